This is an optimization exercise on Yosys and OpenROAD, whose aim is small area and a short achievable clock period, not a production implementation.
At most, simulation tests tie the RTL to the original design; equivalence was not proved.
The runs stand in the order in which they began. Some may have run side by side, so a run need not build on the results above it, and the first need not be the original design.
Not every run is shown, and edits may drop behaviour that the tests do not exercise.
The RTL of runs 3 to 9, 12 to 14, 20, 28, 30, 31 and 37 was laid out without a check of its function.
No activity file was given, so power comes from the tool's default toggle rates.

==> design/flow/config.mk <==
export PLATFORM = sky130hd
export DESIGN_NAME = BLOCK_ULA_OPS
export DESIGN_NICKNAME = BLOCK_ULA_OPS
export VERILOG_FILES = /design/flow/design.v
export SDC_FILE = /design/flow/constraint.sdc
export NUM_CORES = 4
export LEC_CHECK = 0
export CAP_MARGIN = 20
export CORE_MARGIN = 2
export CORE_UTILIZATION = 40
export SLEW_MARGIN = 20
==> design/flow/constraint.sdc <==
create_clock -name core_clock -period 11.0 [get_ports {clk}]
set_input_delay 2.2000 -clock core_clock [delete_from_list [all_inputs] [get_ports {clk}]]
set_output_delay 2.2000 -clock core_clock [all_outputs]
set_load 0.01 [all_outputs]
==> design/flow/design.v <==
module BLOCK_ULA_OPS #(
    parameter DATA_WIDTH = 8,
    parameter ADDR_WIDTH = 12,
    parameter ULA_WIDTH = 24
    ) (
        input clk,
        input [(ADDR_WIDTH-1):0] MUX_REG1_IN,                    
        input [(DATA_WIDTH-1):0] REG1_IN,
        input [(DATA_WIDTH-1):0] MUX_REG2_IN_0,  
        input [(ADDR_WIDTH-1):0] MUX_REG2_IN_1,  
        input [(ADDR_WIDTH-1):0] MUX_REG2_IN_2,  
        input [(DATA_WIDTH-1):0] REG2_IN,
        output wire [(ULA_WIDTH-1):0] ULA_OUT,
        output reg REG_COMP_OUT,
        output reg REG_OVERFLOW_OUT,
        input [1:0] SEL_MUX1,
        input [1:0] SEL_MUX2,
        input CTRL_REG_OP1, CTRL_REG_OP2,
        input CTRL_REG_OVERFLOW, CTRL_REG_COMP,
        input [3:0] SEL_ULA
    );
reg [(DATA_WIDTH-1):0] REG1_OUT, REG2_OUT;
wire [(ULA_WIDTH-1):0] MUX1_OUT, MUX2_OUT;
wire [(ULA_WIDTH-1):0] ULA_IN_1, ULA_IN_2;
wire ULA_COMP_OUT, ULA_OVERFLOW_OUT;
wire [(ULA_WIDTH-1):0] ULA_MATH_ADD, ULA_MATH_SUB, ULA_MATH_MULT, ULA_MATH_DIV;
wire [(ULA_WIDTH-1):0] ULA_DATA1, ULA_DATA2;
wire [(ULA_WIDTH-1):0] ULA_MATH_PLUS1, ULA_MATH_LESS1, ULA_MATH_PLUS2;
wire ULA_COMP_EQUAL, ULA_COMP_BIGGER, ULA_COMP_SMALLER;
wire [(ULA_WIDTH-1):0] ULA_LOGIC_NOT, ULA_LOGIC_AND, ULA_LOGIC_OR, ULA_LOGIC_XOR;
    always @ (posedge clk)  
    begin
        if(CTRL_REG_OP1)
            REG1_OUT <= REG1_IN;
    end
    always @ (posedge clk)  
    begin
        if(CTRL_REG_OP2)
            REG2_OUT <= REG2_IN;
    end
    always @ (posedge clk)   
    begin
        if(CTRL_REG_COMP)
            REG_COMP_OUT <= ULA_COMP_OUT;
    end
    always @ (posedge clk)  
    begin
        if(CTRL_REG_OVERFLOW)
            REG_OVERFLOW_OUT <= ULA_OVERFLOW_OUT;
    end
    assign ULA_MATH_ADD = ULA_IN_2 + ULA_IN_1;
    assign ULA_MATH_SUB = ULA_IN_2 - ULA_IN_1;
    assign ULA_MATH_MULT = ULA_IN_2 * ULA_IN_1;
    assign ULA_MATH_DIV = {ULA_WIDTH{1'b0}};
    assign ULA_DATA1 = ULA_IN_1;
    assign ULA_DATA2 = ULA_IN_2;
    assign ULA_MATH_PLUS1 = ULA_IN_2 + {ULA_WIDTH{1'b1}};
    assign ULA_MATH_LESS1 = ULA_IN_2 - {ULA_WIDTH{1'b1}};
    assign ULA_MATH_PLUS2 = ULA_IN_2 + {ULA_WIDTH/2{2'b10}};
    assign ULA_COMP_EQUAL = (ULA_IN_2 == ULA_IN_1) ? 1'b1 :
                            1'b0;
    assign ULA_COMP_BIGGER = (ULA_IN_2 > ULA_IN_1) ? 1'b1 :
                             1'b0;
    assign ULA_COMP_SMALLER = (ULA_IN_2 < ULA_IN_1) ? 1'b1 :
                              1'b0;
    assign ULA_LOGIC_NOT = ~ULA_IN_1;
    assign ULA_LOGIC_AND = ULA_IN_2 & ULA_IN_1;
    assign ULA_LOGIC_OR = ULA_IN_2 | ULA_IN_1;
    assign ULA_LOGIC_XOR = ULA_IN_2 ^ ULA_IN_1;
    assign ULA_OUT = (SEL_ULA == 4'b0000) ? ULA_MATH_ADD :
                     (SEL_ULA == 4'b0001) ? ULA_MATH_SUB :
                     (SEL_ULA == 4'b0010) ? ULA_MATH_MULT :
                     (SEL_ULA == 4'b0011) ? ULA_MATH_DIV :
                     (SEL_ULA == 4'b0100) ? ULA_DATA1 :
                     (SEL_ULA == 4'b0101) ? ULA_DATA2 :
                     (SEL_ULA == 4'b0110) ? ULA_MATH_PLUS1 :
                     (SEL_ULA == 4'b0111) ? ULA_MATH_LESS1 :
                     (SEL_ULA == 4'b1000) ? ULA_MATH_PLUS2 :
                     (SEL_ULA == 4'b1100) ? ULA_LOGIC_NOT :
                     (SEL_ULA == 4'b1101) ? ULA_LOGIC_AND :
                     (SEL_ULA == 4'b1110) ? ULA_LOGIC_OR :
                     (SEL_ULA == 4'b1111) ? ULA_LOGIC_XOR :
                     {ULA_WIDTH{1'b0}};
    assign ULA_COMP_OUT = (SEL_ULA == 4'b1001) ? ULA_COMP_EQUAL :
                          (SEL_ULA == 4'b1010) ? ULA_COMP_SMALLER :
                          (SEL_ULA == 4'b1011) ? ULA_COMP_BIGGER :
                          1'b0;
    assign ULA_OVERFLOW_OUT = ((SEL_ULA == 4'b0000) && (ULA_MATH_ADD > 255)) ? 1'b1 :
                              ((SEL_ULA == 4'b0001) && (ULA_MATH_SUB < 0)) ? 1'b1 :
                              ((SEL_ULA == 4'b0010) && (ULA_MATH_MULT > 255)) ? 1'b1 :
                              1'b0;
    assign MUX1_OUT = (SEL_MUX1 == 2'b00) ? {ULA_WIDTH{1'b0}} :
                      (SEL_MUX1 == 2'b01) ? {ULA_WIDTH{1'b1}} :
                      (SEL_MUX1 == 2'b10) ? MUX_REG1_IN :    
                      (SEL_MUX1 == 2'b11) ? REG1_OUT :       
                      {ULA_WIDTH{1'b0}};
    assign MUX2_OUT = (SEL_MUX2 == 2'b00) ? MUX_REG2_IN_2 :    
                      (SEL_MUX2 == 2'b01) ? MUX_REG2_IN_1 :
                      (SEL_MUX2 == 2'b10) ? MUX_REG2_IN_0 :
                      (SEL_MUX2 == 2'b11) ? REG2_OUT :       
                      {ULA_WIDTH{1'b0}};
    assign ULA_IN_1 = MUX1_OUT;
    assign ULA_IN_2 = MUX2_OUT;
endmodule
==> design/flow/run.sh <==
#!/bin/bash
# synth_recipe.tcl (not shown) runs the flow's synth.tcl, then flattens the netlist and writes it again
# the make line also repeats each setting of config.mk as NAME=value (left out here)
make -C /OpenROAD-flow-scripts/flow DESIGN_CONFIG=/design/flow/config.mk WORK_HOME=/design/flow/orfs CLKGATE_MAP_FILE= SYNTH_SCRIPT=/design/flow/synth_recipe.tcl finish
==> summary.txt, run 1 <==
Worst hold path
The min-delay analysis places its worst path in the category flop to flop. The startpoint identified for the worst hold timing path is REG1_OUT[1].

Setup path
Of all nets on the critical path, the largest fanout is 10. The worst setup path is launched from a primary input. The launching point of the worst reg2reg path is REG2_OUT[3]. The kind of end point of the critical path is a primary output. The capture instance of the worst register-to-register path is REG_OVERFLOW_OUT. The worst setup path is of the primary input to primary output kind. For flop-to-flop paths, the worst setup slack is 4.03 ns. The number of cells on the worst reg-to-reg path is 23. The required time of the critical path is 8.80 ns. The data arrival time of the critical path is 8.60 ns. The start point of the critical path is SEL_MUX1[1]. The capture point of the worst path is ULA_OUT[11].

Final layout
The area growth from synthesis to layout is 30.5%. The number of nets in the layout is 1789. The fraction of final layout cells with drive strength greater than 1 is 0.194. In the layout the commonest cells are sky130_fd_sc_hd__inv_1 (223), sky130_fd_sc_hd__buf_4 (188), sky130_fd_sc_hd__nand2_1 (172). The library cell used most frequently in the layout, excluding fill and tap cells, is sky130_fd_sc_hd__inv_1. Registers take 541 sq um. The count of fill cells added during filler insertion is 2394. The area of the multi-input gates is 8520 sq um. The final instance count without filler cells is 1811.

0 antenna diodes ended up in the layout.

Detailed routing
The total via count after detailed routing is 10000. The post-route antenna net violation count is 0. The number of detailed-routing iterations run before antenna repair is 6. In the routed design, unresolved DRC markers number 0. The routed wire length is 37200 microns.

The number of vias per cell is 5.54. The per-cell routed wire length is 20.5 microns. The number of DRC markers in iteration 0 is 955.

Synthesis
The portion of synthesized area spent on multiplexers is 0.0443. The synthesized-area fraction occupied by ao, oa, aoi and oai cells was 0.179. The gate count after technology mapping is 1256. After synthesis, the cell types taking the most area are sky130_fd_sc_hd__fa_1 (29%), sky130_fd_sc_hd__ha_1 (10%), sky130_fd_sc_hd__inv_1 (8.5%). The primary flip-flop cell chosen by synthesis mapping is sky130_fd_sc_hd__edfxtp_1. The summed instance area of the synthesized netlist is 9980 sq um. Of the post-synthesis cell area, the dominant cell type holds 0.291. The flip-flop and latch count after synthesis is 18. Of the total synthesized cell area, the portion taken by XOR and XNOR cells is 0.0527. The synthesized area per cell is 7.94 sq um. In this run, synthesis inferred 18 flip-flops with an integrated enable.

The largest area contributor in the netlist is sky130_fd_sc_hd__fa_1. The share of synthesized flip-flops with an asynchronous set or reset is 0. The main combinational cell family by area after synthesis is adder cells. Of the total synthesized cell area, the portion taken by AND, OR, NAND and NOR gates is 0.155. Of the total synthesized cell area, the portion taken by full adders, half adders and majority gates is 0.395. The sequential fraction of the synthesis area is 0.0542. The count of synthesis-stage warnings from yosys is 1. The distinct cell type count after synthesis is 78.

CTS
The buffer depth of the longest clock path is 2. TritonCTS built the clock tree. The count of H-tree levels built during CTS is 1. Buffers inserted to repair hold after CTS numbered 0. The clock latency on the worst-skew pair is 0.26 ns. Counting the buffers created by CTS gives 3.

The tree is rooted in a sky130_fd_sc_hd__clkbuf_16. The clock transition time at the flip-flop clock pins of the worst setup and hold paths is 0.06 ns. For this design, the sink count on the clock tree is 18.

Placed design
Port buffering added 98 buffers. The final estimated routing congestion in global placement is 1.03. The setup slack after placement is -0.528 ns. After detailed placement, the design holds a cell count of 1797. The placed wire-length estimate is 31300 microns.

Timing
Static timing analysis puts the maximum clock frequency at 92.6 MHz. The worst pin sits at a relative slew slack of 0.338. Setup violations remaining at the end of the flow were counted as 0. The worst setup margin is 0.200 ns. The final-layout worst hold slack is 1.46 ns. At the pin with the least slew margin, the transition time is 0.991 ns. The number of pins exceeding their max-slew limit in the final report came to 0.

The maximum clock skew at final layout is 0.00398 ns. The number of hold-slack violations in the final timing report is 0. The final critical-path share of the clock period is 0.982. For the finished layout, the period the worst path requires is 10.80 ns.

Global routing
The number of antenna violations at the first check in global routing came to 0. Entering global routing, the biggest net connects 33 pins. The via count of the first global-routing pass was 10100.

The global routing usage summed across all routing layers is 0.288. The global-route wire length before repair is 58000 microns. Global routing finished with a remaining overflow of 0.

Power and ir drop
The leakage power figure is 6.18 nW. In this run the power density over the cells is 334 nW/um^2. The worst IR drop on VDD is 0.000366 V.

Flow run
Across the run, the number of max-cap violations was 0.

Run status
The run finished with no timing, DRC or antenna violations.

Floorplan
During I/O placement, the number of pins put on the boundary was 99. The row count is 57. The vertical die dimension is 162 microns. The initial core utilization is 0.409. The die area is 26200 sq um. In this run the standard cell core region covers 24400 sq um. The floorplan step set the die width to 162 microns.
-- critical path, stage by stage --
cell,delay (ns)
sky130_fd_sc_hd__clkdlybuf4s50_1,0.52
sky130_fd_sc_hd__buf_6,0.16
sky130_fd_sc_hd__nand2_2,0.09
sky130_fd_sc_hd__buf_4,0.16
sky130_fd_sc_hd__o21a_1,0.21
sky130_fd_sc_hd__buf_4,0.18
sky130_fd_sc_hd__ha_1,0.24
sky130_fd_sc_hd__fa_1,0.46
sky130_fd_sc_hd__ha_1,0.24
sky130_fd_sc_hd__fa_1,0.53
sky130_fd_sc_hd__inv_1,0.05
sky130_fd_sc_hd__fa_1,0.46
sky130_fd_sc_hd__fa_1,0.55
sky130_fd_sc_hd__inv_1,0.04
sky130_fd_sc_hd__ha_1,0.32
sky130_fd_sc_hd__buf_4,0.17
sky130_fd_sc_hd__o21ai_1,0.14
sky130_fd_sc_hd__o21ai_1,0.12
sky130_fd_sc_hd__buf_4,0.16
sky130_fd_sc_hd__buf_4,0.14
sky130_fd_sc_hd__a21oi_1,0.15
sky130_fd_sc_hd__xnor2_1,0.21
sky130_fd_sc_hd__a221oi_2,0.35
sky130_fd_sc_hd__o221ai_1,0.19
sky130_fd_sc_hd__clkdlybuf4s50_1,0.53
-- state kept, by name, summed over array words and instances (netlist names) --
register and flops:
REG1_OUT 8, REG_COMP_OUT 1, REG2_OUT 8, REG_OVERFLOW_OUT 1
-- how the worst min path moves through the flow --
| stage | slack [ns] | to | depth (start not counted) |
|---|---|---|---|
| 2_1_floorplan | 1.21 | REG_COMP_OUT | 6 |
| 3_3_place_gp | 1.53 | REG_COMP_OUT | 6 |
| 3_5_place_dp | 1.51 | REG_COMP_OUT | 6 |
| 4_1_cts | 1.53 | REG_COMP_OUT | 6 |
| 5_1_grt | 1.50 | REG_COMP_OUT | 6 |
| 6_report | 1.46 | REG_COMP_OUT | 6 |
-- cells by family after synthesis --
family / after synthesis
simple gates: 354
buf+inv: 309
flops: 18
mux: 24
fa+ha+maj: 228
xor+xnor: 60
compound gates: 263
-- metal layers --
layer | vias to the layer above | global-route usage | part of all wire
met2 | 439 | 0.464 | 0.46
met5 | - | 0 | 0
met4 | 0 | 0.0619 | 0.023
met1 | 4951 | 0.408 | 0.43
met3 | 54 | 0.0498 | 0.080
li1 | 4581 | - | -
-- Yosys cell counts, types with 13 or more instances --
master	instances
sky130_fd_sc_hd__nand2_1	174
sky130_fd_sc_hd__nor2_1	98
sky130_fd_sc_hd__a21oi_1	63
sky130_fd_sc_hd__o21ai_0	41
sky130_fd_sc_hd__edfxtp_1	18
sky130_fd_sc_hd__mux4_2	16
sky130_fd_sc_hd__xnor2_1	47
sky130_fd_sc_hd__fa_1	145
sky130_fd_sc_hd__clkbuf_1	50
sky130_fd_sc_hd__a21o_1	18
sky130_fd_sc_hd__nor3_1	14
sky130_fd_sc_hd__xor2_1	13
sky130_fd_sc_hd__ha_1	83
sky130_fd_sc_hd__inv_1	227
sky130_fd_sc_hd__o21a_1	15
-- through the flow --
step                      setup TNS [ns]   util  instance area (sq um)  total power, mW
after floorplan                        0      -                   9980             2.04
after global placement             -2.24  0.515                  12600             3.67
after detailed placement           -2.62  0.515                  12600             3.71
after CTS                              0  0.523                  12700             3.99
after global routing             -0.0620  0.534                  13000             4.75
final                                  0  0.534                  13000             4.36
-- final cells by class --
class	instances	share of cell area
multi-input cells	929	0.654
repair buffers	297	0.198
inverters	239	0.0697
flip-flops and latches	18	0.0415
well taps	324	0.0311
clock buffers	3	0.00576
clock inverters	1	0.000288
-- where the power goes --
part	internal, mW	switching (mW)
Sequential	0.0821	0.00162
Clock	0.0485	0.0275
Combinational	1.96	2.24
-- timing repair --
item,in CTS,in global routing
pin swaps,14,21
gates resized for setup,34,58
setup endpoints to repair,9,14
setup buffers,3,7
==> run 2, diff against run 1 <==
==> design/flow/design.v (replaced) <==
module ULA_FA (input a, input b, input c, output s, output co);
    assign s = a ^ b ^ c;
    assign co = (a & b) | (a & c) | (b & c);
endmodule
module BLOCK_ULA_OPS #(
    parameter DATA_WIDTH = 8,
    parameter ADDR_WIDTH = 12,
    parameter ULA_WIDTH = 24
    ) (
        input clk,
        input [(ADDR_WIDTH-1):0] MUX_REG1_IN,                    
        input [(DATA_WIDTH-1):0] REG1_IN,
        input [(DATA_WIDTH-1):0] MUX_REG2_IN_0,  
        input [(ADDR_WIDTH-1):0] MUX_REG2_IN_1,  
        input [(ADDR_WIDTH-1):0] MUX_REG2_IN_2,  
        input [(DATA_WIDTH-1):0] REG2_IN,
        output wire [(ULA_WIDTH-1):0] ULA_OUT,
        output reg REG_COMP_OUT,
        output reg REG_OVERFLOW_OUT,
        input [1:0] SEL_MUX1,
        input [1:0] SEL_MUX2,
        input CTRL_REG_OP1, CTRL_REG_OP2,
        input CTRL_REG_OVERFLOW, CTRL_REG_COMP,
        input [3:0] SEL_ULA
    );
reg [(DATA_WIDTH-1):0] REG1_OUT, REG2_OUT;
    always @ (posedge clk)  
    begin
        if(CTRL_REG_OP1)
            REG1_OUT <= REG1_IN;
    end
    always @ (posedge clk)  
    begin
        if(CTRL_REG_OP2)
            REG2_OUT <= REG2_IN;
    end
    wire ahi = (SEL_MUX1 == 2'b01);
    wire [11:0] a12 = (SEL_MUX1 == 2'b00) ? 12'h000 :
                      (SEL_MUX1 == 2'b01) ? 12'hFFF :
                      (SEL_MUX1 == 2'b10) ? MUX_REG1_IN :
                                            {4'h0, REG1_OUT};
    wire [11:0] b12 = (SEL_MUX2 == 2'b00) ? MUX_REG2_IN_2 :
                      (SEL_MUX2 == 2'b01) ? MUX_REG2_IN_1 :
                      (SEL_MUX2 == 2'b10) ? {4'h0, MUX_REG2_IN_0} :
                                            {4'h0, REG2_OUT};
    wire op_mul = (SEL_ULA == 4'd2);
    wire op_cmp = (SEL_ULA == 4'd9) || (SEL_ULA == 4'd10) || (SEL_ULA == 4'd11);
    wire op_brow = (SEL_ULA == 4'd0) || (SEL_ULA == 4'd1) || (SEL_ULA == 4'd6) ||
                   (SEL_ULA == 4'd7) || (SEL_ULA == 4'd8) || op_cmp;
    wire [11:0] am = ({12{op_mul}} & a12) | {11'h000, op_brow};
    reg [11:0] x;
    reg cin;
    always @* begin
        cin = 1'b0;
        case (SEL_ULA)
            4'd0, 4'd4:  x = a12;
            4'd1, 4'd12: begin x = ~a12; cin = (SEL_ULA == 4'd1); end
            4'd5:        x = b12;
            4'd6:        x = 12'hFFF;
            4'd7:        begin x = 12'h000; cin = 1'b1; end
            4'd8:        x = 12'hAAA;
            4'd9, 4'd10, 4'd11: begin x = ~a12; cin = 1'b1; end
            4'd13:       x = a12 & b12;
            4'd14:       x = a12 | b12;
            4'd15:       x = a12 ^ b12;
            default:     x = 12'h000;
        endcase
    end
    wire [11:0] ppn [0:11];
    genvar gi, gj;
    generate for (gi = 0; gi < 12; gi = gi + 1) begin : g_pp
        for (gj = 0; gj < 12; gj = gj + 1) begin : g_ppj
            if (gj == 1 && gi < 11)
                assign ppn[gi][gj] = ~((b12[gi] & am[gj]) | x[gi + 1]);
            else
                assign ppn[gi][gj] = ~(b12[gi] & am[gj]);
        end
    end endgenerate
    wire [11:0] xn = ~x;
    wire cinn = ~cin;
    wire tc_2, tc_4, tc_6, tc_8, tc_10, tc_12, tc_14, tc_16, tc_18, tc_20, tc_22, tc_24, tc_26, tc_28, tc_30, tc_32, tc_34, tc_36, tc_38, tc_40, tc_42, tc_44, tc_46, tc_48, tc_50, tc_52, tc_54, tc_56, tc_58, tc_60, tc_62, tc_64, tc_66, tc_68, tc_70, tc_72, tc_74, tc_76, tc_78, tc_80, tc_82, tc_84, tc_86, tc_88, tc_90, tc_92, tc_94, tc_96, tc_98, tc_100, tc_102, tc_104, tc_106, tc_108, tc_110, tc_112, tc_114, tc_116, tc_118, tc_120, tc_122, tc_124, tc_126, tc_128, tc_130, tc_132, tc_134, tc_136, tc_138, tc_140, tc_142, tc_144, tc_146, tc_148, tc_150, tc_152, tc_154, tc_156, tc_158, tc_160, tc_162, tc_164, tc_166, tc_168, tc_170, tc_172, tc_174, tc_176, tc_178, tc_180, tc_182, tc_184, tc_186, tc_188, tc_190, tc_192, tc_194, tc_196, tc_198, tc_200, tc_202, tc_204, tc_206, tc_208, tc_210, tc_212, tc_214, tc_216, tc_218, tc_220, tc_222, tc_224, ts_1, ts_3, ts_5, ts_7, ts_9, ts_11, ts_13, ts_15, ts_17, ts_19, ts_21, ts_23, ts_25, ts_27, ts_29, ts_31, ts_33, ts_35, ts_37, ts_39, ts_41, ts_43, ts_45, ts_47, ts_49, ts_51, ts_53, ts_55, ts_57, ts_59, ts_61, ts_63, ts_65, ts_67, ts_69, ts_71, ts_73, ts_75, ts_77, ts_79, ts_81, ts_83, ts_85, ts_87, ts_89, ts_91, ts_93, ts_95, ts_97, ts_99, ts_101, ts_103, ts_105, ts_107, ts_109, ts_111, ts_113, ts_115, ts_117, ts_119, ts_121, ts_123, ts_125, ts_127, ts_129, ts_131, ts_133, ts_135, ts_137, ts_139, ts_141, ts_143, ts_145, ts_147, ts_149, ts_151, ts_153, ts_155, ts_157, ts_159, ts_161, ts_163, ts_165, ts_167, ts_169, ts_171, ts_173, ts_175, ts_177, ts_179, ts_181, ts_183, ts_185, ts_187, ts_189, ts_191, ts_193, ts_195, ts_197, ts_199, ts_201, ts_203, ts_205, ts_207, ts_209, ts_211, ts_213, ts_215, ts_217, ts_219, ts_221, ts_223;
    ULA_FA fa0 (.a(ppn[0][10]), .b(ppn[1][9]), .c(ppn[2][8]), .s(ts_3), .co(tc_4));
    ULA_FA fa1 (.a(ppn[0][11]), .b(ppn[1][10]), .c(ppn[2][9]), .s(ts_7), .co(tc_8));
    ULA_FA fa2 (.a(ppn[3][8]), .b(ppn[4][7]), .c(ppn[5][6]), .s(ts_9), .co(tc_10));
    ULA_FA fa3 (.a(ppn[1][11]), .b(ppn[2][10]), .c(ppn[3][9]), .s(ts_13), .co(tc_14));
    ULA_FA fa4 (.a(ppn[4][8]), .b(ppn[5][7]), .c(ppn[6][6]), .s(ts_15), .co(tc_16));
    ULA_FA fa5 (.a(ppn[2][11]), .b(ppn[3][10]), .c(ppn[4][9]), .s(ts_19), .co(tc_20));
    ULA_FA fa6 (.a(ppn[5][8]), .b(ppn[6][7]), .c(ppn[7][6]), .s(ts_21), .co(tc_22));
    ULA_FA fa7 (.a(ppn[3][11]), .b(ppn[4][10]), .c(ppn[5][9]), .s(ts_23), .co(tc_24));
    ULA_FA fa8 (.a(ppn[0][7]), .b(ppn[1][6]), .c(ppn[2][5]), .s(ts_27), .co(tc_28));
    ULA_FA fa9 (.a(ppn[0][8]), .b(ppn[1][7]), .c(ppn[2][6]), .s(ts_31), .co(tc_32));
    ULA_FA fa10 (.a(ppn[3][5]), .b(ppn[4][4]), .c(ppn[5][3]), .s(ts_33), .co(tc_34));
    ULA_FA fa11 (.a(ts_1), .b(ppn[2][7]), .c(ppn[3][6]), .s(ts_37), .co(tc_38));
    ULA_FA fa12 (.a(ppn[4][5]), .b(ppn[5][4]), .c(ppn[6][3]), .s(ts_39), .co(tc_40));
    ULA_FA fa13 (.a(ppn[7][2]), .b(ppn[8][1]), .c(ppn[9][0]), .s(ts_41), .co(tc_42));
    ULA_FA fa14 (.a(tc_2), .b(ts_3), .c(ts_5), .s(ts_43), .co(tc_44));
    ULA_FA fa15 (.a(ppn[5][5]), .b(ppn[6][4]), .c(ppn[7][3]), .s(ts_45), .co(tc_46));
    ULA_FA fa16 (.a(ppn[8][2]), .b(ppn[9][1]), .c(ppn[10][0]), .s(ts_47), .co(tc_48));
    ULA_FA fa17 (.a(tc_4), .b(tc_6), .c(ts_7), .s(ts_49), .co(tc_50));
    ULA_FA fa18 (.a(ts_9), .b(ts_11), .c(ppn[8][3]), .s(ts_51), .co(tc_52));
    ULA_FA fa19 (.a(ppn[9][2]), .b(ppn[10][1]), .c(ppn[11][0]), .s(ts_53), .co(tc_54));
    ULA_FA fa20 (.a(tc_8), .b(tc_10), .c(tc_12), .s(ts_55), .co(tc_56));
    ULA_FA fa21 (.a(ts_13), .b(ts_15), .c(ts_17), .s(ts_57), .co(tc_58));
    ULA_FA fa22 (.a(ppn[9][3]), .b(ppn[10][2]), .c(ppn[11][1]), .s(ts_59), .co(tc_60));
    ULA_FA fa23 (.a(tc_14), .b(tc_16), .c(tc_18), .s(ts_61), .co(tc_62));
    ULA_FA fa24 (.a(ts_19), .b(ts_21), .c(ppn[8][5]), .s(ts_63), .co(tc_64));
    ULA_FA fa25 (.a(ppn[9][4]), .b(ppn[10][3]), .c(ppn[11][2]), .s(ts_65), .co(tc_66));
    ULA_FA fa26 (.a(tc_20), .b(tc_22), .c(ts_23), .s(ts_67), .co(tc_68));
    ULA_FA fa27 (.a(ppn[6][8]), .b(ppn[7][7]), .c(ppn[8][6]), .s(ts_69), .co(tc_70));
    ULA_FA fa28 (.a(ppn[9][5]), .b(ppn[10][4]), .c(ppn[11][3]), .s(ts_71), .co(tc_72));
    ULA_FA fa29 (.a(tc_24), .b(ppn[4][11]), .c(ppn[5][10]), .s(ts_73), .co(tc_74));
    ULA_FA fa30 (.a(ppn[6][9]), .b(ppn[7][8]), .c(ppn[8][7]), .s(ts_75), .co(tc_76));
    ULA_FA fa31 (.a(ppn[9][6]), .b(ppn[10][5]), .c(ppn[11][4]), .s(ts_77), .co(tc_78));
    ULA_FA fa32 (.a(ppn[5][11]), .b(ppn[6][10]), .c(ppn[7][9]), .s(ts_79), .co(tc_80));
    ULA_FA fa33 (.a(ppn[8][8]), .b(ppn[9][7]), .c(ppn[10][6]), .s(ts_81), .co(tc_82));
    ULA_FA fa34 (.a(ppn[6][11]), .b(ppn[7][10]), .c(ppn[8][9]), .s(ts_83), .co(tc_84));
    ULA_FA fa35 (.a(ppn[0][5]), .b(ppn[1][4]), .c(ppn[2][3]), .s(ts_87), .co(tc_88));
    ULA_FA fa36 (.a(ts_25), .b(ppn[2][4]), .c(ppn[3][3]), .s(ts_91), .co(tc_92));
    ULA_FA fa37 (.a(ppn[4][2]), .b(ppn[5][1]), .c(ppn[6][0]), .s(ts_93), .co(tc_94));
    ULA_FA fa38 (.a(tc_26), .b(ts_27), .c(ts_29), .s(ts_95), .co(tc_96));
    ULA_FA fa39 (.a(ppn[5][2]), .b(ppn[6][1]), .c(ppn[7][0]), .s(ts_97), .co(tc_98));
    ULA_FA fa40 (.a(tc_28), .b(tc_30), .c(ts_31), .s(ts_99), .co(tc_100));
    ULA_FA fa41 (.a(ts_33), .b(ts_35), .c(ppn[8][0]), .s(ts_101), .co(tc_102));
    ULA_FA fa42 (.a(tc_32), .b(tc_34), .c(tc_36), .s(ts_103), .co(tc_104));
    ULA_FA fa43 (.a(ts_37), .b(ts_39), .c(ts_41), .s(ts_105), .co(tc_106));
    ULA_FA fa44 (.a(tc_38), .b(tc_40), .c(tc_42), .s(ts_107), .co(tc_108));
    ULA_FA fa45 (.a(ts_43), .b(ts_45), .c(ts_47), .s(ts_109), .co(tc_110));
    ULA_FA fa46 (.a(tc_44), .b(tc_46), .c(tc_48), .s(ts_111), .co(tc_112));
    ULA_FA fa47 (.a(ts_49), .b(ts_51), .c(ts_53), .s(ts_113), .co(tc_114));
    ULA_FA fa48 (.a(tc_50), .b(tc_52), .c(tc_54), .s(ts_115), .co(tc_116));
    ULA_FA fa49 (.a(ts_55), .b(ts_57), .c(ts_59), .s(ts_117), .co(tc_118));
    ULA_FA fa50 (.a(tc_56), .b(tc_58), .c(tc_60), .s(ts_119), .co(tc_120));
    ULA_FA fa51 (.a(ts_61), .b(ts_63), .c(ts_65), .s(ts_121), .co(tc_122));
    ULA_FA fa52 (.a(tc_62), .b(tc_64), .c(tc_66), .s(ts_123), .co(tc_124));
    ULA_FA fa53 (.a(ts_67), .b(ts_69), .c(ts_71), .s(ts_125), .co(tc_126));
    ULA_FA fa54 (.a(tc_68), .b(tc_70), .c(tc_72), .s(ts_127), .co(tc_128));
    ULA_FA fa55 (.a(ts_73), .b(ts_75), .c(ts_77), .s(ts_129), .co(tc_130));
    ULA_FA fa56 (.a(tc_74), .b(tc_76), .c(tc_78), .s(ts_131), .co(tc_132));
    ULA_FA fa57 (.a(ts_79), .b(ts_81), .c(ppn[11][5]), .s(ts_133), .co(tc_134));
    ULA_FA fa58 (.a(tc_80), .b(tc_82), .c(ts_83), .s(ts_135), .co(tc_136));
    ULA_FA fa59 (.a(ppn[9][8]), .b(ppn[10][7]), .c(ppn[11][6]), .s(ts_137), .co(tc_138));
    ULA_FA fa60 (.a(tc_84), .b(ppn[7][11]), .c(ppn[8][10]), .s(ts_139), .co(tc_140));
    ULA_FA fa61 (.a(ppn[9][9]), .b(ppn[10][8]), .c(ppn[11][7]), .s(ts_141), .co(tc_142));
    ULA_FA fa62 (.a(ppn[8][11]), .b(ppn[9][10]), .c(ppn[10][9]), .s(ts_143), .co(tc_144));
    ULA_FA fa63 (.a(ts_85), .b(ppn[2][2]), .c(ppn[3][1]), .s(ts_147), .co(tc_148));
    ULA_FA fa64 (.a(tc_86), .b(ts_87), .c(ts_89), .s(ts_149), .co(tc_150));
    ULA_FA fa65 (.a(tc_88), .b(tc_90), .c(ts_91), .s(ts_151), .co(tc_152));
    ULA_FA fa66 (.a(tc_92), .b(tc_94), .c(ts_95), .s(ts_153), .co(tc_154));
    ULA_FA fa67 (.a(tc_96), .b(tc_98), .c(ts_99), .s(ts_155), .co(tc_156));
    ULA_FA fa68 (.a(tc_100), .b(tc_102), .c(ts_103), .s(ts_157), .co(tc_158));
    ULA_FA fa69 (.a(tc_104), .b(tc_106), .c(ts_107), .s(ts_159), .co(tc_160));
    ULA_FA fa70 (.a(tc_108), .b(tc_110), .c(ts_111), .s(ts_161), .co(tc_162));
    ULA_FA fa71 (.a(tc_112), .b(tc_114), .c(ts_115), .s(ts_163), .co(tc_164));
    ULA_FA fa72 (.a(tc_116), .b(tc_118), .c(ts_119), .s(ts_165), .co(tc_166));
    ULA_FA fa73 (.a(tc_120), .b(tc_122), .c(ts_123), .s(ts_167), .co(tc_168));
    ULA_FA fa74 (.a(tc_124), .b(tc_126), .c(ts_127), .s(ts_169), .co(tc_170));
    ULA_FA fa75 (.a(tc_128), .b(tc_130), .c(ts_131), .s(ts_171), .co(tc_172));
    ULA_FA fa76 (.a(tc_132), .b(tc_134), .c(ts_135), .s(ts_173), .co(tc_174));
    ULA_FA fa77 (.a(tc_136), .b(tc_138), .c(ts_139), .s(ts_175), .co(tc_176));
    ULA_FA fa78 (.a(tc_140), .b(tc_142), .c(ts_143), .s(ts_177), .co(tc_178));
    ULA_FA fa79 (.a(tc_144), .b(ppn[9][11]), .c(ppn[10][10]), .s(ts_179), .co(tc_180));
    ULA_FA fa80 (.a(ppn[0][2]), .b(ppn[1][1]), .c(ppn[2][0]), .s(ts_185), .co(tc_186));
    ULA_FA fa81 (.a(ts_145), .b(ppn[2][1]), .c(ppn[3][0]), .s(ts_187), .co(tc_188));
    ULA_FA fa82 (.a(tc_146), .b(ts_147), .c(ppn[4][0]), .s(ts_189), .co(tc_190));
    ULA_FA fa83 (.a(tc_148), .b(ts_149), .c(ppn[5][0]), .s(ts_191), .co(tc_192));
    ULA_FA fa84 (.a(tc_150), .b(ts_151), .c(ts_93), .s(ts_193), .co(tc_194));
    ULA_FA fa85 (.a(tc_152), .b(ts_153), .c(ts_97), .s(ts_195), .co(tc_196));
    ULA_FA fa86 (.a(tc_154), .b(ts_155), .c(ts_101), .s(ts_197), .co(tc_198));
    ULA_FA fa87 (.a(tc_156), .b(ts_157), .c(ts_105), .s(ts_199), .co(tc_200));
    ULA_FA fa88 (.a(tc_158), .b(ts_159), .c(ts_109), .s(ts_201), .co(tc_202));
    ULA_FA fa89 (.a(tc_160), .b(ts_161), .c(ts_113), .s(ts_203), .co(tc_204));
    ULA_FA fa90 (.a(tc_162), .b(ts_163), .c(ts_117), .s(ts_205), .co(tc_206));
    ULA_FA fa91 (.a(tc_164), .b(ts_165), .c(ts_121), .s(ts_207), .co(tc_208));
    ULA_FA fa92 (.a(tc_166), .b(ts_167), .c(ts_125), .s(ts_209), .co(tc_210));
    ULA_FA fa93 (.a(tc_168), .b(ts_169), .c(ts_129), .s(ts_211), .co(tc_212));
    ULA_FA fa94 (.a(tc_170), .b(ts_171), .c(ts_133), .s(ts_213), .co(tc_214));
    ULA_FA fa95 (.a(tc_172), .b(ts_173), .c(ts_137), .s(ts_215), .co(tc_216));
    ULA_FA fa96 (.a(tc_174), .b(ts_175), .c(ts_141), .s(ts_217), .co(tc_218));
    ULA_FA fa97 (.a(tc_176), .b(ts_177), .c(ppn[11][8]), .s(ts_219), .co(tc_220));
    ULA_FA fa98 (.a(tc_178), .b(ts_179), .c(ppn[11][9]), .s(ts_221), .co(tc_222));
    ULA_FA fa99 (.a(tc_180), .b(ppn[10][11]), .c(ppn[11][10]), .s(ts_223), .co(tc_224));
    assign ts_1 = ~(ppn[0][9] ^ ppn[1][8]);
    assign tc_2 = ppn[0][9] | ppn[1][8];
    assign ts_5 = ~(ppn[3][7] ^ ppn[4][6]);
    assign tc_6 = ppn[3][7] | ppn[4][6];
    assign ts_11 = ~(ppn[6][5] ^ ppn[7][4]);
    assign tc_12 = ppn[6][5] | ppn[7][4];
    assign ts_17 = ~(ppn[7][5] ^ ppn[8][4]);
    assign tc_18 = ppn[7][5] | ppn[8][4];
    assign ts_25 = ~(ppn[0][6] ^ ppn[1][5]);
    assign tc_26 = ppn[0][6] | ppn[1][5];
    assign ts_29 = ~(ppn[3][4] ^ ppn[4][3]);
    assign tc_30 = ppn[3][4] | ppn[4][3];
    assign ts_35 = ~(ppn[6][2] ^ ppn[7][1]);
    assign tc_36 = ppn[6][2] | ppn[7][1];
    assign ts_85 = ~(ppn[0][4] ^ ppn[1][3]);
    assign tc_86 = ppn[0][4] | ppn[1][3];
    assign ts_89 = ~(ppn[3][2] ^ ppn[4][1]);
    assign tc_90 = ppn[3][2] | ppn[4][1];
    assign ts_145 = ~(ppn[0][3] ^ ppn[1][2]);
    assign tc_146 = ppn[0][3] | ppn[1][2];
    assign ts_181 = ~(ppn[0][0] ^ xn[0]);
    assign tc_182 = ppn[0][0] | xn[0];
    assign ts_183 = ~(ppn[0][1] ^ ppn[1][0]);
    assign tc_184 = ppn[0][1] | ppn[1][0];
    wire [23:0] row1 = {1'b1, tc_224, tc_222, tc_220, tc_218, tc_216, tc_214, tc_212, tc_210, tc_208, tc_206, tc_204, tc_202, tc_200, tc_198, tc_196, tc_194, tc_192, tc_190, tc_188, tc_186, tc_184, tc_182, ts_181};
    wire [23:0] row2 = {1'b1, ppn[11][11], ts_223, ts_221, ts_219, ts_217, ts_215, ts_213, ts_211, ts_209, ts_207, ts_205, ts_203, ts_201, ts_199, ts_197, ts_195, ts_193, ts_191, ts_189, ts_187, ts_185, ts_183, cinn};
    wire [23:0] res = ~(row1 + row2 + 24'd1);
    wire hf = ((SEL_ULA == 4'd0) || (SEL_ULA == 4'd4) || (SEL_ULA == 4'd14) || (SEL_ULA == 4'd15)) ? ahi :
              ((SEL_ULA == 4'd1) || (SEL_ULA == 4'd12)) ? ~ahi :
              (SEL_ULA == 4'd6);
    wire ha = (SEL_ULA == 4'd8);
    wire mneg = op_mul & ahi;
    wire keep = ~hf & ~op_cmp & ~mneg;
    wire bnz = |b12;
    wire [11:0] hi = ({12{keep}} & res[23:12]) | {12{hf & ~res[12]}} |
                     ({12{ha}} & 12'hAAA) | {12{mneg & bnz}};
    wire [11:0] lo = res[11:0] & {12{~op_cmp}};
    assign ULA_OUT = {hi, lo};
    wire zl = ~|res[11:0];
    wire c12 = res[12];
    wire comp = (SEL_ULA == 4'd9)  ? (~ahi & zl) :
                (SEL_ULA == 4'd10) ? (ahi | ~c12) :
                (SEL_ULA == 4'd11) ? (~ahi & c12 & ~zl) :
                1'b0;
    wire ovf = ((SEL_ULA == 4'd0) || (SEL_ULA == 4'd2)) && (|ULA_OUT[23:8]);
    always @ (posedge clk)   
    begin
        if(CTRL_REG_COMP)
            REG_COMP_OUT <= comp;
    end
    always @ (posedge clk)  
    begin
        if(CTRL_REG_OVERFLOW)
            REG_OVERFLOW_OUT <= ovf;
    end
endmodule
--- a/design/flow/config.mk
+++ b/design/flow/config.mk
@@ -10,2 +10,3 @@
 export CORE_UTILIZATION = 40
 export SLEW_MARGIN = 20
+export SYNTH_HIERARCHICAL = 1
==> run 2 against run 1 <==
Non-clock buffer count decreased by 139. Utilization shrank 2.8 points. Critical path depth decreased by 3. Clock power up 11%. First-iteration DRC count decreased by 38%. Fmax is 0.71% higher. Synthesized area shrank 34%. Setup slack improved by 0.077 ns. Sequential power is 2% lower. Synthesized cell count fell by 38%. Hold slack better by 0.44 ns. Critical path type unchanged. Largest power group unchanged. Highest routed layer is now met5.
==> summary.txt, run 2 <==
Run status
The flow ran to the end and the layout has no timing, DRC or antenna violations.

Power and ir drop
The leakage power figure is 2.65 nW. The worst IR drop on VDD is 0.000101 V. The total power divided by cell area is 94.7 nW/um^2. The internal power is 0.412 mW. The share of total power dissipated in combinational logic is 0.788. The design draws 0.786 mW. The net switching power is 0.374 mW. The switching part of the total power is 0.475. The clock power share is 0.107. The register share of total power is 0.105.

Final layout
In the layout the commonest cells are sky130_fd_sc_hd__nand2_1 (165), sky130_fd_sc_hd__fa_1 (101), sky130_fd_sc_hd__clkdlybuf4s50_1 (98). At the end of the flow, the number of nets in the layout was 1127. Leaving out fill and tap cells, the most frequent cell in the layout is sky130_fd_sc_hd__nand2_1. The fraction of final layout cells with drive strength greater than 1 is 0.114.

The multi-input combinational cells in the finished layout cover a total of 5800 sq um. The count of fill cells added during filler insertion is 1561. The sequential cell area in the final layout is 541 sq um. 0 antenna diodes ended up in the layout. From synthesis to final layout, the design area changed by 25.3%. Summing all non-filler instances in the final layout gives an area of 8310 sq um. The largest registers in the layout are REG1_OUT x8, REG2_OUT x8. The final instance count without filler cells is 1115.

Global routing
The number of antenna violations at the first check in global routing was 1. The via count of the first global-routing pass was 6521. In the global route stage, overall resource usage came out at 0.247.

The pin count of the biggest net entering global routing is 32. After global routing the overflow that remains totals 0. The global-route wire length before repair is 34300 microns.

Setup path
The worst setup path is captured at a primary output. The launching point of the worst reg2reg path is REG2_OUT[5]. The data arrival time of the critical path is 8.52 ns.

The endpoint identified for the worst register-to-register timing path is REG_OVERFLOW_OUT. The required time of the critical path is 8.80 ns. In this run the worst path has a maximum fanout of 8. The critical path class is primary input to primary output. The reg-to-reg setup timing slack is 4.27 ns.

The worst reg2reg path depth is 20. STA classifies the critical path startpoint as a primary input.

Placed design
Routability-driven placement finished with a final weighted congestion of 0.922. The number of buffers inserted by port buffering is 98. The placed wire-length estimate is 17500 microns. The number of cells in the design after placement is 1110.

The area of placed instances is 8130 sq um.

Detailed routing
The number of DRC markers in iteration 0 is 595. The per-cell routed wire length is 19.2 microns. The total via count after detailed routing is 6371. The routed wire length is 21500 microns. The post-route antenna net violation count is 0.

After detailed routing, the number of vias per cell comes to 5.71. The detailed-route DRC error count is 0. The number of detailed-routing iterations run before antenna repair is 5.

Timing
At the pin with the least slew margin, the transition time is 0.821 ns. The number of pins exceeding their max-slew limit in the final report is 0. The worst-case headroom to the max-slew limit is 0.445. The minimum clock period is 10.72 ns.

The number of endpoints failing setup at the final stage is 0. The final critical-path share of the clock period is 0.975. The top achievable clock speed is 93.3 MHz. The number of hold-slack violations in the final timing report came to 0. Between clock sinks in the finished design, the worst skew comes to 0.00942 ns.

CTS
The TritonCTS buffer count is 3. In this run the number of H-tree levels came out at 1. The number of buffers inserted for hold repair after clock tree synthesis is 0.

The CTS tree is done. The cell sitting at the root of the clock tree is a sky130_fd_sc_hd__clkbuf_16. The clock transition time at the flip-flop clock pins of the worst setup and hold paths is 0.07 ns. The clock latency on the worst-skew pair is 0.27 ns.

Counting along the longest clock path gives a buffer depth of 2. The CTS sink count is 18.

Synthesis
The summed instance area of the synthesized netlist is 6630 sq um. Ranked by total cell area, the synthesized netlist is headed by sky130_fd_sc_hd__fa_1 (30%), sky130_fd_sc_hd__ha_1 (11%), sky130_fd_sc_hd__nand2_1 (9.4%). The area share of the leading cell type in the synthesized netlist is 0.305. The share of synthesized flip-flops with an asynchronous set or reset is 0. Among all flip-flop cells after synthesis, the most frequent one is sky130_fd_sc_hd__edfxtp_1. During synthesis, Yosys emitted a total of 7 warnings. The sequential fraction of the synthesis area is 0.0815.

Of all cell types, the one taking the most synthesized area is sky130_fd_sc_hd__fa_1. After synthesis the netlist holds a flip-flop and latch count of 18. The distinct cell type count after synthesis is 70. In this run the mean area of a mapped cell was 8.47 sq um.

The most repeated cell in the gate-level netlist after synthesis is sky130_fd_sc_hd__nand2_1. In the synthesized netlist, the number of instances is 783. The commonest cells after synthesis are sky130_fd_sc_hd__nand2_1 (166), sky130_fd_sc_hd__fa_1 (101), sky130_fd_sc_hd__nor2_1 (61), sky130_fd_sc_hd__ha_1 (57).

The number of flops mapped to enable cells by yosys is 18.

Floorplan
The floorplan step defined a core boundary enclosing 16400 sq um. The die area is 17600 sq um. In this run the core area contains 47 standard-cell rows. In this run the horizontal extent of the chip is 133 microns. 99 I/O pins were placed.

The vertical die dimension is 133 microns. The initial core utilization is 0.404.

Worst hold path
In this run the most critical hold path is launched from REG2_OUT[6]. The class of the worst hold path is flop to flop. Along the worst hold path, the cell count comes to 7. The path with the worst hold slack has its endpoint at REG_OVERFLOW_OUT.

Flow run
Across the run, the number of max-cap violations was 0.
-- run 2: cell types whose count changed in the layout (fill, tap and decap cells not counted), moves of 11 or more --
cell                              before  now
sky130_fd_sc_hd__a22oi_1               6   17
sky130_fd_sc_hd__nor2_1               94   55
sky130_fd_sc_hd__a21oi_1              59   37
sky130_fd_sc_hd__clkdlybuf4s50_1      84   98
sky130_fd_sc_hd__o21ai_0              34   19
sky130_fd_sc_hd__ha_1                 77   55
sky130_fd_sc_hd__o21ai_1              18    7
sky130_fd_sc_hd__inv_1               223   44
sky130_fd_sc_hd__buf_4               188   60
sky130_fd_sc_hd__fa_1                145  101
sky130_fd_sc_hd__xnor2_1              44   14
sky130_fd_sc_hd__a21o_1               18    5
-- run 2: power groups by stage --
stage	clock, mW	combinational [mW]	sequential [mW]
after floorplan	0	0.353	0.0840
after detailed placement	0	0.604	0.0840
final	0.0841	0.620	0.0824
after CTS	0.0854	0.606	0.0825
after global routing	0.0893	0.670	0.0829
after global placement	0	0.595	0.0839
-- run 2: critical path: stages --
cell	delay (ns)
sky130_fd_sc_hd__clkdlybuf4s50_1	0.61
sky130_fd_sc_hd__nor2b_1	0.10
sky130_fd_sc_hd__a21oi_1	0.26
sky130_fd_sc_hd__ha_1	0.28
sky130_fd_sc_hd__mux2i_1	0.14
sky130_fd_sc_hd__o22ai_1	0.10
sky130_fd_sc_hd__a221o_1	0.29
sky130_fd_sc_hd__a221oi_2	0.30
sky130_fd_sc_hd__fa_1	0.49
sky130_fd_sc_hd__fa_1	0.40
sky130_fd_sc_hd__fa_1	0.54
sky130_fd_sc_hd__fa_1	0.42
sky130_fd_sc_hd__ha_1	0.35
sky130_fd_sc_hd__buf_4	0.19
sky130_fd_sc_hd__a31oi_2	0.25
sky130_fd_sc_hd__nor3b_1	0.27
sky130_fd_sc_hd__a21oi_2	0.12
sky130_fd_sc_hd__a31oi_1	0.20
sky130_fd_sc_hd__o21ai_1	0.10
sky130_fd_sc_hd__xor2_1	0.16
sky130_fd_sc_hd__o21ai_0	0.19
sky130_fd_sc_hd__clkdlybuf4s50_1	0.57
-- run 2: how the worst max path moves through the flow --
| stage | startpoint | to | depth (start not counted) |
|---|---|---|---|
| 4_1_cts | SEL_MUX2[0] | ULA_OUT[22] | 23 |
| 3_5_place_dp | SEL_MUX2[0] | ULA_OUT[22] | 23 |
| 2_1_floorplan | SEL_ULA[1] | ULA_OUT[21] | 24 |
| 6_report | SEL_MUX1[0] | ULA_OUT[22] | 22 |
| 3_3_place_gp | SEL_MUX2[0] | ULA_OUT[22] | 23 |
| 5_1_grt | SEL_MUX2[0] | ULA_OUT[21] | 23 |
-- run 2: area by class of cell --
type,count,area share
clock buffers,3,0.00904
clock inverters,1,0.000452
inverters,48,0.0218
multi-input cells,667,0.698
flip-flops and latches,18,0.0651
well taps,220,0.0331
repair buffers,158,0.172
-- run 2: modules after synthesis, one instance, submodules excluded --
module,cells,area (sq um),flops+latches,copies in the design
BLOCK_ULA_OPS,683,4630,18,1
ULA_FA,1,20.0,0,100
-- run 2: kinds of logic (layout without fill, tap and decap cells) --
| kind of cell | Yosys count | after routing | synth area share |
|---|---|---|---|
| buffers and inverters | 98 | 210 | 0.0570 |
| adder cells (fa/ha/maj) | 158 | 158 | 0.413 |
| XOR/XNOR | 19 | 19 | 0.0251 |
| multiplexers | 20 | 20 | 0.0464 |
| AO/OA/AOI/OAI | 165 | 165 | 0.173 |
| AND/OR/NAND/NOR | 305 | 305 | 0.204 |
| flip-flops | 18 | 18 | 0.0815 |
-- run 2: routing by layer --
metal,GRT usage,vias up,part of all wire
li1,-,2923,-
met2,0.413,261,0.48
met4,0.0806,2,0.032
met1,0.338,3154,0.43
met5,0,-,0.00047
met3,0.0261,31,0.063
-- run 2: repair_timing --
action | CTS | global route
resized for setup | 0 | 22
setup endpoints to repair | 0 | 12
buffers inserted | 0 | 1
-- run 2: per-stage QoR --
step           setup WS (ns)  utilization  hold slack (ns)  setup TNS [ns]
2_1_floorplan          0.819            -             1.39               0
3_3_place_gp           0.151        0.496             1.87               0
3_5_place_dp          0.0629        0.496             1.86               0
4_1_cts               0.0591        0.500             1.88               0
5_1_grt              -0.0201        0.506             1.97         -0.0201
6_report               0.277        0.506             1.89               0
==> run 3, diff against run 2 <==
==> design/flow/design.v (replaced) <==
module ULA_FA (input a, input b, input c, output s, output co);
    assign s = a ^ b ^ c;
    assign co = (a & b) | (a & c) | (b & c);
endmodule
module BLOCK_ULA_OPS #(
    parameter DATA_WIDTH = 8,
    parameter ADDR_WIDTH = 12,
    parameter ULA_WIDTH = 24
    ) (
        input clk,
        input [(ADDR_WIDTH-1):0] MUX_REG1_IN,                    
        input [(DATA_WIDTH-1):0] REG1_IN,
        input [(DATA_WIDTH-1):0] MUX_REG2_IN_0,  
        input [(ADDR_WIDTH-1):0] MUX_REG2_IN_1,  
        input [(ADDR_WIDTH-1):0] MUX_REG2_IN_2,  
        input [(DATA_WIDTH-1):0] REG2_IN,
        output wire [(ULA_WIDTH-1):0] ULA_OUT,
        output reg REG_COMP_OUT,
        output reg REG_OVERFLOW_OUT,
        input [1:0] SEL_MUX1,
        input [1:0] SEL_MUX2,
        input CTRL_REG_OP1, CTRL_REG_OP2,
        input CTRL_REG_OVERFLOW, CTRL_REG_COMP,
        input [3:0] SEL_ULA
    );
reg [(DATA_WIDTH-1):0] REG1_OUT, REG2_OUT;
    always @ (posedge clk)  
    begin
        if(CTRL_REG_OP1)
            REG1_OUT <= REG1_IN;
    end
    always @ (posedge clk)  
    begin
        if(CTRL_REG_OP2)
            REG2_OUT <= REG2_IN;
    end
    wire ahi = (SEL_MUX1 == 2'b01);
    wire [11:0] a12 = (SEL_MUX1 == 2'b00) ? 12'h000 :
                      (SEL_MUX1 == 2'b01) ? 12'hFFF :
                      (SEL_MUX1 == 2'b10) ? MUX_REG1_IN :
                                            {4'h0, REG1_OUT};
    wire [11:0] b12 = (SEL_MUX2 == 2'b00) ? MUX_REG2_IN_2 :
                      (SEL_MUX2 == 2'b01) ? MUX_REG2_IN_1 :
                      (SEL_MUX2 == 2'b10) ? {4'h0, MUX_REG2_IN_0} :
                                            {4'h0, REG2_OUT};
    wire op_mul = (SEL_ULA == 4'd2);
    wire op_cmp = (SEL_ULA == 4'd9) || (SEL_ULA == 4'd10) || (SEL_ULA == 4'd11);
    wire op_brow = (SEL_ULA == 4'd0) || (SEL_ULA == 4'd1) || (SEL_ULA == 4'd6) ||
                   (SEL_ULA == 4'd7) || (SEL_ULA == 4'd8) || op_cmp;
    wire [11:0] am = ({12{op_mul}} & a12) | {11'h000, op_brow};
    reg [11:0] x;
    reg cin;
    always @* begin
        cin = 1'b0;
        case (SEL_ULA)
            4'd0, 4'd4:  x = a12;
            4'd1, 4'd12: begin x = ~a12; cin = (SEL_ULA == 4'd1); end
            4'd5:        x = b12;
            4'd6:        x = 12'hFFF;
            4'd7:        begin x = 12'h000; cin = 1'b1; end
            4'd8:        x = 12'hAAA;
            4'd9, 4'd10, 4'd11: begin x = ~a12; cin = 1'b1; end
            4'd13:       x = a12 & b12;
            4'd14:       x = a12 | b12;
            4'd15:       x = a12 ^ b12;
            default:     x = 12'h000;
        endcase
    end
    wire [11:0] ppn [0:11];
    genvar gi, gj;
    generate for (gi = 0; gi < 12; gi = gi + 1) begin : g_pp
        for (gj = 0; gj < 12; gj = gj + 1) begin : g_ppj
            if (gj == 1 && gi < 11)
                assign ppn[gi][gj] = ~((b12[gi] & am[gj]) | x[gi + 1]);
            else
                assign ppn[gi][gj] = ~(b12[gi] & am[gj]);
        end
    end endgenerate
    wire [11:0] xn = ~x;
    wire cinn = ~cin;
    wire ts_1, tc_2, ts_3, tc_4, ts_5, tc_6, ts_7, tc_8, ts_9, tc_10, ts_11, tc_12, ts_13, tc_14, ts_15, tc_16, ts_17, tc_18, ts_19, tc_20, ts_21, tc_22, ts_23, tc_24, ts_25, tc_26, ts_27, tc_28, ts_29, tc_30, ts_31, tc_32, ts_33, tc_34, ts_35, tc_36, ts_37, tc_38, ts_39, tc_40, ts_43, tc_44, ts_45, tc_46, ts_49, tc_50, ts_51, tc_52, ts_55, tc_56, ts_57, tc_58, ts_61, tc_62, ts_63, tc_64, ts_65, tc_66, ts_67, tc_68, ts_69, tc_70, ts_71, tc_72, ts_73, tc_74, ts_75, tc_76, ts_77, tc_78, ts_79, tc_80, ts_81, tc_82, ts_83, tc_84, ts_85, tc_86, ts_87, tc_88, ts_89, tc_90, ts_91, tc_92, ts_95, tc_96, ts_99, tc_100, ts_103, tc_104, ts_105, tc_106, ts_107, tc_108, ts_109, tc_110, ts_111, tc_112, ts_113, tc_114, ts_115, tc_116, ts_117, tc_118, ts_119, tc_120, ts_121, tc_122, ts_123, tc_124, ts_125, tc_126, ts_127, tc_128, ts_129, tc_130, ts_131, tc_132, ts_133, tc_134, ts_135, tc_136, ts_137, tc_138, ts_139, tc_140, ts_141, tc_142, ts_143, tc_144, ts_145, tc_146, ts_147, tc_148, ts_149, tc_150, ts_151, tc_152, ts_153, tc_154, ts_155, tc_156, ts_157, tc_158, ts_159, tc_160, ts_161, tc_162, ts_163, tc_164, ts_165, tc_166, ts_167, tc_168, ts_169, tc_170, ts_171, tc_172, ts_173, tc_174, ts_175, tc_176, ts_177, tc_178, ts_179, tc_180, ts_181, tc_182, ts_185, tc_186, ts_193, tc_194, ts_195, tc_196, ts_197, tc_198, ts_199, tc_200, ts_201, tc_202, ts_203, tc_204, ts_205, tc_206, ts_207, tc_208, ts_209, tc_210, ts_211, tc_212, ts_213, tc_214, ts_215, tc_216, ts_217, tc_218, ts_219, tc_220, ts_221, tc_222, ts_223, tc_224, ts_41, tc_42, ts_47, tc_48, ts_53, tc_54, ts_59, tc_60, ts_93, tc_94, ts_97, tc_98, ts_101, tc_102, ts_183, tc_184, ts_187, tc_188, ts_189, tc_190, ts_191, tc_192;
    ULA_FA fa0 (.a(ppn[0][9]), .b(ppn[1][8]), .c(ppn[2][7]), .s(ts_1), .co(tc_2));
    ULA_FA fa1 (.a(ppn[0][10]), .b(ppn[1][9]), .c(ppn[2][8]), .s(ts_3), .co(tc_4));
    ULA_FA fa2 (.a(ppn[3][7]), .b(ppn[4][6]), .c(ppn[5][5]), .s(ts_5), .co(tc_6));
    ULA_FA fa3 (.a(ppn[0][11]), .b(ppn[1][10]), .c(ppn[2][9]), .s(ts_7), .co(tc_8));
    ULA_FA fa4 (.a(ppn[3][8]), .b(ppn[4][7]), .c(ppn[5][6]), .s(ts_9), .co(tc_10));
    ULA_FA fa5 (.a(ppn[6][5]), .b(ppn[7][4]), .c(ppn[8][3]), .s(ts_11), .co(tc_12));
    ULA_FA fa6 (.a(ppn[1][11]), .b(ppn[2][10]), .c(ppn[3][9]), .s(ts_13), .co(tc_14));
    ULA_FA fa7 (.a(ppn[4][8]), .b(ppn[5][7]), .c(ppn[6][6]), .s(ts_15), .co(tc_16));
    ULA_FA fa8 (.a(ppn[7][5]), .b(ppn[8][4]), .c(ppn[9][3]), .s(ts_17), .co(tc_18));
    ULA_FA fa9 (.a(ppn[2][11]), .b(ppn[3][10]), .c(ppn[4][9]), .s(ts_19), .co(tc_20));
    ULA_FA fa10 (.a(ppn[5][8]), .b(ppn[6][7]), .c(ppn[7][6]), .s(ts_21), .co(tc_22));
    ULA_FA fa11 (.a(ppn[3][11]), .b(ppn[4][10]), .c(ppn[5][9]), .s(ts_23), .co(tc_24));
    ULA_FA fa12 (.a(ppn[0][6]), .b(ppn[1][5]), .c(ppn[2][4]), .s(ts_25), .co(tc_26));
    ULA_FA fa13 (.a(ppn[0][7]), .b(ppn[1][6]), .c(ppn[2][5]), .s(ts_27), .co(tc_28));
    ULA_FA fa14 (.a(ppn[3][4]), .b(ppn[4][3]), .c(ppn[5][2]), .s(ts_29), .co(tc_30));
    ULA_FA fa15 (.a(ppn[0][8]), .b(ppn[1][7]), .c(ppn[2][6]), .s(ts_31), .co(tc_32));
    ULA_FA fa16 (.a(ppn[3][5]), .b(ppn[4][4]), .c(ppn[5][3]), .s(ts_33), .co(tc_34));
    ULA_FA fa17 (.a(ppn[6][2]), .b(ppn[8][0]), .c(ppn[7][1]), .s(ts_35), .co(tc_36));
    ULA_FA fa18 (.a(ppn[3][6]), .b(ppn[4][5]), .c(ppn[5][4]), .s(ts_37), .co(tc_38));
    ULA_FA fa19 (.a(ppn[6][3]), .b(ppn[7][2]), .c(ppn[9][0]), .s(ts_39), .co(tc_40));
    ULA_FA fa20 (.a(ppn[6][4]), .b(ppn[7][3]), .c(ppn[8][2]), .s(ts_43), .co(tc_44));
    ULA_FA fa21 (.a(ppn[10][0]), .b(ppn[9][1]), .c(tc_2), .s(ts_45), .co(tc_46));
    ULA_FA fa22 (.a(ppn[9][2]), .b(ppn[11][0]), .c(ppn[10][1]), .s(ts_49), .co(tc_50));
    ULA_FA fa23 (.a(tc_4), .b(tc_6), .c(ts_7), .s(ts_51), .co(tc_52));
    ULA_FA fa24 (.a(ppn[10][2]), .b(ppn[11][1]), .c(tc_8), .s(ts_55), .co(tc_56));
    ULA_FA fa25 (.a(tc_10), .b(tc_12), .c(ts_13), .s(ts_57), .co(tc_58));
    ULA_FA fa26 (.a(ppn[8][5]), .b(ppn[9][4]), .c(ppn[10][3]), .s(ts_61), .co(tc_62));
    ULA_FA fa27 (.a(ppn[11][2]), .b(tc_14), .c(tc_16), .s(ts_63), .co(tc_64));
    ULA_FA fa28 (.a(tc_18), .b(ts_19), .c(ts_21), .s(ts_65), .co(tc_66));
    ULA_FA fa29 (.a(ppn[6][8]), .b(ppn[7][7]), .c(ppn[8][6]), .s(ts_67), .co(tc_68));
    ULA_FA fa30 (.a(ppn[9][5]), .b(ppn[10][4]), .c(ppn[11][3]), .s(ts_69), .co(tc_70));
    ULA_FA fa31 (.a(tc_20), .b(tc_22), .c(ts_23), .s(ts_71), .co(tc_72));
    ULA_FA fa32 (.a(ppn[4][11]), .b(ppn[5][10]), .c(ppn[6][9]), .s(ts_73), .co(tc_74));
    ULA_FA fa33 (.a(ppn[7][8]), .b(ppn[8][7]), .c(ppn[9][6]), .s(ts_75), .co(tc_76));
    ULA_FA fa34 (.a(ppn[10][5]), .b(ppn[11][4]), .c(tc_24), .s(ts_77), .co(tc_78));
    ULA_FA fa35 (.a(ppn[5][11]), .b(ppn[6][10]), .c(ppn[7][9]), .s(ts_79), .co(tc_80));
    ULA_FA fa36 (.a(ppn[8][8]), .b(ppn[9][7]), .c(ppn[10][6]), .s(ts_81), .co(tc_82));
    ULA_FA fa37 (.a(ppn[6][11]), .b(ppn[7][10]), .c(ppn[8][9]), .s(ts_83), .co(tc_84));
    ULA_FA fa38 (.a(ppn[0][4]), .b(ppn[1][3]), .c(ppn[2][2]), .s(ts_85), .co(tc_86));
    ULA_FA fa39 (.a(ppn[0][5]), .b(ppn[1][4]), .c(ppn[2][3]), .s(ts_87), .co(tc_88));
    ULA_FA fa40 (.a(ppn[3][2]), .b(ppn[5][0]), .c(ppn[4][1]), .s(ts_89), .co(tc_90));
    ULA_FA fa41 (.a(ppn[3][3]), .b(ppn[4][2]), .c(ppn[6][0]), .s(ts_91), .co(tc_92));
    ULA_FA fa42 (.a(ppn[7][0]), .b(ppn[6][1]), .c(tc_26), .s(ts_95), .co(tc_96));
    ULA_FA fa43 (.a(tc_28), .b(tc_30), .c(ts_31), .s(ts_99), .co(tc_100));
    ULA_FA fa44 (.a(tc_32), .b(tc_34), .c(tc_36), .s(ts_103), .co(tc_104));
    ULA_FA fa45 (.a(ts_37), .b(ts_39), .c(ts_41), .s(ts_105), .co(tc_106));
    ULA_FA fa46 (.a(tc_38), .b(tc_40), .c(ts_43), .s(ts_107), .co(tc_108));
    ULA_FA fa47 (.a(ts_45), .b(tc_42), .c(ts_47), .s(ts_109), .co(tc_110));
    ULA_FA fa48 (.a(tc_44), .b(ts_49), .c(tc_46), .s(ts_111), .co(tc_112));
    ULA_FA fa49 (.a(tc_48), .b(ts_51), .c(ts_53), .s(ts_113), .co(tc_114));
    ULA_FA fa50 (.a(tc_50), .b(ts_55), .c(tc_52), .s(ts_115), .co(tc_116));
    ULA_FA fa51 (.a(tc_54), .b(ts_57), .c(ts_59), .s(ts_117), .co(tc_118));
    ULA_FA fa52 (.a(ts_61), .b(tc_56), .c(tc_58), .s(ts_119), .co(tc_120));
    ULA_FA fa53 (.a(tc_60), .b(ts_63), .c(ts_65), .s(ts_121), .co(tc_122));
    ULA_FA fa54 (.a(tc_62), .b(ts_67), .c(ts_69), .s(ts_123), .co(tc_124));
    ULA_FA fa55 (.a(tc_64), .b(tc_66), .c(ts_71), .s(ts_125), .co(tc_126));
    ULA_FA fa56 (.a(tc_68), .b(tc_70), .c(ts_73), .s(ts_127), .co(tc_128));
    ULA_FA fa57 (.a(ts_75), .b(ts_77), .c(tc_72), .s(ts_129), .co(tc_130));
    ULA_FA fa58 (.a(ppn[11][5]), .b(tc_74), .c(tc_76), .s(ts_131), .co(tc_132));
    ULA_FA fa59 (.a(ts_79), .b(ts_81), .c(tc_78), .s(ts_133), .co(tc_134));
    ULA_FA fa60 (.a(ppn[9][8]), .b(ppn[10][7]), .c(ppn[11][6]), .s(ts_135), .co(tc_136));
    ULA_FA fa61 (.a(tc_80), .b(tc_82), .c(ts_83), .s(ts_137), .co(tc_138));
    ULA_FA fa62 (.a(ppn[7][11]), .b(ppn[8][10]), .c(ppn[9][9]), .s(ts_139), .co(tc_140));
    ULA_FA fa63 (.a(ppn[10][8]), .b(ppn[11][7]), .c(tc_84), .s(ts_141), .co(tc_142));
    ULA_FA fa64 (.a(ppn[8][11]), .b(ppn[9][10]), .c(ppn[10][9]), .s(ts_143), .co(tc_144));
    ULA_FA fa65 (.a(ppn[0][3]), .b(ppn[1][2]), .c(ppn[3][0]), .s(ts_145), .co(tc_146));
    ULA_FA fa66 (.a(ppn[4][0]), .b(ppn[3][1]), .c(ts_85), .s(ts_147), .co(tc_148));
    ULA_FA fa67 (.a(tc_86), .b(ts_87), .c(ts_89), .s(ts_149), .co(tc_150));
    ULA_FA fa68 (.a(tc_88), .b(tc_90), .c(ts_91), .s(ts_151), .co(tc_152));
    ULA_FA fa69 (.a(tc_92), .b(ts_95), .c(tc_94), .s(ts_153), .co(tc_154));
    ULA_FA fa70 (.a(tc_96), .b(tc_98), .c(ts_99), .s(ts_155), .co(tc_156));
    ULA_FA fa71 (.a(tc_100), .b(ts_103), .c(tc_102), .s(ts_157), .co(tc_158));
    ULA_FA fa72 (.a(tc_104), .b(ts_107), .c(tc_106), .s(ts_159), .co(tc_160));
    ULA_FA fa73 (.a(tc_108), .b(ts_111), .c(tc_110), .s(ts_161), .co(tc_162));
    ULA_FA fa74 (.a(tc_112), .b(ts_115), .c(tc_114), .s(ts_163), .co(tc_164));
    ULA_FA fa75 (.a(tc_116), .b(ts_119), .c(tc_118), .s(ts_165), .co(tc_166));
    ULA_FA fa76 (.a(ts_123), .b(tc_120), .c(tc_122), .s(ts_167), .co(tc_168));
    ULA_FA fa77 (.a(tc_124), .b(ts_127), .c(ts_129), .s(ts_169), .co(tc_170));
    ULA_FA fa78 (.a(tc_128), .b(ts_131), .c(ts_133), .s(ts_171), .co(tc_172));
    ULA_FA fa79 (.a(ts_135), .b(tc_132), .c(ts_137), .s(ts_173), .co(tc_174));
    ULA_FA fa80 (.a(tc_136), .b(ts_139), .c(ts_141), .s(ts_175), .co(tc_176));
    ULA_FA fa81 (.a(ppn[11][8]), .b(tc_140), .c(ts_143), .s(ts_177), .co(tc_178));
    ULA_FA fa82 (.a(ppn[9][11]), .b(ppn[10][10]), .c(ppn[11][9]), .s(ts_179), .co(tc_180));
    ULA_FA fa83 (.a(ppn[0][0]), .b(xn[0]), .c(cinn), .s(ts_181), .co(tc_182));
    ULA_FA fa84 (.a(ppn[0][2]), .b(ppn[2][0]), .c(ppn[1][1]), .s(ts_185), .co(tc_186));
    ULA_FA fa85 (.a(tc_150), .b(ts_151), .c(ts_93), .s(ts_193), .co(tc_194));
    ULA_FA fa86 (.a(tc_152), .b(ts_97), .c(ts_153), .s(ts_195), .co(tc_196));
    ULA_FA fa87 (.a(ts_101), .b(tc_154), .c(ts_155), .s(ts_197), .co(tc_198));
    ULA_FA fa88 (.a(tc_156), .b(ts_105), .c(ts_157), .s(ts_199), .co(tc_200));
    ULA_FA fa89 (.a(tc_158), .b(ts_109), .c(ts_159), .s(ts_201), .co(tc_202));
    ULA_FA fa90 (.a(ts_113), .b(tc_160), .c(ts_161), .s(ts_203), .co(tc_204));
    ULA_FA fa91 (.a(ts_117), .b(tc_162), .c(ts_163), .s(ts_205), .co(tc_206));
    ULA_FA fa92 (.a(ts_121), .b(tc_164), .c(ts_165), .s(ts_207), .co(tc_208));
    ULA_FA fa93 (.a(ts_125), .b(tc_166), .c(ts_167), .s(ts_209), .co(tc_210));
    ULA_FA fa94 (.a(tc_126), .b(tc_168), .c(ts_169), .s(ts_211), .co(tc_212));
    ULA_FA fa95 (.a(tc_130), .b(ts_171), .c(tc_170), .s(ts_213), .co(tc_214));
    ULA_FA fa96 (.a(tc_134), .b(ts_173), .c(tc_172), .s(ts_215), .co(tc_216));
    ULA_FA fa97 (.a(tc_138), .b(ts_175), .c(tc_174), .s(ts_217), .co(tc_218));
    ULA_FA fa98 (.a(tc_142), .b(ts_177), .c(tc_176), .s(ts_219), .co(tc_220));
    ULA_FA fa99 (.a(tc_144), .b(ts_179), .c(tc_178), .s(ts_221), .co(tc_222));
    ULA_FA fa100 (.a(ppn[10][11]), .b(ppn[11][10]), .c(tc_180), .s(ts_223), .co(tc_224));
    ULA_FA ha0 (.a(ppn[8][1]), .b(ts_1), .c(1'b1), .s(ts_41), .co(tc_42));
    ULA_FA ha1 (.a(ts_3), .b(ts_5), .c(1'b1), .s(ts_47), .co(tc_48));
    ULA_FA ha2 (.a(ts_9), .b(ts_11), .c(1'b1), .s(ts_53), .co(tc_54));
    ULA_FA ha3 (.a(ts_15), .b(ts_17), .c(1'b1), .s(ts_59), .co(tc_60));
    ULA_FA ha4 (.a(ppn[5][1]), .b(ts_25), .c(1'b1), .s(ts_93), .co(tc_94));
    ULA_FA ha5 (.a(ts_27), .b(ts_29), .c(1'b1), .s(ts_97), .co(tc_98));
    ULA_FA ha6 (.a(ts_33), .b(ts_35), .c(1'b1), .s(ts_101), .co(tc_102));
    ULA_FA ha7 (.a(ppn[1][0]), .b(ppn[0][1]), .c(1'b1), .s(ts_183), .co(tc_184));
    ULA_FA ha8 (.a(ppn[2][1]), .b(ts_145), .c(1'b1), .s(ts_187), .co(tc_188));
    ULA_FA ha9 (.a(tc_146), .b(ts_147), .c(1'b1), .s(ts_189), .co(tc_190));
    ULA_FA ha10 (.a(tc_148), .b(ts_149), .c(1'b1), .s(ts_191), .co(tc_192));
    wire [23:0] row1 = {1'b1, tc_224, tc_222, tc_220, tc_218, tc_216, tc_214, tc_212, tc_210, tc_208, tc_206, tc_204, tc_202, tc_200, tc_198, tc_196, tc_194, tc_192, tc_190, tc_188, tc_186, tc_184, tc_182, ts_181};
    wire [23:0] row2 = {1'b1, ppn[11][11], ts_223, ts_221, ts_219, ts_217, ts_215, ts_213, ts_211, ts_209, ts_207, ts_205, ts_203, ts_201, ts_199, ts_197, ts_195, ts_193, ts_191, ts_189, ts_187, ts_185, ts_183, 1'b1};
    wire [23:0] res = ~(row1 + row2 + 24'd1);
    wire hf = ((SEL_ULA == 4'd0) || (SEL_ULA == 4'd4) || (SEL_ULA == 4'd14) || (SEL_ULA == 4'd15)) ? ahi :
              ((SEL_ULA == 4'd1) || (SEL_ULA == 4'd12)) ? ~ahi :
              (SEL_ULA == 4'd6);
    wire ha = (SEL_ULA == 4'd8);
    wire mneg = op_mul & ahi;
    wire keep = ~hf & ~op_cmp & ~mneg;
    wire bnz = |b12;
    wire [11:0] hi = ({12{keep}} & res[23:12]) | {12{hf & ~res[12]}} |
                     ({12{ha}} & 12'hAAA) | {12{mneg & bnz}};
    wire [11:0] lo = res[11:0] & {12{~op_cmp}};
    assign ULA_OUT = {hi, lo};
    wire zl = ~|res[11:0];
    wire c12 = res[12];
    wire comp = (SEL_ULA == 4'd9)  ? (~ahi & zl) :
                (SEL_ULA == 4'd10) ? (ahi | ~c12) :
                (SEL_ULA == 4'd11) ? (~ahi & c12 & ~zl) :
                1'b0;
    wire ovf = ((SEL_ULA == 4'd0) || (SEL_ULA == 4'd2)) && (|ULA_OUT[23:8]);
    always @ (posedge clk)   
    begin
        if(CTRL_REG_COMP)
            REG_COMP_OUT <= comp;
    end
    always @ (posedge clk)  
    begin
        if(CTRL_REG_OVERFLOW)
            REG_OVERFLOW_OUT <= ovf;
    end
endmodule
==> run 3 against run 2 <==
Still clean on timing, DRC and antenna. Final area increased by 2.1%. Non-clock buffer count increased by 4. First-iteration DRC count decreased by 13%. Flip-flop and latch count unchanged. Critical path type unchanged.
==> summary.txt, run 3 <==
Synthesis
The distinct cell type count after synthesis is 67. During synthesis, Yosys emitted a total of 7 warnings. The summed instance area of the synthesized netlist is 6750 sq um.

Among all flip-flop cells after synthesis, the most frequent one is sky130_fd_sc_hd__edfxtp_1. Of the total synthesized cell area, the portion taken by XOR and XNOR cells is 0.0258. The synthesized area per cell is 8.67 sq um. The sequential fraction of the synthesis area is 0.0801.

The synthesized design contains 18 register bits. The synthesized-area fraction occupied by ao, oa, aoi and oai cells was 0.172. The largest area contributor in the netlist is sky130_fd_sc_hd__fa_1. The most repeated cell in the gate-level netlist after synthesis is sky130_fd_sc_hd__nand2_1. The share of synthesized flip-flops with an asynchronous set or reset is 0. The adder-cell share of the synthesized area is 0.421.

The share of synthesized area in the top cell type comes to 0.335. In the post-synthesis netlist, the biggest area contributors are sky130_fd_sc_hd__fa_1 (34%), sky130_fd_sc_hd__nand2_1 (9.2%), sky130_fd_sc_hd__ha_1 (8.5%). The number of flops mapped to enable cells by yosys is 18.

Of the total synthesized cell area, the portion taken by AND, OR, NAND and NOR gates is 0.193. The main combinational cell family by area after synthesis is adder cells. The mux cell area share after synthesis is 0.0549. Counting instances in the post-synthesis netlist gives the leading cell types as sky130_fd_sc_hd__nand2_1 (166), sky130_fd_sc_hd__fa_1 (113), sky130_fd_sc_hd__nor2_1 (58), sky130_fd_sc_hd__ha_1 (46), sky130_fd_sc_hd__clkbuf_1 (38). The cell count after synthesis came out at 778.

Setup path
The required time of the critical path is 8.80 ns. The reg-to-reg setup timing slack is 4.67 ns. The launching point of the worst reg2reg path is REG2_OUT[7]. The worst register-to-register path has a depth of 21. The kind of end point of the critical path is a primary output. The capture instance of the worst register-to-register path is REG_OVERFLOW_OUT.

The maximum fanout along the worst path is 5. The data arrival time of the critical path is 8.50 ns. The critical path class is primary input to primary output. The kind of start point of the critical path is a primary input.

Placed design
The area of placed instances is 8320 sq um. Prior to clock tree synthesis, the placed netlist has a worst setup slack of -0.0565 ns. The congestion estimate from routability-driven global placement came to 0.944. The number of cells in the design after placement is 1115. The number of buffers inserted by port buffering is 98. Summed over all nets, the half-perimeter wirelength after detailed placement is 17300 microns.

Timing
The routed design could run at a clock period as short as 10.70 ns. The number of pins exceeding their max-slew limit in the final report is 0. The maximum clock skew at final layout is 0.00443 ns.

In the finished design, the share of the clock period the worst path needs comes to 0.973. Headroom to the max-slew limit came out at 0.451. The worst setup margin is 0.296 ns. The top achievable clock speed is 93.4 MHz.

The number of hold-slack violations in the final timing report came to 0. The number of endpoints failing setup at the final stage is 0. The transition time of the tightest slew-check pin is 0.823 ns.

Global routing
The first global-routing pass estimated 34500 microns of wire. The pin count of the biggest net entering global routing is 43. The via count of the first global-routing pass is 6785. For this run the aggregate overflow at the end of global routing stands at 0. The number of antenna violations at the first check in global routing is 0. In the global route stage, overall resource usage came out at 0.242.

Floorplan
The vertical die dimension is 134 microns. The die covers 17900 sq um. The initial core utilization is 0.408.

From left edge to right edge, the die measures 134 microns. The total I/O pin count is 99. The row count is 47.

In this run the standard cell core region covers 16500 sq um.

Flow run
The number of max-cap violations is 0.

CTS
For this design, the sink count on the clock tree is 18. The clock reaches the later pin of the worst-skew pair after 0.25 ns. The TritonCTS buffer count is 3. The clock passes through at most 2 buffers. The count of H-tree levels built during CTS is 1.

The tree is rooted in a sky130_fd_sc_hd__clkbuf_16. The CTS tree is done. The number of buffers inserted for hold repair after clock tree synthesis is 0. Clock-pin slew was measured on the worst setup and hold paths at 0.06 ns.

Worst hold path
The sink of the worst hold path is REG_OVERFLOW_OUT. The number of cells on the worst hold path is 7. The beginning of the worst hold path is REG2_OUT[3].

The tightest min-delay check is of the flop to flop type.

Final layout
The number of antenna repair diodes is 0. The largest registers in the layout are REG1_OUT x8, REG2_OUT x8. The final core area utilization is 0.513. The library cells used most frequently in the layout, excluding fill and tap cells, are sky130_fd_sc_hd__nand2_1 (165), sky130_fd_sc_hd__fa_1 (113), sky130_fd_sc_hd__clkdlybuf4s50_1 (97). Across the whole layout, storage elements account for 541 sq um.

The final instance count without filler cells is 1119. The relative area change from synthesis to final layout is 25.7%. Summing all non-filler instances in the final layout gives an area of 8480 sq um. The fraction of final layout cells with drive strength greater than 1 is 0.116. The count of fill cells added during filler insertion is 1527. In the final layout, the multi-input gates occupy 5970 sq um.

The library cell used most frequently in the layout, excluding fill and tap cells, is sky130_fd_sc_hd__nand2_1. The number of nets in the layout is 1132.

Detailed routing
In the routed design, unresolved DRC markers number 0. The total via count after detailed routing is 6441. After the first detailed-routing iteration, the DRC count stood at 519. The post-route antenna net violation count is 0. The number of detailed-routing iterations run before antenna repair is 5. Summed over all layers, the routed wires come to 21000 microns. The number of vias per cell is 5.76. The per-cell routed wire length is 18.7 microns.

Run status
The flow ran to the end and the layout has no timing, DRC or antenna violations.

Power and ir drop
The design draws 1.04 mW. In this run the power density over the cells is 123 nW/um^2. The leakage power figure is 2.81 nW. IR analysis of the VDD net gives a maximum drop of 0.000196 V.
## run 3: changes by cell type after synthesis, sizes merged, moves of 8 or more
cell / delta
a21o: +8
a22o: -8
a22oi: -8
buf: +11
fa: +12
ha: -11
inv: -14
nor3: -15
o21ai: +15
## run 3: cells by family (layout without fill, tap and decap cells)
family | after synthesis | in the layout
multiplexers | 27 | 27
adder cells (fa/ha/maj) | 159 | 159
buffers and inverters | 88 | 199
XOR/XNOR | 19 | 19
other | 1 | 11
flip-flops | 18 | 18
AND/OR/NAND/NOR | 296 | 296
AO/OA/AOI/OAI | 170 | 170
## run 3: report_power, final
part | leakage [nW] | switching [mW] | total (mW) | internal [mW]
Combinational | 2.60 | 0.455 | 0.880 | 0.425
Sequential | 0.178 | 0.00116 | 0.0829 | 0.0818
Clock | 0.0385 | 0.0282 | 0.0766 | 0.0485
Total | 2.81 | 0.484 | 1.04 | 0.555
## run 3: worst max-delay path by stage
stage | from | to | slack [ns]
after floorplan | SEL_MUX1[1] | ULA_OUT[23] | 1.08
after global placement | SEL_MUX2[0] | ULA_OUT[23] | 0.06
after detailed placement | SEL_MUX2[0] | ULA_OUT[23] | -0.06
after CTS | SEL_MUX2[0] | ULA_OUT[23] | 0.05
after global routing | SEL_MUX1[1] | ULA_OUT[23] | -0.02
final | SEL_MUX1[1] | ULA_OUT[23] | 0.30
## run 3: per-module statistics from Yosys, one instance, submodules excluded
module	flip-flops and latches	area [sq um]
ULA_FA	0	20.0
BLOCK_ULA_OPS	18	4500
## run 3: cell type report
| type | count | area share |
|---|---|---|
| clock buffers | 3 | 0.00885 |
| flip-flops and latches | 18 | 0.0637 |
| inverters | 33 | 0.0146 |
| well taps | 220 | 0.0324 |
| repair buffers | 162 | 0.176 |
| clock inverters | 1 | 0.000442 |
| multi-input cells | 682 | 0.704 |
## run 3: per-stage QoR
stage,TNS [ns],hold slack (ns)
4_1_cts,0,1.80
3_5_place_dp,-0.0565,1.79
2_1_floorplan,0,1.47
6_report,0,1.81
3_3_place_gp,0,1.76
5_1_grt,-0.0187,1.84
## run 3: metal layers
metal | track usage | wire length, microns | share of wire
met5 | 0 | 0 | 0
met4 | 0.0762 | 658 | 0.031
met3 | 0.0457 | 1600 | 0.076
met2 | 0.413 | 10200 | 0.49
met1 | 0.311 | 8540 | 0.41
## run 3: critical path: stages
cell	delay (ns)
sky130_fd_sc_hd__clkdlybuf4s50_1	0.55
sky130_fd_sc_hd__nor2b_1	0.20
sky130_fd_sc_hd__buf_4	0.18
sky130_fd_sc_hd__a21oi_2	0.08
sky130_fd_sc_hd__ha_1	0.28
sky130_fd_sc_hd__mux2i_1	0.14
sky130_fd_sc_hd__o22ai_1	0.10
sky130_fd_sc_hd__nand2_1	0.07
sky130_fd_sc_hd__and3_1	0.15
sky130_fd_sc_hd__a21oi_1	0.04
sky130_fd_sc_hd__a221oi_1	0.30
sky130_fd_sc_hd__buf_4	0.20
sky130_fd_sc_hd__fa_1	0.40
sky130_fd_sc_hd__fa_1	0.39
sky130_fd_sc_hd__fa_1	0.51
sky130_fd_sc_hd__fa_1	0.42
sky130_fd_sc_hd__ha_1	0.32
sky130_fd_sc_hd__buf_4	0.16
sky130_fd_sc_hd__o211ai_1	0.11
sky130_fd_sc_hd__a211o_1	0.24
sky130_fd_sc_hd__nand3_1	0.20
sky130_fd_sc_hd__a311oi_2	0.26
sky130_fd_sc_hd__buf_4	0.16
sky130_fd_sc_hd__o211ai_1	0.08
sky130_fd_sc_hd__and2_1	0.20
sky130_fd_sc_hd__inv_1	0.05
sky130_fd_sc_hd__clkdlybuf4s50_1	0.52
## run 3: timing repair
action / CTS / global route
setup endpoints to repair: 2 / 12
resized for setup: 1 / 22
setup buffers: 0 / 0
==> run 4, diff against run 3 <==
==> design/flow/flow/run.sh (new file) <==
#!/bin/bash
# The standard layout, with the port buffers that buffer_ports inserts made
# sky130_fd_sc_hd__buf_1 instead of the cell it picks on its own.
set -euo pipefail
bash standard.sh BUFFER_PORTS_ARGS="-buffer_cell sky130_fd_sc_hd__buf_1" finish > standard_make.log 2>&1
==> design/flow/standard.sh (new file) <==
#!/bin/bash
# synth_recipe.tcl (not shown) runs the flow's synth.tcl, then flattens the netlist and writes it again
# the make line also repeats each setting of config.mk as NAME=value (left out here)
make -C /OpenROAD-flow-scripts/flow DESIGN_CONFIG=/design/flow/config.mk WORK_HOME=/design/flow/orfs CLKGATE_MAP_FILE= SYNTH_SCRIPT=/design/flow/synth_recipe.tcl "${@:-finish}"
removed: design/flow/run.sh
==> run 4 against run 3 <==
Still clean on timing, DRC and antenna. Register-to-register slack worse by 0.17 ns. Utilization fell by 5.3 points. Final area decreased by 10%. Synthesized cell count is the same. Final cell count is 2.0% lower. Sequential power barely moved. Total power is 15% lower. Non-clock buffer count decreased by 21.
==> summary.txt, run 4 <==
Run status
The flow ran to the end and the layout has no timing, DRC or antenna violations.

Setup path
The most critical setup path has its startpoint at SEL_MUX1[0]. The kind of start point of the critical path is a primary input. Broken down by cell family, the worst path's largest delay share belongs to adder cells.

Data on the critical path arrives at its endpoint at 8.39 ns. The dominant cell type by count on the critical path is sky130_fd_sc_hd__fa_1. The worst path buffer plus inverter count is 4. The kind of end point of the critical path is a primary output. Traced cell by cell, the critical path runs through buf_1, nor2b_1, buf_4, a22oi_1, nor2_1, buf_4, nand2_1, fa_1, fa_1, fa_1, fa_1, fa_1, ha_1, a21o_1, and4_1, a2111oi_2, nand4_1, a31oi_1, xnor2_1, o21ai_1, buf_1. In this run the worst path has a maximum fanout of 12. The launching point of the worst reg2reg path is REG2_OUT[7]. The peak per-stage delay on the critical path is 0.49 ns.

The worst-path cell with the longest stage delay is sky130_fd_sc_hd__a2111oi_2. The critical path is of the primary input to primary output type. Data on the critical path is required at its endpoint by 8.80 ns.

Timing
Based on the critical path, the design can be clocked at up to 94.4 MHz. Setup repair after global routing left no endpoint under its margin. The maximum clock skew at final layout is 0.000867 ns.

The worst-case headroom to the max-slew limit is 0.596. The number of hold-slack violations in the final timing report is 0. The summed negative setup slack over all endpoints is 0 ns. The number of pins exceeding their max-slew limit in the final report is 0. Dividing the final minimum period by the clock period gives 0.963. The transition time of the tightest slew-check pin is 0.606 ns.

The minimum clock period is 10.59 ns. The number of endpoints failing setup at the final stage is 0.

Floorplan
The initial core utilization is 0.408. The overall die width is 134 microns. The total I/O pin count is 99. The floorplan step set the die height to 134 microns. The floorplan step defined a die boundary enclosing 17900 sq um.

The total area inside the core boundary comes to 16500 sq um. In this run the core area contains 47 standard-cell rows.

Final layout
In the final design database the tool counted 1111 nets. The layout has 1674 filler cells. The most common cell after layout, fill and taps aside is sky130_fd_sc_hd__nand2_1.

The relative area change from synthesis to final layout is 12.7%. The largest registers in the layout are REG1_OUT x8, REG2_OUT x8. The fraction of final layout cells with drive strength greater than 1 is 0.0730. In the layout the commonest cells are sky130_fd_sc_hd__nand2_1 (166), sky130_fd_sc_hd__fa_1 (113), sky130_fd_sc_hd__buf_1 (97).

The number of antenna repair diodes is 0.

Synthesis
Of all cell types, the one taking the most synthesized area is sky130_fd_sc_hd__fa_1. The sequential fraction of the synthesis area is 0.0801. The summed instance area of the synthesized netlist is 6750 sq um.

In this run, distinct cell masters in the synthesized netlist total 67. Of all flip-flops after synthesis, the portion carrying an async set or reset was 0. Sorting the synthesized cells by how often they occur yields sky130_fd_sc_hd__nand2_1 (166), sky130_fd_sc_hd__fa_1 (113), sky130_fd_sc_hd__nor2_1 (58), sky130_fd_sc_hd__ha_1 (46), sky130_fd_sc_hd__clkbuf_1 (38). The most used flip-flop cell after synthesis is sky130_fd_sc_hd__edfxtp_1. The area share of the leading cell type in the synthesized netlist is 0.335. After synthesis, the cell types taking the most area are sky130_fd_sc_hd__fa_1 (34%), sky130_fd_sc_hd__nand2_1 (9.2%), sky130_fd_sc_hd__ha_1 (8.5%). During synthesis, Yosys emitted a total of 7 warnings.

Counting every instance in the synthesized netlist gives 778. The synthesized design contains 18 enable-type register cells. The flip-flop and latch count after synthesis is 18. Among all cell types in the netlist, the one instantiated most often is sky130_fd_sc_hd__nand2_1. Dividing the synthesized area by the synthesized cell count gives 8.67 sq um.

Detailed routing
The per-cell routed wire length is 18.2 microns. In this run, the number of DRC markers left after iteration 0 of detailed routing was 427. The routed design has 19900 microns of wire. The routed layout has 6177 vias. The number of vias per cell is 5.63. The number of detailed-routing iterations run before antenna repair is 6. For this run, design rule violations remaining after detail routing come to 0. The post-route antenna net violation count is 0.

Global routing
The pin count of the biggest net entering global routing is 43. Global routing finished with a remaining overflow of 0. The global-route wire length before repair is 33100 microns.

The via count of the first global-routing pass is 6374. The number of antenna violations at the first check in global routing was 0. In the global route stage, overall resource usage came out at 0.232.

Power and ir drop
Across the VDD grid, the largest voltage drop is 0.0000955 V. The post-route total power is 0.885 mW. The total power divided by cell area is 116 nW/um^2. The leakage power figure is 2.42 nW.

CTS
TritonCTS built the clock tree. The clock transition time at the flip-flop clock pins of the worst setup and hold paths is 0.05 ns. The count of H-tree levels built during CTS is 1. The buffer depth of the longest clock path is 2.

The clock latency on the worst-skew pair is 0.25 ns. The post-CTS setup-driven buffer insertion count is 0. The clock net in this run drives a total of 18 sinks. The root buffer selected by CTS is sky130_fd_sc_hd__clkbuf_16. TritonCTS created 3 clock buffers.

Flow run
The number of max-cap violations is 0.

Worst hold path
The worst hold path belongs to the class flop to flop. The beginning of the worst hold path is REG2_OUT[1].

Placed design
The wire-length estimate of the detail-placed layout is 16200 microns. Routability-driven placement finished with a final weighted congestion of 0.882. The number of buffers inserted by port buffering is 98.
## run 4: cell counts after synthesis
Identical to the previous run, type by type.
## run 4: path summary, 6_finish.rpt
kind,to,slack [ns],depth (start not counted)
setup / recovery,ULA_OUT[21],0.41,21
hold / removal,REG_OVERFLOW_OUT,1.94,7
setup reg to reg,REG_OVERFLOW_OUT,4.50,21
hold reg to reg,REG_OVERFLOW_OUT,1.94,7
## run 4: cell families (layout without fill, tap and decap cells)
family	count (synthesis)	count (layout)	synth area share
AO/OA/AOI/OAI	170	170	0.172
other	1	11	0.000556
AND/OR/NAND/NOR	296	296	0.193
XOR/XNOR	19	19	0.0258
buffers and inverters	88	177	0.0527
flip-flops	18	18	0.0801
multiplexers	27	27	0.0549
adder cells (fa/ha/maj)	159	159	0.421
## run 4: metrics by stage
step / hold WS, ns / utilization / area (sq um) / setup WS, ns / std cells
4_1_cts: 1.93 / 0.460 / 7590 / 0.0914 / 1097
2_1_floorplan: 1.47 / - / 6780 / 1.08 / 788
3_3_place_gp: 1.88 / 0.455 / 7520 / 0.0568 / 1094
5_1_grt: 2.03 / 0.460 / 7600 / 0.0104 / 1097
6_report: 1.94 / 0.460 / 7600 / 0.410 / 1097
3_5_place_dp: 1.90 / 0.455 / 7520 / 0.105 / 1094
## run 4: final cells by class
type                    count  area [sq um]  area share
well taps                 220           275      0.0362
flip-flops and latches     18           541      0.0711
clock buffers               3          75.1     0.00988
repair buffers            141           692      0.0910
multi-input cells         682          5890       0.775
inverters                  33           124      0.0163
## run 4: per-module statistics from Yosys (local to each module, per instance)
module,copies in the design,cell area (sq um),flops+latches,cells inside
BLOCK_ULA_OPS,1,4500,18,666
ULA_FA,112,20.0,0,1
## run 4: power by group
part	switching (mW)	total, mW	internal, mW
Clock	0.0227	0.0705	0.0478
Combinational	0.441	0.732	0.291
Sequential	0.00109	0.0830	0.0819
## run 4: layer usage
layer,vias to the layer above,GRT usage,wire [microns]
li1,2880,-,-
met1,3018,0.312,8540
met2,242,0.381,9300
met3,37,0.0397,1450
met4,0,0.0757,649
met5,-,0,0
## run 4: what timing repair did
item                                    CTS  global route
hold buffers                              0             0
endpoints found under the setup margin    0             1
gates resized for setup                   0             2
## run 4: worst reg2reg max path: cells and delay by family, from the launching register on
family | cells | cell delay (ns)
xor+xnor | 1 | 0.45
buf+inv | 1 | 0.10
compound gates | 11 | 2.31
flops | 1 | 0.36
mux | 1 | 0.61
simple gates | 2 | 0.49
fa+ha+maj | 5 | 1.90
==> run 5, diff against run 4 <==
==> design/flow/flow/run.sh (replaced) <==
#!/bin/bash
# The standard layout, with the port buffers that buffer_ports inserts made
# sky130_fd_sc_hd__buf_2 instead of the cell it picks on its own.
set -euo pipefail
bash standard.sh BUFFER_PORTS_ARGS="-buffer_cell sky130_fd_sc_hd__buf_2" finish > standard_make.log 2>&1
==> run 5 against run 4 <==
Flip-flop and latch count stayed put. First-iteration DRC count rose by 8.7%. Die area is the same. Critical path type unchanged. Via count down 1.0%. Synthesized cell count is the same. Critical path depth fell by 2. Largest cell class unchanged. Global-route usage fell by 0.072 points. Clock skew grew 0.00092 ns. Critical endpoint unchanged. Still clean on timing, DRC and antenna.
==> summary.txt, run 5 <==
Synthesis
The most repeated cell in the gate-level netlist after synthesis is sky130_fd_sc_hd__nand2_1. The netlist uses 67 different library cells. Synthesis handed over a netlist of 778 instances. The flip-flop and latch count after synthesis is 18.

The primary flip-flop cell chosen by synthesis mapping is sky130_fd_sc_hd__edfxtp_1. The largest area contributor in the netlist is sky130_fd_sc_hd__fa_1. Of the post-synthesis cell area, the dominant cell type holds 0.335.

The share of synthesized flip-flops with an asynchronous set or reset is 0. The summed instance area of the synthesized netlist is 6750 sq um. The share of the Yosys chip area taken by registers is 0.0801. For this run, the number of Yosys warnings is 7.

Counting instances in the post-synthesis netlist gives the leading cell types as sky130_fd_sc_hd__nand2_1 (166), sky130_fd_sc_hd__fa_1 (113), sky130_fd_sc_hd__nor2_1 (58), sky130_fd_sc_hd__ha_1 (46), sky130_fd_sc_hd__clkbuf_1 (38). In the post-synthesis netlist, the biggest area contributors are sky130_fd_sc_hd__fa_1 (34%), sky130_fd_sc_hd__nand2_1 (9.2%), sky130_fd_sc_hd__ha_1 (8.5%). The synthesized area per cell is 8.67 sq um.

The number of flops mapped to enable cells by yosys is 18.

Floorplan
The die covers 17900 sq um. The total I/O pin count is 99. The vertical die dimension is 134 microns. The row count is 47. The placeable core region is 16500 sq um. The die is 134 microns wide. The initial core utilization is 0.408.

CTS
The later pin in the worst-skew pair is clocked with a latency of 0.25 ns. The post-CTS setup-driven buffer insertion count is 0. After clock tree synthesis, the clock-pin slew on the worst setup and hold paths is 0.05 ns. CTS built an H-tree with a depth of 1. The number of buffers inserted for hold repair after clock tree synthesis is 0. CTS placed an instance of sky130_fd_sc_hd__clkbuf_16 at the clock tree root. The TritonCTS buffer count is 3.

Once the clock tree was built, the resizer swapped 0 gates to a different size. The clock drives 18 sinks. The CTS tree is done. In this run the deepest clock path goes through 2 buffers.

Setup path
STA classifies the critical path startpoint as a primary input. The kind of end point of the critical path is a primary output. The kind of cell adding the most delay to the critical path is adder cells. The peak per-stage delay on the critical path is 0.58 ns. At the worst endpoint, the required time is 8.80 ns. The worst register-to-register path begins at REG2_OUT[7]. The worst path buffer plus inverter count is 2. Along the worst path, the maximum fanout reaches 9.

The critical path goes through buf_2, nor2_1, nand2_1, nor2_1, nand2_1, fa_1, fa_1, fa_1, fa_1, fa_1, ha_1, a21o_1, and4_1, a2111oi_0, nand4_1, a31oi_1, xnor2_1, o21ai_1, buf_2. The largest individual stage delay along the critical path comes from the cell sky130_fd_sc_hd__a2111oi_0. The number of cells on the worst reg-to-reg path is 22. The worst register-to-register path ends at REG_OVERFLOW_OUT. The data arrival time of the critical path is 8.24 ns. The critical path class is primary input to primary output. By instance count, the cell type seen most on the critical path is sky130_fd_sc_hd__fa_1. The reg-to-reg setup timing slack is 4.58 ns.

Final layout
The fraction of final layout cells with drive strength greater than 1 is 0.179. The relative area change from synthesis to final layout is 13.9%. The number of nets in the layout is 1107. The number of antenna diodes in the final layout is 0. The most common cell after layout, fill and taps aside is sky130_fd_sc_hd__nand2_1. The count of fill cells added during filler insertion is 1651. In the final layout, the registers with the most flip-flops are REG1_OUT x8, REG2_OUT x8. The library cells used most frequently in the layout, excluding fill and tap cells, are sky130_fd_sc_hd__nand2_1 (166), sky130_fd_sc_hd__fa_1 (113), sky130_fd_sc_hd__buf_2 (98).

Power and ir drop
Summed over all cells, the static leakage comes to 2.69 nW. Dividing total power by cell area gives a power density of 119 nW/um^2. The post-route total power is 0.915 mW. The worst IR drop on VDD is 0.000104 V.

Detailed routing
The detailed-route DRC error count is 0. The post-route antenna net violation count is 0. Dividing the detail-routed via count by the number of cells gives 5.59. In this run, the number of DRC markers left after iteration 0 of detailed routing was 464. The per-cell routed wire length is 18.3 microns. The routed design has 20000 microns of wire. The total via count after detailed routing is 6113. The number of detailed-routing iterations run before antenna repair is 7.

Timing
The worst-case headroom to the max-slew limit is 0.579. The clock period could shrink to 10.44 ns. The transition time of the tightest slew-check pin is 0.616 ns. The clock arrives with 0.00179 ns of skew. For this run, the top clock speed supported by timing is 95.8 MHz.

The number of pins exceeding their max-slew limit in the final report came to 0. The number of endpoints failing setup at the final stage is 0. The number of hold-slack violations in the final timing report is 0. Setup repair after global routing left no endpoint under its margin. Hold timing on the final database bottoms out at a slack of 2.05 ns.

The worst setup margin is 0.563 ns. The final critical-path share of the clock period is 0.949. The summed negative setup slack over all endpoints is 0 ns.

Flow run
Max-cap violations in this run came to 0.

Placed design
The final estimated routing congestion in global placement is 0.880. Timing analysis after detailed placement gives a worst setup slack of 0.550 ns. The number of buffers inserted by port buffering is 98. The placed wire-length estimate is 16000 microns.

Worst hold path
The worst hold path was traced through 7 stages. In this run the most critical hold path is launched from REG2_OUT[3]. The class of the worst hold path is flop to flop. The path with the worst hold slack has its endpoint at REG_OVERFLOW_OUT.

Global routing
Global routing finished with a remaining overflow of 0. The number of antenna violations at the first check in global routing came to 0. The global routing usage summed across all routing layers is 0.231.

The via count of the first global-routing pass is 6291. The first global-routing pass estimated 33100 microns of wire. Entering global routing, the biggest net connects 43 pins.

Run status
The run finished with no timing, DRC or antenna violations.
[run 5: cell types whose count changed in the layout (fill, tap and decap cells not counted)]
cell | previous run | this run
sky130_fd_sc_hd__a2111oi_0 | 0 | 1
sky130_fd_sc_hd__a2111oi_2 | 2 | 1
sky130_fd_sc_hd__buf_1 | 97 | 0
sky130_fd_sc_hd__buf_2 | 0 | 98
sky130_fd_sc_hd__buf_4 | 43 | 39
sky130_fd_sc_hd__clkbuf_2 | 1 | 0
[run 5: cells by family after synthesis]
group	after synthesis	share of synthesized area
flops	18	0.0801
simple gates	296	0.193
compound gates	170	0.172
other cells	1	0.000556
xor+xnor	19	0.0258
mux	27	0.0549
fa+ha+maj	159	0.421
buf+inv	88	0.0527
[run 5: layout make-up]
| type | count | area [sq um] | share of cell area |
|---|---|---|---|
| sequential | 18 | 541 | 0.0703 |
| tap | 220 | 275 | 0.0358 |
| timing repair buffer | 137 | 783 | 0.102 |
| clock buffer | 3 | 75.1 | 0.00977 |
| inverter | 33 | 124 | 0.0161 |
| multi-input combinational | 682 | 5890 | 0.766 |
[run 5: worst max path at each step]
stage | from | endpoint | slack (ns) | depth (start not counted)
finish | SEL_ULA[0] | ULA_OUT[21] | 0.56 | 19
floorplan | SEL_MUX1[1] | ULA_OUT[23] | 1.08 | 22
global placement | SEL_ULA[0] | ULA_OUT[21] | 0.59 | 19
detailed placement | SEL_ULA[0] | ULA_OUT[21] | 0.55 | 21
CTS | SEL_ULA[0] | ULA_OUT[21] | 0.54 | 19
global route | SEL_ULA[0] | ULA_OUT[21] | 0.16 | 19
[run 5: power by group]
group          switching, mW  internal, mW  total, mW
clock network         0.0231        0.0478     0.0708
registers            0.00100        0.0819     0.0829
logic                  0.439         0.322      0.761
[run 5: tightest hold or removal path, delay by kind of cell (launching register included)]
| kind | cells | cell delay, ns |
|---|---|---|
| AO/OA/AOI/OAI | 4 | 0.78 |
| AND/OR/NAND/NOR | 2 | 0.28 |
| flip-flops | 1 | 0.31 |
| multiplexers | 1 | 0.52 |
[run 5: per-layer routing]
metal,part of all wire,GRT usage,up-vias
li1,-,-,2860
met1,0.43,0.318,3009
met2,0.48,0.395,216
met3,0.057,0.0193,28
met4,0.029,0.0615,0
met5,0,0,-
[run 5: modules after synthesis (local to each module, per instance)]
module,cell area [sq um],copies in the design,flip-flops and latches,cells inside
ULA_FA,20.0,112,0,1
BLOCK_ULA_OPS,4500,1,18,666
[run 5: through the flow]
stage               utilization  cells  cell area, sq um
global placement          0.461   1090              7610
finish                    0.465   1093              7690
detailed placement        0.461   1090              7610
CTS                       0.465   1093              7690
global route              0.465   1093              7690
floorplan                     -    788              6780
==> run 6, diff against run 5 <==
--- a/design/flow/design.v
+++ b/design/flow/design.v
@@ -194,5 +194,82 @@
     wire [23:0] row1 = {1'b1, tc_224, tc_222, tc_220, tc_218, tc_216, tc_214, tc_212, tc_210, tc_208, tc_206, tc_204, tc_202, tc_200, tc_198, tc_196, tc_194, tc_192, tc_190, tc_188, tc_186, tc_184, tc_182, ts_181};
     wire [23:0] row2 = {1'b1, ppn[11][11], ts_223, ts_221, ts_219, ts_217, ts_215, ts_213, ts_211, ts_209, ts_207, ts_205, ts_203, ts_201, ts_199, ts_197, ts_195, ts_193, ts_191, ts_189, ts_187, ts_185, ts_183, 1'b1};
-    wire [23:0] res = ~(row1 + row2 + 24'd1);
+    wire [23:0] cp = row1 ^ row2;
+    wire [23:0] cg = row1 & row2;
+    wire ag1 = cg[1] | (cp[1] & (cg[0] | cp[0]));
+    wire ag2 = cg[2] | (cp[2] & ag1);
+    wire ag3 = cg[3] | (cp[3] & ag2);
+    wire ag4 = cg[4] | (cp[4] & ag3);
+    wire ag5 = cg[6] | (cp[6] & cg[5]);
+    wire ap5 = cp[6] & cp[5];
+    wire ag6 = cg[8] | (cp[8] & cg[7]);
+    wire ap6 = cp[8] & cp[7];
+    wire ag7 = cg[10] | (cp[10] & cg[9]);
+    wire ap7 = cp[10] & cp[9];
+    wire ag8 = cg[12] | (cp[12] & cg[11]);
+    wire ap8 = cp[12] & cp[11];
+    wire ag9 = cg[14] | (cp[14] & cg[13]);
+    wire ap9 = cp[14] & cp[13];
+    wire ag10 = cg[16] | (cp[16] & cg[15]);
+    wire ap10 = cp[16] & cp[15];
+    wire ag11 = cg[18] | (cp[18] & cg[17]);
+    wire ap11 = cp[18] & cp[17];
+    wire ag12 = cg[20] | (cp[20] & cg[19]);
+    wire ap12 = cp[20] & cp[19];
+    wire ag13 = cg[22] | (cp[22] & cg[21]);
+    wire ap13 = cp[22] & cp[21];
+    wire ag14 = ag5 | (ap5 & ag4);
+    wire ag15 = ag7 | (ap7 & ag6);
+    wire ap15 = ap7 & ap6;
+    wire ag16 = ag9 | (ap9 & ag8);
+    wire ap16 = ap9 & ap8;
+    wire ag17 = ag11 | (ap11 & ag10);
+    wire ap17 = ap11 & ap10;
+    wire ag18 = ag13 | (ap13 & ag12);
+    wire ap18 = ap13 & ap12;
+    wire ag19 = ag15 | (ap15 & ag14);
+    wire ag20 = ag17 | (ap17 & ag16);
+    wire ap20 = ap17 & ap16;
+    wire ag21 = ag20 | (ap20 & ag19);
+    wire ag22 = ag16 | (ap16 & ag19);
+    wire ag23 = ag18 | (ap18 & ag21);
+    wire ag24 = ag6 | (ap6 & ag14);
+    wire ag25 = ag8 | (ap8 & ag19);
+    wire ag26 = ag10 | (ap10 & ag22);
+    wire ag27 = ag12 | (ap12 & ag21);
+    wire ag28 = cg[5] | (cp[5] & ag4);
+    wire ag29 = cg[7] | (cp[7] & ag14);
+    wire ag30 = cg[9] | (cp[9] & ag24);
+    wire ag31 = cg[11] | (cp[11] & ag19);
+    wire ag32 = cg[13] | (cp[13] & ag25);
+    wire ag33 = cg[15] | (cp[15] & ag22);
+    wire ag34 = cg[17] | (cp[17] & ag26);
+    wire ag35 = cg[19] | (cp[19] & ag21);
+    wire ag36 = cg[21] | (cp[21] & ag27);
+    wire ag37 = cg[23] | (cp[23] & ag23);
+    wire [23:0] res;
+    assign res[0] = cp[0];
+    assign res[1] = ~(cp[1] ^ (cg[0] | cp[0]));
+    assign res[2] = ~(cp[2] ^ ag1);
+    assign res[3] = ~(cp[3] ^ ag2);
+    assign res[4] = ~(cp[4] ^ ag3);
+    assign res[5] = ~(cp[5] ^ ag4);
+    assign res[6] = ~(cp[6] ^ ag28);
+    assign res[7] = ~(cp[7] ^ ag14);
+    assign res[8] = ~(cp[8] ^ ag29);
+    assign res[9] = ~(cp[9] ^ ag24);
+    assign res[10] = ~(cp[10] ^ ag30);
+    assign res[11] = ~(cp[11] ^ ag19);
+    assign res[12] = ~(cp[12] ^ ag31);
+    assign res[13] = ~(cp[13] ^ ag25);
+    assign res[14] = ~(cp[14] ^ ag32);
+    assign res[15] = ~(cp[15] ^ ag22);
+    assign res[16] = ~(cp[16] ^ ag33);
+    assign res[17] = ~(cp[17] ^ ag26);
+    assign res[18] = ~(cp[18] ^ ag34);
+    assign res[19] = ~(cp[19] ^ ag21);
+    assign res[20] = ~(cp[20] ^ ag35);
+    assign res[21] = ~(cp[21] ^ ag27);
+    assign res[22] = ~(cp[22] ^ ag36);
+    assign res[23] = ~(cp[23] ^ ag23);
     wire hf = ((SEL_ULA == 4'd0) || (SEL_ULA == 4'd4) || (SEL_ULA == 4'd14) || (SEL_ULA == 4'd15)) ? ahi :
               ((SEL_ULA == 4'd1) || (SEL_ULA == 4'd12)) ? ~ahi :
==> design/flow/flow/run.sh (replaced) <==
#!/bin/bash
# The standard layout, with the port buffers that buffer_ports inserts made
# sky130_fd_sc_hd__buf_1 instead of the cell it picks on its own.
set -euo pipefail
bash standard.sh BUFFER_PORTS_ARGS="-buffer_cell sky130_fd_sc_hd__buf_1" finish > standard_make.log 2>&1
==> run 6 against run 5 <==
Setup slack worse by 0.20 ns. First-iteration DRC count fell by 9.1%. Synthesized cell count shrank 11%. Critical endpoint is now ULA_OUT[15]. Highest routed layer unchanged.
==> summary.txt, run 6 <==
Floorplan
After floorplanning, the core was divided into 46 placement rows. The die area is 16900 sq um. The overall die width is 130 microns. For this configuration, the core starts out at a cell density of 0.404.

The vertical die dimension is 130 microns. In this run the standard cell core region covers 15700 sq um. The total I/O pin count is 99.

Power and ir drop
The worst-case IR drop observed on VDD is 0.0000682 V. The analysis attributes to cell leakage a power of 2.29 nW. Total power for the finished layout comes to 0.762 mW. The total power divided by cell area is 103 nW/um^2.

Timing
The minimum clock period is 10.63 ns. The worst setup margin is 0.368 ns. The final critical-path share of the clock period is 0.967. Clock skew on the completed layout was measured at 0.00171 ns.

The summed negative setup slack over all endpoints is 0 ns. The transition time of the tightest slew-check pin is 0.869 ns. The number of pins exceeding their max-slew limit in the final report is 0.

The number of endpoints failing setup at the final stage is 0. The worst-case headroom to the max-slew limit is 0.405. The number of hold-slack violations in the final timing report is 0. Setup repair after global routing left no endpoint under its margin. For this run, the top clock speed supported by timing is 94.1 MHz.

Final layout
Excluding fillers, the count of instances in the completed layout stands at 1024. In the final layout, the registers with the most flip-flops are REG1_OUT x8, REG2_OUT x8. Leaving out fill and tap cells, the most frequent cells in the layout are sky130_fd_sc_hd__nand2_1 (156), sky130_fd_sc_hd__fa_1 (124), sky130_fd_sc_hd__buf_1 (96). In the final layout, the share of cells above drive strength 1 is 0.100. The number of nets in the layout is 1049.

The final core area utilization is 0.469. Leaving out fill and tap cells, the most frequent cell in the layout is sky130_fd_sc_hd__nand2_1. 0 antenna diodes ended up in the layout. Compared with the post-synthesis result, the final layout area differs by 16.0%.

Fill cells in the final layout number 1526.

Global routing
Summed over all layers, the global routing overflow is 0. The first global-routing pass estimated 30100 microns of wire. The pin count of the biggest net entering global routing is 28. In the global route stage, overall resource usage came out at 0.229. The via count of the first global-routing pass is 5659. The number of antenna violations at the first check in global routing is 0.

Synthesis
Counting flops with a built-in enable in the synthesized netlist gives 18. A synthesized cell averages 9.13 sq um. The most repeated cell in the gate-level netlist after synthesis is sky130_fd_sc_hd__nand2_1. The share of synthesized flip-flops with an asynchronous set or reset is 0. The cell area that synthesis handed to floorplanning was 6350 sq um. In this run, synthesis produced a sequential element count of 18.

The largest area contributor in the netlist is sky130_fd_sc_hd__fa_1. The commonest cells after synthesis are sky130_fd_sc_hd__nand2_1 (156), sky130_fd_sc_hd__fa_1 (124), sky130_fd_sc_hd__nor2_1 (50), sky130_fd_sc_hd__ha_1 (43), sky130_fd_sc_hd__inv_1 (36). The primary flip-flop cell chosen by synthesis mapping is sky130_fd_sc_hd__edfxtp_1. The count of synthesis-stage warnings from yosys is 7. Ranked by total cell area, the synthesized netlist is headed by sky130_fd_sc_hd__fa_1 (39%), sky130_fd_sc_hd__nand2_1 (9.2%), sky130_fd_sc_hd__edfxtp_1 (8.5%). Of the post-synthesis cell area, the dominant cell type holds 0.391. The gate count after technology mapping is 695.

The netlist uses 55 different library cells. The share of the Yosys chip area taken by registers is 0.0852.

Run status
The run finished with no timing, DRC or antenna violations.

Detailed routing
The number of vias per cell is 5.30. The detailed-route DRC error count is 0. The post-route antenna net violation count is 0.

In the final routed layout, each cell accounts on average for 17.9 microns. The number of DRC markers in iteration 0 is 422. Summed over all layers, the routed wires come to 18300 microns. The number of detailed-routing iterations run before antenna repair is 5. The total via count after detailed routing is 5426.

Setup path
The worst setup path is launched from a primary input. Counting stages on the worst path, the most repeated cell is sky130_fd_sc_hd__fa_1. The data arrival time of the critical path is 8.43 ns. The required time of the critical path is 8.80 ns.

The kind of end point of the critical path is a primary output. Together, buffers and inverters on the worst path number 4. The slowest stage of the critical path is the sky130_fd_sc_hd__fa_1 cell. The kind of cell adding the most delay to the critical path is adder cells. The maximum fanout along the worst path is 11. The peak per-stage delay on the critical path is 0.54 ns. The critical path class is primary input to primary output.

Placed design
The placed wire-length estimate is 14900 microns. The setup slack after placement is 0.206 ns. Buffers placed on the I/O ports in this run total 98.

The final estimated routing congestion in global placement is 0.874. Counting tap cells, the placed design contains a total of 1020 instances.

CTS
After clock tree synthesis, the clock-pin slew on the worst setup and hold paths is 0.05 ns. Buffers inserted during clock tree synthesis total 3. In this run the number of H-tree levels came out at 1.

The root buffer selected by CTS is sky130_fd_sc_hd__clkbuf_16. The CTS tree is done. For the worst-skew pair, the clock arrives at the later sink with an insertion delay of 0.25 ns. The buffer depth of the longest clock path is 2. Counting every sink on the clock net gives 18.

Worst hold path
In this run the worst hold path is classified as flop to flop.

Flow run
Max-cap violations in this run came to 0.
==> run 6: cell count changes after synthesis, moves of 9 or more <==
cell / before / now
sky130_fd_sc_hd__fa_1: 113 / 124
sky130_fd_sc_hd__a21o_1: 13 / 4
sky130_fd_sc_hd__o21ai_0: 33 / 11
sky130_fd_sc_hd__nand2_1: 166 / 156
sky130_fd_sc_hd__o21ai_1: 9 / 22
sky130_fd_sc_hd__a21oi_1: 37 / 21
==> run 6: path summary, 6_finish.rpt <==
| check | startpoint | end | slack, ns | depth (start not counted) |
|---|---|---|---|---|
| worst min register to register | REG2_OUT[1] | REG_OVERFLOW_OUT | 1.60 | 5 |
| worst max-delay path | SEL_MUX1[1] | ULA_OUT[15] | 0.37 | 26 |
| worst max register to register | REG2_OUT[7] | REG_OVERFLOW_OUT | 4.01 | 26 |
| worst min-delay path | REG2_OUT[1] | REG_OVERFLOW_OUT | 1.60 | 5 |
==> run 6: Yosys stat by module (local to each module, per instance) <==
module | cell area, sq um | flops+latches | cells inside
BLOCK_ULA_OPS | 4110 | 18 | 583
ULA_FA | 20.0 | 0 | 1
==> run 6: what timing repair did <==
action | 4_1_cts | 5_1_grt
buffers inserted | 0 | 0
resized for setup | 0 | 6
setup endpoints to repair | 0 | 7
hold buffers | 0 | 0
==> run 6: metal layers <==
metal	GRT usage	wire, microns	vias to the layer above
li1	-	-	2551
met1	0.330	8150	2657
met2	0.381	8670	201
met3	0.0299	1200	17
met4	0.0329	269	0
met5	0	0	-
==> run 6: worst min-delay path, cell delays in order, from the launching register on <==
cell and delay [ns]:
sky130_fd_sc_hd__edfxtp_1 0.31, sky130_fd_sc_hd__mux4_2 0.53, sky130_fd_sc_hd__nor4_4 0.10, sky130_fd_sc_hd__a31oi_2 0.30
sky130_fd_sc_hd__a21oi_4 0.08, sky130_fd_sc_hd__a31oi_1 0.14
==> run 6: cell families (layout without fill, tap and decap cells) <==
logic type	after synthesis	after routing	synth area share
AOI/OAI and AO/OA	119	119	0.124
xor gates and xnor gates	11	11	0.0152
adders and majority gates	167	167	0.476
buffers and inverters	89	192	0.0558
DFF	18	18	0.0852
muxes	30	30	0.0631
other	1	11	0.000591
and+or+nand+nor	260	260	0.180
==> run 6: layout make-up <==
type / instances / area, sq um / area share
clock buffers: 3 / 75.1 / 0.0102
clock inverters: 1 / 3.75 / 0.000510
inverters: 42 / 158 / 0.0214
multi-input cells: 598 / 5520 / 0.750
flip-flops and latches: 18 / 541 / 0.0734
well taps: 216 / 270 / 0.0367
repair buffers: 146 / 793 / 0.108
==> run 6: metrics by stage <==
step,hold slack (ns),cell area [sq um]
after floorplan,1.18,6380
after global placement,1.58,7260
after detailed placement,1.57,7260
after CTS,1.59,7340
after global routing,1.66,7360
final,1.60,7360
==> run 6: where the power goes <==
| group | internal, mW | switching, mW | total [mW] | leakage, nW |
|---|---|---|---|---|
| Sequential | 0.0818 | 0.00126 | 0.0831 | 0.178 |
| Clock | 0.0483 | 0.0255 | 0.0738 | 0.0385 |
| Combinational | 0.246 | 0.359 | 0.605 | 2.07 |
==> run 7, diff against run 6 <==
--- a/design/flow/config.mk
+++ b/design/flow/config.mk
@@ -9,4 +9,5 @@
 export CORE_MARGIN = 2
 export CORE_UTILIZATION = 40
+export SETUP_SLACK_MARGIN = 1.0
 export SLEW_MARGIN = 20
 export SYNTH_HIERARCHICAL = 1
==> run 7 against run 6 <==
Synthesized area is the same. Final cell count grew 5.4%. Hold slack lost 0.049 ns. Total power grew 28%. Utilization grew 6.2 points. Critical path depth shrank 1. Via count grew 7.5%. Die area is the same. Global-route usage grew 1.4 points. Highest routed layer unchanged.
==> summary.txt, run 7 <==
Final layout
Once layout is complete, the utilization of the core stands at 0.531. The largest registers in the layout are REG1_OUT x8, REG2_OUT x8. Leaving out fill and tap cells, the most frequent cells in the layout are sky130_fd_sc_hd__nand2_1 (150), sky130_fd_sc_hd__fa_1 (112), sky130_fd_sc_hd__buf_4 (89).

The number of antenna repair diodes is 0. The fraction of final layout cells with drive strength greater than 1 is 0.254. In the final design database the tool counted 1104 nets. The relative area change from synthesis to final layout is 31.3%.

The most common cell after layout, fill and taps aside is sky130_fd_sc_hd__nand2_1.

Timing
The transition time of the tightest slew-check pin is 0.867 ns. In this run the tightest slew margin relative to its limit is 0.420. The number of hold-slack violations in the final timing report is 0. The worst setup margin is 0.988 ns. The number of endpoints failing setup at the final stage is 0. The minimum clock period is 10.01 ns. The top achievable clock speed is 99.9 MHz. The final critical-path share of the clock period is 0.910.

Setup repair after global routing could not meet its margin everywhere. The number of pins exceeding their max-slew limit in the final report was 0. The summed negative setup slack over all endpoints is 0 ns. For the final database, setup skew stands at 0.00436 ns.

Detailed routing
The number of detailed-routing iterations run before antenna repair is 5. In the routed design, unresolved DRC markers number 0. In the final routed layout, each cell accounts on average for 18.3 microns. The post-route antenna net violation count is 0. After detailed routing, the total wire length is 19800 microns. Across all layers, the routed design uses 5833 vias.

After detailed routing, the number of vias per cell comes to 5.41. The number of DRC markers in iteration 0 is 560.

Synthesis
The summed instance area of the synthesized netlist is 6350 sq um. The most repeated cell in the gate-level netlist after synthesis is sky130_fd_sc_hd__nand2_1. The largest area contributor in the netlist is sky130_fd_sc_hd__fa_1. In this run, synthesis produced a sequential element count of 18. The adder-cell share of the synthesized area is 0.476. The gate count after technology mapping is 695. The synthesized-area fraction occupied by ao, oa, aoi and oai cells is 0.124. The primary flip-flop cell chosen by synthesis mapping is sky130_fd_sc_hd__edfxtp_1. By count the netlist is led by sky130_fd_sc_hd__nand2_1 (156), sky130_fd_sc_hd__fa_1 (124), sky130_fd_sc_hd__nor2_1 (50), sky130_fd_sc_hd__ha_1 (43), sky130_fd_sc_hd__inv_1 (36). The count of synthesis-stage warnings from yosys is 7. The post-synthesis share of cell area spent on xor and xnor gates is 0.0152. Of the post-synthesis cell area, the dominant cell type holds 0.391. Of all flip-flops after synthesis, the portion carrying an async set or reset was 0. The synthesized area per cell is 9.13 sq um. The netlist uses 55 different library cells. The main combinational cell family by area after synthesis is adder cells. The sequential fraction of the synthesis area is 0.0852.

The post-synthesis share of cell area spent on and, or, nand and nor gates is 0.180. By area the synthesized netlist is led by sky130_fd_sc_hd__fa_1 (39%), sky130_fd_sc_hd__nand2_1 (9.2%), sky130_fd_sc_hd__edfxtp_1 (8.5%). Yosys mapped a number of flops with a built-in enable equal to 18. The mux cell area share after synthesis is 0.0631.

Setup path
The largest individual stage delay along the critical path comes from the cell sky130_fd_sc_hd__fa_1. The peak per-stage delay on the critical path is 0.59 ns. The kind of end point of the critical path is a primary output. Of all nets on the critical path, the largest fanout is 7.

For the worst setup path, the data required time is 8.80 ns. At the worst endpoint, the arrival time is 7.81 ns. The dominant cell type by count on the critical path is sky130_fd_sc_hd__fa_1. The kind of start point of the critical path is a primary input. The setup path with the least slack is of type primary input to primary output. The start point of the critical path is SEL_MUX2[0].

The launching point of the worst reg2reg path is REG2_OUT[0]. The reg-to-reg setup timing slack is 4.47 ns. The worst reg2reg path depth is 21.

Floorplan
After floorplanning, the core was sized to cover 15700 sq um. The floorplan step set the die width to 130 microns. From bottom edge to top edge, the die measures 130 microns. The die covers 16900 sq um.

The initial utilization of the core area, before any placement, comes to 0.404. The row count is 46. 99 I/O pins were placed.

CTS
Buffers inserted during clock tree synthesis total 3. The longest clock path from root to sink contains 2 buffers. The later pin in the worst-skew pair is clocked with a latency of 0.25 ns. The clock net in this run drives a total of 18 sinks. In this run the number of H-tree levels came out at 1. After clock tree synthesis, the clock-pin slew on the worst setup and hold paths is 0.06 ns. The CTS tree is done. The root buffer selected by CTS is sky130_fd_sc_hd__clkbuf_16.

The number of buffers inserted for hold repair after clock tree synthesis is 0.

Power and ir drop
Dividing total power by cell area gives a power density of 117 nW/um^2. The combinational share of power is 0.839. Of the total power, registers draw 0.085. Of the total power, the clock network draws 0.075. The internal power of the cells totals 0.505 mW. Of the total power, the share spent switching nets is 0.482.

The analysis attributes to cell leakage a power of 2.72 nW. The worst-case IR drop observed on VDD is 0.0000836 V. The net switching power is 0.471 mW.

Worst hold path
In this run the worst hold path is classified as flop to flop. In this run the most critical hold path is launched from REG2_OUT[6]. The worst hold path passes through 6 cells.

Global routing
The total global routing overflow is 0. The global routing usage summed across all routing layers is 0.244. The via count of the first global-routing pass came to 6208. Entering global routing, the biggest net connects 28 pins. The global-route wire length before repair is 32000 microns. The number of antenna violations at the first check in global routing is 0.

Placed design
The setup slack after placement is 0.167 ns. The final estimated routing congestion in global placement is 0.896. The number of buffers inserted by port buffering is 98. After legalization and detailed placement, the total HPWL measured 14600 microns.

Run status
The flow ran to the end and the layout has no timing, DRC or antenna violations.

Flow run
The number of max-cap violations is 0.
==> run 7: modules after synthesis, one instance, submodules excluded <==
module,times used,flops+latches
BLOCK_ULA_OPS,1,18
ULA_FA,112,0
==> run 7: layout make-up <==
| cell class | instances | area [sq um] |
|---|---|---|
| fillers | 1472 | 7380 |
| multi-input cells | 599 | 6000 |
| repair buffers | 200 | 1290 |
| flip-flops and latches | 18 | 541 |
| well taps | 216 | 270 |
| inverters | 42 | 158 |
| clock buffers | 3 | 75.1 |
| clock inverters | 1 | 3.75 |
==> run 7: power by group through the flow <==
stage          Combinational (mW)  Sequential, mW  Clock (mW)
6_report                    0.820          0.0834      0.0734
5_1_grt                     0.897          0.0839      0.0780
4_1_cts                     0.738          0.0834      0.0745
3_5_place_dp                0.620          0.0845           0
3_3_place_gp                0.620          0.0844           0
2_1_floorplan               0.408          0.0844           0
==> run 7: critical path: cells and delay by family <==
| family | cells | cell delay, ns |
|---|---|---|
| adders and majority gates | 6 | 2.36 |
| AOI/OAI and AO/OA | 8 | 1.50 |
| muxes | 2 | 0.67 |
| and+or+nand+nor | 4 | 0.50 |
| buffers and inverters | 4 | 0.44 |
| xor gates and xnor gates | 1 | 0.17 |
==> run 7: worst paths after layout <==
| check | endpoint |
|---|---|
| setup / recovery | ULA_OUT[19] |
| hold / removal | REG_OVERFLOW_OUT |
| setup reg to reg | REG_OVERFLOW_OUT |
| hold reg to reg | REG_OVERFLOW_OUT |
==> run 7: kinds of logic after synthesis <==
group / Yosys count
other cells: 1
flops: 18
buf+inv: 89
xor+xnor: 11
compound gates: 119
simple gates: 260
mux: 30
fa+ha+maj: 167
==> run 7: through the flow <==
step                power [mW]  cells  area (sq um)  hold WS (ns)
floorplan                0.492    705          6440          1.20
global placement         0.704   1012          7190          1.52
detailed placement       0.705   1012          7190          1.51
CTS                      0.896   1056          8010          1.53
global route              1.06   1079          8340          1.61
finish                   0.976   1079          8340          1.55
==> run 7: metal layers <==
layer	vias up	global-route usage	wire [microns]
li1	2661	-	-
met3	28	0.0349	1200
met1	2909	0.338	8580
met2	235	0.417	9830
met5	-	0	0
met4	0	0.0386	188
==> run 7: what timing repair did <==
action,4_1_cts,5_1_grt
gates resized for setup,85,42
cloned,2,0
setup endpoints to repair,12,12
pin swaps,37,45
buffers inserted,38,23
hold endpoints to repair,0,0
==> run 8, diff against run 7 <==
--- a/design/flow/config.mk
+++ b/design/flow/config.mk
@@ -8,6 +8,6 @@
 export CAP_MARGIN = 20
 export CORE_MARGIN = 2
-export CORE_UTILIZATION = 40
-export SETUP_SLACK_MARGIN = 1.0
+export CORE_UTILIZATION = 65
+export PLACE_DENSITY = 0.75
 export SLEW_MARGIN = 20
 export SYNTH_HIERARCHICAL = 1
==> run 8 against run 7 <==
Still clean on timing, DRC and antenna. Sequential share of layout area up 1.1 points. Combinational power is 27% lower. Clock power is 37% lower. Die area shrank 37%. Utilization increased by 21 points. Hold slack lost 0.082 ns. Register-to-register slack got worse by 0.46 ns. Wire length down 8.8%.
==> summary.txt, run 8 <==
Final layout
In the layout the commonest cells are sky130_fd_sc_hd__nand2_1 (156), sky130_fd_sc_hd__fa_1 (124), sky130_fd_sc_hd__buf_1 (94). Leaving out fill and tap cells, the most frequent cell in the layout is sky130_fd_sc_hd__nand2_1. The relative area change from synthesis to final layout is 12.4%. The largest registers in the layout are REG1_OUT x8, REG2_OUT x8. The number of antenna diodes in the final layout is 0. The fraction of final layout cells with drive strength greater than 1 is 0.0986. The number of nets in the layout is 1042.

Floorplan
The overall die width is 103 microns. The floorplan step defined a die boundary enclosing 10600 sq um. The placeable core region is 9640 sq um.

The row count is 36. The initial core utilization is 0.658. The vertical die dimension is 103 microns. The total I/O pin count is 99.

Power and ir drop
For this design the static power due to leakage is 2.23 nW. Across the VDD grid, the largest voltage drop is 0.000124 V. In this run the power density over the cells is 102 nW/um^2. Power comes to 0.726 mW.

CTS
CTS saw 18 sinks. In this run, CTS created clock tree buffers numbering 3. The buffer depth of the longest clock path is 2. The number of buffers inserted for hold repair after clock tree synthesis is 0.

The root buffer selected by CTS is sky130_fd_sc_hd__clkbuf_8. TritonCTS built the clock tree. In this run the number of H-tree levels came out at 1. For the worst-skew pair, the clock arrives at the later sink with an insertion delay of 0.25 ns. The clock transition time at the flip-flop clock pins of the worst setup and hold paths is 0.07 ns.

Worst hold path
The class of the worst hold path is flop to flop.

Detailed routing
Dividing the detail-routed via count by the number of cells gives 6.09. In the routed design, unresolved DRC markers number 0. After detailed routing, the average wire length per cell comes to 19.3 microns.

The routed wire length is 18000 microns. The number of detailed-routing iterations run before antenna repair is 6. The detailed router finished its first iteration with 457 violations. The final route contains 5690 vias. The post-route antenna net violation count is 0.

Synthesis
sky130_fd_sc_hd__nand2_1 is the most common cell in the netlist. In the synthesized netlist the dominant register cell turns out to be sky130_fd_sc_hd__edfxtp_1. After technology mapping, the gate count stands at 695. The share of the Yosys chip area taken by registers is 0.0852. By count the netlist is led by sky130_fd_sc_hd__nand2_1 (156), sky130_fd_sc_hd__fa_1 (124), sky130_fd_sc_hd__nor2_1 (50), sky130_fd_sc_hd__ha_1 (43), sky130_fd_sc_hd__inv_1 (36). The share of synthesized flip-flops with an asynchronous set or reset is 0. Sorting the synthesized cells by area gives the leading types as sky130_fd_sc_hd__fa_1 (39%), sky130_fd_sc_hd__nand2_1 (9.2%), sky130_fd_sc_hd__edfxtp_1 (8.5%). The count of synthesis-stage warnings from yosys is 7. The flip-flop and latch count after synthesis is 18. In this run, synthesis inferred 18 flip-flops with an integrated enable. The area share of the leading cell type in the synthesized netlist is 0.391. Synthesis instantiated 55 different standard cells from the library. After synthesis, the mean cell area works out to 9.13 sq um. The summed instance area of the synthesized netlist is 6350 sq um. The largest area contributor in the netlist is sky130_fd_sc_hd__fa_1.

Global routing
The number of antenna violations at the first check in global routing is 0. The first global-routing pass estimated 29100 microns of wire. The via count of the first global-routing pass came to 5955. The pin count of the biggest net entering global routing is 28. For this run, the total global-route usage over all layers was measured as 0.363. The total global routing overflow is 0.

Timing
The worst-case headroom to the max-slew limit is 0.452. Based on the critical path, the design can be clocked at up to 93.3 MHz. The final critical-path share of the clock period is 0.974.

Setup repair after global routing left no endpoint under its margin. The number of hold-slack violations in the final timing report came to 0. For the pin with the worst max-slew slack, the measured transition is 0.819 ns. The clock period could shrink to 10.72 ns. After layout, the worst setup slack is 0.283 ns. The clock arrives with 0.00404 ns of skew. Setup violations remaining at the end of the flow were counted as 0. The number of pins exceeding their max-slew limit in the final report is 0.

Setup path
The critical path goes through clkdlybuf4s15_1, nand2_1, nor2_1, nand2_1, fa_1, fa_1, fa_1, fa_1, fa_1, ha_1, a21oi_2, o21a_1, o22ai_1, a211oi_2, inv_1, a31o_1, fa_1, xor2_1, o21ai_1, buf_1. The worst setup path is captured at a primary output. On the worst path, the slowest cell contributes a delay of 0.58 ns. The largest individual stage delay along the critical path comes from the cell sky130_fd_sc_hd__clkdlybuf4s15_1. Together, buffers and inverters on the worst path number 3. Of all nets on the critical path, the largest fanout is 16.

The kind of start point of the critical path is a primary input. The critical path class is primary input to primary output. The kind of cell adding the most delay to the critical path is adder cells. For the worst setup path, the data arrival time is 8.52 ns. The dominant cell type by count on the critical path is sky130_fd_sc_hd__fa_1.

STA puts the critical path data required time at 8.80 ns.

Placed design
Routability-driven placement finished with a final weighted congestion of 1.00. Timing analysis after detailed placement gives a worst setup slack of -0.0946 ns. Buffers placed on the I/O ports in this run total 98. The placed wire-length estimate is 14700 microns.

Flow run
The number of max-cap violations is 0.

Run status
The flow ran to the end and the layout has no timing, DRC or antenna violations.
-- run 8: cell count changes in the layout (fill, tap and decap cells not counted), sizes merged --
cell           change
buf               -60
clkbuf             -2
clkdlybuf4s15      +1
mux4               -1
-- run 8: worst paths after layout --
check / from / endpoint / slack, ns / cells past startpoint
max: SEL_ULA[1] / ULA_OUT[22] / 0.28 / 20
min: REG2_OUT[0] / REG_OVERFLOW_OUT / 1.47 / 5
max reg2reg: REG2_OUT[7] / REG_OVERFLOW_OUT / 4.01 / 25
min reg2reg: REG2_OUT[0] / REG_OVERFLOW_OUT / 1.47 / 5
-- run 8: kinds of logic (layout without fill, tap and decap cells) --
logic type      count (synthesis)  count (layout)  share of synthesized area
other cells                     1              11                   0.000591
mux                            30              30                     0.0631
xor+xnor                       11              11                     0.0152
fa+ha+maj                     167             167                      0.476
flops                          18              18                     0.0852
simple gates                  260             260                      0.180
compound gates                119             119                      0.124
buf+inv                        89             185                     0.0558
-- run 8: layout make-up --
type | instances | area, sq um
clock buffers | 3 | 41.3
repair buffers | 139 | 686
multi-input cells | 598 | 5540
fillers | 773 | 2510
well taps | 133 | 166
flip-flops and latches | 18 | 541
clock inverters | 1 | 3.75
inverters | 42 | 158
-- run 8: layer usage --
| layer | vias to the layer above | global-route usage | wire (microns) |
|---|---|---|---|
| li1 | 2531 | - | - |
| met1 | 2838 | 0.472 | 7120 |
| met2 | 277 | 0.626 | 9150 |
| met3 | 44 | 0.0631 | 1340 |
| met4 | 0 | 0.110 | 430 |
| met5 | - | 0 | 0 |
-- run 8: power breakdown --
part | switching [mW] | internal [mW]
Sequential | 0.00133 | 0.0818
Clock | 0.0217 | 0.0248
Combinational | 0.360 | 0.237
Total | 0.383 | 0.343
-- run 8: per-module statistics from Yosys (local to each module, per instance) --
| module | flip-flops and latches | cells |
|---|---|---|
| ULA_FA | 0 | 1 |
| BLOCK_ULA_OPS | 18 | 583 |
-- run 8: tightest hold or removal path: stages (launching register included) --
cell                       delay (ns)
sky130_fd_sc_hd__edfxtp_1        0.33
sky130_fd_sc_hd__mux4_2          0.33
sky130_fd_sc_hd__nor4_4          0.07
sky130_fd_sc_hd__a31oi_2         0.32
sky130_fd_sc_hd__a21oi_4         0.10
sky130_fd_sc_hd__a31oi_1         0.18
-- run 8: repair_timing --
item                       CTS  global route
resized for setup            1            14
setup buffers                0             0
hold endpoints to repair     0             0
setup endpoints to repair    7            10
-- run 8: metrics by stage --
step | instance area, sq um | TNS (ns) | hold WS [ns] | utilization | instances
after floorplan | 6380 | 0 | 1.18 | - | 705
after global placement | 7030 | 0 | 1.42 | 0.729 | 930
after detailed placement | 7040 | -0.449 | 1.42 | 0.730 | 930
after CTS | 7080 | 0 | 1.46 | 0.735 | 934
after global routing | 7130 | 0 | 1.51 | 0.740 | 934
final | 7130 | 0 | 1.47 | 0.740 | 934
==> run 9, diff against run 8 <==
--- a/design/flow/config.mk
+++ b/design/flow/config.mk
@@ -8,6 +8,6 @@
 export CAP_MARGIN = 20
 export CORE_MARGIN = 2
-export CORE_UTILIZATION = 65
-export PLACE_DENSITY = 0.75
+export CORE_UTILIZATION = 40
+export GPL_TIMING_DRIVEN = 0
 export SLEW_MARGIN = 20
 export SYNTH_HIERARCHICAL = 1
==> run 9 against run 8 <==
Still clean. Synthesized area unchanged. Clock power up 64%. Final area grew 2.6%. Synthesized cell count stayed put. Highest routed layer unchanged.
==> summary.txt, run 9 <==
Detailed routing
The number of detailed-routing iterations run before antenna repair is 7. The final layout contains routed wiring with a total length of 18400 microns. The post-route antenna net violation count is 0.

In the final routed layout, each cell accounts on average for 17.9 microns. The final route contains 5494 vias. The detailed-route DRC error count is 0. In the routed layout, each cell is associated on average with a via count of 5.35. After the first detailed-routing iteration, the DRC count stood at 431.

Timing
In the finished design, the share of the clock period the worst path needs comes to 0.978. The minimum clock period is 10.76 ns. The number of endpoints failing setup at the final stage is 0. The number of pins exceeding their max-slew limit in the final report is 0. The number of hold-slack violations in the final timing report is 0. For the final database, setup skew stands at 0.00257 ns.

The worst-case headroom to the max-slew limit is 0.483. Derived from the worst setup path, the maximum achievable clock frequency is 93.0 MHz. The transition time of the tightest slew-check pin is 0.775 ns.

Setup path
The dominant cell type by count on the critical path is sky130_fd_sc_hd__fa_1. The peak per-stage delay on the critical path is 0.57 ns. STA classifies the critical path startpoint as a primary input. The maximum fanout along the worst path is 10. The critical path class is primary input to primary output. The worst setup path is captured at a primary output. The data arrival time of the critical path is 8.56 ns.

Among all stages on the critical path, the largest delay is contributed by sky130_fd_sc_hd__mux4_2. The required time of the critical path is 8.80 ns.

Final layout
The number of antenna repair diodes is 0. The most common cell after layout, fill and taps aside is sky130_fd_sc_hd__nand2_1. The final layout contains 1051 nets. The library cells used most frequently in the layout, excluding fill and tap cells, are sky130_fd_sc_hd__nand2_1 (156), sky130_fd_sc_hd__fa_1 (123), sky130_fd_sc_hd__buf_1 (99). The sequential cell area in the final layout is 541 sq um. The fraction of final layout cells with drive strength greater than 1 is 0.0988. After filler insertion, the fill cell instance count of the layout stands at 1567. From synthesis to final layout, the design area changed by 15.3%. The area of the multi-input gates is 5620 sq um. Summing all non-filler instances in the final layout gives an area of 7320 sq um.

The largest registers in the layout are REG1_OUT x8, REG2_OUT x8.

CTS
No sink is reached through more buffers than the 2 on the longest clock path. The CTS sink count is 18. For this design, the CTS-stage hold fixing added 0 buffers. The CTS tree is done. The number of clock buffers added by TritonCTS is 3. The later pin in the worst-skew pair is clocked with a latency of 0.26 ns. The clock transition time at the flip-flop clock pins of the worst setup and hold paths is 0.05 ns.

In this run the number of H-tree levels came out at 1. The tree is rooted in a sky130_fd_sc_hd__clkbuf_16.

Global routing
In the global route stage, overall resource usage came out at 0.235. The via count of the first global-routing pass came to 5716. The number of antenna violations at the first check in global routing is 0. Global routing finished with a remaining overflow of 0. Entering global routing, the biggest net connects 17 pins. The global-route wire length before repair is 30400 microns.

Placed design
In this run the cell area measured after placement is 7020 sq um. Summed over all nets, the half-perimeter wirelength after detailed placement is 15000 microns. Buffers placed on the I/O ports in this run total 96. The final estimated routing congestion in global placement is 0.921.

Power and ir drop
The internal portion of the total power is 0.379 mW. The net switching power is 0.424 mW. Overall power consumption after layout is estimated at 0.804 mW. The clock power share is 0.095. The total power divided by cell area is 110 nW/um^2. IR analysis of the VDD net gives a maximum drop of 0.000126 V.

The combinational share of power is 0.802. The leakage power figure is 2.22 nW. Of the total power, the share spent switching nets is 0.528.

The register share of total power is 0.103.

Floorplan
The initial core utilization is 0.404. The overall die width is 130 microns. In this run the core area contains 46 standard-cell rows. The floorplan step defined a die boundary enclosing 16900 sq um. 99 I/O pins were placed.

The placeable core region is 15700 sq um. The vertical die dimension is 130 microns.

Run status
The run finished with no timing, DRC or antenna violations.

Synthesis
The most used flip-flop cell after synthesis is sky130_fd_sc_hd__edfxtp_1. Averaged over all synthesized cells, the footprint is 9.13 sq um. The flip-flop and latch count after synthesis is 18. By count the netlist is led by sky130_fd_sc_hd__nand2_1 (156), sky130_fd_sc_hd__fa_1 (124), sky130_fd_sc_hd__nor2_1 (50), sky130_fd_sc_hd__ha_1 (43), sky130_fd_sc_hd__inv_1 (36). The share of the Yosys chip area taken by registers is 0.0852. The number of flops mapped to enable cells by yosys is 18. In the synthesized netlist, the number of instances is 695.

Sorting the synthesized cells by area gives the leading types as sky130_fd_sc_hd__fa_1 (39%), sky130_fd_sc_hd__nand2_1 (9.2%), sky130_fd_sc_hd__edfxtp_1 (8.5%). The most repeated cell in the gate-level netlist after synthesis is sky130_fd_sc_hd__nand2_1. The area share of the leading cell type in the synthesized netlist is 0.391.

Summing every instance area after synthesis gives 6350 sq um. The Yosys step of the flow raised 7 warnings. Synthesis instantiated 55 different standard cells from the library. Of all cell types, the one taking the most synthesized area is sky130_fd_sc_hd__fa_1. For this run, asynchronously set or reset flops after synthesis account for 0.

Worst hold path
The class of the worst hold path is flop to flop.

Flow run
Max-cap violations in this run came to 0.
==> run 9: cell counts after synthesis <==
No cell type changed its count.
==> run 9: per-module statistics from Yosys (local to each module, per instance) <==
| module | flip-flops and latches | copies in the design |
|---|---|---|
| BLOCK_ULA_OPS | 18 | 1 |
| ULA_FA | 0 | 112 |
==> run 9: cells by family after synthesis <==
group | count (synthesis) | share of synthesized area
simple gates | 260 | 0.180
fa+ha+maj | 167 | 0.476
compound gates | 119 | 0.124
buf+inv | 89 | 0.0558
mux | 30 | 0.0631
flops | 18 | 0.0852
xor+xnor | 11 | 0.0152
other cells | 1 | 0.000591
==> run 9: worst max-delay path, delay by kind of cell <==
kind / cells / cell delay (ns)
buffers and inverters: 5 / 0.73
adder cells (fa/ha/maj): 6 / 2.48
XOR/XNOR: 1 / 0.20
AO/OA/AOI/OAI: 8 / 1.77
AND/OR/NAND/NOR: 4 / 0.47
multiplexers: 2 / 0.71
==> run 9: path summary, 6_finish.rpt <==
| kind | cells after the start | endpoint | start | slack (ns) |
|---|---|---|---|---|
| worst max register to register | 24 | REG_OVERFLOW_OUT | REG2_OUT[5] | 3.89 |
| worst max-delay path | 26 | ULA_OUT[15] | SEL_MUX2[0] | 0.24 |
| worst min register to register | 6 | REG_OVERFLOW_OUT | REG2_OUT[7] | 1.45 |
| worst min-delay path | 6 | REG_OVERFLOW_OUT | REG2_OUT[7] | 1.45 |
==> run 9: repair_timing <==
item                                    4_1_cts  5_1_grt
endpoints found under the setup margin       14       11
endpoints found under the hold margin         0        0
setup buffers                                 1        5
gates resized for setup                      31       48
pin swaps                                     1        2
==> run 9: power by group through the flow <==
stage	clock (mW)	sequential [mW]	combinational [mW]
floorplan	0	0.0844	0.392
global route	0.0803	0.0834	0.716
global placement	0	0.0842	0.585
finish	0.0762	0.0829	0.644
detailed placement	0	0.0843	0.591
CTS	0.0774	0.0829	0.630
==> run 9: metrics by stage <==
step	worst slack, ns	std cells	util	hold WS, ns	TNS [ns]
5_1_grt	-0.0392	1026	0.466	1.55	-0.179
4_1_cts	0.0271	1021	0.458	1.44	0
3_3_place_gp	-1.61	1017	0.446	1.38	-15.95
3_5_place_dp	-1.65	1017	0.446	1.35	-16.44
2_1_floorplan	0.621	705	-	1.18	0
6_report	0.244	1026	0.466	1.45	0
==> run 9: area by class of cell <==
type / count / share of cell area
plain buffers: 46 / 0.0335
clock buffers: 3 / 0.0103
clock inverters: 1 / 0.000513
inverters: 42 / 0.0215
multi-input cells: 598 / 0.768
flip-flops and latches: 18 / 0.0739
well taps: 216 / 0.0369
repair buffers: 102 / 0.0554
==> run 9: routing by layer <==
metal / vias to the layer above / part of all wire / track usage
met5: - / 0 / 0
met4: 0 / 0.021 / 0.0544
met3: 25 / 0.061 / 0.0344
met2: 196 / 0.47 / 0.392
met1: 2718 / 0.44 / 0.326
li1: 2555 / - / -
==> run 10, diff against run 9 <==
--- a/design/flow/design.v
+++ b/design/flow/design.v
@@ -45,32 +45,49 @@
                                             {4'h0, REG2_OUT};
     wire op_mul = (SEL_ULA == 4'd2);
-    wire op_cmp = (SEL_ULA == 4'd9) || (SEL_ULA == 4'd10) || (SEL_ULA == 4'd11);
-    wire op_brow = (SEL_ULA == 4'd0) || (SEL_ULA == 4'd1) || (SEL_ULA == 4'd6) ||
-                   (SEL_ULA == 4'd7) || (SEL_ULA == 4'd8) || op_cmp;
-    wire [11:0] am = ({12{op_mul}} & a12) | {11'h000, op_brow};
-    reg [11:0] x;
+    wire mneg = op_mul & ahi;
+    wire op_brow = (SEL_ULA == 4'd0) || (SEL_ULA == 4'd1) || (SEL_ULA == 4'd5) ||
+                   (SEL_ULA == 4'd6) || (SEL_ULA == 4'd7) || (SEL_ULA == 4'd8);
+    genvar gi, gj;
+    wire mul_j = op_mul & (SEL_MUX1 == 2'b10);
+    wire mul_r = op_mul & (SEL_MUX1 == 2'b11);
+    wire [11:0] am = ({12{mul_j}} & MUX_REG1_IN) | ({12{mul_r}} & {4'h0, REG1_OUT}) |
+                     {11'h000, op_brow};
+    reg [3:0] tt_e, tt_o;
     reg cin;
     always @* begin
         cin = 1'b0;
+        tt_e = 4'b0000;
         case (SEL_ULA)
-            4'd0, 4'd4:  x = a12;
-            4'd1, 4'd12: begin x = ~a12; cin = (SEL_ULA == 4'd1); end
-            4'd5:        x = b12;
-            4'd6:        x = 12'hFFF;
-            4'd7:        begin x = 12'h000; cin = 1'b1; end
-            4'd8:        x = 12'hAAA;
-            4'd9, 4'd10, 4'd11: begin x = ~a12; cin = 1'b1; end
-            4'd13:       x = a12 & b12;
-            4'd14:       x = a12 | b12;
-            4'd15:       x = a12 ^ b12;
-            default:     x = 12'h000;
+            4'd0, 4'd4:  tt_e = 4'b1100;                    
+            4'd1:        begin tt_e = 4'b0011; cin = 1'b1; end  
+            4'd2:        begin tt_e = {1'b0, mneg, 1'b0, mneg}; cin = mneg; end  
+            4'd6:        tt_e = 4'b1111;
+            4'd7:        cin = 1'b1;
+            4'd12:       tt_e = 4'b0011;                    
+            4'd13:       tt_e = 4'b1000;                    
+            4'd14:       tt_e = 4'b1110;                    
+            4'd15:       tt_e = 4'b0110;                    
+            default:     tt_e = 4'b0000;
         endcase
+        tt_o = (SEL_ULA == 4'd8) ? 4'b1111 : tt_e;
     end
+    wire [11:0] x;
+    generate for (gi = 0; gi < 12; gi = gi + 1) begin : g_x
+        wire [3:0] tt = gi[0] ? tt_o : tt_e;
+        assign x[gi] = (tt[3] & a12[gi] & b12[gi]) | (tt[2] & a12[gi] & ~b12[gi]) |
+                       (tt[1] & ~a12[gi] & b12[gi]) | (tt[0] & ~a12[gi] & ~b12[gi]);
+    end endgenerate
+    wire hf = ((SEL_ULA == 4'd0) || (SEL_ULA == 4'd4) || (SEL_ULA == 4'd14) || (SEL_ULA == 4'd15)) ? ahi :
+              ((SEL_ULA == 4'd1) || (SEL_ULA == 4'd12)) ? ~ahi :
+              (SEL_ULA == 4'd6) || mneg;
+    wire ha = (SEL_ULA == 4'd8);
+    wire [23:12] h = {12{hf}} | ({12{ha}} & 12'hAAA);
     wire [11:0] ppn [0:11];
-    genvar gi, gj;
     generate for (gi = 0; gi < 12; gi = gi + 1) begin : g_pp
         for (gj = 0; gj < 12; gj = gj + 1) begin : g_ppj
             if (gj == 1 && gi < 11)
                 assign ppn[gi][gj] = ~((b12[gi] & am[gj]) | x[gi + 1]);
+            else if (gj == 11 && gi > 0)
+                assign ppn[gi][gj] = ~((b12[gi] & am[gj]) | h[gi + 11]);
             else
                 assign ppn[gi][gj] = ~(b12[gi] & am[gj]);
@@ -79,4 +96,5 @@
     wire [11:0] xn = ~x;
     wire cinn = ~cin;
+    wire hn23 = ~h[23];
     wire ts_1, tc_2, ts_3, tc_4, ts_5, tc_6, ts_7, tc_8, ts_9, tc_10, ts_11, tc_12, ts_13, tc_14, ts_15, tc_16, ts_17, tc_18, ts_19, tc_20, ts_21, tc_22, ts_23, tc_24, ts_25, tc_26, ts_27, tc_28, ts_29, tc_30, ts_31, tc_32, ts_33, tc_34, ts_35, tc_36, ts_37, tc_38, ts_39, tc_40, ts_43, tc_44, ts_45, tc_46, ts_49, tc_50, ts_51, tc_52, ts_55, tc_56, ts_57, tc_58, ts_61, tc_62, ts_63, tc_64, ts_65, tc_66, ts_67, tc_68, ts_69, tc_70, ts_71, tc_72, ts_73, tc_74, ts_75, tc_76, ts_77, tc_78, ts_79, tc_80, ts_81, tc_82, ts_83, tc_84, ts_85, tc_86, ts_87, tc_88, ts_89, tc_90, ts_91, tc_92, ts_95, tc_96, ts_99, tc_100, ts_103, tc_104, ts_105, tc_106, ts_107, tc_108, ts_109, tc_110, ts_111, tc_112, ts_113, tc_114, ts_115, tc_116, ts_117, tc_118, ts_119, tc_120, ts_121, tc_122, ts_123, tc_124, ts_125, tc_126, ts_127, tc_128, ts_129, tc_130, ts_131, tc_132, ts_133, tc_134, ts_135, tc_136, ts_137, tc_138, ts_139, tc_140, ts_141, tc_142, ts_143, tc_144, ts_145, tc_146, ts_147, tc_148, ts_149, tc_150, ts_151, tc_152, ts_153, tc_154, ts_155, tc_156, ts_157, tc_158, ts_159, tc_160, ts_161, tc_162, ts_163, tc_164, ts_165, tc_166, ts_167, tc_168, ts_169, tc_170, ts_171, tc_172, ts_173, tc_174, ts_175, tc_176, ts_177, tc_178, ts_179, tc_180, ts_181, tc_182, ts_185, tc_186, ts_193, tc_194, ts_195, tc_196, ts_197, tc_198, ts_199, tc_200, ts_201, tc_202, ts_203, tc_204, ts_205, tc_206, ts_207, tc_208, ts_209, tc_210, ts_211, tc_212, ts_213, tc_214, ts_215, tc_216, ts_217, tc_218, ts_219, tc_220, ts_221, tc_222, ts_223, tc_224, ts_41, tc_42, ts_47, tc_48, ts_53, tc_54, ts_59, tc_60, ts_93, tc_94, ts_97, tc_98, ts_101, tc_102, ts_183, tc_184, ts_187, tc_188, ts_189, tc_190, ts_191, tc_192;
     ULA_FA fa0 (.a(ppn[0][9]), .b(ppn[1][8]), .c(ppn[2][7]), .s(ts_1), .co(tc_2));
@@ -86,10 +104,10 @@
     ULA_FA fa4 (.a(ppn[3][8]), .b(ppn[4][7]), .c(ppn[5][6]), .s(ts_9), .co(tc_10));
     ULA_FA fa5 (.a(ppn[6][5]), .b(ppn[7][4]), .c(ppn[8][3]), .s(ts_11), .co(tc_12));
-    ULA_FA fa6 (.a(ppn[1][11]), .b(ppn[2][10]), .c(ppn[3][9]), .s(ts_13), .co(tc_14));
-    ULA_FA fa7 (.a(ppn[4][8]), .b(ppn[5][7]), .c(ppn[6][6]), .s(ts_15), .co(tc_16));
-    ULA_FA fa8 (.a(ppn[7][5]), .b(ppn[8][4]), .c(ppn[9][3]), .s(ts_17), .co(tc_18));
-    ULA_FA fa9 (.a(ppn[2][11]), .b(ppn[3][10]), .c(ppn[4][9]), .s(ts_19), .co(tc_20));
-    ULA_FA fa10 (.a(ppn[5][8]), .b(ppn[6][7]), .c(ppn[7][6]), .s(ts_21), .co(tc_22));
-    ULA_FA fa11 (.a(ppn[3][11]), .b(ppn[4][10]), .c(ppn[5][9]), .s(ts_23), .co(tc_24));
+    ULA_FA fa6 (.a(ppn[2][10]), .b(ppn[3][9]), .c(ppn[4][8]), .s(ts_13), .co(tc_14));
+    ULA_FA fa7 (.a(ppn[5][7]), .b(ppn[6][6]), .c(ppn[7][5]), .s(ts_15), .co(tc_16));
+    ULA_FA fa8 (.a(ppn[8][4]), .b(ppn[9][3]), .c(ppn[10][2]), .s(ts_17), .co(tc_18));
+    ULA_FA fa9 (.a(ppn[3][10]), .b(ppn[4][9]), .c(ppn[5][8]), .s(ts_19), .co(tc_20));
+    ULA_FA fa10 (.a(ppn[6][7]), .b(ppn[7][6]), .c(ppn[8][5]), .s(ts_21), .co(tc_22));
+    ULA_FA fa11 (.a(ppn[4][10]), .b(ppn[5][9]), .c(ppn[6][8]), .s(ts_23), .co(tc_24));
     ULA_FA fa12 (.a(ppn[0][6]), .b(ppn[1][5]), .c(ppn[2][4]), .s(ts_25), .co(tc_26));
     ULA_FA fa13 (.a(ppn[0][7]), .b(ppn[1][6]), .c(ppn[2][5]), .s(ts_27), .co(tc_28));
@@ -104,18 +122,18 @@
     ULA_FA fa22 (.a(ppn[9][2]), .b(ppn[11][0]), .c(ppn[10][1]), .s(ts_49), .co(tc_50));
     ULA_FA fa23 (.a(tc_4), .b(tc_6), .c(ts_7), .s(ts_51), .co(tc_52));
-    ULA_FA fa24 (.a(ppn[10][2]), .b(ppn[11][1]), .c(tc_8), .s(ts_55), .co(tc_56));
+    ULA_FA fa24 (.a(ppn[11][1]), .b(ppn[1][11]), .c(tc_8), .s(ts_55), .co(tc_56));
     ULA_FA fa25 (.a(tc_10), .b(tc_12), .c(ts_13), .s(ts_57), .co(tc_58));
-    ULA_FA fa26 (.a(ppn[8][5]), .b(ppn[9][4]), .c(ppn[10][3]), .s(ts_61), .co(tc_62));
-    ULA_FA fa27 (.a(ppn[11][2]), .b(tc_14), .c(tc_16), .s(ts_63), .co(tc_64));
+    ULA_FA fa26 (.a(ppn[9][4]), .b(ppn[10][3]), .c(ppn[11][2]), .s(ts_61), .co(tc_62));
+    ULA_FA fa27 (.a(ppn[2][11]), .b(tc_14), .c(tc_16), .s(ts_63), .co(tc_64));
     ULA_FA fa28 (.a(tc_18), .b(ts_19), .c(ts_21), .s(ts_65), .co(tc_66));
-    ULA_FA fa29 (.a(ppn[6][8]), .b(ppn[7][7]), .c(ppn[8][6]), .s(ts_67), .co(tc_68));
-    ULA_FA fa30 (.a(ppn[9][5]), .b(ppn[10][4]), .c(ppn[11][3]), .s(ts_69), .co(tc_70));
+    ULA_FA fa29 (.a(ppn[7][7]), .b(ppn[8][6]), .c(ppn[9][5]), .s(ts_67), .co(tc_68));
+    ULA_FA fa30 (.a(ppn[10][4]), .b(ppn[11][3]), .c(ppn[3][11]), .s(ts_69), .co(tc_70));
     ULA_FA fa31 (.a(tc_20), .b(tc_22), .c(ts_23), .s(ts_71), .co(tc_72));
-    ULA_FA fa32 (.a(ppn[4][11]), .b(ppn[5][10]), .c(ppn[6][9]), .s(ts_73), .co(tc_74));
-    ULA_FA fa33 (.a(ppn[7][8]), .b(ppn[8][7]), .c(ppn[9][6]), .s(ts_75), .co(tc_76));
-    ULA_FA fa34 (.a(ppn[10][5]), .b(ppn[11][4]), .c(tc_24), .s(ts_77), .co(tc_78));
-    ULA_FA fa35 (.a(ppn[5][11]), .b(ppn[6][10]), .c(ppn[7][9]), .s(ts_79), .co(tc_80));
-    ULA_FA fa36 (.a(ppn[8][8]), .b(ppn[9][7]), .c(ppn[10][6]), .s(ts_81), .co(tc_82));
-    ULA_FA fa37 (.a(ppn[6][11]), .b(ppn[7][10]), .c(ppn[8][9]), .s(ts_83), .co(tc_84));
+    ULA_FA fa32 (.a(ppn[5][10]), .b(ppn[6][9]), .c(ppn[7][8]), .s(ts_73), .co(tc_74));
+    ULA_FA fa33 (.a(ppn[8][7]), .b(ppn[9][6]), .c(ppn[10][5]), .s(ts_75), .co(tc_76));
+    ULA_FA fa34 (.a(ppn[11][4]), .b(ppn[4][11]), .c(tc_24), .s(ts_77), .co(tc_78));
+    ULA_FA fa35 (.a(ppn[6][10]), .b(ppn[7][9]), .c(ppn[8][8]), .s(ts_79), .co(tc_80));
+    ULA_FA fa36 (.a(ppn[9][7]), .b(ppn[10][6]), .c(ppn[11][5]), .s(ts_81), .co(tc_82));
+    ULA_FA fa37 (.a(ppn[7][10]), .b(ppn[8][9]), .c(ppn[9][8]), .s(ts_83), .co(tc_84));
     ULA_FA fa38 (.a(ppn[0][4]), .b(ppn[1][3]), .c(ppn[2][2]), .s(ts_85), .co(tc_86));
     ULA_FA fa39 (.a(ppn[0][5]), .b(ppn[1][4]), .c(ppn[2][3]), .s(ts_87), .co(tc_88));
@@ -138,11 +156,11 @@
     ULA_FA fa56 (.a(tc_68), .b(tc_70), .c(ts_73), .s(ts_127), .co(tc_128));
     ULA_FA fa57 (.a(ts_75), .b(ts_77), .c(tc_72), .s(ts_129), .co(tc_130));
-    ULA_FA fa58 (.a(ppn[11][5]), .b(tc_74), .c(tc_76), .s(ts_131), .co(tc_132));
+    ULA_FA fa58 (.a(ppn[5][11]), .b(tc_74), .c(tc_76), .s(ts_131), .co(tc_132));
     ULA_FA fa59 (.a(ts_79), .b(ts_81), .c(tc_78), .s(ts_133), .co(tc_134));
-    ULA_FA fa60 (.a(ppn[9][8]), .b(ppn[10][7]), .c(ppn[11][6]), .s(ts_135), .co(tc_136));
+    ULA_FA fa60 (.a(ppn[10][7]), .b(ppn[11][6]), .c(ppn[6][11]), .s(ts_135), .co(tc_136));
     ULA_FA fa61 (.a(tc_80), .b(tc_82), .c(ts_83), .s(ts_137), .co(tc_138));
-    ULA_FA fa62 (.a(ppn[7][11]), .b(ppn[8][10]), .c(ppn[9][9]), .s(ts_139), .co(tc_140));
-    ULA_FA fa63 (.a(ppn[10][8]), .b(ppn[11][7]), .c(tc_84), .s(ts_141), .co(tc_142));
-    ULA_FA fa64 (.a(ppn[8][11]), .b(ppn[9][10]), .c(ppn[10][9]), .s(ts_143), .co(tc_144));
+    ULA_FA fa62 (.a(ppn[8][10]), .b(ppn[9][9]), .c(ppn[10][8]), .s(ts_139), .co(tc_140));
+    ULA_FA fa63 (.a(ppn[11][7]), .b(ppn[7][11]), .c(tc_84), .s(ts_141), .co(tc_142));
+    ULA_FA fa64 (.a(ppn[9][10]), .b(ppn[10][9]), .c(ppn[11][8]), .s(ts_143), .co(tc_144));
     ULA_FA fa65 (.a(ppn[0][3]), .b(ppn[1][2]), .c(ppn[3][0]), .s(ts_145), .co(tc_146));
     ULA_FA fa66 (.a(ppn[4][0]), .b(ppn[3][1]), .c(ts_85), .s(ts_147), .co(tc_148));
@@ -161,6 +179,6 @@
     ULA_FA fa79 (.a(ts_135), .b(tc_132), .c(ts_137), .s(ts_173), .co(tc_174));
     ULA_FA fa80 (.a(tc_136), .b(ts_139), .c(ts_141), .s(ts_175), .co(tc_176));
-    ULA_FA fa81 (.a(ppn[11][8]), .b(tc_140), .c(ts_143), .s(ts_177), .co(tc_178));
-    ULA_FA fa82 (.a(ppn[9][11]), .b(ppn[10][10]), .c(ppn[11][9]), .s(ts_179), .co(tc_180));
+    ULA_FA fa81 (.a(ppn[8][11]), .b(tc_140), .c(ts_143), .s(ts_177), .co(tc_178));
+    ULA_FA fa82 (.a(ppn[10][10]), .b(ppn[11][9]), .c(ppn[9][11]), .s(ts_179), .co(tc_180));
     ULA_FA fa83 (.a(ppn[0][0]), .b(xn[0]), .c(cinn), .s(ts_181), .co(tc_182));
     ULA_FA fa84 (.a(ppn[0][2]), .b(ppn[2][0]), .c(ppn[1][1]), .s(ts_185), .co(tc_186));
@@ -180,5 +198,5 @@
     ULA_FA fa98 (.a(tc_142), .b(ts_177), .c(tc_176), .s(ts_219), .co(tc_220));
     ULA_FA fa99 (.a(tc_144), .b(ts_179), .c(tc_178), .s(ts_221), .co(tc_222));
-    ULA_FA fa100 (.a(ppn[10][11]), .b(ppn[11][10]), .c(tc_180), .s(ts_223), .co(tc_224));
+    ULA_FA fa100 (.a(ppn[11][10]), .b(ppn[10][11]), .c(tc_180), .s(ts_223), .co(tc_224));
     ULA_FA ha0 (.a(ppn[8][1]), .b(ts_1), .c(1'b1), .s(ts_41), .co(tc_42));
     ULA_FA ha1 (.a(ts_3), .b(ts_5), .c(1'b1), .s(ts_47), .co(tc_48));
@@ -192,5 +210,5 @@
     ULA_FA ha9 (.a(tc_146), .b(ts_147), .c(1'b1), .s(ts_189), .co(tc_190));
     ULA_FA ha10 (.a(tc_148), .b(ts_149), .c(1'b1), .s(ts_191), .co(tc_192));
-    wire [23:0] row1 = {1'b1, tc_224, tc_222, tc_220, tc_218, tc_216, tc_214, tc_212, tc_210, tc_208, tc_206, tc_204, tc_202, tc_200, tc_198, tc_196, tc_194, tc_192, tc_190, tc_188, tc_186, tc_184, tc_182, ts_181};
+    wire [23:0] row1 = {(hn23), tc_224, tc_222, tc_220, tc_218, tc_216, tc_214, tc_212, tc_210, tc_208, tc_206, tc_204, tc_202, tc_200, tc_198, tc_196, tc_194, tc_192, tc_190, tc_188, tc_186, tc_184, tc_182, ts_181};
     wire [23:0] row2 = {1'b1, ppn[11][11], ts_223, ts_221, ts_219, ts_217, ts_215, ts_213, ts_211, ts_209, ts_207, ts_205, ts_203, ts_201, ts_199, ts_197, ts_195, ts_193, ts_191, ts_189, ts_187, ts_185, ts_183, 1'b1};
     wire [23:0] cp = row1 ^ row2;
@@ -272,20 +290,15 @@
     assign res[22] = ~(cp[22] ^ ag36);
     assign res[23] = ~(cp[23] ^ ag23);
-    wire hf = ((SEL_ULA == 4'd0) || (SEL_ULA == 4'd4) || (SEL_ULA == 4'd14) || (SEL_ULA == 4'd15)) ? ahi :
-              ((SEL_ULA == 4'd1) || (SEL_ULA == 4'd12)) ? ~ahi :
-              (SEL_ULA == 4'd6);
-    wire ha = (SEL_ULA == 4'd8);
-    wire mneg = op_mul & ahi;
-    wire keep = ~hf & ~op_cmp & ~mneg;
-    wire bnz = |b12;
-    wire [11:0] hi = ({12{keep}} & res[23:12]) | {12{hf & ~res[12]}} |
-                     ({12{ha}} & 12'hAAA) | {12{mneg & bnz}};
-    wire [11:0] lo = res[11:0] & {12{~op_cmp}};
-    assign ULA_OUT = {hi, lo};
-    wire zl = ~|res[11:0];
-    wire c12 = res[12];
-    wire comp = (SEL_ULA == 4'd9)  ? (~ahi & zl) :
-                (SEL_ULA == 4'd10) ? (ahi | ~c12) :
-                (SEL_ULA == 4'd11) ? (~ahi & c12 & ~zl) :
+    assign ULA_OUT = res;
+    wire [12:0] blt, bgt;
+    assign blt[0] = 1'b0;
+    assign bgt[0] = 1'b0;
+    generate for (gi = 0; gi < 12; gi = gi + 1) begin : g_cmp
+        assign blt[gi + 1] = (~b12[gi] & a12[gi]) | (~b12[gi] & blt[gi]) | (a12[gi] & blt[gi]);
+        assign bgt[gi + 1] = (b12[gi] & ~a12[gi]) | (b12[gi] & bgt[gi]) | (~a12[gi] & bgt[gi]);
+    end endgenerate
+    wire comp = (SEL_ULA == 4'd9)  ? (~ahi & ~blt[12] & ~bgt[12]) :
+                (SEL_ULA == 4'd10) ? (ahi | blt[12]) :
+                (SEL_ULA == 4'd11) ? (~ahi & bgt[12]) :
                 1'b0;
     wire ovf = ((SEL_ULA == 4'd0) || (SEL_ULA == 4'd2)) && (|ULA_OUT[23:8]);
--- a/design/flow/config.mk
+++ b/design/flow/config.mk
@@ -9,5 +9,4 @@
 export CORE_MARGIN = 2
 export CORE_UTILIZATION = 40
-export GPL_TIMING_DRIVEN = 0
 export SLEW_MARGIN = 20
 export SYNTH_HIERARCHICAL = 1
==> run 10 against run 9 <==
Fmax rose by 1.8%. Via count is 8.5% lower. Wire length shrank 12%. Final cell count fell by 13%. Flip-flop and latch count unchanged. Die area down 8.1%. Synthesized cell count down 14%. Sequential power rose by 1%.
==> summary.txt, run 10 <==
Run status
The run finished with no timing, DRC or antenna violations.

Global routing
The via count of the first global-routing pass is 5370. The global routing usage summed across all routing layers is 0.216. The number of antenna violations at the first check in global routing is 0. Entering global routing, the biggest net connects 19 pins. Summed over all layers, the global routing overflow is 0. The global-route wire length before repair is 27100 microns.

Detailed routing
Dividing the detail-routed wire length by the instance count gives 18.2 microns. The total via count after detailed routing is 5027. The number of DRC markers in iteration 0 is 327. Summed over all layers, the routed wires come to 16200 microns. The post-route antenna net violation count is 0. The detailed-route DRC error count is 0. After detailed routing, the number of vias per cell comes to 5.65. For this run, the detailed router's first-pass iteration total came to 7.

Floorplan
The row count is 44. The total I/O pin count is 99. The vertical die dimension is 125 microns.

The die covers 15500 sq um. In this run the standard cell core region covers 14400 sq um. From left edge to right edge, the die measures 125 microns. The initial core utilization is 0.405.

CTS
The number of buffers inserted for hold repair after clock tree synthesis is 0. The CTS sink count is 18. The CTS tree is done. The post-CTS setup-driven buffer insertion count is 0. In this run the clock root is driven by a sky130_fd_sc_hd__clkbuf_16.

TritonCTS created 3 clock buffers. After clock tree synthesis, the clock-pin slew on the worst setup and hold paths is 0.05 ns. The clock latency on the worst-skew pair is 0.25 ns. In this run the deepest clock path goes through 2 buffers. The count of H-tree levels built during CTS is 1.

Placed design
The number of buffers inserted by port buffering is 98. The setup slack after placement is 0.398 ns. The wire-length estimate of the detail-placed layout is 13600 microns. The congestion estimate from routability-driven global placement came to 0.958.

Synthesis
Ranked by total cell area, the synthesized netlist is headed by sky130_fd_sc_hd__fa_1 (43%), sky130_fd_sc_hd__nand2_1 (9.6%), sky130_fd_sc_hd__edfxtp_1 (9.3%). A synthesized cell averages 9.74 sq um. Counting flops with a built-in enable in the synthesized netlist gives 18.

The gate count after technology mapping is 597. The share of synthesized flip-flops with an asynchronous set or reset is 0. The primary flip-flop cell chosen by synthesis mapping is sky130_fd_sc_hd__edfxtp_1. Of the synthesized area, sequential elements account for 0.0929. The distinct cell type count after synthesis is 59.

In this run, synthesis produced a sequential element count of 18. Yosys printed 7 warnings. After synthesis, the most frequently instantiated cells are sky130_fd_sc_hd__nand2_1 (148), sky130_fd_sc_hd__fa_1 (124), sky130_fd_sc_hd__a21oi_1 (47), sky130_fd_sc_hd__clkbuf_1 (32), sky130_fd_sc_hd__inv_1 (30). The area share of the leading cell type in the synthesized netlist is 0.427. The largest area contributor in the netlist is sky130_fd_sc_hd__fa_1. In this run the cell area of the synthesized design comes to 5820 sq um. The most repeated cell in the gate-level netlist after synthesis is sky130_fd_sc_hd__nand2_1.

Setup path
The worst-path cell with the longest stage delay is sky130_fd_sc_hd__fa_1. Data arrives at the worst endpoint at 8.37 ns. Broken down by cell family, the worst path's largest delay share belongs to adder cells.

The kind of start point of the critical path is a primary input. The kind of end point of the critical path is a primary output. The worst reg2reg path depth is 20. On the worst path, the slowest cell contributes a delay of 0.53 ns. In this run the critical register-to-register path is launched from REG1_OUT[5]. The capture instance of the worst register-to-register path is REG_OVERFLOW_OUT. The dominant cell type by count on the critical path is sky130_fd_sc_hd__fa_1. The critical path class is primary input to primary output. Of all nets on the critical path, the largest fanout is 16.

Counting both buffers and inverters, the worst setup path holds a total of 2. Traced cell by cell, the critical path runs through buf_1, nor2_1, nand2_1, o21ai_0, nand2b_1, mux4_2, a21oi_1, fa_1, fa_1, fa_1, fa_1, ha_1, or4_1, o211ai_1, a21oi_1, o22a_1, a211oi_1, nor3_1, fa_1, xnor2_1, buf_1. The required time of the critical path is 8.80 ns. The reg-to-reg setup timing slack is 3.96 ns.

Power and ir drop
The leakage power figure is 1.99 nW. The worst IR drop on VDD is 0.0000643 V. Of the total power, the clock network draws 0.122.

The combinational share of power is 0.738. Summed over all nets, the switching power comes to 0.293 mW. The internal power is 0.308 mW.

The register share of total power is 0.139. The post-route total power is 0.601 mW. In this run the power density over the cells is 90.7 nW/um^2. The switching part of the total power is 0.487.

Timing
The final critical-path share of the clock period is 0.961. The worst setup margin is 0.430 ns. The worst-case headroom to the max-slew limit is 0.433. The summed negative setup slack over all endpoints is 0 ns. The top achievable clock speed is 94.6 MHz. Setup violations remaining at the end of the flow were counted as 0. The number of pins exceeding their max-slew limit in the final report is 0. The worst path in the final design needs a cycle of 10.57 ns, including I/O delays and setup. The transition time of the tightest slew-check pin is 0.841 ns. Setup repair after global routing left no endpoint under its margin. Between clock sinks in the finished design, the worst skew comes to 0.00337 ns. The number of hold-slack violations in the final timing report is 0.

Final layout
In the final layout, the multi-input gates occupy 5040 sq um. The top cell types in the final layout, fill and taps aside, are sky130_fd_sc_hd__nand2_1 (148), sky130_fd_sc_hd__fa_1 (124), sky130_fd_sc_hd__buf_1 (97). At the end of the flow, the number of nets in the layout was 923. The relative area change from synthesis to final layout is 14.0%. Fill cells in the final layout number 1386. The most common cell after layout, fill and taps aside is sky130_fd_sc_hd__nand2_1. The largest registers in the layout are REG1_OUT x8, REG2_OUT x8.

The fraction of final layout cells with drive strength greater than 1 is 0.0907. The number of antenna diodes in the final layout is 0. Summing all flip-flop and latch instances after layout gives 541 sq um.

Worst hold path
For hold timing, the worst endpoint is REG_COMP_OUT. The worst hold path was traced through 7 stages. The class of the worst hold path is flop to flop.

The startpoint identified for the worst hold timing path is REG1_OUT[4].

Flow run
The number of max-cap violations is 0.
-- run 10: cell types whose count changed after synthesis, moves of 8 or more --
cell / delta
sky130_fd_sc_hd__a21oi_1: +26
sky130_fd_sc_hd__a22oi_1: -11
sky130_fd_sc_hd__ha_1: -24
sky130_fd_sc_hd__mux2i_1: -12
sky130_fd_sc_hd__mux4_2: +8
sky130_fd_sc_hd__nand2_1: -8
sky130_fd_sc_hd__nor2_1: -30
sky130_fd_sc_hd__o21ai_1: -20
-- run 10: final cells by class --
class / instances / area share
clock buffers: 3 / 0.0113
multi-input cells: 521 / 0.760
flip-flops and latches: 18 / 0.0815
inverters: 30 / 0.0170
repair buffers: 133 / 0.0953
well taps: 184 / 0.0347
clock inverters: 1 / 0.000566
-- run 10: worst max path at each step --
stage                      from           to  slack [ns]  depth (start not counted)
floorplan           SEL_MUX1[1]  ULA_OUT[22]        0.77                         21
global placement     SEL_ULA[0]  ULA_OUT[22]        0.54                         21
detailed placement   SEL_ULA[0]  ULA_OUT[22]        0.40                         21
CTS                  SEL_ULA[0]  ULA_OUT[22]        0.38                         21
global route         SEL_ULA[2]  ULA_OUT[22]        0.04                         20
finish               SEL_ULA[2]  ULA_OUT[22]        0.43                         21
-- run 10: per-layer routing --
layer  wire (microns)  up-vias  share of wire  GRT usage
li1                 -     2228              -          -
met1             6840     2537           0.42      0.294
met2             7930      228           0.49      0.374
met3             1070       34          0.066     0.0210
met4              388        0          0.024     0.0502
met5                0        -              0          0
-- run 10: cells by family after synthesis --
group / synth area share
AO/OA/AOI/OAI: 0.116
XOR/XNOR: 0.0151
adder cells (fa/ha/maj): 0.480
buffers and inverters: 0.0473
flip-flops: 0.0929
multiplexers: 0.0901
other: 0.000645
AND/OR/NAND/NOR: 0.158
-- run 10: stage by stage --
stage / utilization / instances / cell area (sq um) / hold WS [ns]
3_5_place_dp: 0.456 / 886 / 6550 / 1.42
5_1_grt: 0.462 / 890 / 6630 / 1.51
6_report: 0.462 / 890 / 6630 / 1.42
4_1_cts: 0.462 / 890 / 6630 / 1.42
2_1_floorplan: - / 607 / 5850 / 1.18
3_3_place_gp: 0.456 / 886 / 6550 / 1.43
-- run 10: tightest hold or removal path: stages, from the launching register on --
cell and delay, ns:
sky130_fd_sc_hd__edfxtp_1 0.41, sky130_fd_sc_hd__inv_1 0.07, sky130_fd_sc_hd__a311oi_1 0.11, sky130_fd_sc_hd__o21a_1 0.21, sky130_fd_sc_hd__a21boi_0 0.16, sky130_fd_sc_hd__o21ai_1 0.11, sky130_fd_sc_hd__nand3_1 0.10, sky130_fd_sc_hd__a31oi_1 0.07
-- run 10: what timing repair did --
action / 4_1_cts / 5_1_grt
gates resized for setup: 0 / 1
setup endpoints to repair: 0 / 1
endpoints found under the hold margin: 0 / 0
-- run 10: power by group through the flow --
stage | registers, mW | logic [mW] | clock network (mW)
2_1_floorplan | 0.0844 | 0.310 | 0
3_3_place_gp | 0.0850 | 0.441 | 0
3_5_place_dp | 0.0851 | 0.448 | 0
4_1_cts | 0.0838 | 0.450 | 0.0748
5_1_grt | 0.0843 | 0.504 | 0.0769
6_report | 0.0838 | 0.444 | 0.0737
-- run 10: Yosys stat by module (local to each module, per instance) --
| module | times used | flip-flops and latches | cells |
|---|---|---|---|
| BLOCK_ULA_OPS | 1 | 18 | 485 |
| ULA_FA | 112 | 0 | 1 |
==> run 11, diff against run 10 <==
--- a/design/flow/config.mk
+++ b/design/flow/config.mk
@@ -8,5 +8,6 @@
 export CAP_MARGIN = 20
 export CORE_MARGIN = 2
-export CORE_UTILIZATION = 40
+export CORE_UTILIZATION = 65
+export PLACE_DENSITY = 0.75
 export SLEW_MARGIN = 20
 export SYNTH_HIERARCHICAL = 1
==> run 11 against run 10 <==
Still clean. Total power down 3.0%. Fmax about the same. Final area down 2.2%. Largest cell class unchanged. Largest power group unchanged.
==> summary.txt, run 11 <==
Synthesis
The synthesized-area fraction occupied by ao, oa, aoi and oai cells came to 0.116. The count of synthesis-stage warnings from yosys is 7. The sequential fraction of the synthesis area is 0.0929. Of the post-synthesis cell area, the part taken by muxes is 0.0901. The distinct cell type count after synthesis is 59. The adder-cell share of the synthesized area is 0.480. Of all cell types, the one taking the most synthesized area is sky130_fd_sc_hd__fa_1.

The share of synthesized flip-flops with an asynchronous set or reset is 0. The cell count after synthesis came out at 597. The post-synthesis share of cell area spent on xor and xnor gates is 0.0151. The most repeated cell in the gate-level netlist after synthesis is sky130_fd_sc_hd__nand2_1. After synthesis, the cell types taking the most area are sky130_fd_sc_hd__fa_1 (43%), sky130_fd_sc_hd__nand2_1 (9.6%), sky130_fd_sc_hd__edfxtp_1 (9.3%). Yosys mapped a number of flops with a built-in enable equal to 18. The area share of the leading cell type in the synthesized netlist is 0.427. The primary flip-flop cell chosen by synthesis mapping is sky130_fd_sc_hd__edfxtp_1.

Of the total synthesized cell area, the portion taken by AND, OR, NAND and NOR gates is 0.158. The main combinational cell family by area after synthesis is adder cells. Dividing the synthesized area by the synthesized cell count gives 9.74 sq um.

In this run the cell area of the synthesized design comes to 5820 sq um. After synthesis, the most frequently instantiated cells are sky130_fd_sc_hd__nand2_1 (148), sky130_fd_sc_hd__fa_1 (124), sky130_fd_sc_hd__a21oi_1 (47), sky130_fd_sc_hd__clkbuf_1 (32), sky130_fd_sc_hd__inv_1 (30). The flip-flop and latch count after synthesis is 18.

Timing
Setup violations remaining at the end of the flow were counted as 0. The minimum clock period is 10.57 ns. Setup repair after global routing left no endpoint under its margin. The number of pins exceeding their max-slew limit in the final report came to 0.

For the pin with the worst max-slew slack, the measured transition is 0.839 ns. The top achievable clock speed is 94.6 MHz. The summed negative setup slack over all endpoints is 0 ns. The worst-case headroom to the max-slew limit is 0.439. The number of hold-slack violations in the final timing report is 0. The worst setup margin is 0.426 ns. The maximum clock skew at final layout is 0.00639 ns.

The final critical-path share of the clock period is 0.961.

Placed design
The placed wire-length estimate is 12800 microns. The number of buffers inserted by port buffering is 98. The setup slack after placement is 0.548 ns. The final estimated routing congestion in global placement is 1.02.

After detailed placement, the total cell area comes to 6440 sq um.

Setup path
Data on the critical path is required at its endpoint by 8.80 ns. For the worst setup path, the data arrival time is 8.37 ns. The worst setup path is launched from a primary input. Along the worst path, the maximum fanout reaches 8. The critical path class is primary input to primary output. STA classifies the critical path endpoint as a primary output.

Global routing
Global routing finished with a remaining overflow of 0. The pin count of the biggest net entering global routing is 19. The global-route wire length before repair is 26400 microns.

In the global route stage, overall resource usage came out at 0.346. The via count of the first global-routing pass is 5448. The number of antenna violations at the first check in global routing is 0.

Final layout
At the end of the flow, the number of nets in the layout was 921. The largest registers in the layout are REG1_OUT x8, REG2_OUT x8. Once layout is done, the placed cells without fillers occupy 6490 sq um. At the end of the flow the core is filled with cells to 0.744. The fraction of final layout cells with drive strength greater than 1 is 0.0866.

The number of antenna repair diodes is 0. Fill cells in the final layout number 648. Relative to the synthesized area, the layout overhead comes to 11.5%. In the layout the commonest cells are sky130_fd_sc_hd__nand2_1 (148), sky130_fd_sc_hd__fa_1 (124), sky130_fd_sc_hd__buf_1 (98).

The library cell used most frequently in the layout, excluding fill and tap cells, is sky130_fd_sc_hd__nand2_1.

Detailed routing
After detailed routing, the average wire length per cell comes to 19.3 microns. The number of detailed-routing iterations run before antenna repair is 6. The detailed-route DRC error count is 0. The number of DRC markers in iteration 0 is 392.

Summed over all layers, the routed wires come to 15600 microns. The total via count after detailed routing is 5041. The post-route antenna net violation count is 0.

The number of vias per cell is 6.21.

Floorplan
The initial core utilization is 0.667. The die area is 9720 sq um. Measured along the y axis, the die boundary spans 98.6 microns. The die is 98.6 microns wide. After floorplanning, the core was sized to cover 8720 sq um. The row count is 34. During I/O placement, the number of pins put on the boundary was 99.

Power and ir drop
The switching part of the total power is 0.511. The total power divided by cell area is 89.9 nW/um^2. The post-route total power is 0.584 mW.

The clock power share is 0.084. The net switching power is 0.298 mW. Cell internal power was estimated by the tool at 0.285 mW. The combinational share of power is 0.773. The register share of total power is 0.143. The worst-case IR drop observed on VDD is 0.0000813 V. The leakage power figure is 1.96 nW.

Run status
The flow ran to the end and the layout has no timing, DRC or antenna violations.

CTS
The root buffer selected by CTS is sky130_fd_sc_hd__clkbuf_8. CTS built an H-tree with a depth of 1. The number of resized instances in the post-cts repair step is 0. In this run the post-CTS setup repair buffer count came out at 0. The clock latency on the worst-skew pair is 0.26 ns. The TritonCTS buffer count is 3. The CTS tree is done.

The CTS sink count is 18. The buffer depth of the longest clock path is 2. After clock tree synthesis, the flow added hold-fix buffers numbering 0. The clock transition time at the flip-flop clock pins of the worst setup and hold paths is 0.07 ns.

Worst hold path
The path class of the tightest hold or removal check is flop to flop.

Flow run
The number of max-cap violations is 0.
==> run 11: cell counts after synthesis <==
Identical to the previous run, type by type.
==> run 11: layout make-up <==
class,count,area (sq um),area share
clock buffer,3,41.3,0.00636
clock inverter,1,3.75,0.000579
inverter,30,113,0.0174
multi-input combinational,521,5040,0.777
sequential,18,541,0.0833
tap,108,135,0.0208
timing repair buffer,131,616,0.0949
==> run 11: through the flow <==
stage | hold WS [ns] | std cells
global route | 1.50 | 812
CTS | 1.45 | 812
detailed placement | 1.44 | 808
global placement | 1.41 | 808
floorplan | 1.18 | 607
finish | 1.47 | 812
==> run 11: worst paths after layout <==
check / start / to / slack [ns] / depth (start not counted)
min: REG1_OUT[0] / REG_COMP_OUT / 1.47 / 7
max reg2reg: REG1_OUT[0] / REG_OVERFLOW_OUT / 3.78 / 22
max: SEL_MUX1[1] / ULA_OUT[22] / 0.43 / 23
min reg2reg: REG1_OUT[0] / REG_COMP_OUT / 1.47 / 7
==> run 11: routing by layer <==
metal | GRT usage | wire length (microns)
met1 | 0.451 | 6020
met2 | 0.588 | 7800
met3 | 0.0660 | 1260
met4 | 0.122 | 554
met5 | 0 | 0
==> run 11: modules after synthesis (local to each module, per instance) <==
module / flops+latches / area, sq um
BLOCK_ULA_OPS: 18 / 3570
ULA_FA: 0 / 20.0
==> run 11: kinds of logic after synthesis <==
family	after synthesis
fa+ha+maj	150
simple gates	215
flops	18
xor+xnor	10
mux	29
buf+inv	68
compound gates	106
other cells	1
==> run 11: power by group through the flow <==
stage	Clock (mW)	Combinational (mW)	Sequential, mW
2_1_floorplan	0	0.310	0.0844
4_1_cts	0.0489	0.448	0.0834
6_report	0.0491	0.451	0.0834
3_3_place_gp	0	0.433	0.0848
5_1_grt	0.0518	0.501	0.0839
3_5_place_dp	0	0.445	0.0849
==> run 11: critical path, stage by stage <==
cell                       delay (ns)
sky130_fd_sc_hd__buf_1           0.25
sky130_fd_sc_hd__nor2b_1         0.12
sky130_fd_sc_hd__nor2_1          0.20
sky130_fd_sc_hd__nor2_1          0.06
sky130_fd_sc_hd__a21oi_1         0.16
sky130_fd_sc_hd__o21ai_0         0.12
sky130_fd_sc_hd__buf_4           0.18
sky130_fd_sc_hd__mux4_2          0.48
sky130_fd_sc_hd__a21oi_1         0.18
sky130_fd_sc_hd__fa_1            0.47
sky130_fd_sc_hd__fa_1            0.44
sky130_fd_sc_hd__fa_1            0.54
sky130_fd_sc_hd__fa_1            0.46
sky130_fd_sc_hd__ha_1            0.25
sky130_fd_sc_hd__or4_1           0.53
sky130_fd_sc_hd__o211ai_1        0.11
sky130_fd_sc_hd__a21oi_1         0.10
sky130_fd_sc_hd__o22a_1          0.30
sky130_fd_sc_hd__a211oi_1        0.32
sky130_fd_sc_hd__nor3_1          0.12
sky130_fd_sc_hd__fa_1            0.39
sky130_fd_sc_hd__xnor2_1         0.21
sky130_fd_sc_hd__buf_1           0.17
==> run 12, diff against run 11 <==
--- a/design/flow/design.v
+++ b/design/flow/design.v
@@ -212,82 +212,5 @@
     wire [23:0] row1 = {(hn23), tc_224, tc_222, tc_220, tc_218, tc_216, tc_214, tc_212, tc_210, tc_208, tc_206, tc_204, tc_202, tc_200, tc_198, tc_196, tc_194, tc_192, tc_190, tc_188, tc_186, tc_184, tc_182, ts_181};
     wire [23:0] row2 = {1'b1, ppn[11][11], ts_223, ts_221, ts_219, ts_217, ts_215, ts_213, ts_211, ts_209, ts_207, ts_205, ts_203, ts_201, ts_199, ts_197, ts_195, ts_193, ts_191, ts_189, ts_187, ts_185, ts_183, 1'b1};
-    wire [23:0] cp = row1 ^ row2;
-    wire [23:0] cg = row1 & row2;
-    wire ag1 = cg[1] | (cp[1] & (cg[0] | cp[0]));
-    wire ag2 = cg[2] | (cp[2] & ag1);
-    wire ag3 = cg[3] | (cp[3] & ag2);
-    wire ag4 = cg[4] | (cp[4] & ag3);
-    wire ag5 = cg[6] | (cp[6] & cg[5]);
-    wire ap5 = cp[6] & cp[5];
-    wire ag6 = cg[8] | (cp[8] & cg[7]);
-    wire ap6 = cp[8] & cp[7];
-    wire ag7 = cg[10] | (cp[10] & cg[9]);
-    wire ap7 = cp[10] & cp[9];
-    wire ag8 = cg[12] | (cp[12] & cg[11]);
-    wire ap8 = cp[12] & cp[11];
-    wire ag9 = cg[14] | (cp[14] & cg[13]);
-    wire ap9 = cp[14] & cp[13];
-    wire ag10 = cg[16] | (cp[16] & cg[15]);
-    wire ap10 = cp[16] & cp[15];
-    wire ag11 = cg[18] | (cp[18] & cg[17]);
-    wire ap11 = cp[18] & cp[17];
-    wire ag12 = cg[20] | (cp[20] & cg[19]);
-    wire ap12 = cp[20] & cp[19];
-    wire ag13 = cg[22] | (cp[22] & cg[21]);
-    wire ap13 = cp[22] & cp[21];
-    wire ag14 = ag5 | (ap5 & ag4);
-    wire ag15 = ag7 | (ap7 & ag6);
-    wire ap15 = ap7 & ap6;
-    wire ag16 = ag9 | (ap9 & ag8);
-    wire ap16 = ap9 & ap8;
-    wire ag17 = ag11 | (ap11 & ag10);
-    wire ap17 = ap11 & ap10;
-    wire ag18 = ag13 | (ap13 & ag12);
-    wire ap18 = ap13 & ap12;
-    wire ag19 = ag15 | (ap15 & ag14);
-    wire ag20 = ag17 | (ap17 & ag16);
-    wire ap20 = ap17 & ap16;
-    wire ag21 = ag20 | (ap20 & ag19);
-    wire ag22 = ag16 | (ap16 & ag19);
-    wire ag23 = ag18 | (ap18 & ag21);
-    wire ag24 = ag6 | (ap6 & ag14);
-    wire ag25 = ag8 | (ap8 & ag19);
-    wire ag26 = ag10 | (ap10 & ag22);
-    wire ag27 = ag12 | (ap12 & ag21);
-    wire ag28 = cg[5] | (cp[5] & ag4);
-    wire ag29 = cg[7] | (cp[7] & ag14);
-    wire ag30 = cg[9] | (cp[9] & ag24);
-    wire ag31 = cg[11] | (cp[11] & ag19);
-    wire ag32 = cg[13] | (cp[13] & ag25);
-    wire ag33 = cg[15] | (cp[15] & ag22);
-    wire ag34 = cg[17] | (cp[17] & ag26);
-    wire ag35 = cg[19] | (cp[19] & ag21);
-    wire ag36 = cg[21] | (cp[21] & ag27);
-    wire ag37 = cg[23] | (cp[23] & ag23);
-    wire [23:0] res;
-    assign res[0] = cp[0];
-    assign res[1] = ~(cp[1] ^ (cg[0] | cp[0]));
-    assign res[2] = ~(cp[2] ^ ag1);
-    assign res[3] = ~(cp[3] ^ ag2);
-    assign res[4] = ~(cp[4] ^ ag3);
-    assign res[5] = ~(cp[5] ^ ag4);
-    assign res[6] = ~(cp[6] ^ ag28);
-    assign res[7] = ~(cp[7] ^ ag14);
-    assign res[8] = ~(cp[8] ^ ag29);
-    assign res[9] = ~(cp[9] ^ ag24);
-    assign res[10] = ~(cp[10] ^ ag30);
-    assign res[11] = ~(cp[11] ^ ag19);
-    assign res[12] = ~(cp[12] ^ ag31);
-    assign res[13] = ~(cp[13] ^ ag25);
-    assign res[14] = ~(cp[14] ^ ag32);
-    assign res[15] = ~(cp[15] ^ ag22);
-    assign res[16] = ~(cp[16] ^ ag33);
-    assign res[17] = ~(cp[17] ^ ag26);
-    assign res[18] = ~(cp[18] ^ ag34);
-    assign res[19] = ~(cp[19] ^ ag21);
-    assign res[20] = ~(cp[20] ^ ag35);
-    assign res[21] = ~(cp[21] ^ ag27);
-    assign res[22] = ~(cp[22] ^ ag36);
-    assign res[23] = ~(cp[23] ^ ag23);
+    wire [23:0] res = ~(row1 + row2 + 24'd1);
     assign ULA_OUT = res;
     wire [12:0] blt, bgt;
==> run 12 against run 11 <==
Still clean. Clock power decreased by 5.1%. Final cell count is 7.9% higher. Via count increased by 12%. First-iteration DRC count grew 42%. Flip-flop and latch count is the same. Sequential power hardly changed. Final area up 3.3%. Synthesized area is 2.3% higher. Largest cell class unchanged. Largest power group unchanged. Highest routed layer unchanged.
==> summary.txt, run 12 <==
Floorplan
The placeable core region is 8810 sq um. The floorplan step set the die width to 99.7 microns. Pin placement for this block handled 99 I/O pins. The row count is 34. The initial utilization of the core area, before any placement, comes to 0.675.

The die area is 9930 sq um. The vertical die dimension is 99.7 microns.

Setup path
The capture instance of the worst register-to-register path is REG_OVERFLOW_OUT. The launching point of the worst reg2reg path is REG2_OUT[4]. Traced cell by cell, the critical path runs through buf_1, nor2b_1, buf_4, and3_1, and2_1, buf_4, nand2_1, fa_1, fa_1, fa_1, fa_1, fa_1, ha_1, o21a_1, o2111ai_1, o221ai_1, a222oi_1, a21oi_1, a21o_1, a21oi_1, xor2_1, buf_1.

The start point of the critical path is SEL_MUX1[1]. In this design, the stage delay of the slowest critical-path cell is 0.54 ns. The worst-path cell with the longest stage delay is sky130_fd_sc_hd__fa_1.

In this design, the critical path's most frequently occurring cell is sky130_fd_sc_hd__fa_1. The reg-to-reg setup timing slack is 3.64 ns. Of all nets on the critical path, the largest fanout is 11. The critical path is of the primary input to primary output type. For the worst setup path, the data arrival time is 8.42 ns.

The required time of the critical path is 8.80 ns. The kind of end point of the critical path is a primary output. The worst reg2reg path depth is 19. The worst setup path is launched from a primary input. The capture point of the worst path is ULA_OUT[22].

Synthesis
Counting every instance in the synthesized netlist gives 656. In this run, synthesis inferred 18 flip-flops with an integrated enable. The summed instance area of the synthesized netlist is 5950 sq um. The synthesized netlist contains 62 unique library cells. The primary flip-flop cell chosen by synthesis mapping is sky130_fd_sc_hd__edfxtp_1.

After synthesis, the cell types taking the most area are sky130_fd_sc_hd__fa_1 (38%), sky130_fd_sc_hd__nand2_1 (10%), sky130_fd_sc_hd__edfxtp_1 (9.1%). The synthesized area per cell is 9.07 sq um. For this run, the register share of the synthesized area comes to 0.0909. Of all cell types, the one taking the most synthesized area is sky130_fd_sc_hd__fa_1. The flip-flop and latch count after synthesis is 18. The area share of the leading cell type in the synthesized netlist is 0.380. The count of synthesis-stage warnings from yosys is 7.

Of all flip-flops after synthesis, the portion carrying an async set or reset was 0. The most repeated cell in the gate-level netlist after synthesis is sky130_fd_sc_hd__nand2_1. Ranked by instance count, the synthesized netlist is headed by sky130_fd_sc_hd__nand2_1 (162), sky130_fd_sc_hd__fa_1 (113), sky130_fd_sc_hd__a21oi_1 (64), sky130_fd_sc_hd__clkbuf_1 (36), sky130_fd_sc_hd__nor2_1 (35).

Placed design
The number of cells in the design after placement is 872. The final estimated routing congestion in global placement is 0.958. The placed wire-length estimate is 13700 microns. The count of buffers added on input and output ports is 98.

Final layout
The number of antenna repair diodes is 0. The area growth from synthesis to layout is 12.7%. The most common cell after layout, fill and taps aside is sky130_fd_sc_hd__nand2_1. In the final layout, the share of cells above drive strength 1 is 0.0977. Leaving out filler cells and counting taps, the final layout contains 876. The library cells used most frequently in the layout, excluding fill and tap cells, are sky130_fd_sc_hd__nand2_1 (162), sky130_fd_sc_hd__fa_1 (113), sky130_fd_sc_hd__buf_1 (98). The number of nets in the layout is 977. The largest registers in the layout are REG1_OUT x8, REG2_OUT x8.

Timing
Static timing analysis puts the maximum clock frequency at 94.1 MHz. The summed negative setup slack over all endpoints is 0 ns. For the pin with the worst max-slew slack, the measured transition is 0.668 ns. The number of endpoints failing setup at the final stage is 0. The final critical-path share of the clock period is 0.966. Measured against its own limit, the worst slew margin works out to 0.553. The final-layout worst hold slack is 1.43 ns. Subtracting the final worst setup slack from the clock period gives 10.62 ns. Between clock sinks in the finished design, the worst skew comes to 0.00370 ns.

The number of hold-slack violations in the final timing report was 0. The number of pins exceeding their max-slew limit in the final report came to 0.

Detailed routing
The detailed router finished its first iteration with 557 violations. The routed length on met1 is 6210 microns. The met2 routed wirelength is 8510 microns. The post-route antenna net violation count is 0.

The number of detailed-routing iterations run before antenna repair is 5. Dividing the detail-routed via count by the number of cells gives 6.42. The routed wire length is 16900 microns. The wire length on met3 is 1530 microns. The per-cell routed wire length is 19.3 microns. Routed signal wires occupy layers up through met4.

The total via count after detailed routing is 5621. The detailed-route DRC error count is 0.

Power and ir drop
In this run the power density over the cells is 103 nW/um^2. The design draws 0.688 mW. In this run the static leakage power is 1.94 nW. IR analysis of the VDD net gives a maximum drop of 0.0000926 V.

Global routing
The via count of the first global-routing pass is 5661. The total global routing overflow is 0. The number of antenna violations at the first check in global routing is 0.

The pin count of the biggest net entering global routing is 20. The global-route wire length before repair is 27500 microns. In the global route stage, overall resource usage came out at 0.353.

CTS
The TritonCTS buffer count is 3. The post-CTS setup-driven buffer insertion count is 0. The CTS tree is done. CTS placed an instance of sky130_fd_sc_hd__clkbuf_8 at the clock tree root.

Clock tree synthesis found a total of 18 sinks. CTS built an H-tree with a depth of 1. The clock transition time at the flip-flop clock pins of the worst setup and hold paths is 0.07 ns. The buffer depth of the longest clock path is 2. For the worst-skew pair, the clock arrives at the later sink with an insertion delay of 0.25 ns.

Worst hold path
The class of the worst hold path is flop to flop. The worst hold path begins at REG1_OUT[5].

Run status
The run finished with no timing, DRC or antenna violations.

Flow run
Across the run, the number of max-cap violations was 0.
## run 12: cell types whose count changed in the layout (fill, tap and decap cells not counted), sizes merged, moves of 5 or more
cell	previous run	this run
nand2	148	162
maj3	7	2
fa	124	113
a21oi	47	66
mux4	18	13
inv	30	9
xnor2	6	11
buf	131	137
nor2	20	35
o21ai	13	33
## run 12: timing repair
item,in CTS,in global routing
gates resized for setup,0,5
hold buffers,0,0
setup endpoints to repair,0,3
## run 12: logic make-up (layout without fill, tap and decap cells)
logic type / count (synthesis) / after routing / share of synthesized area
multiplexers: 22 / 22 / 0.0648
AO/OA/AOI/OAI: 165 / 165 / 0.179
adder cells (fa/ha/maj): 137 / 137 / 0.430
XOR/XNOR: 17 / 17 / 0.0263
AND/OR/NAND/NOR: 248 / 248 / 0.178
buffers and inverters: 48 / 150 / 0.0305
flip-flops: 18 / 18 / 0.0909
other: 1 / 11 / 0.000630
## run 12: power by group
group | internal, mW | total [mW] | leakage [nW] | switching [mW]
sequential | 0.0814 | 0.0834 | 0.177 | 0.00193
combinational | 0.224 | 0.558 | 1.74 | 0.335
clock | 0.0248 | 0.0466 | 0.0231 | 0.0218
total | 0.330 | 0.688 | 1.94 | 0.358
## run 12: layer usage
layer  vias up  global-route usage
li1       2489                   -
met1      2722               0.458
met2       350               0.615
met3        60              0.0443
met4         0               0.126
met5         -                   0
## run 12: final cells by class
| type | count | area (sq um) |
|---|---|---|
| multi-input cells | 600 | 5290 |
| fillers | 659 | 2100 |
| repair buffers | 137 | 661 |
| flip-flops and latches | 18 | 541 |
| well taps | 108 | 135 |
| clock buffers | 3 | 41.3 |
| inverters | 9 | 33.8 |
| clock inverters | 1 | 3.75 |
## run 12: worst min path at each step
stage	endpoint	slack, ns	cells past startpoint
2_1_floorplan	REG_COMP_OUT	1.18	6
3_3_place_gp	REG_COMP_OUT	1.37	6
3_5_place_dp	REG_COMP_OUT	1.37	7
4_1_cts	REG_COMP_OUT	1.40	7
5_1_grt	REG_COMP_OUT	1.50	7
6_report	REG_COMP_OUT	1.43	7
## run 12: Yosys stat by module, one instance, submodules excluded
| module | copies in the design | area (sq um) |
|---|---|---|
| ULA_FA | 112 | 20.0 |
| BLOCK_ULA_OPS | 1 | 3710 |
## run 12: metrics by stage
stage | area, sq um | util | setup slack (ns)
final | 6700 | 0.761 | 0.378
after global routing | 6700 | 0.761 | -0.0117
after CTS | 6680 | 0.758 | 0.207
after detailed placement | 6630 | 0.753 | 0.210
after global placement | 6630 | 0.753 | 0.340
after floorplan | 5990 | - | 0.894
## run 12: worst max-delay path: cells and delay by family
| kind | cells | cell delay (ns) |
|---|---|---|
| AOI/OAI and AO/OA | 7 | 1.72 |
| xor gates and xnor gates | 1 | 0.19 |
| adders and majority gates | 6 | 2.73 |
| buffers and inverters | 4 | 0.88 |
| and+or+nand+nor | 4 | 0.69 |
==> run 13, diff against run 12 <==
--- a/design/flow/design.v
+++ b/design/flow/design.v
@@ -2,4 +2,10 @@
     assign s = a ^ b ^ c;
     assign co = (a & b) | (a & c) | (b & c);
+endmodule
+module ULA_HS (input a, input b, output s);
+    assign s = ~(a ^ b);
+endmodule
+module ULA_HC (input a, input b, output co);
+    assign co = a | b;
 endmodule
 module BLOCK_ULA_OPS #(
@@ -199,15 +205,26 @@
     ULA_FA fa99 (.a(tc_144), .b(ts_179), .c(tc_178), .s(ts_221), .co(tc_222));
     ULA_FA fa100 (.a(ppn[11][10]), .b(ppn[10][11]), .c(tc_180), .s(ts_223), .co(tc_224));
-    ULA_FA ha0 (.a(ppn[8][1]), .b(ts_1), .c(1'b1), .s(ts_41), .co(tc_42));
-    ULA_FA ha1 (.a(ts_3), .b(ts_5), .c(1'b1), .s(ts_47), .co(tc_48));
-    ULA_FA ha2 (.a(ts_9), .b(ts_11), .c(1'b1), .s(ts_53), .co(tc_54));
-    ULA_FA ha3 (.a(ts_15), .b(ts_17), .c(1'b1), .s(ts_59), .co(tc_60));
-    ULA_FA ha4 (.a(ppn[5][1]), .b(ts_25), .c(1'b1), .s(ts_93), .co(tc_94));
-    ULA_FA ha5 (.a(ts_27), .b(ts_29), .c(1'b1), .s(ts_97), .co(tc_98));
-    ULA_FA ha6 (.a(ts_33), .b(ts_35), .c(1'b1), .s(ts_101), .co(tc_102));
-    ULA_FA ha7 (.a(ppn[1][0]), .b(ppn[0][1]), .c(1'b1), .s(ts_183), .co(tc_184));
-    ULA_FA ha8 (.a(ppn[2][1]), .b(ts_145), .c(1'b1), .s(ts_187), .co(tc_188));
-    ULA_FA ha9 (.a(tc_146), .b(ts_147), .c(1'b1), .s(ts_189), .co(tc_190));
-    ULA_FA ha10 (.a(tc_148), .b(ts_149), .c(1'b1), .s(ts_191), .co(tc_192));
+    ULA_HS ha0s (.a(ppn[8][1]), .b(ts_1), .s(ts_41));
+    ULA_HC ha0c (.a(ppn[8][1]), .b(ts_1), .co(tc_42));
+    ULA_HS ha1s (.a(ts_3), .b(ts_5), .s(ts_47));
+    ULA_HC ha1c (.a(ts_3), .b(ts_5), .co(tc_48));
+    ULA_HS ha2s (.a(ts_9), .b(ts_11), .s(ts_53));
+    ULA_HC ha2c (.a(ts_9), .b(ts_11), .co(tc_54));
+    ULA_HS ha3s (.a(ts_15), .b(ts_17), .s(ts_59));
+    ULA_HC ha3c (.a(ts_15), .b(ts_17), .co(tc_60));
+    ULA_HS ha4s (.a(ppn[5][1]), .b(ts_25), .s(ts_93));
+    ULA_HC ha4c (.a(ppn[5][1]), .b(ts_25), .co(tc_94));
+    ULA_HS ha5s (.a(ts_27), .b(ts_29), .s(ts_97));
+    ULA_HC ha5c (.a(ts_27), .b(ts_29), .co(tc_98));
+    ULA_HS ha6s (.a(ts_33), .b(ts_35), .s(ts_101));
+    ULA_HC ha6c (.a(ts_33), .b(ts_35), .co(tc_102));
+    ULA_HS ha7s (.a(ppn[1][0]), .b(ppn[0][1]), .s(ts_183));
+    ULA_HC ha7c (.a(ppn[1][0]), .b(ppn[0][1]), .co(tc_184));
+    ULA_HS ha8s (.a(ppn[2][1]), .b(ts_145), .s(ts_187));
+    ULA_HC ha8c (.a(ppn[2][1]), .b(ts_145), .co(tc_188));
+    ULA_HS ha9s (.a(tc_146), .b(ts_147), .s(ts_189));
+    ULA_HC ha9c (.a(tc_146), .b(ts_147), .co(tc_190));
+    ULA_HS ha10s (.a(tc_148), .b(ts_149), .s(ts_191));
+    ULA_HC ha10c (.a(tc_148), .b(ts_149), .co(tc_192));
     wire [23:0] row1 = {(hn23), tc_224, tc_222, tc_220, tc_218, tc_216, tc_214, tc_212, tc_210, tc_208, tc_206, tc_204, tc_202, tc_200, tc_198, tc_196, tc_194, tc_192, tc_190, tc_188, tc_186, tc_184, tc_182, ts_181};
     wire [23:0] row2 = {1'b1, ppn[11][11], ts_223, ts_221, ts_219, ts_217, ts_215, ts_213, ts_211, ts_209, ts_207, ts_205, ts_203, ts_201, ts_199, ts_197, ts_195, ts_193, ts_191, ts_189, ts_187, ts_185, ts_183, 1'b1};
==> run 13 against run 12 <==
Sequential power barely moved. Final cell count rose by 7.2%. Sequential share of layout area fell by 0.14 points. Count of clock-buffer cells in the layout did not move. Clock skew barely moved. Synthesized cell count rose by 9.8%. Hold slack improved by 0.10 ns. Non-clock buffer count fell by 12. Clock power rose by 7.5%. Global-route usage rose by 1.1 points. Synthesized area rose by 4.4%. Highest routed layer unchanged.
==> summary.txt, run 13 <==
Placed design
The final estimated routing congestion in global placement is 0.999. Buffers placed on the I/O ports in this run total 98. After legalization and detailed placement, the total HPWL measured 14200 microns.

Synthesis
The summed instance area of the synthesized netlist is 6210 sq um. For this run, the leading register cell type out of synthesis is sky130_fd_sc_hd__edfxtp_1. The mux cell area share after synthesis is 0.0794. For this run, asynchronously set or reset flops after synthesis account for 0. Yosys attributes the largest share of cell area to sky130_fd_sc_hd__fa_1 (33%), sky130_fd_sc_hd__nand2_1 (10%), sky130_fd_sc_hd__edfxtp_1 (8.7%). In the synthesized netlist, the cells that appear most often are sky130_fd_sc_hd__nand2_1 (167), sky130_fd_sc_hd__fa_1 (102), sky130_fd_sc_hd__a21oi_1 (49), sky130_fd_sc_hd__nor2_1 (45), sky130_fd_sc_hd__clkbuf_1 (33). The adder-cell share of the synthesized area is 0.379. The synthesized-area fraction occupied by ao, oa, aoi and oai cells is 0.175. The distinct cell type count after synthesis is 65.

The flip-flop and latch count after synthesis is 18. The post-synthesis share of cell area spent on xor and xnor gates is 0.0282. Synthesis produced 720 cells. The main combinational cell family by area after synthesis is adder cells. Yosys instantiated no cell more often than sky130_fd_sc_hd__nand2_1. Of the post-synthesis cell area, the dominant cell type holds 0.329. Summed over all instances, the cell type with the most area after synthesis is sky130_fd_sc_hd__fa_1. Of the total synthesized cell area, the portion taken by AND, OR, NAND and NOR gates is 0.210. The sequential fraction of the synthesis area is 0.0871. The count of synthesis-stage warnings from yosys is 7. After synthesis, the mean cell area works out to 8.62 sq um. The number of flops mapped to enable cells by yosys is 18.

Worst hold path
The number of cells on the worst hold path is 6. The startpoint identified for the worst hold timing path is REG1_OUT[6]. The class of the worst hold path is flop to flop. The sink of the worst hold path is REG_COMP_OUT.

Timing
Setup repair after global routing left no endpoint under its margin. The worst-case headroom to the max-slew limit is 0.488. Final hold analysis gives a worst-case slack of 1.53 ns. The minimum clock period is 10.67 ns. The number of pins exceeding their max-slew limit in the final report is 0.

The top achievable clock speed is 93.7 MHz. At the pin with the least slew margin, the transition time is 0.757 ns. Adding up every negative setup slack in the final design gives 0 ns.

The number of hold-slack violations in the final timing report came to 0. Setup violations remaining at the end of the flow were counted as 0. Of the available clock period, the critical path in the final layout requires 0.970. Across the routed clock network, the largest skew measured is 0.00351 ns.

Floorplan
99 I/O pins were placed. The core region is 9240 sq um. The floorplan has 35 rows. The overall die width is 102 microns. The initial utilization of the core area, before any placement, comes to 0.672. The vertical die dimension is 102 microns. The die area is 10300 sq um.

Power and ir drop
The analysis attributes to net switching a power of 0.280 mW. VDD sags by at most 0.0000744 V. Of the total power, registers draw 0.154. The combinational share of power is 0.753. The share of total power dissipated in the clock network is 0.092.

The internal power of the cells totals 0.262 mW. In this run the static leakage power is 1.99 nW. Of the total power, the share spent switching nets is 0.516. The total power divided by cell area is 79.4 nW/um^2.

Global routing
The number of antenna violations at the first check in global routing is 0. The via count of the first global-routing pass is 6087. The total global routing overflow is 0.

The pin count of the biggest net entering global routing is 18. The first global-routing pass estimated 29300 microns of wire. For this run, the total global-route usage over all layers was measured as 0.364.

Detailed routing
The routed wire length is 18100 microns. The number of detailed-routing iterations run before antenna repair is 9. The number of vias per cell is 6.54. In this run the remaining antenna-violating nets after routing total 0. The detailed-route DRC error count is 0. Across all layers, the routed design uses 6145 vias. The first routing iteration left 780 violations.

Dividing the detail-routed wire length by the instance count gives 19.3 microns.

Final layout
After the last flow step, the layout net total stands at 1008. The relative area change from synthesis to final layout is 9.98%. The count of fill cells added during filler insertion is 678. 0 antenna diodes ended up in the layout. In the layout the commonest cells are sky130_fd_sc_hd__nand2_1 (167), sky130_fd_sc_hd__fa_1 (102), sky130_fd_sc_hd__buf_1 (95). The area of the multi-input gates is 5410 sq um. The largest registers in the layout are REG1_OUT x8, REG2_OUT x8. The fraction of final layout cells with drive strength greater than 1 is 0.0741. The sequential cell area in the final layout is 541 sq um. Leaving out fill and tap cells, the most frequent cell in the layout is sky130_fd_sc_hd__nand2_1.

CTS
The CTS tree is done. Once the clock tree was built, the setup fixing pass inserted 0 buffers. The clock latency on the worst-skew pair is 0.26 ns. The tree is rooted in a sky130_fd_sc_hd__clkbuf_8. In this run the deepest clock path goes through 2 buffers. The clock transition time at the flip-flop clock pins of the worst setup and hold paths is 0.08 ns. The TritonCTS buffer count is 3.

The tree built by TritonCTS fans out to 18 sinks. CTS built an H-tree with a depth of 1.

Setup path
The launching point of the worst reg2reg path is REG2_OUT[0]. Data arrives at the worst endpoint at 8.47 ns. The required time of the critical path is 8.80 ns. The capture instance of the worst register-to-register path is REG_OVERFLOW_OUT. The critical path class is primary input to primary output. The kind of end point of the critical path is a primary output.

The worst reg2reg path depth is 17. The reg-to-reg setup timing slack is 4.61 ns. The kind of start point of the critical path is a primary input. The maximum fanout along the worst path is 16. The start point of the critical path is SEL_MUX2[0].

Run status
The flow ran to the end and the layout has no timing, DRC or antenna violations.

Flow run
The tool flagged a number of max-cap violations equal to 0.
[run 13: cell types whose count changed after synthesis, moves of 5 or more]
cell	before	now
sky130_fd_sc_hd__inv_1	9	26
sky130_fd_sc_hd__a21oi_1	64	49
sky130_fd_sc_hd__fa_1	113	102
sky130_fd_sc_hd__or2_1	0	11
sky130_fd_sc_hd__nor2_1	35	45
sky130_fd_sc_hd__nor3_1	6	15
sky130_fd_sc_hd__a221oi_1	1	8
sky130_fd_sc_hd__mux2i_1	7	14
sky130_fd_sc_hd__or3_1	1	7
sky130_fd_sc_hd__mux2_2	2	7
sky130_fd_sc_hd__nand2_1	162	167
sky130_fd_sc_hd__nand4_1	0	5
sky130_fd_sc_hd__or4_1	5	0
sky130_fd_sc_hd__xnor2_1	10	15
[run 13: final cells by class]
cell class / instances / area share
repair buffers: 125 / 0.0841
inverters: 26 / 0.0143
well taps: 129 / 0.0236
multi-input cells: 637 / 0.792
clock inverters: 1 / 0.000550
flip-flops and latches: 18 / 0.0792
clock buffers: 3 / 0.00605
[run 13: metrics by stage]
step                power, mW  std cells  utilization  worst slack [ns]  area, sq um
detailed placement      0.483        935        0.733             0.292         6780
floorplan               0.369        720            -             0.579         6210
finish                  0.542        939        0.739             0.327         6830
CTS                     0.534        939        0.738             0.288         6820
global route            0.584        939        0.739           0.00527         6830
global placement        0.470        935        0.733             0.490         6780
[run 13: worst max-delay path by stage]
stage	endpoint	slack (ns)	cells past startpoint
2_1_floorplan	ULA_OUT[23]	0.58	22
3_3_place_gp	ULA_OUT[23]	0.49	21
3_5_place_dp	ULA_OUT[23]	0.29	21
4_1_cts	ULA_OUT[23]	0.29	21
5_1_grt	ULA_OUT[23]	0.005	18
6_report	ULA_OUT[23]	0.33	19
[run 13: per-layer routing]
layer  part of all wire  global-route usage  up-vias
met5                  0                   0        -
met4              0.038               0.126        0
met3               0.10              0.0738       83
met2               0.48               0.605      400
met1               0.38               0.478     2952
li1                   -                   -     2710
[run 13: power groups by stage]
stage | logic, mW | registers, mW | clock network, mW
2_1_floorplan | 0.285 | 0.0845 | 0
3_3_place_gp | 0.385 | 0.0850 | 0
3_5_place_dp | 0.398 | 0.0853 | 0
4_1_cts | 0.400 | 0.0837 | 0.0507
5_1_grt | 0.447 | 0.0842 | 0.0528
6_report | 0.408 | 0.0837 | 0.0501
[run 13: worst max-delay path, stage by stage]
cell and delay, ns:
sky130_fd_sc_hd__buf_1 0.41, sky130_fd_sc_hd__buf_4 0.26, sky130_fd_sc_hd__mux4_2 0.73, sky130_fd_sc_hd__nand2_1 0.16
sky130_fd_sc_hd__fa_1 0.46, sky130_fd_sc_hd__or2_1 0.27, sky130_fd_sc_hd__fa_1 0.44, sky130_fd_sc_hd__fa_1 0.52
sky130_fd_sc_hd__fa_1 0.43, sky130_fd_sc_hd__ha_1 0.41, sky130_fd_sc_hd__nand4_1 0.14, sky130_fd_sc_hd__a211oi_1 0.34
sky130_fd_sc_hd__o41ai_1 0.23, sky130_fd_sc_hd__a211oi_1 0.40, sky130_fd_sc_hd__o2111a_1 0.29, sky130_fd_sc_hd__o21ai_1 0.14
sky130_fd_sc_hd__a211o_1 0.33, sky130_fd_sc_hd__and3_1 0.17, sky130_fd_sc_hd__buf_1 0.12
[run 13: repair_timing]
| action | CTS | global route |
|---|---|---|
| hold buffers | 0 | 0 |
| setup endpoints to repair | 0 | 3 |
| resized for setup | 0 | 4 |
[run 13: logic make-up (layout without fill, tap and decap cells)]
kind of cell,Yosys count,count (layout)
adder cells (fa/ha/maj),127,127
XOR/XNOR,20,20
AO/OA/AOI/OAI,162,162
flip-flops,18,18
AND/OR/NAND/NOR,295,295
buffers and inverters,65,155
multiplexers,33,33
[run 13: per-module statistics from Yosys (local to each module, per instance)]
module | times used | cell area, sq um
ULA_HS | 11 | 8.76
BLOCK_ULA_OPS | 1 | 4020
ULA_HC | 11 | 6.26
ULA_FA | 101 | 20.0
==> run 14, diff against run 13 <==
--- a/design/flow/design.v
+++ b/design/flow/design.v
@@ -125,7 +125,7 @@
     ULA_FA fa19 (.a(ppn[6][3]), .b(ppn[7][2]), .c(ppn[9][0]), .s(ts_39), .co(tc_40));
     ULA_FA fa20 (.a(ppn[6][4]), .b(ppn[7][3]), .c(ppn[8][2]), .s(ts_43), .co(tc_44));
-    ULA_FA fa21 (.a(ppn[10][0]), .b(ppn[9][1]), .c(tc_2), .s(ts_45), .co(tc_46));
-    ULA_FA fa22 (.a(ppn[9][2]), .b(ppn[11][0]), .c(ppn[10][1]), .s(ts_49), .co(tc_50));
-    ULA_FA fa23 (.a(tc_4), .b(tc_6), .c(ts_7), .s(ts_51), .co(tc_52));
+    ULA_FA fa21 (.a(ppn[10][0]), .b(tc_2), .c(ts_3), .s(ts_45), .co(tc_46));
+    ULA_FA fa22 (.a(ppn[9][2]), .b(ppn[11][0]), .c(tc_4), .s(ts_49), .co(tc_50));
+    ULA_FA fa23 (.a(tc_6), .b(ts_7), .c(ts_9), .s(ts_51), .co(tc_52));
     ULA_FA fa24 (.a(ppn[11][1]), .b(ppn[1][11]), .c(tc_8), .s(ts_55), .co(tc_56));
     ULA_FA fa25 (.a(tc_10), .b(tc_12), .c(ts_13), .s(ts_57), .co(tc_58));
@@ -146,20 +146,20 @@
     ULA_FA fa40 (.a(ppn[3][2]), .b(ppn[5][0]), .c(ppn[4][1]), .s(ts_89), .co(tc_90));
     ULA_FA fa41 (.a(ppn[3][3]), .b(ppn[4][2]), .c(ppn[6][0]), .s(ts_91), .co(tc_92));
-    ULA_FA fa42 (.a(ppn[7][0]), .b(ppn[6][1]), .c(tc_26), .s(ts_95), .co(tc_96));
+    ULA_FA fa42 (.a(ppn[7][0]), .b(tc_26), .c(ts_27), .s(ts_95), .co(tc_96));
     ULA_FA fa43 (.a(tc_28), .b(tc_30), .c(ts_31), .s(ts_99), .co(tc_100));
-    ULA_FA fa44 (.a(tc_32), .b(tc_34), .c(tc_36), .s(ts_103), .co(tc_104));
-    ULA_FA fa45 (.a(ts_37), .b(ts_39), .c(ts_41), .s(ts_105), .co(tc_106));
+    ULA_FA fa44 (.a(tc_32), .b(tc_34), .c(ts_37), .s(ts_103), .co(tc_104));
+    ULA_FA fa45 (.a(ts_39), .b(tc_36), .c(ts_41), .s(ts_105), .co(tc_106));
     ULA_FA fa46 (.a(tc_38), .b(tc_40), .c(ts_43), .s(ts_107), .co(tc_108));
     ULA_FA fa47 (.a(ts_45), .b(tc_42), .c(ts_47), .s(ts_109), .co(tc_110));
     ULA_FA fa48 (.a(tc_44), .b(ts_49), .c(tc_46), .s(ts_111), .co(tc_112));
-    ULA_FA fa49 (.a(tc_48), .b(ts_51), .c(ts_53), .s(ts_113), .co(tc_114));
+    ULA_FA fa49 (.a(ts_51), .b(tc_48), .c(ts_53), .s(ts_113), .co(tc_114));
     ULA_FA fa50 (.a(tc_50), .b(ts_55), .c(tc_52), .s(ts_115), .co(tc_116));
-    ULA_FA fa51 (.a(tc_54), .b(ts_57), .c(ts_59), .s(ts_117), .co(tc_118));
+    ULA_FA fa51 (.a(ts_57), .b(ts_59), .c(tc_54), .s(ts_117), .co(tc_118));
     ULA_FA fa52 (.a(ts_61), .b(tc_56), .c(tc_58), .s(ts_119), .co(tc_120));
     ULA_FA fa53 (.a(tc_60), .b(ts_63), .c(ts_65), .s(ts_121), .co(tc_122));
     ULA_FA fa54 (.a(tc_62), .b(ts_67), .c(ts_69), .s(ts_123), .co(tc_124));
     ULA_FA fa55 (.a(tc_64), .b(tc_66), .c(ts_71), .s(ts_125), .co(tc_126));
-    ULA_FA fa56 (.a(tc_68), .b(tc_70), .c(ts_73), .s(ts_127), .co(tc_128));
-    ULA_FA fa57 (.a(ts_75), .b(ts_77), .c(tc_72), .s(ts_129), .co(tc_130));
+    ULA_FA fa56 (.a(tc_68), .b(ts_73), .c(ts_75), .s(ts_127), .co(tc_128));
+    ULA_FA fa57 (.a(tc_70), .b(ts_77), .c(tc_72), .s(ts_129), .co(tc_130));
     ULA_FA fa58 (.a(ppn[5][11]), .b(tc_74), .c(tc_76), .s(ts_131), .co(tc_132));
     ULA_FA fa59 (.a(ts_79), .b(ts_81), .c(tc_78), .s(ts_133), .co(tc_134));
@@ -170,31 +170,31 @@
     ULA_FA fa64 (.a(ppn[9][10]), .b(ppn[10][9]), .c(ppn[11][8]), .s(ts_143), .co(tc_144));
     ULA_FA fa65 (.a(ppn[0][3]), .b(ppn[1][2]), .c(ppn[3][0]), .s(ts_145), .co(tc_146));
-    ULA_FA fa66 (.a(ppn[4][0]), .b(ppn[3][1]), .c(ts_85), .s(ts_147), .co(tc_148));
+    ULA_FA fa66 (.a(ppn[4][0]), .b(ts_85), .c(ppn[3][1]), .s(ts_147), .co(tc_148));
     ULA_FA fa67 (.a(tc_86), .b(ts_87), .c(ts_89), .s(ts_149), .co(tc_150));
-    ULA_FA fa68 (.a(tc_88), .b(tc_90), .c(ts_91), .s(ts_151), .co(tc_152));
+    ULA_FA fa68 (.a(tc_88), .b(ts_91), .c(tc_90), .s(ts_151), .co(tc_152));
     ULA_FA fa69 (.a(tc_92), .b(ts_95), .c(tc_94), .s(ts_153), .co(tc_154));
-    ULA_FA fa70 (.a(tc_96), .b(tc_98), .c(ts_99), .s(ts_155), .co(tc_156));
+    ULA_FA fa70 (.a(tc_96), .b(ts_99), .c(tc_98), .s(ts_155), .co(tc_156));
     ULA_FA fa71 (.a(tc_100), .b(ts_103), .c(tc_102), .s(ts_157), .co(tc_158));
     ULA_FA fa72 (.a(tc_104), .b(ts_107), .c(tc_106), .s(ts_159), .co(tc_160));
     ULA_FA fa73 (.a(tc_108), .b(ts_111), .c(tc_110), .s(ts_161), .co(tc_162));
-    ULA_FA fa74 (.a(tc_112), .b(ts_115), .c(tc_114), .s(ts_163), .co(tc_164));
-    ULA_FA fa75 (.a(tc_116), .b(ts_119), .c(tc_118), .s(ts_165), .co(tc_166));
+    ULA_FA fa74 (.a(tc_112), .b(ts_115), .c(ts_117), .s(ts_163), .co(tc_164));
+    ULA_FA fa75 (.a(tc_116), .b(ts_119), .c(ts_121), .s(ts_165), .co(tc_166));
     ULA_FA fa76 (.a(ts_123), .b(tc_120), .c(tc_122), .s(ts_167), .co(tc_168));
-    ULA_FA fa77 (.a(tc_124), .b(ts_127), .c(ts_129), .s(ts_169), .co(tc_170));
+    ULA_FA fa77 (.a(ts_127), .b(tc_124), .c(ts_129), .s(ts_169), .co(tc_170));
     ULA_FA fa78 (.a(tc_128), .b(ts_131), .c(ts_133), .s(ts_171), .co(tc_172));
     ULA_FA fa79 (.a(ts_135), .b(tc_132), .c(ts_137), .s(ts_173), .co(tc_174));
-    ULA_FA fa80 (.a(tc_136), .b(ts_139), .c(ts_141), .s(ts_175), .co(tc_176));
+    ULA_FA fa80 (.a(ts_139), .b(tc_136), .c(ts_141), .s(ts_175), .co(tc_176));
     ULA_FA fa81 (.a(ppn[8][11]), .b(tc_140), .c(ts_143), .s(ts_177), .co(tc_178));
     ULA_FA fa82 (.a(ppn[10][10]), .b(ppn[11][9]), .c(ppn[9][11]), .s(ts_179), .co(tc_180));
     ULA_FA fa83 (.a(ppn[0][0]), .b(xn[0]), .c(cinn), .s(ts_181), .co(tc_182));
     ULA_FA fa84 (.a(ppn[0][2]), .b(ppn[2][0]), .c(ppn[1][1]), .s(ts_185), .co(tc_186));
-    ULA_FA fa85 (.a(tc_150), .b(ts_151), .c(ts_93), .s(ts_193), .co(tc_194));
-    ULA_FA fa86 (.a(tc_152), .b(ts_97), .c(ts_153), .s(ts_195), .co(tc_196));
-    ULA_FA fa87 (.a(ts_101), .b(tc_154), .c(ts_155), .s(ts_197), .co(tc_198));
+    ULA_FA fa85 (.a(ts_93), .b(ts_151), .c(tc_150), .s(ts_193), .co(tc_194));
+    ULA_FA fa86 (.a(ts_97), .b(tc_152), .c(ts_153), .s(ts_195), .co(tc_196));
+    ULA_FA fa87 (.a(tc_154), .b(ts_155), .c(ts_101), .s(ts_197), .co(tc_198));
     ULA_FA fa88 (.a(tc_156), .b(ts_105), .c(ts_157), .s(ts_199), .co(tc_200));
-    ULA_FA fa89 (.a(tc_158), .b(ts_109), .c(ts_159), .s(ts_201), .co(tc_202));
+    ULA_FA fa89 (.a(ts_109), .b(tc_158), .c(ts_159), .s(ts_201), .co(tc_202));
     ULA_FA fa90 (.a(ts_113), .b(tc_160), .c(ts_161), .s(ts_203), .co(tc_204));
-    ULA_FA fa91 (.a(ts_117), .b(tc_162), .c(ts_163), .s(ts_205), .co(tc_206));
-    ULA_FA fa92 (.a(ts_121), .b(tc_164), .c(ts_165), .s(ts_207), .co(tc_208));
+    ULA_FA fa91 (.a(tc_114), .b(tc_162), .c(ts_163), .s(ts_205), .co(tc_206));
+    ULA_FA fa92 (.a(tc_118), .b(ts_165), .c(tc_164), .s(ts_207), .co(tc_208));
     ULA_FA fa93 (.a(ts_125), .b(tc_166), .c(ts_167), .s(ts_209), .co(tc_210));
     ULA_FA fa94 (.a(tc_126), .b(tc_168), .c(ts_169), .s(ts_211), .co(tc_212));
@@ -205,22 +205,22 @@
     ULA_FA fa99 (.a(tc_144), .b(ts_179), .c(tc_178), .s(ts_221), .co(tc_222));
     ULA_FA fa100 (.a(ppn[11][10]), .b(ppn[10][11]), .c(tc_180), .s(ts_223), .co(tc_224));
-    ULA_HS ha0s (.a(ppn[8][1]), .b(ts_1), .s(ts_41));
-    ULA_HC ha0c (.a(ppn[8][1]), .b(ts_1), .co(tc_42));
-    ULA_HS ha1s (.a(ts_3), .b(ts_5), .s(ts_47));
-    ULA_HC ha1c (.a(ts_3), .b(ts_5), .co(tc_48));
-    ULA_HS ha2s (.a(ts_9), .b(ts_11), .s(ts_53));
-    ULA_HC ha2c (.a(ts_9), .b(ts_11), .co(tc_54));
+    ULA_HS ha0s (.a(ts_1), .b(ppn[8][1]), .s(ts_41));
+    ULA_HC ha0c (.a(ts_1), .b(ppn[8][1]), .co(tc_42));
+    ULA_HS ha1s (.a(ts_5), .b(ppn[9][1]), .s(ts_47));
+    ULA_HC ha1c (.a(ts_5), .b(ppn[9][1]), .co(tc_48));
+    ULA_HS ha2s (.a(ts_11), .b(ppn[10][1]), .s(ts_53));
+    ULA_HC ha2c (.a(ts_11), .b(ppn[10][1]), .co(tc_54));
     ULA_HS ha3s (.a(ts_15), .b(ts_17), .s(ts_59));
     ULA_HC ha3c (.a(ts_15), .b(ts_17), .co(tc_60));
-    ULA_HS ha4s (.a(ppn[5][1]), .b(ts_25), .s(ts_93));
-    ULA_HC ha4c (.a(ppn[5][1]), .b(ts_25), .co(tc_94));
-    ULA_HS ha5s (.a(ts_27), .b(ts_29), .s(ts_97));
-    ULA_HC ha5c (.a(ts_27), .b(ts_29), .co(tc_98));
+    ULA_HS ha4s (.a(ts_25), .b(ppn[5][1]), .s(ts_93));
+    ULA_HC ha4c (.a(ts_25), .b(ppn[5][1]), .co(tc_94));
+    ULA_HS ha5s (.a(ts_29), .b(ppn[6][1]), .s(ts_97));
+    ULA_HC ha5c (.a(ts_29), .b(ppn[6][1]), .co(tc_98));
     ULA_HS ha6s (.a(ts_33), .b(ts_35), .s(ts_101));
     ULA_HC ha6c (.a(ts_33), .b(ts_35), .co(tc_102));
     ULA_HS ha7s (.a(ppn[1][0]), .b(ppn[0][1]), .s(ts_183));
     ULA_HC ha7c (.a(ppn[1][0]), .b(ppn[0][1]), .co(tc_184));
-    ULA_HS ha8s (.a(ppn[2][1]), .b(ts_145), .s(ts_187));
-    ULA_HC ha8c (.a(ppn[2][1]), .b(ts_145), .co(tc_188));
+    ULA_HS ha8s (.a(ts_145), .b(ppn[2][1]), .s(ts_187));
+    ULA_HC ha8c (.a(ts_145), .b(ppn[2][1]), .co(tc_188));
     ULA_HS ha9s (.a(tc_146), .b(ts_147), .s(ts_189));
     ULA_HC ha9c (.a(tc_146), .b(ts_147), .co(tc_190));
@@ -229,5 +229,82 @@
     wire [23:0] row1 = {(hn23), tc_224, tc_222, tc_220, tc_218, tc_216, tc_214, tc_212, tc_210, tc_208, tc_206, tc_204, tc_202, tc_200, tc_198, tc_196, tc_194, tc_192, tc_190, tc_188, tc_186, tc_184, tc_182, ts_181};
     wire [23:0] row2 = {1'b1, ppn[11][11], ts_223, ts_221, ts_219, ts_217, ts_215, ts_213, ts_211, ts_209, ts_207, ts_205, ts_203, ts_201, ts_199, ts_197, ts_195, ts_193, ts_191, ts_189, ts_187, ts_185, ts_183, 1'b1};
-    wire [23:0] res = ~(row1 + row2 + 24'd1);
+    wire [23:0] cp = row1 ^ row2;
+    wire [23:0] cg = row1 & row2;
+    wire ag1 = cg[1] | (cp[1] & (cg[0] | cp[0]));
+    wire ag2 = cg[2] | (cp[2] & ag1);
+    wire ag3 = cg[3] | (cp[3] & ag2);
+    wire ag4 = cg[4] | (cp[4] & ag3);
+    wire ag5 = cg[6] | (cp[6] & cg[5]);
+    wire ap5 = cp[6] & cp[5];
+    wire ag6 = cg[8] | (cp[8] & cg[7]);
+    wire ap6 = cp[8] & cp[7];
+    wire ag7 = cg[10] | (cp[10] & cg[9]);
+    wire ap7 = cp[10] & cp[9];
+    wire ag8 = cg[12] | (cp[12] & cg[11]);
+    wire ap8 = cp[12] & cp[11];
+    wire ag9 = cg[14] | (cp[14] & cg[13]);
+    wire ap9 = cp[14] & cp[13];
+    wire ag10 = cg[16] | (cp[16] & cg[15]);
+    wire ap10 = cp[16] & cp[15];
+    wire ag11 = cg[18] | (cp[18] & cg[17]);
+    wire ap11 = cp[18] & cp[17];
+    wire ag12 = cg[20] | (cp[20] & cg[19]);
+    wire ap12 = cp[20] & cp[19];
+    wire ag13 = cg[22] | (cp[22] & cg[21]);
+    wire ap13 = cp[22] & cp[21];
+    wire ag14 = ag5 | (ap5 & ag4);
+    wire ag15 = ag7 | (ap7 & ag6);
+    wire ap15 = ap7 & ap6;
+    wire ag16 = ag9 | (ap9 & ag8);
+    wire ap16 = ap9 & ap8;
+    wire ag17 = ag11 | (ap11 & ag10);
+    wire ap17 = ap11 & ap10;
+    wire ag18 = ag13 | (ap13 & ag12);
+    wire ap18 = ap13 & ap12;
+    wire ag19 = ag15 | (ap15 & ag14);
+    wire ag20 = ag17 | (ap17 & ag16);
+    wire ap20 = ap17 & ap16;
+    wire ag21 = ag20 | (ap20 & ag19);
+    wire ag22 = ag16 | (ap16 & ag19);
+    wire ag23 = ag18 | (ap18 & ag21);
+    wire ag24 = ag6 | (ap6 & ag14);
+    wire ag25 = ag8 | (ap8 & ag19);
+    wire ag26 = ag10 | (ap10 & ag22);
+    wire ag27 = ag12 | (ap12 & ag21);
+    wire ag28 = cg[5] | (cp[5] & ag4);
+    wire ag29 = cg[7] | (cp[7] & ag14);
+    wire ag30 = cg[9] | (cp[9] & ag24);
+    wire ag31 = cg[11] | (cp[11] & ag19);
+    wire ag32 = cg[13] | (cp[13] & ag25);
+    wire ag33 = cg[15] | (cp[15] & ag22);
+    wire ag34 = cg[17] | (cp[17] & ag26);
+    wire ag35 = cg[19] | (cp[19] & ag21);
+    wire ag36 = cg[21] | (cp[21] & ag27);
+    wire ag37 = cg[23] | (cp[23] & ag23);
+    wire [23:0] res;
+    assign res[0] = cp[0];
+    assign res[1] = ~(cp[1] ^ (cg[0] | cp[0]));
+    assign res[2] = ~(cp[2] ^ ag1);
+    assign res[3] = ~(cp[3] ^ ag2);
+    assign res[4] = ~(cp[4] ^ ag3);
+    assign res[5] = ~(cp[5] ^ ag4);
+    assign res[6] = ~(cp[6] ^ ag28);
+    assign res[7] = ~(cp[7] ^ ag14);
+    assign res[8] = ~(cp[8] ^ ag29);
+    assign res[9] = ~(cp[9] ^ ag24);
+    assign res[10] = ~(cp[10] ^ ag30);
+    assign res[11] = ~(cp[11] ^ ag19);
+    assign res[12] = ~(cp[12] ^ ag31);
+    assign res[13] = ~(cp[13] ^ ag25);
+    assign res[14] = ~(cp[14] ^ ag32);
+    assign res[15] = ~(cp[15] ^ ag22);
+    assign res[16] = ~(cp[16] ^ ag33);
+    assign res[17] = ~(cp[17] ^ ag26);
+    assign res[18] = ~(cp[18] ^ ag34);
+    assign res[19] = ~(cp[19] ^ ag21);
+    assign res[20] = ~(cp[20] ^ ag35);
+    assign res[21] = ~(cp[21] ^ ag27);
+    assign res[22] = ~(cp[22] ^ ag36);
+    assign res[23] = ~(cp[23] ^ ag23);
     assign ULA_OUT = res;
     wire [12:0] blt, bgt;
==> run 14 against run 13 <==
Register-to-register slack worse by 0.67 ns. Final area fell by 5.8%. Synthesized cell count decreased by 13%. Sequential share of layout area grew 0.49 points. Critical path type unchanged. Largest cell class unchanged. Largest power group unchanged.
==> summary.txt, run 14 <==
Run status
The flow ran to the end and the layout has no timing, DRC or antenna violations.

Synthesis
The number of flops mapped to enable cells by yosys is 18. Ranked by total cell area, the synthesized netlist is headed by sky130_fd_sc_hd__fa_1 (39%), sky130_fd_sc_hd__nand2_1 (9.9%), sky130_fd_sc_hd__edfxtp_1 (9.4%). The gate count after technology mapping is 630. Of the post-synthesis cell area, the dominant cell type holds 0.394. During synthesis, Yosys emitted a total of 7 warnings. The share of synthesized flip-flops with an asynchronous set or reset is 0. The synthesized area per cell is 9.10 sq um. Yosys mapped the design onto 52 distinct sky130hd cell types. By count the netlist is led by sky130_fd_sc_hd__nand2_1 (152), sky130_fd_sc_hd__fa_1 (113), sky130_fd_sc_hd__a21oi_1 (44), sky130_fd_sc_hd__nor2_1 (32). Of the synthesized area, sequential elements account for 0.0942.

The most repeated cell in the gate-level netlist after synthesis is sky130_fd_sc_hd__nand2_1. The flip-flop and latch count after synthesis is 18. The biggest area contributor in the post-synthesis netlist is sky130_fd_sc_hd__fa_1.

The primary flip-flop cell chosen by synthesis mapping is sky130_fd_sc_hd__edfxtp_1. In this run the cell area of the synthesized design comes to 5740 sq um.

Setup path
The worst setup path is of the primary input to primary output kind. For the worst setup path, the data arrival time is 8.29 ns. The worst setup path is launched from a primary input.

The kind of end point of the critical path is a primary output. In this run the worst path has a maximum fanout of 11. The required time of the critical path is 8.80 ns.

Final layout
The count of fill cells added during filler insertion is 673. The finished cells cover 6430 sq um. The top cell types in the final layout, fill and taps aside, are sky130_fd_sc_hd__nand2_1 (152), sky130_fd_sc_hd__fa_1 (113), sky130_fd_sc_hd__buf_1 (96).

In the final layout, the share of cells above drive strength 1 is 0.0872. The sequential cells in the finished layout cover a total of 541 sq um. The largest registers in the layout are REG1_OUT x8, REG2_OUT x8.

The multi-input combinational cells in the finished layout cover a total of 4930 sq um. Once layout is complete, the utilization of the core stands at 0.744. The relative area change from synthesis to final layout is 12.1%. The net count of the finished layout is 940.

The number of antenna repair diodes is 0. The most common cell after layout, fill and taps aside is sky130_fd_sc_hd__nand2_1.

Floorplan
The row count is 34. Pin placement for this block handled 99 I/O pins. In this run the vertical extent of the chip is 97.9 microns. In this run the horizontal extent of the chip is 97.9 microns. The core region is 8640 sq um. The die area is 9590 sq um. For this configuration, the core starts out at a cell density of 0.664.

Detailed routing
In the final routed layout, each cell accounts on average for 18.7 microns. The count of nets left with antenna violations once routing finished came out at 0. The first routing iteration left 361 violations. Summed over all layers, the routed wires come to 15800 microns. The number of vias per cell is 6.15. The number of detailed-routing iterations run before antenna repair is 5. After detailed routing, the number of remaining DRC violations is 0. The total via count after detailed routing is 5181.

Placed design
Routability-driven placement finished with a final weighted congestion of 0.949. The placed wire-length estimate is 13200 microns. The area of placed instances is 6370 sq um. The number of buffers inserted by port buffering is 98.

CTS
The TritonCTS buffer count is 3. The CTS sink count is 18. The count of H-tree levels built during CTS is 1. Buffers inserted to repair hold after CTS numbered 0.

The CTS tree is done. In this run the clock root is driven by a sky130_fd_sc_hd__clkbuf_8. The later pin in the worst-skew pair is clocked with a latency of 0.25 ns. Counting along the longest clock path gives a buffer depth of 2. Clock-pin slew was measured on the worst setup and hold paths at 0.07 ns.

Timing
Derived from the worst setup path, the maximum achievable clock frequency is 95.3 MHz. The number of endpoints failing setup at the final stage is 0. For the pin with the worst max-slew slack, the measured transition is 0.623 ns. The clock arrives with 0.00234 ns of skew.

Setup repair after global routing left no endpoint under its margin. For the finished layout, the period the worst path requires is 10.49 ns. The number of hold-slack violations in the final timing report came to 0.

The number of pins exceeding their max-slew limit in the final report is 0. Dividing the final minimum period by the clock period gives 0.954. The worst-case headroom to the max-slew limit is 0.585. The summed negative setup slack over all endpoints is 0 ns.

Worst hold path
The tightest min-delay check is of the flop to flop type.

Global routing
The number of antenna violations at the first check in global routing came to 0. For this run, the total global-route usage over all layers was measured as 0.350. The via count of the first global-routing pass was 5523. The pin count of the biggest net entering global routing is 19. The first global-routing pass estimated 26600 microns of wire. The total global routing overflow is 0.

Power and ir drop
The leakage power figure is 1.95 nW. The worst IR drop on VDD is 0.000109 V. In this run the power density over the cells is 70.4 nW/um^2. The post-route total power is 0.452 mW.

Flow run
The number of max-cap violations is 0.
-- run 14: logic make-up after synthesis --
| kind of cell | Yosys count | share of synthesized area |
|---|---|---|
| AOI/OAI and AO/OA | 122 | 0.136 |
| xor gates and xnor gates | 20 | 0.0305 |
| and+or+nand+nor | 239 | 0.179 |
| muxes | 26 | 0.0672 |
| DFF | 18 | 0.0942 |
| buffers and inverters | 68 | 0.0476 |
| adders and majority gates | 137 | 0.446 |
-- run 14: path summary, 6_finish.rpt --
kind / slack, ns / startpoint / to / cells after the start
worst max-delay path: 0.51 / SEL_ULA[1] / ULA_OUT[22] / 23
worst min-delay path: 1.33 / REG1_OUT[7] / REG_COMP_OUT / 6
worst max register to register: 3.94 / REG2_OUT[3] / REG_OVERFLOW_OUT / 18
worst min register to register: 1.33 / REG1_OUT[7] / REG_COMP_OUT / 6
-- run 14: worst max-delay path, cell delays in order --
cell and delay [ns]:
sky130_fd_sc_hd__buf_1 0.09, sky130_fd_sc_hd__inv_1 0.09, sky130_fd_sc_hd__nor2_2 0.24, sky130_fd_sc_hd__nand3_1 0.25, sky130_fd_sc_hd__buf_4 0.23, sky130_fd_sc_hd__a21oi_1 0.19
sky130_fd_sc_hd__buf_4 0.24, sky130_fd_sc_hd__nand2_1 0.10, sky130_fd_sc_hd__fa_1 0.53, sky130_fd_sc_hd__xnor2_1 0.26, sky130_fd_sc_hd__fa_1 0.48, sky130_fd_sc_hd__fa_1 0.51
sky130_fd_sc_hd__fa_1 0.42, sky130_fd_sc_hd__ha_1 0.33, sky130_fd_sc_hd__a2111oi_1 0.45, sky130_fd_sc_hd__a2111oi_0 0.19, sky130_fd_sc_hd__buf_4 0.17, sky130_fd_sc_hd__o21ai_0 0.24
sky130_fd_sc_hd__nand2b_1 0.09, sky130_fd_sc_hd__a21o_1 0.20, sky130_fd_sc_hd__fa_1 0.37, sky130_fd_sc_hd__xnor2_1 0.20, sky130_fd_sc_hd__buf_1 0.18
-- run 14: area by class of cell --
type	count	share of cell area
Multi-Input combinational cell	544	0.767
Timing Repair Buffer	137	0.103
Sequential cell	18	0.0841
Tap cell	108	0.0210
Inverter	31	0.0181
Clock buffer	3	0.00642
Clock inverter	1	0.000584
-- run 14: power by group --
group          leakage (nW)  switching [mW]  internal [mW]
logic                  1.75           0.195          0.127
registers             0.177         0.00209         0.0814
clock network        0.0231          0.0219         0.0248
-- run 14: metrics by stage --
stage / instances / hold WS, ns / setup slack, ns
after floorplan: 630 / 1.03 / 0.713
after global placement: 838 / 1.26 / 0.474
after detailed placement: 838 / 1.28 / 0.339
after CTS: 842 / 1.29 / 0.343
after global routing: 842 / 1.42 / 0.0148
final: 842 / 1.33 / 0.506
-- run 14: what timing repair did --
item                       4_1_cts  5_1_grt
gates resized for setup          0        5
setup endpoints to repair        0        2
buffers inserted                 0        0
-- run 14: Yosys stat by module, one instance, submodules excluded --
| module | flip-flops and latches | area [sq um] | copies in the design |
|---|---|---|---|
| BLOCK_ULA_OPS | 18 | 3550 | 1 |
| ULA_HS | 0 | 8.76 | 11 |
| ULA_HC | 0 | 6.26 | 11 |
| ULA_FA | 0 | 20.0 | 101 |
-- run 14: metal layers --
layer / vias up / global-route usage / share of wire
met5: - / 0 / 0
met4: 0 / 0.159 / 0.053
met2: 249 / 0.589 / 0.49
met3: 58 / 0.0494 / 0.072
li1: 2332 / - / -
met1: 2542 / 0.455 / 0.39
==> run 15, diff against run 14 <==
--- a/design/flow/design.v
+++ b/design/flow/design.v
@@ -125,7 +125,7 @@
     ULA_FA fa19 (.a(ppn[6][3]), .b(ppn[7][2]), .c(ppn[9][0]), .s(ts_39), .co(tc_40));
     ULA_FA fa20 (.a(ppn[6][4]), .b(ppn[7][3]), .c(ppn[8][2]), .s(ts_43), .co(tc_44));
-    ULA_FA fa21 (.a(ppn[10][0]), .b(tc_2), .c(ts_3), .s(ts_45), .co(tc_46));
-    ULA_FA fa22 (.a(ppn[9][2]), .b(ppn[11][0]), .c(tc_4), .s(ts_49), .co(tc_50));
-    ULA_FA fa23 (.a(tc_6), .b(ts_7), .c(ts_9), .s(ts_51), .co(tc_52));
+    ULA_FA fa21 (.a(ppn[10][0]), .b(ppn[9][1]), .c(tc_2), .s(ts_45), .co(tc_46));
+    ULA_FA fa22 (.a(ppn[9][2]), .b(ppn[11][0]), .c(ppn[10][1]), .s(ts_49), .co(tc_50));
+    ULA_FA fa23 (.a(tc_4), .b(tc_6), .c(ts_7), .s(ts_51), .co(tc_52));
     ULA_FA fa24 (.a(ppn[11][1]), .b(ppn[1][11]), .c(tc_8), .s(ts_55), .co(tc_56));
     ULA_FA fa25 (.a(tc_10), .b(tc_12), .c(ts_13), .s(ts_57), .co(tc_58));
@@ -146,20 +146,20 @@
     ULA_FA fa40 (.a(ppn[3][2]), .b(ppn[5][0]), .c(ppn[4][1]), .s(ts_89), .co(tc_90));
     ULA_FA fa41 (.a(ppn[3][3]), .b(ppn[4][2]), .c(ppn[6][0]), .s(ts_91), .co(tc_92));
-    ULA_FA fa42 (.a(ppn[7][0]), .b(tc_26), .c(ts_27), .s(ts_95), .co(tc_96));
+    ULA_FA fa42 (.a(ppn[7][0]), .b(ppn[6][1]), .c(tc_26), .s(ts_95), .co(tc_96));
     ULA_FA fa43 (.a(tc_28), .b(tc_30), .c(ts_31), .s(ts_99), .co(tc_100));
-    ULA_FA fa44 (.a(tc_32), .b(tc_34), .c(ts_37), .s(ts_103), .co(tc_104));
-    ULA_FA fa45 (.a(ts_39), .b(tc_36), .c(ts_41), .s(ts_105), .co(tc_106));
+    ULA_FA fa44 (.a(tc_32), .b(tc_34), .c(tc_36), .s(ts_103), .co(tc_104));
+    ULA_FA fa45 (.a(ts_37), .b(ts_39), .c(ts_41), .s(ts_105), .co(tc_106));
     ULA_FA fa46 (.a(tc_38), .b(tc_40), .c(ts_43), .s(ts_107), .co(tc_108));
     ULA_FA fa47 (.a(ts_45), .b(tc_42), .c(ts_47), .s(ts_109), .co(tc_110));
     ULA_FA fa48 (.a(tc_44), .b(ts_49), .c(tc_46), .s(ts_111), .co(tc_112));
-    ULA_FA fa49 (.a(ts_51), .b(tc_48), .c(ts_53), .s(ts_113), .co(tc_114));
+    ULA_FA fa49 (.a(tc_48), .b(ts_51), .c(ts_53), .s(ts_113), .co(tc_114));
     ULA_FA fa50 (.a(tc_50), .b(ts_55), .c(tc_52), .s(ts_115), .co(tc_116));
-    ULA_FA fa51 (.a(ts_57), .b(ts_59), .c(tc_54), .s(ts_117), .co(tc_118));
+    ULA_FA fa51 (.a(tc_54), .b(ts_57), .c(ts_59), .s(ts_117), .co(tc_118));
     ULA_FA fa52 (.a(ts_61), .b(tc_56), .c(tc_58), .s(ts_119), .co(tc_120));
     ULA_FA fa53 (.a(tc_60), .b(ts_63), .c(ts_65), .s(ts_121), .co(tc_122));
     ULA_FA fa54 (.a(tc_62), .b(ts_67), .c(ts_69), .s(ts_123), .co(tc_124));
     ULA_FA fa55 (.a(tc_64), .b(tc_66), .c(ts_71), .s(ts_125), .co(tc_126));
-    ULA_FA fa56 (.a(tc_68), .b(ts_73), .c(ts_75), .s(ts_127), .co(tc_128));
-    ULA_FA fa57 (.a(tc_70), .b(ts_77), .c(tc_72), .s(ts_129), .co(tc_130));
+    ULA_FA fa56 (.a(tc_68), .b(tc_70), .c(ts_73), .s(ts_127), .co(tc_128));
+    ULA_FA fa57 (.a(ts_75), .b(ts_77), .c(tc_72), .s(ts_129), .co(tc_130));
     ULA_FA fa58 (.a(ppn[5][11]), .b(tc_74), .c(tc_76), .s(ts_131), .co(tc_132));
     ULA_FA fa59 (.a(ts_79), .b(ts_81), .c(tc_78), .s(ts_133), .co(tc_134));
@@ -170,31 +170,31 @@
     ULA_FA fa64 (.a(ppn[9][10]), .b(ppn[10][9]), .c(ppn[11][8]), .s(ts_143), .co(tc_144));
     ULA_FA fa65 (.a(ppn[0][3]), .b(ppn[1][2]), .c(ppn[3][0]), .s(ts_145), .co(tc_146));
-    ULA_FA fa66 (.a(ppn[4][0]), .b(ts_85), .c(ppn[3][1]), .s(ts_147), .co(tc_148));
+    ULA_FA fa66 (.a(ppn[4][0]), .b(ppn[3][1]), .c(ts_85), .s(ts_147), .co(tc_148));
     ULA_FA fa67 (.a(tc_86), .b(ts_87), .c(ts_89), .s(ts_149), .co(tc_150));
-    ULA_FA fa68 (.a(tc_88), .b(ts_91), .c(tc_90), .s(ts_151), .co(tc_152));
+    ULA_FA fa68 (.a(tc_88), .b(tc_90), .c(ts_91), .s(ts_151), .co(tc_152));
     ULA_FA fa69 (.a(tc_92), .b(ts_95), .c(tc_94), .s(ts_153), .co(tc_154));
-    ULA_FA fa70 (.a(tc_96), .b(ts_99), .c(tc_98), .s(ts_155), .co(tc_156));
+    ULA_FA fa70 (.a(tc_96), .b(tc_98), .c(ts_99), .s(ts_155), .co(tc_156));
     ULA_FA fa71 (.a(tc_100), .b(ts_103), .c(tc_102), .s(ts_157), .co(tc_158));
     ULA_FA fa72 (.a(tc_104), .b(ts_107), .c(tc_106), .s(ts_159), .co(tc_160));
     ULA_FA fa73 (.a(tc_108), .b(ts_111), .c(tc_110), .s(ts_161), .co(tc_162));
-    ULA_FA fa74 (.a(tc_112), .b(ts_115), .c(ts_117), .s(ts_163), .co(tc_164));
-    ULA_FA fa75 (.a(tc_116), .b(ts_119), .c(ts_121), .s(ts_165), .co(tc_166));
+    ULA_FA fa74 (.a(tc_112), .b(ts_115), .c(tc_114), .s(ts_163), .co(tc_164));
+    ULA_FA fa75 (.a(tc_116), .b(ts_119), .c(tc_118), .s(ts_165), .co(tc_166));
     ULA_FA fa76 (.a(ts_123), .b(tc_120), .c(tc_122), .s(ts_167), .co(tc_168));
-    ULA_FA fa77 (.a(ts_127), .b(tc_124), .c(ts_129), .s(ts_169), .co(tc_170));
+    ULA_FA fa77 (.a(tc_124), .b(ts_127), .c(ts_129), .s(ts_169), .co(tc_170));
     ULA_FA fa78 (.a(tc_128), .b(ts_131), .c(ts_133), .s(ts_171), .co(tc_172));
     ULA_FA fa79 (.a(ts_135), .b(tc_132), .c(ts_137), .s(ts_173), .co(tc_174));
-    ULA_FA fa80 (.a(ts_139), .b(tc_136), .c(ts_141), .s(ts_175), .co(tc_176));
+    ULA_FA fa80 (.a(tc_136), .b(ts_139), .c(ts_141), .s(ts_175), .co(tc_176));
     ULA_FA fa81 (.a(ppn[8][11]), .b(tc_140), .c(ts_143), .s(ts_177), .co(tc_178));
     ULA_FA fa82 (.a(ppn[10][10]), .b(ppn[11][9]), .c(ppn[9][11]), .s(ts_179), .co(tc_180));
     ULA_FA fa83 (.a(ppn[0][0]), .b(xn[0]), .c(cinn), .s(ts_181), .co(tc_182));
     ULA_FA fa84 (.a(ppn[0][2]), .b(ppn[2][0]), .c(ppn[1][1]), .s(ts_185), .co(tc_186));
-    ULA_FA fa85 (.a(ts_93), .b(ts_151), .c(tc_150), .s(ts_193), .co(tc_194));
-    ULA_FA fa86 (.a(ts_97), .b(tc_152), .c(ts_153), .s(ts_195), .co(tc_196));
-    ULA_FA fa87 (.a(tc_154), .b(ts_155), .c(ts_101), .s(ts_197), .co(tc_198));
+    ULA_FA fa85 (.a(tc_150), .b(ts_151), .c(ts_93), .s(ts_193), .co(tc_194));
+    ULA_FA fa86 (.a(tc_152), .b(ts_97), .c(ts_153), .s(ts_195), .co(tc_196));
+    ULA_FA fa87 (.a(ts_101), .b(tc_154), .c(ts_155), .s(ts_197), .co(tc_198));
     ULA_FA fa88 (.a(tc_156), .b(ts_105), .c(ts_157), .s(ts_199), .co(tc_200));
-    ULA_FA fa89 (.a(ts_109), .b(tc_158), .c(ts_159), .s(ts_201), .co(tc_202));
+    ULA_FA fa89 (.a(tc_158), .b(ts_109), .c(ts_159), .s(ts_201), .co(tc_202));
     ULA_FA fa90 (.a(ts_113), .b(tc_160), .c(ts_161), .s(ts_203), .co(tc_204));
-    ULA_FA fa91 (.a(tc_114), .b(tc_162), .c(ts_163), .s(ts_205), .co(tc_206));
-    ULA_FA fa92 (.a(tc_118), .b(ts_165), .c(tc_164), .s(ts_207), .co(tc_208));
+    ULA_FA fa91 (.a(ts_117), .b(tc_162), .c(ts_163), .s(ts_205), .co(tc_206));
+    ULA_FA fa92 (.a(ts_121), .b(tc_164), .c(ts_165), .s(ts_207), .co(tc_208));
     ULA_FA fa93 (.a(ts_125), .b(tc_166), .c(ts_167), .s(ts_209), .co(tc_210));
     ULA_FA fa94 (.a(tc_126), .b(tc_168), .c(ts_169), .s(ts_211), .co(tc_212));
@@ -205,22 +205,22 @@
     ULA_FA fa99 (.a(tc_144), .b(ts_179), .c(tc_178), .s(ts_221), .co(tc_222));
     ULA_FA fa100 (.a(ppn[11][10]), .b(ppn[10][11]), .c(tc_180), .s(ts_223), .co(tc_224));
-    ULA_HS ha0s (.a(ts_1), .b(ppn[8][1]), .s(ts_41));
-    ULA_HC ha0c (.a(ts_1), .b(ppn[8][1]), .co(tc_42));
-    ULA_HS ha1s (.a(ts_5), .b(ppn[9][1]), .s(ts_47));
-    ULA_HC ha1c (.a(ts_5), .b(ppn[9][1]), .co(tc_48));
-    ULA_HS ha2s (.a(ts_11), .b(ppn[10][1]), .s(ts_53));
-    ULA_HC ha2c (.a(ts_11), .b(ppn[10][1]), .co(tc_54));
+    ULA_HS ha0s (.a(ppn[8][1]), .b(ts_1), .s(ts_41));
+    ULA_HC ha0c (.a(ppn[8][1]), .b(ts_1), .co(tc_42));
+    ULA_HS ha1s (.a(ts_3), .b(ts_5), .s(ts_47));
+    ULA_HC ha1c (.a(ts_3), .b(ts_5), .co(tc_48));
+    ULA_HS ha2s (.a(ts_9), .b(ts_11), .s(ts_53));
+    ULA_HC ha2c (.a(ts_9), .b(ts_11), .co(tc_54));
     ULA_HS ha3s (.a(ts_15), .b(ts_17), .s(ts_59));
     ULA_HC ha3c (.a(ts_15), .b(ts_17), .co(tc_60));
-    ULA_HS ha4s (.a(ts_25), .b(ppn[5][1]), .s(ts_93));
-    ULA_HC ha4c (.a(ts_25), .b(ppn[5][1]), .co(tc_94));
-    ULA_HS ha5s (.a(ts_29), .b(ppn[6][1]), .s(ts_97));
-    ULA_HC ha5c (.a(ts_29), .b(ppn[6][1]), .co(tc_98));
+    ULA_HS ha4s (.a(ppn[5][1]), .b(ts_25), .s(ts_93));
+    ULA_HC ha4c (.a(ppn[5][1]), .b(ts_25), .co(tc_94));
+    ULA_HS ha5s (.a(ts_27), .b(ts_29), .s(ts_97));
+    ULA_HC ha5c (.a(ts_27), .b(ts_29), .co(tc_98));
     ULA_HS ha6s (.a(ts_33), .b(ts_35), .s(ts_101));
     ULA_HC ha6c (.a(ts_33), .b(ts_35), .co(tc_102));
     ULA_HS ha7s (.a(ppn[1][0]), .b(ppn[0][1]), .s(ts_183));
     ULA_HC ha7c (.a(ppn[1][0]), .b(ppn[0][1]), .co(tc_184));
-    ULA_HS ha8s (.a(ts_145), .b(ppn[2][1]), .s(ts_187));
-    ULA_HC ha8c (.a(ts_145), .b(ppn[2][1]), .co(tc_188));
+    ULA_HS ha8s (.a(ppn[2][1]), .b(ts_145), .s(ts_187));
+    ULA_HC ha8c (.a(ppn[2][1]), .b(ts_145), .co(tc_188));
     ULA_HS ha9s (.a(tc_146), .b(ts_147), .s(ts_189));
     ULA_HC ha9c (.a(tc_146), .b(ts_147), .co(tc_190));
==> run 15 against run 14 <==
Still clean on timing, DRC and antenna. Count of clock-buffer cells in the layout unchanged. Sequential share of layout area up 0.071 points. Combinational power about the same. Critical path depth down 1. Wire length down 1.8%. Total power up 0.25%. Final cell count down 0.83%. Die area unchanged. Via count up 0.37%. Synthesized area unchanged. Critical path type unchanged. Largest cell class unchanged. Largest power group unchanged.
==> summary.txt, run 15 <==
Synthesis
In the synthesized netlist the dominant register cell turns out to be sky130_fd_sc_hd__edfxtp_1. Yosys printed 7 warnings. The flip-flop and latch count after synthesis is 18. The synthesized netlist contains 52 unique library cells. The gate count after technology mapping is 630. The most common cell in the synthesized netlist is sky130_fd_sc_hd__nand2_1.

By area the synthesized netlist is led by sky130_fd_sc_hd__fa_1 (39%), sky130_fd_sc_hd__nand2_1 (9.9%), sky130_fd_sc_hd__edfxtp_1 (9.4%). The summed instance area of the synthesized netlist is 5740 sq um. Of the synthesized area, sequential elements account for 0.0942. The number of flops mapped to enable cells by yosys is 18. The synthesized area per cell is 9.10 sq um. The largest area contributor in the netlist is sky130_fd_sc_hd__fa_1.

By count the netlist is led by sky130_fd_sc_hd__nand2_1 (152), sky130_fd_sc_hd__fa_1 (113), sky130_fd_sc_hd__a21oi_1 (44), sky130_fd_sc_hd__nor2_1 (32). The share of synthesized flip-flops with an asynchronous set or reset is 0. The share of synthesized area in the top cell type comes to 0.394.

Setup path
The required time of the critical path is 8.80 ns. The maximum fanout along the worst path is 6. STA classifies the critical path endpoint as a primary output. The data arrival time of the critical path is 8.31 ns. The worst setup path is launched from a primary input.

The critical path class is primary input to primary output.

Timing
The number of hold-slack violations in the final timing report is 0. Setup repair after global routing left no endpoint under its margin. The worst-case headroom to the max-slew limit is 0.579.

The minimum clock period is 10.51 ns. The tightest hold path in the finished design has a slack of 1.35 ns. Setup violations remaining at the end of the flow were counted as 0. In the final timing run, aggregate negative setup slack is 0 ns. The number of pins exceeding their max-slew limit in the final report was 0. Static timing analysis puts the maximum clock frequency at 95.2 MHz. For the pin with the worst max-slew slack, the measured transition is 0.628 ns.

Dividing the final minimum period by the clock period gives 0.955. The maximum clock skew at final layout is 0.00113 ns.

CTS
The count of H-tree levels built during CTS is 1. The buffer depth of the longest clock path is 2. Post-CTS timing repair inserted 0 buffers for setup.

The TritonCTS buffer count is 3. Counting every sink on the clock net gives 18. The clock transition time at the flip-flop clock pins of the worst setup and hold paths is 0.07 ns. The CTS tree is done. Clock latency on the worst-skew pair, taken at its later pin, is 0.25 ns. The root buffer selected by CTS is sky130_fd_sc_hd__clkbuf_8.

Power and ir drop
The leakage power figure is 1.92 nW. The total power divided by cell area is 71.1 nW/um^2. The worst-case IR drop observed on VDD is 0.000104 V.

Final layout
Of the cells placed in the final design, the portion with a size suffix greater than 1 is 0.0743. The sequential cell area in the final layout is 541 sq um. The most common cell after layout, fill and taps aside is sky130_fd_sc_hd__nand2_1.

The area of the multi-input gates is 4930 sq um. Fill cells in the final layout number 675. The number of nets in the layout is 933. Relative to the synthesized area, the layout overhead comes to 11.1%. The largest registers in the layout are REG1_OUT x8, REG2_OUT x8. In the layout the commonest cells are sky130_fd_sc_hd__nand2_1 (152), sky130_fd_sc_hd__fa_1 (113), sky130_fd_sc_hd__buf_1 (98). 0 antenna diodes ended up in the layout.

Global routing
The total overflow left after global routing is 0. The first global-routing pass estimated 25900 microns of wire. The number of antenna violations at the first check in global routing was 0. The global routing usage summed across all routing layers is 0.340. The via count of the first global-routing pass is 5521. The pin count of the biggest net entering global routing is 18.

Detailed routing
The detailed-route DRC error count is 0. In the detailed route, the total length drawn on met3 is 1200 microns. The met2 routed wirelength is 7670 microns. The routed length on met1 is 5870 microns. Wires add up to 15500 microns. In this run, the number of DRC markers left after iteration 0 of detailed routing was 322. The final route contains 5200 vias. In this run the top signal layer used is met4.

Dividing the detail-routed wire length by the instance count gives 18.6 microns. Dividing the detail-routed via count by the number of cells gives 6.23. The number of detailed-routing iterations run before antenna repair is 5. The post-route antenna net violation count is 0.

Worst hold path
The class of the worst hold path is flop to flop.

Floorplan
In this run the horizontal extent of the chip is 97.9 microns. The vertical die dimension is 97.9 microns. The row count is 34. The die covers 9590 sq um.

The initial core utilization is 0.664. The total I/O pin count is 99. The placeable core region is 8640 sq um.

Placed design
The number of buffers inserted by port buffering is 98. The final estimated routing congestion in global placement is 0.958. The placed wire-length estimate is 12700 microns.

Flow run
The number of max-cap violations is 0.

Run status
The flow ran to the end and the layout has no timing, DRC or antenna violations.
## run 15: cell counts after synthesis
Identical to the previous run, type by type.
## run 15: critical path, stage by stage
cell and delay [ns]:
sky130_fd_sc_hd__buf_1 0.11, sky130_fd_sc_hd__nor2b_1 0.34, sky130_fd_sc_hd__nor2_1 0.15, sky130_fd_sc_hd__a221oi_1 0.54
sky130_fd_sc_hd__inv_1 0.19, sky130_fd_sc_hd__nand2_1 0.22, sky130_fd_sc_hd__mux2i_1 0.11, sky130_fd_sc_hd__nor2_1 0.11
sky130_fd_sc_hd__a221oi_1 0.07, sky130_fd_sc_hd__fa_1 0.49, sky130_fd_sc_hd__fa_1 0.44, sky130_fd_sc_hd__fa_1 0.59
sky130_fd_sc_hd__fa_1 0.42, sky130_fd_sc_hd__ha_1 0.33, sky130_fd_sc_hd__a2111oi_1 0.48, sky130_fd_sc_hd__a2111oi_1 0.20
sky130_fd_sc_hd__o21ai_0 0.27, sky130_fd_sc_hd__nand2b_1 0.08, sky130_fd_sc_hd__a21o_1 0.19, sky130_fd_sc_hd__fa_1 0.37
sky130_fd_sc_hd__xnor2_1 0.21, sky130_fd_sc_hd__buf_1 0.18
## run 15: power by group
group          internal (mW)  total, mW  switching, mW
logic                  0.126      0.323          0.197
registers             0.0815     0.0836        0.00212
clock network         0.0248     0.0463         0.0215
total                  0.233      0.453          0.221
## run 15: path summary, 6_finish.rpt
| kind | slack, ns | end | start | cells past startpoint |
|---|---|---|---|---|
| min reg2reg | 1.35 | REG_COMP_OUT | REG1_OUT[5] | 6 |
| max | 0.49 | ULA_OUT[22] | SEL_MUX1[1] | 22 |
| max reg2reg | 4.12 | REG_OVERFLOW_OUT | REG2_OUT[1] | 17 |
| min | 1.35 | REG_COMP_OUT | REG1_OUT[5] | 6 |
## run 15: layer usage
metal / track usage / up-vias
met4: 0.161 / 0
met2: 0.587 / 312
met5: 0 / -
met3: 0.0301 / 65
met1: 0.435 / 2508
li1: - / 2315
## run 15: timing repair
action | CTS | global route
endpoints found under the setup margin | 0 | 4
resized for setup | 0 | 3
hold buffers | 0 | 0
## run 15: cells by family after synthesis
kind of cell | after synthesis | share of synthesized area
adder cells (fa/ha/maj) | 137 | 0.446
AO/OA/AOI/OAI | 122 | 0.136
flip-flops | 18 | 0.0942
XOR/XNOR | 20 | 0.0305
multiplexers | 26 | 0.0672
AND/OR/NAND/NOR | 239 | 0.179
buffers and inverters | 68 | 0.0476
## run 15: per-stage QoR
step	util	cell area [sq um]	setup slack, ns	total power [mW]	cells
after floorplan	-	5740	0.797	0.308	630
after global placement	0.732	6320	0.540	0.397	831
after detailed placement	0.732	6320	0.374	0.404	831
after CTS	0.737	6370	0.365	0.452	835
after global routing	0.738	6370	0.0195	0.493	835
final	0.738	6370	0.493	0.453	835
## run 15: modules after synthesis, one instance, submodules excluded
| module | area [sq um] | copies in the design | flip-flops and latches |
|---|---|---|---|
| ULA_HS | 8.76 | 11 | 0 |
| ULA_HC | 6.26 | 11 | 0 |
| ULA_FA | 20.0 | 101 | 0 |
| BLOCK_ULA_OPS | 3550 | 1 | 18 |
## run 15: final cells by class
type / instances / share of cell area
Multi-Input combinational cell: 544 / 0.773
Timing Repair Buffer: 130 / 0.0954
Clock buffer: 3 / 0.00648
Tap cell: 108 / 0.0212
Inverter: 31 / 0.0183
Clock inverter: 1 / 0.000589
Sequential cell: 18 / 0.0848
==> run 16, diff against run 15 <==
==> design/flow/flow/run.sh (replaced) <==
#!/bin/bash
# The standard layout, with the port buffers that buffer_ports inserts made
# sky130_fd_sc_hd__buf_2 instead of the cell it picks on its own.
set -euo pipefail
bash standard.sh BUFFER_PORTS_ARGS="-buffer_cell sky130_fd_sc_hd__buf_2" finish > standard_make.log 2>&1
==> run 16 against run 15 <==
Still clean on timing, DRC and antenna. Register-to-register slack improved by 0.02 ns. Clock power fell by 3%. Total power rose by 1.3%. Synthesized area unchanged. Count of clock-buffer cells in the layout unchanged. Final area rose by 0.69%. Clock skew about the same. Fmax is 0.15% lower. Critical endpoint is now ULA_OUT[21]. Highest routed layer unchanged.
==> summary.txt, run 16 <==
Run status
The run finished with no timing, DRC or antenna violations.

CTS
The CTS sink count is 18. The clock transition time at the flip-flop clock pins of the worst setup and hold paths is 0.06 ns. TritonCTS built the clock tree.

The clock latency on the worst-skew pair is 0.25 ns. The root buffer selected by CTS is sky130_fd_sc_hd__clkbuf_8. In this run, CTS created clock tree buffers numbering 3. No sink is reached through more buffers than the 2 on the longest clock path. The count of H-tree levels built during CTS is 1.

Setup path
For flop-to-flop paths, the worst setup slack is 4.14 ns. The launching point of the worst reg2reg path is REG2_OUT[1]. The kind of end point of the critical path is a primary output. In this run the critical register-to-register path is captured at REG_OVERFLOW_OUT. The number of cells on the worst reg-to-reg path is 17. The critical path class is primary input to primary output.

The required time of the critical path is 8.80 ns. STA classifies the critical path startpoint as a primary input. In this run the worst path has a maximum fanout of 16. Data arrives at the worst endpoint at 8.32 ns.

Detailed routing
The number of vias per cell is 6.35. After detailed routing, the number of remaining DRC violations is 0. The number of detailed-routing iterations run before antenna repair is 5.

The number of DRC markers in iteration 0 is 354. For this block, the via count after detailed routing is 5229. The post-route antenna net violation count is 0. For this block, the routed nets add up to 16000 microns of wire. Dividing the detail-routed wire length by the instance count gives 19.5 microns.

Timing
The top achievable clock speed is 95.0 MHz. Dividing the final minimum period by the clock period gives 0.957. The number of hold-slack violations in the final timing report came to 0. The maximum clock skew at final layout is 0.00141 ns. The number of pins exceeding their max-slew limit in the final report is 0. The worst setup margin is 0.477 ns. The number of endpoints failing setup at the final stage is 0. The final-layout worst hold slack is 1.40 ns. For the final routed database, the setup TNS stands at 0 ns. Setup repair after global routing left no endpoint under its margin.

For the pin with the worst max-slew slack, the measured transition is 0.688 ns. The worst-case headroom to the max-slew limit is 0.540. The minimum clock period is 10.52 ns.

Floorplan
The floorplan step defined a die boundary enclosing 9590 sq um. The floorplan has 34 rows. The die is 97.9 microns wide.

For this configuration, the core starts out at a cell density of 0.664. The vertical die dimension is 97.9 microns. The total I/O pin count is 99. In this run the standard cell core region covers 8640 sq um.

Final layout
The fraction of final layout cells with drive strength greater than 1 is 0.198. The net count of the finished layout is 922. The repair_antennas step left the layout with diodes totalling 0.

Leaving out fill and tap cells, the most frequent cell in the layout is sky130_fd_sc_hd__nand2_1. The area of the multi-input gates is 4930 sq um. Compared with the post-synthesis result, the final layout area differs by 11.9%. The largest registers in the layout are REG1_OUT x8, REG2_OUT x8. The top cell types in the final layout, fill and taps aside, are sky130_fd_sc_hd__nand2_1 (152), sky130_fd_sc_hd__fa_1 (113), sky130_fd_sc_hd__buf_2 (98). After filler insertion, the fill cell instance count of the layout stands at 642. The sequential cell area in the final layout is 541 sq um.

Synthesis
The gate count after technology mapping is 630. Among all flip-flop cells after synthesis, the most frequent one is sky130_fd_sc_hd__edfxtp_1. By area the synthesized netlist is led by sky130_fd_sc_hd__fa_1 (39%), sky130_fd_sc_hd__nand2_1 (9.9%), sky130_fd_sc_hd__edfxtp_1 (9.4%). Of the synthesized area, sequential elements account for 0.0942.

By count the netlist is led by sky130_fd_sc_hd__nand2_1 (152), sky130_fd_sc_hd__fa_1 (113), sky130_fd_sc_hd__a21oi_1 (44), sky130_fd_sc_hd__nor2_1 (32). The number of flops mapped to enable cells by yosys is 18. The synthesized netlist occupies a cell area of 5740 sq um.

In this run, synthesis produced a sequential element count of 18. Averaged over all synthesized cells, the footprint is 9.10 sq um. Yosys instantiated no cell more often than sky130_fd_sc_hd__nand2_1.

Yosys mapped the design onto 52 distinct sky130hd cell types. Summed over all instances, the cell type with the most area after synthesis is sky130_fd_sc_hd__fa_1. The share of synthesized area in the top cell type comes to 0.394. The count of synthesis-stage warnings from yosys is 7. The share of synthesized flip-flops with an asynchronous set or reset is 0.

Power and ir drop
The post-route total power is 0.459 mW. VDD sags by at most 0.0000896 V. The leakage power figure is 2.15 nW. The total power divided by cell area is 71.5 nW/um^2.

Worst hold path
In this run the most critical hold path is launched from REG1_OUT[7]. The path with the worst hold slack has its endpoint at REG_COMP_OUT. The number of cells on the worst hold path is 5.

The path class of the tightest hold or removal check is flop to flop.

Global routing
The number of antenna violations at the first check in global routing is 0. The met1 capacity usage during global routing is 0.444. The global-route met2 utilization is 0.599. The most congested layer reported by global routing is met2. The global routing usage summed across all routing layers is 0.348. The global-route wire length before repair is 26400 microns. The via count of the first global-routing pass came to 5658.

For met3 alone, demand over resource in global routing was 0.0451. The total overflow left after global routing is 0. Entering global routing, the biggest net connects 19 pins.

Placed design
The HPWL after detailed placement is 12700 microns. At the end of routability-driven placement, the weighted congestion stood at 0.966. Prior to clock tree synthesis, the placed netlist has a worst setup slack of 0.349 ns.

During placement, the flow inserted port buffers numbering 98.

Flow run
Max-cap violations in this run came to 0.
-- run 16: cell count changes in the layout (fill, tap and decap cells not counted), sizes merged --
cell  change
buf      -11
-- run 16: Yosys stat by module, one instance, submodules excluded --
module / cell area [sq um] / cells / flops+latches
ULA_HS: 8.76 / 1 / 0
BLOCK_ULA_OPS: 3550 / 507 / 18
ULA_FA: 20.0 / 1 / 0
ULA_HC: 6.26 / 1 / 0
-- run 16: final cells by class --
class,count,area share
Sequential cell,18,0.0842
Tap cell,108,0.0211
Clock buffer,3,0.00643
Timing Repair Buffer,119,0.101
Multi-Input combinational cell,544,0.769
Clock inverter,1,0.000585
Inverter,31,0.0181
-- run 16: cells by family (layout without fill, tap and decap cells) --
group / after synthesis / in the layout / synth area share
buf+inv: 68 / 154 / 0.0476
simple gates: 239 / 239 / 0.179
flops: 18 / 18 / 0.0942
compound gates: 122 / 122 / 0.136
mux: 26 / 26 / 0.0672
fa+ha+maj: 137 / 137 / 0.446
xor+xnor: 20 / 20 / 0.0305
-- run 16: worst max-delay path, stage by stage --
cell and delay (ns):
sky130_fd_sc_hd__buf_2 0.26, sky130_fd_sc_hd__nor2b_1 0.16, sky130_fd_sc_hd__nor2_1 0.26, sky130_fd_sc_hd__o22a_1 0.17, sky130_fd_sc_hd__o21ai_1 0.06, sky130_fd_sc_hd__nand2b_1 0.24, sky130_fd_sc_hd__mux2i_1 0.17, sky130_fd_sc_hd__nor2_1 0.06
sky130_fd_sc_hd__a221oi_1 0.39, sky130_fd_sc_hd__fa_1 0.54, sky130_fd_sc_hd__fa_1 0.52, sky130_fd_sc_hd__fa_1 0.55, sky130_fd_sc_hd__fa_1 0.46, sky130_fd_sc_hd__ha_1 0.29, sky130_fd_sc_hd__o21ai_0 0.07, sky130_fd_sc_hd__nand2b_1 0.08
sky130_fd_sc_hd__a21oi_1 0.08, sky130_fd_sc_hd__a2111oi_1 0.66, sky130_fd_sc_hd__o21ai_0 0.24, sky130_fd_sc_hd__nand2b_1 0.12, sky130_fd_sc_hd__a21o_1 0.13, sky130_fd_sc_hd__fa_1 0.40, sky130_fd_sc_hd__inv_1 0.08, sky130_fd_sc_hd__buf_2 0.13
-- run 16: timing repair --
item                                    4_1_cts  5_1_grt
hold buffers                                  0        0
endpoints found under the setup margin        0        6
setup buffers                                 0        0
gates resized for setup                       0        4
-- run 16: metrics by stage --
step | cells | util | instance area [sq um]
global placement | 820 | 0.737 | 6360
floorplan | 630 | - | 5740
finish | 824 | 0.743 | 6420
CTS | 824 | 0.742 | 6410
detailed placement | 820 | 0.737 | 6360
global route | 824 | 0.743 | 6420
-- run 16: where the power goes --
group / switching (mW) / internal [mW]
registers: 0.00212 / 0.0815
logic: 0.196 / 0.134
clock network: 0.0203 / 0.0247
total: 0.219 / 0.241
-- run 16: worst max-delay path by stage --
| stage | startpoint | end | slack (ns) | cells after the start |
|---|---|---|---|---|
| finish | SEL_MUX1[1] | ULA_OUT[21] | 0.48 | 24 |
| global route | SEL_ULA[1] | ULA_OUT[22] | 0.03 | 20 |
| CTS | SEL_MUX1[0] | ULA_OUT[22] | 0.34 | 22 |
| detailed placement | SEL_MUX1[0] | ULA_OUT[22] | 0.35 | 22 |
| global placement | SEL_ULA[1] | ULA_OUT[21] | 0.59 | 22 |
| floorplan | SEL_MUX1[1] | ULA_OUT[22] | 0.80 | 20 |
-- run 16: per-layer routing --
| metal | part of all wire | vias up |
|---|---|---|
| li1 | - | 2301 |
| met1 | 0.38 | 2568 |
| met2 | 0.50 | 293 |
| met3 | 0.078 | 67 |
| met4 | 0.041 | 0 |
| met5 | 0 | - |
==> run 17, diff against run 16 <==
==> design/flow/flow/run.sh (replaced) <==
#!/bin/bash
# The standard layout, with the port buffers that buffer_ports inserts made
# sky130_fd_sc_hd__buf_1 instead of the cell it picks on its own.
set -euo pipefail
bash standard.sh BUFFER_PORTS_ARGS="-buffer_cell sky130_fd_sc_hd__buf_1" finish > standard_make.log 2>&1
--- a/design/flow/config.mk
+++ b/design/flow/config.mk
@@ -9,4 +9,6 @@
 export CORE_MARGIN = 2
 export CORE_UTILIZATION = 65
+export CTS_BUF_LIST = sky130_fd_sc_hd__clkbuf_4
+export CTS_CLUSTER_SIZE = 30
 export PLACE_DENSITY = 0.75
 export SLEW_MARGIN = 20
==> run 17 against run 16 <==
Final area shrank 0.97%. Combinational power shrank 2%. Fmax shrank 0.19%. Synthesized area is the same. Sequential share of layout area grew 0.083 points.
==> summary.txt, run 17 <==
Synthesis
In the post-synthesis netlist, the biggest area contributors are sky130_fd_sc_hd__fa_1 (39%), sky130_fd_sc_hd__nand2_1 (9.9%), sky130_fd_sc_hd__edfxtp_1 (9.4%). The count of synthesis-stage warnings from yosys is 7. The netlist uses 52 different library cells. Yosys mapped a number of flops with a built-in enable equal to 18. The sequential fraction of the synthesis area is 0.0942.

Each instance of the synthesized netlist takes up on average 9.10 sq um. Synthesis produced a netlist whose cell count is 630. In the synthesized netlist the async set-or-reset flop fraction comes to 0. Of the post-synthesis cell area, the dominant cell type holds 0.394. The largest area contributor in the netlist is sky130_fd_sc_hd__fa_1. The most repeated cell in the gate-level netlist after synthesis is sky130_fd_sc_hd__nand2_1. The summed instance area of the synthesized netlist is 5740 sq um.

In the synthesized netlist, the cells that appear most often are sky130_fd_sc_hd__nand2_1 (152), sky130_fd_sc_hd__fa_1 (113), sky130_fd_sc_hd__a21oi_1 (44), sky130_fd_sc_hd__nor2_1 (32). The primary flip-flop cell chosen by synthesis mapping is sky130_fd_sc_hd__edfxtp_1. After synthesis the netlist holds a flip-flop and latch count of 18.

CTS
In this run the clock root is driven by a sky130_fd_sc_hd__clkbuf_4. The CTS tree is done. The clock transition time at the flip-flop clock pins of the worst setup and hold paths is 0.10 ns. In this run the deepest clock path goes through 2 buffers.

The TritonCTS buffer count is 3. The later pin in the worst-skew pair is clocked with a latency of 0.29 ns. CTS built an H-tree with a depth of 1.

CTS saw 18 sinks. The number of setup buffers added after CTS is 0.

Detailed routing
After detailed routing, the number of remaining DRC violations is 0. In the final routed layout, each cell accounts on average for 18.6 microns. The detail route stage leaves a number of antenna-violating nets equal to 0.

For this block, the via count after detailed routing is 5210. The number of DRC markers in iteration 0 is 350. The first detailed-routing pass ran for 5 iterations.

Wires add up to 15500 microns. After detailed routing, the number of vias per cell comes to 6.24.

Final layout
Leaving out fill and tap cells, the most frequent cells in the layout are sky130_fd_sc_hd__nand2_1 (152), sky130_fd_sc_hd__fa_1 (113), sky130_fd_sc_hd__buf_1 (98). The fraction of final layout cells with drive strength greater than 1 is 0.0743. The count of fill cells added during filler insertion is 678.

0 antenna diodes ended up in the layout. In the final layout, the registers with the most flip-flops are REG1_OUT x8, REG2_OUT x8. Summing all flip-flop and latch instances after layout gives 541 sq um. Compared with the post-synthesis result, the final layout area differs by 10.8%. The multi-input combinational cells in the finished layout cover a total of 4930 sq um. The library cell used most frequently in the layout, excluding fill and tap cells, is sky130_fd_sc_hd__nand2_1.

In the final design database the tool counted 933 nets. Measured on the finished design, the core utilization comes to 0.736.

Placed design
The final estimated routing congestion in global placement is 0.958. The placed wire-length estimate is 12700 microns. During placement, the flow inserted port buffers numbering 98.

Timing
On the final layout, the worst clock skew is 0.00280 ns. Setup repair after global routing left no endpoint under its margin. The number of endpoints failing setup at the final stage is 0. The number of hold-slack violations in the final timing report is 0. Measured against its own limit, the worst slew margin works out to 0.582.

Dividing the final minimum period by the clock period gives 0.958. The summed negative setup slack over all endpoints is 0 ns. The routed design could run at a clock period as short as 10.54 ns. The number of pins exceeding their max-slew limit in the final report is 0. At the pin with the least slew margin, the transition time is 0.624 ns.

Timing would allow up to 94.8 MHz.

Setup path
The kind of start point of the critical path is a primary input. The critical path class is primary input to primary output. The critical path goes through buf_1, nor2b_1, nor2_1, a221oi_1, inv_1, nand2_1, mux2i_1, nor2_1, a221oi_1, fa_1, fa_1, fa_1, fa_1, ha_1, a2111oi_1, a2111oi_1, o21ai_0, nand2b_1, a21o_1, fa_1, xnor2_1, buf_1. The peak per-stage delay on the critical path is 0.59 ns. The most critical setup path has its startpoint at SEL_MUX1[1]. Among the stages of the critical path, the cell type that occurs most often is sky130_fd_sc_hd__fa_1. The data arrival time of the critical path is 8.34 ns. For the worst setup path, the data required time is 8.80 ns.

The kind of end point of the critical path is a primary output. Among all stages on the critical path, the largest delay is contributed by sky130_fd_sc_hd__fa_1. The launching point of the worst reg2reg path is REG2_OUT[1]. The kind of cell adding the most delay to the critical path is adder cells.

The worst path buffer plus inverter count is 3. The maximum fanout along the worst path is 6.

Floorplan
The die is 97.9 microns wide. The total I/O pin count is 99. The row count is 34. The die area is 9590 sq um. The floorplan step defined a core boundary enclosing 8640 sq um.

The initial utilization of the core area, before any placement, comes to 0.664. The vertical die dimension is 97.9 microns.

Power and ir drop
The leakage power figure is 1.91 nW. The total power divided by cell area is 69.2 nW/um^2. VDD sags by at most 0.0000928 V.

Global routing
The via count of the first global-routing pass is 5521. Entering global routing, the biggest net connects 18 pins. The total global routing overflow is 0. The number of antenna violations at the first check in global routing came to 0.

The global-route wire length before repair is 25900 microns. Across every metal layer, demand over resource in global routing totals 0.339.

Run status
The run finished with no timing, DRC or antenna violations.

Worst hold path
The tightest min-delay check is of the flop to flop type. In this run the most critical hold path is launched from REG1_OUT[5].

Flow run
The number of max-cap violations is 0.
==> run 17: cell counts after synthesis <==
No cell type changed its count.
==> run 17: worst paths after layout <==
kind                            slack, ns                to  cells after the start
worst max-delay path                 0.46       ULA_OUT[22]                     22
worst min-delay path                 1.35      REG_COMP_OUT                      6
worst max register to register       4.09  REG_OVERFLOW_OUT                     17
worst min register to register       1.35      REG_COMP_OUT                      6
==> run 17: final cells by class <==
cell class | count | area share
clock inverter | 1 | 0.000591
clock buffer | 3 | 0.00354
tap | 108 | 0.0213
inverter | 31 | 0.0183
timing repair buffer | 130 | 0.0957
multi-input combinational | 544 | 0.776
sequential | 18 | 0.0851
==> run 17: repair_timing <==
action,in CTS,in global routing
hold endpoints to repair,0,0
setup endpoints to repair,0,4
hold buffers,0,0
resized for setup,0,3
==> run 17: modules after synthesis, one instance, submodules excluded <==
module | flops+latches | cell area (sq um) | copies in the design
ULA_FA | 0 | 20.0 | 101
ULA_HS | 0 | 8.76 | 11
BLOCK_ULA_OPS | 18 | 3550 | 1
ULA_HC | 0 | 6.26 | 11
==> run 17: power breakdown <==
group | total (mW) | leakage, nW | internal [mW] | switching [mW]
Combinational | 0.324 | 1.72 | 0.126 | 0.197
Clock | 0.0329 | 0.0154 | 0.0132 | 0.0197
Sequential | 0.0835 | 0.177 | 0.0813 | 0.00212
Total | 0.440 | 1.91 | 0.221 | 0.219
==> run 17: worst reg2reg max path, stage by stage, from the launching register on <==
cell and delay, ns:
sky130_fd_sc_hd__edfxtp_1 0.39, sky130_fd_sc_hd__mux4_2 0.70, sky130_fd_sc_hd__nand2_1 0.19, sky130_fd_sc_hd__fa_1 0.44, sky130_fd_sc_hd__fa_1 0.48, sky130_fd_sc_hd__fa_1 0.43
sky130_fd_sc_hd__fa_1 0.54, sky130_fd_sc_hd__fa_1 0.42, sky130_fd_sc_hd__ha_1 0.33, sky130_fd_sc_hd__a2111oi_1 0.48, sky130_fd_sc_hd__a2111oi_1 0.20, sky130_fd_sc_hd__or2_2 0.34
sky130_fd_sc_hd__fa_1 0.49, sky130_fd_sc_hd__inv_1 0.05, sky130_fd_sc_hd__or4_1 0.52, sky130_fd_sc_hd__nor4_1 0.19, sky130_fd_sc_hd__nand3_1 0.20, sky130_fd_sc_hd__o31a_1 0.28
==> run 17: kinds of logic (layout without fill, tap and decap cells) <==
kind of cell             Yosys count  after routing  share of synthesized area
buffers and inverters             68            165                     0.0476
AO/OA/AOI/OAI                    122            122                      0.136
flip-flops                        18             18                     0.0942
adder cells (fa/ha/maj)          137            137                      0.446
XOR/XNOR                          20             20                     0.0305
multiplexers                      26             26                     0.0672
AND/OR/NAND/NOR                  239            239                      0.179
==> run 17: stage by stage <==
stage / power (mW) / std cells / setup slack, ns / area, sq um / hold slack (ns)
5_1_grt: 0.479 / 835 / 0.0195 / 6350 / 1.47
6_report: 0.440 / 835 / 0.457 / 6350 / 1.35
3_5_place_dp: 0.404 / 831 / 0.374 / 6320 / 1.31
3_3_place_gp: 0.397 / 831 / 0.540 / 6320 / 1.30
4_1_cts: 0.438 / 835 / 0.365 / 6350 / 1.33
2_1_floorplan: 0.308 / 630 / 0.797 / 5740 / 1.03
==> run 17: routing by layer <==
metal | up-vias | global-route usage | part of all wire
li1 | 2315 | - | -
met1 | 2517 | 0.436 | 0.36
met4 | 0 | 0.158 | 0.043
met3 | 59 | 0.0315 | 0.095
met2 | 319 | 0.585 | 0.50
met5 | - | 0 | 0
==> run 18, diff against run 17 <==
--- a/design/flow/config.mk
+++ b/design/flow/config.mk
@@ -8,8 +8,6 @@
 export CAP_MARGIN = 20
 export CORE_MARGIN = 2
-export CORE_UTILIZATION = 65
-export CTS_BUF_LIST = sky130_fd_sc_hd__clkbuf_4
-export CTS_CLUSTER_SIZE = 30
-export PLACE_DENSITY = 0.75
+export CORE_UTILIZATION = 75
+export PLACE_DENSITY = 0.85
 export SLEW_MARGIN = 20
 export SYNTH_HIERARCHICAL = 1
==> run 18 against run 17 <==
Still clean. Register-to-register slack got worse by 0.10 ns. Synthesized cell count unchanged. Via count increased by 8.7%. Critical path depth unchanged. Utilization increased by 14 points. Clock skew increased by 0.0035 ns. Synthesized area unchanged. Wire length increased by 13%. Combinational power increased by 5%. Critical endpoint unchanged.
==> summary.txt, run 18 <==
Timing
The worst-case headroom to the max-slew limit is 0.400. At the pin with the least slew margin, the transition time is 0.897 ns. Setup slack closes at 0.340 ns. The final critical-path share of the clock period is 0.969. The number of pins exceeding their max-slew limit in the final report is 0. The number of hold-slack violations in the final timing report is 0. The maximum clock skew at final layout is 0.00627 ns. The number of endpoints failing setup at the final stage is 0. The minimum clock period is 10.66 ns.

Setup repair after global routing left no endpoint under its margin. The top achievable clock speed is 93.8 MHz. The summed negative setup slack over all endpoints is 0 ns.

Placed design
The setup slack after placement is 0.106 ns. The congestion estimate from routability-driven global placement came to 1.05. The placed wire-length estimate is 14200 microns.

The number of buffers inserted by port buffering is 98.

Setup path
The worst path buffer plus inverter count is 3. The worst setup path is captured at a primary output. Walking the worst path, the cells encountered are buf_1, nor2b_1, nor2_1, a221oi_1, inv_1, nand2_1, mux2i_1, nor2_1, a221oi_1, fa_1, fa_1, fa_1, fa_1, ha_1, a2111oi_2, a2111oi_2, o21ai_0, nand2b_1, a21o_1, fa_1, xnor2_1, buf_1. The slowest stage of the critical path belongs to the cell sky130_fd_sc_hd__fa_1. Data on the critical path arrives at its endpoint at 8.46 ns.

The most numerous cell type found on the critical path is sky130_fd_sc_hd__fa_1. The peak per-stage delay on the critical path is 0.58 ns. The required time of the critical path is 8.80 ns. The worst setup path is launched from a primary input. By startpoint and endpoint, the worst setup path is classified as primary input to primary output. The maximum fanout along the worst path is 6. Among cell families on the critical path, the largest total delay comes from adder cells.

Synthesis
By count the netlist is led by sky130_fd_sc_hd__nand2_1 (152), sky130_fd_sc_hd__fa_1 (113), sky130_fd_sc_hd__a21oi_1 (44), sky130_fd_sc_hd__nor2_1 (32). The largest area contributor in the netlist is sky130_fd_sc_hd__fa_1. Of the synthesized area, sequential elements account for 0.0942. The distinct cell type count after synthesis is 52. The average instance in the mapped netlist occupies 9.10 sq um. The synthesized design contains 18 register bits.

The primary flip-flop cell chosen by synthesis mapping is sky130_fd_sc_hd__edfxtp_1. Synthesis produced 630 cells. The share of synthesized flip-flops with an asynchronous set or reset is 0. The area share of the leading cell type in the synthesized netlist is 0.394. The mapped netlist covers 5740 sq um. By instance count, the leading cell after synthesis is sky130_fd_sc_hd__nand2_1.

The number of flops mapped to enable cells by yosys is 18. After synthesis, the cell types taking the most area are sky130_fd_sc_hd__fa_1 (39%), sky130_fd_sc_hd__nand2_1 (9.9%), sky130_fd_sc_hd__edfxtp_1 (9.4%). Yosys printed 7 warnings.

Floorplan
Row generation in the floorplan step produced 31 rows. The vertical die dimension is 91.5 microns. From left edge to right edge, the die measures 91.5 microns. The initial utilization of the core area, before any placement, comes to 0.782.

The die area is 8360 sq um. The placeable core region is 7330 sq um. The total I/O pin count is 99.

Final layout
The relative area change from synthesis to final layout is 11.5%. The largest registers in the layout are REG1_OUT x8, REG2_OUT x8. After the last flow step, the layout net total stands at 936. The layout has 372 filler cells. The top cell types in the final layout, fill and taps aside, are sky130_fd_sc_hd__nand2_1 (152), sky130_fd_sc_hd__fa_1 (113), sky130_fd_sc_hd__buf_1 (98). The fraction of final layout cells with drive strength greater than 1 is 0.0808. The number of antenna diodes in the final layout is 0. Leaving out fill and tap cells, the most frequent cell in the layout is sky130_fd_sc_hd__nand2_1.

Flow run
Max-cap violations in this run came to 0.

Global routing
Across every metal layer, demand over resource in global routing totals 0.440. The via count of the first global-routing pass came to 6048. The pin count of the biggest net entering global routing is 19. The total global routing overflow is 0. The number of antenna violations at the first check in global routing is 0.

The first global-routing pass estimated 28800 microns of wire.

Detailed routing
The total via count after detailed routing is 5665. The first detailed-routing pass took 6 iterations. The detail route stage leaves a number of antenna-violating nets equal to 0. After the first detailed-routing iteration, the DRC count stood at 637. In the routed design, unresolved DRC markers number 0. The number of vias per cell is 6.83. In the final routed layout, each cell accounts on average for 21.1 microns. The routed wire length is 17500 microns.

CTS
The number of buffers inserted for hold repair after clock tree synthesis is 0. CTS built an H-tree with a depth of 1. Clock tree synthesis selected as its root buffer the cell sky130_fd_sc_hd__clkbuf_8. The longest clock path from root to sink contains 2 buffers.

The clock transition time at the flip-flop clock pins of the worst setup and hold paths is 0.07 ns. The clock reaches the later pin of the worst-skew pair after 0.26 ns. The TritonCTS buffer count is 3. TritonCTS built the clock tree. CTS saw 18 sinks.

Power and ir drop
VDD sags by at most 0.0000951 V. The total power divided by cell area is 74.1 nW/um^2. The analysis attributes to cell leakage a power of 1.93 nW. The design draws 0.474 mW.

Worst hold path
The tightest min-delay check is of the flop to flop type.

Run status
The run finished with no timing, DRC or antenna violations.
[run 18: kinds of logic after synthesis]
kind of cell,synth area share
and+or+nand+nor,0.179
xor gates and xnor gates,0.0305
adders and majority gates,0.446
AOI/OAI and AO/OA,0.136
muxes,0.0672
buffers and inverters,0.0476
DFF,0.0942
[run 18: what timing repair did]
item	in CTS	in global routing
setup buffers	0	0
setup endpoints to repair	0	4
gates resized for setup	0	5
[run 18: modules after synthesis, one instance, submodules excluded]
module | flip-flops and latches | cells inside
ULA_HC | 0 | 1
BLOCK_ULA_OPS | 18 | 507
ULA_FA | 0 | 1
ULA_HS | 0 | 1
[run 18: final cells by class]
cell class,count,area (sq um),area share
Clock inverter,1,3.75,0.000587
Clock buffer,3,41.3,0.00646
Inverter,31,116,0.0182
Multi-Input combinational cell,544,4940,0.772
Sequential cell,18,541,0.0845
Tap cell,99,124,0.0194
Timing Repair Buffer,133,631,0.0986
[run 18: final timing paths]
check	slack, ns	start	to	depth (start not counted)
worst max register to register	3.99	REG2_OUT[0]	REG_OVERFLOW_OUT	19
worst max-delay path	0.34	SEL_MUX1[0]	ULA_OUT[22]	22
worst min register to register	1.24	REG1_OUT[5]	REG_COMP_OUT	7
worst min-delay path	1.24	REG1_OUT[5]	REG_COMP_OUT	7
[run 18: routing by layer]
metal  part of all wire  vias to the layer above  track usage
met4              0.078                        0        0.278
met5                  0                        -            0
met1               0.32                     2643        0.522
li1                   -                     2324            -
met3               0.12                      173       0.0838
met2               0.48                      525        0.737
[run 18: metrics by stage]
step | cell area (sq um) | util | instances | hold slack, ns
6_report | 6390 | 0.872 | 829 | 1.24
5_1_grt | 6390 | 0.872 | 829 | 1.31
4_1_cts | 6380 | 0.870 | 829 | 1.24
3_5_place_dp | 6330 | 0.864 | 825 | 1.22
3_3_place_gp | 6330 | 0.864 | 825 | 1.19
2_1_floorplan | 5740 | - | 630 | 1.03
[run 18: power breakdown]
part / switching (mW) / internal [mW]
registers: 0.00222 / 0.0814
clock network: 0.0240 / 0.0249
logic: 0.212 / 0.130
[run 18: worst min-delay path, cell delays in order, from the launching register on]
cell	delay (ns)
sky130_fd_sc_hd__edfxtp_1	0.36
sky130_fd_sc_hd__o21ai_1	0.09
sky130_fd_sc_hd__buf_4	0.16
sky130_fd_sc_hd__nand2_1	0.09
sky130_fd_sc_hd__nand3_1	0.08
sky130_fd_sc_hd__o211ai_2	0.18
sky130_fd_sc_hd__a21oi_1	0.06
sky130_fd_sc_hd__o32ai_1	0.10
==> run 19, diff against run 18 <==
--- a/design/flow/design.v
+++ b/design/flow/design.v
@@ -125,7 +125,7 @@
     ULA_FA fa19 (.a(ppn[6][3]), .b(ppn[7][2]), .c(ppn[9][0]), .s(ts_39), .co(tc_40));
     ULA_FA fa20 (.a(ppn[6][4]), .b(ppn[7][3]), .c(ppn[8][2]), .s(ts_43), .co(tc_44));
-    ULA_FA fa21 (.a(ppn[10][0]), .b(ppn[9][1]), .c(tc_2), .s(ts_45), .co(tc_46));
-    ULA_FA fa22 (.a(ppn[9][2]), .b(ppn[11][0]), .c(ppn[10][1]), .s(ts_49), .co(tc_50));
-    ULA_FA fa23 (.a(tc_4), .b(tc_6), .c(ts_7), .s(ts_51), .co(tc_52));
+    ULA_FA fa21 (.a(ppn[10][0]), .b(tc_2), .c(ts_3), .s(ts_45), .co(tc_46));
+    ULA_FA fa22 (.a(ppn[9][2]), .b(ppn[11][0]), .c(tc_4), .s(ts_49), .co(tc_50));
+    ULA_FA fa23 (.a(tc_6), .b(ts_7), .c(ts_9), .s(ts_51), .co(tc_52));
     ULA_FA fa24 (.a(ppn[11][1]), .b(ppn[1][11]), .c(tc_8), .s(ts_55), .co(tc_56));
     ULA_FA fa25 (.a(tc_10), .b(tc_12), .c(ts_13), .s(ts_57), .co(tc_58));
@@ -146,20 +146,20 @@
     ULA_FA fa40 (.a(ppn[3][2]), .b(ppn[5][0]), .c(ppn[4][1]), .s(ts_89), .co(tc_90));
     ULA_FA fa41 (.a(ppn[3][3]), .b(ppn[4][2]), .c(ppn[6][0]), .s(ts_91), .co(tc_92));
-    ULA_FA fa42 (.a(ppn[7][0]), .b(ppn[6][1]), .c(tc_26), .s(ts_95), .co(tc_96));
+    ULA_FA fa42 (.a(ppn[7][0]), .b(tc_26), .c(ts_27), .s(ts_95), .co(tc_96));
     ULA_FA fa43 (.a(tc_28), .b(tc_30), .c(ts_31), .s(ts_99), .co(tc_100));
-    ULA_FA fa44 (.a(tc_32), .b(tc_34), .c(tc_36), .s(ts_103), .co(tc_104));
-    ULA_FA fa45 (.a(ts_37), .b(ts_39), .c(ts_41), .s(ts_105), .co(tc_106));
+    ULA_FA fa44 (.a(tc_32), .b(tc_34), .c(ts_37), .s(ts_103), .co(tc_104));
+    ULA_FA fa45 (.a(ts_39), .b(tc_36), .c(ts_41), .s(ts_105), .co(tc_106));
     ULA_FA fa46 (.a(tc_38), .b(tc_40), .c(ts_43), .s(ts_107), .co(tc_108));
     ULA_FA fa47 (.a(ts_45), .b(tc_42), .c(ts_47), .s(ts_109), .co(tc_110));
     ULA_FA fa48 (.a(tc_44), .b(ts_49), .c(tc_46), .s(ts_111), .co(tc_112));
-    ULA_FA fa49 (.a(tc_48), .b(ts_51), .c(ts_53), .s(ts_113), .co(tc_114));
+    ULA_FA fa49 (.a(ts_51), .b(tc_48), .c(ts_53), .s(ts_113), .co(tc_114));
     ULA_FA fa50 (.a(tc_50), .b(ts_55), .c(tc_52), .s(ts_115), .co(tc_116));
-    ULA_FA fa51 (.a(tc_54), .b(ts_57), .c(ts_59), .s(ts_117), .co(tc_118));
+    ULA_FA fa51 (.a(ts_57), .b(ts_59), .c(tc_54), .s(ts_117), .co(tc_118));
     ULA_FA fa52 (.a(ts_61), .b(tc_56), .c(tc_58), .s(ts_119), .co(tc_120));
     ULA_FA fa53 (.a(tc_60), .b(ts_63), .c(ts_65), .s(ts_121), .co(tc_122));
     ULA_FA fa54 (.a(tc_62), .b(ts_67), .c(ts_69), .s(ts_123), .co(tc_124));
     ULA_FA fa55 (.a(tc_64), .b(tc_66), .c(ts_71), .s(ts_125), .co(tc_126));
-    ULA_FA fa56 (.a(tc_68), .b(tc_70), .c(ts_73), .s(ts_127), .co(tc_128));
-    ULA_FA fa57 (.a(ts_75), .b(ts_77), .c(tc_72), .s(ts_129), .co(tc_130));
+    ULA_FA fa56 (.a(tc_68), .b(ts_73), .c(ts_75), .s(ts_127), .co(tc_128));
+    ULA_FA fa57 (.a(tc_70), .b(ts_77), .c(tc_72), .s(ts_129), .co(tc_130));
     ULA_FA fa58 (.a(ppn[5][11]), .b(tc_74), .c(tc_76), .s(ts_131), .co(tc_132));
     ULA_FA fa59 (.a(ts_79), .b(ts_81), .c(tc_78), .s(ts_133), .co(tc_134));
@@ -170,31 +170,31 @@
     ULA_FA fa64 (.a(ppn[9][10]), .b(ppn[10][9]), .c(ppn[11][8]), .s(ts_143), .co(tc_144));
     ULA_FA fa65 (.a(ppn[0][3]), .b(ppn[1][2]), .c(ppn[3][0]), .s(ts_145), .co(tc_146));
-    ULA_FA fa66 (.a(ppn[4][0]), .b(ppn[3][1]), .c(ts_85), .s(ts_147), .co(tc_148));
+    ULA_FA fa66 (.a(ppn[4][0]), .b(ts_85), .c(ppn[3][1]), .s(ts_147), .co(tc_148));
     ULA_FA fa67 (.a(tc_86), .b(ts_87), .c(ts_89), .s(ts_149), .co(tc_150));
-    ULA_FA fa68 (.a(tc_88), .b(tc_90), .c(ts_91), .s(ts_151), .co(tc_152));
+    ULA_FA fa68 (.a(tc_88), .b(ts_91), .c(tc_90), .s(ts_151), .co(tc_152));
     ULA_FA fa69 (.a(tc_92), .b(ts_95), .c(tc_94), .s(ts_153), .co(tc_154));
-    ULA_FA fa70 (.a(tc_96), .b(tc_98), .c(ts_99), .s(ts_155), .co(tc_156));
+    ULA_FA fa70 (.a(tc_96), .b(ts_99), .c(tc_98), .s(ts_155), .co(tc_156));
     ULA_FA fa71 (.a(tc_100), .b(ts_103), .c(tc_102), .s(ts_157), .co(tc_158));
     ULA_FA fa72 (.a(tc_104), .b(ts_107), .c(tc_106), .s(ts_159), .co(tc_160));
     ULA_FA fa73 (.a(tc_108), .b(ts_111), .c(tc_110), .s(ts_161), .co(tc_162));
-    ULA_FA fa74 (.a(tc_112), .b(ts_115), .c(tc_114), .s(ts_163), .co(tc_164));
-    ULA_FA fa75 (.a(tc_116), .b(ts_119), .c(tc_118), .s(ts_165), .co(tc_166));
+    ULA_FA fa74 (.a(tc_112), .b(ts_115), .c(ts_117), .s(ts_163), .co(tc_164));
+    ULA_FA fa75 (.a(tc_116), .b(ts_119), .c(ts_121), .s(ts_165), .co(tc_166));
     ULA_FA fa76 (.a(ts_123), .b(tc_120), .c(tc_122), .s(ts_167), .co(tc_168));
-    ULA_FA fa77 (.a(tc_124), .b(ts_127), .c(ts_129), .s(ts_169), .co(tc_170));
+    ULA_FA fa77 (.a(ts_127), .b(tc_124), .c(ts_129), .s(ts_169), .co(tc_170));
     ULA_FA fa78 (.a(tc_128), .b(ts_131), .c(ts_133), .s(ts_171), .co(tc_172));
     ULA_FA fa79 (.a(ts_135), .b(tc_132), .c(ts_137), .s(ts_173), .co(tc_174));
-    ULA_FA fa80 (.a(tc_136), .b(ts_139), .c(ts_141), .s(ts_175), .co(tc_176));
+    ULA_FA fa80 (.a(ts_139), .b(tc_136), .c(ts_141), .s(ts_175), .co(tc_176));
     ULA_FA fa81 (.a(ppn[8][11]), .b(tc_140), .c(ts_143), .s(ts_177), .co(tc_178));
     ULA_FA fa82 (.a(ppn[10][10]), .b(ppn[11][9]), .c(ppn[9][11]), .s(ts_179), .co(tc_180));
     ULA_FA fa83 (.a(ppn[0][0]), .b(xn[0]), .c(cinn), .s(ts_181), .co(tc_182));
     ULA_FA fa84 (.a(ppn[0][2]), .b(ppn[2][0]), .c(ppn[1][1]), .s(ts_185), .co(tc_186));
-    ULA_FA fa85 (.a(tc_150), .b(ts_151), .c(ts_93), .s(ts_193), .co(tc_194));
-    ULA_FA fa86 (.a(tc_152), .b(ts_97), .c(ts_153), .s(ts_195), .co(tc_196));
-    ULA_FA fa87 (.a(ts_101), .b(tc_154), .c(ts_155), .s(ts_197), .co(tc_198));
+    ULA_FA fa85 (.a(ts_93), .b(ts_151), .c(tc_150), .s(ts_193), .co(tc_194));
+    ULA_FA fa86 (.a(ts_97), .b(tc_152), .c(ts_153), .s(ts_195), .co(tc_196));
+    ULA_FA fa87 (.a(tc_154), .b(ts_155), .c(ts_101), .s(ts_197), .co(tc_198));
     ULA_FA fa88 (.a(tc_156), .b(ts_105), .c(ts_157), .s(ts_199), .co(tc_200));
-    ULA_FA fa89 (.a(tc_158), .b(ts_109), .c(ts_159), .s(ts_201), .co(tc_202));
+    ULA_FA fa89 (.a(ts_109), .b(tc_158), .c(ts_159), .s(ts_201), .co(tc_202));
     ULA_FA fa90 (.a(ts_113), .b(tc_160), .c(ts_161), .s(ts_203), .co(tc_204));
-    ULA_FA fa91 (.a(ts_117), .b(tc_162), .c(ts_163), .s(ts_205), .co(tc_206));
-    ULA_FA fa92 (.a(ts_121), .b(tc_164), .c(ts_165), .s(ts_207), .co(tc_208));
+    ULA_FA fa91 (.a(tc_114), .b(tc_162), .c(ts_163), .s(ts_205), .co(tc_206));
+    ULA_FA fa92 (.a(tc_118), .b(ts_165), .c(tc_164), .s(ts_207), .co(tc_208));
     ULA_FA fa93 (.a(ts_125), .b(tc_166), .c(ts_167), .s(ts_209), .co(tc_210));
     ULA_FA fa94 (.a(tc_126), .b(tc_168), .c(ts_169), .s(ts_211), .co(tc_212));
@@ -205,22 +205,22 @@
     ULA_FA fa99 (.a(tc_144), .b(ts_179), .c(tc_178), .s(ts_221), .co(tc_222));
     ULA_FA fa100 (.a(ppn[11][10]), .b(ppn[10][11]), .c(tc_180), .s(ts_223), .co(tc_224));
-    ULA_HS ha0s (.a(ppn[8][1]), .b(ts_1), .s(ts_41));
-    ULA_HC ha0c (.a(ppn[8][1]), .b(ts_1), .co(tc_42));
-    ULA_HS ha1s (.a(ts_3), .b(ts_5), .s(ts_47));
-    ULA_HC ha1c (.a(ts_3), .b(ts_5), .co(tc_48));
-    ULA_HS ha2s (.a(ts_9), .b(ts_11), .s(ts_53));
-    ULA_HC ha2c (.a(ts_9), .b(ts_11), .co(tc_54));
+    ULA_HS ha0s (.a(ts_1), .b(ppn[8][1]), .s(ts_41));
+    ULA_HC ha0c (.a(ts_1), .b(ppn[8][1]), .co(tc_42));
+    ULA_HS ha1s (.a(ts_5), .b(ppn[9][1]), .s(ts_47));
+    ULA_HC ha1c (.a(ts_5), .b(ppn[9][1]), .co(tc_48));
+    ULA_HS ha2s (.a(ts_11), .b(ppn[10][1]), .s(ts_53));
+    ULA_HC ha2c (.a(ts_11), .b(ppn[10][1]), .co(tc_54));
     ULA_HS ha3s (.a(ts_15), .b(ts_17), .s(ts_59));
     ULA_HC ha3c (.a(ts_15), .b(ts_17), .co(tc_60));
-    ULA_HS ha4s (.a(ppn[5][1]), .b(ts_25), .s(ts_93));
-    ULA_HC ha4c (.a(ppn[5][1]), .b(ts_25), .co(tc_94));
-    ULA_HS ha5s (.a(ts_27), .b(ts_29), .s(ts_97));
-    ULA_HC ha5c (.a(ts_27), .b(ts_29), .co(tc_98));
+    ULA_HS ha4s (.a(ts_25), .b(ppn[5][1]), .s(ts_93));
+    ULA_HC ha4c (.a(ts_25), .b(ppn[5][1]), .co(tc_94));
+    ULA_HS ha5s (.a(ts_29), .b(ppn[6][1]), .s(ts_97));
+    ULA_HC ha5c (.a(ts_29), .b(ppn[6][1]), .co(tc_98));
     ULA_HS ha6s (.a(ts_33), .b(ts_35), .s(ts_101));
     ULA_HC ha6c (.a(ts_33), .b(ts_35), .co(tc_102));
     ULA_HS ha7s (.a(ppn[1][0]), .b(ppn[0][1]), .s(ts_183));
     ULA_HC ha7c (.a(ppn[1][0]), .b(ppn[0][1]), .co(tc_184));
-    ULA_HS ha8s (.a(ppn[2][1]), .b(ts_145), .s(ts_187));
-    ULA_HC ha8c (.a(ppn[2][1]), .b(ts_145), .co(tc_188));
+    ULA_HS ha8s (.a(ts_145), .b(ppn[2][1]), .s(ts_187));
+    ULA_HC ha8c (.a(ts_145), .b(ppn[2][1]), .co(tc_188));
     ULA_HS ha9s (.a(tc_146), .b(ts_147), .s(ts_189));
     ULA_HC ha9c (.a(tc_146), .b(ts_147), .co(tc_190));
@@ -232,79 +232,116 @@
     wire [23:0] cg = row1 & row2;
     wire ag1 = cg[1] | (cp[1] & (cg[0] | cp[0]));
-    wire ag2 = cg[2] | (cp[2] & ag1);
-    wire ag3 = cg[3] | (cp[3] & ag2);
-    wire ag4 = cg[4] | (cp[4] & ag3);
-    wire ag5 = cg[6] | (cp[6] & cg[5]);
-    wire ap5 = cp[6] & cp[5];
-    wire ag6 = cg[8] | (cp[8] & cg[7]);
-    wire ap6 = cp[8] & cp[7];
-    wire ag7 = cg[10] | (cp[10] & cg[9]);
-    wire ap7 = cp[10] & cp[9];
-    wire ag8 = cg[12] | (cp[12] & cg[11]);
-    wire ap8 = cp[12] & cp[11];
-    wire ag9 = cg[14] | (cp[14] & cg[13]);
-    wire ap9 = cp[14] & cp[13];
-    wire ag10 = cg[16] | (cp[16] & cg[15]);
-    wire ap10 = cp[16] & cp[15];
-    wire ag11 = cg[18] | (cp[18] & cg[17]);
-    wire ap11 = cp[18] & cp[17];
-    wire ag12 = cg[20] | (cp[20] & cg[19]);
-    wire ap12 = cp[20] & cp[19];
-    wire ag13 = cg[22] | (cp[22] & cg[21]);
-    wire ap13 = cp[22] & cp[21];
-    wire ag14 = ag5 | (ap5 & ag4);
-    wire ag15 = ag7 | (ap7 & ag6);
-    wire ap15 = ap7 & ap6;
-    wire ag16 = ag9 | (ap9 & ag8);
-    wire ap16 = ap9 & ap8;
-    wire ag17 = ag11 | (ap11 & ag10);
-    wire ap17 = ap11 & ap10;
-    wire ag18 = ag13 | (ap13 & ag12);
-    wire ap18 = ap13 & ap12;
-    wire ag19 = ag15 | (ap15 & ag14);
-    wire ag20 = ag17 | (ap17 & ag16);
-    wire ap20 = ap17 & ap16;
-    wire ag21 = ag20 | (ap20 & ag19);
-    wire ag22 = ag16 | (ap16 & ag19);
-    wire ag23 = ag18 | (ap18 & ag21);
-    wire ag24 = ag6 | (ap6 & ag14);
-    wire ag25 = ag8 | (ap8 & ag19);
-    wire ag26 = ag10 | (ap10 & ag22);
-    wire ag27 = ag12 | (ap12 & ag21);
-    wire ag28 = cg[5] | (cp[5] & ag4);
-    wire ag29 = cg[7] | (cp[7] & ag14);
-    wire ag30 = cg[9] | (cp[9] & ag24);
-    wire ag31 = cg[11] | (cp[11] & ag19);
-    wire ag32 = cg[13] | (cp[13] & ag25);
-    wire ag33 = cg[15] | (cp[15] & ag22);
-    wire ag34 = cg[17] | (cp[17] & ag26);
-    wire ag35 = cg[19] | (cp[19] & ag21);
-    wire ag36 = cg[21] | (cp[21] & ag27);
-    wire ag37 = cg[23] | (cp[23] & ag23);
+    wire ag2 = cg[3] | (cp[3] & cg[2]);
+    wire ap2 = cp[3] & cp[2];
+    wire ag3 = cg[5] | (cp[5] & cg[4]);
+    wire ap3 = cp[5] & cp[4];
+    wire ag4 = cg[7] | (cp[7] & cg[6]);
+    wire ap4 = cp[7] & cp[6];
+    wire ag5 = cg[2] | (cp[2] & ag1);
+    wire ag6 = ag2 | (ap2 & ag1);
+    wire ag7 = cg[6] | (cp[6] & ag3);
+    wire ap7 = cp[6] & ap3;
+    wire ag8 = ag4 | (ap4 & ag3);
+    wire ap8 = ap4 & ap3;
+    wire ag9 = cg[4] | (cp[4] & ag6);
+    wire ag10 = ag3 | (ap3 & ag6);
+    wire ag11 = ag7 | (ap7 & ag6);
+    wire ag12 = ag8 | (ap8 & ag6);
+    wire ag13 = cg[9] | (cp[9] & cg[8]);
+    wire ap13 = cp[9] & cp[8];
+    wire ag14 = cg[11] | (cp[11] & cg[10]);
+    wire ap14 = cp[11] & cp[10];
+    wire ag15 = cg[13] | (cp[13] & cg[12]);
+    wire ap15 = cp[13] & cp[12];
+    wire ag16 = cg[15] | (cp[15] & cg[14]);
+    wire ap16 = cp[15] & cp[14];
+    wire ag17 = cg[17] | (cp[17] & cg[16]);
+    wire ap17 = cp[17] & cp[16];
+    wire ag18 = cg[19] | (cp[19] & cg[18]);
+    wire ap18 = cp[19] & cp[18];
+    wire ag19 = cg[21] | (cp[21] & cg[20]);
+    wire ap19 = cp[21] & cp[20];
+    wire ag20 = cg[10] | (cp[10] & ag13);
+    wire ap20 = cp[10] & ap13;
+    wire ag21 = ag14 | (ap14 & ag13);
+    wire ap21 = ap14 & ap13;
+    wire ag22 = cg[14] | (cp[14] & ag15);
+    wire ap22 = cp[14] & ap15;
+    wire ag23 = ag16 | (ap16 & ag15);
+    wire ap23 = ap16 & ap15;
+    wire ag24 = cg[18] | (cp[18] & ag17);
+    wire ap24 = cp[18] & ap17;
+    wire ag25 = ag18 | (ap18 & ag17);
+    wire ap25 = ap18 & ap17;
+    wire ag26 = cg[22] | (cp[22] & ag19);
+    wire ap26 = cp[22] & ap19;
+    wire ag27 = cg[12] | (cp[12] & ag21);
+    wire ap27 = cp[12] & ap21;
+    wire ag28 = ag15 | (ap15 & ag21);
+    wire ap28 = ap15 & ap21;
+    wire ag29 = ag22 | (ap22 & ag21);
+    wire ap29 = ap22 & ap21;
+    wire ag30 = ag23 | (ap23 & ag21);
+    wire ap30 = ap23 & ap21;
+    wire ag31 = cg[20] | (cp[20] & ag25);
+    wire ap31 = cp[20] & ap25;
+    wire ag32 = ag19 | (ap19 & ag25);
+    wire ap32 = ap19 & ap25;
+    wire ag33 = ag26 | (ap26 & ag25);
+    wire ap33 = ap26 & ap25;
+    wire ag34 = cg[16] | (cp[16] & ag30);
+    wire ap34 = cp[16] & ap30;
+    wire ag35 = ag17 | (ap17 & ag30);
+    wire ap35 = ap17 & ap30;
+    wire ag36 = ag24 | (ap24 & ag30);
+    wire ap36 = ap24 & ap30;
+    wire ag37 = ag25 | (ap25 & ag30);
+    wire ap37 = ap25 & ap30;
+    wire ag38 = ag31 | (ap31 & ag30);
+    wire ap38 = ap31 & ap30;
+    wire ag39 = ag32 | (ap32 & ag30);
+    wire ap39 = ap32 & ap30;
+    wire ag40 = ag33 | (ap33 & ag30);
+    wire ap40 = ap33 & ap30;
+    wire ag41 = cg[8] | (cp[8] & ag12);
+    wire ag42 = ag13 | (ap13 & ag12);
+    wire ag43 = ag20 | (ap20 & ag12);
+    wire ag44 = ag21 | (ap21 & ag12);
+    wire ag45 = ag27 | (ap27 & ag12);
+    wire ag46 = ag28 | (ap28 & ag12);
+    wire ag47 = ag29 | (ap29 & ag12);
+    wire ag48 = ag30 | (ap30 & ag12);
+    wire ag49 = ag34 | (ap34 & ag12);
+    wire ag50 = ag35 | (ap35 & ag12);
+    wire ag51 = ag36 | (ap36 & ag12);
+    wire ag52 = ag37 | (ap37 & ag12);
+    wire ag53 = ag38 | (ap38 & ag12);
+    wire ag54 = ag39 | (ap39 & ag12);
+    wire ag55 = ag40 | (ap40 & ag12);
     wire [23:0] res;
     assign res[0] = cp[0];
     assign res[1] = ~(cp[1] ^ (cg[0] | cp[0]));
     assign res[2] = ~(cp[2] ^ ag1);
-    assign res[3] = ~(cp[3] ^ ag2);
-    assign res[4] = ~(cp[4] ^ ag3);
-    assign res[5] = ~(cp[5] ^ ag4);
-    assign res[6] = ~(cp[6] ^ ag28);
-    assign res[7] = ~(cp[7] ^ ag14);
-    assign res[8] = ~(cp[8] ^ ag29);
-    assign res[9] = ~(cp[9] ^ ag24);
-    assign res[10] = ~(cp[10] ^ ag30);
-    assign res[11] = ~(cp[11] ^ ag19);
-    assign res[12] = ~(cp[12] ^ ag31);
-    assign res[13] = ~(cp[13] ^ ag25);
-    assign res[14] = ~(cp[14] ^ ag32);
-    assign res[15] = ~(cp[15] ^ ag22);
-    assign res[16] = ~(cp[16] ^ ag33);
-    assign res[17] = ~(cp[17] ^ ag26);
-    assign res[18] = ~(cp[18] ^ ag34);
-    assign res[19] = ~(cp[19] ^ ag21);
-    assign res[20] = ~(cp[20] ^ ag35);
-    assign res[21] = ~(cp[21] ^ ag27);
-    assign res[22] = ~(cp[22] ^ ag36);
-    assign res[23] = ~(cp[23] ^ ag23);
+    assign res[3] = ~(cp[3] ^ ag5);
+    assign res[4] = ~(cp[4] ^ ag6);
+    assign res[5] = ~(cp[5] ^ ag9);
+    assign res[6] = ~(cp[6] ^ ag10);
+    assign res[7] = ~(cp[7] ^ ag11);
+    assign res[8] = ~(cp[8] ^ ag12);
+    assign res[9] = ~(cp[9] ^ ag41);
+    assign res[10] = ~(cp[10] ^ ag42);
+    assign res[11] = ~(cp[11] ^ ag43);
+    assign res[12] = ~(cp[12] ^ ag44);
+    assign res[13] = ~(cp[13] ^ ag45);
+    assign res[14] = ~(cp[14] ^ ag46);
+    assign res[15] = ~(cp[15] ^ ag47);
+    assign res[16] = ~(cp[16] ^ ag48);
+    assign res[17] = ~(cp[17] ^ ag49);
+    assign res[18] = ~(cp[18] ^ ag50);
+    assign res[19] = ~(cp[19] ^ ag51);
+    assign res[20] = ~(cp[20] ^ ag52);
+    assign res[21] = ~(cp[21] ^ ag53);
+    assign res[22] = ~(cp[22] ^ ag54);
+    assign res[23] = ~(cp[23] ^ ag55);
     assign ULA_OUT = res;
     wire [12:0] blt, bgt;
--- a/design/flow/config.mk
+++ b/design/flow/config.mk
@@ -8,6 +8,6 @@
 export CAP_MARGIN = 20
 export CORE_MARGIN = 2
-export CORE_UTILIZATION = 75
-export PLACE_DENSITY = 0.85
+export CORE_UTILIZATION = 65
+export PLACE_DENSITY = 0.75
 export SLEW_MARGIN = 20
 export SYNTH_HIERARCHICAL = 1
==> run 19 against run 18 <==
Still clean. First-iteration DRC count is 47% lower. Die area is 17% higher. Count of clock-buffer cells in the layout stayed put. Hold slack worse by 0.091 ns. Sequential share of layout area hardly changed. Total power is 0.12% lower. Critical path depth stayed put. Wire length is 6.3% lower. Flip-flop and latch count stayed put. Global-route usage is 8.5 points lower. Critical path type unchanged.
==> summary.txt, run 19 <==
Final layout
The fraction of final layout cells with drive strength greater than 1 is 0.0531. The repair_antennas step left the layout with diodes totalling 0. The largest registers in the layout are REG1_OUT x8, REG2_OUT x8. The final core area utilization is 0.731. Leaving out fill and tap cells, the most frequent cell in the layout is sky130_fd_sc_hd__nand2_1. The post-layout instance area is 6380 sq um. The number of nets in the layout is 954.

The top cell types in the final layout, fill and taps aside, are sky130_fd_sc_hd__nand2_1 (165), sky130_fd_sc_hd__fa_1 (104), sky130_fd_sc_hd__buf_1 (98). The relative area change from synthesis to final layout is 9.38%.

Power and ir drop
In this run the power density over the cells is 74.2 nW/um^2. The net switching power is 0.235 mW. Total power for the finished layout comes to 0.473 mW.

The register share of total power is 0.177. The leakage power figure is 1.79 nW. Of the total power, the share spent switching nets is 0.497. The worst IR drop on VDD is 0.0000965 V. The internal power is 0.238 mW. The clock power share is 0.100. Of the total power, combinational logic draws 0.723.

Worst hold path
The beginning of the worst hold path is REG1_OUT[7]. The class of the worst hold path is flop to flop. The number of cells on the worst hold path is 4. The sink of the worst hold path is REG_COMP_OUT.

Synthesis
sky130_fd_sc_hd__nand2_1 is the most common cell in the netlist. Of all flip-flops after synthesis, the portion carrying an async set or reset was 0. After technology mapping, the gate count stands at 673.

The largest area contributor in the netlist is sky130_fd_sc_hd__fa_1. Counting instances in the post-synthesis netlist gives the leading cell types as sky130_fd_sc_hd__nand2_1 (165), sky130_fd_sc_hd__fa_1 (104), sky130_fd_sc_hd__a21oi_1 (49), sky130_fd_sc_hd__clkbuf_1 (39), sky130_fd_sc_hd__nor2_1 (38). The synthesized area per cell is 8.66 sq um. The cell area that synthesis handed to floorplanning was 5830 sq um. The most used flip-flop cell after synthesis is sky130_fd_sc_hd__edfxtp_1. By area the synthesized netlist is led by sky130_fd_sc_hd__fa_1 (36%), sky130_fd_sc_hd__nand2_1 (11%), sky130_fd_sc_hd__edfxtp_1 (9.3%).

The number of flops mapped to enable cells by yosys is 18. Of the synthesized area, sequential elements account for 0.0927. Yosys mapped the design onto 49 distinct sky130hd cell types. The count of synthesis-stage warnings from yosys is 7. Of the post-synthesis cell area, the dominant cell type holds 0.357. The flip-flop and latch count after synthesis is 18.

Floorplan
The floorplan step set the die height to 98.7 microns. The core region is 8720 sq um. The initialized floorplan defines 34 standard-cell rows. The initial core utilization is 0.669. For this design the top-level I/O count stands at 99. The die area is 9740 sq um. In this run the horizontal extent of the chip is 98.7 microns.

CTS
The tree is rooted in a sky130_fd_sc_hd__clkbuf_8. Clock tree synthesis inserted a total of 3 buffers. The CTS tree is done. The clock transition time at the flip-flop clock pins of the worst setup and hold paths is 0.07 ns. The buffer depth of the longest clock path is 2. The post-CTS setup-driven buffer insertion count is 0. In this run, post-CTS hold repair placed 0 buffers. The CTS sink count is 18. In this run the number of H-tree levels came out at 1. The clock latency on the worst-skew pair is 0.25 ns. The number of resized instances in the post-cts repair step is 0.

Global routing
The pin count of the biggest net entering global routing is 25. Global routing finished with a remaining overflow of 0. The via count of the first global-routing pass is 5806. The global-route wire length before repair is 27700 microns. Across every metal layer, demand over resource in global routing totals 0.355. The number of antenna violations at the first check in global routing is 0.

Detailed routing
For this block, the via count after detailed routing is 5556. The number of DRC markers in iteration 0 is 340. Dividing the detail-routed wire length by the instance count gives 19.0 microns. In the routed design, unresolved DRC markers number 0.

The post-route antenna net violation count is 0. The routed wire length is 16400 microns. For this run, the detailed router's first-pass iteration total came to 6. Using the TritonRoute via totals, the vias-per-cell ratio works out to 6.45.

Timing
The transition time of the tightest slew-check pin is 0.918 ns. The minimum clock period is 10.44 ns. The final-layout worst hold slack is 1.15 ns. The maximum clock skew at final layout is 0.00226 ns. The number of pins exceeding their max-slew limit in the final report is 0. The number of hold-slack violations in the final timing report is 0. In this run the tightest slew margin relative to its limit is 0.388.

Derived from the worst setup path, the maximum achievable clock frequency is 95.8 MHz. In the final timing run, aggregate negative setup slack is 0 ns. Setup repair after global routing left no endpoint under its margin. The final critical-path share of the clock period is 0.949. The number of endpoints failing setup at the final stage is 0.

Setup path
The kind of end point of the critical path is a primary output. The capture instance of the worst register-to-register path is REG_OVERFLOW_OUT. On the worst path, the slowest cell contributes a delay of 0.63 ns.

Walking the worst path, the cells encountered are buf_1, nor2b_1, nor2_1, nor2_1, a21oi_1, o21ai_0, nor2_1, a21oi_1, a221oi_1, fa_1, fa_1, fa_1, fa_1, ha_1, or3_1, o211ai_1, a21oi_2, o21a_1, o21a_1, nor2_1, xor2_1, buf_1. At the worst endpoint, the required time is 8.80 ns. The reg-to-reg setup timing slack is 4.22 ns. In this run the worst path has a maximum fanout of 14. The worst register-to-register path begins at REG2_OUT[4]. At the worst endpoint, the arrival time is 8.24 ns.

For this design, the slowest cell found on the critical path is sky130_fd_sc_hd__o21ai_0. For the worst flop-to-flop path, the logic depth is 18. The worst setup path is of the primary input to primary output kind. The kind of start point of the critical path is a primary input.

Placed design
The wire-length estimate of the detail-placed layout is 12800 microns. The area of placed instances is 6330 sq um. The number of buffers inserted by port buffering is 98. The congestion estimate from routability-driven global placement came to 0.997.

Run status
The flow ran to the end and the layout has no timing, DRC or antenna violations.

Flow run
Max-cap violations in this run came to 0.
==> run 19: layout make-up <==
cell class | instances | area (sq um)
inverter | 16 | 60.1
fill | 689 | 2340
tap | 108 | 135
timing repair buffer | 119 | 526
sequential | 18 | 541
clock inverter | 1 | 3.75
clock buffer | 3 | 41.3
multi-input combinational | 597 | 5070
==> run 19: kinds of logic after synthesis <==
logic type	Yosys count	share of synthesized area
AOI/OAI and AO/OA	153	0.165
buffers and inverters	58	0.0376
muxes	22	0.0592
adders and majority gates	127	0.406
DFF	18	0.0927
xor gates and xnor gates	29	0.0436
and+or+nand+nor	266	0.196
==> run 19: worst max path at each step <==
stage	startpoint	endpoint	slack (ns)
floorplan	SEL_MUX1[1]	ULA_OUT[21]	1.46
global route	SEL_MUX1[1]	ULA_OUT[21]	0.16
global placement	SEL_MUX1[1]	ULA_OUT[21]	0.71
CTS	SEL_MUX1[1]	ULA_OUT[21]	0.60
finish	SEL_MUX1[1]	ULA_OUT[21]	0.56
detailed placement	SEL_MUX1[1]	ULA_OUT[21]	0.63
==> run 19: Yosys stat by module (local to each module, per instance) <==
module	cells	area (sq um)	flip-flops and latches
BLOCK_ULA_OPS	550	3640	18
ULA_HS	1	8.76	0
ULA_HC	1	6.26	0
ULA_FA	1	20.0	0
==> run 19: routing by layer <==
metal  wire (microns)  up-vias  share of wire  GRT usage
li1                 -     2477              -          -
met5                0        -              0          0
met4              639        0          0.039      0.141
met3             1340       62          0.082     0.0362
met2             8190      324           0.50      0.607
met1             6210     2693           0.38      0.468
==> run 19: power by group through the flow <==
stage / Combinational [mW] / Clock, mW / Sequential [mW]
2_1_floorplan: 0.239 / 0 / 0.0845
3_3_place_gp: 0.326 / 0 / 0.0848
3_5_place_dp: 0.337 / 0 / 0.0850
4_1_cts: 0.339 / 0.0476 / 0.0835
5_1_grt: 0.376 / 0.0508 / 0.0841
6_report: 0.342 / 0.0474 / 0.0836
==> run 19: worst max-delay path, delay by kind of cell <==
| kind | cells | cell delay (ns) |
|---|---|---|
| compound gates | 8 | 1.70 |
| buf+inv | 2 | 0.44 |
| fa+ha+maj | 5 | 2.16 |
| simple gates | 6 | 1.51 |
| xor+xnor | 1 | 0.20 |
==> run 19: per-stage QoR <==
stage / worst slack, ns / instances
final: 0.564 / 862
after floorplan: 1.46 / 673
after detailed placement: 0.630 / 858
after global routing: 0.155 / 862
after global placement: 0.714 / 858
after CTS: 0.599 / 862
==> run 20, diff against run 19 <==
--- a/design/flow/design.v
+++ b/design/flow/design.v
@@ -238,110 +238,100 @@
     wire ag4 = cg[7] | (cp[7] & cg[6]);
     wire ap4 = cp[7] & cp[6];
-    wire ag5 = cg[2] | (cp[2] & ag1);
-    wire ag6 = ag2 | (ap2 & ag1);
-    wire ag7 = cg[6] | (cp[6] & ag3);
-    wire ap7 = cp[6] & ap3;
-    wire ag8 = ag4 | (ap4 & ag3);
-    wire ap8 = ap4 & ap3;
-    wire ag9 = cg[4] | (cp[4] & ag6);
-    wire ag10 = ag3 | (ap3 & ag6);
-    wire ag11 = ag7 | (ap7 & ag6);
-    wire ag12 = ag8 | (ap8 & ag6);
-    wire ag13 = cg[9] | (cp[9] & cg[8]);
-    wire ap13 = cp[9] & cp[8];
-    wire ag14 = cg[11] | (cp[11] & cg[10]);
-    wire ap14 = cp[11] & cp[10];
-    wire ag15 = cg[13] | (cp[13] & cg[12]);
-    wire ap15 = cp[13] & cp[12];
-    wire ag16 = cg[15] | (cp[15] & cg[14]);
-    wire ap16 = cp[15] & cp[14];
-    wire ag17 = cg[17] | (cp[17] & cg[16]);
-    wire ap17 = cp[17] & cp[16];
-    wire ag18 = cg[19] | (cp[19] & cg[18]);
-    wire ap18 = cp[19] & cp[18];
-    wire ag19 = cg[21] | (cp[21] & cg[20]);
-    wire ap19 = cp[21] & cp[20];
-    wire ag20 = cg[10] | (cp[10] & ag13);
-    wire ap20 = cp[10] & ap13;
-    wire ag21 = ag14 | (ap14 & ag13);
-    wire ap21 = ap14 & ap13;
-    wire ag22 = cg[14] | (cp[14] & ag15);
-    wire ap22 = cp[14] & ap15;
-    wire ag23 = ag16 | (ap16 & ag15);
-    wire ap23 = ap16 & ap15;
-    wire ag24 = cg[18] | (cp[18] & ag17);
-    wire ap24 = cp[18] & ap17;
-    wire ag25 = ag18 | (ap18 & ag17);
-    wire ap25 = ap18 & ap17;
-    wire ag26 = cg[22] | (cp[22] & ag19);
-    wire ap26 = cp[22] & ap19;
-    wire ag27 = cg[12] | (cp[12] & ag21);
-    wire ap27 = cp[12] & ap21;
-    wire ag28 = ag15 | (ap15 & ag21);
-    wire ap28 = ap15 & ap21;
-    wire ag29 = ag22 | (ap22 & ag21);
-    wire ap29 = ap22 & ap21;
-    wire ag30 = ag23 | (ap23 & ag21);
-    wire ap30 = ap23 & ap21;
-    wire ag31 = cg[20] | (cp[20] & ag25);
-    wire ap31 = cp[20] & ap25;
-    wire ag32 = ag19 | (ap19 & ag25);
-    wire ap32 = ap19 & ap25;
-    wire ag33 = ag26 | (ap26 & ag25);
-    wire ap33 = ap26 & ap25;
-    wire ag34 = cg[16] | (cp[16] & ag30);
-    wire ap34 = cp[16] & ap30;
-    wire ag35 = ag17 | (ap17 & ag30);
-    wire ap35 = ap17 & ap30;
-    wire ag36 = ag24 | (ap24 & ag30);
-    wire ap36 = ap24 & ap30;
-    wire ag37 = ag25 | (ap25 & ag30);
-    wire ap37 = ap25 & ap30;
-    wire ag38 = ag31 | (ap31 & ag30);
-    wire ap38 = ap31 & ap30;
-    wire ag39 = ag32 | (ap32 & ag30);
-    wire ap39 = ap32 & ap30;
-    wire ag40 = ag33 | (ap33 & ag30);
-    wire ap40 = ap33 & ap30;
-    wire ag41 = cg[8] | (cp[8] & ag12);
-    wire ag42 = ag13 | (ap13 & ag12);
-    wire ag43 = ag20 | (ap20 & ag12);
-    wire ag44 = ag21 | (ap21 & ag12);
-    wire ag45 = ag27 | (ap27 & ag12);
-    wire ag46 = ag28 | (ap28 & ag12);
-    wire ag47 = ag29 | (ap29 & ag12);
-    wire ag48 = ag30 | (ap30 & ag12);
-    wire ag49 = ag34 | (ap34 & ag12);
-    wire ag50 = ag35 | (ap35 & ag12);
-    wire ag51 = ag36 | (ap36 & ag12);
-    wire ag52 = ag37 | (ap37 & ag12);
-    wire ag53 = ag38 | (ap38 & ag12);
-    wire ag54 = ag39 | (ap39 & ag12);
-    wire ag55 = ag40 | (ap40 & ag12);
+    wire ag5 = cg[9] | (cp[9] & cg[8]);
+    wire ap5 = cp[9] & cp[8];
+    wire ag6 = cg[2] | (cp[2] & ag1);
+    wire ag7 = ag2 | (ap2 & ag1);
+    wire ag8 = cg[6] | (cp[6] & ag3);
+    wire ap8 = cp[6] & ap3;
+    wire ag9 = ag4 | (ap4 & ag3);
+    wire ap9 = ap4 & ap3;
+    wire ag10 = cg[4] | (cp[4] & ag7);
+    wire ag11 = ag3 | (ap3 & ag7);
+    wire ag12 = ag8 | (ap8 & ag7);
+    wire ag13 = ag9 | (ap9 & ag7);
+    wire ag14 = cg[8] | (cp[8] & ag13);
+    wire ag15 = ag5 | (ap5 & ag13);
+    wire ag16 = cg[11] | (cp[11] & cg[10]);
+    wire ap16 = cp[11] & cp[10];
+    wire ag17 = cg[13] | (cp[13] & cg[12]);
+    wire ap17 = cp[13] & cp[12];
+    wire ag18 = cg[15] | (cp[15] & cg[14]);
+    wire ap18 = cp[15] & cp[14];
+    wire ag19 = cg[17] | (cp[17] & cg[16]);
+    wire ap19 = cp[17] & cp[16];
+    wire ag20 = cg[19] | (cp[19] & cg[18]);
+    wire ap20 = cp[19] & cp[18];
+    wire ag21 = cg[21] | (cp[21] & cg[20]);
+    wire ap21 = cp[21] & cp[20];
+    wire ag22 = cg[12] | (cp[12] & ag16);
+    wire ap22 = cp[12] & ap16;
+    wire ag23 = ag17 | (ap17 & ag16);
+    wire ap23 = ap17 & ap16;
+    wire ag24 = cg[16] | (cp[16] & ag18);
+    wire ap24 = cp[16] & ap18;
+    wire ag25 = ag19 | (ap19 & ag18);
+    wire ap25 = ap19 & ap18;
+    wire ag26 = cg[20] | (cp[20] & ag20);
+    wire ap26 = cp[20] & ap20;
+    wire ag27 = ag21 | (ap21 & ag20);
+    wire ap27 = ap21 & ap20;
+    wire ag28 = cg[14] | (cp[14] & ag23);
+    wire ap28 = cp[14] & ap23;
+    wire ag29 = ag18 | (ap18 & ag23);
+    wire ap29 = ap18 & ap23;
+    wire ag30 = ag24 | (ap24 & ag23);
+    wire ap30 = ap24 & ap23;
+    wire ag31 = ag25 | (ap25 & ag23);
+    wire ap31 = ap25 & ap23;
+    wire ag32 = cg[22] | (cp[22] & ag27);
+    wire ap32 = cp[22] & ap27;
+    wire ag33 = cg[18] | (cp[18] & ag31);
+    wire ap33 = cp[18] & ap31;
+    wire ag34 = ag20 | (ap20 & ag31);
+    wire ap34 = ap20 & ap31;
+    wire ag35 = ag26 | (ap26 & ag31);
+    wire ap35 = ap26 & ap31;
+    wire ag36 = ag27 | (ap27 & ag31);
+    wire ap36 = ap27 & ap31;
+    wire ag37 = ag32 | (ap32 & ag31);
+    wire ap37 = ap32 & ap31;
+    wire ag38 = cg[10] | (cp[10] & ag15);
+    wire ag39 = ag16 | (ap16 & ag15);
+    wire ag40 = ag22 | (ap22 & ag15);
+    wire ag41 = ag23 | (ap23 & ag15);
+    wire ag42 = ag28 | (ap28 & ag15);
+    wire ag43 = ag29 | (ap29 & ag15);
+    wire ag44 = ag30 | (ap30 & ag15);
+    wire ag45 = ag31 | (ap31 & ag15);
+    wire ag46 = ag33 | (ap33 & ag15);
+    wire ag47 = ag34 | (ap34 & ag15);
+    wire ag48 = ag35 | (ap35 & ag15);
+    wire ag49 = ag36 | (ap36 & ag15);
+    wire ag50 = ag37 | (ap37 & ag15);
     wire [23:0] res;
     assign res[0] = cp[0];
     assign res[1] = ~(cp[1] ^ (cg[0] | cp[0]));
     assign res[2] = ~(cp[2] ^ ag1);
-    assign res[3] = ~(cp[3] ^ ag5);
-    assign res[4] = ~(cp[4] ^ ag6);
-    assign res[5] = ~(cp[5] ^ ag9);
-    assign res[6] = ~(cp[6] ^ ag10);
-    assign res[7] = ~(cp[7] ^ ag11);
-    assign res[8] = ~(cp[8] ^ ag12);
-    assign res[9] = ~(cp[9] ^ ag41);
-    assign res[10] = ~(cp[10] ^ ag42);
-    assign res[11] = ~(cp[11] ^ ag43);
-    assign res[12] = ~(cp[12] ^ ag44);
-    assign res[13] = ~(cp[13] ^ ag45);
-    assign res[14] = ~(cp[14] ^ ag46);
-    assign res[15] = ~(cp[15] ^ ag47);
-    assign res[16] = ~(cp[16] ^ ag48);
-    assign res[17] = ~(cp[17] ^ ag49);
-    assign res[18] = ~(cp[18] ^ ag50);
-    assign res[19] = ~(cp[19] ^ ag51);
-    assign res[20] = ~(cp[20] ^ ag52);
-    assign res[21] = ~(cp[21] ^ ag53);
-    assign res[22] = ~(cp[22] ^ ag54);
-    assign res[23] = ~(cp[23] ^ ag55);
+    assign res[3] = ~(cp[3] ^ ag6);
+    assign res[4] = ~(cp[4] ^ ag7);
+    assign res[5] = ~(cp[5] ^ ag10);
+    assign res[6] = ~(cp[6] ^ ag11);
+    assign res[7] = ~(cp[7] ^ ag12);
+    assign res[8] = ~(cp[8] ^ ag13);
+    assign res[9] = ~(cp[9] ^ ag14);
+    assign res[10] = ~(cp[10] ^ ag15);
+    assign res[11] = ~(cp[11] ^ ag38);
+    assign res[12] = ~(cp[12] ^ ag39);
+    assign res[13] = ~(cp[13] ^ ag40);
+    assign res[14] = ~(cp[14] ^ ag41);
+    assign res[15] = ~(cp[15] ^ ag42);
+    assign res[16] = ~(cp[16] ^ ag43);
+    assign res[17] = ~(cp[17] ^ ag44);
+    assign res[18] = ~(cp[18] ^ ag45);
+    assign res[19] = ~(cp[19] ^ ag46);
+    assign res[20] = ~(cp[20] ^ ag47);
+    assign res[21] = ~(cp[21] ^ ag48);
+    assign res[22] = ~(cp[22] ^ ag49);
+    assign res[23] = ~(cp[23] ^ ag50);
     assign ULA_OUT = res;
     wire [12:0] blt, bgt;
==> run 20 against run 19 <==
Still clean on timing, DRC and antenna. Synthesized cell count down 2.1%. Setup slack worse by 0.18 ns. Sequential power about the same. Utilization increased by 1.3 points. Clock power is 4% lower. Total power up 5.8%. Flip-flop and latch count stayed put. Via count about the same. Global-route usage is 0.42 points higher. Sequential share of layout area down 0.19 points. Critical path type unchanged.
==> summary.txt, run 20 <==
Synthesis
The most common cell in the synthesized netlist is sky130_fd_sc_hd__nand2_1. In the synthesized netlist the dominant register cell turns out to be sky130_fd_sc_hd__edfxtp_1. In this run, distinct cell masters in the synthesized netlist total 58. A synthesized cell averages 8.92 sq um.

By area the synthesized netlist is led by sky130_fd_sc_hd__fa_1 (36%), sky130_fd_sc_hd__nand2_1 (9.6%), sky130_fd_sc_hd__edfxtp_1 (9.2%). The count of synthesis-stage warnings from yosys is 7. The largest area contributor in the netlist is sky130_fd_sc_hd__fa_1. The area share of the leading cell type in the synthesized netlist is 0.358. The commonest cells after synthesis are sky130_fd_sc_hd__nand2_1 (151), sky130_fd_sc_hd__fa_1 (105), sky130_fd_sc_hd__a21oi_1 (52), sky130_fd_sc_hd__nor2_1 (36), sky130_fd_sc_hd__clkbuf_1 (34). The sequential fraction of the synthesis area is 0.0920. The gate count after technology mapping is 659.

The number of flops mapped to enable cells by yosys is 18. After synthesis the cells add up to 5880 sq um. Counting flops with an async set or reset pin after synthesis yields a share of 0. The flip-flop and latch count after synthesis is 18.

CTS
The count of H-tree levels built during CTS is 1. The tree is rooted in a sky130_fd_sc_hd__clkbuf_8. The buffer depth of the longest clock path is 2. The number of resized instances in the post-cts repair step is 0. The clock latency on the worst-skew pair is 0.25 ns. TritonCTS built the clock tree. CTS saw 18 sinks. The clock transition time at the flip-flop clock pins of the worst setup and hold paths is 0.07 ns. In this run the post-CTS setup repair buffer count came out at 0. Hold repair after CTS inserted 0 buffers. The number of clock buffers added by TritonCTS is 3.

Final layout
The fraction of final layout cells with drive strength greater than 1 is 0.0742. The number of nets in the layout is 956. The relative area change from synthesis to final layout is 11.0%. In the final layout, the registers with the most flip-flops are REG1_OUT x8, REG2_OUT x8. The sequential cell area in the final layout is 541 sq um. The library cell used most frequently in the layout, excluding fill and tap cells, is sky130_fd_sc_hd__nand2_1.

The area of the multi-input gates is 5130 sq um. The layout has 656 filler cells. The count of cells in the finished layout, fillers not included, comes to 863. Leaving out fill and tap cells, the most frequent cells in the layout are sky130_fd_sc_hd__nand2_1 (151), sky130_fd_sc_hd__fa_1 (105), sky130_fd_sc_hd__buf_1 (98). 0 antenna diodes ended up in the layout. The post-layout instance area is 6520 sq um.

Detailed routing
The number of vias per cell is 6.44. In the final routed layout, each cell accounts on average for 19.3 microns. Across all layers, the routed design uses 5559 vias. The post-route antenna net violation count is 0. After detailed routing, the total wire length is 16700 microns. In the routed design, unresolved DRC markers number 0. The first routing iteration left 453 violations. The number of detailed-routing iterations run before antenna repair is 5.

Worst hold path
The number of cells on the worst hold path is 6. The class of the worst hold path is flop to flop.

Placed design
At the end of routability-driven placement, the weighted congestion stood at 1.05. The number of buffers inserted by port buffering is 98. The number of cells in the design after placement is 859.

The setup slack after placement is 0.166 ns. The placed wire-length estimate is 13700 microns. The area of placed instances is 6460 sq um.

Power and ir drop
The post-route total power is 0.501 mW. The analysis attributes to cell leakage a power of 1.84 nW. The total power divided by cell area is 76.8 nW/um^2.

The worst IR drop on VDD is 0.0000816 V.

Timing
For the pin with the worst max-slew slack, the measured transition is 0.898 ns. The number of endpoints failing setup at the final stage is 0. The maximum clock skew at final layout is 0.00243 ns.

After layout, the minimum clock period comes to 10.61 ns. Setup repair after global routing left no endpoint under its margin. The number of pins exceeding their max-slew limit in the final report is 0. Measured against its own limit, the worst slew margin works out to 0.395. The final critical-path share of the clock period is 0.965. For the final routed database, the setup TNS stands at 0 ns. The number of hold-slack violations in the final timing report is 0. The worst setup margin is 0.388 ns. The top achievable clock speed is 94.2 MHz.

Floorplan
The initial core utilization is 0.671. The floorplan has 34 rows. The die area is 9820 sq um. The placeable core region is 8760 sq um. The overall die width is 99.1 microns. The die is 99.1 microns tall. The total I/O pin count is 99.

Global routing
The global routing usage summed across all routing layers is 0.359. The pin count of the biggest net entering global routing is 20. The number of antenna violations at the first check in global routing is 0. The total global routing overflow is 0. The first global-routing pass estimated 28100 microns of wire. The via count of the first global-routing pass was 5796.

Setup path
Walking the worst path, the cells encountered are buf_1, clkinv_1, nor2_1, and3_1, and2_1, nand2_1, fa_1, fa_1, fa_1, fa_1, fa_1, ha_1, a21o_1, nor2b_1, or4_1, a2111oi_2, nor3_1, or2_1, nor2_1, xor2_1, buf_1. The kind of cell adding the most delay to the critical path is adder cells. The worst-path cell with the longest stage delay is sky130_fd_sc_hd__fa_1. The peak per-stage delay on the critical path is 0.55 ns. The critical path crosses 21 cells after its start point. The worst setup path is launched from a primary input. STA classifies the critical path endpoint as a primary output. The worst path buffer plus inverter count is 3. The most numerous cell type found on the critical path is sky130_fd_sc_hd__fa_1. The critical path class is primary input to primary output. Along the worst path, the maximum fanout reaches 12.

For the worst setup path, the data required time is 8.80 ns. For the worst setup path, the data arrival time is 8.41 ns. The worst reg2reg path depth is 19.

Run status
The run finished with no timing, DRC or antenna violations.

Flow run
The number of max-cap violations is 0.
[run 20: cell types whose count changed after synthesis, moves of 5 or more]
cell                       before  now
sky130_fd_sc_hd__o221ai_1       9    1
sky130_fd_sc_hd__clkbuf_1      39   34
sky130_fd_sc_hd__mux2_2         0    5
sky130_fd_sc_hd__nand2_1      165  151
sky130_fd_sc_hd__o22ai_1       10    3
sky130_fd_sc_hd__a31oi_1        7    2
[run 20: modules after synthesis (local to each module, per instance)]
module | cells inside | flops+latches | copies in the design
BLOCK_ULA_OPS | 536 | 18 | 1
ULA_FA | 1 | 0 | 101
ULA_HS | 1 | 0 | 11
ULA_HC | 1 | 0 | 11
[run 20: logic make-up (layout without fill, tap and decap cells)]
kind of cell	Yosys count	in the layout	synth area share
fa+ha+maj	128	128	0.406
simple gates	257	257	0.192
flops	18	18	0.0920
buf+inv	55	151	0.0381
compound gates	145	145	0.158
xor+xnor	27	27	0.0402
mux	29	29	0.0739
[run 20: worst reg2reg max path, cell delays in order, from the launching register on]
cell and delay [ns]:
sky130_fd_sc_hd__edfxtp_1 0.40, sky130_fd_sc_hd__mux4_2 0.66, sky130_fd_sc_hd__a222oi_1 0.37, sky130_fd_sc_hd__o21ai_0 0.13, sky130_fd_sc_hd__a21oi_1 0.27, sky130_fd_sc_hd__fa_1 0.50, sky130_fd_sc_hd__or2_1 0.27, sky130_fd_sc_hd__fa_1 0.51
sky130_fd_sc_hd__fa_1 0.43, sky130_fd_sc_hd__ha_1 0.37, sky130_fd_sc_hd__a21oi_1 0.15, sky130_fd_sc_hd__nand2_1 0.09, sky130_fd_sc_hd__o21bai_1 0.17, sky130_fd_sc_hd__fa_1 0.50, sky130_fd_sc_hd__inv_1 0.05, sky130_fd_sc_hd__nor4_1 0.65
sky130_fd_sc_hd__o211ai_1 0.25, sky130_fd_sc_hd__nor4_1 0.24, sky130_fd_sc_hd__nand4_1 0.12, sky130_fd_sc_hd__o31a_1 0.30
[run 20: final timing paths]
path | start | end | slack (ns)
setup / recovery | SEL_ULA[1] | ULA_OUT[23] | 0.39
hold / removal | REG1_OUT[5] | REG_COMP_OUT | 1.34
setup reg to reg | REG2_OUT[7] | REG_OVERFLOW_OUT | 4.31
hold reg to reg | REG1_OUT[5] | REG_COMP_OUT | 1.34
[run 20: power breakdown]
part / internal, mW / switching (mW) / leakage, nW / total [mW]
Combinational: 0.146 / 0.225 / 1.64 / 0.371
Clock: 0.0247 / 0.0210 / 0.0231 / 0.0457
Sequential: 0.0815 / 0.00233 / 0.177 / 0.0838
Total: 0.252 / 0.248 / 1.84 / 0.501
[run 20: per-stage QoR]
step / utilization / hold WS (ns)
after floorplan: - / 1.05
after global placement: 0.738 / 1.31
after detailed placement: 0.738 / 1.31
after CTS: 0.743 / 1.32
after global routing: 0.744 / 1.41
final: 0.744 / 1.34
[run 20: final cells by class]
class / instances / share of cell area
Tap cell: 108 / 0.0207
Clock buffer: 3 / 0.00633
Timing Repair Buffer: 131 / 0.0944
Multi-Input combinational cell: 586 / 0.786
Sequential cell: 18 / 0.0829
Clock inverter: 1 / 0.000575
Inverter: 16 / 0.00921
[run 20: routing by layer]
metal  share of wire  track usage  wire length (microns)  vias to the layer above
met5               0            0                      0                        -
met4           0.030        0.119                    498                        0
met3           0.095       0.0548                   1580                       50
met2            0.49        0.606                   8180                      308
met1            0.38        0.480                   6420                     2725
li1                -            -                      -                     2476
==> run 21, diff against run 20 <==
==> design/flow/design.v: back to that of run 19 <==
--- a/design/flow/config.mk
+++ b/design/flow/config.mk
@@ -10,4 +10,5 @@
 export CORE_UTILIZATION = 65
 export PLACE_DENSITY = 0.75
+export SETUP_SLACK_MARGIN = 0.7
 export SLEW_MARGIN = 20
 export SYNTH_HIERARCHICAL = 1
==> run 21 against run 20 <==
Utilization is 0.93 points lower. Clock power is 4% higher. Via count is 0.68% higher. Non-clock buffer count is 12 lower. Setup slack better by 0.58 ns. Synthesized area is 0.81% lower. Still clean on timing, DRC and antenna. Hold slack worse by 0.17 ns. First-iteration DRC count is 9.1% lower. Sequential power hardly changed. Highest routed layer unchanged. Final area is 1.7% lower.
==> summary.txt, run 21 <==
Timing
Final hold analysis gives a worst-case slack of 1.16 ns. The number of hold-slack violations in the final timing report came to 0. Static timing analysis puts the maximum clock frequency at 99.7 MHz.

The worst pin sits at a relative slew slack of 0.500. The transition time of the tightest slew-check pin is 0.743 ns. Setup violations remaining at the end of the flow were counted as 0. Of the available clock period, the critical path in the final layout requires 0.912. Setup slack on the critical path of the routed design comes to 0.972 ns. Setup repair after global routing left no endpoint under its margin. The maximum clock skew at final layout is 0.000916 ns.

In the final timing run, aggregate negative setup slack is 0 ns. The number of pins exceeding their max-slew limit in the final report is 0. The minimum clock period is 10.03 ns.

Setup path
The worst reg2reg path depth is 18. The startpoint identified for the worst register-to-register timing path is REG2_OUT[4]. The start point of the critical path is SEL_ULA[1]. Of all nets on the critical path, the largest fanout is 23. By startpoint and endpoint, the worst setup path is classified as primary input to primary output. For the worst setup path, the data required time is 8.80 ns.

The worst setup path is launched from a primary input. STA classifies the critical path endpoint as a primary output. The endpoint identified for the worst register-to-register timing path is REG_OVERFLOW_OUT. For the worst setup path, the data arrival time is 7.83 ns.

The worst register-to-register path has a setup slack of 4.21 ns.

Detailed routing
The detailed-route DRC error count is 0. The total via count after detailed routing is 5597. The number of vias per cell is 6.49. The number of detailed-routing iterations run before antenna repair is 6. After detailed routing, the average wire length per cell comes to 19.1 microns.

The post-route antenna net violation count is 0. The final layout contains routed wiring with a total length of 16500 microns. The number of DRC markers in iteration 0 is 412.

CTS
The tree is rooted in a sky130_fd_sc_hd__clkbuf_8. The count of H-tree levels built during CTS is 1. The post-CTS setup-driven buffer insertion count is 0. The clock reaches the later pin of the worst-skew pair after 0.25 ns.

The CTS tree is done. The clock transition time at the flip-flop clock pins of the worst setup and hold paths is 0.07 ns. Counting along the longest clock path gives a buffer depth of 2. The number of buffers inserted for hold repair after clock tree synthesis is 0. The TritonCTS buffer count is 3. The CTS sink count is 18.

Synthesis
Each instance of the synthesized netlist takes up on average 8.66 sq um. The share of synthesized flip-flops with an asynchronous set or reset is 0. Counting flops and latches in the post-synthesis netlist gives 18. The number of flops mapped to enable cells by yosys is 18. The share of the Yosys chip area taken by registers is 0.0927. The synthesized design spends more area on one cell type than any other, namely sky130_fd_sc_hd__fa_1. The gate count after technology mapping is 673.

By area the synthesized netlist is led by sky130_fd_sc_hd__fa_1 (36%), sky130_fd_sc_hd__nand2_1 (11%), sky130_fd_sc_hd__edfxtp_1 (9.3%). Sorting the synthesized cells by how often they occur yields sky130_fd_sc_hd__nand2_1 (165), sky130_fd_sc_hd__fa_1 (104), sky130_fd_sc_hd__a21oi_1 (49), sky130_fd_sc_hd__clkbuf_1 (39), sky130_fd_sc_hd__nor2_1 (38). The primary flip-flop cell chosen by synthesis mapping is sky130_fd_sc_hd__edfxtp_1. The most repeated cell in the gate-level netlist after synthesis is sky130_fd_sc_hd__nand2_1. Yosys printed 7 warnings. The distinct cell type count after synthesis is 49. The summed instance area of the synthesized netlist is 5830 sq um. The area share of the leading cell type in the synthesized netlist is 0.357.

Placed design
The setup slack after placement is 0.630 ns. Summing all placed instances gives a cell area of 6330 sq um. The number of cells in the design after placement is 858.

Buffers placed on the I/O ports in this run total 98. The final estimated routing congestion in global placement is 0.997. The placed wire-length estimate is 12800 microns.

Global routing
The via count of the first global-routing pass is 5802. The global routing usage summed across all routing layers is 0.356. Entering global routing, the biggest net connects 25 pins. The first global-routing pass estimated 27700 microns of wire. The number of antenna violations at the first check in global routing is 0.

Global routing finished with a remaining overflow of 0.

Power and ir drop
The register share of total power is 0.176. For this design the total switching power over the nets is 0.235 mW. The leakage power figure is 1.80 nW. The total power divided by cell area is 73.9 nW/um^2. The switching part of the total power is 0.497.

The worst IR drop on VDD is 0.0000955 V. The clock power share is 0.100. The combinational share of power is 0.724.

The internal power is 0.238 mW.

Floorplan
The vertical die dimension is 98.7 microns. Pin placement for this block handled 99 I/O pins. In this run the core area contains 34 standard-cell rows. After floorplanning, the core was sized to cover 8720 sq um. The floorplan step set the die width to 98.7 microns.

The initial core utilization is 0.669. The die covers 9740 sq um.

Final layout
The filler cells instantiated in the layout total 680. In the final layout, the share of cells above drive strength 1 is 0.0690. The largest registers in the layout are REG1_OUT x8, REG2_OUT x8. Leaving out fill and tap cells, the most frequent cells in the layout are sky130_fd_sc_hd__nand2_1 (165), sky130_fd_sc_hd__fa_1 (104), sky130_fd_sc_hd__buf_1 (96). Summing all multi-input logic gate instances after layout gives 5100 sq um. The post-layout instance area is 6410 sq um.

In the final layout, flip-flops and latches occupy 541 sq um. The number of nets in the layout is 954. Relative to the synthesized area, the layout overhead comes to 9.96%. The final instance count without filler cells is 862. 0 antenna diodes ended up in the layout. The most common cell after layout, fill and taps aside is sky130_fd_sc_hd__nand2_1.

Worst hold path
The path class of the tightest hold or removal check is flop to flop. The worst hold path terminates at REG_COMP_OUT. The beginning of the worst hold path is REG1_OUT[7]. Counting instances, the worst hold path has a depth of 4.

Flow run
Max-cap violations in this run came to 0.

Run status
The run finished with no timing, DRC or antenna violations.
[run 21: changes by cell type in the layout (fill, tap and decap cells not counted), sizes merged, moves of 4 or more]
cell | before | now
nand2 | 151 | 165
mux2 | 5 | 0
a31oi | 2 | 7
a221oi | 8 | 4
a2111oi | 4 | 0
a21boi | 4 | 8
buf | 131 | 117
o21bai | 4 | 0
o221ai | 1 | 9
o22ai | 3 | 10
[run 21: per-module statistics from Yosys, one instance, submodules excluded]
module	times used	cell area, sq um	cells
ULA_HS	11	8.76	1
BLOCK_ULA_OPS	1	3640	550
ULA_FA	101	20.0	1
ULA_HC	11	6.26	1
[run 21: cell families after synthesis]
group           synth area share
buf+inv                   0.0376
compound gates             0.165
simple gates               0.196
fa+ha+maj                  0.406
flops                     0.0927
mux                       0.0592
xor+xnor                  0.0436
[run 21: final cells by class]
class / count / area share
Clock buffer: 3 / 0.00644
Clock inverter: 1 / 0.000585
Inverter: 16 / 0.00937
Multi-Input combinational cell: 597 / 0.796
Sequential cell: 18 / 0.0843
Tap cell: 108 / 0.0211
Timing Repair Buffer: 119 / 0.0824
[run 21: power by group through the flow]
stage          Sequential (mW)  Combinational (mW)  Clock (mW)
2_1_floorplan           0.0845               0.239           0
3_3_place_gp            0.0848               0.326           0
3_5_place_dp            0.0850               0.337           0
4_1_cts                 0.0835               0.339      0.0476
5_1_grt                 0.0841               0.377      0.0508
6_report                0.0835               0.343      0.0473
[run 21: metal layers]
metal | global-route usage | vias up | wire length [microns]
met5 | 0 | - | 0
met2 | 0.608 | 308 | 8300
met3 | 0.0362 | 59 | 1240
met1 | 0.471 | 2750 | 6320
met4 | 0.141 | 0 | 621
li1 | - | 2480 | -
[run 21: worst max-delay path by stage]
stage,to
finish,ULA_OUT[21]
global route,ULA_OUT[21]
CTS,ULA_OUT[21]
detailed placement,ULA_OUT[21]
global placement,ULA_OUT[21]
floorplan,ULA_OUT[21]
[run 21: timing repair]
action | CTS | global route
setup endpoints to repair | 5 | 11
resized for setup | 2 | 12
pin swaps | 0 | 0
[run 21: worst max-delay path: stages]
cell	delay (ns)
sky130_fd_sc_hd__buf_1	0.07
sky130_fd_sc_hd__buf_4	0.25
sky130_fd_sc_hd__inv_1	0.09
sky130_fd_sc_hd__nor2_1	0.22
sky130_fd_sc_hd__and3_1	0.25
sky130_fd_sc_hd__and2_2	0.32
sky130_fd_sc_hd__nand2_1	0.12
sky130_fd_sc_hd__fa_1	0.59
sky130_fd_sc_hd__fa_1	0.44
sky130_fd_sc_hd__fa_1	0.47
sky130_fd_sc_hd__fa_1	0.51
sky130_fd_sc_hd__fa_1	0.41
sky130_fd_sc_hd__ha_1	0.23
sky130_fd_sc_hd__or3_1	0.39
sky130_fd_sc_hd__o211ai_1	0.19
sky130_fd_sc_hd__a21oi_2	0.16
sky130_fd_sc_hd__o21a_1	0.22
sky130_fd_sc_hd__o21a_1	0.19
sky130_fd_sc_hd__nor2_1	0.11
sky130_fd_sc_hd__xor2_1	0.20
sky130_fd_sc_hd__buf_1	0.17
[run 21: per-stage QoR]
step | utilization | power (mW)
after floorplan | - | 0.324
after global placement | 0.726 | 0.411
after detailed placement | 0.726 | 0.422
after CTS | 0.732 | 0.470
after global routing | 0.735 | 0.512
final | 0.735 | 0.474
==> run 22, diff against run 21 <==
--- a/design/flow/config.mk
+++ b/design/flow/config.mk
@@ -9,6 +9,6 @@
 export CORE_MARGIN = 2
 export CORE_UTILIZATION = 65
+export GPL_TIMING_DRIVEN = 0
 export PLACE_DENSITY = 0.75
-export SETUP_SLACK_MARGIN = 0.7
 export SLEW_MARGIN = 20
 export SYNTH_HIERARCHICAL = 1
==> run 22 against run 21 <==
Still clean. Synthesized cell count stayed put. Sequential power about the same. Setup slack got worse by 0.65 ns. Register-to-register slack worse by 0.15 ns. Count of clock-buffer cells in the layout is the same. Flip-flop and latch count unchanged. Critical path depth unchanged. Critical path type unchanged.
==> summary.txt, run 22 <==
Floorplan
In this run the core area contains 34 standard-cell rows. The die is 98.7 microns wide. The die covers 9740 sq um. The initial utilization of the core area, before any placement, comes to 0.669. The placeable core region is 8720 sq um.

The vertical die dimension is 98.7 microns. The total I/O pin count is 99.

Global routing
For this run, the total global-route usage over all layers was measured as 0.356. The number of antenna violations at the first check in global routing is 0. The via count of the first global-routing pass came to 5782. Entering global routing, the biggest net connects 11 pins. Summed over all layers, the global routing overflow is 0. The first global-routing pass estimated 27500 microns of wire.

Setup path
The worst setup path is launched from a primary input. By instance count, the cell type seen most on the critical path is sky130_fd_sc_hd__fa_1. Counting both buffers and inverters, the worst setup path holds a total of 4. The peak per-stage delay on the critical path is 0.58 ns. Among cell families on the critical path, the largest total delay comes from adder cells. The critical path is of the primary input to primary output type. The required time of the critical path is 8.80 ns.

STA classifies the critical path endpoint as a primary output. The largest individual stage delay along the critical path comes from the cell sky130_fd_sc_hd__fa_1. STA puts the critical path data arrival time at 8.48 ns.

The signal on the critical path passes through buf_1, nor2b_1, clkbuf_1, and3_1, and2_1, clkbuf_1, nand2_1, fa_1, fa_1, fa_1, fa_1, fa_1, ha_1, or3_1, o211ai_1, a21boi_1, o21a_1, o21a_1, nor2_1, xor2_1, buf_1. Along the worst path, the maximum fanout reaches 10.

CTS
The post-CTS setup-driven buffer insertion count is 0. The CTS sink count is 18. The root buffer selected by CTS is sky130_fd_sc_hd__clkbuf_8. The count of H-tree levels built during CTS is 1. Clock latency on the worst-skew pair, taken at its later pin, is 0.25 ns.

The number of buffers inserted for hold repair after clock tree synthesis is 0. TritonCTS built the clock tree. The clock transition time at the flip-flop clock pins of the worst setup and hold paths is 0.07 ns.

The number of resized instances in the post-cts repair step is 0. No sink is reached through more buffers than the 2 on the longest clock path. In this run, CTS created clock tree buffers numbering 3.

Timing
The maximum clock skew at final layout is 0.00726 ns. The number of endpoints failing setup at the final stage is 0. The summed negative setup slack over all endpoints is 0 ns. Setup repair after global routing left no endpoint under its margin. Dividing the final minimum period by the clock period gives 0.971. At the pin with the least slew margin, the transition time is 1.08 ns. Measured against its own limit, the worst slew margin works out to 0.270. The worst path in the final design needs a cycle of 10.68 ns, including I/O delays and setup.

The number of pins exceeding their max-slew limit in the final report was 0. The number of hold-slack violations in the final timing report is 0. The top achievable clock speed is 93.6 MHz.

Power and ir drop
The leakage power figure is 1.73 nW. Overall power consumption after layout is estimated at 0.472 mW. The worst IR drop on VDD is 0.000110 V. The total power divided by cell area is 74.0 nW/um^2.

Synthesis
By area the synthesized netlist is led by sky130_fd_sc_hd__fa_1 (36%), sky130_fd_sc_hd__nand2_1 (11%), sky130_fd_sc_hd__edfxtp_1 (9.3%). The share of synthesized area in the top cell type comes to 0.357. Among all flip-flop cells after synthesis, the most frequent one is sky130_fd_sc_hd__edfxtp_1. Counting flops with an async set or reset pin after synthesis yields a share of 0.

The flip-flop and latch count after synthesis is 18. Counting instances in the post-synthesis netlist gives the leading cell types as sky130_fd_sc_hd__nand2_1 (165), sky130_fd_sc_hd__fa_1 (104), sky130_fd_sc_hd__a21oi_1 (49), sky130_fd_sc_hd__clkbuf_1 (39), sky130_fd_sc_hd__nor2_1 (38). The share of the Yosys chip area taken by registers is 0.0927. The distinct cell type count after synthesis is 49. The cell count after synthesis came out at 673. The count of synthesis-stage warnings from yosys is 7. In this run the mean area of a mapped cell was 8.66 sq um. The largest area contributor in the netlist is sky130_fd_sc_hd__fa_1. Counting flops with a built-in enable in the synthesized netlist gives 18. After synthesis the cells add up to 5830 sq um. Yosys instantiated no cell more often than sky130_fd_sc_hd__nand2_1.

Final layout
The number of nets in the layout is 975. The repair_antennas step left the layout with diodes totalling 0. The largest registers in the layout are REG1_OUT x8, REG2_OUT x8. In the layout the commonest cells are sky130_fd_sc_hd__nand2_1 (165), sky130_fd_sc_hd__fa_1 (104), sky130_fd_sc_hd__buf_1 (100). The relative area change from synthesis to final layout is 9.40%. After filler insertion, the fill cell instance count of the layout stands at 698. Leaving out fill and tap cells, the most frequent cell in the layout is sky130_fd_sc_hd__nand2_1.

In the final layout, the share of cells above drive strength 1 is 0.0258.

Detailed routing
The post-route antenna net violation count is 0. For this block, the initial DRC count from the detailed router was 493. The per-cell routed wire length is 18.9 microns. The number of vias per cell is 6.39. The detailed-route DRC error count is 0. The routed layout has 5639 vias. The final layout contains routed wiring with a total length of 16700 microns.

The number of detailed-routing iterations run before antenna repair is 5.

Flow run
Max-cap violations in this run came to 0.

Placed design
After legalization and detailed placement, the total HPWL measured 13800 microns. The congestion estimate from routability-driven global placement came to 0.954. The number of buffers inserted by port buffering is 98.

Run status
The flow ran to the end and the layout has no timing, DRC or antenna violations.

Worst hold path
The worst hold path belongs to the class flop to flop.
run 22: cell count changes in the layout (fill, tap and decap cells not counted), moves of 2 or more:
| cell | change |
|---|---|
| sky130_fd_sc_hd__and2_1 | +4 |
| sky130_fd_sc_hd__and2_2 | -4 |
| sky130_fd_sc_hd__buf_1 | +4 |
| sky130_fd_sc_hd__buf_4 | -21 |
| sky130_fd_sc_hd__clkbuf_1 | +39 |
| sky130_fd_sc_hd__clkbuf_2 | -2 |
run 22: modules after synthesis, one instance, submodules excluded:
module | area [sq um] | flops+latches
ULA_HS | 8.76 | 0
ULA_HC | 6.26 | 0
BLOCK_ULA_OPS | 3640 | 18
ULA_FA | 20.0 | 0
run 22: cell type report:
| class | count | area [sq um] | area share |
|---|---|---|---|
| buffer | 42 | 159 | 0.0249 |
| clock buffer | 3 | 41.3 | 0.00647 |
| clock inverter | 1 | 3.75 | 0.000588 |
| inverter | 16 | 60.1 | 0.00942 |
| multi-input combinational | 597 | 5070 | 0.795 |
| sequential | 18 | 541 | 0.0847 |
| tap | 108 | 135 | 0.0212 |
| timing repair buffer | 98 | 368 | 0.0577 |
run 22: final timing paths:
check	start	end	slack [ns]	cells after the start
max reg2reg	REG2_OUT[0]	REG_OVERFLOW_OUT	4.06	18
min	REG1_OUT[7]	REG_COMP_OUT	1.19	4
min reg2reg	REG1_OUT[7]	REG_COMP_OUT	1.19	4
max	SEL_MUX1[1]	ULA_OUT[15]	0.32	21
run 22: worst reg2reg max path, cell delays in order, from the launching register on:
cell                       delay, ns
sky130_fd_sc_hd__edfxtp_1       0.33
sky130_fd_sc_hd__mux4_2         0.22
sky130_fd_sc_hd__clkbuf_1       0.35
sky130_fd_sc_hd__clkbuf_1       0.40
sky130_fd_sc_hd__nand2_1        0.15
sky130_fd_sc_hd__fa_1           0.58
sky130_fd_sc_hd__fa_1           0.45
sky130_fd_sc_hd__fa_1           0.47
sky130_fd_sc_hd__fa_1           0.51
sky130_fd_sc_hd__fa_1           0.43
sky130_fd_sc_hd__ha_1           0.23
sky130_fd_sc_hd__or3_1          0.37
sky130_fd_sc_hd__o211ai_1       0.21
sky130_fd_sc_hd__a21boi_1       0.17
sky130_fd_sc_hd__o21a_1         0.23
sky130_fd_sc_hd__or2_2          0.30
sky130_fd_sc_hd__or4_1          0.56
sky130_fd_sc_hd__or4_1          0.45
sky130_fd_sc_hd__o31a_1         0.27
run 22: kinds of logic after synthesis:
kind of cell	count (synthesis)	synth area share
xor gates and xnor gates	29	0.0436
DFF	18	0.0927
adders and majority gates	127	0.406
and+or+nand+nor	266	0.196
AOI/OAI and AO/OA	153	0.165
buffers and inverters	58	0.0376
muxes	22	0.0592
run 22: routing by layer:
metal,vias up,GRT usage,share of wire
li1,2526,-,-
met1,2705,0.479,0.39
met2,341,0.598,0.48
met3,67,0.0440,0.088
met4,0,0.135,0.044
met5,-,0,0
run 22: metrics by stage:
stage | hold slack [ns] | setup slack (ns) | instance area (sq um) | instances | util
global placement | 1.15 | 0.584 | 6330 | 879 | 0.726
global route | 1.26 | 0.0252 | 6380 | 883 | 0.731
CTS | 1.19 | 0.429 | 6380 | 883 | 0.731
finish | 1.19 | 0.322 | 6380 | 883 | 0.731
detailed placement | 1.18 | 0.447 | 6330 | 879 | 0.726
floorplan | 0.900 | 1.46 | 5830 | 673 | -
run 22: where the power goes:
part	switching, mW	total (mW)	internal (mW)
sequential	0.00217	0.0837	0.0815
combinational	0.211	0.342	0.131
clock	0.0212	0.0459	0.0248
total	0.235	0.472	0.237
==> run 23, diff against run 22 <==
--- a/design/flow/config.mk
+++ b/design/flow/config.mk
@@ -9,6 +9,6 @@
 export CORE_MARGIN = 2
 export CORE_UTILIZATION = 65
-export GPL_TIMING_DRIVEN = 0
 export PLACE_DENSITY = 0.75
+export SETUP_SLACK_MARGIN = 1.2
 export SLEW_MARGIN = 20
 export SYNTH_HIERARCHICAL = 1
==> run 23 against run 22 <==
Sequential power up 0.5%. Clock power up 7.2%. Critical path type unchanged. Critical endpoint is now ULA_OUT[18]. Global-route usage up 0.25 points. Still clean.
==> summary.txt, run 23 <==
Run status
The run finished with no timing, DRC or antenna violations.

CTS
Buffers inserted to repair hold after CTS numbered 0. TritonCTS built the clock tree. CTS built an H-tree with a depth of 1. For this design, the sink count on the clock tree is 18.

Clock tree synthesis inserted a total of 3 buffers. CTS placed an instance of sky130_fd_sc_hd__clkbuf_8 at the clock tree root. After clock tree synthesis, the clock-pin slew on the worst setup and hold paths is 0.08 ns. The buffer depth of the longest clock path is 2. The clock latency on the worst-skew pair is 0.26 ns.

Placed design
The placed wire-length estimate is 12800 microns. At the end of routability-driven placement, the weighted congestion stood at 0.997. Before CTS, the worst setup slack after placement is 0.630 ns. Port buffering added 98 buffers.

Worst hold path
In this run the most critical hold path is launched from REG1_OUT[7]. The sink of the worst hold path is REG_COMP_OUT. The tightest min-delay check is of the flop to flop type.

The number of cells on the worst hold path is 4.

Power and ir drop
The internal power is 0.256 mW. Across the VDD grid, the largest voltage drop is 0.0000941 V. The switching part of the total power is 0.494. Of the total power, combinational logic draws 0.736. Summed over all cells, the static leakage comes to 2.13 nW. The register share of total power is 0.167.

Dividing total power by cell area gives a power density of 72.0 nW/um^2. The net switching power is 0.249 mW. The share of total power dissipated in the clock network is 0.097.

Synthesis
By area the synthesized netlist is led by sky130_fd_sc_hd__fa_1 (36%), sky130_fd_sc_hd__nand2_1 (11%), sky130_fd_sc_hd__edfxtp_1 (9.3%). The distinct cell type count after synthesis is 49. The synthesized area per cell is 8.66 sq um. The share of synthesized flip-flops with an asynchronous set or reset is 0. Among all flip-flop cells after synthesis, the most frequent one is sky130_fd_sc_hd__edfxtp_1. The area share of the leading cell type in the synthesized netlist is 0.357. The flip-flop and latch count after synthesis is 18. During synthesis, Yosys emitted a total of 7 warnings. The number of flops mapped to enable cells by yosys is 18. Synthesis handed over a netlist of 673 instances. The share of the Yosys chip area taken by registers is 0.0927.

The summed instance area of the synthesized netlist is 5830 sq um. In the post-synthesis netlist, the cell with the most instances is sky130_fd_sc_hd__nand2_1. Summed over all instances, the cell type with the most area after synthesis is sky130_fd_sc_hd__fa_1. The commonest cells after synthesis are sky130_fd_sc_hd__nand2_1 (165), sky130_fd_sc_hd__fa_1 (104), sky130_fd_sc_hd__a21oi_1 (49), sky130_fd_sc_hd__clkbuf_1 (39), sky130_fd_sc_hd__nor2_1 (38).

Final layout
Registers take 541 sq um. 0 antenna diodes ended up in the layout. In the layout the commonest cells are sky130_fd_sc_hd__nand2_1 (165), sky130_fd_sc_hd__fa_1 (102), sky130_fd_sc_hd__buf_1 (92). In the final layout, the multi-input gates occupy 5240 sq um. The largest registers in the layout are REG1_OUT x8, REG2_OUT x8.

Compared with the post-synthesis result, the final layout area differs by 20.3%. The number of nets in the layout is 1005. The count of fill cells added during filler insertion is 590. The library cell used most frequently in the layout, excluding fill and tap cells, is sky130_fd_sc_hd__nand2_1. The fraction of final layout cells with drive strength greater than 1 is 0.149.

Setup path
At the worst endpoint, the arrival time is 7.47 ns. The critical path class is primary input to primary output. Of all nets on the critical path, the largest fanout is 14.

The number of cells on the worst reg-to-reg path is 19. The kind of end point of the critical path is a primary output. At the worst endpoint, the required time is 8.80 ns. The capture instance of the worst register-to-register path is REG_OVERFLOW_OUT. STA classifies the critical path startpoint as a primary input. The launching point of the worst reg2reg path is REG2_OUT[4].

For flop-to-flop paths, the worst setup slack is 4.22 ns.

Timing
The number of pins exceeding their max-slew limit in the final report came to 0. The maximum clock skew at final layout is 0.00689 ns. The worst setup margin is 1.33 ns. In this run the tightest slew margin relative to its limit is 0.500. For the pin with the worst max-slew slack, the measured transition is 0.742 ns. The minimum clock period is 9.67 ns.

The top achievable clock speed is 103 MHz. The summed negative setup slack over all endpoints is 0 ns. Dividing the final minimum period by the clock period gives 0.880. Setup violations remaining at the end of the flow were counted as 0. Setup repair after global routing could not meet its margin everywhere.

The number of hold-slack violations in the final timing report is 0.

Detailed routing
The number of detailed-routing iterations run before antenna repair is 6. Dividing the detail-routed wire length by the instance count gives 20.2 microns. The routed wire length is 18400 microns. The total via count after detailed routing is 6062. After detailed routing, the number of remaining DRC violations is 0.

The number of vias per cell is 6.64. The post-route antenna net violation count is 0. The number of DRC markers in iteration 0 is 515.

Global routing
The global routing usage summed across all routing layers is 0.358. The number of antenna violations at the first check in global routing is 0. The via count of the first global-routing pass is 5837. The global-route wire length before repair is 28000 microns.

Entering global routing, the biggest net connects 25 pins. The total overflow left after global routing is 0.

Floorplan
The placeable core region is 8720 sq um. The vertical die dimension is 98.7 microns. The die covers 9740 sq um. 99 I/O pins were placed. For this configuration, the core starts out at a cell density of 0.669. The overall die width is 98.7 microns.

The row count is 34.

Flow run
Across the run, the number of max-cap violations was 0.
## run 23: cell counts after synthesis
No cell type changed its count.
## run 23: worst max path at each step
stage / slack [ns] / cells past startpoint / from / to
2_1_floorplan: 1.46 / 19 / SEL_MUX1[1] / ULA_OUT[21]
3_3_place_gp: 0.71 / 20 / SEL_MUX1[1] / ULA_OUT[21]
3_5_place_dp: 0.63 / 22 / SEL_MUX1[1] / ULA_OUT[21]
4_1_cts: 1.21 / 22 / SEL_ULA[1] / ULA_OUT[21]
5_1_grt: 1.13 / 21 / SEL_ULA[0] / ULA_OUT[21]
6_report: 1.33 / 21 / SEL_MUX1[1] / ULA_OUT[18]
## run 23: stage by stage
step	power, mW	utilization	cells	area (sq um)	hold slack [ns]
after floorplan	0.324	-	673	5830	0.900
after global placement	0.411	0.726	858	6330	1.12
after detailed placement	0.422	0.726	858	6330	1.11
after CTS	0.476	0.743	867	6480	1.13
after global routing	0.541	0.804	913	7010	1.26
final	0.505	0.804	913	7010	1.20
## run 23: repair_timing
action,in CTS,in global routing
setup buffers,5,42
setup endpoints to repair,12,11
resized for setup,24,29
gates cloned,0,4
pin swaps,1,7
## run 23: power groups by stage
stage,Clock [mW],Sequential (mW),Combinational [mW]
finish,0.0492,0.0841,0.372
global route,0.0522,0.0846,0.404
CTS,0.0476,0.0835,0.345
detailed placement,0,0.0850,0.337
global placement,0,0.0848,0.326
floorplan,0,0.0845,0.239
## run 23: final cells by class
class	count	share of cell area
Multi-Input combinational cell	598	0.748
Timing Repair Buffer	169	0.141
Sequential cell	18	0.0771
Tap cell	108	0.0193
Inverter	16	0.00857
Clock buffer	3	0.00589
Clock inverter	1	0.000535
## run 23: per-module statistics from Yosys (local to each module, per instance)
module | cells | times used
ULA_HC | 1 | 11
ULA_HS | 1 | 11
BLOCK_ULA_OPS | 550 | 1
ULA_FA | 1 | 101
## run 23: kinds of logic (layout without fill, tap and decap cells)
kind of cell / Yosys count / count (layout) / synth area share
fa+ha+maj: 127 / 127 / 0.406
buf+inv: 58 / 189 / 0.0376
simple gates: 266 / 266 / 0.196
compound gates: 153 / 153 / 0.165
mux: 22 / 23 / 0.0592
xor+xnor: 29 / 29 / 0.0436
flops: 18 / 18 / 0.0927
## run 23: metal layers
layer	vias to the layer above	share of wire	track usage	wire, microns
met5	-	0	0	0
met4	0	0.056	0.140	1030
met3	101	0.099	0.0383	1820
met2	449	0.50	0.612	9210
met1	2921	0.35	0.475	6370
li1	2591	-	-	-
## run 23: critical path, stage by stage
cell,delay [ns]
sky130_fd_sc_hd__clkbuf_4,0.25
sky130_fd_sc_hd__nor2b_4,0.21
sky130_fd_sc_hd__clkdlybuf4s15_2,0.26
sky130_fd_sc_hd__nand2_1,0.08
sky130_fd_sc_hd__a21oi_1,0.20
sky130_fd_sc_hd__buf_4,0.25
sky130_fd_sc_hd__nand2_1,0.09
sky130_fd_sc_hd__fa_1,0.40
sky130_fd_sc_hd__fa_1,0.56
sky130_fd_sc_hd__fa_1,0.42
sky130_fd_sc_hd__fa_1,0.52
sky130_fd_sc_hd__fa_1,0.42
sky130_fd_sc_hd__ha_1,0.33
sky130_fd_sc_hd__a21oi_1,0.16
sky130_fd_sc_hd__o21ai_1,0.15
sky130_fd_sc_hd__or2_2,0.32
sky130_fd_sc_hd__o22ai_2,0.14
sky130_fd_sc_hd__nor2b_1,0.07
sky130_fd_sc_hd__nor2_1,0.12
sky130_fd_sc_hd__xnor2_1,0.13
sky130_fd_sc_hd__buf_1,0.16
==> run 24, diff against run 23 <==
--- a/design/flow/config.mk
+++ b/design/flow/config.mk
@@ -10,5 +10,5 @@
 export CORE_UTILIZATION = 65
 export PLACE_DENSITY = 0.75
-export SETUP_SLACK_MARGIN = 1.2
+export SETUP_SLACK_MARGIN = 1.8
 export SLEW_MARGIN = 20
 export SYNTH_HIERARCHICAL = 1
==> run 24 against run 23 <==
Synthesized cell count unchanged. Non-clock buffer count increased by 27. Final area increased by 8.0%. Setup slack improved by 0.19 ns. Fmax increased by 2.0%.
==> summary.txt, run 24 <==
Floorplan
During I/O placement, the number of pins put on the boundary was 99. The row count is 34. For this configuration, the core starts out at a cell density of 0.669. The overall die width is 98.7 microns. The die covers 9740 sq um. The die is 98.7 microns tall. The placeable core region is 8720 sq um.

Setup path
The worst path buffer plus inverter count is 5. The critical path goes through buf_12, nor2b_4, buf_4, nand2_1, a21oi_4, buf_2, nand2_1, fa_1, fa_1, fa_1, fa_1, ha_4, nand2_4, o211ai_1, o211ai_1, buf_4, a21oi_4, o21a_1, o21a_1, nor2_1, xor2_1, buf_2. Data on the critical path arrives at its endpoint at 7.29 ns. The launching point of the worst reg2reg path is REG2_OUT[4]. STA puts the critical path data required time at 8.80 ns.

The worst setup path is launched from a primary input. In this design, the stage delay of the slowest critical-path cell is 0.57 ns. The dominant cell type by count on the critical path is sky130_fd_sc_hd__fa_1. On the critical path the largest part of the delay comes from adder cells.

The kind of end point of the critical path is a primary output. On the critical path, the stage with the largest delay is an instance of sky130_fd_sc_hd__fa_1. The worst reg2reg path depth is 20. In this run the critical register-to-register path is captured at REG_OVERFLOW_OUT. For flop-to-flop paths, the worst setup slack is 4.24 ns.

The critical path class is primary input to primary output. The maximum fanout along the worst path is 14.

Global routing
The pin count of the biggest net entering global routing is 26. The via count of the first global-routing pass is 6449. The first global-routing pass estimated 31000 microns of wire. For this run, the total global-route usage over all layers was measured as 0.406. The number of antenna violations at the first check in global routing is 0. The total global routing overflow is 0.

Placed design
The placed wire-length estimate is 12700 microns. The number of buffers inserted by port buffering is 98. At the end of routability-driven placement, the weighted congestion stood at 0.955. The placed instances occupy a cell area of 6330 sq um.

Synthesis
The most repeated cell in the gate-level netlist after synthesis is sky130_fd_sc_hd__nand2_1. The synthesized area per cell is 8.66 sq um. After synthesis, the largest family of logic cells by area is adder cells. The area share of the leading cell type in the synthesized netlist is 0.357. The gate count after technology mapping is 673. The mux cell area share after synthesis is 0.0592. The summed instance area of the synthesized netlist is 5830 sq um.

The adder-cell share of the synthesized area is 0.406. Of all flip-flops after synthesis, the portion carrying an async set or reset was 0. The post-synthesis share of cell area spent on and, or, nand and nor gates is 0.196. The primary flip-flop cell chosen by synthesis mapping is sky130_fd_sc_hd__edfxtp_1.

By count the netlist is led by sky130_fd_sc_hd__nand2_1 (165), sky130_fd_sc_hd__fa_1 (104), sky130_fd_sc_hd__a21oi_1 (49), sky130_fd_sc_hd__clkbuf_1 (39), sky130_fd_sc_hd__nor2_1 (38). The post-synthesis share of cell area spent on xor and xnor gates is 0.0436. The number of flops mapped to enable cells by yosys is 18.

The distinct cell type count after synthesis is 49. Sorting the synthesized cells by area gives the leading types as sky130_fd_sc_hd__fa_1 (36%), sky130_fd_sc_hd__nand2_1 (11%), sky130_fd_sc_hd__edfxtp_1 (9.3%). The flip-flop and latch count after synthesis is 18.

The synthesized-area fraction occupied by ao, oa, aoi and oai cells is 0.165. Yosys printed 7 warnings. The sequential fraction of the synthesis area is 0.0927. The largest area contributor in the netlist is sky130_fd_sc_hd__fa_1.

Power and ir drop
The register share of total power is 0.142. Summed over all nets, the switching power comes to 0.286 mW. The switching part of the total power is 0.484. The clock power share is 0.080.

The internal power of the cells totals 0.305 mW. The worst IR drop on VDD is 0.000117 V. The share of total power dissipated in combinational logic is 0.777. The completed layout was analyzed and its total power is 0.591 mW. The total power divided by cell area is 78.0 nW/um^2.

The leakage power figure is 2.34 nW.

Detailed routing
Using the TritonRoute via totals, the vias-per-cell ratio works out to 6.88. After detailed routing, the met3 layer carries 2620 microns of wire. The routed wire length is 21500 microns. The post-route antenna net violation count is 0. In the final routed layout, each cell accounts on average for 22.9 microns. The detailed-route DRC error count is 0. The first routing iteration left 761 violations. For this block, the via count after detailed routing is 6458.

The routed length on met1 is 6870 microns. The detailed router used layers up to and including met4. Detailed routing placed a total of 10000 microns of wire on met2. The number of detailed-routing iterations run before antenna repair is 9.

Timing
The summed negative setup slack over all endpoints is 0 ns. The number of endpoints failing setup at the final stage is 0. The minimum clock period is 9.49 ns.

In the finished design, the share of the clock period the worst path needs comes to 0.863. The number of pins exceeding their max-slew limit in the final report is 0. The top achievable clock speed is 105 MHz. Setup repair after global routing could not meet its margin everywhere. On the final layout, the worst clock skew is 0.00137 ns. The number of hold-slack violations in the final timing report was 0. The worst-case headroom to the max-slew limit is 0.379. The transition time of the tightest slew-check pin is 0.922 ns.

Worst hold path
The beginning of the worst hold path is REG1_OUT[7]. The class of the worst hold path is flop to flop. The path with the worst hold slack has its endpoint at REG_COMP_OUT. The number of cells on the worst hold path is 4.

CTS
The buffer depth of the longest clock path is 2. After clock tree synthesis, the clock-pin slew on the worst setup and hold paths is 0.07 ns. The cell sitting at the root of the clock tree is a sky130_fd_sc_hd__clkbuf_8. For the worst-skew pair, the clock arrives at the later sink with an insertion delay of 0.26 ns.

The CTS tree is done. The count of H-tree levels built during CTS is 1. The CTS sink count is 18. In this run, CTS created clock tree buffers numbering 3.

Final layout
The relative area change from synthesis to final layout is 29.9%. Leaving out fill and tap cells, the most frequent cell in the layout is sky130_fd_sc_hd__nand2_1. The largest registers in the layout are REG1_OUT x8, REG2_OUT x8.

Of the cells placed in the final design, the portion with a size suffix greater than 1 is 0.254. In the layout the commonest cells are sky130_fd_sc_hd__nand2_1 (158), sky130_fd_sc_hd__fa_1 (92), sky130_fd_sc_hd__buf_4 (87). The count of fill cells added during filler insertion is 462. The repair_antennas step left the layout with diodes totalling 0. The post-layout instance area is 7580 sq um.

The final layout contains 1031 nets.

Run status
The flow ran to the end and the layout has no timing, DRC or antenna violations.

Flow run
The number of max-cap violations is 0.
-- run 24: modules after synthesis, one instance, submodules excluded --
module	flip-flops and latches	times used
ULA_FA	0	101
BLOCK_ULA_OPS	18	1
ULA_HC	0	11
ULA_HS	0	11
-- run 24: worst min-delay path, cell delays in order (launching register included) --
cell and delay, ns:
sky130_fd_sc_hd__edfxtp_1 0.37, sky130_fd_sc_hd__o21ai_1 0.23, sky130_fd_sc_hd__a21oi_1 0.19, sky130_fd_sc_hd__o21ai_0 0.13
sky130_fd_sc_hd__o32ai_1 0.16
-- run 24: final cells by class --
type / instances / area (sq um) / share of cell area
flip-flops and latches: 18 / 541 / 0.0713
inverters: 16 / 63.8 / 0.00842
multi-input cells: 597 / 5550 / 0.732
repair buffers: 196 / 1250 / 0.165
well taps: 108 / 135 / 0.0178
clock buffers: 3 / 41.3 / 0.00545
-- run 24: cell families (layout without fill, tap and decap cells) --
| group | count (synthesis) | after routing |
|---|---|---|
| buffers and inverters | 58 | 215 |
| flip-flops | 18 | 18 |
| XOR/XNOR | 29 | 29 |
| multiplexers | 22 | 22 |
| adder cells (fa/ha/maj) | 127 | 127 |
| AND/OR/NAND/NOR | 266 | 266 |
| AO/OA/AOI/OAI | 153 | 153 |
-- run 24: stage by stage --
step	hold WS, ns	cells	util	worst slack (ns)
floorplan	0.900	673	-	1.81
global placement	1.12	855	0.726	0.821
detailed placement	1.15	855	0.726	0.683
CTS	1.16	925	0.826	1.74
global route	1.26	938	0.869	1.39
finish	1.23	938	0.869	1.51
-- run 24: worst max path at each step --
| stage | cells past startpoint | slack, ns | from | to |
|---|---|---|---|---|
| after floorplan | 19 | 1.81 | SEL_MUX1[0] | ULA_OUT[18] |
| after global placement | 19 | 0.82 | SEL_MUX1[1] | ULA_OUT[21] |
| after detailed placement | 19 | 0.68 | SEL_MUX1[1] | ULA_OUT[18] |
| after CTS | 21 | 1.74 | SEL_ULA[1] | ULA_OUT[21] |
| after global routing | 25 | 1.39 | SEL_ULA[2] | ULA_OUT[21] |
| final | 22 | 1.51 | SEL_MUX1[1] | ULA_OUT[21] |
-- run 24: power by group through the flow --
stage	Combinational (mW)	Clock, mW	Sequential (mW)
2_1_floorplan	0.242	0	0.0845
4_1_cts	0.400	0.0467	0.0835
3_3_place_gp	0.328	0	0.0847
6_report	0.459	0.0473	0.0841
3_5_place_dp	0.339	0	0.0850
5_1_grt	0.490	0.0496	0.0845
-- run 24: metal layers --
| metal | GRT usage | vias to the layer above |
|---|---|---|
| li1 | - | 2624 |
| met5 | 0 | - |
| met1 | 0.483 | 3016 |
| met4 | 0.203 | 0 |
| met2 | 0.711 | 609 |
| met3 | 0.0716 | 209 |
-- run 24: what timing repair did --
| item | in CTS | in global routing |
|---|---|---|
| setup endpoints to repair | 17 | 14 |
| cloned | 0 | 1 |
| gates resized for setup | 91 | 72 |
| hold buffers | 0 | 0 |
| buffers inserted | 67 | 12 |
| pin swaps | 34 | 40 |
==> run 25, diff against run 24 <==
--- a/design/flow/config.mk
+++ b/design/flow/config.mk
@@ -10,5 +10,5 @@
 export CORE_UTILIZATION = 65
 export PLACE_DENSITY = 0.75
-export SETUP_SLACK_MARGIN = 1.8
+export SETUP_SLACK_MARGIN = 0.5
 export SLEW_MARGIN = 20
 export SYNTH_HIERARCHICAL = 1
==> run 25 against run 24 <==
Flip-flop and latch count unchanged. Sequential power down 0.7%. Still clean. Wire length down 24%. Largest power group unchanged. Clock skew up 0.00065 ns. Combinational power down 25%. Final area down 16%. Highest routed layer unchanged.
==> summary.txt, run 25 <==
Setup path
The dominant cell type by count on the critical path is sky130_fd_sc_hd__fa_1. The kind of start point of the critical path is a primary input. Of all nets on the critical path, the largest fanout is 14.

For this run, the slowest stage of the critical path takes 0.59 ns. STA classifies the critical path endpoint as a primary output. The worst-path cell with the longest stage delay is sky130_fd_sc_hd__fa_1. The critical path goes through buf_1, nor2b_1, and3_1, and2_1, nand2_1, fa_1, fa_1, fa_1, fa_1, fa_1, ha_1, or3_1, o211ai_1, a21oi_2, o21a_1, o21a_1, nor2_1, xor2_1, buf_1. By startpoint and endpoint, the worst setup path is classified as primary input to primary output. STA puts the critical path data arrival time at 8.06 ns. Data on the critical path is required at its endpoint by 8.80 ns.

Worst hold path
The class of the worst hold path is flop to flop.

Timing
The final-layout worst hold slack is 1.20 ns. The maximum clock skew at final layout is 0.00202 ns. The worst pin sits at a relative slew slack of 0.398. The number of pins exceeding their max-slew limit in the final report is 0. The transition time of the tightest slew-check pin is 0.903 ns. The number of hold-slack violations in the final timing report was 0. Derived from the worst setup path, the maximum achievable clock frequency is 97.5 MHz. The minimum clock period is 10.26 ns. Setup repair after global routing could not meet its margin everywhere. In the finished design, the share of the clock period the worst path needs comes to 0.932. The summed negative setup slack over all endpoints is 0 ns. Setup violations remaining at the end of the flow were counted as 0. The worst path meets setup with 0.744 ns of slack.

Synthesis
The count of synthesis-stage warnings from yosys is 7. The synthesized area per cell is 8.66 sq um. Of the post-synthesis cell area, the dominant cell type holds 0.357.

Among all cell types in the netlist, the one instantiated most often is sky130_fd_sc_hd__nand2_1. The sequential fraction of the synthesis area is 0.0927. The largest area contributor in the netlist is sky130_fd_sc_hd__fa_1.

In the synthesized netlist, the number of instances is 673. By area the synthesized netlist is led by sky130_fd_sc_hd__fa_1 (36%), sky130_fd_sc_hd__nand2_1 (11%), sky130_fd_sc_hd__edfxtp_1 (9.3%). The summed instance area of the synthesized netlist is 5830 sq um.

The share of synthesized flip-flops with an asynchronous set or reset is 0. By count the netlist is led by sky130_fd_sc_hd__nand2_1 (165), sky130_fd_sc_hd__fa_1 (104), sky130_fd_sc_hd__a21oi_1 (49), sky130_fd_sc_hd__clkbuf_1 (39), sky130_fd_sc_hd__nor2_1 (38). Synthesis instantiated 49 different standard cells from the library. The primary flip-flop cell chosen by synthesis mapping is sky130_fd_sc_hd__edfxtp_1. The flip-flop and latch count after synthesis is 18. The number of flops mapped to enable cells by yosys is 18.

Global routing
The via count of the first global-routing pass is 5806. In the global route stage, met3 resource usage came out at 0.0362. In the global route stage, met1 resource usage came out at 0.468. The number of antenna violations at the first check in global routing came to 0. The pin count of the biggest net entering global routing is 25. The most congested layer reported by global routing is met2.

In the global route stage, met2 resource usage came out at 0.607. Across every metal layer, demand over resource in global routing totals 0.355. The first global-routing pass estimated 27700 microns of wire. Summed over all layers, the global routing overflow is 0.

Final layout
The post-layout instance area is 6390 sq um. The number of nets in the layout is 954. The repair_antennas step left the layout with diodes totalling 0. In the final layout, the registers with the most flip-flops are REG1_OUT x8, REG2_OUT x8. The top cell types in the final layout, fill and taps aside, are sky130_fd_sc_hd__nand2_1 (165), sky130_fd_sc_hd__fa_1 (104), sky130_fd_sc_hd__buf_1 (98). The finished layout holds 862 standard cells, fillers aside. Measured on the finished design, the core utilization comes to 0.733.

The layout has 689 filler cells. The library cell used most frequently in the layout, excluding fill and tap cells, is sky130_fd_sc_hd__nand2_1. The relative area change from synthesis to final layout is 9.59%. The fraction of final layout cells with drive strength greater than 1 is 0.0570.

Placed design
In this run, placement finished with an instance count of 858. The area of placed instances is 6330 sq um. The final estimated routing congestion in global placement is 0.997.

The setup slack after placement is 0.630 ns. The number of buffers inserted by port buffering is 98. The wire-length estimate of the detail-placed layout is 12800 microns.

Detailed routing
After detailed routing, the average wire length per cell comes to 19.1 microns. The post-route antenna net violation count is 0. The number of DRC markers in iteration 0 is 401. The total via count after detailed routing is 5604. In the routed design, unresolved DRC markers number 0. Dividing the detail-routed via count by the number of cells gives 6.50. The first detailed-routing pass took 5 iterations. The routed wire length is 16400 microns.

Floorplan
The floorplan has 34 rows. The floorplan step defined a die boundary enclosing 9740 sq um. Pin placement for this block handled 99 I/O pins. The overall die width is 98.7 microns. The vertical die dimension is 98.7 microns. The initial core utilization is 0.669. The core region is 8720 sq um.

CTS
The number of clock buffers added by TritonCTS is 3. Buffers inserted to repair hold after CTS numbered 0. The clock transition time at the flip-flop clock pins of the worst setup and hold paths is 0.07 ns.

The CTS sink count is 18. CTS built an H-tree with a depth of 1. In this run the clock root is driven by a sky130_fd_sc_hd__clkbuf_8. The CTS tree is done. The post-CTS setup-driven buffer insertion count is 0.

The later pin in the worst-skew pair is clocked with a latency of 0.25 ns. In this run the deepest clock path goes through 2 buffers.

Power and ir drop
The net switching power is 0.235 mW. The clock power share is 0.099. The share of total power dissipated in combinational logic is 0.725.

The switching part of the total power is 0.496. The worst-case IR drop observed on VDD is 0.0000957 V. The leakage power figure is 1.79 nW. The post-route total power is 0.473 mW. The total power divided by cell area is 74.0 nW/um^2. The share of total power dissipated in sequential elements is 0.177. The internal power is 0.238 mW.

Flow run
The number of max-cap violations is 0.

Run status
The run finished with no timing, DRC or antenna violations.
## run 25: cell counts after synthesis
Identical to the previous run, type by type.
## run 25: repair_timing
item	in CTS	in global routing
setup endpoints to repair	0	11
resized for setup	0	4
hold endpoints to repair	0	0
## run 25: area by class of cell
| cell class | count | area, sq um | share of cell area |
|---|---|---|---|
| well taps | 108 | 135 | 0.0211 |
| flip-flops and latches | 18 | 541 | 0.0846 |
| clock inverters | 1 | 3.75 | 0.000587 |
| multi-input cells | 597 | 5080 | 0.796 |
| repair buffers | 119 | 526 | 0.0822 |
| clock buffers | 3 | 41.3 | 0.00646 |
| inverters | 16 | 60.1 | 0.00940 |
## run 25: power groups by stage
stage          Clock, mW  Sequential (mW)  Combinational, mW
4_1_cts           0.0476           0.0835              0.339
2_1_floorplan          0           0.0845              0.239
3_3_place_gp           0           0.0848              0.326
3_5_place_dp           0           0.0850              0.337
5_1_grt           0.0508           0.0841              0.376
6_report          0.0468           0.0835              0.343
## run 25: per-module statistics from Yosys, one instance, submodules excluded
module | copies in the design | area [sq um]
ULA_HS | 11 | 8.76
ULA_HC | 11 | 6.26
ULA_FA | 101 | 20.0
BLOCK_ULA_OPS | 1 | 3640
## run 25: cell families after synthesis
| logic type | synth area share |
|---|---|
| multiplexers | 0.0592 |
| AND/OR/NAND/NOR | 0.196 |
| adder cells (fa/ha/maj) | 0.406 |
| AO/OA/AOI/OAI | 0.165 |
| XOR/XNOR | 0.0436 |
| flip-flops | 0.0927 |
| buffers and inverters | 0.0376 |
## run 25: worst max-delay path: cells and delay by family
family / cells / cell delay, ns
and+or+nand+nor: 6 / 1.55
xor gates and xnor gates: 1 / 0.20
buffers and inverters: 2 / 0.67
adders and majority gates: 6 / 2.64
AOI/OAI and AO/OA: 4 / 0.76
## run 25: final timing paths
check,startpoint,endpoint,slack (ns),cells after the start
hold / removal,REG1_OUT[7],REG_COMP_OUT,1.20,4
hold reg to reg,REG1_OUT[7],REG_COMP_OUT,1.20,4
setup / recovery,SEL_MUX1[1],ULA_OUT[21],0.74,19
setup reg to reg,REG2_OUT[4],REG_OVERFLOW_OUT,4.22,18
## run 25: layer usage
layer,vias up,part of all wire
li1,2480,-
met1,2704,0.37
met2,359,0.50
met3,61,0.097
met4,0,0.037
met5,-,0
==> run 26, diff against run 25 <==
--- a/design/flow/config.mk
+++ b/design/flow/config.mk
@@ -10,5 +10,5 @@
 export CORE_UTILIZATION = 65
 export PLACE_DENSITY = 0.75
-export SETUP_SLACK_MARGIN = 0.5
+export SETUP_SLACK_MARGIN = 0.9
 export SLEW_MARGIN = 20
 export SYNTH_HIERARCHICAL = 1
==> run 26 against run 25 <==
Clock skew is 0.0011 ns lower. Fmax grew 4.1%. Non-clock buffer count increased by 4. Clock power up 1%. Synthesized area did not move. First-iteration DRC count increased by 1.2%.
==> summary.txt, run 26 <==
Setup path
In this run the register-to-register setup slack is 4.29 ns. The worst reg2reg path depth is 18. The required time of the critical path is 8.80 ns. The most critical setup path has its endpoint at ULA_OUT[21]. The kind of end point of the critical path is a primary output. The kind of start point of the critical path is a primary input.

Tracing the worst setup path back leads to its startpoint at SEL_ULA[1]. Data arrives at the worst endpoint at 7.65 ns. The maximum fanout along the worst path is 23. In this run the critical register-to-register path is captured at REG_OVERFLOW_OUT. The critical path class is primary input to primary output. The worst register-to-register path begins at REG2_OUT[4].

Synthesis
Ranked by total cell area, the synthesized netlist is headed by sky130_fd_sc_hd__fa_1 (36%), sky130_fd_sc_hd__nand2_1 (11%), sky130_fd_sc_hd__edfxtp_1 (9.3%). In this run, distinct cell masters in the synthesized netlist total 49. The cell area that synthesis handed to floorplanning was 5830 sq um. The synthesized design contains 18 enable-type register cells. The primary flip-flop cell chosen by synthesis mapping is sky130_fd_sc_hd__edfxtp_1. Summed over all instances, the cell type with the most area after synthesis is sky130_fd_sc_hd__fa_1.

By count the netlist is led by sky130_fd_sc_hd__nand2_1 (165), sky130_fd_sc_hd__fa_1 (104), sky130_fd_sc_hd__a21oi_1 (49), sky130_fd_sc_hd__clkbuf_1 (39), sky130_fd_sc_hd__nor2_1 (38). The flip-flop and latch count after synthesis is 18. The sequential fraction of the synthesis area is 0.0927.

The share of synthesized area in the top cell type comes to 0.357. Yosys printed 7 warnings. The gate count after technology mapping is 673. The share of synthesized flip-flops with an asynchronous set or reset is 0. The synthesized area per cell is 8.66 sq um. The most repeated cell in the gate-level netlist after synthesis is sky130_fd_sc_hd__nand2_1.

Floorplan
In this run the count of I/O pins placed on the die edge is 99. The floorplan has 34 rows. The overall die width is 98.7 microns. The die area is 9740 sq um. The placeable core region is 8720 sq um. The initial utilization of the core area, before any placement, comes to 0.669.

The vertical die dimension is 98.7 microns.

Detailed routing
The total via count after detailed routing is 5626. The per-cell routed wire length is 19.2 microns. Using the TritonRoute via totals, the vias-per-cell ratio works out to 6.50. The number of detailed-routing iterations run before antenna repair is 6. In this run the remaining antenna-violating nets after routing total 0.

The routed wire length is 16600 microns. After detailed routing, the number of remaining DRC violations is 0. The first routing iteration left 406 violations.

Timing
The transition time of the tightest slew-check pin is 0.772 ns. The top achievable clock speed is 102 MHz. The number of hold-slack violations in the final timing report is 0. The final-layout worst hold slack is 1.18 ns. The number of pins exceeding their max-slew limit in the final report was 0.

The final critical-path share of the clock period is 0.896. The routed design could run at a clock period as short as 9.85 ns. For the final database, setup skew stands at 0.000888 ns. The summed negative setup slack over all endpoints is 0 ns. The worst pin sits at a relative slew slack of 0.480. Setup repair after global routing left no endpoint under its margin. Setup violations remaining at the end of the flow were counted as 0.

Global routing
The via count of the first global-routing pass is 5819. The total global routing overflow is 0. The global-route wire length before repair is 27700 microns. The pin count of the biggest net entering global routing is 25.

Across every metal layer, demand over resource in global routing totals 0.355. The number of antenna violations at the first check in global routing came to 0.

Run status
The flow ran to the end and the layout has no timing, DRC or antenna violations.

Final layout
In the layout the commonest cells are sky130_fd_sc_hd__nand2_1 (165), sky130_fd_sc_hd__fa_1 (104), sky130_fd_sc_hd__buf_1 (95). The largest registers in the layout are REG1_OUT x8, REG2_OUT x8. Compared with the post-synthesis result, the final layout area differs by 11.2%. Of the cells placed in the final design, the portion with a size suffix greater than 1 is 0.0831. Leaving out fill and tap cells, the most frequent cell in the layout is sky130_fd_sc_hd__nand2_1. The number of nets in the layout is 958. The number of antenna repair diodes is 0.

CTS
After clock tree synthesis, the flow added hold-fix buffers numbering 0. TritonCTS built the clock tree. The CTS sink count is 18. For the worst-skew pair, the clock arrives at the later sink with an insertion delay of 0.25 ns. The tree is rooted in a sky130_fd_sc_hd__clkbuf_8. In this run the number of H-tree levels came out at 1. The TritonCTS buffer count is 3. Clock-pin slew was measured on the worst setup and hold paths at 0.07 ns. No sink is reached through more buffers than the 2 on the longest clock path.

Placed design
Routability-driven placement finished with a final weighted congestion of 0.997. The placed wire-length estimate is 12800 microns. Input and output buffers added on the ports amount to 98.

Power and ir drop
The post-route total power is 0.479 mW. The leakage power figure is 1.83 nW. Across the VDD grid, the largest voltage drop is 0.0000959 V. Power spread over the standard cell area amounts to 73.9 nW/um^2.

Worst hold path
The class of the worst hold path is flop to flop.

Flow run
Max-cap violations in this run came to 0.
run 26: changes by cell type in the layout (fill, tap and decap cells not counted), moves of 2 or more:
cell	before	now
sky130_fd_sc_hd__nor2_1	38	35
sky130_fd_sc_hd__and2_4	0	3
sky130_fd_sc_hd__nor2_2	0	3
sky130_fd_sc_hd__clkbuf_2	0	2
sky130_fd_sc_hd__buf_4	21	24
sky130_fd_sc_hd__buf_1	98	95
sky130_fd_sc_hd__and2_1	5	1
run 26: through the flow:
step / util / setup slack (ns) / instances / cell area, sq um
2_1_floorplan: - / 1.46 / 673 / 5830
5_1_grt: 0.743 / 0.897 / 866 / 6480
3_5_place_dp: 0.726 / 0.630 / 858 / 6330
4_1_cts: 0.732 / 0.902 / 862 / 6390
3_3_place_gp: 0.726 / 0.714 / 858 / 6330
6_report: 0.743 / 1.15 / 866 / 6480
run 26: kinds of logic (layout without fill, tap and decap cells):
family | after synthesis | in the layout | share of synthesized area
and+or+nand+nor | 266 | 266 | 0.196
AOI/OAI and AO/OA | 153 | 153 | 0.165
adders and majority gates | 127 | 127 | 0.406
buffers and inverters | 58 | 143 | 0.0376
xor gates and xnor gates | 29 | 29 | 0.0436
muxes | 22 | 22 | 0.0592
DFF | 18 | 18 | 0.0927
run 26: metal layers:
| layer | vias to the layer above | GRT usage | share of wire |
|---|---|---|---|
| li1 | 2484 | - | - |
| met1 | 2750 | 0.469 | 0.38 |
| met2 | 334 | 0.604 | 0.50 |
| met3 | 58 | 0.0390 | 0.086 |
| met4 | 0 | 0.146 | 0.036 |
| met5 | - | 0 | 0 |
run 26: final cells by class:
class                           instances  area (sq um)
Fill cell                             679          2240
Sequential cell                        18           541
Clock inverter                          1          3.75
Tap cell                              108           135
Inverter                               16          60.1
Timing Repair Buffer                  123           563
Clock buffer                            3          41.3
Multi-Input combinational cell        597          5140
run 26: worst max-delay path, cell delays in order:
cell	delay [ns]
sky130_fd_sc_hd__buf_1	0.08
sky130_fd_sc_hd__buf_6	0.20
sky130_fd_sc_hd__inv_1	0.09
sky130_fd_sc_hd__nor2_2	0.18
sky130_fd_sc_hd__nand3_2	0.20
sky130_fd_sc_hd__a21oi_1	0.18
sky130_fd_sc_hd__buf_4	0.22
sky130_fd_sc_hd__nand2_1	0.09
sky130_fd_sc_hd__fa_1	0.42
sky130_fd_sc_hd__fa_1	0.50
sky130_fd_sc_hd__fa_1	0.47
sky130_fd_sc_hd__fa_1	0.51
sky130_fd_sc_hd__fa_1	0.41
sky130_fd_sc_hd__ha_1	0.23
sky130_fd_sc_hd__or3_1	0.39
sky130_fd_sc_hd__o211ai_1	0.19
sky130_fd_sc_hd__a21oi_2	0.16
sky130_fd_sc_hd__o21a_1	0.22
sky130_fd_sc_hd__o21a_1	0.19
sky130_fd_sc_hd__nor2_1	0.11
sky130_fd_sc_hd__xor2_1	0.20
sky130_fd_sc_hd__buf_1	0.17
run 26: repair_timing:
item | in CTS | in global routing
gates resized for setup | 4 | 23
endpoints found under the setup margin | 10 | 11
setup buffers | 0 | 4
pin swaps | 0 | 1
run 26: modules after synthesis, one instance, submodules excluded:
module         cells  flip-flops and latches
ULA_HS             1                       0
BLOCK_ULA_OPS    550                      18
ULA_FA             1                       0
ULA_HC             1                       0
run 26: where the power goes:
group / switching [mW] / leakage, nW / internal [mW] / total, mW
sequential: 0.00205 / 0.177 / 0.0815 / 0.0835
clock: 0.0226 / 0.0231 / 0.0248 / 0.0475
combinational: 0.213 / 1.63 / 0.135 / 0.348
total: 0.238 / 1.83 / 0.241 / 0.479
run 26: worst min path at each step:
| stage | slack (ns) | endpoint | cells after the start | from |
|---|---|---|---|---|
| finish | 1.18 | REG_COMP_OUT | 4 | REG1_OUT[7] |
| global route | 1.24 | REG_COMP_OUT | 4 | REG1_OUT[7] |
| CTS | 1.13 | REG_COMP_OUT | 4 | REG1_OUT[7] |
| detailed placement | 1.11 | REG_COMP_OUT | 4 | REG1_OUT[7] |
| global placement | 1.12 | REG_COMP_OUT | 4 | REG1_OUT[7] |
| floorplan | 0.90 | REG_COMP_OUT | 4 | REG1_OUT[7] |
==> run 27, diff against run 26 <==
--- a/design/flow/config.mk
+++ b/design/flow/config.mk
@@ -10,5 +10,5 @@
 export CORE_UTILIZATION = 65
 export PLACE_DENSITY = 0.75
-export SETUP_SLACK_MARGIN = 0.9
+export SETUP_SLACK_MARGIN = 1.0
 export SLEW_MARGIN = 20
 export SYNTH_HIERARCHICAL = 1
==> run 27 against run 26 <==
Sequential share of layout area shrank 0.062 points. Utilization is 0.56 points higher. Global-route usage about the same. Wire length shrank 0.17%. Critical path depth shrank 1. Critical endpoint unchanged.
==> summary.txt, run 27 <==
Run status
The run finished with no timing, DRC or antenna violations.

Floorplan
99 I/O pins were placed. The initial core utilization is 0.669. The row count is 34. The vertical die dimension is 98.7 microns. The core region is 8720 sq um. The die area is 9740 sq um.

Measured along the x axis, the die boundary spans 98.7 microns.

Synthesis
The gate count after technology mapping is 673. The commonest cells after synthesis are sky130_fd_sc_hd__nand2_1 (165), sky130_fd_sc_hd__fa_1 (104), sky130_fd_sc_hd__a21oi_1 (49), sky130_fd_sc_hd__clkbuf_1 (39), sky130_fd_sc_hd__nor2_1 (38). The sequential fraction of the synthesis area is 0.0927. The share of synthesized area in the top cell type comes to 0.357. The primary flip-flop cell chosen by synthesis mapping is sky130_fd_sc_hd__edfxtp_1. In this run the cell area of the synthesized design comes to 5830 sq um. After synthesis, the share of flip-flops with an asynchronous set or reset is 0. The synthesized area per cell is 8.66 sq um. The most repeated cell in the gate-level netlist after synthesis is sky130_fd_sc_hd__nand2_1. By area the synthesized netlist is led by sky130_fd_sc_hd__fa_1 (36%), sky130_fd_sc_hd__nand2_1 (11%), sky130_fd_sc_hd__edfxtp_1 (9.3%). The flip-flop and latch count after synthesis is 18. The synthesized design contains 18 enable-type register cells. During synthesis, Yosys emitted a total of 7 warnings. The largest area contributor in the netlist is sky130_fd_sc_hd__fa_1. After synthesis, the netlist uses 49 different library cells.

Timing
The minimum clock period is 9.81 ns. Setup violations remaining at the end of the flow were counted as 0. The number of hold-slack violations in the final timing report was 0. Static timing analysis puts the maximum clock frequency at 102 MHz.

The final critical-path share of the clock period is 0.891. For the pin with the worst max-slew slack, the measured transition is 0.752 ns. The number of pins exceeding their max-slew limit in the final report is 0.

The maximum clock skew at final layout is 0.000732 ns. In this run the tightest slew margin relative to its limit is 0.494. Setup slack closes at 1.19 ns. Setup repair after global routing left no endpoint under its margin. In the final timing run, aggregate negative setup slack is 0 ns.

Power and ir drop
Internal power comes to 0.242 mW. The post-route total power is 0.480 mW. In this run the power density over the cells is 73.5 nW/um^2. The net switching power is 0.238 mW. The worst-case IR drop observed on VDD is 0.0000965 V. Of the total power, the share spent switching nets is 0.496. The analysis attributes to cell leakage a power of 1.86 nW. The share of total power dissipated in the clock network is 0.099. The combinational share of power is 0.727. The register share of total power is 0.174.

Final layout
Leaving out filler cells and counting taps, the final layout contains 869. At the end of the flow, the number of nets in the layout was 961. Leaving out fill and tap cells, the most frequent cells in the layout are sky130_fd_sc_hd__nand2_1 (165), sky130_fd_sc_hd__fa_1 (104), sky130_fd_sc_hd__buf_1 (94).

The fraction of final layout cells with drive strength greater than 1 is 0.0880. Counting the fill cells in the layout gives 668. The area growth from synthesis to layout is 12.0%. The library cell used most frequently in the layout, excluding fill and tap cells, is sky130_fd_sc_hd__nand2_1.

In the final layout, the registers with the most flip-flops are REG1_OUT x8, REG2_OUT x8. The number of antenna diodes in the final layout is 0.

Setup path
The maximum fanout along the worst path is 14. At the worst endpoint, the arrival time is 7.61 ns. The required time of the critical path is 8.80 ns.

The kind of end point of the critical path is a primary output. The reg-to-reg setup timing slack is 4.26 ns. By startpoint and endpoint, the worst setup path is classified as primary input to primary output. The kind of start point of the critical path is a primary input.

Detailed routing
The total via count after detailed routing is 5623. After the first detailed-routing iteration, the DRC count stood at 369. After detailed routing, the number of remaining DRC violations is 0. The post-route antenna net violation count is 0. The pre-antenna-repair detailed-routing pass consisted of 6 iterations. The routed wire length is 16600 microns. In the final routed layout, each cell accounts on average for 19.1 microns.

Using the TritonRoute via totals, the vias-per-cell ratio works out to 6.47.

Placed design
Including well taps, the total number of placed cells is 858. Prior to clock tree synthesis, the placed netlist has a worst setup slack of 0.630 ns. The number of buffers inserted by port buffering is 98. The placed wire-length estimate is 12800 microns. The final estimated routing congestion in global placement is 0.997.

CTS
Counting along the longest clock path gives a buffer depth of 2. The clock drives 18 sinks. TritonCTS built the clock tree. The count of H-tree levels built during CTS is 1. The clock transition time at the flip-flop clock pins of the worst setup and hold paths is 0.07 ns.

The TritonCTS buffer count is 3. The clock latency on the worst-skew pair is 0.25 ns. The root buffer selected by CTS is sky130_fd_sc_hd__clkbuf_8.

Global routing
The number of antenna violations at the first check in global routing is 0. Entering global routing, the biggest net connects 25 pins. The global routing usage summed across all routing layers is 0.356. The via count of the first global-routing pass was 5847. The first global-routing pass estimated 27800 microns of wire. Global routing finished with a remaining overflow of 0.

Flow run
The tool flagged a number of max-cap violations equal to 0.

Worst hold path
The min-delay analysis places its worst path in the category flop to flop.
## run 27: per-module statistics from Yosys, one instance, submodules excluded
module | cells | copies in the design | flops+latches
BLOCK_ULA_OPS | 550 | 1 | 18
ULA_FA | 1 | 101 | 0
ULA_HC | 1 | 11 | 0
ULA_HS | 1 | 11 | 0
## run 27: cell families after synthesis
family,Yosys count,synth area share
muxes,22,0.0592
and+or+nand+nor,266,0.196
adders and majority gates,127,0.406
AOI/OAI and AO/OA,153,0.165
xor gates and xnor gates,29,0.0436
DFF,18,0.0927
buffers and inverters,58,0.0376
## run 27: metal layers
layer,GRT usage,wire length (microns),vias up
li1,-,-,2495
met4,0.150,631,0
met1,0.468,6170,2713
met3,0.0426,1490,65
met5,0,0,-
met2,0.602,8290,350
## run 27: path summary, 6_finish.rpt
kind,startpoint,endpoint,cells past startpoint
worst max-delay path,SEL_MUX1[1],ULA_OUT[21],21
worst min-delay path,REG1_OUT[7],REG_COMP_OUT,4
worst max register to register,REG2_OUT[4],REG_OVERFLOW_OUT,18
worst min register to register,REG1_OUT[7],REG_COMP_OUT,4
## run 27: worst max-delay path, cell delays in order
cell and delay (ns):
sky130_fd_sc_hd__buf_2 0.28, sky130_fd_sc_hd__nor2b_1 0.22, sky130_fd_sc_hd__buf_4 0.20, sky130_fd_sc_hd__nand2_1 0.07
sky130_fd_sc_hd__a21oi_1 0.13, sky130_fd_sc_hd__buf_4 0.22, sky130_fd_sc_hd__nand2_1 0.09, sky130_fd_sc_hd__fa_1 0.43
sky130_fd_sc_hd__fa_1 0.50, sky130_fd_sc_hd__fa_1 0.47, sky130_fd_sc_hd__fa_1 0.51, sky130_fd_sc_hd__fa_1 0.41
sky130_fd_sc_hd__ha_1 0.23, sky130_fd_sc_hd__or3_1 0.39, sky130_fd_sc_hd__o211ai_1 0.19, sky130_fd_sc_hd__a21oi_2 0.16
sky130_fd_sc_hd__o21a_1 0.22, sky130_fd_sc_hd__o21a_1 0.19, sky130_fd_sc_hd__nor2_1 0.11, sky130_fd_sc_hd__xor2_1 0.20
sky130_fd_sc_hd__buf_1 0.17
## run 27: area by class of cell
class	count	area, sq um	area share
sequential	18	541	0.0828
timing repair buffer	126	594	0.0910
tap	108	135	0.0207
inverter	16	60.1	0.00920
clock inverter	1	3.75	0.000575
clock buffer	3	41.3	0.00632
multi-input combinational	597	5150	0.789
## run 27: power groups by stage
stage / clock (mW) / sequential (mW) / combinational (mW)
final: 0.0476 / 0.0835 / 0.349
after global routing: 0.0508 / 0.0841 / 0.383
after CTS: 0.0476 / 0.0835 / 0.340
after detailed placement: 0 / 0.0850 / 0.337
after global placement: 0 / 0.0848 / 0.326
after floorplan: 0 / 0.0845 / 0.239
## run 27: stage by stage
| step | area [sq um] | hold WS, ns | utilization |
|---|---|---|---|
| 2_1_floorplan | 5830 | 0.900 | - |
| 3_3_place_gp | 6330 | 1.12 | 0.726 |
| 3_5_place_dp | 6330 | 1.11 | 0.726 |
| 4_1_cts | 6390 | 1.13 | 0.733 |
| 5_1_grt | 6530 | 1.24 | 0.749 |
| 6_report | 6530 | 1.21 | 0.749 |
## run 27: what timing repair did
item | 4_1_cts | 5_1_grt
setup buffers | 0 | 7
hold buffers | 0 | 0
endpoints found under the hold margin | 0 | 0
pin swaps | 0 | 1
resized for setup | 8 | 25
endpoints found under the setup margin | 11 | 11
==> run 28, diff against run 27 <==
==> design/flow/design.v: back to that of run 14 <==
--- a/design/flow/config.mk
+++ b/design/flow/config.mk
@@ -10,5 +10,5 @@
 export CORE_UTILIZATION = 65
 export PLACE_DENSITY = 0.75
-export SETUP_SLACK_MARGIN = 1.0
+export SETUP_SLACK_MARGIN = 0.9
 export SLEW_MARGIN = 20
 export SYNTH_HIERARCHICAL = 1
==> run 28 against run 27 <==
Hold slack improved by 0.14 ns. Flip-flop and latch count unchanged. Setup slack lost 0.18 ns. Global-route usage decreased by 0.39 points. Sequential power about the same. Utilization increased by 3.1 points. Largest power group unchanged. Critical path type unchanged. Final area rose by 3.2%. Via count down 6.0%. Count of clock-buffer cells in the layout did not move. Fmax decreased by 1.8%. First-iteration DRC count fell by 30%. Still clean on timing, DRC and antenna. Clock power down 1%.
==> summary.txt, run 28 <==
Run status
The flow ran to the end and the layout has no timing, DRC or antenna violations.

Final layout
The area growth from synthesis to layout is 17.5%. In the layout the commonest cells are sky130_fd_sc_hd__nand2_1 (152), sky130_fd_sc_hd__fa_1 (108), sky130_fd_sc_hd__buf_1 (91). The number of antenna repair diodes is 0. The final instance count without filler cells is 856. The most common cell after layout, fill and taps aside is sky130_fd_sc_hd__nand2_1. The fraction of final layout cells with drive strength greater than 1 is 0.158.

The number of nets in the layout is 954. The finished cells cover 6740 sq um. In the final layout, the registers with the most flip-flops are REG1_OUT x8, REG2_OUT x8.

Once layout is complete, the utilization of the core stands at 0.780.

Global routing
The via count of the first global-routing pass came to 5526. The global routing usage summed across all routing layers is 0.352. The first global-routing pass estimated 26700 microns of wire. The number of antenna violations at the first check in global routing was 0. The pin count of the biggest net entering global routing is 18.

After global routing the overflow that remains totals 0.

Timing
The transition time of the tightest slew-check pin is 0.691 ns. Dividing the final minimum period by the clock period gives 0.907. The summed negative setup slack over all endpoints is 0 ns. After layout, the worst setup slack is 1.02 ns.

The number of pins exceeding their max-slew limit in the final report is 0. The number of hold-slack violations in the final timing report is 0. Headroom to the max-slew limit came out at 0.535.

The top achievable clock speed is 100 MHz. The clock arrives with 0.00243 ns of skew. Subtracting the final worst setup slack from the clock period gives 9.98 ns. Setup repair after global routing could not meet its margin everywhere. Setup violations remaining at the end of the flow were counted as 0. The final-layout worst hold slack is 1.34 ns.

Power and ir drop
The leakage power figure is 2.08 nW. The internal power of the cells totals 0.249 mW. The worst IR drop on VDD is 0.000110 V.

The share of total power dissipated in combinational logic is 0.729. The net switching power is 0.232 mW. Of the total power, the share spent switching nets is 0.482.

The register share of total power is 0.174. Of the total power, the clock network draws 0.097. Power spread over the standard cell area amounts to 71.4 nW/um^2. The design draws 0.481 mW.

Floorplan
The vertical die dimension is 97.9 microns. Measured along the x axis, the die boundary spans 97.9 microns. The total I/O pin count is 99. The initial core utilization is 0.664.

The die covers 9590 sq um. After floorplanning, the core was divided into 34 placement rows. The placeable core region is 8640 sq um.

Detailed routing
The routed wire length is 16300 microns. In this run, the number of DRC markers left after iteration 0 of detailed routing was 259. Detailed routing inserted a total of 5288 vias.

In the final routed layout, each cell accounts on average for 19.1 microns. The number of vias per cell is 6.18. The first detailed-routing pass ran for 5 iterations.

The detail route stage leaves a number of antenna-violating nets equal to 0. For this run, design rule violations remaining after detail routing come to 0.

CTS
The CTS sink count is 18. CTS placed an instance of sky130_fd_sc_hd__clkbuf_8 at the clock tree root. The number of buffers inserted for hold repair after clock tree synthesis is 0. At the later pin of the worst-skew pair, clock insertion delay measures 0.26 ns. TritonCTS built the clock tree. The count of H-tree levels built during CTS is 1. Counting along the longest clock path gives a buffer depth of 2. The TritonCTS buffer count is 3. The clock transition time at the flip-flop clock pins of the worst setup and hold paths is 0.07 ns.

Synthesis
During synthesis, Yosys emitted a total of 7 warnings. Counting flops with an async set or reset pin after synthesis yields a share of 0. The most repeated cell in the gate-level netlist after synthesis is sky130_fd_sc_hd__nand2_1. The sequential fraction of the synthesis area is 0.0942. The synthesized netlist contains 52 unique library cells. Of the post-synthesis cell area, the dominant cell type holds 0.394.

After synthesis, the cell types taking the most area are sky130_fd_sc_hd__fa_1 (39%), sky130_fd_sc_hd__nand2_1 (9.9%), sky130_fd_sc_hd__edfxtp_1 (9.4%). Summed over all instances, the cell type with the most area after synthesis is sky130_fd_sc_hd__fa_1. The summed instance area of the synthesized netlist is 5740 sq um. The number of flops mapped to enable cells by yosys is 18. Counting flops and latches in the post-synthesis netlist gives 18.

Each instance of the synthesized netlist takes up on average 9.10 sq um. The gate count after technology mapping is 630. After synthesis, the most frequently instantiated cells are sky130_fd_sc_hd__nand2_1 (152), sky130_fd_sc_hd__fa_1 (113), sky130_fd_sc_hd__a21oi_1 (44), sky130_fd_sc_hd__nor2_1 (32). The primary flip-flop cell chosen by synthesis mapping is sky130_fd_sc_hd__edfxtp_1.

Setup path
The maximum fanout along the worst path is 10. The data arrival time of the critical path is 7.78 ns. STA puts the critical path data required time at 8.80 ns. The worst setup path is of the primary input to primary output kind. The kind of end point of the critical path is a primary output. STA classifies the critical path startpoint as a primary input.

Placed design
During placement, the flow inserted port buffers numbering 98. The placed wire-length estimate is 13000 microns. The number of cells in the design after placement is 836.

The congestion estimate from routability-driven global placement came to 0.940. The setup slack after placement is 0.203 ns. After detailed placement, the total cell area comes to 6370 sq um.

Flow run
Across the run, the number of max-cap violations was 0.

Worst hold path
The class of the worst hold path is flop to flop.
run 28: cell types whose count changed in the layout (fill, tap and decap cells not counted), sizes merged, moves of 8 or more:
| cell | before | now |
|---|---|---|
| buf | 123 | 148 |
| nand2 | 165 | 152 |
| o221ai | 9 | 1 |
| nor3 | 12 | 4 |
| fa | 104 | 113 |
| inv | 16 | 31 |
run 28: logic make-up after synthesis:
family | after synthesis | synth area share
multiplexers | 26 | 0.0672
buffers and inverters | 68 | 0.0476
adder cells (fa/ha/maj) | 137 | 0.446
AND/OR/NAND/NOR | 239 | 0.179
AO/OA/AOI/OAI | 122 | 0.136
flip-flops | 18 | 0.0942
XOR/XNOR | 20 | 0.0305
run 28: what timing repair did:
action	in CTS	in global routing
setup endpoints to repair	11	8
pin swaps	0	13
gates resized for setup	18	35
buffers inserted	4	11
cloned	0	1
hold endpoints to repair	0	0
run 28: path summary, 6_finish.rpt:
path / from / end / slack [ns] / depth (start not counted)
min reg2reg: REG1_OUT[5] / REG_COMP_OUT / 1.34 / 6
max: SEL_MUX1[0] / ULA_OUT[21] / 1.02 / 24
min: REG1_OUT[5] / REG_COMP_OUT / 1.34 / 6
max reg2reg: REG2_OUT[4] / REG_OVERFLOW_OUT / 4.20 / 18
run 28: modules after synthesis, one instance, submodules excluded:
| module | cells | area, sq um |
|---|---|---|
| BLOCK_ULA_OPS | 507 | 3550 |
| ULA_FA | 1 | 20.0 |
| ULA_HC | 1 | 6.26 |
| ULA_HS | 1 | 8.76 |
run 28: per-layer routing:
| layer | share of wire | wire length [microns] | vias up | track usage |
|---|---|---|---|---|
| met2 | 0.51 | 8400 | 276 | 0.613 |
| met4 | 0.034 | 554 | 0 | 0.149 |
| met5 | 0 | 0 | - | 0 |
| li1 | - | - | 2370 | - |
| met3 | 0.079 | 1300 | 49 | 0.0351 |
| met1 | 0.37 | 6080 | 2593 | 0.452 |
run 28: power groups by stage:
stage | clock [mW] | sequential [mW] | combinational (mW)
CTS | 0.0471 | 0.0836 | 0.330
detailed placement | 0 | 0.0850 | 0.319
global route | 0.0490 | 0.0842 | 0.386
floorplan | 0 | 0.0845 | 0.223
global placement | 0 | 0.0848 | 0.311
finish | 0.0469 | 0.0836 | 0.351
run 28: layout make-up:
cell class	instances	area, sq um
Timing Repair Buffer	151	782
Tap cell	108	135
Fill cell	619	1900
Clock inverter	1	3.75
Inverter	31	116
Multi-Input combinational cell	544	5120
Clock buffer	3	41.3
Sequential cell	18	541
run 28: critical path: stages:
cell                       delay, ns
sky130_fd_sc_hd__buf_2          0.14
sky130_fd_sc_hd__buf_4          0.18
sky130_fd_sc_hd__nor2b_1        0.12
sky130_fd_sc_hd__buf_4          0.16
sky130_fd_sc_hd__and3_4         0.21
sky130_fd_sc_hd__and2_2         0.21
sky130_fd_sc_hd__buf_6          0.16
sky130_fd_sc_hd__nand2_1        0.08
sky130_fd_sc_hd__fa_1           0.42
sky130_fd_sc_hd__fa_1           0.48
sky130_fd_sc_hd__fa_1           0.54
sky130_fd_sc_hd__fa_1           0.45
sky130_fd_sc_hd__fa_1           0.51
sky130_fd_sc_hd__ha_1           0.21
sky130_fd_sc_hd__a21o_1         0.19
sky130_fd_sc_hd__a21o_1         0.19
sky130_fd_sc_hd__a21oi_2        0.14
sky130_fd_sc_hd__o21ai_2        0.08
sky130_fd_sc_hd__o21ai_2        0.17
sky130_fd_sc_hd__nand2b_1       0.08
sky130_fd_sc_hd__a21o_1         0.19
sky130_fd_sc_hd__fa_2           0.51
sky130_fd_sc_hd__inv_1          0.06
sky130_fd_sc_hd__buf_1          0.12
==> run 29, diff against run 28 <==
==> design/flow/design.v: back to that of run 19 <==
==> design/flow/flow/run.sh (replaced) <==
#!/bin/bash
# The standard layout, with the port buffers that buffer_ports inserts made
# sky130_fd_sc_hd__buf_2 instead of the cell it picks on its own.
set -euo pipefail
bash standard.sh BUFFER_PORTS_ARGS="-buffer_cell sky130_fd_sc_hd__buf_2" finish > standard_make.log 2>&1
==> run 29 against run 28 <==
First-iteration DRC count rose by 84%. Synthesized cell count rose by 6.8%. Final area down 3.2%. Total power up 0.33%. Count of clock-buffer cells in the layout did not move. Largest cell class unchanged. Critical path type unchanged.
==> summary.txt, run 29 <==
CTS
The clock transition time at the flip-flop clock pins of the worst setup and hold paths is 0.07 ns. After clock tree synthesis, the flow added hold-fix buffers numbering 0. The clock latency on the worst-skew pair is 0.25 ns.

The CTS sink count is 18. The CTS tree is done. The TritonCTS buffer count is 3.

The longest clock path from root to sink contains 2 buffers. The cell sitting at the root of the clock tree is a sky130_fd_sc_hd__clkbuf_8. CTS built an H-tree with a depth of 1.

Global routing
The global-route wire length before repair is 27900 microns. Entering global routing, the biggest net connects 26 pins. The number of antenna violations at the first check in global routing is 0.

The total global routing overflow is 0. In the global route stage, overall resource usage came out at 0.359. The via count of the first global-routing pass is 5799.

Setup path
The worst setup path is launched from a primary input. Of all nets on the critical path, the largest fanout is 14. The start point of the critical path is SEL_MUX1[0].

The logic depth of the worst path, buffers included is 20. Data arrives at the worst endpoint at 7.65 ns. The dominant cell type by count on the critical path is sky130_fd_sc_hd__fa_1. The worst reg2reg path depth is 18. The peak per-stage delay on the critical path is 0.75 ns. The cell family contributing the most delay on the critical path is adder cells.

By startpoint and endpoint, the worst setup path is classified as primary input to primary output. Walking the worst path, the cells encountered are buf_2, nor2b_1, buf_4, nor2_1, a21oi_1, o221ai_1, a21oi_1, fa_1, fa_1, fa_1, fa_1, ha_1, a21oi_1, o21ai_0, or2_2, o22ai_1, nor2b_1, nor2_1, xnor2_1, buf_2. At the worst endpoint, the required time is 8.80 ns.

The worst setup path is captured at a primary output. The launching point of the worst reg2reg path is REG2_OUT[4]. The worst-path cell with the longest stage delay is sky130_fd_sc_hd__o221ai_1. The critical path contains buffers and inverters numbering 3 combined.

Power and ir drop
The post-route total power is 0.483 mW. The worst IR drop on VDD is 0.0000957 V. For this design the ratio of total power to cell area is 74.1 nW/um^2. Summed over all cells, the static leakage comes to 2.05 nW.

Detailed routing
The number of vias per cell is 6.49. For this block, the routed nets add up to 16700 microns of wire. The total via count after detailed routing is 5552. In this run the remaining antenna-violating nets after routing total 0. The number of DRC markers in iteration 0 is 476. After detailed routing, the average wire length per cell comes to 19.5 microns. The detailed-route DRC error count is 0. Before antenna repair, the detailed router went through 5 iterations.

Timing
Based on the critical path, the design can be clocked at up to 102 MHz. The worst pin sits at a relative slew slack of 0.377. Setup repair after global routing could not meet its margin everywhere. The final critical-path share of the clock period is 0.896. The number of pins exceeding their max-slew limit in the final report is 0. The transition time of the tightest slew-check pin is 0.934 ns. In the final timing run, aggregate negative setup slack is 0 ns. Setup violations remaining at the end of the flow were counted as 0. The number of hold-slack violations in the final timing report is 0.

The minimum clock period is 9.85 ns. The maximum clock skew at final layout is 0.00477 ns.

Final layout
In the layout the commonest cells are sky130_fd_sc_hd__nand2_1 (165), sky130_fd_sc_hd__fa_1 (104), sky130_fd_sc_hd__buf_2 (96). Summing all non-filler instances in the final layout gives an area of 6520 sq um. The number of antenna diodes in the final layout is 0. The most common cell after layout, fill and taps aside is sky130_fd_sc_hd__nand2_1. In the final layout, the share of cells above drive strength 1 is 0.191. Relative to the synthesized area, the layout overhead comes to 11.8%. The largest registers in the layout are REG1_OUT x8, REG2_OUT x8. The number of nets in the layout is 949. The layout has 660 filler cells.

Flow run
Across the run, the number of max-cap violations was 0.

Floorplan
The overall die width is 98.7 microns. The vertical die dimension is 98.7 microns. The placeable core region is 8720 sq um.

The floorplan has 34 rows. The total I/O pin count is 99. The initial core utilization is 0.669. The die covers 9740 sq um.

Worst hold path
The class of the worst hold path is flop to flop. The startpoint identified for the worst hold timing path is REG1_OUT[7]. The worst hold path was traced through 4 stages.

Synthesis
The most repeated cell in the gate-level netlist after synthesis is sky130_fd_sc_hd__nand2_1. The sequential fraction of the synthesis area is 0.0927. The share of synthesized flip-flops with an asynchronous set or reset is 0. The primary flip-flop cell chosen by synthesis mapping is sky130_fd_sc_hd__edfxtp_1. A synthesized cell averages 8.66 sq um. The flip-flop and latch count after synthesis is 18. Synthesis produced 673 cells. The largest area contributor in the netlist is sky130_fd_sc_hd__fa_1. The distinct cell type count after synthesis is 49.

In the synthesized netlist, the cells that appear most often are sky130_fd_sc_hd__nand2_1 (165), sky130_fd_sc_hd__fa_1 (104), sky130_fd_sc_hd__a21oi_1 (49), sky130_fd_sc_hd__clkbuf_1 (39), sky130_fd_sc_hd__nor2_1 (38). After synthesis, the cell types taking the most area are sky130_fd_sc_hd__fa_1 (36%), sky130_fd_sc_hd__nand2_1 (11%), sky130_fd_sc_hd__edfxtp_1 (9.3%). The share of synthesized area in the top cell type comes to 0.357. The number of flops mapped to enable cells by yosys is 18.

The count of synthesis-stage warnings from yosys is 7. The summed instance area of the synthesized netlist is 5830 sq um.

Placed design
The number of buffers inserted by port buffering is 98. The placed wire-length estimate is 13000 microns. Summing all placed instances gives a cell area of 6410 sq um.

The congestion estimate from routability-driven global placement came to 0.949.

Run status
The run finished with no timing, DRC or antenna violations.
run 29: cell count changes after synthesis, moves of 7 or more:
cell	delta
sky130_fd_sc_hd__a221oi_1	-7
sky130_fd_sc_hd__clkbuf_1	+8
sky130_fd_sc_hd__fa_1	-9
sky130_fd_sc_hd__inv_1	-15
sky130_fd_sc_hd__nand2_1	+13
sky130_fd_sc_hd__nor3_1	+8
sky130_fd_sc_hd__o21ai_0	+8
sky130_fd_sc_hd__o221ai_1	+8
sky130_fd_sc_hd__xor2_1	+7
run 29: area by class of cell:
type	count	area, sq um	share of cell area
Clock buffer	3	41.3	0.00633
Inverter	16	63.8	0.00979
Tap cell	108	135	0.0207
Sequential cell	18	541	0.0829
Multi-Input combinational cell	597	5120	0.785
Timing Repair Buffer	114	619	0.0950
run 29: worst reg2reg max path, cell delays in order, from the launching register on:
cell and delay (ns):
sky130_fd_sc_hd__edfxtp_1 0.36, sky130_fd_sc_hd__mux4_2 0.70, sky130_fd_sc_hd__nand2_1 0.15, sky130_fd_sc_hd__o221ai_1 0.13, sky130_fd_sc_hd__a31oi_1 0.25, sky130_fd_sc_hd__fa_1 0.47
sky130_fd_sc_hd__fa_1 0.47, sky130_fd_sc_hd__xnor2_1 0.20, sky130_fd_sc_hd__ha_1 0.30, sky130_fd_sc_hd__and3_1 0.18, sky130_fd_sc_hd__a211oi_1 0.54, sky130_fd_sc_hd__nand2_1 0.22
sky130_fd_sc_hd__a21o_1 0.24, sky130_fd_sc_hd__a21oi_1 0.18, sky130_fd_sc_hd__fa_1 0.47, sky130_fd_sc_hd__or4_1 0.53, sky130_fd_sc_hd__or4_1 0.48, sky130_fd_sc_hd__or4_1 0.46
sky130_fd_sc_hd__o31a_1 0.26
run 29: report_power, final:
group / internal [mW] / total, mW / switching, mW
clock network: 0.0243 / 0.0445 / 0.0202
registers: 0.0815 / 0.0835 / 0.00199
logic: 0.145 / 0.355 / 0.210
total: 0.251 / 0.483 / 0.232
run 29: cells by family after synthesis:
| group | share of synthesized area |
|---|---|
| muxes | 0.0592 |
| xor gates and xnor gates | 0.0436 |
| and+or+nand+nor | 0.196 |
| buffers and inverters | 0.0376 |
| AOI/OAI and AO/OA | 0.165 |
| adders and majority gates | 0.406 |
| DFF | 0.0927 |
run 29: worst paths after layout:
kind / endpoint / slack (ns)
max: ULA_OUT[18] / 1.15
min: REG_COMP_OUT / 1.16
max reg2reg: REG_OVERFLOW_OUT / 4.15
min reg2reg: REG_COMP_OUT / 1.16
run 29: repair_timing:
item | CTS | global route
setup endpoints to repair | 7 | 14
pin swaps | 0 | 0
resized for setup | 4 | 19
buffers inserted | 1 | 0
run 29: through the flow:
| step | instances | worst slack (ns) | hold slack, ns | util |
|---|---|---|---|---|
| global placement | 852 | 0.918 | 1.10 | 0.735 |
| detailed placement | 852 | 0.748 | 1.11 | 0.735 |
| CTS | 856 | 0.900 | 1.12 | 0.742 |
| floorplan | 673 | 1.46 | 0.900 | - |
| finish | 856 | 1.15 | 1.16 | 0.748 |
| global route | 856 | 0.889 | 1.23 | 0.748 |
run 29: layer usage:
metal  global-route usage  share of wire
met4                0.145          0.045
met1                0.463           0.37
met3               0.0532          0.098
met2                0.611           0.49
met5                    0              0
run 29: per-module statistics from Yosys, one instance, submodules excluded:
module / cells / cell area [sq um]
BLOCK_ULA_OPS: 550 / 3640
ULA_FA: 1 / 20.0
ULA_HC: 1 / 6.26
ULA_HS: 1 / 8.76
==> run 30, diff against run 29 <==
--- a/design/flow/design.v
+++ b/design/flow/design.v
@@ -236,112 +236,116 @@
     wire ag3 = cg[5] | (cp[5] & cg[4]);
     wire ap3 = cp[5] & cp[4];
-    wire ag4 = cg[7] | (cp[7] & cg[6]);
-    wire ap4 = cp[7] & cp[6];
-    wire ag5 = cg[2] | (cp[2] & ag1);
-    wire ag6 = ag2 | (ap2 & ag1);
-    wire ag7 = cg[6] | (cp[6] & ag3);
-    wire ap7 = cp[6] & ap3;
-    wire ag8 = ag4 | (ap4 & ag3);
-    wire ap8 = ap4 & ap3;
-    wire ag9 = cg[4] | (cp[4] & ag6);
-    wire ag10 = ag3 | (ap3 & ag6);
-    wire ag11 = ag7 | (ap7 & ag6);
-    wire ag12 = ag8 | (ap8 & ag6);
-    wire ag13 = cg[9] | (cp[9] & cg[8]);
-    wire ap13 = cp[9] & cp[8];
-    wire ag14 = cg[11] | (cp[11] & cg[10]);
-    wire ap14 = cp[11] & cp[10];
-    wire ag15 = cg[13] | (cp[13] & cg[12]);
-    wire ap15 = cp[13] & cp[12];
-    wire ag16 = cg[15] | (cp[15] & cg[14]);
-    wire ap16 = cp[15] & cp[14];
-    wire ag17 = cg[17] | (cp[17] & cg[16]);
-    wire ap17 = cp[17] & cp[16];
-    wire ag18 = cg[19] | (cp[19] & cg[18]);
-    wire ap18 = cp[19] & cp[18];
-    wire ag19 = cg[21] | (cp[21] & cg[20]);
-    wire ap19 = cp[21] & cp[20];
-    wire ag20 = cg[10] | (cp[10] & ag13);
-    wire ap20 = cp[10] & ap13;
-    wire ag21 = ag14 | (ap14 & ag13);
-    wire ap21 = ap14 & ap13;
-    wire ag22 = cg[14] | (cp[14] & ag15);
-    wire ap22 = cp[14] & ap15;
-    wire ag23 = ag16 | (ap16 & ag15);
-    wire ap23 = ap16 & ap15;
-    wire ag24 = cg[18] | (cp[18] & ag17);
-    wire ap24 = cp[18] & ap17;
-    wire ag25 = ag18 | (ap18 & ag17);
-    wire ap25 = ap18 & ap17;
-    wire ag26 = cg[22] | (cp[22] & ag19);
-    wire ap26 = cp[22] & ap19;
-    wire ag27 = cg[12] | (cp[12] & ag21);
-    wire ap27 = cp[12] & ap21;
-    wire ag28 = ag15 | (ap15 & ag21);
-    wire ap28 = ap15 & ap21;
-    wire ag29 = ag22 | (ap22 & ag21);
-    wire ap29 = ap22 & ap21;
-    wire ag30 = ag23 | (ap23 & ag21);
-    wire ap30 = ap23 & ap21;
-    wire ag31 = cg[20] | (cp[20] & ag25);
-    wire ap31 = cp[20] & ap25;
-    wire ag32 = ag19 | (ap19 & ag25);
-    wire ap32 = ap19 & ap25;
-    wire ag33 = ag26 | (ap26 & ag25);
-    wire ap33 = ap26 & ap25;
-    wire ag34 = cg[16] | (cp[16] & ag30);
-    wire ap34 = cp[16] & ap30;
-    wire ag35 = ag17 | (ap17 & ag30);
-    wire ap35 = ap17 & ap30;
-    wire ag36 = ag24 | (ap24 & ag30);
-    wire ap36 = ap24 & ap30;
-    wire ag37 = ag25 | (ap25 & ag30);
-    wire ap37 = ap25 & ap30;
-    wire ag38 = ag31 | (ap31 & ag30);
-    wire ap38 = ap31 & ap30;
-    wire ag39 = ag32 | (ap32 & ag30);
-    wire ap39 = ap32 & ap30;
-    wire ag40 = ag33 | (ap33 & ag30);
-    wire ap40 = ap33 & ap30;
-    wire ag41 = cg[8] | (cp[8] & ag12);
-    wire ag42 = ag13 | (ap13 & ag12);
-    wire ag43 = ag20 | (ap20 & ag12);
-    wire ag44 = ag21 | (ap21 & ag12);
-    wire ag45 = ag27 | (ap27 & ag12);
-    wire ag46 = ag28 | (ap28 & ag12);
-    wire ag47 = ag29 | (ap29 & ag12);
-    wire ag48 = ag30 | (ap30 & ag12);
-    wire ag49 = ag34 | (ap34 & ag12);
-    wire ag50 = ag35 | (ap35 & ag12);
-    wire ag51 = ag36 | (ap36 & ag12);
-    wire ag52 = ag37 | (ap37 & ag12);
-    wire ag53 = ag38 | (ap38 & ag12);
-    wire ag54 = ag39 | (ap39 & ag12);
-    wire ag55 = ag40 | (ap40 & ag12);
+    wire ag4 = cg[2] | (cp[2] & ag1);
+    wire ag5 = ag2 | (ap2 & ag1);
+    wire ag6 = cg[6] | (cp[6] & ag3);
+    wire ap6 = cp[6] & ap3;
+    wire ag7 = cg[4] | (cp[4] & ag5);
+    wire ag8 = ag3 | (ap3 & ag5);
+    wire ag9 = ag6 | (ap6 & ag5);
+    wire ag10 = cg[8] | (cp[8] & cg[7]);
+    wire ap10 = cp[8] & cp[7];
+    wire ag11 = cg[10] | (cp[10] & cg[9]);
+    wire ap11 = cp[10] & cp[9];
+    wire ag12 = cg[12] | (cp[12] & cg[11]);
+    wire ap12 = cp[12] & cp[11];
+    wire ag13 = cg[14] | (cp[14] & cg[13]);
+    wire ap13 = cp[14] & cp[13];
+    wire ag14 = cg[16] | (cp[16] & cg[15]);
+    wire ap14 = cp[16] & cp[15];
+    wire ag15 = cg[18] | (cp[18] & cg[17]);
+    wire ap15 = cp[18] & cp[17];
+    wire ag16 = cg[20] | (cp[20] & cg[19]);
+    wire ap16 = cp[20] & cp[19];
+    wire ag17 = cg[22] | (cp[22] & cg[21]);
+    wire ap17 = cp[22] & cp[21];
+    wire ag18 = cg[9] | (cp[9] & ag10);
+    wire ap18 = cp[9] & ap10;
+    wire ag19 = ag11 | (ap11 & ag10);
+    wire ap19 = ap11 & ap10;
+    wire ag20 = cg[13] | (cp[13] & ag12);
+    wire ap20 = cp[13] & ap12;
+    wire ag21 = ag13 | (ap13 & ag12);
+    wire ap21 = ap13 & ap12;
+    wire ag22 = cg[17] | (cp[17] & ag14);
+    wire ap22 = cp[17] & ap14;
+    wire ag23 = ag15 | (ap15 & ag14);
+    wire ap23 = ap15 & ap14;
+    wire ag24 = cg[21] | (cp[21] & ag16);
+    wire ap24 = cp[21] & ap16;
+    wire ag25 = ag17 | (ap17 & ag16);
+    wire ap25 = ap17 & ap16;
+    wire ag26 = cg[11] | (cp[11] & ag19);
+    wire ap26 = cp[11] & ap19;
+    wire ag27 = ag12 | (ap12 & ag19);
+    wire ap27 = ap12 & ap19;
+    wire ag28 = ag20 | (ap20 & ag19);
+    wire ap28 = ap20 & ap19;
+    wire ag29 = ag21 | (ap21 & ag19);
+    wire ap29 = ap21 & ap19;
+    wire ag30 = cg[19] | (cp[19] & ag23);
+    wire ap30 = cp[19] & ap23;
+    wire ag31 = ag16 | (ap16 & ag23);
+    wire ap31 = ap16 & ap23;
+    wire ag32 = ag24 | (ap24 & ag23);
+    wire ap32 = ap24 & ap23;
+    wire ag33 = ag25 | (ap25 & ag23);
+    wire ap33 = ap25 & ap23;
+    wire ag34 = cg[15] | (cp[15] & ag29);
+    wire ap34 = cp[15] & ap29;
+    wire ag35 = ag14 | (ap14 & ag29);
+    wire ap35 = ap14 & ap29;
+    wire ag36 = ag22 | (ap22 & ag29);
+    wire ap36 = ap22 & ap29;
+    wire ag37 = ag23 | (ap23 & ag29);
+    wire ap37 = ap23 & ap29;
+    wire ag38 = ag30 | (ap30 & ag29);
+    wire ap38 = ap30 & ap29;
+    wire ag39 = ag31 | (ap31 & ag29);
+    wire ap39 = ap31 & ap29;
+    wire ag40 = ag32 | (ap32 & ag29);
+    wire ap40 = ap32 & ap29;
+    wire ag41 = ag33 | (ap33 & ag29);
+    wire ap41 = ap33 & ap29;
+    wire ag42 = cg[7] | (cp[7] & ag9);
+    wire ag43 = ag10 | (ap10 & ag9);
+    wire ag44 = ag18 | (ap18 & ag9);
+    wire ag45 = ag19 | (ap19 & ag9);
+    wire ag46 = ag26 | (ap26 & ag9);
+    wire ag47 = ag27 | (ap27 & ag9);
+    wire ag48 = ag28 | (ap28 & ag9);
+    wire ag49 = ag29 | (ap29 & ag9);
+    wire ag50 = ag34 | (ap34 & ag9);
+    wire ag51 = ag35 | (ap35 & ag9);
+    wire ag52 = ag36 | (ap36 & ag9);
+    wire ag53 = ag37 | (ap37 & ag9);
+    wire ag54 = ag38 | (ap38 & ag9);
+    wire ag55 = ag39 | (ap39 & ag9);
+    wire ag56 = ag40 | (ap40 & ag9);
+    wire ag57 = ag41 | (ap41 & ag9);
     wire [23:0] res;
     assign res[0] = cp[0];
     assign res[1] = ~(cp[1] ^ (cg[0] | cp[0]));
     assign res[2] = ~(cp[2] ^ ag1);
-    assign res[3] = ~(cp[3] ^ ag5);
-    assign res[4] = ~(cp[4] ^ ag6);
-    assign res[5] = ~(cp[5] ^ ag9);
-    assign res[6] = ~(cp[6] ^ ag10);
-    assign res[7] = ~(cp[7] ^ ag11);
-    assign res[8] = ~(cp[8] ^ ag12);
-    assign res[9] = ~(cp[9] ^ ag41);
-    assign res[10] = ~(cp[10] ^ ag42);
-    assign res[11] = ~(cp[11] ^ ag43);
-    assign res[12] = ~(cp[12] ^ ag44);
-    assign res[13] = ~(cp[13] ^ ag45);
-    assign res[14] = ~(cp[14] ^ ag46);
-    assign res[15] = ~(cp[15] ^ ag47);
-    assign res[16] = ~(cp[16] ^ ag48);
-    assign res[17] = ~(cp[17] ^ ag49);
-    assign res[18] = ~(cp[18] ^ ag50);
-    assign res[19] = ~(cp[19] ^ ag51);
-    assign res[20] = ~(cp[20] ^ ag52);
-    assign res[21] = ~(cp[21] ^ ag53);
-    assign res[22] = ~(cp[22] ^ ag54);
-    assign res[23] = ~(cp[23] ^ ag55);
+    assign res[3] = ~(cp[3] ^ ag4);
+    assign res[4] = ~(cp[4] ^ ag5);
+    assign res[5] = ~(cp[5] ^ ag7);
+    assign res[6] = ~(cp[6] ^ ag8);
+    assign res[7] = ~(cp[7] ^ ag9);
+    assign res[8] = ~(cp[8] ^ ag42);
+    assign res[9] = ~(cp[9] ^ ag43);
+    assign res[10] = ~(cp[10] ^ ag44);
+    assign res[11] = ~(cp[11] ^ ag45);
+    assign res[12] = ~(cp[12] ^ ag46);
+    assign res[13] = ~(cp[13] ^ ag47);
+    assign res[14] = ~(cp[14] ^ ag48);
+    assign res[15] = ~(cp[15] ^ ag49);
+    assign res[16] = ~(cp[16] ^ ag50);
+    assign res[17] = ~(cp[17] ^ ag51);
+    assign res[18] = ~(cp[18] ^ ag52);
+    assign res[19] = ~(cp[19] ^ ag53);
+    assign res[20] = ~(cp[20] ^ ag54);
+    assign res[21] = ~(cp[21] ^ ag55);
+    assign res[22] = ~(cp[22] ^ ag56);
+    assign res[23] = ~(cp[23] ^ ag57);
     assign ULA_OUT = res;
     wire [12:0] blt, bgt;
==> design/flow/flow/run.sh (replaced) <==
#!/bin/bash
# The standard layout, with the port buffers that buffer_ports inserts made
# sky130_fd_sc_hd__buf_1 instead of the cell it picks on its own.
set -euo pipefail
bash standard.sh BUFFER_PORTS_ARGS="-buffer_cell sky130_fd_sc_hd__buf_1" finish > standard_make.log 2>&1
==> run 30 against run 29 <==
Still clean on timing, DRC and antenna. Total power up 8.3%. Synthesized area increased by 2.4%. Count of clock-buffer cells in the layout unchanged. Setup slack worse by 0.15 ns. Flip-flop and latch count stayed put. Sequential share of layout area shrank 0.72 points.
==> summary.txt, run 30 <==
Final layout
The top cell types in the final layout, fill and taps aside, are sky130_fd_sc_hd__nand2_1 (165), sky130_fd_sc_hd__fa_1 (99), sky130_fd_sc_hd__buf_1 (92). In the final layout, the share of cells above drive strength 1 is 0.171. The largest registers in the layout are REG1_OUT x8, REG2_OUT x8.

The number of nets in the layout is 1021. The count of fill cells added during filler insertion is 573. The number of antenna repair diodes is 0. Once layout is done, the placed cells without fillers occupy 7140 sq um. From synthesis to final layout, the design area changed by 19.7%. The library cell used most frequently in the layout, excluding fill and tap cells, is sky130_fd_sc_hd__nand2_1.

Global routing
After global routing the overflow that remains totals 0. For this run, global-route usage on met2 was measured as 0.687. The met3 routing resource usage after global routing is 0.0585. For this run, global-route usage on met1 was measured as 0.499. The global-route wire length before repair is 30700 microns. The number of antenna violations at the first check in global routing is 0. The pin count of the biggest net entering global routing is 26. The via count of the first global-routing pass is 6098. The global routing usage summed across all routing layers is 0.399. met2 is the most crowded layer.

Setup path
The kind of end point of the critical path is a primary output. The critical path is of the primary input to primary output type. The worst register-to-register path ends at REG_OVERFLOW_OUT. The worst path buffer plus inverter count is 2. Counting cells, the worst reg-to-reg path comes to 17. Along the worst path, the maximum fanout reaches 8. The launching point of the worst reg2reg path is REG2_OUT[3].

The peak per-stage delay on the critical path is 0.56 ns. The reg-to-reg setup timing slack is 4.51 ns. Among all stages on the critical path, the largest delay is contributed by sky130_fd_sc_hd__fa_1.

Walking the worst path, the cells encountered are clkbuf_4, nand2b_4, nor4_4, and2_4, nand2_1, fa_2, fa_1, fa_1, fa_1, fa_1, ha_2, and4_4, a221o_1, a22o_1, a21o_1, o31a_1, o21a_1, or2_2, buf_1. The kind of cell adding the most delay to the critical path is adder cells. STA classifies the critical path startpoint as a primary input. The required time of the critical path is 8.80 ns.

The data arrival time of the critical path is 7.80 ns. The dominant cell type by count on the critical path is sky130_fd_sc_hd__fa_1.

Power and ir drop
The switching part of the total power is 0.493. The register share of total power is 0.160. Cell internal power was estimated by the tool at 0.265 mW. The leakage power figure is 2.17 nW. The clock power share is 0.089.

VDD sags by at most 0.0000849 V. For this design the total switching power over the nets is 0.258 mW. Power spread over the standard cell area amounts to 73.2 nW/um^2.

The combinational share of power is 0.751.

Timing
Subtracting the final worst setup slack from the clock period gives 10.00 ns. The final-layout worst hold slack is 1.40 ns. The number of hold-slack violations in the final timing report is 0. The summed negative setup slack over all endpoints is 0 ns. In the finished design, the share of the clock period the worst path needs comes to 0.909. The transition time of the tightest slew-check pin is 0.873 ns. Static timing analysis puts the maximum clock frequency at 100 MHz. The number of endpoints failing setup at the final stage is 0. The number of pins exceeding their max-slew limit in the final report came to 0.

The worst-case headroom to the max-slew limit is 0.412. For the final database, setup skew stands at 0.00566 ns. Setup repair after global routing left no endpoint under its margin.

Placed design
Routability-driven placement finished with a final weighted congestion of 0.987. The placed instances occupy a cell area of 6550 sq um. The number of buffers inserted by port buffering is 98. The placed wire-length estimate is 15000 microns.

Synthesis
In the synthesized netlist the async set-or-reset flop fraction comes to 0. In this run the cell area of the synthesized design comes to 5970 sq um. The primary flip-flop cell chosen by synthesis mapping is sky130_fd_sc_hd__edfxtp_1. Of the post-synthesis cell area, the dominant cell type holds 0.349. The flip-flop and latch count after synthesis is 18. The synthesized design contains 18 enable-type register cells. Counting instances in the post-synthesis netlist gives the leading cell types as sky130_fd_sc_hd__nand2_1 (166), sky130_fd_sc_hd__fa_1 (104), sky130_fd_sc_hd__a21oi_1 (47), sky130_fd_sc_hd__nor2_1 (38), sky130_fd_sc_hd__clkbuf_1 (35). For this run, the number of Yosys warnings is 7.

The most repeated cell in the gate-level netlist after synthesis is sky130_fd_sc_hd__nand2_1. The synthesized netlist contains 57 unique library cells. The sequential fraction of the synthesis area is 0.0906. Sorting the synthesized cells by area gives the leading types as sky130_fd_sc_hd__fa_1 (35%), sky130_fd_sc_hd__nand2_1 (10%), sky130_fd_sc_hd__edfxtp_1 (9.1%). The largest area contributor in the netlist is sky130_fd_sc_hd__fa_1. Synthesis handed over a netlist of 690 instances. The synthesized area per cell is 8.65 sq um.

CTS
After clock tree synthesis, the clock-pin slew on the worst setup and hold paths is 0.07 ns. CTS placed an instance of sky130_fd_sc_hd__clkbuf_8 at the clock tree root. TritonCTS built the clock tree. For this design, the sink count on the clock tree is 18. The TritonCTS buffer count is 3. The count of H-tree levels built during CTS is 1.

The clock latency on the worst-skew pair is 0.25 ns. The buffer depth of the longest clock path is 2.

Worst hold path
The worst hold path begins at REG1_OUT[3]. The path with the worst hold slack has its endpoint at REG_COMP_OUT. Counting instances, the worst hold path has a depth of 6. The class of the worst hold path is flop to flop.

Detailed routing
The post-route antenna net violation count is 0. For this run, design rule violations remaining after detail routing come to 0. The total via count after detailed routing is 6160. Before antenna repair, the detailed router went through 5 iterations. After detailed routing, the average wire length per cell comes to 21.2 microns. The final layout contains routed wiring with a total length of 19700 microns. Using the TritonRoute via totals, the vias-per-cell ratio works out to 6.63. In this run, the number of DRC markers left after iteration 0 of detailed routing was 614.

Floorplan
After floorplanning, the core was divided into 34 placement rows. Measured along the y axis, the die boundary spans 99.8 microns. The overall die width is 99.8 microns. The initial utilization of the core area, before any placement, comes to 0.678.

In this run the count of I/O pins placed on the die edge is 99. The placeable core region is 8810 sq um. The die area is 9960 sq um.

Flow run
The number of max-cap violations is 0.

Run status
The flow ran to the end and the layout has no timing, DRC or antenna violations.
[run 30: cell types whose count changed in the layout (fill, tap and decap cells not counted), moves of 4 or more]
cell,previous run,this run
sky130_fd_sc_hd__buf_1,0,92
sky130_fd_sc_hd__buf_2,96,4
sky130_fd_sc_hd__buf_4,16,65
sky130_fd_sc_hd__a21oi_1,49,40
sky130_fd_sc_hd__a21oi_2,0,8
sky130_fd_sc_hd__a21o_1,12,19
sky130_fd_sc_hd__buf_6,1,6
sky130_fd_sc_hd__fa_1,104,99
sky130_fd_sc_hd__fa_2,0,5
sky130_fd_sc_hd__nor2_1,36,31
sky130_fd_sc_hd__nor2b_1,7,3
[run 30: power by group through the flow]
| stage | Sequential, mW | Combinational, mW | Clock, mW |
|---|---|---|---|
| floorplan | 0.0843 | 0.249 | 0 |
| global placement | 0.0848 | 0.343 | 0 |
| detailed placement | 0.0851 | 0.355 | 0 |
| CTS | 0.0836 | 0.366 | 0.0464 |
| global route | 0.0841 | 0.430 | 0.0493 |
| finish | 0.0837 | 0.393 | 0.0465 |
[run 30: layout make-up]
cell class	count	area (sq um)	area share
Clock inverter	1	3.75	0.000525
Inverter	14	55.1	0.00771
Sequential cell	18	541	0.0757
Timing Repair Buffer	171	973	0.136
Tap cell	108	135	0.0189
Multi-Input combinational cell	614	5390	0.755
Clock buffer	3	41.3	0.00578
[run 30: cells by family after synthesis]
group	synth area share
buf+inv	0.0388
xor+xnor	0.0455
simple gates	0.195
mux	0.0503
fa+ha+maj	0.399
flops	0.0906
compound gates	0.181
[run 30: worst max path at each step]
| stage | from | endpoint | slack (ns) | cells past startpoint |
|---|---|---|---|---|
| final | SEL_ULA[0] | ULA_OUT[22] | 1.0 | 19 |
| after global routing | SEL_ULA[0] | ULA_OUT[22] | 0.84 | 20 |
| after CTS | SEL_ULA[3] | ULA_OUT[23] | 0.90 | 22 |
| after detailed placement | SEL_MUX1[0] | ULA_OUT[23] | 0.43 | 20 |
| after global placement | SEL_ULA[0] | ULA_OUT[23] | 0.65 | 20 |
| after floorplan | SEL_ULA[1] | ULA_OUT[23] | 0.90 | 21 |
[run 30: worst register-to-register path, cell delays in order (launching register included)]
cell and delay [ns]:
sky130_fd_sc_hd__edfxtp_1 0.35, sky130_fd_sc_hd__mux4_2 0.58, sky130_fd_sc_hd__nand2_1 0.16, sky130_fd_sc_hd__fa_1 0.45, sky130_fd_sc_hd__fa_1 0.56, sky130_fd_sc_hd__fa_2 0.45, sky130_fd_sc_hd__fa_2 0.56, sky130_fd_sc_hd__fa_1 0.42
sky130_fd_sc_hd__ha_2 0.40, sky130_fd_sc_hd__nand2_1 0.10, sky130_fd_sc_hd__nor2_1 0.14, sky130_fd_sc_hd__o2111ai_2 0.19, sky130_fd_sc_hd__nand3b_1 0.23, sky130_fd_sc_hd__a31oi_1 0.14, sky130_fd_sc_hd__xor2_1 0.17, sky130_fd_sc_hd__or4b_1 0.56
sky130_fd_sc_hd__or4_1 0.50, sky130_fd_sc_hd__o31a_1 0.27
[run 30: through the flow]
stage	util	std cells	setup slack, ns	total power, mW
after floorplan	-	690	0.902	0.333
after global placement	0.744	885	0.654	0.428
after detailed placement	0.744	885	0.426	0.441
after CTS	0.774	909	0.905	0.496
after global routing	0.811	929	0.843	0.563
final	0.811	929	0.999	0.523
[run 30: modules after synthesis, one instance, submodules excluded]
module	cells inside	area, sq um	times used	flops+latches
BLOCK_ULA_OPS	567	3780	1	18
ULA_FA	1	20.0	101	0
ULA_HC	1	6.26	11	0
ULA_HS	1	8.76	11	0
[run 30: timing repair]
item	CTS	global route
hold buffers	0	0
gates cloned	0	1
buffers inserted	20	19
resized for setup	25	43
pin swaps	2	7
setup endpoints to repair	6	7
[run 30: layer usage]
metal / share of wire / up-vias / routed length (microns)
met2: 0.48 / 500 / 9460
met5: 0 / - / 0
met4: 0.067 / 0 / 1320
met3: 0.11 / 126 / 2230
li1: - / 2652 / -
met1: 0.34 / 2882 / 6680
==> run 31, diff against run 30 <==
--- a/design/flow/design.v
+++ b/design/flow/design.v
@@ -236,116 +236,106 @@
     wire ag3 = cg[5] | (cp[5] & cg[4]);
     wire ap3 = cp[5] & cp[4];
-    wire ag4 = cg[2] | (cp[2] & ag1);
-    wire ag5 = ag2 | (ap2 & ag1);
-    wire ag6 = cg[6] | (cp[6] & ag3);
-    wire ap6 = cp[6] & ap3;
-    wire ag7 = cg[4] | (cp[4] & ag5);
-    wire ag8 = ag3 | (ap3 & ag5);
-    wire ag9 = ag6 | (ap6 & ag5);
-    wire ag10 = cg[8] | (cp[8] & cg[7]);
-    wire ap10 = cp[8] & cp[7];
-    wire ag11 = cg[10] | (cp[10] & cg[9]);
-    wire ap11 = cp[10] & cp[9];
-    wire ag12 = cg[12] | (cp[12] & cg[11]);
-    wire ap12 = cp[12] & cp[11];
-    wire ag13 = cg[14] | (cp[14] & cg[13]);
-    wire ap13 = cp[14] & cp[13];
-    wire ag14 = cg[16] | (cp[16] & cg[15]);
-    wire ap14 = cp[16] & cp[15];
-    wire ag15 = cg[18] | (cp[18] & cg[17]);
-    wire ap15 = cp[18] & cp[17];
-    wire ag16 = cg[20] | (cp[20] & cg[19]);
-    wire ap16 = cp[20] & cp[19];
-    wire ag17 = cg[22] | (cp[22] & cg[21]);
-    wire ap17 = cp[22] & cp[21];
-    wire ag18 = cg[9] | (cp[9] & ag10);
-    wire ap18 = cp[9] & ap10;
-    wire ag19 = ag11 | (ap11 & ag10);
-    wire ap19 = ap11 & ap10;
-    wire ag20 = cg[13] | (cp[13] & ag12);
-    wire ap20 = cp[13] & ap12;
-    wire ag21 = ag13 | (ap13 & ag12);
-    wire ap21 = ap13 & ap12;
-    wire ag22 = cg[17] | (cp[17] & ag14);
-    wire ap22 = cp[17] & ap14;
-    wire ag23 = ag15 | (ap15 & ag14);
-    wire ap23 = ap15 & ap14;
-    wire ag24 = cg[21] | (cp[21] & ag16);
-    wire ap24 = cp[21] & ap16;
-    wire ag25 = ag17 | (ap17 & ag16);
-    wire ap25 = ap17 & ap16;
-    wire ag26 = cg[11] | (cp[11] & ag19);
-    wire ap26 = cp[11] & ap19;
-    wire ag27 = ag12 | (ap12 & ag19);
-    wire ap27 = ap12 & ap19;
-    wire ag28 = ag20 | (ap20 & ag19);
-    wire ap28 = ap20 & ap19;
-    wire ag29 = ag21 | (ap21 & ag19);
-    wire ap29 = ap21 & ap19;
-    wire ag30 = cg[19] | (cp[19] & ag23);
-    wire ap30 = cp[19] & ap23;
-    wire ag31 = ag16 | (ap16 & ag23);
-    wire ap31 = ap16 & ap23;
-    wire ag32 = ag24 | (ap24 & ag23);
-    wire ap32 = ap24 & ap23;
-    wire ag33 = ag25 | (ap25 & ag23);
-    wire ap33 = ap25 & ap23;
-    wire ag34 = cg[15] | (cp[15] & ag29);
-    wire ap34 = cp[15] & ap29;
-    wire ag35 = ag14 | (ap14 & ag29);
-    wire ap35 = ap14 & ap29;
-    wire ag36 = ag22 | (ap22 & ag29);
-    wire ap36 = ap22 & ap29;
-    wire ag37 = ag23 | (ap23 & ag29);
-    wire ap37 = ap23 & ap29;
-    wire ag38 = ag30 | (ap30 & ag29);
-    wire ap38 = ap30 & ap29;
-    wire ag39 = ag31 | (ap31 & ag29);
-    wire ap39 = ap31 & ap29;
-    wire ag40 = ag32 | (ap32 & ag29);
-    wire ap40 = ap32 & ap29;
-    wire ag41 = ag33 | (ap33 & ag29);
-    wire ap41 = ap33 & ap29;
-    wire ag42 = cg[7] | (cp[7] & ag9);
-    wire ag43 = ag10 | (ap10 & ag9);
-    wire ag44 = ag18 | (ap18 & ag9);
-    wire ag45 = ag19 | (ap19 & ag9);
-    wire ag46 = ag26 | (ap26 & ag9);
-    wire ag47 = ag27 | (ap27 & ag9);
-    wire ag48 = ag28 | (ap28 & ag9);
-    wire ag49 = ag29 | (ap29 & ag9);
-    wire ag50 = ag34 | (ap34 & ag9);
-    wire ag51 = ag35 | (ap35 & ag9);
-    wire ag52 = ag36 | (ap36 & ag9);
-    wire ag53 = ag37 | (ap37 & ag9);
-    wire ag54 = ag38 | (ap38 & ag9);
-    wire ag55 = ag39 | (ap39 & ag9);
-    wire ag56 = ag40 | (ap40 & ag9);
-    wire ag57 = ag41 | (ap41 & ag9);
+    wire ag4 = cg[7] | (cp[7] & cg[6]);
+    wire ap4 = cp[7] & cp[6];
+    wire ag5 = cg[2] | (cp[2] & ag1);
+    wire ag6 = ag2 | (ap2 & ag1);
+    wire ag7 = cg[6] | (cp[6] & ag3);
+    wire ap7 = cp[6] & ap3;
+    wire ag8 = ag4 | (ap4 & ag3);
+    wire ap8 = ap4 & ap3;
+    wire ag9 = cg[4] | (cp[4] & ag6);
+    wire ag10 = ag3 | (ap3 & ag6);
+    wire ag11 = ag7 | (ap7 & ag6);
+    wire ag12 = ag8 | (ap8 & ag6);
+    wire ag13 = cg[8] | (cp[8] & ag12);
+    wire ag14 = cg[10] | (cp[10] & cg[9]);
+    wire ap14 = cp[10] & cp[9];
+    wire ag15 = cg[12] | (cp[12] & cg[11]);
+    wire ap15 = cp[12] & cp[11];
+    wire ag16 = cg[14] | (cp[14] & cg[13]);
+    wire ap16 = cp[14] & cp[13];
+    wire ag17 = cg[16] | (cp[16] & cg[15]);
+    wire ap17 = cp[16] & cp[15];
+    wire ag18 = cg[18] | (cp[18] & cg[17]);
+    wire ap18 = cp[18] & cp[17];
+    wire ag19 = cg[20] | (cp[20] & cg[19]);
+    wire ap19 = cp[20] & cp[19];
+    wire ag20 = cg[22] | (cp[22] & cg[21]);
+    wire ap20 = cp[22] & cp[21];
+    wire ag21 = cg[11] | (cp[11] & ag14);
+    wire ap21 = cp[11] & ap14;
+    wire ag22 = ag15 | (ap15 & ag14);
+    wire ap22 = ap15 & ap14;
+    wire ag23 = cg[15] | (cp[15] & ag16);
+    wire ap23 = cp[15] & ap16;
+    wire ag24 = ag17 | (ap17 & ag16);
+    wire ap24 = ap17 & ap16;
+    wire ag25 = cg[19] | (cp[19] & ag18);
+    wire ap25 = cp[19] & ap18;
+    wire ag26 = ag19 | (ap19 & ag18);
+    wire ap26 = ap19 & ap18;
+    wire ag27 = cg[13] | (cp[13] & ag22);
+    wire ap27 = cp[13] & ap22;
+    wire ag28 = ag16 | (ap16 & ag22);
+    wire ap28 = ap16 & ap22;
+    wire ag29 = ag23 | (ap23 & ag22);
+    wire ap29 = ap23 & ap22;
+    wire ag30 = ag24 | (ap24 & ag22);
+    wire ap30 = ap24 & ap22;
+    wire ag31 = cg[21] | (cp[21] & ag26);
+    wire ap31 = cp[21] & ap26;
+    wire ag32 = ag20 | (ap20 & ag26);
+    wire ap32 = ap20 & ap26;
+    wire ag33 = cg[17] | (cp[17] & ag30);
+    wire ap33 = cp[17] & ap30;
+    wire ag34 = ag18 | (ap18 & ag30);
+    wire ap34 = ap18 & ap30;
+    wire ag35 = ag25 | (ap25 & ag30);
+    wire ap35 = ap25 & ap30;
+    wire ag36 = ag26 | (ap26 & ag30);
+    wire ap36 = ap26 & ap30;
+    wire ag37 = ag31 | (ap31 & ag30);
+    wire ap37 = ap31 & ap30;
+    wire ag38 = ag32 | (ap32 & ag30);
+    wire ap38 = ap32 & ap30;
+    wire ag39 = cg[9] | (cp[9] & ag13);
+    wire ag40 = ag14 | (ap14 & ag13);
+    wire ag41 = ag21 | (ap21 & ag13);
+    wire ag42 = ag22 | (ap22 & ag13);
+    wire ag43 = ag27 | (ap27 & ag13);
+    wire ag44 = ag28 | (ap28 & ag13);
+    wire ag45 = ag29 | (ap29 & ag13);
+    wire ag46 = ag30 | (ap30 & ag13);
+    wire ag47 = ag33 | (ap33 & ag13);
+    wire ag48 = ag34 | (ap34 & ag13);
+    wire ag49 = ag35 | (ap35 & ag13);
+    wire ag50 = ag36 | (ap36 & ag13);
+    wire ag51 = ag37 | (ap37 & ag13);
+    wire ag52 = ag38 | (ap38 & ag13);
     wire [23:0] res;
     assign res[0] = cp[0];
     assign res[1] = ~(cp[1] ^ (cg[0] | cp[0]));
     assign res[2] = ~(cp[2] ^ ag1);
-    assign res[3] = ~(cp[3] ^ ag4);
-    assign res[4] = ~(cp[4] ^ ag5);
-    assign res[5] = ~(cp[5] ^ ag7);
-    assign res[6] = ~(cp[6] ^ ag8);
-    assign res[7] = ~(cp[7] ^ ag9);
-    assign res[8] = ~(cp[8] ^ ag42);
-    assign res[9] = ~(cp[9] ^ ag43);
-    assign res[10] = ~(cp[10] ^ ag44);
-    assign res[11] = ~(cp[11] ^ ag45);
-    assign res[12] = ~(cp[12] ^ ag46);
-    assign res[13] = ~(cp[13] ^ ag47);
-    assign res[14] = ~(cp[14] ^ ag48);
-    assign res[15] = ~(cp[15] ^ ag49);
-    assign res[16] = ~(cp[16] ^ ag50);
-    assign res[17] = ~(cp[17] ^ ag51);
-    assign res[18] = ~(cp[18] ^ ag52);
-    assign res[19] = ~(cp[19] ^ ag53);
-    assign res[20] = ~(cp[20] ^ ag54);
-    assign res[21] = ~(cp[21] ^ ag55);
-    assign res[22] = ~(cp[22] ^ ag56);
-    assign res[23] = ~(cp[23] ^ ag57);
+    assign res[3] = ~(cp[3] ^ ag5);
+    assign res[4] = ~(cp[4] ^ ag6);
+    assign res[5] = ~(cp[5] ^ ag9);
+    assign res[6] = ~(cp[6] ^ ag10);
+    assign res[7] = ~(cp[7] ^ ag11);
+    assign res[8] = ~(cp[8] ^ ag12);
+    assign res[9] = ~(cp[9] ^ ag13);
+    assign res[10] = ~(cp[10] ^ ag39);
+    assign res[11] = ~(cp[11] ^ ag40);
+    assign res[12] = ~(cp[12] ^ ag41);
+    assign res[13] = ~(cp[13] ^ ag42);
+    assign res[14] = ~(cp[14] ^ ag43);
+    assign res[15] = ~(cp[15] ^ ag44);
+    assign res[16] = ~(cp[16] ^ ag45);
+    assign res[17] = ~(cp[17] ^ ag46);
+    assign res[18] = ~(cp[18] ^ ag47);
+    assign res[19] = ~(cp[19] ^ ag48);
+    assign res[20] = ~(cp[20] ^ ag49);
+    assign res[21] = ~(cp[21] ^ ag50);
+    assign res[22] = ~(cp[22] ^ ag51);
+    assign res[23] = ~(cp[23] ^ ag52);
     assign ULA_OUT = res;
     wire [12:0] blt, bgt;
==> run 31 against run 30 <==
Wire length is 16% lower. Synthesized cell count down 7.8%. Global-route usage down 4.7 points. Highest routed layer unchanged. Total power shrank 5.4%. Critical endpoint is now ULA_OUT[19]. Setup slack gained 0.083 ns. Largest power group unchanged. Final cell count down 8.5%. Register-to-register slack worse by 0.25 ns. Die area down 3.7%.
==> summary.txt, run 31 <==
Power and ir drop
The worst IR drop on VDD is 0.0000950 V. The design draws 0.494 mW. The total power divided by cell area is 74.3 nW/um^2.

The analysis attributes to cell leakage a power of 1.91 nW.

Detailed routing
After the first detailed-routing iteration, the DRC count stood at 490. The routed design has 16500 microns of wire. Dividing the detail-routed via count by the number of cells gives 6.32. The per-cell routed wire length is 19.4 microns.

The first detailed-routing pass took 5 iterations. For this block, the via count after detailed routing is 5376. The detail route stage leaves a number of antenna-violating nets equal to 0. In the routed design, unresolved DRC markers number 0.

Synthesis
For this run, the leading register cell type out of synthesis is sky130_fd_sc_hd__edfxtp_1. In this run, synthesis produced a sequential element count of 18. The commonest cells after synthesis are sky130_fd_sc_hd__nand2_1 (151), sky130_fd_sc_hd__fa_1 (105), sky130_fd_sc_hd__a21oi_1 (53), sky130_fd_sc_hd__clkbuf_1 (35), sky130_fd_sc_hd__nor2_1 (32). After synthesis, the share of cell area in mux cells is 0.0783. The count of synthesis-stage warnings from yosys is 7. The adder-cell share of the synthesized area is 0.418. The synthesized area per cell is 9.02 sq um.

Of the total synthesized cell area, the portion taken by XOR and XNOR cells is 0.0473. The area share of the leading cell type in the synthesized netlist is 0.366. The synthesized-area fraction occupied by ao, oa, aoi and oai cells is 0.133.

The netlist uses 57 different library cells. The largest area contributor in the netlist is sky130_fd_sc_hd__fa_1. Of the total synthesized cell area, the portion taken by AND, OR, NAND and NOR gates is 0.191. The number of flops mapped to enable cells by yosys is 18.

Of the synthesized area, sequential elements account for 0.0942. For this run, asynchronously set or reset flops after synthesis account for 0. Yosys attributes the largest share of cell area to sky130_fd_sc_hd__fa_1 (37%), sky130_fd_sc_hd__nand2_1 (9.9%), sky130_fd_sc_hd__edfxtp_1 (9.4%). In the post-synthesis netlist, the cell with the most instances is sky130_fd_sc_hd__nand2_1.

Synthesis produced 636 cells. The summed instance area of the synthesized netlist is 5740 sq um. By area, the combinational part of the netlist is dominated by adder cells.

Setup path
The critical path goes through clkbuf_4, buf_8, mux4_2, buf_4, nand2_1, fa_1, fa_1, fa_1, fa_1, fa_1, ha_1, o21ai_1, a21oi_2, o211ai_1, a21oi_2, o31ai_4, buf_6, nand2b_1, a21oi_2, xor2_1, buf_2. The kind of start point of the critical path is a primary input. The critical path class is primary input to primary output. Among cell families on the critical path, the largest total delay comes from adder cells. The number of buffers and inverters on the critical path is 5. The worst-path cell with the longest stage delay is sky130_fd_sc_hd__mux4_2. In this run the worst path has a maximum fanout of 7. The required time of the critical path is 8.80 ns. For this run, the slowest stage of the critical path takes 0.63 ns. Data arrives at the worst endpoint at 7.72 ns. The kind of end point of the critical path is a primary output. The dominant cell type by count on the critical path is sky130_fd_sc_hd__fa_1.

Final layout
The area growth from synthesis to layout is 15.9%. In the final layout, the registers with the most flip-flops are REG1_OUT x8, REG2_OUT x8. For this run, the post-layout net count is 942. The top cell types in the final layout, fill and taps aside, are sky130_fd_sc_hd__nand2_1 (151), sky130_fd_sc_hd__fa_1 (103), sky130_fd_sc_hd__buf_1 (91). The number of antenna repair diodes is 0. For this run, the share of the core covered by cells in the final layout is 0.770. Leaving out fill and tap cells, the most frequent cell in the layout is sky130_fd_sc_hd__nand2_1. In the final layout, the share of cells above drive strength 1 is 0.143. After routing the design area is 6650 sq um.

Floorplan
For this configuration, the core starts out at a cell density of 0.664. The overall die width is 98.0 microns. The row count is 34. The die covers 9600 sq um. The total I/O pin count is 99.

The total area inside the core boundary comes to 8640 sq um. The vertical die dimension is 98.0 microns.

Flow run
The number of max-cap violations is 0.

Global routing
Entering global routing, the biggest net connects 22 pins. The via count of the first global-routing pass was 5487. The first global-routing pass estimated 26600 microns of wire. For this run, the total global-route usage over all layers was measured as 0.351.

The number of antenna violations at the first check in global routing came to 0. Global routing finished with a remaining overflow of 0.

CTS
In this run, CTS created clock tree buffers numbering 3. For this design, the CTS-stage hold fixing added 0 buffers. Clock-pin slew was measured on the worst setup and hold paths at 0.07 ns. The buffer depth of the longest clock path is 2. TritonCTS built the clock tree. For this design, the sink count on the clock tree is 18. The count of H-tree levels built during CTS is 1. The cell sitting at the root of the clock tree is a sky130_fd_sc_hd__clkbuf_8. The clock latency on the worst-skew pair is 0.26 ns.

Timing
The top achievable clock speed is 101 MHz. Setup violations remaining at the end of the flow were counted as 0. Dividing the final minimum period by the clock period gives 0.902. Setup repair after global routing left no endpoint under its margin. The number of hold-slack violations in the final timing report is 0.

The worst pin sits at a relative slew slack of 0.498. At the pin with the least slew margin, the transition time is 0.745 ns. Between clock sinks in the finished design, the worst skew comes to 0.000957 ns. For the final routed database, the setup TNS stands at 0 ns. The final-layout worst hold slack is 1.38 ns.

The number of pins exceeding their max-slew limit in the final report is 0. The minimum clock period is 9.92 ns.

Placed design
The number of buffers inserted by port buffering is 98. Summing all placed instances gives a cell area of 6300 sq um. The placed wire-length estimate is 12800 microns. The congestion estimate from routability-driven global placement came to 0.960.

Run status
The flow ran to the end and the layout has no timing, DRC or antenna violations.

Worst hold path
The class of the worst hold path is flop to flop.
## run 31: worst paths after layout
path                     from               end  slack [ns]  cells past startpoint
setup / recovery  SEL_MUX2[0]       ULA_OUT[19]        1.08                     21
hold / removal    REG1_OUT[3]      REG_COMP_OUT        1.38                      6
setup reg to reg  REG2_OUT[1]  REG_OVERFLOW_OUT        4.26                     19
hold reg to reg   REG1_OUT[3]      REG_COMP_OUT        1.38                      6
## run 31: logic make-up (layout without fill, tap and decap cells)
logic type | after synthesis | count (layout)
XOR/XNOR | 31 | 31
adder cells (fa/ha/maj) | 129 | 129
multiplexers | 31 | 31
flip-flops | 18 | 18
buffers and inverters | 56 | 162
AND/OR/NAND/NOR | 248 | 248
AO/OA/AOI/OAI | 123 | 123
## run 31: per-module statistics from Yosys (local to each module, per instance)
module,area [sq um],cells inside
ULA_HS,8.76,1
ULA_HC,6.26,1
BLOCK_ULA_OPS,3550,513
ULA_FA,20.0,1
## run 31: worst register-to-register path, cell delays in order, from the launching register on
cell                       delay (ns)
sky130_fd_sc_hd__edfxtp_1        0.37
sky130_fd_sc_hd__mux4_2          0.67
sky130_fd_sc_hd__nand2_1         0.16
sky130_fd_sc_hd__fa_1            0.44
sky130_fd_sc_hd__fa_1            0.48
sky130_fd_sc_hd__fa_1            0.53
sky130_fd_sc_hd__fa_1            0.42
sky130_fd_sc_hd__ha_1            0.30
sky130_fd_sc_hd__o21a_1          0.13
sky130_fd_sc_hd__nor2_2          0.15
sky130_fd_sc_hd__fa_2            0.22
sky130_fd_sc_hd__inv_1           0.05
sky130_fd_sc_hd__fa_1            0.37
sky130_fd_sc_hd__xnor2_1         0.21
sky130_fd_sc_hd__nor4_1          0.65
sky130_fd_sc_hd__nand4b_1        0.20
sky130_fd_sc_hd__nor3_1          0.25
sky130_fd_sc_hd__nand3b_1        0.12
sky130_fd_sc_hd__or4_1           0.50
sky130_fd_sc_hd__o31a_1          0.28
## run 31: where the power goes
part	switching, mW	internal [mW]	leakage, nW
Combinational	0.212	0.151	1.71
Clock	0.0229	0.0249	0.0231
Sequential	0.00205	0.0814	0.177
Total	0.237	0.257	1.91
## run 31: what timing repair did
item,CTS,global route
setup buffers,5,11
cloned,0,0
pin swaps,2,11
gates resized for setup,19,40
hold endpoints to repair,0,0
setup endpoints to repair,7,7
## run 31: stage by stage
stage	worst slack, ns	instances
floorplan	1.06	636
global placement	0.383	830
detailed placement	0.132	830
CTS	0.953	839
global route	0.842	850
finish	1.08	850
## run 31: layout make-up
cell class / count / area [sq um]
well taps: 108 / 135
clock buffers: 3 / 41.3
fillers: 654 / 1990
repair buffers: 144 / 768
inverters: 14 / 52.6
flip-flops and latches: 18 / 541
clock inverters: 1 / 3.75
multi-input cells: 562 / 5110
## run 31: metal layers
metal  track usage  part of all wire  wire length (microns)
met3        0.0515             0.095                   1570
met5             0                 0                      0
met1         0.468              0.37                   6070
met2         0.583              0.50                   8160
met4         0.146             0.041                    670
==> run 32, diff against run 31 <==
==> design/flow/design.v: back to that of run 19 <==
--- a/design/flow/config.mk
+++ b/design/flow/config.mk
@@ -10,5 +10,5 @@
 export CORE_UTILIZATION = 65
 export PLACE_DENSITY = 0.75
-export SETUP_SLACK_MARGIN = 0.9
+export SETUP_SLACK_MARGIN = 0.8
 export SLEW_MARGIN = 20
 export SYNTH_HIERARCHICAL = 1
==> run 32 against run 31 <==
Hold slack got worse by 0.21 ns. Total power is 3.8% lower. Count of clock-buffer cells in the layout unchanged. Die area increased by 1.5%. Sequential share of layout area is 0.27 points higher. Final cell count increased by 1.4%. First-iteration DRC count is 23% lower. Combinational power is 5% lower. Flip-flop and latch count is the same. Synthesized area grew 1.6%. Final area fell by 3.2%. Largest power group unchanged.
==> summary.txt, run 32 <==
Run status
The run finished with no timing, DRC or antenna violations.

Final layout
The most common cell after layout, fill and taps aside is sky130_fd_sc_hd__nand2_1. The post-layout instance area is 6440 sq um. For this run, the post-layout net count is 954. 0 antenna diodes ended up in the layout. The fraction of final layout cells with drive strength greater than 1 is 0.0729. The count of fill cells added during filler insertion is 680.

The top cell types in the final layout, fill and taps aside, are sky130_fd_sc_hd__nand2_1 (165), sky130_fd_sc_hd__fa_1 (104), sky130_fd_sc_hd__buf_1 (95). The relative area change from synthesis to final layout is 10.4%. The largest registers in the layout are REG1_OUT x8, REG2_OUT x8.

Floorplan
The core region is 8720 sq um. In this run the core area contains 34 standard-cell rows. From bottom edge to top edge, the die measures 98.7 microns. The overall die width is 98.7 microns. The die covers 9740 sq um. The initial utilization of the core area, before any placement, comes to 0.669. The total I/O pin count is 99.

Detailed routing
Wire segments on met3 add up to 1560 microns in the final route. In the routed design, unresolved DRC markers number 0. The number of DRC markers in iteration 0 is 378. After detailed routing, the wire length on met1 is 6050 microns. After detailed routing, the average wire length per cell comes to 19.2 microns.

The number of vias per cell is 6.52. The number of detailed-routing iterations run before antenna repair is 5. Summing over every cut layer, the via total after detailed routing is 5617. The uppermost signal routing layer after detailed routing is met4. The final layout contains routed wiring with a total length of 16500 microns. Summed over all nets, wire length on met2 after detailed routing comes to 8240 microns. The post-route antenna net violation count is 0.

Synthesis
In the synthesized netlist, the cells that appear most often are sky130_fd_sc_hd__nand2_1 (165), sky130_fd_sc_hd__fa_1 (104), sky130_fd_sc_hd__a21oi_1 (49), sky130_fd_sc_hd__clkbuf_1 (39), sky130_fd_sc_hd__nor2_1 (38). The sequential fraction of the synthesis area is 0.0927. The count of synthesis-stage warnings from yosys is 7. The cell count after synthesis came out at 673.

The number of flops mapped to enable cells by yosys is 18. sky130_fd_sc_hd__nand2_1 is the most common cell in the netlist. The area share of the leading cell type in the synthesized netlist is 0.357.

The largest area contributor in the netlist is sky130_fd_sc_hd__fa_1. Sorting the synthesized cells by area gives the leading types as sky130_fd_sc_hd__fa_1 (36%), sky130_fd_sc_hd__nand2_1 (11%), sky130_fd_sc_hd__edfxtp_1 (9.3%). The most used flip-flop cell after synthesis is sky130_fd_sc_hd__edfxtp_1. The share of synthesized flip-flops with an asynchronous set or reset is 0. The synthesized area per cell is 8.66 sq um. Counting distinct cell types in the post-synthesis netlist gives 49. Synthesis inferred 18 register bits. The synthesized netlist occupies a cell area of 5830 sq um.

CTS
Clock-pin slew was measured on the worst setup and hold paths at 0.07 ns. The number of buffers inserted for hold repair after clock tree synthesis is 0. Buffers inserted during clock tree synthesis total 3. Clock latency on the worst-skew pair, taken at its later pin, is 0.25 ns. After clock tree synthesis, the repair step resized 3 gates. The CTS sink count is 18.

Counting along the longest clock path gives a buffer depth of 2. The root buffer cell chosen for the clock tree is sky130_fd_sc_hd__clkbuf_8. TritonCTS built the clock tree. In this run the number of H-tree levels came out at 1.

Once the clock tree was built, the setup fixing pass inserted 0 buffers.

Timing
The maximum clock skew at final layout is 0.00194 ns. The number of hold-slack violations in the final timing report is 0. After routing, the total negative slack on setup checks comes to 0 ns. The number of pins exceeding their max-slew limit in the final report is 0. Setup repair after global routing left no endpoint under its margin.

Dividing the final minimum period by the clock period gives 0.905. The top achievable clock speed is 100 MHz. The number of endpoints failing setup at the final stage is 0. The final-layout worst hold slack is 1.17 ns. After layout, the minimum clock period comes to 9.95 ns. The worst-case headroom to the max-slew limit is 0.481. The transition time of the tightest slew-check pin is 0.770 ns.

Power and ir drop
The share of total power dissipated in sequential elements is 0.176. The leakage power figure is 1.81 nW. IR analysis of the VDD net gives a maximum drop of 0.0000966 V. Of the total power, the clock network draws 0.099. The switching part of the total power is 0.497.

The net switching power is 0.237 mW. The combinational share of power is 0.725. The design draws 0.476 mW. The total power divided by cell area is 73.9 nW/um^2. The internal power is 0.239 mW.

Setup path
The maximum fanout along the worst path is 18. The data arrival time of the critical path is 7.75 ns. The setup path with the least slack is of type primary input to primary output. STA classifies the critical path startpoint as a primary input. STA classifies the critical path endpoint as a primary output. At the worst endpoint, the required time is 8.80 ns.

Placed design
The placed wire-length estimate is 12800 microns. The final estimated routing congestion in global placement is 0.997. Port buffering added 98 buffers. Summing all placed instances gives a cell area of 6330 sq um.

Global routing
In the global route stage, overall resource usage came out at 0.356. The number of antenna violations at the first check in global routing was 0. The global-route wire length before repair is 27700 microns. The total overflow left after global routing is 0.

The via count of the first global-routing pass was 5805. Entering global routing, the biggest net connects 25 pins.

Worst hold path
The class of the worst hold path is flop to flop.

Flow run
The number of max-cap violations is 0.
[run 32: power groups by stage]
stage	sequential (mW)	combinational, mW	clock [mW]
floorplan	0.0845	0.239	0
global placement	0.0848	0.326	0
detailed placement	0.0850	0.337	0
CTS	0.0835	0.339	0.0476
global route	0.0841	0.379	0.0508
finish	0.0836	0.345	0.0472
[run 32: logic make-up after synthesis]
| group | Yosys count | share of synthesized area |
|---|---|---|
| AND/OR/NAND/NOR | 266 | 0.196 |
| AO/OA/AOI/OAI | 153 | 0.165 |
| adder cells (fa/ha/maj) | 127 | 0.406 |
| buffers and inverters | 58 | 0.0376 |
| XOR/XNOR | 29 | 0.0436 |
| multiplexers | 22 | 0.0592 |
| flip-flops | 18 | 0.0927 |
[run 32: layout make-up]
type,count,area [sq um],area share
Clock buffer,3,41.3,0.00641
Clock inverter,1,3.75,0.000583
Inverter,16,60.1,0.00933
Multi-Input combinational cell,597,5120,0.796
Sequential cell,18,541,0.0839
Tap cell,108,135,0.0210
Timing Repair Buffer,119,533,0.0828
[run 32: worst paths after layout]
kind / startpoint / endpoint / slack, ns / cells past startpoint
setup reg to reg: REG2_OUT[4] / REG_OVERFLOW_OUT / 4.23 / 18
setup / recovery: SEL_MUX2[1] / ULA_OUT[21] / 1.05 / 17
hold / removal: REG1_OUT[7] / REG_COMP_OUT / 1.17 / 4
hold reg to reg: REG1_OUT[7] / REG_COMP_OUT / 1.17 / 4
[run 32: worst max-delay path: stages]
cell and delay (ns):
sky130_fd_sc_hd__buf_1 0.47, sky130_fd_sc_hd__mux4_2 0.63, sky130_fd_sc_hd__nand2_1 0.15, sky130_fd_sc_hd__fa_1 0.59, sky130_fd_sc_hd__fa_1 0.45, sky130_fd_sc_hd__fa_1 0.46
sky130_fd_sc_hd__fa_1 0.51, sky130_fd_sc_hd__fa_1 0.41, sky130_fd_sc_hd__ha_1 0.23, sky130_fd_sc_hd__or3_1 0.39, sky130_fd_sc_hd__o211ai_1 0.19, sky130_fd_sc_hd__a21oi_2 0.16
sky130_fd_sc_hd__o21a_1 0.22, sky130_fd_sc_hd__o21a_1 0.19, sky130_fd_sc_hd__nor2_1 0.11, sky130_fd_sc_hd__xor2_1 0.20, sky130_fd_sc_hd__buf_1 0.17
[run 32: modules after synthesis, one instance, submodules excluded]
module,cells inside,flops+latches
BLOCK_ULA_OPS,550,18
ULA_FA,1,0
ULA_HS,1,0
ULA_HC,1,0
[run 32: metrics by stage]
| stage | instances | util | setup WS, ns |
|---|---|---|---|
| finish | 862 | 0.738 | 1.05 |
| global route | 862 | 0.738 | 0.827 |
| CTS | 862 | 0.732 | 0.835 |
| detailed placement | 858 | 0.726 | 0.630 |
| global placement | 858 | 0.726 | 0.714 |
| floorplan | 673 | - | 1.46 |
[run 32: per-layer routing]
metal	global-route usage	up-vias
met5	0	-
met4	0.141	0
met3	0.0362	64
met2	0.608	355
met1	0.471	2721
li1	-	2477
==> run 33, diff against run 32 <==
--- a/design/flow/config.mk
+++ b/design/flow/config.mk
@@ -8,7 +8,7 @@
 export CAP_MARGIN = 20
 export CORE_MARGIN = 2
-export CORE_UTILIZATION = 65
-export PLACE_DENSITY = 0.75
-export SETUP_SLACK_MARGIN = 0.8
+export CORE_UTILIZATION = 55
+export PLACE_DENSITY = 0.7
+export SETUP_SLACK_MARGIN = 1.0
 export SLEW_MARGIN = 20
 export SYNTH_HIERARCHICAL = 1
==> run 33 against run 32 <==
Final area grew 2.1%. Still clean on timing, DRC and antenna. Sequential share of layout area fell by 0.17 points. Critical endpoint unchanged. Combinational power barely moved. Count of clock-buffer cells in the layout did not move.
==> summary.txt, run 33 <==
Run status
The flow ran to the end and the layout has no timing, DRC or antenna violations.

Power and ir drop
The total power divided by cell area is 72.1 nW/um^2. The worst IR drop on VDD is 0.0000868 V. The clock power share is 0.090. The register share of total power is 0.177. In this run the power spent charging and discharging nets is 0.230 mW.

Of the total power, combinational logic draws 0.733. Overall power consumption after layout is estimated at 0.474 mW. The internal power is 0.243 mW.

Of the total power, the share spent switching nets is 0.486. Summed over all cells, the static leakage comes to 1.88 nW.

CTS
The CTS tree is done. The TritonCTS buffer count is 3. The clock latency on the worst-skew pair is 0.24 ns. The root buffer cell chosen for the clock tree is sky130_fd_sc_hd__clkbuf_8. The count of H-tree levels built during CTS is 1. Buffers inserted to repair hold after CTS numbered 0. The buffer depth of the longest clock path is 2. Clock-pin slew was measured on the worst setup and hold paths at 0.06 ns. Clock tree synthesis found a total of 18 sinks.

Final layout
The count of fill cells added during filler insertion is 928. The area growth from synthesis to layout is 12.7%. The most common cell after layout, fill and taps aside is sky130_fd_sc_hd__nand2_1. Registers take 541 sq um.

The repair_antennas step left the layout with diodes totalling 0. The largest registers in the layout are REG1_OUT x8, REG2_OUT x8. In the final layout, the multi-input gates occupy 5130 sq um. The final core area utilization is 0.637. The final instance count without filler cells is 902. Of the cells placed in the final design, the portion with a size suffix greater than 1 is 0.0914. The post-layout instance area is 6570 sq um. The number of nets in the layout is 967. In the layout the commonest cells are sky130_fd_sc_hd__nand2_1 (165), sky130_fd_sc_hd__fa_1 (104), sky130_fd_sc_hd__buf_1 (93).

Synthesis
Ranked by total cell area, the synthesized netlist is headed by sky130_fd_sc_hd__fa_1 (36%), sky130_fd_sc_hd__nand2_1 (11%), sky130_fd_sc_hd__edfxtp_1 (9.3%). The commonest cells after synthesis are sky130_fd_sc_hd__nand2_1 (165), sky130_fd_sc_hd__fa_1 (104), sky130_fd_sc_hd__a21oi_1 (49), sky130_fd_sc_hd__clkbuf_1 (39), sky130_fd_sc_hd__nor2_1 (38). In this run, synthesis produced a sequential element count of 18. Averaged over all synthesized cells, the footprint is 8.66 sq um.

The count of synthesis-stage warnings from yosys is 7. The share of synthesized flip-flops with an asynchronous set or reset is 0. The sequential fraction of the synthesis area is 0.0927. The primary flip-flop cell chosen by synthesis mapping is sky130_fd_sc_hd__edfxtp_1. The area share of the leading cell type in the synthesized netlist is 0.357.

The cell area that synthesis handed to floorplanning was 5830 sq um. By instance count, the leading cell after synthesis is sky130_fd_sc_hd__nand2_1. After technology mapping, the gate count stands at 673. Of all cell types, the one taking the most synthesized area is sky130_fd_sc_hd__fa_1. Yosys mapped a number of flops with a built-in enable equal to 18. The netlist uses 49 different library cells.

Detailed routing
The total via count after detailed routing is 5574. The routed wire length is 16600 microns. The number of vias per cell is 6.18.

The number of detailed-routing iterations run before antenna repair is 7. After detailed routing, the number of remaining DRC violations is 0. The number of DRC markers in iteration 0 is 351. The post-route antenna net violation count is 0. The per-cell routed wire length is 18.4 microns.

Floorplan
The total I/O pin count is 99. The initial core utilization is 0.565. Row generation in the floorplan step produced 37 rows.

The placeable core region is 10300 sq um. The die area is 11400 sq um. The die is 107 microns tall.

The die is 107 microns wide.

Setup path
The kind of end point of the critical path is a primary output. The worst register-to-register path begins at REG2_OUT[4]. The peak per-stage delay on the critical path is 0.57 ns. The critical path contains buffers and inverters numbering 2 combined.

The reg-to-reg setup timing slack is 4.24 ns. The worst-path cell with the longest stage delay is sky130_fd_sc_hd__mux4_2. The kind of cell adding the most delay to the critical path is adder cells. The maximum fanout along the worst path is 16. The worst reg2reg path depth is 19. Walking the worst path, the cells encountered are buf_1, mux4_2, nand2_1, fa_1, fa_1, fa_1, fa_1, fa_1, ha_1, or3_1, o211ai_1, a21oi_4, o21a_1, o21a_1, nor2_1, xor2_1, buf_1. The most critical setup path has its endpoint at ULA_OUT[21]. The logic depth of the worst path, buffers included is 17. The kind of start point of the critical path is a primary input.

The capture instance of the worst register-to-register path is REG_OVERFLOW_OUT. For the worst setup path, the data required time is 8.80 ns. The most numerous cell type found on the critical path is sky130_fd_sc_hd__fa_1. The start point of the critical path is SEL_MUX2[1].

The worst setup path is of the primary input to primary output kind. The data arrival time of the critical path is 7.57 ns.

Worst hold path
The path class of the tightest hold or removal check is flop to flop.

Timing
The number of pins exceeding their max-slew limit in the final report is 0. Dividing the final minimum period by the clock period gives 0.888. After layout, the minimum clock period comes to 9.77 ns. The summed negative setup slack over all endpoints is 0 ns.

The maximum clock skew at final layout is 0.00213 ns. Based on the critical path, the design can be clocked at up to 102 MHz. The transition time of the tightest slew-check pin is 0.689 ns.

Setup repair after global routing could not meet its margin everywhere. The worst-case headroom to the max-slew limit is 0.536. The number of endpoints failing setup at the final stage is 0. Hold timing on the final database bottoms out at a slack of 1.15 ns. Setup slack closes at 1.23 ns. The number of hold-slack violations in the final timing report was 0.

Placed design
The setup slack after placement is 0.853 ns. Summing all placed instances gives a cell area of 6390 sq um. Counting tap cells, the placed design contains a total of 889 instances.

Routability-driven placement finished with a final weighted congestion of 0.943. The number of buffers inserted by port buffering is 98. Summed over all nets, the half-perimeter wirelength after detailed placement is 13100 microns.

Global routing
The via count of the first global-routing pass is 5601. The global routing usage summed across all routing layers is 0.300. The global-route wire length before repair is 26900 microns. The total global routing overflow is 0. The number of antenna violations at the first check in global routing is 0.

The pin count of the biggest net entering global routing is 23.

Flow run
The number of max-cap violations is 0.
==> run 33: power groups by stage <==
stage | clock network, mW | registers, mW | logic (mW)
6_report | 0.0426 | 0.0837 | 0.347
5_1_grt | 0.0463 | 0.0841 | 0.388
4_1_cts | 0.0437 | 0.0836 | 0.340
3_5_place_dp | 0 | 0.0851 | 0.337
3_3_place_gp | 0 | 0.0849 | 0.330
2_1_floorplan | 0 | 0.0845 | 0.239
==> run 33: final cells by class <==
cell class | instances | share of cell area
timing repair buffer | 132 | 0.0962
inverter | 16 | 0.00914
sequential | 18 | 0.0823
clock buffer | 3 | 0.00628
tap | 136 | 0.0259
multi-input combinational | 597 | 0.780
==> run 33: how the worst min path moves through the flow <==
| stage | start | end | slack [ns] | cells after the start |
|---|---|---|---|---|
| 2_1_floorplan | REG1_OUT[7] | REG_COMP_OUT | 0.90 | 4 |
| 5_1_grt | REG1_OUT[7] | REG_COMP_OUT | 1.23 | 4 |
| 3_3_place_gp | REG1_OUT[7] | REG_COMP_OUT | 1.11 | 4 |
| 3_5_place_dp | REG1_OUT[7] | REG_COMP_OUT | 1.12 | 4 |
| 6_report | REG1_OUT[7] | REG_COMP_OUT | 1.15 | 4 |
| 4_1_cts | REG1_OUT[7] | REG_COMP_OUT | 1.14 | 4 |
==> run 33: per-layer routing <==
metal  wire [microns]  vias up  share of wire  track usage
met5                0        -              0            0
met4              507        0          0.031       0.0881
met3             1350       41          0.081       0.0280
met2             8380      303           0.50        0.533
met1             6380     2724           0.38        0.392
li1                 -     2506              -            -
==> run 33: logic make-up after synthesis <==
family | synth area share
compound gates | 0.165
xor+xnor | 0.0436
fa+ha+maj | 0.406
buf+inv | 0.0376
flops | 0.0927
mux | 0.0592
simple gates | 0.196
==> run 33: Yosys stat by module, one instance, submodules excluded <==
module / cell area [sq um] / cells inside / copies in the design / flops+latches
BLOCK_ULA_OPS: 3640 / 550 / 1 / 18
ULA_FA: 20.0 / 1 / 101 / 0
ULA_HS: 8.76 / 1 / 11 / 0
ULA_HC: 6.26 / 1 / 11 / 0
==> run 33: timing repair <==
item	4_1_cts	5_1_grt
hold endpoints to repair	0	0
gates resized for setup	7	16
pin swaps	0	1
setup endpoints to repair	6	11
setup buffers	0	10
==> run 33: tightest hold or removal path, stage by stage, from the launching register on <==
cell	delay (ns)
sky130_fd_sc_hd__edfxtp_1	0.34
sky130_fd_sc_hd__o21ai_1	0.21
sky130_fd_sc_hd__a21oi_1	0.16
sky130_fd_sc_hd__o21ai_0	0.15
sky130_fd_sc_hd__o32ai_1	0.15
==> run 34, diff against run 33 <==
--- a/design/flow/config.mk
+++ b/design/flow/config.mk
@@ -8,7 +8,7 @@
 export CAP_MARGIN = 20
 export CORE_MARGIN = 2
-export CORE_UTILIZATION = 55
-export PLACE_DENSITY = 0.7
-export SETUP_SLACK_MARGIN = 1.0
+export CORE_UTILIZATION = 45
+export PLACE_DENSITY = 0.65
+export SETUP_SLACK_MARGIN = 0.9
 export SLEW_MARGIN = 20
 export SYNTH_HIERARCHICAL = 1
==> run 34 against run 33 <==
Still clean. First-iteration DRC count grew 22%. Count of clock-buffer cells in the layout is the same. Global-route usage shrank 4.5 points. Synthesized cell count is the same. Synthesized area is the same. Combinational power is essentially flat. Utilization shrank 11 points. Flip-flop and latch count is the same. Die area grew 21%. Total power grew 6.7%. Non-clock buffer count shrank 3. Critical path type unchanged. Critical endpoint unchanged.
==> summary.txt, run 34 <==
Final layout
The sequential cell area in the final layout is 541 sq um. The most common cell after layout, fill and taps aside is sky130_fd_sc_hd__nand2_1. Relative to the synthesized area, the layout overhead comes to 13.5%.

The count of fill cells added during filler insertion is 1261. The area of the multi-input gates is 5120 sq um. 0 antenna diodes ended up in the layout. After the flow finishes, the layout carries non-filler instances totaling 936.

Leaving out fill and tap cells, the most frequent cells in the layout are sky130_fd_sc_hd__nand2_1 (165), sky130_fd_sc_hd__fa_1 (104), sky130_fd_sc_hd__buf_1 (95). For this run, the share of the core covered by cells in the final layout is 0.524. In the final layout, the share of cells above drive strength 1 is 0.0812. The largest registers in the layout are REG1_OUT x8, REG2_OUT x8. The number of nets in the layout is 964.

Synthesis
For this run, the leading register cell type out of synthesis is sky130_fd_sc_hd__edfxtp_1. The commonest cells after synthesis are sky130_fd_sc_hd__nand2_1 (165), sky130_fd_sc_hd__fa_1 (104), sky130_fd_sc_hd__a21oi_1 (49), sky130_fd_sc_hd__clkbuf_1 (39), sky130_fd_sc_hd__nor2_1 (38). The gate count after technology mapping is 673. The most repeated cell in the gate-level netlist after synthesis is sky130_fd_sc_hd__nand2_1. The synthesized area per cell is 8.66 sq um. The cell area that synthesis handed to floorplanning was 5830 sq um.

The flip-flop and latch count after synthesis is 18. The sequential fraction of the synthesis area is 0.0927. After synthesis, the cell types taking the most area are sky130_fd_sc_hd__fa_1 (36%), sky130_fd_sc_hd__nand2_1 (11%), sky130_fd_sc_hd__edfxtp_1 (9.3%). The distinct cell type count after synthesis is 49. The count of synthesis-stage warnings from yosys is 7. The area share of the leading cell type in the synthesized netlist is 0.357. In the synthesized netlist the async set-or-reset flop fraction comes to 0. The number of flops mapped to enable cells by yosys is 18. sky130_fd_sc_hd__fa_1 takes more of the synthesized area than any other cell.

Timing
The final-layout worst hold slack is 1.22 ns. The number of endpoints failing setup at the final stage is 0. The worst-case headroom to the max-slew limit is 0.420.

For this run, the top clock speed supported by timing is 102 MHz. Setup repair after global routing left no endpoint under its margin. The summed negative setup slack over all endpoints is 0 ns.

The number of pins exceeding their max-slew limit in the final report was 0. The routed design could run at a clock period as short as 9.78 ns. On the final layout, the worst clock skew is 0.00261 ns. The number of hold-slack violations in the final timing report is 0.

For the pin with the worst max-slew slack, the measured transition is 0.870 ns. The final critical-path share of the clock period is 0.889.

Global routing
The global-route wire length before repair is 28700 microns. The number of antenna violations at the first check in global routing is 0. After global routing the overflow that remains totals 0. The via count of the first global-routing pass is 5818. The pin count of the biggest net entering global routing is 23. The global routing usage summed across all routing layers is 0.256.

Setup path
For this run, the slowest stage of the critical path takes 0.58 ns. Of all nets on the critical path, the largest fanout is 16. The kind of end point of the critical path is a primary output. The capture instance of the worst register-to-register path is REG_OVERFLOW_OUT.

The worst path buffer plus inverter count is 2. In this run the worst setup path begins at SEL_MUX2[1]. The startpoint identified for the worst register-to-register timing path is REG2_OUT[4]. The signal on the critical path passes through buf_1, mux4_2, nand2_1, fa_1, fa_1, fa_1, fa_1, fa_1, ha_1, or3_1, o211ai_1, a21oi_4, o21a_1, o21a_1, nor2_1, xor2_1, buf_1. The worst reg2reg path depth is 18.

The data arrival time of the critical path is 7.58 ns. The worst setup path is launched from a primary input. Data on the critical path is required at its endpoint by 8.80 ns.

The capture point of the worst path is ULA_OUT[21]. The setup path with the least slack is of type primary input to primary output. The largest individual stage delay along the critical path comes from the cell sky130_fd_sc_hd__mux4_2. The kind of cell adding the most delay to the critical path is adder cells. The dominant cell type by count on the critical path is sky130_fd_sc_hd__fa_1. The reg-to-reg setup timing slack is 4.16 ns. The logic depth of the worst path, buffers included is 17.

Floorplan
The floorplan has 41 rows. The overall die width is 118 microns. The initial utilization of the core area, before any placement, comes to 0.462. The floorplan step defined a die boundary enclosing 13900 sq um. In this run the vertical extent of the chip is 118 microns. The total area inside the core boundary comes to 12600 sq um. During I/O placement, the number of pins put on the boundary was 99.

CTS
Clock latency on the worst-skew pair, taken at its later pin, is 0.25 ns. TritonCTS built the clock tree. The buffer depth of the longest clock path is 2. Clock tree synthesis inserted a total of 3 buffers. The count of H-tree levels built during CTS is 1.

The number of buffers inserted for hold repair after clock tree synthesis is 0. The cell sitting at the root of the clock tree is a sky130_fd_sc_hd__clkbuf_16. The clock transition time at the flip-flop clock pins of the worst setup and hold paths is 0.05 ns. CTS saw 18 sinks.

Detailed routing
Signal routing reaches up to met4. Summed over all layers, the routed wires come to 17300 microns. The met2 routed wirelength is 8530 microns. The detailed-route DRC error count is 0. The per-cell routed wire length is 18.5 microns. The count of nets left with antenna violations once routing finished came out at 0. The total via count after detailed routing is 5527. The wire length on met3 is 1320 microns. The number of vias per cell is 5.90. The number of DRC markers in iteration 0 is 429.

The number of detailed-routing iterations run before antenna repair is 5. After detailed routing, the wire length on met1 is 6880 microns.

Placed design
Including well taps, the total number of placed cells is 926. Summed over all nets, the half-perimeter wirelength after detailed placement is 13600 microns. The final estimated routing congestion in global placement is 0.942.

The number of buffers inserted by port buffering is 98.

Worst hold path
The worst hold path belongs to the class flop to flop. In this run the most critical hold path is launched from REG1_OUT[7].

Power and ir drop
For this design the ratio of total power to cell area is 76.4 nW/um^2. Summed over all cells, the static leakage comes to 1.87 nW. The worst IR drop on VDD is 0.0000797 V.

Run status
The flow ran to the end and the layout has no timing, DRC or antenna violations.

Flow run
Max-cap violations in this run came to 0.
==> run 34: cell count changes in the layout (fill, tap and decap cells not counted), sizes merged <==
cell | previous run | this run
clkinv | 0 | 1
clkbuf | 7 | 6
buf | 128 | 126
==> run 34: layout make-up <==
cell class / instances / share of cell area
inverters: 16 / 0.00908
flip-flops and latches: 18 / 0.0817
well taps: 172 / 0.0325
clock buffers: 3 / 0.0113
clock inverters: 1 / 0.000567
multi-input cells: 597 / 0.773
repair buffers: 129 / 0.0913
==> run 34: cells by family after synthesis <==
family                     count (synthesis)  synth area share
adders and majority gates                127             0.406
and+or+nand+nor                          266             0.196
muxes                                     22            0.0592
buffers and inverters                     58            0.0376
DFF                                       18            0.0927
AOI/OAI and AO/OA                        153             0.165
xor gates and xnor gates                  29            0.0436
==> run 34: routing by layer <==
layer | vias to the layer above | global-route usage
met5 | - | 0
met4 | 0 | 0.0813
met3 | 51 | 0.0373
met2 | 259 | 0.443
met1 | 2720 | 0.331
li1 | 2497 | -
==> run 34: worst reg2reg max path, stage by stage (launching register included) <==
cell and delay (ns):
sky130_fd_sc_hd__edfxtp_1 0.37, sky130_fd_sc_hd__mux4_2 0.71, sky130_fd_sc_hd__nand2_1 0.15, sky130_fd_sc_hd__o221ai_1 0.11, sky130_fd_sc_hd__a31oi_1 0.24, sky130_fd_sc_hd__fa_1 0.47, sky130_fd_sc_hd__fa_1 0.47, sky130_fd_sc_hd__xnor2_1 0.15
sky130_fd_sc_hd__ha_1 0.34, sky130_fd_sc_hd__and3_1 0.20, sky130_fd_sc_hd__a211oi_1 0.47, sky130_fd_sc_hd__nand2_1 0.20, sky130_fd_sc_hd__a21o_1 0.23, sky130_fd_sc_hd__a21oi_1 0.19, sky130_fd_sc_hd__fa_1 0.47, sky130_fd_sc_hd__or4_1 0.54
sky130_fd_sc_hd__or4_1 0.50, sky130_fd_sc_hd__or4_1 0.48, sky130_fd_sc_hd__o31a_1 0.29
==> run 34: stage by stage <==
| step | setup slack (ns) | total power, mW | area [sq um] |
|---|---|---|---|
| after floorplan | 1.46 | 0.324 | 5830 |
| after global placement | 0.954 | 0.422 | 6440 |
| after detailed placement | 0.880 | 0.430 | 6440 |
| after CTS | 0.959 | 0.504 | 6540 |
| after global routing | 0.928 | 0.550 | 6620 |
| final | 1.22 | 0.505 | 6620 |
==> run 34: where the power goes <==
group	switching [mW]	internal (mW)	total [mW]
logic	0.214	0.136	0.350
registers	0.00201	0.0816	0.0836
clock network	0.0233	0.0483	0.0716
total	0.239	0.266	0.505
==> run 34: how the worst min path moves through the flow <==
stage | end | slack, ns | cells after the start
2_1_floorplan | REG_COMP_OUT | 0.90 | 4
3_3_place_gp | REG_COMP_OUT | 1.13 | 4
3_5_place_dp | REG_COMP_OUT | 1.18 | 4
4_1_cts | REG_COMP_OUT | 1.19 | 4
5_1_grt | REG_COMP_OUT | 1.29 | 4
6_report | REG_COMP_OUT | 1.22 | 4
==> run 34: modules after synthesis, one instance, submodules excluded <==
module	cell area (sq um)	cells	times used	flops+latches
BLOCK_ULA_OPS	3640	550	1	18
ULA_FA	20.0	1	101	0
ULA_HC	6.26	1	11	0
ULA_HS	8.76	1	11	0
==> run 34: timing repair <==
action	in CTS	in global routing
buffers inserted	2	4
endpoints found under the setup margin	1	11
pin swaps	1	0
endpoints found under the hold margin	0	0
gates resized for setup	0	18
==> run 35, diff against run 34 <==
--- a/design/flow/config.mk
+++ b/design/flow/config.mk
@@ -8,6 +8,7 @@
 export CAP_MARGIN = 20
 export CORE_MARGIN = 2
-export CORE_UTILIZATION = 45
-export PLACE_DENSITY = 0.65
+export CORE_UTILIZATION = 55
+export GPL_TIMING_DRIVEN = 0
+export PLACE_DENSITY = 0.7
 export SETUP_SLACK_MARGIN = 0.9
 export SLEW_MARGIN = 20
==> run 35 against run 34 <==
Non-clock buffer count increased by 20. Still clean on timing, DRC and antenna. Register-to-register slack gained 0.08 ns. Synthesized area is the same. Highest routed layer unchanged. Largest cell class unchanged. Total power down 4.6%.
==> summary.txt, run 35 <==
Setup path
The critical path in this run is classified as primary input to primary output. The data arrival time of the critical path is 7.75 ns. The kind of end point of the critical path is a primary output. The worst setup path is launched from a primary input.

At the worst endpoint, the required time is 8.80 ns. Of all nets on the critical path, the largest fanout is 10.

Final layout
The library cells used most frequently in the layout, excluding fill and tap cells, are sky130_fd_sc_hd__nand2_1 (165), sky130_fd_sc_hd__fa_1 (102), sky130_fd_sc_hd__buf_1 (95). The final layout contains 984 nets. The library cell used most frequently in the layout, excluding fill and tap cells, is sky130_fd_sc_hd__nand2_1.

After filler insertion, the fill cell instance count of the layout stands at 922. The number of antenna diodes in the final layout is 0. The sequential cell area in the final layout is 541 sq um. The fraction of final layout cells with drive strength greater than 1 is 0.112.

The largest registers in the layout are REG1_OUT x8, REG2_OUT x8. The post-layout instance area is 6690 sq um. The relative area change from synthesis to final layout is 14.7%. In the final layout, the multi-input gates occupy 5170 sq um.

Placed design
The final estimated routing congestion in global placement is 0.951. During placement, the flow inserted port buffers numbering 98. The placed wire-length estimate is 13700 microns. The area of placed instances is 6370 sq um.

CTS
The cell sitting at the root of the clock tree is a sky130_fd_sc_hd__clkbuf_8. The TritonCTS buffer count is 3. Hold repair after CTS inserted 0 buffers. In this run the number of H-tree levels came out at 1. The later pin in the worst-skew pair is clocked with a latency of 0.25 ns.

The clock transition time at the flip-flop clock pins of the worst setup and hold paths is 0.07 ns. Counting every sink on the clock net gives 18. The buffer depth of the longest clock path is 2. TritonCTS built the clock tree.

Flow run
The number of max-cap violations is 0.

Global routing
The number of antenna violations at the first check in global routing was 0. The global-route wire length before repair is 27500 microns. The pin count of the biggest net entering global routing is 11. The via count of the first global-routing pass is 5623. For this run, the total global-route usage over all layers was measured as 0.307. Global routing finished with a remaining overflow of 0.

Synthesis
Yosys attributes the largest share of cell area to sky130_fd_sc_hd__fa_1 (36%), sky130_fd_sc_hd__nand2_1 (11%), sky130_fd_sc_hd__edfxtp_1 (9.3%). Among all flip-flop cells after synthesis, the most frequent one is sky130_fd_sc_hd__edfxtp_1. The most repeated cell in the gate-level netlist after synthesis is sky130_fd_sc_hd__nand2_1. The number of flops mapped to enable cells by yosys is 18. Of the synthesized area, sequential elements account for 0.0927. The area share of the leading cell type in the synthesized netlist is 0.357.

The synthesized area per cell is 8.66 sq um. The distinct cell type count after synthesis is 49. The count of synthesis-stage warnings from yosys is 7. Counting flops with an async set or reset pin after synthesis yields a share of 0.

The gate count after technology mapping is 673. The flip-flop and latch count after synthesis is 18. The synthesized netlist occupies a cell area of 5830 sq um. Ranked by instance count, the synthesized netlist is headed by sky130_fd_sc_hd__nand2_1 (165), sky130_fd_sc_hd__fa_1 (104), sky130_fd_sc_hd__a21oi_1 (49), sky130_fd_sc_hd__clkbuf_1 (39), sky130_fd_sc_hd__nor2_1 (38).

The largest area contributor in the netlist is sky130_fd_sc_hd__fa_1.

Worst hold path
The class of the worst hold path is flop to flop.

Timing
The final-layout worst hold slack is 1.14 ns. For this run, the top clock speed supported by timing is 101 MHz. The final critical-path share of the clock period is 0.904.

Between clock sinks in the finished design, the worst skew comes to 0.00386 ns. The number of pins exceeding their max-slew limit in the final report was 0. The number of hold-slack violations in the final timing report came to 0. Setup violations remaining at the end of the flow were counted as 0. The minimum clock period is 9.95 ns. The summed negative setup slack over all endpoints is 0 ns. Setup repair after global routing could not meet its margin everywhere. The worst-case headroom to the max-slew limit is 0.434.

For the pin with the worst max-slew slack, the measured transition is 0.849 ns.

Detailed routing
In the routed design, unresolved DRC markers number 0. The routed design has 17000 microns of wire. The per-cell routed wire length is 18.5 microns. The first TritonRoute pass finished after 6 iterations. The first routing iteration left 396 violations. The total via count after detailed routing is 5684. The number of vias per cell is 6.18. The post-route antenna net violation count is 0.

Floorplan
The row count is 37. The die area is 11400 sq um. In this run the count of I/O pins placed on the die edge is 99. The overall die width is 107 microns. The initial core utilization is 0.565.

In this run the standard cell core region covers 10300 sq um. The vertical die dimension is 107 microns.

Run status
The flow ran to the end and the layout has no timing, DRC or antenna violations.

Power and ir drop
The completed layout was analyzed and its total power is 0.482 mW. The leakage power figure is 1.91 nW. IR analysis of the VDD net gives a maximum drop of 0.0000845 V.

For this design the ratio of total power to cell area is 72.1 nW/um^2.
==> run 35: cell counts after synthesis <==
Identical to the previous run, type by type.
==> run 35: per-module statistics from Yosys, one instance, submodules excluded <==
module	cell area (sq um)	times used	flops+latches
ULA_HS	8.76	11	0
ULA_HC	6.26	11	0
BLOCK_ULA_OPS	3640	1	18
ULA_FA	20.0	101	0
==> run 35: cell families after synthesis <==
group / after synthesis / synth area share
XOR/XNOR: 29 / 0.0436
buffers and inverters: 58 / 0.0376
multiplexers: 22 / 0.0592
adder cells (fa/ha/maj): 127 / 0.406
AO/OA/AOI/OAI: 153 / 0.165
flip-flops: 18 / 0.0927
AND/OR/NAND/NOR: 266 / 0.196
==> run 35: worst paths after layout <==
| path | depth (start not counted) | end | slack, ns | from |
|---|---|---|---|---|
| setup / recovery | 21 | ULA_OUT[21] | 1.05 | SEL_MUX1[1] |
| hold / removal | 4 | REG_COMP_OUT | 1.14 | REG1_OUT[7] |
| setup reg to reg | 19 | REG_OVERFLOW_OUT | 4.24 | REG2_OUT[4] |
| hold reg to reg | 4 | REG_COMP_OUT | 1.14 | REG1_OUT[7] |
==> run 35: per-stage QoR <==
stage / worst slack, ns / std cells / utilization
final: 1.05 / 919 / 0.648
after floorplan: 1.46 / 673 / -
after global routing: 0.831 / 919 / 0.648
after CTS: 0.902 / 911 / 0.630
after global placement: 0.523 / 907 / 0.617
after detailed placement: 0.367 / 907 / 0.617
==> run 35: timing repair <==
item                                    CTS  global route
endpoints found under the setup margin   11            11
resized for setup                        38            78
pin swaps                                 1             4
gates cloned                              0             1
buffers inserted                          1             7
==> run 35: final cells by class <==
class                   count  area share
well taps                 136      0.0254
multi-input cells         597       0.774
inverters                  16     0.00898
repair buffers            107      0.0657
clock buffers               3     0.00618
plain buffers              42      0.0393
flip-flops and latches     18      0.0808
==> run 35: power breakdown <==
group	switching, mW	leakage [nW]	internal [mW]
Sequential	0.00207	0.177	0.0815
Clock	0.0202	0.0216	0.0243
Combinational	0.215	1.71	0.139
Total	0.237	1.91	0.245
==> run 35: layer usage <==
layer	wire length (microns)	GRT usage	vias up
met5	0	0	-
met4	544	0.0993	0
met3	1230	0.0249	52
met2	8420	0.526	300
met1	6800	0.416	2791
li1	-	-	2541
==> run 35: worst max-delay path, stage by stage <==
cell                       delay (ns)
sky130_fd_sc_hd__buf_2           0.13
sky130_fd_sc_hd__nor2b_2         0.21
sky130_fd_sc_hd__buf_6           0.17
sky130_fd_sc_hd__and3_4          0.20
sky130_fd_sc_hd__and2_2          0.19
sky130_fd_sc_hd__clkbuf_8        0.19
sky130_fd_sc_hd__nand2_1         0.10
sky130_fd_sc_hd__fa_2            0.59
sky130_fd_sc_hd__fa_2            0.46
sky130_fd_sc_hd__fa_1            0.45
sky130_fd_sc_hd__fa_1            0.52
sky130_fd_sc_hd__fa_1            0.42
sky130_fd_sc_hd__ha_1            0.22
sky130_fd_sc_hd__or3_1           0.38
sky130_fd_sc_hd__o211ai_1        0.20
sky130_fd_sc_hd__a21oi_2         0.18
sky130_fd_sc_hd__o21a_1          0.23
sky130_fd_sc_hd__o21a_1          0.19
sky130_fd_sc_hd__nor2_1          0.14
sky130_fd_sc_hd__xor2_1          0.21
sky130_fd_sc_hd__clkbuf_2        0.17
==> run 36, diff against run 35 <==
--- a/design/flow/config.mk
+++ b/design/flow/config.mk
@@ -9,5 +9,4 @@
 export CORE_MARGIN = 2
 export CORE_UTILIZATION = 55
-export GPL_TIMING_DRIVEN = 0
 export PLACE_DENSITY = 0.7
 export SETUP_SLACK_MARGIN = 0.9
==> run 36 against run 35 <==
Still clean. Clock power down 4%. Sequential share of layout area up 0.21 points. First-iteration DRC count down 9.8%. Final area down 2.5%. Synthesized area unchanged. Via count down 2.6%. Critical endpoint is now ULA_OUT[18].
==> summary.txt, run 36 <==
Run status
The run finished with no timing, DRC or antenna violations.

Final layout
The largest registers in the layout are REG1_OUT x8, REG2_OUT x8. The most common cell after layout, fill and taps aside is sky130_fd_sc_hd__nand2_1. The net count of the finished layout is 960. The final core area utilization is 0.631. The area growth from synthesis to layout is 11.8%. The number of antenna repair diodes is 0. In the layout the commonest cells are sky130_fd_sc_hd__nand2_1 (165), sky130_fd_sc_hd__fa_1 (104), sky130_fd_sc_hd__buf_1 (93). The fraction of final layout cells with drive strength greater than 1 is 0.0830. The finished cells cover 6520 sq um.

Synthesis
Yosys printed 7 warnings. Summed over all instances, the cell type with the most area after synthesis is sky130_fd_sc_hd__fa_1. Of the total synthesized cell area, the portion taken by full adders, half adders and majority gates is 0.406. Of the total synthesized cell area, the portion taken by AND, OR, NAND and NOR gates is 0.196.

The most used flip-flop cell after synthesis is sky130_fd_sc_hd__edfxtp_1. Of the total synthesized cell area, the portion taken by XOR and XNOR cells is 0.0436. The number of different library cells used by synthesis comes to 49. By count the netlist is led by sky130_fd_sc_hd__nand2_1 (165), sky130_fd_sc_hd__fa_1 (104), sky130_fd_sc_hd__a21oi_1 (49), sky130_fd_sc_hd__clkbuf_1 (39), sky130_fd_sc_hd__nor2_1 (38). The most repeated cell in the gate-level netlist after synthesis is sky130_fd_sc_hd__nand2_1. The summed instance area of the synthesized netlist is 5830 sq um.

Yosys attributes the largest share of cell area to sky130_fd_sc_hd__fa_1 (36%), sky130_fd_sc_hd__nand2_1 (11%), sky130_fd_sc_hd__edfxtp_1 (9.3%). The synthesized area per cell is 8.66 sq um. The synthesized-area fraction occupied by ao, oa, aoi and oai cells is 0.165. After synthesis, the share of cell area in mux cells is 0.0592. Synthesis handed over a netlist of 673 instances. The share of synthesized flip-flops with an asynchronous set or reset is 0. The number of flops mapped to enable cells by yosys is 18.

The main combinational cell family by area after synthesis is adder cells. The sequential fraction of the synthesis area is 0.0927. After synthesis the netlist holds a flip-flop and latch count of 18. Of the post-synthesis cell area, the dominant cell type holds 0.357.

Timing
The worst-case headroom to the max-slew limit is 0.485. Setup repair after global routing left no endpoint under its margin. After layout, the worst setup slack is 1.20 ns.

Summed over all failing endpoints, the final setup total negative slack is 0 ns. For the pin with the worst max-slew slack, the measured transition is 0.764 ns. The maximum clock skew at final layout is 0.00382 ns. The number of pins exceeding their max-slew limit in the final report came to 0. The number of endpoints failing setup at the final stage is 0. The final-layout worst hold slack is 1.17 ns. Based on the critical path, the design can be clocked at up to 102 MHz. The smallest clock period supported by the final layout is computed as 9.80 ns. The number of hold-slack violations in the final timing report is 0.

The final critical-path share of the clock period is 0.891.

Placed design
The count of buffers added on input and output ports is 98. The setup slack after placement is 0.853 ns. After detailed placement, the total cell area comes to 6390 sq um. The final estimated routing congestion in global placement is 0.943. The placed wire-length estimate is 13100 microns.

Detailed routing
In this run, the number of DRC markers left after iteration 0 of detailed routing was 357. The routed wire length is 16700 microns. The total via count after detailed routing is 5539. The per-cell routed wire length is 18.6 microns.

Dividing the detail-routed via count by the number of cells gives 6.19. The pre-antenna-repair detailed-routing pass consisted of 5 iterations. In this run the remaining antenna-violating nets after routing total 0. The detailed-route DRC error count is 0.

Floorplan
The placeable core region is 10300 sq um. The total I/O pin count is 99. The vertical die dimension is 107 microns. The initial core utilization is 0.565. The row count is 37.

The die area is 11400 sq um. The overall die width is 107 microns.

CTS
The root buffer selected by CTS is sky130_fd_sc_hd__clkbuf_8. CTS built an H-tree with a depth of 1. At the later pin of the worst-skew pair, clock insertion delay measures 0.24 ns. After clock tree synthesis, the clock-pin slew on the worst setup and hold paths is 0.06 ns. TritonCTS built the clock tree. The buffer depth of the longest clock path is 2. The CTS sink count is 18. The TritonCTS buffer count is 3.

Setup path
The worst setup path is captured at a primary output. The data arrival time of the critical path is 7.60 ns. For the worst setup path, the data required time is 8.80 ns.

The maximum fanout along the worst path is 17. The reg-to-reg setup timing slack is 4.27 ns. The setup path with the least slack is of type primary input to primary output. The kind of start point of the critical path is a primary input.

Global routing
The pin count of the biggest net entering global routing is 23. The number of antenna violations at the first check in global routing is 0. After global routing the overflow that remains totals 0.

The via count of the first global-routing pass is 5573. The global routing usage summed across all routing layers is 0.300. The first global-routing pass estimated 26800 microns of wire.

Worst hold path
The worst hold path belongs to the class flop to flop.

Power and ir drop
The leakage power figure is 1.84 nW. The worst IR drop on VDD is 0.0000856 V. The total power divided by cell area is 72.1 nW/um^2.

Flow run
Max-cap violations in this run came to 0.
run 36: cell counts after synthesis:
Identical to the previous run, type by type.
run 36: critical path, cell delays in order:
cell and delay [ns]:
sky130_fd_sc_hd__buf_1 0.45, sky130_fd_sc_hd__mux4_2 0.64, sky130_fd_sc_hd__nand2_1 0.18, sky130_fd_sc_hd__fa_1 0.58, sky130_fd_sc_hd__fa_1 0.44, sky130_fd_sc_hd__fa_1 0.51, sky130_fd_sc_hd__fa_1 0.43, sky130_fd_sc_hd__fa_1 0.46
sky130_fd_sc_hd__ha_1 0.33, sky130_fd_sc_hd__a21oi_1 0.14, sky130_fd_sc_hd__o21ai_0 0.22, sky130_fd_sc_hd__or2_2 0.35, sky130_fd_sc_hd__o22ai_1 0.19, sky130_fd_sc_hd__nor2b_1 0.08, sky130_fd_sc_hd__nor2_1 0.11, sky130_fd_sc_hd__xnor2_1 0.12
sky130_fd_sc_hd__buf_1 0.16
run 36: cell type report:
class                   count  area, sq um
multi-input cells         597         5130
fillers                   929         3800
repair buffers            125          579
flip-flops and latches     18          541
well taps                 136          170
inverters                  16         60.1
clock buffers               3         41.3
run 36: logic make-up (layout without fill, tap and decap cells):
group / after synthesis / in the layout
mux: 22 / 22
xor+xnor: 29 / 29
simple gates: 266 / 266
compound gates: 153 / 153
buf+inv: 58 / 144
fa+ha+maj: 127 / 127
flops: 18 / 18
run 36: path summary, 6_finish.rpt:
| kind | from | endpoint | cells after the start |
|---|---|---|---|
| setup reg to reg | REG2_OUT[4] | REG_OVERFLOW_OUT | 18 |
| hold reg to reg | REG1_OUT[7] | REG_COMP_OUT | 4 |
| hold / removal | REG1_OUT[7] | REG_COMP_OUT | 4 |
| setup / recovery | SEL_MUX2[1] | ULA_OUT[18] | 17 |
run 36: modules after synthesis (local to each module, per instance):
module | area [sq um] | times used | flip-flops and latches
ULA_HC | 6.26 | 11 | 0
BLOCK_ULA_OPS | 3640 | 1 | 18
ULA_FA | 20.0 | 101 | 0
ULA_HS | 8.76 | 11 | 0
run 36: what timing repair did:
action	in CTS	in global routing
buffers inserted	0	3
endpoints found under the setup margin	2	11
hold buffers	0	0
resized for setup	3	19
pin swaps	0	0
cloned	0	0
run 36: layer usage:
metal  up-vias  track usage  routed length [microns]
li1       2493            -                        -
met1      2729        0.395                     6510
met2       279        0.537                     8510
met3        38       0.0255                     1250
met4         0       0.0788                      395
met5         -            0                        0
run 36: per-stage QoR:
| step | total power, mW | std cells |
|---|---|---|
| after floorplan | 0.324 | 673 |
| after global routing | 0.515 | 895 |
| final | 0.470 | 895 |
| after CTS | 0.467 | 892 |
| after detailed placement | 0.423 | 889 |
| after global placement | 0.415 | 889 |
run 36: power by group:
group	internal, mW	total, mW	switching [mW]
Combinational	0.134	0.344	0.209
Sequential	0.0816	0.0837	0.00216
Clock	0.0242	0.0427	0.0185
Total	0.240	0.470	0.230
==> run 37, diff against run 36 <==
--- a/design/flow/design.v
+++ b/design/flow/design.v
@@ -57,6 +57,5 @@
     wire mul_j = op_mul & (SEL_MUX1 == 2'b10);
     wire mul_r = op_mul & (SEL_MUX1 == 2'b11);
-    wire [11:0] am = ({12{mul_j}} & MUX_REG1_IN) | ({12{mul_r}} & {4'h0, REG1_OUT}) |
-                     {11'h000, op_brow};
+    wire [11:0] am = ({12{mul_j}} & MUX_REG1_IN) | ({12{mul_r}} & {4'h0, REG1_OUT});
     reg [3:0] tt_e, tt_o;
     reg cin;
@@ -96,4 +95,6 @@
             else if (gj == 11 && gi > 0)
                 assign ppn[gi][gj] = ~((b12[gi] & am[gj]) | h[gi + 11]);
+            else if (gj == 0)
+                assign ppn[gi][gj] = ~((b12[gi] & am[gj]) | (b12[gi] & op_brow));
             else
                 assign ppn[gi][gj] = ~(b12[gi] & am[gj]);
==> run 37 against run 36 <==
Count of clock-buffer cells in the layout stayed put. Total power grew 20%. Flip-flop and latch count stayed put. Via count increased by 11%. Non-clock buffer count up 15. Clock skew down 0.00053 ns. Hold slack improved by 0.31 ns. Die area up 9.3%.
==> summary.txt, run 37 <==
Placed design
The number of buffers inserted by port buffering is 98. Routability-driven placement finished with a final weighted congestion of 0.936. The number of cells in the design after placement is 976. The placed wire-length estimate is 14600 microns.

Power and ir drop
For this design the static power due to leakage is 2.20 nW. The combinational share of power is 0.719. The share of total power dissipated in the clock network is 0.131. The internal power is 0.292 mW. Of the total power, the share spent switching nets is 0.480. In this run the power density over the cells is 77.7 nW/um^2. For this design the total switching power over the nets is 0.270 mW. The worst IR drop on VDD is 0.0000968 V. Of the total power, registers draw 0.149.

Final layout
The relative area change from synthesis to final layout is 13.1%. The number of nets in the layout is 1047. The number of antenna repair diodes is 0. In the layout the commonest cells are sky130_fd_sc_hd__nand2_1 (159), sky130_fd_sc_hd__fa_1 (104), sky130_fd_sc_hd__buf_1 (95). After the flow finishes, the layout carries non-filler instances totaling 990. After filler insertion, the fill cell instance count of the layout stands at 1004. The final core area utilization is 0.637.

The most common cell after layout, fill and taps aside is sky130_fd_sc_hd__nand2_1. The largest registers in the layout are REG1_OUT x8, REG2_OUT x8. Of the cells placed in the final design, the portion with a size suffix greater than 1 is 0.100.

Timing
The maximum clock skew at final layout is 0.00329 ns. The top achievable clock speed is 101 MHz. The number of hold-slack violations in the final timing report is 0. The summed negative setup slack over all endpoints is 0 ns.

The clock period could shrink to 9.92 ns. The number of endpoints failing setup at the final stage is 0. Dividing the final minimum period by the clock period gives 0.902.

The worst-case headroom to the max-slew limit is 0.402. Setup repair after global routing could not meet its margin everywhere. The transition time of the tightest slew-check pin is 0.897 ns.

The number of pins exceeding their max-slew limit in the final report is 0.

Detailed routing
After detailed routing, the number of remaining DRC violations is 0. The number of vias per cell is 6.22. Detailed routing inserted a total of 6157 vias. Dividing the detail-routed wire length by the instance count gives 18.8 microns. The first detailed-routing pass took 5 iterations. In this run, the number of DRC markers left after iteration 0 of detailed routing was 484. The post-route antenna net violation count is 0. The routed wire length is 18600 microns.

Setup path
Traced cell by cell, the critical path runs through buf_2, mux4_2, nand2_1, fa_1, fa_1, fa_1, fa_1, fa_1, ha_2, a21o_1, a21o_1, a21oi_4, o21ai_0, nor3_1, o21a_1, nor3b_2, nor2_1, xor2_1, buf_1. The worst setup path is launched from a primary input. The kind of end point of the critical path is a primary output. On the critical path, the stage with the largest delay is an instance of sky130_fd_sc_hd__mux4_2.

The worst register-to-register path has a depth of 17. The launching point of the worst reg2reg path is REG2_OUT[7]. The critical path class is primary input to primary output. The reg-to-reg setup timing slack is 4.65 ns. The maximum fanout along the worst path is 18. The dominant cell type by count on the critical path is sky130_fd_sc_hd__fa_1.

The required time of the critical path is 8.80 ns. Data on the critical path arrives at its endpoint at 7.72 ns. The worst register-to-register path ends at REG_OVERFLOW_OUT. Tracing the worst setup path back leads to its startpoint at SEL_MUX2[0].

The peak per-stage delay on the critical path is 0.77 ns.

Worst hold path
The number of cells on the worst hold path is 7. In this run the most critical hold path is launched from REG1_OUT[6]. The tightest min-delay check is of the flop to flop type.

The path with the worst hold slack has its endpoint at REG_COMP_OUT.

Synthesis
For this run, the register share of the synthesized area comes to 0.0845. Yosys instantiated no cell more often than sky130_fd_sc_hd__nand2_1. The count of synthesis-stage warnings from yosys is 7. After synthesis, the most frequently instantiated cells are sky130_fd_sc_hd__nand2_1 (159), sky130_fd_sc_hd__fa_1 (104), sky130_fd_sc_hd__a21oi_1 (71), sky130_fd_sc_hd__clkbuf_1 (42), sky130_fd_sc_hd__nor2_1 (40).

After synthesis the cells add up to 6400 sq um. The area share of the leading cell type in the synthesized netlist is 0.326. After synthesis the netlist holds a flip-flop and latch count of 18.

In the synthesized netlist the async set-or-reset flop fraction comes to 0. Summed over all instances, the cell type with the most area after synthesis is sky130_fd_sc_hd__fa_1. The number of flops mapped to enable cells by yosys is 18. Sorting the synthesized cells by area gives the leading types as sky130_fd_sc_hd__fa_1 (33%), sky130_fd_sc_hd__nand2_1 (9.3%), sky130_fd_sc_hd__edfxtp_1 (8.5%). The synthesized area per cell is 8.48 sq um. The distinct cell type count after synthesis is 63. Among all flip-flop cells after synthesis, the most frequent one is sky130_fd_sc_hd__edfxtp_1. Counting every instance in the synthesized netlist gives 754.

Floorplan
The placeable core region is 11400 sq um. The row count is 39. The overall die width is 112 microns. The vertical die dimension is 112 microns. The total I/O pin count is 99. The floorplan step defined a die boundary enclosing 12500 sq um. The initial core utilization is 0.563.

CTS
TritonCTS built the clock tree. The count of H-tree levels built during CTS is 1. TritonCTS created 3 clock buffers. The number of buffers inserted for hold repair after clock tree synthesis is 0. The cell sitting at the root of the clock tree is a sky130_fd_sc_hd__clkbuf_16. Clock-pin slew was measured on the worst setup and hold paths at 0.05 ns. CTS saw 18 sinks. The clock passes through at most 2 buffers. The clock latency on the worst-skew pair is 0.25 ns.

Global routing
Entering global routing, the biggest net connects 37 pins. The first global-routing pass estimated 30500 microns of wire. The total overflow left after global routing is 0. The number of antenna violations at the first check in global routing is 0. The global routing usage summed across all routing layers is 0.302. The via count of the first global-routing pass is 6291.

Run status
The run finished with no timing, DRC or antenna violations.

Flow run
The number of max-cap violations is 0.
[run 37: repair_timing]
action | CTS | global route
buffers inserted | 3 | 7
setup endpoints to repair | 7 | 10
gates resized for setup | 5 | 22
[run 37: per-stage QoR]
| step | worst slack (ns) | hold WS [ns] | instance area (sq um) | power (mW) |
|---|---|---|---|---|
| global placement | 0.703 | 1.52 | 6990 | 0.465 |
| global route | 0.822 | 1.63 | 7240 | 0.609 |
| detailed placement | 0.543 | 1.52 | 6990 | 0.474 |
| finish | 1.08 | 1.48 | 7240 | 0.562 |
| floorplan | 1.07 | 1.28 | 6400 | 0.363 |
| CTS | 0.902 | 1.54 | 7110 | 0.552 |
[run 37: power groups by stage]
stage | registers, mW | clock network (mW) | logic, mW
floorplan | 0.0846 | 0 | 0.279
global placement | 0.0849 | 0 | 0.380
detailed placement | 0.0854 | 0 | 0.389
CTS | 0.0840 | 0.0747 | 0.393
global route | 0.0846 | 0.0770 | 0.448
finish | 0.0840 | 0.0738 | 0.405
[run 37: layout make-up]
class	instances	area, sq um	area share
sequential	18	541	0.0747
tap	143	179	0.0247
timing repair buffer	140	694	0.0960
clock buffer	3	75.1	0.0104
clock inverter	1	3.75	0.000519
multi-input combinational	668	5680	0.785
inverter	17	63.8	0.00882
[run 37: metal layers]
metal  track usage  part of all wire  wire, microns
met2         0.518              0.49           9130
met1         0.401              0.41           7560
met3        0.0386             0.078           1450
met5             0                 0              0
met4        0.0922             0.026            480
[run 37: worst max path at each step]
stage / slack, ns / cells after the start / to
floorplan: 1.07 / 22 / ULA_OUT[23]
global route: 0.82 / 23 / ULA_OUT[23]
detailed placement: 0.54 / 19 / ULA_OUT[23]
finish: 1.08 / 19 / ULA_OUT[23]
CTS: 0.90 / 19 / ULA_OUT[23]
global placement: 0.70 / 19 / ULA_OUT[23]
[run 37: per-module statistics from Yosys (local to each module, per instance)]
| module | flip-flops and latches | copies in the design |
|---|---|---|
| ULA_HC | 0 | 11 |
| BLOCK_ULA_OPS | 18 | 1 |
| ULA_HS | 0 | 11 |
| ULA_FA | 0 | 101 |
[run 37: critical path, delay by kind of cell]
kind | cells | cell delay [ns]
fa+ha+maj | 6 | 2.65
xor+xnor | 1 | 0.14
simple gates | 4 | 0.56
compound gates | 5 | 0.95
buf+inv | 2 | 0.43
mux | 1 | 0.77
[run 37: logic make-up (layout without fill, tap and decap cells)]
| group | Yosys count | after routing | synth area share |
|---|---|---|---|
| AO/OA/AOI/OAI | 198 | 198 | 0.196 |
| XOR/XNOR | 30 | 30 | 0.0411 |
| adder cells (fa/ha/maj) | 127 | 127 | 0.370 |
| buffers and inverters | 68 | 161 | 0.0411 |
| flip-flops | 18 | 18 | 0.0845 |
| multiplexers | 35 | 35 | 0.0708 |
| AND/OR/NAND/NOR | 278 | 278 | 0.196 |

-- what the ideal ports hide --
In the flow no input, the clock included, has a driving cell. The finished layouts below were timed again as built, in two steps.
Step 1, drivers: a clkbuf_16 drives clk and a buf_2 each remaining input, both assumed.
Step 2 adds t to the input delays and takes it off the output delays; t is the mean of the earliest and latest rising clock arrival at the registers after step 1. Input paths then give back, and output paths get back, about the clock's delay inside the block.
Slacks: ideal / step 1 / step 2; pairs: ideal / step 1.
run	t (ns)	setup slack, ns	worst setup path at the end	worst register clock-pin slew, ns
run 1	0.289	0.200 / 0.168 / 0.168	input to output	0.06 / 0.06
run 2	0.301	0.277 / 0.253 / 0.254	input to output	0.07 / 0.07
run 3	0.283	0.296 / 0.270 / 0.270	input to output	0.06 / 0.06
run 4	0.277	0.410 / 0.380 / 0.380	input to output	0.05 / 0.05
run 5	0.275	0.563 / 0.543 / 0.543	input to output	0.05 / 0.05
run 6	0.278	0.368 / 0.348 / 0.348	input to output	0.05 / 0.05
run 7	0.277	0.988 / 0.925 / 0.925	input to output	0.06 / 0.06
run 8	0.276	0.283 / 0.255 / 0.255	input to output	0.07 / 0.07
run 9	0.292	0.244 / 0.203 / 0.203	input to output	0.05 / 0.05
run 10	0.278	0.430 / 0.408 / 0.408	input to output	0.05 / 0.05
run 11	0.284	0.426 / 0.397 / 0.397	input to output	0.07 / 0.07
run 12	0.279	0.378 / 0.355 / 0.355	input to output	0.07 / 0.07
run 13	0.289	0.327 / 0.304 / 0.304	input to output	0.08 / 0.08
run 14	0.280	0.506 / 0.484 / 0.484	input to output	0.07 / 0.07
run 15	0.276	0.493 / 0.471 / 0.471	input to output	0.07 / 0.07
run 16	0.268	0.477 / 0.457 / 0.457	input to output	0.06 / 0.06
run 17	0.309	0.457 / 0.435 / 0.435	input to output	0.10 / 0.10
run 18	0.286	0.340 / 0.319 / 0.319	input to output	0.07 / 0.07
run 19	0.278	0.564 / 0.542 / 0.542	input to output	0.07 / 0.07
run 20	0.271	0.388 / 0.367 / 0.367	input to output	0.07 / 0.07
run 21	0.278	0.972 / 0.951 / 0.951	input to output	0.07 / 0.07
run 22	0.270	0.322 / 0.298 / 0.298	input to output	0.07 / 0.07
run 23	0.281	1.325 / 1.299 / 1.299	input to output	0.08 / 0.08
run 24	0.287	1.511 / 1.444 / 1.444	input to output	0.07 / 0.07
run 25	0.277	0.744 / 0.716 / 0.716	input to output	0.07 / 0.07
run 26	0.279	1.148 / 1.121 / 1.121	input to output	0.07 / 0.07
run 27	0.279	1.194 / 1.169 / 1.169	input to output	0.07 / 0.07
run 28	0.282	1.018 / 0.997 / 0.997	input to output	0.07 / 0.07
run 29	0.272	1.149 / 1.130 / 1.130	input to output	0.07 / 0.07
run 30	0.272	0.999 / 0.977 / 0.977	input to output	0.07 / 0.07
run 31	0.286	1.082 / 1.057 / 1.057	input to output	0.07 / 0.07
run 32	0.278	1.049 / 1.011 / 1.011	input to output	0.07 / 0.07
run 33	0.264	1.229 / 1.203 / 1.203	input to output	0.06 / 0.06
run 34	0.271	1.223 / 1.197 / 1.197	input to output	0.05 / 0.05
run 35	0.270	1.054 / 1.033 / 1.033	input to output	0.07 / 0.07
run 36	0.264	1.201 / 1.175 / 1.175	input to output	0.06 / 0.06
run 37	0.282	1.078 / 1.052 / 1.052	input to output	0.05 / 0.05
After both steps setup and hold are still met in every run listed. For run 24, which loses most, drivers alone change the setup slack by -0.067 ns; drivers and shift together by -0.067 ns.
